Context: an optimization exercise on an open-source flow, tuned for small area, a short achievable clock period and few clock cycles. The choices shown serve that exercise and are no tape-out recipe.
At most, simulation tests tie the RTL to the original design; equivalence was not proved.
Runs are listed by start time; runs that overlapped did not see each other's results, and the first one shown may already differ from the original design.
Not every run is shown, and edits may drop behaviour that the tests do not exercise.
Only the layout flow was run in runs 4, 6, 7 and 10; the RTL was not checked for function there.

### flow/design.v
module DSPBlock_17x24_F400_uid9 (clk, X, Y, R);
   input clk;
   input [16:0] X;
   input [23:0] Y;
   output [40:0] R;
   assign R = X * Y;
endmodule
module DSPBlock_7x24_F400_uid11 (clk, X, Y, R);
   input clk;
   input [6:0] X;
   input [23:0] Y;
   output [30:0] R;
   assign R = X * Y;
endmodule
module IntAdder_32_F400_uid14 (clk, X, Y, Cin, R);
   input clk;
   input [31:0] X;
   input [31:0] Y;
   input Cin;
   output [31:0] R;
   assign R = X + Y + {31'd0, Cin};
endmodule
module IntMultiplier_F400_uid5 (clk, X, Y, R);
   input clk;
   input [23:0] X;
   input [23:0] Y;
   output [47:0] R;
   wire [40:0] tile_0_output;
   wire [30:0] tile_1_output;
   wire [31:0] bitheapFinalAdd_bh7_In0;
   wire [31:0] bitheapFinalAdd_bh7_In1;
   wire [31:0] bitheapFinalAdd_bh7_Out;
   DSPBlock_17x24_F400_uid9 tile_0_mult (
      .clk(clk), .X(X[16:0]), .Y(Y[23:0]), .R(tile_0_output));
   DSPBlock_7x24_F400_uid11 tile_1_mult (
      .clk(clk), .X(X[23:17]), .Y(Y[23:0]), .R(tile_1_output));
   assign bitheapFinalAdd_bh7_In0 = {1'b0, tile_1_output[30:24], tile_0_output[40:17]};
   assign bitheapFinalAdd_bh7_In1 = {8'd0, tile_1_output[23:0]};
   IntAdder_32_F400_uid14 bitheapFinalAdd_bh7 (
      .clk(clk), .Cin(1'b0), .X(bitheapFinalAdd_bh7_In0), .Y(bitheapFinalAdd_bh7_In1),
      .R(bitheapFinalAdd_bh7_Out));
   assign R = {bitheapFinalAdd_bh7_Out[30:0], tile_0_output[16:0]};
endmodule
module IntAdder_33_F400_uid17 (clk, X, Y, Cin, R);
   input clk;
   input [32:0] X;
   input [32:0] Y;
   input Cin;
   output [32:0] R;
   wire Cin_1;
   reg Cin_1_d1;
   wire [33:0] X_1;
   reg [33:0] X_1_d1;
   wire [33:0] S_1;
   always @(posedge clk) begin
      Cin_1_d1 <= Cin_1;
      X_1_d1 <= X_1;
   end
   assign Cin_1 = Cin;
   assign X_1 = {1'b0, X};
   assign S_1 = X_1_d1 + {1'b0, Y} + {33'd0, Cin_1_d1};
   assign R = S_1[32:0];
endmodule
module FPMult_8_23_8_23_8_23_uid2_F400_uid3 (clk, X, Y, R);
   input clk;
   input [33:0] X;
   input [33:0] Y;
   output [33:0] R;
   wire sign;
   reg sign_d1;
   wire [7:0] expX;
   wire [7:0] expY;
   wire [9:0] expSumPreSub;
   wire [9:0] bias;
   wire [9:0] expSum;
   wire [23:0] sigX;
   wire [23:0] sigY;
   wire [47:0] sigProd;
   wire [3:0] excSel;
   reg [1:0] exc;
   reg [1:0] exc_d1;
   wire norm;
   wire [9:0] expPostNorm;
   wire [47:0] sigProdExt;
   wire [32:0] expSig;
   wire sticky;
   wire guard;
   wire round;
   wire [32:0] expSigPostRound;
   reg [1:0] excPostNorm;
   reg [1:0] finalExc;
   always @(posedge clk) begin
      sign_d1 <= sign;
      exc_d1 <= exc;
   end
   assign sign = X[31] ^ Y[31];
   assign expX = X[30:23];
   assign expY = Y[30:23];
   assign expSumPreSub = {2'b00, expX} + {2'b00, expY};
   assign bias = 10'd127;
   assign expSum = expSumPreSub - bias;
   assign sigX = {1'b1, X[22:0]};
   assign sigY = {1'b1, Y[22:0]};
   IntMultiplier_F400_uid5 SignificandMultiplication (
      .clk(clk), .X(sigX), .Y(sigY), .R(sigProd));
   assign excSel = {X[33:32], Y[33:32]};
   always @(*) begin
      case (excSel)
         4'b0000, 4'b0001, 4'b0100: exc = 2'b00;
         4'b0101: exc = 2'b01;
         4'b0110, 4'b1001, 4'b1010: exc = 2'b10;
         default: exc = 2'b11;
      endcase
   end
   assign norm = sigProd[47];
   assign expPostNorm = expSum + {9'd0, norm};
   assign sigProdExt = (norm == 1'b1) ? {sigProd[46:0], 1'b0} : {sigProd[45:0], 2'b00};
   assign expSig = {expPostNorm, sigProdExt[47:25]};
   assign sticky = sigProdExt[24];
   assign guard = (sigProdExt[23:0] == 24'd0) ? 1'b0 : 1'b1;
   assign round = sticky & ((guard & ~sigProdExt[25]) | sigProdExt[25]);
   IntAdder_33_F400_uid17 RoundingAdder (
      .clk(clk), .Cin(round), .X(expSig), .Y(33'd0), .R(expSigPostRound));
   always @(*) begin
      case (expSigPostRound[32:31])
         2'b00: excPostNorm = 2'b01;
         2'b01: excPostNorm = 2'b10;
         2'b11, 2'b10: excPostNorm = 2'b00;
         default: excPostNorm = 2'b11;
      endcase
   end
   always @(*) begin
      case (exc_d1)
         2'b11, 2'b10, 2'b00: finalExc = exc_d1;
         default: finalExc = excPostNorm;
      endcase
   end
   assign R = {finalExc, sign_d1, expSigPostRound[30:0]};
endmodule
module RightShifterSticky24_by_max_26_F400_uid4 (clk, X, S, R, Sticky);
   input clk;
   input [23:0] X;
   input [4:0] S;
   output [25:0] R;
   output Sticky;
   wire [4:0] ps;
   reg [4:0] ps_d1, ps_d2;
   wire [25:0] Xpadded;
   wire [25:0] level5;
   reg [25:0] level5_d1;
   wire stk4;
   reg stk4_d1;
   wire [25:0] level4;
   reg [25:0] level4_d1;
   wire stk3;
   wire [25:0] level3;
   reg [25:0] level3_d1;
   wire stk2;
   reg stk2_d1;
   wire [25:0] level2;
   reg [25:0] level2_d1, level2_d2;
   wire stk1;
   wire [25:0] level1;
   reg [25:0] level1_d1, level1_d2;
   wire stk0;
   wire [25:0] level0;
   always @(posedge clk) begin
      ps_d1 <= ps;
      ps_d2 <= ps_d1;
      level5_d1 <= level5;
      stk4_d1 <= stk4;
      level4_d1 <= level4;
      level3_d1 <= level3;
      stk2_d1 <= stk2;
      level2_d1 <= level2;
      level2_d2 <= level2_d1;
      level1_d1 <= level1;
      level1_d2 <= level1_d1;
   end
   assign ps = S;
   assign Xpadded = {X, 2'b00};
   assign level5 = Xpadded;
   assign stk4 = ((level5_d1[15:0] != 16'd0) && ps[4]) ? 1'b1 : 1'b0;
   assign level4 = (ps[4] == 1'b0) ? level5_d1 : {16'd0, level5_d1[25:16]};
   assign stk3 = (((level4_d1[7:0] != 8'd0) && ps_d1[3]) || stk4_d1) ? 1'b1 : 1'b0;
   assign level3 = (ps[3] == 1'b0) ? level4 : {8'd0, level4[25:8]};
   assign stk2 = (((level3_d1[3:0] != 4'd0) && ps_d1[2]) || stk3) ? 1'b1 : 1'b0;
   assign level2 = (ps[2] == 1'b0) ? level3 : {4'd0, level3[25:4]};
   assign stk1 = (((level2_d2[1:0] != 2'd0) && ps_d2[1]) || stk2_d1) ? 1'b1 : 1'b0;
   assign level1 = (ps[1] == 1'b0) ? level2 : {2'd0, level2[25:2]};
   assign stk0 = (((level1_d2[0:0] != 1'b0) && ps_d2[0]) || stk1) ? 1'b1 : 1'b0;
   assign level0 = (ps[0] == 1'b0) ? level1 : {1'b0, level1[25:1]};
   assign R = level0;
   assign Sticky = stk0;
endmodule
module IntAdder_27_F400_uid6 (clk, X, Y, Cin, R);
   input clk;
   input [26:0] X;
   input [26:0] Y;
   input Cin;
   output [26:0] R;
   wire Cin_1;
   reg Cin_1_d1;
   wire [27:0] X_1;
   reg [27:0] X_1_d1, X_1_d2, X_1_d3, X_1_d4;
   wire [27:0] Y_1;
   reg [27:0] Y_1_d1, Y_1_d2, Y_1_d3;
   wire [27:0] S_1;
   always @(posedge clk) begin
      Cin_1_d1 <= Cin_1;
      X_1_d1 <= X_1;
      X_1_d2 <= X_1_d1;
      X_1_d3 <= X_1_d2;
      X_1_d4 <= X_1_d3;
      Y_1_d1 <= Y_1;
      Y_1_d2 <= Y_1_d1;
      Y_1_d3 <= Y_1_d2;
   end
   assign Cin_1 = Cin;
   assign X_1 = {1'b0, X};
   assign Y_1 = {1'b0, Y};
   assign S_1 = X_1_d4 + Y_1_d3 + {27'd0, Cin_1_d1};
   assign R = S_1[26:0];
endmodule
module Normalizer_Z_28_28_28_F400_uid8 (clk, X, Count, R);
   input clk;
   input [27:0] X;
   output [4:0] Count;
   output [27:0] R;
   wire [27:0] level5;
   wire count4;
   reg count4_d1, count4_d2;
   wire [27:0] level4;
   reg [27:0] level4_d1;
   wire count3;
   reg count3_d1;
   wire [27:0] level3;
   wire count2;
   reg count2_d1;
   wire [27:0] level2;
   reg [27:0] level2_d1;
   wire count1;
   wire [27:0] level1;
   wire count0;
   wire [27:0] level0;
   always @(posedge clk) begin
      count4_d1 <= count4;
      count4_d2 <= count4_d1;
      level4_d1 <= level4;
      count3_d1 <= count3;
      count2_d1 <= count2;
      level2_d1 <= level2;
   end
   assign level5 = X;
   assign count4 = (level5[27:12] == 16'd0) ? 1'b1 : 1'b0;
   assign level4 = (count4 == 1'b0) ? level5 : {level5[11:0], 16'd0};
   assign count3 = (level4_d1[27:20] == 8'd0) ? 1'b1 : 1'b0;
   assign level3 = (count3 == 1'b0) ? level4_d1 : {level4_d1[19:0], 8'd0};
   assign count2 = (level3[27:24] == 4'd0) ? 1'b1 : 1'b0;
   assign level2 = (count2 == 1'b0) ? level3 : {level3[23:0], 4'd0};
   assign count1 = (level2_d1[27:26] == 2'd0) ? 1'b1 : 1'b0;
   assign level1 = (count1 == 1'b0) ? level2_d1 : {level2_d1[25:0], 2'd0};
   assign count0 = (level1[27] == 1'b0) ? 1'b1 : 1'b0;
   assign level0 = (count0 == 1'b0) ? level1 : {level1[26:0], 1'b0};
   assign R = level0;
   assign Count = {count4_d2, count3_d1, count2_d1, count1, count0};
endmodule
module IntAdder_34_F400_uid11 (clk, X, Y, Cin, R);
   input clk;
   input [33:0] X;
   input [33:0] Y;
   input Cin;
   output [33:0] R;
   assign R = X + Y + {33'd0, Cin};
endmodule
module FPAdd_8_23_F400_uid2 (clk, X, Y, R);
   input clk;
   input [33:0] X;
   input [33:0] Y;
   output [33:0] R;
   wire [32:0] excExpFracX;
   wire [32:0] excExpFracY;
   wire swap;
   wire [7:0] eXmeY;
   wire [7:0] eYmeX;
   wire [7:0] expDiff;
   reg [7:0] expDiff_d1;
   wire [33:0] newX;
   wire [33:0] newY;
   wire [7:0] expX;
   reg [7:0] expX_d1;
   wire [1:0] excX;
   wire [1:0] excY;
   wire signX;
   wire signY;
   wire EffSub;
   reg EffSub_d1, EffSub_d2, EffSub_d3, EffSub_d4, EffSub_d5, EffSub_d6, EffSub_d7, EffSub_d8;
   wire [5:0] sXsYExnXY;
   reg [5:0] sXsYExnXY_d1;
   wire [3:0] sdExnXY;
   wire [23:0] fracY;
   reg [1:0] excRt;
   reg [1:0] excRt_d1, excRt_d2, excRt_d3, excRt_d4, excRt_d5, excRt_d6, excRt_d7;
   wire signR;
   reg signR_d1, signR_d2, signR_d3, signR_d4, signR_d5, signR_d6;
   wire shiftedOut;
   wire [4:0] shiftVal;
   wire [25:0] shiftedFracY;
   wire sticky;
   reg sticky_d1;
   wire [26:0] fracYpad;
   wire [26:0] EffSubVector;
   reg [26:0] EffSubVector_d1;
   wire [26:0] fracYpadXorOp;
   wire [26:0] fracXpad;
   wire cInSigAdd;
   wire [26:0] fracAddResult;
   wire [27:0] fracSticky;
   wire [4:0] nZerosNew;
   reg [4:0] nZerosNew_d1;
   wire [27:0] shiftedFrac;
   reg [27:0] shiftedFrac_d1;
   wire [8:0] extendedExpInc;
   reg [8:0] extendedExpInc_d1, extendedExpInc_d2, extendedExpInc_d3, extendedExpInc_d4, extendedExpInc_d5, extendedExpInc_d6;
   wire [9:0] updatedExp;
   wire eqdiffsign;
   reg eqdiffsign_d1, eqdiffsign_d2;
   wire [33:0] expFrac;
   wire stk;
   reg stk_d1;
   wire rnd;
   reg rnd_d1;
   wire lsb;
   reg lsb_d1;
   wire needToRound;
   wire [33:0] RoundedExpFrac;
   wire [1:0] upExc;
   wire [22:0] fracR;
   reg [22:0] fracR_d1;
   wire [7:0] expR;
   reg [7:0] expR_d1;
   wire [3:0] exExpExc;
   reg [3:0] exExpExc_d1;
   reg [1:0] excRt2;
   wire [1:0] excR;
   wire signR2;
   reg signR2_d1, signR2_d2;
   wire [33:0] computedR;
   always @(posedge clk) begin
      expDiff_d1 <= expDiff;
      expX_d1 <= expX;
      EffSub_d1 <= EffSub;
      EffSub_d2 <= EffSub_d1;
      EffSub_d3 <= EffSub_d2;
      EffSub_d4 <= EffSub_d3;
      EffSub_d5 <= EffSub_d4;
      EffSub_d6 <= EffSub_d5;
      EffSub_d7 <= EffSub_d6;
      EffSub_d8 <= EffSub_d7;
      sXsYExnXY_d1 <= sXsYExnXY;
      excRt_d1 <= excRt;
      excRt_d2 <= excRt_d1;
      excRt_d3 <= excRt_d2;
      excRt_d4 <= excRt_d3;
      excRt_d5 <= excRt_d4;
      excRt_d6 <= excRt_d5;
      excRt_d7 <= excRt_d6;
      signR_d1 <= signR;
      signR_d2 <= signR_d1;
      signR_d3 <= signR_d2;
      signR_d4 <= signR_d3;
      signR_d5 <= signR_d4;
      signR_d6 <= signR_d5;
      sticky_d1 <= sticky;
      EffSubVector_d1 <= EffSubVector;
      nZerosNew_d1 <= nZerosNew;
      shiftedFrac_d1 <= shiftedFrac;
      extendedExpInc_d1 <= extendedExpInc;
      extendedExpInc_d2 <= extendedExpInc_d1;
      extendedExpInc_d3 <= extendedExpInc_d2;
      extendedExpInc_d4 <= extendedExpInc_d3;
      extendedExpInc_d5 <= extendedExpInc_d4;
      extendedExpInc_d6 <= extendedExpInc_d5;
      eqdiffsign_d1 <= eqdiffsign;
      eqdiffsign_d2 <= eqdiffsign_d1;
      stk_d1 <= stk;
      rnd_d1 <= rnd;
      lsb_d1 <= lsb;
      fracR_d1 <= fracR;
      expR_d1 <= expR;
      exExpExc_d1 <= exExpExc;
      signR2_d1 <= signR2;
      signR2_d2 <= signR2_d1;
   end
   assign excExpFracX = {X[33:32], X[30:0]};
   assign excExpFracY = {Y[33:32], Y[30:0]};
   assign swap = (excExpFracX < excExpFracY) ? 1'b1 : 1'b0;
   assign eXmeY = X[30:23] - Y[30:23];
   assign eYmeX = Y[30:23] - X[30:23];
   assign expDiff = (swap == 1'b0) ? eXmeY : eYmeX;
   assign newX = (swap == 1'b0) ? X : Y;
   assign newY = (swap == 1'b0) ? Y : X;
   assign expX = newX[30:23];
   assign excX = newX[33:32];
   assign excY = newY[33:32];
   assign signX = newX[31];
   assign signY = newY[31];
   assign EffSub = signX ^ signY;
   assign sXsYExnXY = {signX, signY, excX, excY};
   assign sdExnXY = {excX, excY};
   assign fracY = (excY == 2'b00) ? 24'd0 : {1'b1, newY[22:0]};
   always @(*) begin
      case (sXsYExnXY_d1)
         6'b000000, 6'b010000, 6'b100000, 6'b110000:
            excRt = 2'b00;
         6'b000101, 6'b010101, 6'b100101, 6'b110101,
         6'b000100, 6'b010100, 6'b100100, 6'b110100,
         6'b000001, 6'b010001, 6'b100001, 6'b110001:
            excRt = 2'b01;
         6'b111010, 6'b001010, 6'b001000, 6'b011000, 6'b101000, 6'b111000,
         6'b000010, 6'b010010, 6'b100010, 6'b110010, 6'b001001, 6'b011001,
         6'b101001, 6'b111001, 6'b000110, 6'b010110, 6'b100110, 6'b110110:
            excRt = 2'b10;
         default:
            excRt = 2'b11;
      endcase
   end
   assign signR = ((sXsYExnXY == 6'b100000) || (sXsYExnXY == 6'b010000)) ? 1'b0 : signX;
   assign shiftedOut = (expDiff_d1 > 8'd25) ? 1'b1 : 1'b0;
   assign shiftVal = (shiftedOut == 1'b0) ? expDiff_d1[4:0] : 5'd26;
   RightShifterSticky24_by_max_26_F400_uid4 RightShifterComponent (
      .clk(clk), .S(shiftVal), .X(fracY), .R(shiftedFracY), .Sticky(sticky));
   assign fracYpad = {1'b0, shiftedFracY};
   assign EffSubVector = {27{EffSub}};
   assign fracYpadXorOp = fracYpad ^ EffSubVector_d1;
   assign fracXpad = {2'b01, newX[22:0], 2'b00};
   assign cInSigAdd = EffSub_d3 & ~sticky;
   IntAdder_27_F400_uid6 fracAdder (
      .clk(clk), .Cin(cInSigAdd), .X(fracXpad), .Y(fracYpadXorOp), .R(fracAddResult));
   assign fracSticky = {fracAddResult, sticky_d1};
   Normalizer_Z_28_28_28_F400_uid8 LZCAndShifter (
      .clk(clk), .X(fracSticky), .Count(nZerosNew), .R(shiftedFrac));
   assign extendedExpInc = {1'b0, expX_d1} + 9'd1;
   assign updatedExp = {1'b0, extendedExpInc_d6} - {5'b00000, nZerosNew_d1};
   assign eqdiffsign = (nZerosNew == 5'b11111) ? 1'b1 : 1'b0;
   assign expFrac = {updatedExp, shiftedFrac_d1[26:3]};
   assign stk = shiftedFrac[2] | shiftedFrac[1] | shiftedFrac[0];
   assign rnd = shiftedFrac[3];
   assign lsb = shiftedFrac[4];
   assign needToRound = ((rnd_d1 && stk_d1) || (rnd_d1 && !stk_d1 && lsb_d1)) ? 1'b1 : 1'b0;
   IntAdder_34_F400_uid11 roundingAdder (
      .clk(clk), .Cin(needToRound), .X(expFrac), .Y(34'd0), .R(RoundedExpFrac));
   assign upExc = RoundedExpFrac[33:32];
   assign fracR = RoundedExpFrac[23:1];
   assign expR = RoundedExpFrac[31:24];
   assign exExpExc = {upExc, excRt_d6};
   always @(*) begin
      case (exExpExc_d1)
         4'b0000, 4'b0100, 4'b1000, 4'b1100, 4'b1001, 4'b1101:
            excRt2 = 2'b00;
         4'b0001:
            excRt2 = 2'b01;
         4'b0010, 4'b0110, 4'b1010, 4'b1110, 4'b0101:
            excRt2 = 2'b10;
         default:
            excRt2 = 2'b11;
      endcase
   end
   assign excR = (eqdiffsign_d2 && EffSub_d8 && !(excRt_d7 == 2'b11)) ? 2'b00 : excRt2;
   assign signR2 = (eqdiffsign && EffSub_d6) ? 1'b0 : signR_d6;
   assign computedR = {excR, signR2_d2, expR_d1, fracR_d1};
   assign R = computedR;
endmodule
module IntComparator_31_111_F400_uid4 (clk, X, Y, XltY, XeqY, XgtY);
   input clk;
   input [30:0] X;
   input [30:0] Y;
   output XltY;
   output XeqY;
   output XgtY;
   wire XltYi, XeqYi, XgtYi;
   assign XltYi = (X < Y) ? 1'b1 : 1'b0;
   assign XeqYi = (X == Y) ? 1'b1 : 1'b0;
   assign XgtYi = ~(XeqYi | XltYi);
   assign XltY = XltYi;
   assign XeqY = XeqYi;
   assign XgtY = XgtYi;
endmodule
module FPComparator_8_23_F400_uid2 (clk, X, Y, unordered, XltY, XeqY, XgtY, XleY, XgeY);
   input clk;
   input [33:0] X;
   input [33:0] Y;
   output unordered;
   output XltY;
   output XeqY;
   output XgtY;
   output XleY;
   output XgeY;
   wire [1:0] excX, excY;
   wire signX, signY;
   wire [30:0] ExpFracX, ExpFracY;
   wire isZeroX, isZeroY, isNormalX, isNormalY, isInfX, isInfY, isNaNX, isNaNY;
   wire negativeX, positiveX, negativeY, positiveY;
   wire ExpFracXeqExpFracY, ExpFracXltExpFracY, ExpFracXgtExpFracY;
   wire sameSign, XeqYNum, XltYNum, XgtYNum, unorderedR;
   assign excX = X[33:32];
   assign excY = Y[33:32];
   assign signX = X[31];
   assign signY = Y[31];
   assign ExpFracX = X[30:0];
   assign ExpFracY = Y[30:0];
   assign isZeroX = (excX == 2'b00);
   assign isZeroY = (excY == 2'b00);
   assign isNormalX = (excX == 2'b01);
   assign isNormalY = (excY == 2'b01);
   assign isInfX = (excX == 2'b10);
   assign isInfY = (excY == 2'b10);
   assign isNaNX = (excX == 2'b11);
   assign isNaNY = (excY == 2'b11);
   assign negativeX = signX;
   assign positiveX = ~signX;
   assign negativeY = signY;
   assign positiveY = ~signY;
   IntComparator_31_111_F400_uid4 ExpFracCmp (
      .clk(clk), .X(ExpFracX), .Y(ExpFracY),
      .XeqY(ExpFracXeqExpFracY), .XgtY(ExpFracXgtExpFracY), .XltY(ExpFracXltExpFracY));
   assign sameSign = ~(signX ^ signY);
   assign XeqYNum = (isZeroX & isZeroY)
                  | (isInfX & isInfY & sameSign)
                  | (isNormalX & isNormalY & sameSign & ExpFracXeqExpFracY);
   assign XltYNum = ((~(isInfX & positiveX)) & (isInfY & positiveY))
                  | ((negativeX | isZeroX) & (isNormalY & positiveY))
                  | ((negativeX & ~isZeroX) & isZeroY)
                  | (isNormalX & isNormalY & positiveX & positiveY & ExpFracXltExpFracY)
                  | (isNormalX & isNormalY & negativeX & negativeY & ExpFracXgtExpFracY)
                  | ((isInfX & negativeX) & (~(isInfY & negativeY)));
   assign XgtYNum = ((~(isInfY & positiveY)) & (isInfX & positiveX))
                  | ((negativeY | isZeroY) & (isNormalX & positiveX))
                  | ((negativeY & ~isZeroY) & isZeroX)
                  | (isNormalX & isNormalY & positiveY & positiveX & ExpFracXgtExpFracY)
                  | (isNormalX & isNormalY & negativeY & negativeX & ExpFracXltExpFracY)
                  | ((isInfY & negativeY) & (~(isInfX & negativeX)));
   assign unorderedR = isNaNX | isNaNY;
   assign XltY = XltYNum & ~unorderedR;
   assign XeqY = XeqYNum & ~unorderedR;
   assign XgtY = XgtYNum & ~unorderedR;
   assign XleY = (XeqYNum | XltYNum) & ~unorderedR;
   assign XgeY = (XeqYNum | XgtYNum) & ~unorderedR;
   assign unordered = unorderedR;
endmodule
module conv_pool (clk, rst, in_valid, in_ready, in_w, in_x0, in_x1, in_x2, in_x3,
                  in_bias, in_last, out_valid, out_z);
   input clk;
   input rst;
   input in_valid;
   output in_ready;
   input [33:0] in_w;
   input [33:0] in_x0;
   input [33:0] in_x1;
   input [33:0] in_x2;
   input [33:0] in_x3;
   input [33:0] in_bias;
   input in_last;
   output reg out_valid;
   output [33:0] out_z;
   reg [33:0] W, X0, X1, X2, X3, BIAS;
   reg last;
   reg busy;
   reg bias_slot;
   reg [3:0] count_temp;
   wire [33:0] R0, R1, R2, R3;
   reg [33:0] R1_0, R1_1, R1_2, R1_3;
   reg [33:0] Acc0, Acc1, Acc2, Acc3;
   wire [33:0] TempOut0, TempOut1, TempOut2, TempOut3;
   reg pool_start, pool_p1, pool_p2;
   assign in_ready = ~busy;
   FPMult_8_23_8_23_8_23_uid2_F400_uid3 Mult0 (clk, W, X0, R0);
   FPMult_8_23_8_23_8_23_uid2_F400_uid3 Mult1 (clk, W, X1, R1);
   FPMult_8_23_8_23_8_23_uid2_F400_uid3 Mult2 (clk, W, X2, R2);
   FPMult_8_23_8_23_8_23_uid2_F400_uid3 Mult3 (clk, W, X3, R3);
   FPAdd_8_23_F400_uid2 Adder0 (clk, R1_0, Acc0, TempOut0);
   FPAdd_8_23_F400_uid2 Adder1 (clk, R1_1, Acc1, TempOut1);
   FPAdd_8_23_F400_uid2 Adder2 (clk, R1_2, Acc2, TempOut2);
   FPAdd_8_23_F400_uid2 Adder3 (clk, R1_3, Acc3, TempOut3);
   always @(posedge clk) begin
      R1_0 <= bias_slot ? BIAS : R0;
      R1_1 <= bias_slot ? BIAS : R1;
      R1_2 <= bias_slot ? BIAS : R2;
      R1_3 <= bias_slot ? BIAS : R3;
      if (in_valid && !busy) begin
         W <= in_w;
         X0 <= in_x0;
         X1 <= in_x1;
         X2 <= in_x2;
         X3 <= in_x3;
         BIAS <= in_bias;
         last <= in_last;
      end
   end
   wire capture = busy && (count_temp == 4'd12);
   always @(posedge clk) begin
      if (rst) begin
         busy <= 1'b0;
         bias_slot <= 1'b0;
         count_temp <= 4'd0;
         Acc0 <= 34'd0;
         Acc1 <= 34'd0;
         Acc2 <= 34'd0;
         Acc3 <= 34'd0;
         pool_start <= 1'b0;
      end else begin
         pool_start <= 1'b0;
         if (!busy) begin
            if (in_valid) begin
               busy <= 1'b1;
               count_temp <= 4'd1;
            end
         end else if (capture) begin
            if (bias_slot) begin
               busy <= 1'b0;
               bias_slot <= 1'b0;
               count_temp <= 4'd0;
               pool_start <= 1'b1;
               Acc0 <= 34'd0;
               Acc1 <= 34'd0;
               Acc2 <= 34'd0;
               Acc3 <= 34'd0;
            end else begin
               Acc0 <= TempOut0;
               Acc1 <= TempOut1;
               Acc2 <= TempOut2;
               Acc3 <= TempOut3;
               if (last) begin
                  bias_slot <= 1'b1;
                  count_temp <= 4'd1;
               end else begin
                  busy <= 1'b0;
                  count_temp <= 4'd0;
               end
            end
         end else begin
            count_temp <= count_temp + 4'd1;
         end
      end
   end
   reg [33:0] Relu0, Relu1, Relu2, Relu3;
   always @(posedge clk) begin
      if (capture && bias_slot) begin
         Relu0 <= TempOut0[31] ? 34'd0 : TempOut0;
         Relu1 <= TempOut1[31] ? 34'd0 : TempOut1;
         Relu2 <= TempOut2[31] ? 34'd0 : TempOut2;
         Relu3 <= TempOut3[31] ? 34'd0 : TempOut3;
      end
   end
   reg [33:0] AB, CD, Data;
   wire unorderedAB, AltB, AeqB, AgtB, AleB, AgeB;
   wire unorderedCD, CltD, CeqD, CgtD, CleD, CgeD;
   wire unorderedABCD, ABltCD, ABeqCD, ABgtCD, ABleCD, ABgeCD;
   FPComparator_8_23_F400_uid2 CompInstanceAB (clk, Relu0, Relu1, unorderedAB, AltB, AeqB, AgtB, AleB, AgeB);
   FPComparator_8_23_F400_uid2 CompInstanceCD (clk, Relu2, Relu3, unorderedCD, CltD, CeqD, CgtD, CleD, CgeD);
   FPComparator_8_23_F400_uid2 CompInstanceABCD (clk, AB, CD, unorderedABCD, ABltCD, ABeqCD, ABgtCD, ABleCD, ABgeCD);
   always @(posedge clk) begin
      if (pool_start) begin
         if (AltB && CltD) begin AB <= Relu1; CD <= Relu3; end
         else if (AgeB && CltD) begin AB <= Relu0; CD <= Relu3; end
         else if (AltB && CgeD) begin AB <= Relu1; CD <= Relu2; end
         else if (AgeB && CgeD) begin AB <= Relu0; CD <= Relu2; end
      end
      if (pool_p1) begin
         if (ABgeCD) Data <= AB;
         else if (ABltCD) Data <= CD;
         else Data <= 34'd0;
      end
   end
   always @(posedge clk) begin
      if (rst) begin
         pool_p1 <= 1'b0;
         out_valid <= 1'b0;
      end else begin
         pool_p1 <= pool_start;
         out_valid <= pool_p1;
      end
   end
   assign out_z = Data;
endmodule
### flow/run.sh
#!/bin/bash
# synth_recipe.tcl (not shown) runs the flow's synth.tcl, then flattens the netlist and writes it again
# the make line also repeats each setting of config.mk as NAME=value (left out here)
make -C /OpenROAD-flow-scripts/flow DESIGN_CONFIG=/design/flow/config.mk WORK_HOME=/design/flow/orfs CLKGATE_MAP_FILE= SYNTH_SCRIPT=/design/flow/synth_recipe.tcl finish
### flow/config.mk
export PLATFORM = sky130hd
export DESIGN_NAME = conv_pool
export DESIGN_NICKNAME = conv_pool
export VERILOG_FILES = /design/flow/design.v
export SDC_FILE = /design/flow/constraint.sdc
export NUM_CORES = 4
export LEC_CHECK = 0
export CAP_MARGIN = 20
export CORE_MARGIN = 2
export CORE_UTILIZATION = 40
export SLEW_MARGIN = 20
### flow/constraint.sdc
create_clock -name core_clock -period 11.0 [get_ports {clk}]
set_input_delay 2.2000 -clock core_clock [delete_from_list [all_inputs] [get_ports {clk}]]
set_output_delay 2.2000 -clock core_clock [all_outputs]
set_load 0.01 [all_outputs]
==> results of run 1 <==
==> cell usage in the layout (no fill, tap or decap), drive strengths merged, types with 71 or more instances in the layout <==
cell type,instances
inv,2689
dfxtp,2241
nand2,2223
fa,1772
ha,1179
and2,953
a21oi,869
nor2,818
o21ai,620
xnor2,539
edfxtp,436
mux2i,425
clkbuf,395
xor2,347
buf,319
a21o,294
nand3,272
nor2b,254
clkdlybuf4s50,241
nor3b,156
mux2,143
nor3,136
nand2b,127
and3,116
o21a,108
nand4,107
a31oi,106
o21bai,100
clkinv,74
nor4,71
==> cells by family (layout without fill, tap and decap cells) <==
group | after synthesis | after routing | synth area share
AOI/OAI and AO/OA | 2591 | 2591 | 0.09058
xor gates and xnor gates | 885 | 886 | 0.04409
adders and majority gates | 2951 | 2951 | 0.2838
buffers and inverters | 3426 | 3753 | 0.07286
DFF | 2677 | 2677 | 0.3274
muxes | 576 | 576 | 0.03415
other | 1 | 14 | 0.00002119
and+or+nand+nor | 5388 | 5388 | 0.1471
==> worst register-to-register path, delay by kind of cell, from the launching register on <==
family	cells	cell delay [ns]
compound gates	13	2.52
xor+xnor	3	0.53
fa+ha+maj	10	4.06
buf+inv	9	1.00
flops	1	0.55
simple gates	7	1.56
==> through the flow <==
stage               cells  setup TNS (ns)    util  cell area (um2)
floorplan           18500               0       -           177000
finish              24740               0  0.4461           196800
detailed placement  24180         -0.7237  0.4231           186700
global placement    24180         -0.1729  0.4231           186700
global route        24730      -0.0006430  0.4461           196800
CTS                 24710               0  0.4451           196400
==> final cells by class <==
class | count | share of cell area
multi-input cells | 12390 | 0.5412
flip-flops and latches | 2677 | 0.2945
inverters | 2666 | 0.05087
clock buffers | 392 | 0.04140
well taps | 5904 | 0.03753
repair buffers | 563 | 0.02654
clock inverters | 132 | 0.007813
diodes | 13 | 0.0001653
==> repair_timing <==
action / CTS / global route
buffers inserted: 2 / 14
setup endpoints to repair: 6 / 26
endpoints found under the hold margin: 0 / 0
resized for setup: 2 / 42
cloned: 0 / 3
pin swaps: 0 / 1
==> how the worst max path moves through the flow <==
stage / startpoint / to / slack (ns) / cells after the start
floorplan: W[10] / Mult2.RoundingAdder.X_1_d1[31] / 0.91 / 46
global placement: W[8] / Mult3.RoundingAdder.X_1_d1[31] / -0.15 / 41
detailed placement: X3[12] / Mult3.RoundingAdder.X_1_d1[31] / -0.31 / 38
CTS: W[7] / Mult3.RoundingAdder.X_1_d1[31] / 0.08 / 42
global route: W[6] / Mult3.RoundingAdder.X_1_d1[31] / -0.0006 / 42
finish: W[6] / Mult3.RoundingAdder.X_1_d1[31] / 0.58 / 42
==> routing by layer <==
layer	wire (um)	GRT usage	up-vias
li1	-	-	59680
met1	220500	0.2918	60830
met2	224700	0.3552	3006
met3	23760	0.02452	664
met4	17970	0.07138	4
met5	27	0	-
==> summary.txt, run 1 <==
Global routing
  • First-pass GRT wire length: 745.7 mm
  • Largest net degree at the start of global routing: 160
  • Vias in the first global route: 125,800
  • Initial antenna violation count: 23
  • Aggregate global routing overflow: 0
  • GRT Util Overall: 0.2145

Final layout
  • Multi-input gate area: 106,500 um2
  • Fin nets: around 22,000
  • Fillers: 42,200
  • Register area: 57,960 um2
  • Ratio of cells with drive above 1 in the final layout: 0.05844
  • P&R area growth vs syn: 11.20%

Clock network
  • Post-CTS Hold Buffers: 0
  • CTS buffer count: 289
  • H-tree levels: 5
  • CTS tree: done
  • Root Buffer: clkbuf_16
  • Clock latency (worst-skew pair): roughly 0.96 ns
  • Clock transition at path regs: 0.06 ns
  • CTS Sinks: 2,677
  • CTS max path bufs: 4

Timing
  • Min cycle time layout: ~10 ns
  • # setup viols final: 0
  • Highest clock rate: approximately 96 MHz
  • Normalized max-slew margin: 0.1609
  • Final Cycle Share: 0.9477
  • Worst-Margin Slew: ~1.2 ns
  • Hold WS: 0.2838 ns
  • Slew Viols, Final: 0
  • Fin. Hold Viols: 0
  • Final setup margin: 0.5758 ns
  • Worst Skew: 0.09633 ns

Routing
  • Drt wl/cell: 19.68 um
  • Vias: 124,200
  • Initial DRC count: 8,343
  • Vias per cell: 5.019
  • Antenna Nets Post-Route: 0
  • Number of remaining DRC errors: 0
  • Router iterations before antenna repair: 6
  • Final WL: 486.9 mm

Synth
  • Post-synth top flop: dfxtp_1
  • Most used standard cell by instance count after synthesis: inv_1
  • Top cell type's share of synthesized area: 0.2535
  • Mean Syn Cell Area: 9.570 um2
  • Ys Warns: 7
  • Post-synth EDFFs: 436
  • Post-synth ARST share: 0
  • Synth area leader: dfxtp_1
  • Synth Instances: 18,500
  • #FFs+latches synth: 2,677
  • Post-synth top cells: inv_1, dfxtp_1, nand2_1, fa_1, ha_1
  • Cell Area, Synth: 177,000 um2
  • Post-synthesis sequential area ratio: 0.3274
  • Area contributors post-synth: dfxtp_1, fa_1, ha_1
  • Netlist cell types: around 110

Critical path
  • CP bufs+invs: 9
  • Critical Path AT: ~11 ns
  • Startpoint Class: flip-flop
  • CP max stage cell: edfxtp_1
  • Critical path's top delay family: adder cells
  • Max stage delay on crit path: 0.55 ns
  • Maximum fanout along the worst path: 11
  • FF-to-FF setup slack: 0.58 ns
  • Cell mode on critical path: fa_1
  • Critical R2R Launch: W[6]
  • Critical path class: flip-flop to flip-flop
  • Reg2Reg Depth: 42
  • Req. time, crit path: 11.76 ns
  • Reg2reg end: Mult3.RoundingAdder.X_1_d1[31]
  • CP endpoint kind: flip-flop

Place
  • I/O Buffers: 242
  • HPWL after DPL: roughly 380 mm
  • Place WS: -0.3076 ns
  • Final Wtd Congestion: between 0.8 and 0.9

Hold path
  • Hold EP: Adder3.fracAdder.Y_1_d2[20]
  • Hold Path Cell Cnt: 0
  • Hold WC Path Type: flip-flop to flip-flop
  • Hold Crit Start: Adder3.fracAdder.Y_1_d1[20]

Die
  • Die width: 669.2 um
  • Row Count: roughly 240
  • Chip Height: 669.2 um
  • Starting density of the core: 0.4012
  • Core Footprint: 441,100 um2
  • Full die area: 447,800 um2
  • I/O Pins: 244

Outcome
  • Status: finished clean

Job
  • Max Cap Viol: 0
Testbench counts, summed over its fixed seeds: cycles 57,467.
Power of run 1 is not shown: default switching activity piles up to over one toggle a cycle in this logic, so the estimate is an artifact.
==> inputs of run 2 (changes only) <==
==> flow/design.v (replaced) <==
module booth_enc (b, neg, one, two);
   input [23:0] b;
   output [11:0] neg;
   output [11:0] one;
   output [11:0] two;
   wire [24:0] bx = {b, 1'b0};
   genvar i;
   generate for (i = 0; i < 12; i = i + 1) begin : g
      wire lo = bx[2*i];
      wire m = bx[2*i+1];
      wire z = bx[2*i+2];
      assign neg[i] = z & ~(m & lo);
      assign one[i] = m ^ lo;
      assign two[i] = (z & ~m & ~lo) | (~z & m & lo);
   end endgenerate
endmodule
module mul24_csa (a, neg, one, two, s, c);
   input [23:0] a;
   input [11:0] neg;
   input [11:0] one;
   input [11:0] two;
   output [47:0] s;
   output [47:0] c;
   wire s1;
   wire c2;
   wire s3;
   wire c4;
   wire s5;
   wire c6;
   wire s7;
   wire c8;
   wire s9;
   wire c10;
   wire s11;
   wire c12;
   wire s13;
   wire c14;
   wire s15;
   wire c16;
   wire s17;
   wire c18;
   wire s19;
   wire c20;
   wire s21;
   wire c22;
   wire s23;
   wire c24;
   wire s25;
   wire c26;
   wire s27;
   wire c28;
   wire s29;
   wire c30;
   wire s31;
   wire c32;
   wire s33;
   wire c34;
   wire s35;
   wire c36;
   wire s37;
   wire c38;
   wire s39;
   wire c40;
   wire s41;
   wire c42;
   wire s43;
   wire c44;
   wire s45;
   wire c46;
   wire s47;
   wire c48;
   wire s49;
   wire c50;
   wire s51;
   wire c52;
   wire s53;
   wire c54;
   wire s55;
   wire c56;
   wire s57;
   wire c58;
   wire s59;
   wire c60;
   wire s61;
   wire c62;
   wire s63;
   wire c64;
   wire s65;
   wire c66;
   wire s67;
   wire c68;
   wire s69;
   wire c70;
   wire s71;
   wire c72;
   wire s73;
   wire c74;
   wire s75;
   wire c76;
   wire s77;
   wire c78;
   wire s79;
   wire c80;
   wire s81;
   wire c82;
   wire s83;
   wire c84;
   wire s85;
   wire c86;
   wire s87;
   wire c88;
   wire s89;
   wire c90;
   wire s91;
   wire c92;
   wire s93;
   wire c94;
   wire s95;
   wire c96;
   wire s97;
   wire c98;
   wire s99;
   wire c100;
   wire s101;
   wire c102;
   wire s103;
   wire c104;
   wire s105;
   wire c106;
   wire s107;
   wire c108;
   wire s109;
   wire c110;
   wire s111;
   wire c112;
   wire s113;
   wire c114;
   wire s115;
   wire c116;
   wire s117;
   wire c118;
   wire s119;
   wire c120;
   wire s121;
   wire c122;
   wire s123;
   wire c124;
   wire s125;
   wire c126;
   wire s127;
   wire c128;
   wire s129;
   wire c130;
   wire s131;
   wire c132;
   wire s133;
   wire c134;
   wire s135;
   wire c136;
   wire s137;
   wire c138;
   wire s139;
   wire c140;
   wire s141;
   wire c142;
   wire s143;
   wire c144;
   wire s145;
   wire c146;
   wire s147;
   wire c148;
   wire s149;
   wire c150;
   wire s151;
   wire c152;
   wire s153;
   wire c154;
   wire s155;
   wire c156;
   wire s157;
   wire c158;
   wire s159;
   wire c160;
   wire s161;
   wire c162;
   wire s163;
   wire c164;
   wire s165;
   wire c166;
   wire s167;
   wire c168;
   wire s169;
   wire c170;
   wire s171;
   wire c172;
   wire s173;
   wire c174;
   wire s175;
   wire c176;
   wire s177;
   wire c178;
   wire s179;
   wire c180;
   wire s181;
   wire c182;
   wire s183;
   wire c184;
   wire s185;
   wire c186;
   wire s187;
   wire c188;
   wire s189;
   wire c190;
   wire s191;
   wire c192;
   wire s193;
   wire c194;
   wire s195;
   wire c196;
   wire s197;
   wire c198;
   wire s199;
   wire c200;
   wire s201;
   wire c202;
   wire s203;
   wire c204;
   wire s205;
   wire c206;
   wire s207;
   wire c208;
   wire s209;
   wire c210;
   wire s211;
   wire c212;
   wire s213;
   wire c214;
   wire s215;
   wire c216;
   wire s217;
   wire c218;
   wire s219;
   wire c220;
   wire s221;
   wire c222;
   wire s223;
   wire c224;
   wire s225;
   wire c226;
   wire s227;
   wire c228;
   wire s229;
   wire c230;
   wire s231;
   wire c232;
   wire s233;
   wire c234;
   wire s235;
   wire c236;
   wire s237;
   wire c238;
   wire s239;
   wire c240;
   wire s241;
   wire c242;
   wire s243;
   wire c244;
   wire s245;
   wire c246;
   wire s247;
   wire c248;
   wire s249;
   wire c250;
   wire s251;
   wire c252;
   wire s253;
   wire c254;
   wire s255;
   wire c256;
   wire s257;
   wire c258;
   wire s259;
   wire c260;
   wire s261;
   wire c262;
   wire s263;
   wire c264;
   wire s265;
   wire c266;
   wire s267;
   wire c268;
   wire s269;
   wire c270;
   wire s271;
   wire c272;
   wire s273;
   wire c274;
   wire s275;
   wire c276;
   wire s277;
   wire c278;
   wire s279;
   wire c280;
   wire s281;
   wire c282;
   wire s283;
   wire c284;
   wire s285;
   wire c286;
   wire s287;
   wire c288;
   wire s289;
   wire c290;
   wire s291;
   wire c292;
   wire s293;
   wire c294;
   wire s295;
   wire c296;
   wire s297;
   wire c298;
   wire s299;
   wire c300;
   wire s301;
   wire c302;
   wire s303;
   wire c304;
   wire s305;
   wire c306;
   wire s307;
   wire c308;
   wire s309;
   wire c310;
   wire s311;
   wire c312;
   wire s313;
   wire c314;
   wire s315;
   wire c316;
   wire s317;
   wire c318;
   wire s319;
   wire c320;
   wire s321;
   wire c322;
   wire s323;
   wire c324;
   wire s325;
   wire c326;
   wire s327;
   wire c328;
   wire s329;
   wire c330;
   wire s331;
   wire c332;
   wire s333;
   wire c334;
   wire s335;
   wire c336;
   wire s337;
   wire c338;
   wire s339;
   wire c340;
   wire s341;
   wire c342;
   wire s343;
   wire c344;
   wire s345;
   wire c346;
   wire s347;
   wire c348;
   wire s349;
   wire c350;
   wire s351;
   wire c352;
   wire s353;
   wire c354;
   wire s355;
   wire c356;
   wire s357;
   wire c358;
   wire s359;
   wire c360;
   wire s361;
   wire c362;
   wire s363;
   wire c364;
   wire s365;
   wire c366;
   wire s367;
   wire c368;
   wire s369;
   wire c370;
   wire s371;
   wire c372;
   wire s373;
   wire c374;
   wire s375;
   wire c376;
   wire s377;
   wire c378;
   wire s379;
   wire c380;
   wire s381;
   wire c382;
   wire s383;
   wire c384;
   wire s385;
   wire c386;
   wire s387;
   wire c388;
   wire s389;
   wire c390;
   wire s391;
   wire c392;
   wire s393;
   wire c394;
   wire s395;
   wire c396;
   wire s397;
   wire c398;
   wire s399;
   wire c400;
   wire s401;
   wire c402;
   wire s403;
   wire c404;
   wire s405;
   wire c406;
   wire s407;
   wire c408;
   wire s409;
   wire c410;
   wire s411;
   wire c412;
   wire s413;
   wire c414;
   wire s415;
   wire c416;
   wire s417;
   wire c418;
   wire s419;
   wire c420;
   wire s421;
   wire c422;
   wire s423;
   wire c424;
   wire s425;
   wire c426;
   wire s427;
   wire c428;
   wire s429;
   wire c430;
   wire s431;
   wire c432;
   wire s433;
   wire c434;
   wire s435;
   wire c436;
   wire s437;
   wire c438;
   wire s439;
   wire c440;
   wire s441;
   wire c442;
   wire s443;
   wire c444;
   wire s445;
   wire c446;
   wire s447;
   wire c448;
   wire s449;
   wire c450;
   wire s451;
   wire c452;
   wire s453;
   wire c454;
   wire s455;
   wire c456;
   wire s457;
   wire c458;
   wire s459;
   wire c460;
   wire s461;
   wire c462;
   wire s463;
   wire c464;
   wire s465;
   wire c466;
   wire s467;
   wire c468;
   wire s469;
   wire c470;
   wire s471;
   wire c472;
   wire s473;
   wire c474;
   wire s475;
   wire c476;
   wire s477;
   wire c478;
   wire s479;
   wire c480;
   wire s481;
   wire c482;
   wire s483;
   wire c484;
   wire s485;
   wire c486;
   wire s487;
   wire c488;
   wire s489;
   wire c490;
   wire s491;
   wire c492;
   wire s493;
   wire c494;
   wire s495;
   wire c496;
   wire s497;
   wire c498;
   wire s499;
   wire c500;
   wire s501;
   wire c502;
   wire s503;
   wire c504;
   wire s505;
   wire c506;
   wire s507;
   wire c508;
   wire s509;
   wire c510;
   wire s511;
   wire c512;
   wire s513;
   wire c514;
   wire s515;
   wire c516;
   wire s517;
   wire c518;
   wire s519;
   wire c520;
   wire s521;
   wire c522;
   wire s523;
   wire c524;
   wire s525;
   wire c526;
   wire s527;
   wire c528;
   wire s529;
   wire c530;
   wire s531;
   wire c532;
   wire s533;
   wire c534;
   wire s535;
   wire c536;
   wire s537;
   wire c538;
   wire s539;
   wire c540;
   wire s541;
   wire c542;
   wire s543;
   wire c544;
   wire s545;
   wire c546;
   wire s547;
   wire c548;
   wire s549;
   wire c550;
   wire s551;
   wire c552;
   wire s553;
   wire c554;
   wire s555;
   wire c556;
   wire s557;
   wire c558;
   wire s559;
   wire c560;
   wire s561;
   wire c562;
   wire s563;
   wire c564;
   wire s565;
   wire c566;
   wire s567;
   wire c568;
   wire s569;
   wire c570;
   wire s571;
   wire c572;
   wire s573;
   wire c574;
   wire s575;
   wire c576;
   wire s577;
   wire c578;
   wire s579;
   wire c580;
   wire s581;
   wire c582;
   wire s583;
   wire c584;
   wire s585;
   wire c586;
   wire s587;
   wire c588;
   wire s589;
   wire c590;
   wire s591;
   wire c592;
   wire s593;
   wire c594;
   wire s595;
   wire c596;
   wire bneg0 = neg[0];
   wire bone0 = one[0];
   wire btwo0 = two[0];
   wire [24:0] pp0;
   assign pp0[0] = ((bone0 & a[0]) | (btwo0 & 1'b0)) ^ bneg0;
   assign pp0[1] = ((bone0 & a[1]) | (btwo0 & a[0])) ^ bneg0;
   assign pp0[2] = ((bone0 & a[2]) | (btwo0 & a[1])) ^ bneg0;
   assign pp0[3] = ((bone0 & a[3]) | (btwo0 & a[2])) ^ bneg0;
   assign pp0[4] = ((bone0 & a[4]) | (btwo0 & a[3])) ^ bneg0;
   assign pp0[5] = ((bone0 & a[5]) | (btwo0 & a[4])) ^ bneg0;
   assign pp0[6] = ((bone0 & a[6]) | (btwo0 & a[5])) ^ bneg0;
   assign pp0[7] = ((bone0 & a[7]) | (btwo0 & a[6])) ^ bneg0;
   assign pp0[8] = ((bone0 & a[8]) | (btwo0 & a[7])) ^ bneg0;
   assign pp0[9] = ((bone0 & a[9]) | (btwo0 & a[8])) ^ bneg0;
   assign pp0[10] = ((bone0 & a[10]) | (btwo0 & a[9])) ^ bneg0;
   assign pp0[11] = ((bone0 & a[11]) | (btwo0 & a[10])) ^ bneg0;
   assign pp0[12] = ((bone0 & a[12]) | (btwo0 & a[11])) ^ bneg0;
   assign pp0[13] = ((bone0 & a[13]) | (btwo0 & a[12])) ^ bneg0;
   assign pp0[14] = ((bone0 & a[14]) | (btwo0 & a[13])) ^ bneg0;
   assign pp0[15] = ((bone0 & a[15]) | (btwo0 & a[14])) ^ bneg0;
   assign pp0[16] = ((bone0 & a[16]) | (btwo0 & a[15])) ^ bneg0;
   assign pp0[17] = ((bone0 & a[17]) | (btwo0 & a[16])) ^ bneg0;
   assign pp0[18] = ((bone0 & a[18]) | (btwo0 & a[17])) ^ bneg0;
   assign pp0[19] = ((bone0 & a[19]) | (btwo0 & a[18])) ^ bneg0;
   assign pp0[20] = ((bone0 & a[20]) | (btwo0 & a[19])) ^ bneg0;
   assign pp0[21] = ((bone0 & a[21]) | (btwo0 & a[20])) ^ bneg0;
   assign pp0[22] = ((bone0 & a[22]) | (btwo0 & a[21])) ^ bneg0;
   assign pp0[23] = ((bone0 & a[23]) | (btwo0 & a[22])) ^ bneg0;
   assign pp0[24] = ((bone0 & 1'b0) | (btwo0 & a[23])) ^ bneg0;
   wire bneg1 = neg[1];
   wire bone1 = one[1];
   wire btwo1 = two[1];
   wire [24:0] pp1;
   assign pp1[0] = ((bone1 & a[0]) | (btwo1 & 1'b0)) ^ bneg1;
   assign pp1[1] = ((bone1 & a[1]) | (btwo1 & a[0])) ^ bneg1;
   assign pp1[2] = ((bone1 & a[2]) | (btwo1 & a[1])) ^ bneg1;
   assign pp1[3] = ((bone1 & a[3]) | (btwo1 & a[2])) ^ bneg1;
   assign pp1[4] = ((bone1 & a[4]) | (btwo1 & a[3])) ^ bneg1;
   assign pp1[5] = ((bone1 & a[5]) | (btwo1 & a[4])) ^ bneg1;
   assign pp1[6] = ((bone1 & a[6]) | (btwo1 & a[5])) ^ bneg1;
   assign pp1[7] = ((bone1 & a[7]) | (btwo1 & a[6])) ^ bneg1;
   assign pp1[8] = ((bone1 & a[8]) | (btwo1 & a[7])) ^ bneg1;
   assign pp1[9] = ((bone1 & a[9]) | (btwo1 & a[8])) ^ bneg1;
   assign pp1[10] = ((bone1 & a[10]) | (btwo1 & a[9])) ^ bneg1;
   assign pp1[11] = ((bone1 & a[11]) | (btwo1 & a[10])) ^ bneg1;
   assign pp1[12] = ((bone1 & a[12]) | (btwo1 & a[11])) ^ bneg1;
   assign pp1[13] = ((bone1 & a[13]) | (btwo1 & a[12])) ^ bneg1;
   assign pp1[14] = ((bone1 & a[14]) | (btwo1 & a[13])) ^ bneg1;
   assign pp1[15] = ((bone1 & a[15]) | (btwo1 & a[14])) ^ bneg1;
   assign pp1[16] = ((bone1 & a[16]) | (btwo1 & a[15])) ^ bneg1;
   assign pp1[17] = ((bone1 & a[17]) | (btwo1 & a[16])) ^ bneg1;
   assign pp1[18] = ((bone1 & a[18]) | (btwo1 & a[17])) ^ bneg1;
   assign pp1[19] = ((bone1 & a[19]) | (btwo1 & a[18])) ^ bneg1;
   assign pp1[20] = ((bone1 & a[20]) | (btwo1 & a[19])) ^ bneg1;
   assign pp1[21] = ((bone1 & a[21]) | (btwo1 & a[20])) ^ bneg1;
   assign pp1[22] = ((bone1 & a[22]) | (btwo1 & a[21])) ^ bneg1;
   assign pp1[23] = ((bone1 & a[23]) | (btwo1 & a[22])) ^ bneg1;
   assign pp1[24] = ((bone1 & 1'b0) | (btwo1 & a[23])) ^ bneg1;
   wire bneg2 = neg[2];
   wire bone2 = one[2];
   wire btwo2 = two[2];
   wire [24:0] pp2;
   assign pp2[0] = ((bone2 & a[0]) | (btwo2 & 1'b0)) ^ bneg2;
   assign pp2[1] = ((bone2 & a[1]) | (btwo2 & a[0])) ^ bneg2;
   assign pp2[2] = ((bone2 & a[2]) | (btwo2 & a[1])) ^ bneg2;
   assign pp2[3] = ((bone2 & a[3]) | (btwo2 & a[2])) ^ bneg2;
   assign pp2[4] = ((bone2 & a[4]) | (btwo2 & a[3])) ^ bneg2;
   assign pp2[5] = ((bone2 & a[5]) | (btwo2 & a[4])) ^ bneg2;
   assign pp2[6] = ((bone2 & a[6]) | (btwo2 & a[5])) ^ bneg2;
   assign pp2[7] = ((bone2 & a[7]) | (btwo2 & a[6])) ^ bneg2;
   assign pp2[8] = ((bone2 & a[8]) | (btwo2 & a[7])) ^ bneg2;
   assign pp2[9] = ((bone2 & a[9]) | (btwo2 & a[8])) ^ bneg2;
   assign pp2[10] = ((bone2 & a[10]) | (btwo2 & a[9])) ^ bneg2;
   assign pp2[11] = ((bone2 & a[11]) | (btwo2 & a[10])) ^ bneg2;
   assign pp2[12] = ((bone2 & a[12]) | (btwo2 & a[11])) ^ bneg2;
   assign pp2[13] = ((bone2 & a[13]) | (btwo2 & a[12])) ^ bneg2;
   assign pp2[14] = ((bone2 & a[14]) | (btwo2 & a[13])) ^ bneg2;
   assign pp2[15] = ((bone2 & a[15]) | (btwo2 & a[14])) ^ bneg2;
   assign pp2[16] = ((bone2 & a[16]) | (btwo2 & a[15])) ^ bneg2;
   assign pp2[17] = ((bone2 & a[17]) | (btwo2 & a[16])) ^ bneg2;
   assign pp2[18] = ((bone2 & a[18]) | (btwo2 & a[17])) ^ bneg2;
   assign pp2[19] = ((bone2 & a[19]) | (btwo2 & a[18])) ^ bneg2;
   assign pp2[20] = ((bone2 & a[20]) | (btwo2 & a[19])) ^ bneg2;
   assign pp2[21] = ((bone2 & a[21]) | (btwo2 & a[20])) ^ bneg2;
   assign pp2[22] = ((bone2 & a[22]) | (btwo2 & a[21])) ^ bneg2;
   assign pp2[23] = ((bone2 & a[23]) | (btwo2 & a[22])) ^ bneg2;
   assign pp2[24] = ((bone2 & 1'b0) | (btwo2 & a[23])) ^ bneg2;
   wire bneg3 = neg[3];
   wire bone3 = one[3];
   wire btwo3 = two[3];
   wire [24:0] pp3;
   assign pp3[0] = ((bone3 & a[0]) | (btwo3 & 1'b0)) ^ bneg3;
   assign pp3[1] = ((bone3 & a[1]) | (btwo3 & a[0])) ^ bneg3;
   assign pp3[2] = ((bone3 & a[2]) | (btwo3 & a[1])) ^ bneg3;
   assign pp3[3] = ((bone3 & a[3]) | (btwo3 & a[2])) ^ bneg3;
   assign pp3[4] = ((bone3 & a[4]) | (btwo3 & a[3])) ^ bneg3;
   assign pp3[5] = ((bone3 & a[5]) | (btwo3 & a[4])) ^ bneg3;
   assign pp3[6] = ((bone3 & a[6]) | (btwo3 & a[5])) ^ bneg3;
   assign pp3[7] = ((bone3 & a[7]) | (btwo3 & a[6])) ^ bneg3;
   assign pp3[8] = ((bone3 & a[8]) | (btwo3 & a[7])) ^ bneg3;
   assign pp3[9] = ((bone3 & a[9]) | (btwo3 & a[8])) ^ bneg3;
   assign pp3[10] = ((bone3 & a[10]) | (btwo3 & a[9])) ^ bneg3;
   assign pp3[11] = ((bone3 & a[11]) | (btwo3 & a[10])) ^ bneg3;
   assign pp3[12] = ((bone3 & a[12]) | (btwo3 & a[11])) ^ bneg3;
   assign pp3[13] = ((bone3 & a[13]) | (btwo3 & a[12])) ^ bneg3;
   assign pp3[14] = ((bone3 & a[14]) | (btwo3 & a[13])) ^ bneg3;
   assign pp3[15] = ((bone3 & a[15]) | (btwo3 & a[14])) ^ bneg3;
   assign pp3[16] = ((bone3 & a[16]) | (btwo3 & a[15])) ^ bneg3;
   assign pp3[17] = ((bone3 & a[17]) | (btwo3 & a[16])) ^ bneg3;
   assign pp3[18] = ((bone3 & a[18]) | (btwo3 & a[17])) ^ bneg3;
   assign pp3[19] = ((bone3 & a[19]) | (btwo3 & a[18])) ^ bneg3;
   assign pp3[20] = ((bone3 & a[20]) | (btwo3 & a[19])) ^ bneg3;
   assign pp3[21] = ((bone3 & a[21]) | (btwo3 & a[20])) ^ bneg3;
   assign pp3[22] = ((bone3 & a[22]) | (btwo3 & a[21])) ^ bneg3;
   assign pp3[23] = ((bone3 & a[23]) | (btwo3 & a[22])) ^ bneg3;
   assign pp3[24] = ((bone3 & 1'b0) | (btwo3 & a[23])) ^ bneg3;
   wire bneg4 = neg[4];
   wire bone4 = one[4];
   wire btwo4 = two[4];
   wire [24:0] pp4;
   assign pp4[0] = ((bone4 & a[0]) | (btwo4 & 1'b0)) ^ bneg4;
   assign pp4[1] = ((bone4 & a[1]) | (btwo4 & a[0])) ^ bneg4;
   assign pp4[2] = ((bone4 & a[2]) | (btwo4 & a[1])) ^ bneg4;
   assign pp4[3] = ((bone4 & a[3]) | (btwo4 & a[2])) ^ bneg4;
   assign pp4[4] = ((bone4 & a[4]) | (btwo4 & a[3])) ^ bneg4;
   assign pp4[5] = ((bone4 & a[5]) | (btwo4 & a[4])) ^ bneg4;
   assign pp4[6] = ((bone4 & a[6]) | (btwo4 & a[5])) ^ bneg4;
   assign pp4[7] = ((bone4 & a[7]) | (btwo4 & a[6])) ^ bneg4;
   assign pp4[8] = ((bone4 & a[8]) | (btwo4 & a[7])) ^ bneg4;
   assign pp4[9] = ((bone4 & a[9]) | (btwo4 & a[8])) ^ bneg4;
   assign pp4[10] = ((bone4 & a[10]) | (btwo4 & a[9])) ^ bneg4;
   assign pp4[11] = ((bone4 & a[11]) | (btwo4 & a[10])) ^ bneg4;
   assign pp4[12] = ((bone4 & a[12]) | (btwo4 & a[11])) ^ bneg4;
   assign pp4[13] = ((bone4 & a[13]) | (btwo4 & a[12])) ^ bneg4;
   assign pp4[14] = ((bone4 & a[14]) | (btwo4 & a[13])) ^ bneg4;
   assign pp4[15] = ((bone4 & a[15]) | (btwo4 & a[14])) ^ bneg4;
   assign pp4[16] = ((bone4 & a[16]) | (btwo4 & a[15])) ^ bneg4;
   assign pp4[17] = ((bone4 & a[17]) | (btwo4 & a[16])) ^ bneg4;
   assign pp4[18] = ((bone4 & a[18]) | (btwo4 & a[17])) ^ bneg4;
   assign pp4[19] = ((bone4 & a[19]) | (btwo4 & a[18])) ^ bneg4;
   assign pp4[20] = ((bone4 & a[20]) | (btwo4 & a[19])) ^ bneg4;
   assign pp4[21] = ((bone4 & a[21]) | (btwo4 & a[20])) ^ bneg4;
   assign pp4[22] = ((bone4 & a[22]) | (btwo4 & a[21])) ^ bneg4;
   assign pp4[23] = ((bone4 & a[23]) | (btwo4 & a[22])) ^ bneg4;
   assign pp4[24] = ((bone4 & 1'b0) | (btwo4 & a[23])) ^ bneg4;
   wire bneg5 = neg[5];
   wire bone5 = one[5];
   wire btwo5 = two[5];
   wire [24:0] pp5;
   assign pp5[0] = ((bone5 & a[0]) | (btwo5 & 1'b0)) ^ bneg5;
   assign pp5[1] = ((bone5 & a[1]) | (btwo5 & a[0])) ^ bneg5;
   assign pp5[2] = ((bone5 & a[2]) | (btwo5 & a[1])) ^ bneg5;
   assign pp5[3] = ((bone5 & a[3]) | (btwo5 & a[2])) ^ bneg5;
   assign pp5[4] = ((bone5 & a[4]) | (btwo5 & a[3])) ^ bneg5;
   assign pp5[5] = ((bone5 & a[5]) | (btwo5 & a[4])) ^ bneg5;
   assign pp5[6] = ((bone5 & a[6]) | (btwo5 & a[5])) ^ bneg5;
   assign pp5[7] = ((bone5 & a[7]) | (btwo5 & a[6])) ^ bneg5;
   assign pp5[8] = ((bone5 & a[8]) | (btwo5 & a[7])) ^ bneg5;
   assign pp5[9] = ((bone5 & a[9]) | (btwo5 & a[8])) ^ bneg5;
   assign pp5[10] = ((bone5 & a[10]) | (btwo5 & a[9])) ^ bneg5;
   assign pp5[11] = ((bone5 & a[11]) | (btwo5 & a[10])) ^ bneg5;
   assign pp5[12] = ((bone5 & a[12]) | (btwo5 & a[11])) ^ bneg5;
   assign pp5[13] = ((bone5 & a[13]) | (btwo5 & a[12])) ^ bneg5;
   assign pp5[14] = ((bone5 & a[14]) | (btwo5 & a[13])) ^ bneg5;
   assign pp5[15] = ((bone5 & a[15]) | (btwo5 & a[14])) ^ bneg5;
   assign pp5[16] = ((bone5 & a[16]) | (btwo5 & a[15])) ^ bneg5;
   assign pp5[17] = ((bone5 & a[17]) | (btwo5 & a[16])) ^ bneg5;
   assign pp5[18] = ((bone5 & a[18]) | (btwo5 & a[17])) ^ bneg5;
   assign pp5[19] = ((bone5 & a[19]) | (btwo5 & a[18])) ^ bneg5;
   assign pp5[20] = ((bone5 & a[20]) | (btwo5 & a[19])) ^ bneg5;
   assign pp5[21] = ((bone5 & a[21]) | (btwo5 & a[20])) ^ bneg5;
   assign pp5[22] = ((bone5 & a[22]) | (btwo5 & a[21])) ^ bneg5;
   assign pp5[23] = ((bone5 & a[23]) | (btwo5 & a[22])) ^ bneg5;
   assign pp5[24] = ((bone5 & 1'b0) | (btwo5 & a[23])) ^ bneg5;
   wire bneg6 = neg[6];
   wire bone6 = one[6];
   wire btwo6 = two[6];
   wire [24:0] pp6;
   assign pp6[0] = ((bone6 & a[0]) | (btwo6 & 1'b0)) ^ bneg6;
   assign pp6[1] = ((bone6 & a[1]) | (btwo6 & a[0])) ^ bneg6;
   assign pp6[2] = ((bone6 & a[2]) | (btwo6 & a[1])) ^ bneg6;
   assign pp6[3] = ((bone6 & a[3]) | (btwo6 & a[2])) ^ bneg6;
   assign pp6[4] = ((bone6 & a[4]) | (btwo6 & a[3])) ^ bneg6;
   assign pp6[5] = ((bone6 & a[5]) | (btwo6 & a[4])) ^ bneg6;
   assign pp6[6] = ((bone6 & a[6]) | (btwo6 & a[5])) ^ bneg6;
   assign pp6[7] = ((bone6 & a[7]) | (btwo6 & a[6])) ^ bneg6;
   assign pp6[8] = ((bone6 & a[8]) | (btwo6 & a[7])) ^ bneg6;
   assign pp6[9] = ((bone6 & a[9]) | (btwo6 & a[8])) ^ bneg6;
   assign pp6[10] = ((bone6 & a[10]) | (btwo6 & a[9])) ^ bneg6;
   assign pp6[11] = ((bone6 & a[11]) | (btwo6 & a[10])) ^ bneg6;
   assign pp6[12] = ((bone6 & a[12]) | (btwo6 & a[11])) ^ bneg6;
   assign pp6[13] = ((bone6 & a[13]) | (btwo6 & a[12])) ^ bneg6;
   assign pp6[14] = ((bone6 & a[14]) | (btwo6 & a[13])) ^ bneg6;
   assign pp6[15] = ((bone6 & a[15]) | (btwo6 & a[14])) ^ bneg6;
   assign pp6[16] = ((bone6 & a[16]) | (btwo6 & a[15])) ^ bneg6;
   assign pp6[17] = ((bone6 & a[17]) | (btwo6 & a[16])) ^ bneg6;
   assign pp6[18] = ((bone6 & a[18]) | (btwo6 & a[17])) ^ bneg6;
   assign pp6[19] = ((bone6 & a[19]) | (btwo6 & a[18])) ^ bneg6;
   assign pp6[20] = ((bone6 & a[20]) | (btwo6 & a[19])) ^ bneg6;
   assign pp6[21] = ((bone6 & a[21]) | (btwo6 & a[20])) ^ bneg6;
   assign pp6[22] = ((bone6 & a[22]) | (btwo6 & a[21])) ^ bneg6;
   assign pp6[23] = ((bone6 & a[23]) | (btwo6 & a[22])) ^ bneg6;
   assign pp6[24] = ((bone6 & 1'b0) | (btwo6 & a[23])) ^ bneg6;
   wire bneg7 = neg[7];
   wire bone7 = one[7];
   wire btwo7 = two[7];
   wire [24:0] pp7;
   assign pp7[0] = ((bone7 & a[0]) | (btwo7 & 1'b0)) ^ bneg7;
   assign pp7[1] = ((bone7 & a[1]) | (btwo7 & a[0])) ^ bneg7;
   assign pp7[2] = ((bone7 & a[2]) | (btwo7 & a[1])) ^ bneg7;
   assign pp7[3] = ((bone7 & a[3]) | (btwo7 & a[2])) ^ bneg7;
   assign pp7[4] = ((bone7 & a[4]) | (btwo7 & a[3])) ^ bneg7;
   assign pp7[5] = ((bone7 & a[5]) | (btwo7 & a[4])) ^ bneg7;
   assign pp7[6] = ((bone7 & a[6]) | (btwo7 & a[5])) ^ bneg7;
   assign pp7[7] = ((bone7 & a[7]) | (btwo7 & a[6])) ^ bneg7;
   assign pp7[8] = ((bone7 & a[8]) | (btwo7 & a[7])) ^ bneg7;
   assign pp7[9] = ((bone7 & a[9]) | (btwo7 & a[8])) ^ bneg7;
   assign pp7[10] = ((bone7 & a[10]) | (btwo7 & a[9])) ^ bneg7;
   assign pp7[11] = ((bone7 & a[11]) | (btwo7 & a[10])) ^ bneg7;
   assign pp7[12] = ((bone7 & a[12]) | (btwo7 & a[11])) ^ bneg7;
   assign pp7[13] = ((bone7 & a[13]) | (btwo7 & a[12])) ^ bneg7;
   assign pp7[14] = ((bone7 & a[14]) | (btwo7 & a[13])) ^ bneg7;
   assign pp7[15] = ((bone7 & a[15]) | (btwo7 & a[14])) ^ bneg7;
   assign pp7[16] = ((bone7 & a[16]) | (btwo7 & a[15])) ^ bneg7;
   assign pp7[17] = ((bone7 & a[17]) | (btwo7 & a[16])) ^ bneg7;
   assign pp7[18] = ((bone7 & a[18]) | (btwo7 & a[17])) ^ bneg7;
   assign pp7[19] = ((bone7 & a[19]) | (btwo7 & a[18])) ^ bneg7;
   assign pp7[20] = ((bone7 & a[20]) | (btwo7 & a[19])) ^ bneg7;
   assign pp7[21] = ((bone7 & a[21]) | (btwo7 & a[20])) ^ bneg7;
   assign pp7[22] = ((bone7 & a[22]) | (btwo7 & a[21])) ^ bneg7;
   assign pp7[23] = ((bone7 & a[23]) | (btwo7 & a[22])) ^ bneg7;
   assign pp7[24] = ((bone7 & 1'b0) | (btwo7 & a[23])) ^ bneg7;
   wire bneg8 = neg[8];
   wire bone8 = one[8];
   wire btwo8 = two[8];
   wire [24:0] pp8;
   assign pp8[0] = ((bone8 & a[0]) | (btwo8 & 1'b0)) ^ bneg8;
   assign pp8[1] = ((bone8 & a[1]) | (btwo8 & a[0])) ^ bneg8;
   assign pp8[2] = ((bone8 & a[2]) | (btwo8 & a[1])) ^ bneg8;
   assign pp8[3] = ((bone8 & a[3]) | (btwo8 & a[2])) ^ bneg8;
   assign pp8[4] = ((bone8 & a[4]) | (btwo8 & a[3])) ^ bneg8;
   assign pp8[5] = ((bone8 & a[5]) | (btwo8 & a[4])) ^ bneg8;
   assign pp8[6] = ((bone8 & a[6]) | (btwo8 & a[5])) ^ bneg8;
   assign pp8[7] = ((bone8 & a[7]) | (btwo8 & a[6])) ^ bneg8;
   assign pp8[8] = ((bone8 & a[8]) | (btwo8 & a[7])) ^ bneg8;
   assign pp8[9] = ((bone8 & a[9]) | (btwo8 & a[8])) ^ bneg8;
   assign pp8[10] = ((bone8 & a[10]) | (btwo8 & a[9])) ^ bneg8;
   assign pp8[11] = ((bone8 & a[11]) | (btwo8 & a[10])) ^ bneg8;
   assign pp8[12] = ((bone8 & a[12]) | (btwo8 & a[11])) ^ bneg8;
   assign pp8[13] = ((bone8 & a[13]) | (btwo8 & a[12])) ^ bneg8;
   assign pp8[14] = ((bone8 & a[14]) | (btwo8 & a[13])) ^ bneg8;
   assign pp8[15] = ((bone8 & a[15]) | (btwo8 & a[14])) ^ bneg8;
   assign pp8[16] = ((bone8 & a[16]) | (btwo8 & a[15])) ^ bneg8;
   assign pp8[17] = ((bone8 & a[17]) | (btwo8 & a[16])) ^ bneg8;
   assign pp8[18] = ((bone8 & a[18]) | (btwo8 & a[17])) ^ bneg8;
   assign pp8[19] = ((bone8 & a[19]) | (btwo8 & a[18])) ^ bneg8;
   assign pp8[20] = ((bone8 & a[20]) | (btwo8 & a[19])) ^ bneg8;
   assign pp8[21] = ((bone8 & a[21]) | (btwo8 & a[20])) ^ bneg8;
   assign pp8[22] = ((bone8 & a[22]) | (btwo8 & a[21])) ^ bneg8;
   assign pp8[23] = ((bone8 & a[23]) | (btwo8 & a[22])) ^ bneg8;
   assign pp8[24] = ((bone8 & 1'b0) | (btwo8 & a[23])) ^ bneg8;
   wire bneg9 = neg[9];
   wire bone9 = one[9];
   wire btwo9 = two[9];
   wire [24:0] pp9;
   assign pp9[0] = ((bone9 & a[0]) | (btwo9 & 1'b0)) ^ bneg9;
   assign pp9[1] = ((bone9 & a[1]) | (btwo9 & a[0])) ^ bneg9;
   assign pp9[2] = ((bone9 & a[2]) | (btwo9 & a[1])) ^ bneg9;
   assign pp9[3] = ((bone9 & a[3]) | (btwo9 & a[2])) ^ bneg9;
   assign pp9[4] = ((bone9 & a[4]) | (btwo9 & a[3])) ^ bneg9;
   assign pp9[5] = ((bone9 & a[5]) | (btwo9 & a[4])) ^ bneg9;
   assign pp9[6] = ((bone9 & a[6]) | (btwo9 & a[5])) ^ bneg9;
   assign pp9[7] = ((bone9 & a[7]) | (btwo9 & a[6])) ^ bneg9;
   assign pp9[8] = ((bone9 & a[8]) | (btwo9 & a[7])) ^ bneg9;
   assign pp9[9] = ((bone9 & a[9]) | (btwo9 & a[8])) ^ bneg9;
   assign pp9[10] = ((bone9 & a[10]) | (btwo9 & a[9])) ^ bneg9;
   assign pp9[11] = ((bone9 & a[11]) | (btwo9 & a[10])) ^ bneg9;
   assign pp9[12] = ((bone9 & a[12]) | (btwo9 & a[11])) ^ bneg9;
   assign pp9[13] = ((bone9 & a[13]) | (btwo9 & a[12])) ^ bneg9;
   assign pp9[14] = ((bone9 & a[14]) | (btwo9 & a[13])) ^ bneg9;
   assign pp9[15] = ((bone9 & a[15]) | (btwo9 & a[14])) ^ bneg9;
   assign pp9[16] = ((bone9 & a[16]) | (btwo9 & a[15])) ^ bneg9;
   assign pp9[17] = ((bone9 & a[17]) | (btwo9 & a[16])) ^ bneg9;
   assign pp9[18] = ((bone9 & a[18]) | (btwo9 & a[17])) ^ bneg9;
   assign pp9[19] = ((bone9 & a[19]) | (btwo9 & a[18])) ^ bneg9;
   assign pp9[20] = ((bone9 & a[20]) | (btwo9 & a[19])) ^ bneg9;
   assign pp9[21] = ((bone9 & a[21]) | (btwo9 & a[20])) ^ bneg9;
   assign pp9[22] = ((bone9 & a[22]) | (btwo9 & a[21])) ^ bneg9;
   assign pp9[23] = ((bone9 & a[23]) | (btwo9 & a[22])) ^ bneg9;
   assign pp9[24] = ((bone9 & 1'b0) | (btwo9 & a[23])) ^ bneg9;
   wire bneg10 = neg[10];
   wire bone10 = one[10];
   wire btwo10 = two[10];
   wire [24:0] pp10;
   assign pp10[0] = ((bone10 & a[0]) | (btwo10 & 1'b0)) ^ bneg10;
   assign pp10[1] = ((bone10 & a[1]) | (btwo10 & a[0])) ^ bneg10;
   assign pp10[2] = ((bone10 & a[2]) | (btwo10 & a[1])) ^ bneg10;
   assign pp10[3] = ((bone10 & a[3]) | (btwo10 & a[2])) ^ bneg10;
   assign pp10[4] = ((bone10 & a[4]) | (btwo10 & a[3])) ^ bneg10;
   assign pp10[5] = ((bone10 & a[5]) | (btwo10 & a[4])) ^ bneg10;
   assign pp10[6] = ((bone10 & a[6]) | (btwo10 & a[5])) ^ bneg10;
   assign pp10[7] = ((bone10 & a[7]) | (btwo10 & a[6])) ^ bneg10;
   assign pp10[8] = ((bone10 & a[8]) | (btwo10 & a[7])) ^ bneg10;
   assign pp10[9] = ((bone10 & a[9]) | (btwo10 & a[8])) ^ bneg10;
   assign pp10[10] = ((bone10 & a[10]) | (btwo10 & a[9])) ^ bneg10;
   assign pp10[11] = ((bone10 & a[11]) | (btwo10 & a[10])) ^ bneg10;
   assign pp10[12] = ((bone10 & a[12]) | (btwo10 & a[11])) ^ bneg10;
   assign pp10[13] = ((bone10 & a[13]) | (btwo10 & a[12])) ^ bneg10;
   assign pp10[14] = ((bone10 & a[14]) | (btwo10 & a[13])) ^ bneg10;
   assign pp10[15] = ((bone10 & a[15]) | (btwo10 & a[14])) ^ bneg10;
   assign pp10[16] = ((bone10 & a[16]) | (btwo10 & a[15])) ^ bneg10;
   assign pp10[17] = ((bone10 & a[17]) | (btwo10 & a[16])) ^ bneg10;
   assign pp10[18] = ((bone10 & a[18]) | (btwo10 & a[17])) ^ bneg10;
   assign pp10[19] = ((bone10 & a[19]) | (btwo10 & a[18])) ^ bneg10;
   assign pp10[20] = ((bone10 & a[20]) | (btwo10 & a[19])) ^ bneg10;
   assign pp10[21] = ((bone10 & a[21]) | (btwo10 & a[20])) ^ bneg10;
   assign pp10[22] = ((bone10 & a[22]) | (btwo10 & a[21])) ^ bneg10;
   assign pp10[23] = ((bone10 & a[23]) | (btwo10 & a[22])) ^ bneg10;
   assign pp10[24] = ((bone10 & 1'b0) | (btwo10 & a[23])) ^ bneg10;
   wire bneg11 = neg[11];
   wire bone11 = one[11];
   wire btwo11 = two[11];
   wire [24:0] pp11;
   assign pp11[0] = ((bone11 & a[0]) | (btwo11 & 1'b0)) ^ bneg11;
   assign pp11[1] = ((bone11 & a[1]) | (btwo11 & a[0])) ^ bneg11;
   assign pp11[2] = ((bone11 & a[2]) | (btwo11 & a[1])) ^ bneg11;
   assign pp11[3] = ((bone11 & a[3]) | (btwo11 & a[2])) ^ bneg11;
   assign pp11[4] = ((bone11 & a[4]) | (btwo11 & a[3])) ^ bneg11;
   assign pp11[5] = ((bone11 & a[5]) | (btwo11 & a[4])) ^ bneg11;
   assign pp11[6] = ((bone11 & a[6]) | (btwo11 & a[5])) ^ bneg11;
   assign pp11[7] = ((bone11 & a[7]) | (btwo11 & a[6])) ^ bneg11;
   assign pp11[8] = ((bone11 & a[8]) | (btwo11 & a[7])) ^ bneg11;
   assign pp11[9] = ((bone11 & a[9]) | (btwo11 & a[8])) ^ bneg11;
   assign pp11[10] = ((bone11 & a[10]) | (btwo11 & a[9])) ^ bneg11;
   assign pp11[11] = ((bone11 & a[11]) | (btwo11 & a[10])) ^ bneg11;
   assign pp11[12] = ((bone11 & a[12]) | (btwo11 & a[11])) ^ bneg11;
   assign pp11[13] = ((bone11 & a[13]) | (btwo11 & a[12])) ^ bneg11;
   assign pp11[14] = ((bone11 & a[14]) | (btwo11 & a[13])) ^ bneg11;
   assign pp11[15] = ((bone11 & a[15]) | (btwo11 & a[14])) ^ bneg11;
   assign pp11[16] = ((bone11 & a[16]) | (btwo11 & a[15])) ^ bneg11;
   assign pp11[17] = ((bone11 & a[17]) | (btwo11 & a[16])) ^ bneg11;
   assign pp11[18] = ((bone11 & a[18]) | (btwo11 & a[17])) ^ bneg11;
   assign pp11[19] = ((bone11 & a[19]) | (btwo11 & a[18])) ^ bneg11;
   assign pp11[20] = ((bone11 & a[20]) | (btwo11 & a[19])) ^ bneg11;
   assign pp11[21] = ((bone11 & a[21]) | (btwo11 & a[20])) ^ bneg11;
   assign pp11[22] = ((bone11 & a[22]) | (btwo11 & a[21])) ^ bneg11;
   assign pp11[23] = ((bone11 & a[23]) | (btwo11 & a[22])) ^ bneg11;
   assign pp11[24] = ((bone11 & 1'b0) | (btwo11 & a[23])) ^ bneg11;
   assign s1 = ~bneg0 ^ pp1[23];
   assign c2 = ~bneg0 & pp1[23];
   assign s3 = pp1[24] ^ pp2[22];
   assign c4 = pp1[24] & pp2[22];
   assign s5 = pp0[16] ^ pp1[14];
   assign c6 = pp0[16] & pp1[14];
   assign s7 = pp0[17] ^ pp1[15];
   assign c8 = pp0[17] & pp1[15];
   assign s9 = pp0[18] ^ pp1[16] ^ pp2[14];
   assign c10 = (pp0[18] & pp1[16]) | (pp0[18] & pp2[14]) | (pp1[16] & pp2[14]);
   assign s11 = pp3[12] ^ pp4[10];
   assign c12 = pp3[12] & pp4[10];
   assign s13 = pp0[19] ^ pp1[17] ^ pp2[15];
   assign c14 = (pp0[19] & pp1[17]) | (pp0[19] & pp2[15]) | (pp1[17] & pp2[15]);
   assign s15 = pp3[13] ^ pp4[11];
   assign c16 = pp3[13] & pp4[11];
   assign s17 = pp0[20] ^ pp1[18] ^ pp2[16];
   assign c18 = (pp0[20] & pp1[18]) | (pp0[20] & pp2[16]) | (pp1[18] & pp2[16]);
   assign s19 = pp3[14] ^ pp4[12] ^ pp5[10];
   assign c20 = (pp3[14] & pp4[12]) | (pp3[14] & pp5[10]) | (pp4[12] & pp5[10]);
   assign s21 = pp6[8] ^ pp7[6];
   assign c22 = pp6[8] & pp7[6];
   assign s23 = pp0[21] ^ pp1[19] ^ pp2[17];
   assign c24 = (pp0[21] & pp1[19]) | (pp0[21] & pp2[17]) | (pp1[19] & pp2[17]);
   assign s25 = pp3[15] ^ pp4[13] ^ pp5[11];
   assign c26 = (pp3[15] & pp4[13]) | (pp3[15] & pp5[11]) | (pp4[13] & pp5[11]);
   assign s27 = pp6[9] ^ pp7[7];
   assign c28 = pp6[9] & pp7[7];
   assign s29 = pp0[22] ^ pp1[20] ^ pp2[18];
   assign c30 = (pp0[22] & pp1[20]) | (pp0[22] & pp2[18]) | (pp1[20] & pp2[18]);
   assign s31 = pp3[16] ^ pp4[14] ^ pp5[12];
   assign c32 = (pp3[16] & pp4[14]) | (pp3[16] & pp5[12]) | (pp4[14] & pp5[12]);
   assign s33 = pp6[10] ^ pp7[8] ^ pp8[6];
   assign c34 = (pp6[10] & pp7[8]) | (pp6[10] & pp8[6]) | (pp7[8] & pp8[6]);
   assign s35 = pp9[4] ^ pp10[2];
   assign c36 = pp9[4] & pp10[2];
   assign s37 = pp0[23] ^ pp1[21] ^ pp2[19];
   assign c38 = (pp0[23] & pp1[21]) | (pp0[23] & pp2[19]) | (pp1[21] & pp2[19]);
   assign s39 = pp3[17] ^ pp4[15] ^ pp5[13];
   assign c40 = (pp3[17] & pp4[15]) | (pp3[17] & pp5[13]) | (pp4[15] & pp5[13]);
   assign s41 = pp6[11] ^ pp7[9] ^ pp8[7];
   assign c42 = (pp6[11] & pp7[9]) | (pp6[11] & pp8[7]) | (pp7[9] & pp8[7]);
   assign s43 = pp9[5] ^ pp10[3];
   assign c44 = pp9[5] & pp10[3];
   assign s45 = pp0[24] ^ pp1[22] ^ pp2[20];
   assign c46 = (pp0[24] & pp1[22]) | (pp0[24] & pp2[20]) | (pp1[22] & pp2[20]);
   assign s47 = pp3[18] ^ pp4[16] ^ pp5[14];
   assign c48 = (pp3[18] & pp4[16]) | (pp3[18] & pp5[14]) | (pp4[16] & pp5[14]);
   assign s49 = pp6[12] ^ pp7[10] ^ pp8[8];
   assign c50 = (pp6[12] & pp7[10]) | (pp6[12] & pp8[8]) | (pp7[10] & pp8[8]);
   assign s51 = pp9[6] ^ pp10[4] ^ pp11[2];
   assign c52 = (pp9[6] & pp10[4]) | (pp9[6] & pp11[2]) | (pp10[4] & pp11[2]);
   assign s53 = pp2[21] ^ pp3[19] ^ pp4[17];
   assign c54 = (pp2[21] & pp3[19]) | (pp2[21] & pp4[17]) | (pp3[19] & pp4[17]);
   assign s55 = pp5[15] ^ pp6[13] ^ pp7[11];
   assign c56 = (pp5[15] & pp6[13]) | (pp5[15] & pp7[11]) | (pp6[13] & pp7[11]);
   assign s57 = pp8[9] ^ pp9[7] ^ pp10[5];
   assign c58 = (pp8[9] & pp9[7]) | (pp8[9] & pp10[5]) | (pp9[7] & pp10[5]);
   assign s59 = pp11[3] ^ a[1] ^ 1'b1;
   assign c60 = (pp11[3] & a[1]) | (pp11[3] & 1'b1) | (a[1] & 1'b1);
   assign s61 = pp3[20] ^ pp4[18] ^ pp5[16];
   assign c62 = (pp3[20] & pp4[18]) | (pp3[20] & pp5[16]) | (pp4[18] & pp5[16]);
   assign s63 = pp6[14] ^ pp7[12] ^ pp8[10];
   assign c64 = (pp6[14] & pp7[12]) | (pp6[14] & pp8[10]) | (pp7[12] & pp8[10]);
   assign s65 = pp9[8] ^ pp10[6] ^ pp11[4];
   assign c66 = (pp9[8] & pp10[6]) | (pp9[8] & pp11[4]) | (pp10[6] & pp11[4]);
   assign s67 = a[2] ^ 1'b1 ^ s3;
   assign c68 = (a[2] & 1'b1) | (a[2] & s3) | (1'b1 & s3);
   assign s69 = ~bneg1 ^ pp2[23] ^ pp3[21];
   assign c70 = (~bneg1 & pp2[23]) | (~bneg1 & pp3[21]) | (pp2[23] & pp3[21]);
   assign s71 = pp4[19] ^ pp5[17] ^ pp6[15];
   assign c72 = (pp4[19] & pp5[17]) | (pp4[19] & pp6[15]) | (pp5[17] & pp6[15]);
   assign s73 = pp7[13] ^ pp8[11] ^ pp9[9];
   assign c74 = (pp7[13] & pp8[11]) | (pp7[13] & pp9[9]) | (pp8[11] & pp9[9]);
   assign s75 = pp10[7] ^ pp11[5] ^ a[3];
   assign c76 = (pp10[7] & pp11[5]) | (pp10[7] & a[3]) | (pp11[5] & a[3]);
   assign s77 = pp2[24] ^ pp3[22] ^ pp4[20];
   assign c78 = (pp2[24] & pp3[22]) | (pp2[24] & pp4[20]) | (pp3[22] & pp4[20]);
   assign s79 = pp5[18] ^ pp6[16] ^ pp7[14];
   assign c80 = (pp5[18] & pp6[16]) | (pp5[18] & pp7[14]) | (pp6[16] & pp7[14]);
   assign s81 = pp8[12] ^ pp9[10] ^ pp10[8];
   assign c82 = (pp8[12] & pp9[10]) | (pp8[12] & pp10[8]) | (pp9[10] & pp10[8]);
   assign s83 = pp11[6] ^ a[4];
   assign c84 = pp11[6] & a[4];
   assign s85 = ~bneg2 ^ pp3[23] ^ pp4[21];
   assign c86 = (~bneg2 & pp3[23]) | (~bneg2 & pp4[21]) | (pp3[23] & pp4[21]);
   assign s87 = pp5[19] ^ pp6[17] ^ pp7[15];
   assign c88 = (pp5[19] & pp6[17]) | (pp5[19] & pp7[15]) | (pp6[17] & pp7[15]);
   assign s89 = pp8[13] ^ pp9[11] ^ pp10[9];
   assign c90 = (pp8[13] & pp9[11]) | (pp8[13] & pp10[9]) | (pp9[11] & pp10[9]);
   assign s91 = pp3[24] ^ pp4[22] ^ pp5[20];
   assign c92 = (pp3[24] & pp4[22]) | (pp3[24] & pp5[20]) | (pp4[22] & pp5[20]);
   assign s93 = pp6[18] ^ pp7[16] ^ pp8[14];
   assign c94 = (pp6[18] & pp7[16]) | (pp6[18] & pp8[14]) | (pp7[16] & pp8[14]);
   assign s95 = pp9[12] ^ pp10[10];
   assign c96 = pp9[12] & pp10[10];
   assign s97 = ~bneg3 ^ pp4[23] ^ pp5[21];
   assign c98 = (~bneg3 & pp4[23]) | (~bneg3 & pp5[21]) | (pp4[23] & pp5[21]);
   assign s99 = pp6[19] ^ pp7[17] ^ pp8[15];
   assign c100 = (pp6[19] & pp7[17]) | (pp6[19] & pp8[15]) | (pp7[17] & pp8[15]);
   assign s101 = pp4[24] ^ pp5[22] ^ pp6[20];
   assign c102 = (pp4[24] & pp5[22]) | (pp4[24] & pp6[20]) | (pp5[22] & pp6[20]);
   assign s103 = pp7[18] ^ pp8[16];
   assign c104 = pp7[18] & pp8[16];
   assign s105 = ~bneg4 ^ pp5[23] ^ pp6[21];
   assign c106 = (~bneg4 & pp5[23]) | (~bneg4 & pp6[21]) | (pp5[23] & pp6[21]);
   assign s107 = pp5[24] ^ pp6[22];
   assign c108 = pp5[24] & pp6[22];
   assign s109 = pp0[10] ^ pp1[8];
   assign c110 = pp0[10] & pp1[8];
   assign s111 = pp0[11] ^ pp1[9];
   assign c112 = pp0[11] & pp1[9];
   assign s113 = pp0[12] ^ pp1[10] ^ pp2[8];
   assign c114 = (pp0[12] & pp1[10]) | (pp0[12] & pp2[8]) | (pp1[10] & pp2[8]);
   assign s115 = pp3[6] ^ pp4[4];
   assign c116 = pp3[6] & pp4[4];
   assign s117 = pp0[13] ^ pp1[11] ^ pp2[9];
   assign c118 = (pp0[13] & pp1[11]) | (pp0[13] & pp2[9]) | (pp1[11] & pp2[9]);
   assign s119 = pp3[7] ^ pp4[5];
   assign c120 = pp3[7] & pp4[5];
   assign s121 = pp0[14] ^ pp1[12] ^ pp2[10];
   assign c122 = (pp0[14] & pp1[12]) | (pp0[14] & pp2[10]) | (pp1[12] & pp2[10]);
   assign s123 = pp3[8] ^ pp4[6] ^ pp5[4];
   assign c124 = (pp3[8] & pp4[6]) | (pp3[8] & pp5[4]) | (pp4[6] & pp5[4]);
   assign s125 = pp6[2] ^ pp7[0];
   assign c126 = pp6[2] & pp7[0];
   assign s127 = pp0[15] ^ pp1[13] ^ pp2[11];
   assign c128 = (pp0[15] & pp1[13]) | (pp0[15] & pp2[11]) | (pp1[13] & pp2[11]);
   assign s129 = pp3[9] ^ pp4[7] ^ pp5[5];
   assign c130 = (pp3[9] & pp4[7]) | (pp3[9] & pp5[5]) | (pp4[7] & pp5[5]);
   assign s131 = pp6[3] ^ pp7[1];
   assign c132 = pp6[3] & pp7[1];
   assign s133 = pp2[12] ^ pp3[10] ^ pp4[8];
   assign c134 = (pp2[12] & pp3[10]) | (pp2[12] & pp4[8]) | (pp3[10] & pp4[8]);
   assign s135 = pp5[6] ^ pp6[4] ^ pp7[2];
   assign c136 = (pp5[6] & pp6[4]) | (pp5[6] & pp7[2]) | (pp6[4] & pp7[2]);
   assign s137 = pp8[0] ^ bneg8 ^ s5;
   assign c138 = (pp8[0] & bneg8) | (pp8[0] & s5) | (bneg8 & s5);
   assign s139 = pp2[13] ^ pp3[11] ^ pp4[9];
   assign c140 = (pp2[13] & pp3[11]) | (pp2[13] & pp4[9]) | (pp3[11] & pp4[9]);
   assign s141 = pp5[7] ^ pp6[5] ^ pp7[3];
   assign c142 = (pp5[7] & pp6[5]) | (pp5[7] & pp7[3]) | (pp6[5] & pp7[3]);
   assign s143 = pp8[1] ^ s7 ^ c6;
   assign c144 = (pp8[1] & s7) | (pp8[1] & c6) | (s7 & c6);
   assign s145 = pp5[8] ^ pp6[6] ^ pp7[4];
   assign c146 = (pp5[8] & pp6[6]) | (pp5[8] & pp7[4]) | (pp6[6] & pp7[4]);
   assign s147 = pp8[2] ^ pp9[0] ^ bneg9;
   assign c148 = (pp8[2] & pp9[0]) | (pp8[2] & bneg9) | (pp9[0] & bneg9);
   assign s149 = s9 ^ s11 ^ c8;
   assign c150 = (s9 & s11) | (s9 & c8) | (s11 & c8);
   assign s151 = pp5[9] ^ pp6[7] ^ pp7[5];
   assign c152 = (pp5[9] & pp6[7]) | (pp5[9] & pp7[5]) | (pp6[7] & pp7[5]);
   assign s153 = pp8[3] ^ pp9[1] ^ s13;
   assign c154 = (pp8[3] & pp9[1]) | (pp8[3] & s13) | (pp9[1] & s13);
   assign s155 = s15 ^ c10 ^ c12;
   assign c156 = (s15 & c10) | (s15 & c12) | (c10 & c12);
   assign s157 = pp8[4] ^ pp9[2] ^ pp10[0];
   assign c158 = (pp8[4] & pp9[2]) | (pp8[4] & pp10[0]) | (pp9[2] & pp10[0]);
   assign s159 = bneg10 ^ s17 ^ s19;
   assign c160 = (bneg10 & s17) | (bneg10 & s19) | (s17 & s19);
   assign s161 = s21 ^ c14 ^ c16;
   assign c162 = (s21 & c14) | (s21 & c16) | (c14 & c16);
   assign s163 = pp8[5] ^ pp9[3] ^ pp10[1];
   assign c164 = (pp8[5] & pp9[3]) | (pp8[5] & pp10[1]) | (pp9[3] & pp10[1]);
   assign s165 = s23 ^ s25 ^ s27;
   assign c166 = (s23 & s25) | (s23 & s27) | (s25 & s27);
   assign s167 = c18 ^ c20 ^ c22;
   assign c168 = (c18 & c20) | (c18 & c22) | (c20 & c22);
   assign s169 = pp11[0] ^ bneg11 ^ s29;
   assign c170 = (pp11[0] & bneg11) | (pp11[0] & s29) | (bneg11 & s29);
   assign s171 = s31 ^ s33 ^ s35;
   assign c172 = (s31 & s33) | (s31 & s35) | (s33 & s35);
   assign s173 = c24 ^ c26 ^ c28;
   assign c174 = (c24 & c26) | (c24 & c28) | (c26 & c28);
   assign s175 = pp11[1] ^ s37 ^ s39;
   assign c176 = (pp11[1] & s37) | (pp11[1] & s39) | (s37 & s39);
   assign s177 = s41 ^ s43 ^ c30;
   assign c178 = (s41 & s43) | (s41 & c30) | (s43 & c30);
   assign s179 = c32 ^ c34 ^ c36;
   assign c180 = (c32 & c34) | (c32 & c36) | (c34 & c36);
   assign s181 = a[0] ^ s45 ^ s47;
   assign c182 = (a[0] & s45) | (a[0] & s47) | (s45 & s47);
   assign s183 = s49 ^ s51 ^ c38;
   assign c184 = (s49 & s51) | (s49 & c38) | (s51 & c38);
   assign s185 = c40 ^ c42 ^ c44;
   assign c186 = (c40 & c42) | (c40 & c44) | (c42 & c44);
   assign s187 = s1 ^ s53 ^ s55;
   assign c188 = (s1 & s53) | (s1 & s55) | (s53 & s55);
   assign s189 = s57 ^ s59 ^ c46;
   assign c190 = (s57 & s59) | (s57 & c46) | (s59 & c46);
   assign s191 = c48 ^ c50 ^ c52;
   assign c192 = (c48 & c50) | (c48 & c52) | (c50 & c52);
   assign s193 = c2 ^ s61 ^ s63;
   assign c194 = (c2 & s61) | (c2 & s63) | (s61 & s63);
   assign s195 = s65 ^ s67 ^ c54;
   assign c196 = (s65 & s67) | (s65 & c54) | (s67 & c54);
   assign s197 = c56 ^ c58 ^ c60;
   assign c198 = (c56 & c58) | (c56 & c60) | (c58 & c60);
   assign s199 = c4 ^ s69 ^ s71;
   assign c200 = (c4 & s69) | (c4 & s71) | (s69 & s71);
   assign s201 = s73 ^ s75 ^ c62;
   assign c202 = (s73 & s75) | (s73 & c62) | (s75 & c62);
   assign s203 = c64 ^ c66 ^ c68;
   assign c204 = (c64 & c66) | (c64 & c68) | (c66 & c68);
   assign s205 = 1'b1 ^ s77 ^ s79;
   assign c206 = (1'b1 & s77) | (1'b1 & s79) | (s77 & s79);
   assign s207 = s81 ^ s83 ^ c70;
   assign c208 = (s81 & s83) | (s81 & c70) | (s83 & c70);
   assign s209 = c72 ^ c74 ^ c76;
   assign c210 = (c72 & c74) | (c72 & c76) | (c74 & c76);
   assign s211 = pp11[7] ^ a[5] ^ s85;
   assign c212 = (pp11[7] & a[5]) | (pp11[7] & s85) | (a[5] & s85);
   assign s213 = s87 ^ s89 ^ c78;
   assign c214 = (s87 & s89) | (s87 & c78) | (s89 & c78);
   assign s215 = c80 ^ c82 ^ c84;
   assign c216 = (c80 & c82) | (c80 & c84) | (c82 & c84);
   assign s217 = pp11[8] ^ a[6] ^ 1'b1;
   assign c218 = (pp11[8] & a[6]) | (pp11[8] & 1'b1) | (a[6] & 1'b1);
   assign s219 = s91 ^ s93 ^ s95;
   assign c220 = (s91 & s93) | (s91 & s95) | (s93 & s95);
   assign s221 = c86 ^ c88 ^ c90;
   assign c222 = (c86 & c88) | (c86 & c90) | (c88 & c90);
   assign s223 = pp9[13] ^ pp10[11] ^ pp11[9];
   assign c224 = (pp9[13] & pp10[11]) | (pp9[13] & pp11[9]) | (pp10[11] & pp11[9]);
   assign s225 = a[7] ^ s97 ^ s99;
   assign c226 = (a[7] & s97) | (a[7] & s99) | (s97 & s99);
   assign s227 = c92 ^ c94 ^ c96;
   assign c228 = (c92 & c94) | (c92 & c96) | (c94 & c96);
   assign s229 = pp9[14] ^ pp10[12] ^ pp11[10];
   assign c230 = (pp9[14] & pp10[12]) | (pp9[14] & pp11[10]) | (pp10[12] & pp11[10]);
   assign s231 = a[8] ^ 1'b1 ^ s101;
   assign c232 = (a[8] & 1'b1) | (a[8] & s101) | (1'b1 & s101);
   assign s233 = s103 ^ c98 ^ c100;
   assign c234 = (s103 & c98) | (s103 & c100) | (c98 & c100);
   assign s235 = pp7[19] ^ pp8[17] ^ pp9[15];
   assign c236 = (pp7[19] & pp8[17]) | (pp7[19] & pp9[15]) | (pp8[17] & pp9[15]);
   assign s237 = pp10[13] ^ pp11[11] ^ a[9];
   assign c238 = (pp10[13] & pp11[11]) | (pp10[13] & a[9]) | (pp11[11] & a[9]);
   assign s239 = s105 ^ c102 ^ c104;
   assign c240 = (s105 & c102) | (s105 & c104) | (c102 & c104);
   assign s241 = pp7[20] ^ pp8[18] ^ pp9[16];
   assign c242 = (pp7[20] & pp8[18]) | (pp7[20] & pp9[16]) | (pp8[18] & pp9[16]);
   assign s243 = pp10[14] ^ pp11[12] ^ a[10];
   assign c244 = (pp10[14] & pp11[12]) | (pp10[14] & a[10]) | (pp11[12] & a[10]);
   assign s245 = 1'b1 ^ s107 ^ c106;
   assign c246 = (1'b1 & s107) | (1'b1 & c106) | (s107 & c106);
   assign s247 = ~bneg5 ^ pp6[23] ^ pp7[21];
   assign c248 = (~bneg5 & pp6[23]) | (~bneg5 & pp7[21]) | (pp6[23] & pp7[21]);
   assign s249 = pp8[19] ^ pp9[17] ^ pp10[15];
   assign c250 = (pp8[19] & pp9[17]) | (pp8[19] & pp10[15]) | (pp9[17] & pp10[15]);
   assign s251 = pp11[13] ^ a[11] ^ c108;
   assign c252 = (pp11[13] & a[11]) | (pp11[13] & c108) | (a[11] & c108);
   assign s253 = pp6[24] ^ pp7[22] ^ pp8[20];
   assign c254 = (pp6[24] & pp7[22]) | (pp6[24] & pp8[20]) | (pp7[22] & pp8[20]);
   assign s255 = pp9[18] ^ pp10[16] ^ pp11[14];
   assign c256 = (pp9[18] & pp10[16]) | (pp9[18] & pp11[14]) | (pp10[16] & pp11[14]);
   assign s257 = a[12] ^ 1'b1;
   assign c258 = a[12] & 1'b1;
   assign s259 = ~bneg6 ^ pp7[23] ^ pp8[21];
   assign c260 = (~bneg6 & pp7[23]) | (~bneg6 & pp8[21]) | (pp7[23] & pp8[21]);
   assign s261 = pp9[19] ^ pp10[17] ^ pp11[15];
   assign c262 = (pp9[19] & pp10[17]) | (pp9[19] & pp11[15]) | (pp10[17] & pp11[15]);
   assign s263 = pp7[24] ^ pp8[22] ^ pp9[20];
   assign c264 = (pp7[24] & pp8[22]) | (pp7[24] & pp9[20]) | (pp8[22] & pp9[20]);
   assign s265 = pp10[18] ^ pp11[16];
   assign c266 = pp10[18] & pp11[16];
   assign s267 = ~bneg7 ^ pp8[23] ^ pp9[21];
   assign c268 = (~bneg7 & pp8[23]) | (~bneg7 & pp9[21]) | (pp8[23] & pp9[21]);
   assign s269 = pp8[24] ^ pp9[22];
   assign c270 = pp8[24] & pp9[22];
   assign s271 = pp0[6] ^ pp1[4];
   assign c272 = pp0[6] & pp1[4];
   assign s273 = pp0[7] ^ pp1[5];
   assign c274 = pp0[7] & pp1[5];
   assign s275 = pp0[8] ^ pp1[6] ^ pp2[4];
   assign c276 = (pp0[8] & pp1[6]) | (pp0[8] & pp2[4]) | (pp1[6] & pp2[4]);
   assign s277 = pp3[2] ^ pp4[0];
   assign c278 = pp3[2] & pp4[0];
   assign s279 = pp0[9] ^ pp1[7] ^ pp2[5];
   assign c280 = (pp0[9] & pp1[7]) | (pp0[9] & pp2[5]) | (pp1[7] & pp2[5]);
   assign s281 = pp3[3] ^ pp4[1];
   assign c282 = pp3[3] & pp4[1];
   assign s283 = pp2[6] ^ pp3[4] ^ pp4[2];
   assign c284 = (pp2[6] & pp3[4]) | (pp2[6] & pp4[2]) | (pp3[4] & pp4[2]);
   assign s285 = pp5[0] ^ bneg5 ^ s109;
   assign c286 = (pp5[0] & bneg5) | (pp5[0] & s109) | (bneg5 & s109);
   assign s287 = pp2[7] ^ pp3[5] ^ pp4[3];
   assign c288 = (pp2[7] & pp3[5]) | (pp2[7] & pp4[3]) | (pp3[5] & pp4[3]);
   assign s289 = pp5[1] ^ s111 ^ c110;
   assign c290 = (pp5[1] & s111) | (pp5[1] & c110) | (s111 & c110);
   assign s291 = pp5[2] ^ pp6[0] ^ bneg6;
   assign c292 = (pp5[2] & pp6[0]) | (pp5[2] & bneg6) | (pp6[0] & bneg6);
   assign s293 = s113 ^ s115 ^ c112;
   assign c294 = (s113 & s115) | (s113 & c112) | (s115 & c112);
   assign s295 = pp5[3] ^ pp6[1] ^ s117;
   assign c296 = (pp5[3] & pp6[1]) | (pp5[3] & s117) | (pp6[1] & s117);
   assign s297 = s119 ^ c114 ^ c116;
   assign c298 = (s119 & c114) | (s119 & c116) | (c114 & c116);
   assign s299 = bneg7 ^ s121 ^ s123;
   assign c300 = (bneg7 & s121) | (bneg7 & s123) | (s121 & s123);
   assign s301 = s125 ^ c118 ^ c120;
   assign c302 = (s125 & c118) | (s125 & c120) | (c118 & c120);
   assign s303 = s127 ^ s129 ^ s131;
   assign c304 = (s127 & s129) | (s127 & s131) | (s129 & s131);
   assign s305 = c122 ^ c124 ^ c126;
   assign c306 = (c122 & c124) | (c122 & c126) | (c124 & c126);
   assign s307 = s133 ^ s135 ^ s137;
   assign c308 = (s133 & s135) | (s133 & s137) | (s135 & s137);
   assign s309 = c128 ^ c130 ^ c132;
   assign c310 = (c128 & c130) | (c128 & c132) | (c130 & c132);
   assign s311 = s139 ^ s141 ^ s143;
   assign c312 = (s139 & s141) | (s139 & s143) | (s141 & s143);
   assign s313 = c134 ^ c136 ^ c138;
   assign c314 = (c134 & c136) | (c134 & c138) | (c136 & c138);
   assign s315 = s145 ^ s147 ^ s149;
   assign c316 = (s145 & s147) | (s145 & s149) | (s147 & s149);
   assign s317 = c140 ^ c142 ^ c144;
   assign c318 = (c140 & c142) | (c140 & c144) | (c142 & c144);
   assign s319 = s151 ^ s153 ^ s155;
   assign c320 = (s151 & s153) | (s151 & s155) | (s153 & s155);
   assign s321 = c146 ^ c148 ^ c150;
   assign c322 = (c146 & c148) | (c146 & c150) | (c148 & c150);
   assign s323 = s157 ^ s159 ^ s161;
   assign c324 = (s157 & s159) | (s157 & s161) | (s159 & s161);
   assign s325 = c152 ^ c154 ^ c156;
   assign c326 = (c152 & c154) | (c152 & c156) | (c154 & c156);
   assign s327 = s163 ^ s165 ^ s167;
   assign c328 = (s163 & s165) | (s163 & s167) | (s165 & s167);
   assign s329 = c158 ^ c160 ^ c162;
   assign c330 = (c158 & c160) | (c158 & c162) | (c160 & c162);
   assign s331 = s169 ^ s171 ^ s173;
   assign c332 = (s169 & s171) | (s169 & s173) | (s171 & s173);
   assign s333 = c164 ^ c166 ^ c168;
   assign c334 = (c164 & c166) | (c164 & c168) | (c166 & c168);
   assign s335 = s175 ^ s177 ^ s179;
   assign c336 = (s175 & s177) | (s175 & s179) | (s177 & s179);
   assign s337 = c170 ^ c172 ^ c174;
   assign c338 = (c170 & c172) | (c170 & c174) | (c172 & c174);
   assign s339 = s181 ^ s183 ^ s185;
   assign c340 = (s181 & s183) | (s181 & s185) | (s183 & s185);
   assign s341 = c176 ^ c178 ^ c180;
   assign c342 = (c176 & c178) | (c176 & c180) | (c178 & c180);
   assign s343 = s187 ^ s189 ^ s191;
   assign c344 = (s187 & s189) | (s187 & s191) | (s189 & s191);
   assign s345 = c182 ^ c184 ^ c186;
   assign c346 = (c182 & c184) | (c182 & c186) | (c184 & c186);
   assign s347 = s193 ^ s195 ^ s197;
   assign c348 = (s193 & s195) | (s193 & s197) | (s195 & s197);
   assign s349 = c188 ^ c190 ^ c192;
   assign c350 = (c188 & c190) | (c188 & c192) | (c190 & c192);
   assign s351 = s199 ^ s201 ^ s203;
   assign c352 = (s199 & s201) | (s199 & s203) | (s201 & s203);
   assign s353 = c194 ^ c196 ^ c198;
   assign c354 = (c194 & c196) | (c194 & c198) | (c196 & c198);
   assign s355 = s205 ^ s207 ^ s209;
   assign c356 = (s205 & s207) | (s205 & s209) | (s207 & s209);
   assign s357 = c200 ^ c202 ^ c204;
   assign c358 = (c200 & c202) | (c200 & c204) | (c202 & c204);
   assign s359 = s211 ^ s213 ^ s215;
   assign c360 = (s211 & s213) | (s211 & s215) | (s213 & s215);
   assign s361 = c206 ^ c208 ^ c210;
   assign c362 = (c206 & c208) | (c206 & c210) | (c208 & c210);
   assign s363 = s217 ^ s219 ^ s221;
   assign c364 = (s217 & s219) | (s217 & s221) | (s219 & s221);
   assign s365 = c212 ^ c214 ^ c216;
   assign c366 = (c212 & c214) | (c212 & c216) | (c214 & c216);
   assign s367 = s223 ^ s225 ^ s227;
   assign c368 = (s223 & s225) | (s223 & s227) | (s225 & s227);
   assign s369 = c218 ^ c220 ^ c222;
   assign c370 = (c218 & c220) | (c218 & c222) | (c220 & c222);
   assign s371 = s229 ^ s231 ^ s233;
   assign c372 = (s229 & s231) | (s229 & s233) | (s231 & s233);
   assign s373 = c224 ^ c226 ^ c228;
   assign c374 = (c224 & c226) | (c224 & c228) | (c226 & c228);
   assign s375 = s235 ^ s237 ^ s239;
   assign c376 = (s235 & s237) | (s235 & s239) | (s237 & s239);
   assign s377 = c230 ^ c232 ^ c234;
   assign c378 = (c230 & c232) | (c230 & c234) | (c232 & c234);
   assign s379 = s241 ^ s243 ^ s245;
   assign c380 = (s241 & s243) | (s241 & s245) | (s243 & s245);
   assign s381 = c236 ^ c238 ^ c240;
   assign c382 = (c236 & c238) | (c236 & c240) | (c238 & c240);
   assign s383 = s247 ^ s249 ^ s251;
   assign c384 = (s247 & s249) | (s247 & s251) | (s249 & s251);
   assign s385 = c242 ^ c244 ^ c246;
   assign c386 = (c242 & c244) | (c242 & c246) | (c244 & c246);
   assign s387 = s253 ^ s255 ^ s257;
   assign c388 = (s253 & s255) | (s253 & s257) | (s255 & s257);
   assign s389 = c248 ^ c250 ^ c252;
   assign c390 = (c248 & c250) | (c248 & c252) | (c250 & c252);
   assign s391 = a[13] ^ s259 ^ s261;
   assign c392 = (a[13] & s259) | (a[13] & s261) | (s259 & s261);
   assign s393 = c254 ^ c256 ^ c258;
   assign c394 = (c254 & c256) | (c254 & c258) | (c256 & c258);
   assign s395 = a[14] ^ 1'b1 ^ s263;
   assign c396 = (a[14] & 1'b1) | (a[14] & s263) | (1'b1 & s263);
   assign s397 = s265 ^ c260 ^ c262;
   assign c398 = (s265 & c260) | (s265 & c262) | (c260 & c262);
   assign s399 = pp10[19] ^ pp11[17] ^ a[15];
   assign c400 = (pp10[19] & pp11[17]) | (pp10[19] & a[15]) | (pp11[17] & a[15]);
   assign s401 = s267 ^ c264 ^ c266;
   assign c402 = (s267 & c264) | (s267 & c266) | (c264 & c266);
   assign s403 = pp10[20] ^ pp11[18] ^ a[16];
   assign c404 = (pp10[20] & pp11[18]) | (pp10[20] & a[16]) | (pp11[18] & a[16]);
   assign s405 = 1'b1 ^ s269 ^ c268;
   assign c406 = (1'b1 & s269) | (1'b1 & c268) | (s269 & c268);
   assign s407 = ~bneg8 ^ pp9[23] ^ pp10[21];
   assign c408 = (~bneg8 & pp9[23]) | (~bneg8 & pp10[21]) | (pp9[23] & pp10[21]);
   assign s409 = pp11[19] ^ a[17] ^ c270;
   assign c410 = (pp11[19] & a[17]) | (pp11[19] & c270) | (a[17] & c270);
   assign s411 = pp9[24] ^ pp10[22] ^ pp11[20];
   assign c412 = (pp9[24] & pp10[22]) | (pp9[24] & pp11[20]) | (pp10[22] & pp11[20]);
   assign s413 = a[18] ^ 1'b1;
   assign c414 = a[18] & 1'b1;
   assign s415 = ~bneg9 ^ pp10[23] ^ pp11[21];
   assign c416 = (~bneg9 & pp10[23]) | (~bneg9 & pp11[21]) | (pp10[23] & pp11[21]);
   assign s417 = pp10[24] ^ pp11[22];
   assign c418 = pp10[24] & pp11[22];
   assign s419 = pp0[4] ^ pp1[2];
   assign c420 = pp0[4] & pp1[2];
   assign s421 = pp0[5] ^ pp1[3];
   assign c422 = pp0[5] & pp1[3];
   assign s423 = pp2[2] ^ pp3[0] ^ bneg3;
   assign c424 = (pp2[2] & pp3[0]) | (pp2[2] & bneg3) | (pp3[0] & bneg3);
   assign s425 = pp2[3] ^ pp3[1] ^ s273;
   assign c426 = (pp2[3] & pp3[1]) | (pp2[3] & s273) | (pp3[1] & s273);
   assign s427 = bneg4 ^ s275 ^ s277;
   assign c428 = (bneg4 & s275) | (bneg4 & s277) | (s275 & s277);
   assign s429 = s279 ^ s281 ^ c276;
   assign c430 = (s279 & s281) | (s279 & c276) | (s281 & c276);
   assign s431 = s283 ^ s285 ^ c280;
   assign c432 = (s283 & s285) | (s283 & c280) | (s285 & c280);
   assign s433 = s287 ^ s289 ^ c284;
   assign c434 = (s287 & s289) | (s287 & c284) | (s289 & c284);
   assign s435 = s291 ^ s293 ^ c288;
   assign c436 = (s291 & s293) | (s291 & c288) | (s293 & c288);
   assign s437 = s295 ^ s297 ^ c292;
   assign c438 = (s295 & s297) | (s295 & c292) | (s297 & c292);
   assign s439 = s299 ^ s301 ^ c296;
   assign c440 = (s299 & s301) | (s299 & c296) | (s301 & c296);
   assign s441 = s303 ^ s305 ^ c300;
   assign c442 = (s303 & s305) | (s303 & c300) | (s305 & c300);
   assign s443 = s307 ^ s309 ^ c304;
   assign c444 = (s307 & s309) | (s307 & c304) | (s309 & c304);
   assign s445 = s311 ^ s313 ^ c308;
   assign c446 = (s311 & s313) | (s311 & c308) | (s313 & c308);
   assign s447 = s315 ^ s317 ^ c312;
   assign c448 = (s315 & s317) | (s315 & c312) | (s317 & c312);
   assign s449 = s319 ^ s321 ^ c316;
   assign c450 = (s319 & s321) | (s319 & c316) | (s321 & c316);
   assign s451 = s323 ^ s325 ^ c320;
   assign c452 = (s323 & s325) | (s323 & c320) | (s325 & c320);
   assign s453 = s327 ^ s329 ^ c324;
   assign c454 = (s327 & s329) | (s327 & c324) | (s329 & c324);
   assign s455 = s331 ^ s333 ^ c328;
   assign c456 = (s331 & s333) | (s331 & c328) | (s333 & c328);
   assign s457 = s335 ^ s337 ^ c332;
   assign c458 = (s335 & s337) | (s335 & c332) | (s337 & c332);
   assign s459 = s339 ^ s341 ^ c336;
   assign c460 = (s339 & s341) | (s339 & c336) | (s341 & c336);
   assign s461 = s343 ^ s345 ^ c340;
   assign c462 = (s343 & s345) | (s343 & c340) | (s345 & c340);
   assign s463 = s347 ^ s349 ^ c344;
   assign c464 = (s347 & s349) | (s347 & c344) | (s349 & c344);
   assign s465 = s351 ^ s353 ^ c348;
   assign c466 = (s351 & s353) | (s351 & c348) | (s353 & c348);
   assign s467 = s355 ^ s357 ^ c352;
   assign c468 = (s355 & s357) | (s355 & c352) | (s357 & c352);
   assign s469 = s359 ^ s361 ^ c356;
   assign c470 = (s359 & s361) | (s359 & c356) | (s361 & c356);
   assign s471 = s363 ^ s365 ^ c360;
   assign c472 = (s363 & s365) | (s363 & c360) | (s365 & c360);
   assign s473 = s367 ^ s369 ^ c364;
   assign c474 = (s367 & s369) | (s367 & c364) | (s369 & c364);
   assign s475 = s371 ^ s373 ^ c368;
   assign c476 = (s371 & s373) | (s371 & c368) | (s373 & c368);
   assign s477 = s375 ^ s377 ^ c372;
   assign c478 = (s375 & s377) | (s375 & c372) | (s377 & c372);
   assign s479 = s379 ^ s381 ^ c376;
   assign c480 = (s379 & s381) | (s379 & c376) | (s381 & c376);
   assign s481 = s383 ^ s385 ^ c380;
   assign c482 = (s383 & s385) | (s383 & c380) | (s385 & c380);
   assign s483 = s387 ^ s389 ^ c384;
   assign c484 = (s387 & s389) | (s387 & c384) | (s389 & c384);
   assign s485 = s391 ^ s393 ^ c388;
   assign c486 = (s391 & s393) | (s391 & c388) | (s393 & c388);
   assign s487 = s395 ^ s397 ^ c392;
   assign c488 = (s395 & s397) | (s395 & c392) | (s397 & c392);
   assign s489 = s399 ^ s401 ^ c396;
   assign c490 = (s399 & s401) | (s399 & c396) | (s401 & c396);
   assign s491 = s403 ^ s405 ^ c400;
   assign c492 = (s403 & s405) | (s403 & c400) | (s405 & c400);
   assign s493 = s407 ^ s409 ^ c404;
   assign c494 = (s407 & s409) | (s407 & c404) | (s409 & c404);
   assign s495 = s411 ^ s413 ^ c408;
   assign c496 = (s411 & s413) | (s411 & c408) | (s413 & c408);
   assign s497 = a[19] ^ s415 ^ c412;
   assign c498 = (a[19] & s415) | (a[19] & c412) | (s415 & c412);
   assign s499 = a[20] ^ 1'b1 ^ s417;
   assign c500 = (a[20] & 1'b1) | (a[20] & s417) | (1'b1 & s417);
   assign s501 = ~bneg10 ^ pp11[23] ^ a[21];
   assign c502 = (~bneg10 & pp11[23]) | (~bneg10 & a[21]) | (pp11[23] & a[21]);
   assign s503 = pp11[24] ^ a[22];
   assign c504 = pp11[24] & a[22];
   assign s505 = pp0[2] ^ pp1[0];
   assign c506 = pp0[2] & pp1[0];
   assign s507 = pp0[3] ^ pp1[1];
   assign c508 = pp0[3] & pp1[1];
   assign s509 = pp2[0] ^ bneg2 ^ s419;
   assign c510 = (pp2[0] & bneg2) | (pp2[0] & s419) | (bneg2 & s419);
   assign s511 = pp2[1] ^ s421 ^ c420;
   assign c512 = (pp2[1] & s421) | (pp2[1] & c420) | (s421 & c420);
   assign s513 = s271 ^ s423 ^ c422;
   assign c514 = (s271 & s423) | (s271 & c422) | (s423 & c422);
   assign s515 = c272 ^ s425 ^ c424;
   assign c516 = (c272 & s425) | (c272 & c424) | (s425 & c424);
   assign s517 = c274 ^ s427 ^ c426;
   assign c518 = (c274 & s427) | (c274 & c426) | (s427 & c426);
   assign s519 = c278 ^ s429 ^ c428;
   assign c520 = (c278 & s429) | (c278 & c428) | (s429 & c428);
   assign s521 = c282 ^ s431 ^ c430;
   assign c522 = (c282 & s431) | (c282 & c430) | (s431 & c430);
   assign s523 = c286 ^ s433 ^ c432;
   assign c524 = (c286 & s433) | (c286 & c432) | (s433 & c432);
   assign s525 = c290 ^ s435 ^ c434;
   assign c526 = (c290 & s435) | (c290 & c434) | (s435 & c434);
   assign s527 = c294 ^ s437 ^ c436;
   assign c528 = (c294 & s437) | (c294 & c436) | (s437 & c436);
   assign s529 = c298 ^ s439 ^ c438;
   assign c530 = (c298 & s439) | (c298 & c438) | (s439 & c438);
   assign s531 = c302 ^ s441 ^ c440;
   assign c532 = (c302 & s441) | (c302 & c440) | (s441 & c440);
   assign s533 = c306 ^ s443 ^ c442;
   assign c534 = (c306 & s443) | (c306 & c442) | (s443 & c442);
   assign s535 = c310 ^ s445 ^ c444;
   assign c536 = (c310 & s445) | (c310 & c444) | (s445 & c444);
   assign s537 = c314 ^ s447 ^ c446;
   assign c538 = (c314 & s447) | (c314 & c446) | (s447 & c446);
   assign s539 = c318 ^ s449 ^ c448;
   assign c540 = (c318 & s449) | (c318 & c448) | (s449 & c448);
   assign s541 = c322 ^ s451 ^ c450;
   assign c542 = (c322 & s451) | (c322 & c450) | (s451 & c450);
   assign s543 = c326 ^ s453 ^ c452;
   assign c544 = (c326 & s453) | (c326 & c452) | (s453 & c452);
   assign s545 = c330 ^ s455 ^ c454;
   assign c546 = (c330 & s455) | (c330 & c454) | (s455 & c454);
   assign s547 = c334 ^ s457 ^ c456;
   assign c548 = (c334 & s457) | (c334 & c456) | (s457 & c456);
   assign s549 = c338 ^ s459 ^ c458;
   assign c550 = (c338 & s459) | (c338 & c458) | (s459 & c458);
   assign s551 = c342 ^ s461 ^ c460;
   assign c552 = (c342 & s461) | (c342 & c460) | (s461 & c460);
   assign s553 = c346 ^ s463 ^ c462;
   assign c554 = (c346 & s463) | (c346 & c462) | (s463 & c462);
   assign s555 = c350 ^ s465 ^ c464;
   assign c556 = (c350 & s465) | (c350 & c464) | (s465 & c464);
   assign s557 = c354 ^ s467 ^ c466;
   assign c558 = (c354 & s467) | (c354 & c466) | (s467 & c466);
   assign s559 = c358 ^ s469 ^ c468;
   assign c560 = (c358 & s469) | (c358 & c468) | (s469 & c468);
   assign s561 = c362 ^ s471 ^ c470;
   assign c562 = (c362 & s471) | (c362 & c470) | (s471 & c470);
   assign s563 = c366 ^ s473 ^ c472;
   assign c564 = (c366 & s473) | (c366 & c472) | (s473 & c472);
   assign s565 = c370 ^ s475 ^ c474;
   assign c566 = (c370 & s475) | (c370 & c474) | (s475 & c474);
   assign s567 = c374 ^ s477 ^ c476;
   assign c568 = (c374 & s477) | (c374 & c476) | (s477 & c476);
   assign s569 = c378 ^ s479 ^ c478;
   assign c570 = (c378 & s479) | (c378 & c478) | (s479 & c478);
   assign s571 = c382 ^ s481 ^ c480;
   assign c572 = (c382 & s481) | (c382 & c480) | (s481 & c480);
   assign s573 = c386 ^ s483 ^ c482;
   assign c574 = (c386 & s483) | (c386 & c482) | (s483 & c482);
   assign s575 = c390 ^ s485 ^ c484;
   assign c576 = (c390 & s485) | (c390 & c484) | (s485 & c484);
   assign s577 = c394 ^ s487 ^ c486;
   assign c578 = (c394 & s487) | (c394 & c486) | (s487 & c486);
   assign s579 = c398 ^ s489 ^ c488;
   assign c580 = (c398 & s489) | (c398 & c488) | (s489 & c488);
   assign s581 = c402 ^ s491 ^ c490;
   assign c582 = (c402 & s491) | (c402 & c490) | (s491 & c490);
   assign s583 = c406 ^ s493 ^ c492;
   assign c584 = (c406 & s493) | (c406 & c492) | (s493 & c492);
   assign s585 = c410 ^ s495 ^ c494;
   assign c586 = (c410 & s495) | (c410 & c494) | (s495 & c494);
   assign s587 = c414 ^ s497 ^ c496;
   assign c588 = (c414 & s497) | (c414 & c496) | (s497 & c496);
   assign s589 = c416 ^ s499 ^ c498;
   assign c590 = (c416 & s499) | (c416 & c498) | (s499 & c498);
   assign s591 = c418 ^ s501 ^ c500;
   assign c592 = (c418 & s501) | (c418 & c500) | (s501 & c500);
   assign s593 = 1'b1 ^ s503 ^ c502;
   assign c594 = (1'b1 & s503) | (1'b1 & c502) | (s503 & c502);
   assign s595 = ~bneg11 ^ a[23] ^ c504;
   assign c596 = (~bneg11 & a[23]) | (~bneg11 & c504) | (a[23] & c504);
   assign s[0] = pp0[0];
   assign c[0] = bneg0;
   assign s[1] = pp0[1];
   assign c[1] = 1'b0;
   assign s[2] = bneg1;
   assign c[2] = s505;
   assign s[3] = s507;
   assign c[3] = c506;
   assign s[4] = s509;
   assign c[4] = c508;
   assign s[5] = s511;
   assign c[5] = c510;
   assign s[6] = s513;
   assign c[6] = c512;
   assign s[7] = s515;
   assign c[7] = c514;
   assign s[8] = s517;
   assign c[8] = c516;
   assign s[9] = s519;
   assign c[9] = c518;
   assign s[10] = s521;
   assign c[10] = c520;
   assign s[11] = s523;
   assign c[11] = c522;
   assign s[12] = s525;
   assign c[12] = c524;
   assign s[13] = s527;
   assign c[13] = c526;
   assign s[14] = s529;
   assign c[14] = c528;
   assign s[15] = s531;
   assign c[15] = c530;
   assign s[16] = s533;
   assign c[16] = c532;
   assign s[17] = s535;
   assign c[17] = c534;
   assign s[18] = s537;
   assign c[18] = c536;
   assign s[19] = s539;
   assign c[19] = c538;
   assign s[20] = s541;
   assign c[20] = c540;
   assign s[21] = s543;
   assign c[21] = c542;
   assign s[22] = s545;
   assign c[22] = c544;
   assign s[23] = s547;
   assign c[23] = c546;
   assign s[24] = s549;
   assign c[24] = c548;
   assign s[25] = s551;
   assign c[25] = c550;
   assign s[26] = s553;
   assign c[26] = c552;
   assign s[27] = s555;
   assign c[27] = c554;
   assign s[28] = s557;
   assign c[28] = c556;
   assign s[29] = s559;
   assign c[29] = c558;
   assign s[30] = s561;
   assign c[30] = c560;
   assign s[31] = s563;
   assign c[31] = c562;
   assign s[32] = s565;
   assign c[32] = c564;
   assign s[33] = s567;
   assign c[33] = c566;
   assign s[34] = s569;
   assign c[34] = c568;
   assign s[35] = s571;
   assign c[35] = c570;
   assign s[36] = s573;
   assign c[36] = c572;
   assign s[37] = s575;
   assign c[37] = c574;
   assign s[38] = s577;
   assign c[38] = c576;
   assign s[39] = s579;
   assign c[39] = c578;
   assign s[40] = s581;
   assign c[40] = c580;
   assign s[41] = s583;
   assign c[41] = c582;
   assign s[42] = s585;
   assign c[42] = c584;
   assign s[43] = s587;
   assign c[43] = c586;
   assign s[44] = s589;
   assign c[44] = c588;
   assign s[45] = s591;
   assign c[45] = c590;
   assign s[46] = s593;
   assign c[46] = c592;
   assign s[47] = s595;
   assign c[47] = c594;
endmodule
module fpadd_step1 (X, Y, fracX, expX, fracY, shiftVal, effSub, excRt, signR);
   input [33:0] X;
   input [33:0] Y;
   output [22:0] fracX;
   output [7:0] expX;
   output [23:0] fracY;
   output [4:0] shiftVal;
   output effSub;
   output reg [1:0] excRt;
   output signR;
   wire swap = {X[33:32], X[30:0]} < {Y[33:32], Y[30:0]};
   wire [7:0] eXmeY = X[30:23] - Y[30:23];
   wire [7:0] eYmeX = Y[30:23] - X[30:23];
   wire [4:0] svXY = (eXmeY > 8'd25) ? 5'd26 : eXmeY[4:0];
   wire [4:0] svYX = (eYmeX > 8'd25) ? 5'd26 : eYmeX[4:0];
   wire [33:0] newX = swap ? Y : X;
   wire [33:0] newY = swap ? X : Y;
   wire [1:0] excX = newX[33:32];
   wire [1:0] excY = newY[33:32];
   wire signX = newX[31];
   wire signY = newY[31];
   wire [5:0] sXsYExnXY = {signX, signY, excX, excY};
   assign shiftVal = swap ? svYX : svXY;
   assign fracX = newX[22:0];
   assign expX = newX[30:23];
   assign fracY = (excY == 2'b00) ? 24'd0 : {1'b1, newY[22:0]};
   assign effSub = signX ^ signY;
   assign signR = ((sXsYExnXY == 6'b100000) || (sXsYExnXY == 6'b010000)) ? 1'b0 : signX;
   always @(*) begin
      case (sXsYExnXY)
         6'b000000, 6'b010000, 6'b100000, 6'b110000:
            excRt = 2'b00;
         6'b000101, 6'b010101, 6'b100101, 6'b110101,
         6'b000100, 6'b010100, 6'b100100, 6'b110100,
         6'b000001, 6'b010001, 6'b100001, 6'b110001:
            excRt = 2'b01;
         6'b111010, 6'b001010, 6'b001000, 6'b011000, 6'b101000, 6'b111000,
         6'b000010, 6'b010010, 6'b100010, 6'b110010, 6'b001001, 6'b011001,
         6'b101001, 6'b111001, 6'b000110, 6'b010110, 6'b100110, 6'b110110:
            excRt = 2'b10;
         default:
            excRt = 2'b11;
      endcase
   end
endmodule
module fpadd_step2 (fracX, fracY, shiftVal, effSub, sum, sticky);
   input [22:0] fracX;
   input [23:0] fracY;
   input [4:0] shiftVal;
   input effSub;
   output [26:0] sum;
   output sticky;
   wire [25:0] padded = {fracY, 2'b00};
   wire [25:0] shifted = padded >> shiftVal;
   wire [25:0] lost = padded & ~({26{1'b1}} << shiftVal);
   assign sticky = |lost;
   wire [26:0] yOp = {1'b0, shifted} ^ {27{effSub}};
   wire [26:0] xOp = {2'b01, fracX, 2'b00};
   assign sum = xOp + yOp + {26'd0, effSub & ~sticky};
endmodule
module fpadd_step3 (sum, sticky, expX, updatedExp, frac, needToRound, eqdiffsign);
   input [26:0] sum;
   input sticky;
   input [7:0] expX;
   output [9:0] updatedExp;
   output [22:0] frac;
   output needToRound;
   output eqdiffsign;
   wire [27:0] level5 = {sum, sticky};
   wire count4 = (level5[27:12] == 16'd0);
   wire [27:0] level4 = count4 ? {level5[11:0], 16'd0} : level5;
   wire count3 = (level4[27:20] == 8'd0);
   wire [27:0] level3 = count3 ? {level4[19:0], 8'd0} : level4;
   wire count2 = (level3[27:24] == 4'd0);
   wire [27:0] level2 = count2 ? {level3[23:0], 4'd0} : level3;
   wire count1 = (level2[27:26] == 2'd0);
   wire [27:0] level1 = count1 ? {level2[25:0], 2'd0} : level2;
   wire count0 = ~level1[27];
   wire [27:0] level0 = count0 ? {level1[26:0], 1'b0} : level1;
   wire [4:0] count = {count4, count3, count2, count1, count0};
   assign eqdiffsign = (count == 5'b11111);
   assign updatedExp = {2'b00, expX} + 10'd1 - {5'd0, count};
   assign frac = level0[26:4];
   wire stk = |level0[2:0];
   wire rnd = level0[3];
   wire lsb = level0[4];
   assign needToRound = rnd & (stk | lsb);
endmodule
module fpadd_step4 (updatedExp, frac, needToRound, eqdiffsign, effSub, excRt, signR, R);
   input [9:0] updatedExp;
   input [22:0] frac;
   input needToRound;
   input eqdiffsign;
   input effSub;
   input [1:0] excRt;
   input signR;
   output [33:0] R;
   wire [32:0] rounded = {updatedExp, frac} + {32'd0, needToRound};
   wire [3:0] exExpExc = {rounded[32:31], excRt};
   reg [1:0] excRt2;
   always @(*) begin
      case (exExpExc)
         4'b0000, 4'b0100, 4'b1000, 4'b1100, 4'b1001, 4'b1101:
            excRt2 = 2'b00;
         4'b0001:
            excRt2 = 2'b01;
         4'b0010, 4'b0110, 4'b1010, 4'b1110, 4'b0101:
            excRt2 = 2'b10;
         default:
            excRt2 = 2'b11;
      endcase
   end
   wire [1:0] excR = (eqdiffsign && effSub && !(excRt == 2'b11)) ? 2'b00 : excRt2;
   wire signR2 = (eqdiffsign && effSub) ? 1'b0 : signR;
   assign R = {excR, signR2, rounded[30:0]};
endmodule
module relu_key (X, K);
   input [33:0] X;
   output [31:0] K;
   wire pos = (X[33:32] == 2'b01) & ~X[31];
   assign K = pos ? {1'b1, X[30:0]} : 32'd0;
endmodule
module conv_pool (clk, rst, in_valid, in_ready, in_w, in_x0, in_x1, in_x2, in_x3,
                  in_bias, in_last, out_valid, out_z);
   input clk;
   input rst;
   input in_valid;
   output in_ready;
   input [33:0] in_w;
   input [33:0] in_x0;
   input [33:0] in_x1;
   input [33:0] in_x2;
   input [33:0] in_x3;
   input [33:0] in_bias;
   input in_last;
   output reg out_valid;
   output [33:0] out_z;
   reg [1:0] slot;      
   reg [1:0] step;      
   reg bph;             
   reg lastr;           
   reg newvec;          
   wire adv = in_valid && (step == slot);
   assign in_ready = (slot == 2'd3) && (step == 2'd3) && (bph || !lastr);
   always @(posedge clk) begin
      if (rst) begin
         slot <= 2'd0;
         step <= 2'd0;
         bph <= 1'b0;
         newvec <= 1'b1;
      end else begin
         slot <= slot + 2'd1;
         if (adv) begin
            step <= step + 2'd1;
            if (step == 2'd3) begin
               if (!bph && lastr) begin
                  bph <= 1'b1;
               end else begin
                  bph <= 1'b0;
                  newvec <= bph;
               end
            end
         end
      end
   end
   always @(posedge clk) begin
      if (adv && step == 2'd0 && !bph)
         lastr <= in_last;
   end
   reg [33:0] xsel;
   always @(*) begin
      case (slot)
         2'd0: xsel = in_x0;
         2'd1: xsel = in_x1;
         2'd2: xsel = in_x2;
         default: xsel = in_x3;
      endcase
   end
   wire [33:0] xin = bph ? in_bias : xsel;
   wire [11:0] bneg, bone, btwo;
   booth_enc benc (.b({1'b1, in_w[22:0]}), .neg(bneg), .one(bone), .two(btwo));
   reg [33:0] aX;
   reg [1:0] aWexc;
   reg aWsign;
   reg [7:0] aWexp;
   reg [11:0] aNeg, aOne, aTwo;
   reg aFirst, aBias;
   always @(posedge clk) begin
      aX[31:0] <= xin[31:0];
      aX[33:32] <= adv ? xin[33:32] : 2'b00;
      aWexc <= (bph || !adv) ? 2'b01 : in_w[33:32];
      aWsign <= bph ? 1'b0 : in_w[31];
      aWexp <= bph ? 8'd127 : in_w[30:23];
      aNeg <= bph ? 12'h800 : bneg;
      aOne <= bph ? 12'd0 : bone;
      aTwo <= bph ? 12'h800 : btwo;
      aFirst <= adv && newvec && !bph;
   end
   always @(posedge clk) begin
      if (rst) aBias <= 1'b0;
      else aBias <= adv && bph;
   end
   wire [47:0] ps, pc;
   mul24_csa mul (.a({1'b1, aX[22:0]}), .neg(aNeg), .one(aOne), .two(aTwo), .s(ps), .c(pc));
   reg [3:0] excSel;
   reg [1:0] mExc;
   always @(*) begin
      case ({aX[33:32], aWexc})
         4'b0000, 4'b0001, 4'b0100: mExc = 2'b00;
         4'b0101: mExc = 2'b01;
         4'b0110, 4'b1001, 4'b1010: mExc = 2'b10;
         default: mExc = 2'b11;
      endcase
   end
   reg [47:0] m1S, m1C;
   reg [9:0] m1Exp;
   reg m1Sign;
   reg [1:0] m1Exc;
   reg m1First, m1Bias;
   always @(posedge clk) begin
      m1S <= ps;
      m1C <= pc;
      m1Exp <= {2'b00, aX[30:23]} + {2'b00, aWexp} - 10'd127;
      m1Sign <= aX[31] ^ aWsign;
      m1Exc <= mExc;
      m1First <= aFirst;
   end
   always @(posedge clk) begin
      if (rst) m1Bias <= 1'b0;
      else m1Bias <= aBias;
   end
   wire [47:0] prod = m1S + m1C;
   reg [25:0] m2P;
   reg m2St;
   reg [9:0] m2Exp;
   reg m2Sign;
   reg [1:0] m2Exc;
   reg m2First, m2Bias;
   always @(posedge clk) begin
      m2P <= prod[47:22];
      m2St <= |prod[21:0];
      m2Exp <= m1Exp;
      m2Sign <= m1Sign;
      m2Exc <= m1Exc;
      m2First <= m1First;
   end
   always @(posedge clk) begin
      if (rst) m2Bias <= 1'b0;
      else m2Bias <= m1Bias;
   end
   wire norm = m2P[25];
   wire [22:0] mFrac = norm ? m2P[24:2] : m2P[23:1];
   wire mRb = norm ? m2P[1] : m2P[0];
   wire mSt = norm ? (m2P[0] | m2St) : m2St;
   wire mRound = mRb & (mSt | mFrac[0]);
   wire [32:0] mRounded = {m2Exp + {9'd0, norm}, mFrac} + {32'd0, mRound};
   reg [1:0] excPostNorm;
   always @(*) begin
      case (mRounded[32:31])
         2'b00: excPostNorm = 2'b01;
         2'b01: excPostNorm = 2'b10;
         default: excPostNorm = 2'b00;
      endcase
   end
   wire [1:0] finalExc = (m2Exc == 2'b01) ? excPostNorm : m2Exc;
   reg [33:0] P;
   reg pFirst, pBias;
   always @(posedge clk) begin
      P <= {finalExc, m2Sign, mRounded[30:0]};
      pFirst <= m2First;
   end
   always @(posedge clk) begin
      if (rst) pBias <= 1'b0;
      else pBias <= m2Bias;
   end
   reg [33:0] R;
   wire [33:0] accX = {pFirst ? 2'b00 : R[33:32], R[31] & ~pFirst, R[30:0]};
   wire [22:0] a1FracX;
   wire [7:0] a1ExpX;
   wire [23:0] a1FracY;
   wire [4:0] a1Shift;
   wire a1EffSub, a1SignR;
   wire [1:0] a1ExcRt;
   fpadd_step1 add1 (.X(accX), .Y(P), .fracX(a1FracX), .expX(a1ExpX), .fracY(a1FracY),
                     .shiftVal(a1Shift), .effSub(a1EffSub), .excRt(a1ExcRt), .signR(a1SignR));
   reg [22:0] s1FracX;
   reg [7:0] s1ExpX;
   reg [23:0] s1FracY;
   reg [4:0] s1Shift;
   reg s1EffSub, s1SignR, s1Bias;
   reg [1:0] s1ExcRt;
   always @(posedge clk) begin
      s1FracX <= a1FracX;
      s1ExpX <= a1ExpX;
      s1FracY <= a1FracY;
      s1Shift <= a1Shift;
      s1EffSub <= a1EffSub;
      s1SignR <= a1SignR;
      s1ExcRt <= a1ExcRt;
   end
   wire [26:0] a2Sum;
   wire a2Sticky;
   fpadd_step2 add2 (.fracX(s1FracX), .fracY(s1FracY), .shiftVal(s1Shift), .effSub(s1EffSub),
                     .sum(a2Sum), .sticky(a2Sticky));
   reg [26:0] s2Sum;
   reg s2Sticky, s2EffSub, s2SignR, s2Bias;
   reg [7:0] s2ExpX;
   reg [1:0] s2ExcRt;
   always @(posedge clk) begin
      s2Sum <= a2Sum;
      s2Sticky <= a2Sticky;
      s2ExpX <= s1ExpX;
      s2EffSub <= s1EffSub;
      s2SignR <= s1SignR;
      s2ExcRt <= s1ExcRt;
   end
   wire [9:0] a3Exp;
   wire [22:0] a3Frac;
   wire a3Round, a3Eq;
   fpadd_step3 add3 (.sum(s2Sum), .sticky(s2Sticky), .expX(s2ExpX), .updatedExp(a3Exp),
                     .frac(a3Frac), .needToRound(a3Round), .eqdiffsign(a3Eq));
   reg [9:0] s3Exp;
   reg [22:0] s3Frac;
   reg s3Round, s3Eq, s3EffSub, s3SignR, s3Bias;
   reg [1:0] s3ExcRt;
   always @(posedge clk) begin
      s3Exp <= a3Exp;
      s3Frac <= a3Frac;
      s3Round <= a3Round;
      s3Eq <= a3Eq;
      s3EffSub <= s2EffSub;
      s3SignR <= s2SignR;
      s3ExcRt <= s2ExcRt;
   end
   wire [33:0] a4R;
   fpadd_step4 add4 (.updatedExp(s3Exp), .frac(s3Frac), .needToRound(s3Round), .eqdiffsign(s3Eq),
                     .effSub(s3EffSub), .excRt(s3ExcRt), .signR(s3SignR), .R(a4R));
   reg rBias;
   always @(posedge clk) begin
      R <= a4R;
   end
   always @(posedge clk) begin
      if (rst) begin
         s1Bias <= 1'b0;
         s2Bias <= 1'b0;
         s3Bias <= 1'b0;
         rBias <= 1'b0;
      end else begin
         s1Bias <= pBias;
         s2Bias <= s1Bias;
         s3Bias <= s2Bias;
         rBias <= s3Bias;
      end
   end
   wire [31:0] key;
   relu_key rk (.X(R), .K(key));
   reg [31:0] mx;
   always @(posedge clk) begin
      if (rBias && (slot == 2'd0 || key > mx))
         mx <= key;
   end
   always @(posedge clk) begin
      if (rst) out_valid <= 1'b0;
      else out_valid <= rBias && (slot == 2'd3);
   end
   assign out_z = {1'b0, mx[31], 1'b0, mx[30:0]};
endmodule
==> summary.txt, run 2 <==
Critical path
  • Max stage delay on crit path: 0.72 ns (+0.17 ns)
  • CP endpoint kind: flip-flop
  • Critical Path AT: 6.29 ns (-4.89 ns)
  • Req. time, crit path: 11.53 ns (-0.23 ns)
  • Critical R2R Launch: s2Sum[16]
  • Maximum fanout along the worst path: 45 (+34)
  • Critical path's top delay family: simple AND/OR/NAND/NOR gates
  • Worst-path cell chain: nor4_1, and4_1, inv_1, o21ai_0, a221oi_4, buf_4, a21oi_1, inv_1, o21ai_1, buf_4, clkinv_1, ha_1, fa_1, nor2b_1, o21ai_0, nand2b_1, a211o_1, nand2b_1, o2111ai_1, o41ai_1
  • FF-to-FF setup slack: 5.25 ns (+4.67 ns)
  • CP bufs+invs: 5 (-4)
  • CP max stage cell: and4_1
  • Critical path class: flip-flop to flip-flop
  • Reg2Reg Depth: 20 (-52%)
  • Reg2reg end: s3Exp[8]
  • Startpoint Class: flip-flop

Timing
  • Unrepaired setup endpoints after global routing: no
  • Final setup margin: 5.248 ns (+4.672 ns)
  • Normalized max-slew margin: 0.2390 (+0.07813)
  • TNS Setup: 0 ns (unchanged)
  • # setup viols final: 0 (unchanged)
  • Min cycle time layout: 5.752 ns (-4.672 ns)
  • Fin. Hold Viols: 0 (unchanged)
  • Slew Viols, Final: 0 (unchanged)
  • Worst-Margin Slew: 1.140 ns (-0.1056 ns)
  • Highest clock rate: 173.8 MHz (+81%)
  • Final Cycle Share: 0.5230 (-0.4247)
  • Worst Skew: 0.03966 ns (-0.05667 ns)

Synth
  • Cell Area, Synth: 36,760 um2 (-79%)
  • Most used standard cell by instance count after synthesis: dfxtp_1
  • Synth Instances: 3,959 (-79%)
  • Post-synth EDFFs: 33 (-92%)
  • Netlist cell types: 82 (-23%)
  • Post-synth top cells: dfxtp_1, inv_1, xnor2_1, a22oi_1, fa_1
  • Post-synth ARST share: 0 (unchanged)
  • Post-synth top flop: dfxtp_1
  • Post-synthesis sequential area ratio: 0.2769 (-0.05055)
  • Top cell type's share of synthesized area: 0.2499 (-0.003527)
  • Synth area leader: dfxtp_1
  • Ys Warns: 3 (-4)
  • #FFs+latches synth: 492 (-82%)
  • Area contributors post-synth: dfxtp_1, fa_1, ha_1
  • Mean Syn Cell Area: 9.286 um2 (-3.0%)

Hold path
  • Hold Crit Start: s1ExpX[0]
  • Hold EP: s2ExpX[0]
  • Hold Path Cell Cnt: 0 (unchanged)
  • Hold WC Path Type: flip-flop to flip-flop

Global routing
  • GRT Util Overall: 0.2214 (+0.006861)
  • Initial antenna violation count: 1 (-96%)
  • First-pass GRT wire length: 166.2 mm (-78%)
  • Largest net degree at the start of global routing: 84 (-48%)
  • Aggregate global routing overflow: 0 (unchanged)
  • Vias in the first global route: 29,920 (-76%)

Final layout
  • Largest register FFs: 48
  • Largest Register: m1S
  • Commonest cells after routing, fill and taps aside: dfxtp_1, inv_1, xnor2_1
  • P&R area growth vs syn: 15.16%
  • Ratio of cells with drive above 1 in the final layout: 0.06806 (+0.009616)
  • Most common cell after layout, fill and taps aside: dfxtp_1
  • Filler-free cell count of the finished design: 5,316 (-79%)
  • Fin nets: 4,771 (-78%)
  • Top Registers: m1S x48, m1C x47

Outcome
  • Status: finished clean

Clock network
  • CTS buffer count: 56 (-81%)
  • CTS Sinks: 492 (-82%)
  • Setup Buffers After CTS: 0 (-2)
  • Post-CTS Hold Buffers: 0 (unchanged)
  • Root Buffer: clkbuf_16
  • CTS max path bufs: 3 (-1)
  • Clock latency (worst-skew pair): 0.66 ns (-0.30 ns)
  • CTS tree: done
  • Clock transition at path regs: 0.07 ns (about the same)
  • H-tree levels: 2 (-3)
  • Post-CTS sizing: 0 (-2)

Die
  • I/O Pins: 244 (unchanged)
  • Chip Height: 307.2 um (-54%)
  • Starting density of the core: 0.4023 (+0.001078)
  • Row Count: 111 (-55%)
  • Die width: 307.2 um (-54%)
  • Core Footprint: 91,390 um2 (-79%)
  • Full die area: 94,350 um2 (-79%)

Routing
  • Number of remaining DRC errors: 0 (unchanged)
  • Vias: 29,340 (-76%)
  • Antenna Nets Post-Route: 0 (unchanged)
  • Initial DRC count: 2,054 (-75%)
  • Vias per cell: 5.519 (+10%)
  • Router iterations before antenna repair: 8 (+2)
  • Drt wl/cell: 19.84 um (+0.81%)
  • Final WL: 105.5 mm (-78%)

Place
  • I/O Buffers: 241 (-0.41%)
  • Final Wtd Congestion: 0.8825 (-1.5%)
  • DP Cell Count: 5,209 (-78%)
  • HPWL after DPL: 75.68 mm (-80%)
  • Place WS: 5.285 ns (+5.592 ns)

Job
  • Max Cap Viol: 0 (unchanged)
==> run 2: cell count changes in the layout (fill, tap and decap cells not counted), moves of 235 or more <==
cell       previous run  this run
nand2_1            2223       180
a21oi_1             858       182
and2_1              951        46
inv_1              2648       385
nor2_1              792       188
ha_1               1179       231
a22oi_1              33       268
mux2i_1             425        59
clkbuf_16           298        57
o21ai_0             595       126
fa_1               1772       250
dfxtp_1            2238       457
edfxtp_1            436        33
==> run 2: routing by layer <==
layer / share of wire / vias up / global-route usage
met5: 0 / - / 0
met2: 0.47 / 1106 / 0.3724
met4: 0.042 / 0 / 0.09314
met3: 0.066 / 279 / 0.03494
met1: 0.42 / 13990 / 0.2819
li1: - / 13970 / -
==> run 2: worst max path at each step <==
stage,start,end,slack (ns),depth (start not counted)
6_report,s2Sum[16],s3Exp[8],5.25,20
3_5_place_dp,s2Sum[16],s3Exp[8],5.28,20
3_3_place_gp,s2Sum[16],s3Exp[8],5.22,20
5_1_grt,s2Sum[16],s3Exp[8],4.78,20
2_1_floorplan,s1Shift[0],s2Sum[25],6.18,19
4_1_cts,s2Sum[16],s3Exp[8],5.28,20
==> run 2: cell families (layout without fill, tap and decap cells) <==
group | count (synthesis) | in the layout | synth area share
xor gates and xnor gates | 477 | 477 | 0.1136
other | 1 | 3 | 0.0001020
DFF | 492 | 492 | 0.2769
adders and majority gates | 483 | 483 | 0.2154
AOI/OAI and AO/OA | 969 | 969 | 0.1840
and+or+nand+nor | 767 | 767 | 0.1044
buffers and inverters | 653 | 822 | 0.06718
muxes | 117 | 117 | 0.03842
==> run 2: layout make-up <==
type / instances / area [um2]
antenna: 1 / 2.502
clock buffer: 72 / 1553
clock inverter: 34 / 447.9
fill: 8749 / 49050
inverter: 392 / 1471
multi-input combinational: 2815 / 24160
sequential: 492 / 10180
tap: 1186 / 1484
timing repair buffer: 324 / 3035
==> run 2: stage by stage <==
step                      utilization  cell area [um2]  hold WS (ns)
after floorplan                     -            36770        0.3096
after global placement         0.4413            40330        0.3109
after detailed placement       0.4413            40330        0.3121
after CTS                      0.4632            42330        0.3202
after global routing           0.4632            42330        0.3301
final                          0.4633            42340        0.3186
Testbench counts for the RTL of run 2, summed over its fixed seeds: cycles 17,796.
Power of run 2 is not shown: the default activity estimate is doubtful for this run.
==> inputs of run 3 (changes only) <==
--- a/flow/config.mk
+++ b/flow/config.mk
@@ -5,7 +5,10 @@
 export SDC_FILE = /design/flow/constraint.sdc
 export NUM_CORES = 4
 export LEC_CHECK = 0
+export ABC_CLOCK_PERIOD_IN_PS = 3000
 export CAP_MARGIN = 20
 export CORE_MARGIN = 2
 export CORE_UTILIZATION = 40
+export GPL_TIMING_DRIVEN = 0
+export SETUP_SLACK_MARGIN = 5
 export SLEW_MARGIN = 20
==> summary.txt, run 3 <==
Clock network
  • CTS Sinks: 492 (unchanged)
  • CTS max path bufs: 3 (unchanged)
  • H-tree levels: 2 (unchanged)
  • Setup Buffers After CTS: 0 (unchanged)
  • Clock latency (worst-skew pair): 0.65 ns (about the same)
  • Post-CTS Hold Buffers: 0 (unchanged)
  • CTS buffer count: 54 (-3.6%)
  • Post-CTS sizing: 0 (unchanged)
  • CTS tree: done
  • Clock transition at path regs: 0.06 ns (about the same)
  • Root Buffer: clkbuf_16

Final layout
  • Commonest cells after routing, fill and taps aside: dfxtp_1, inv_1, xnor2_1
  • Post-Route Utilization: 0.4659 (+0.002683)
  • Register area: 10,180 um2 (about the same)
  • Fillers: 8,907 (+1.8%)
  • Diode count: 0 (-1)
  • Top Registers: m1S x48, m1C x47
  • Largest register FFs: 48 (unchanged)
  • Fin nets: 4,947 (+3.7%)
  • P&R area growth vs syn: 15.83%
  • Ratio of cells with drive above 1 in the final layout: 0.04534 (-0.02272)
  • Largest Register: m1S
  • Multi-input gate area: 24,130 um2 (-0.14%)
  • Most common cell after layout, fill and taps aside: dfxtp_1

Die
  • Full die area: 94,350 um2 (unchanged)
  • Starting density of the core: 0.4023 (unchanged)
  • Die width: 307.2 um (unchanged)
  • Chip Height: 307.2 um (unchanged)
  • Row Count: 111 (unchanged)
  • I/O Pins: 244 (unchanged)
  • Core Footprint: 91,390 um2 (unchanged)

Routing
  • Vias per cell: 5.573 (+0.98%)
  • Initial DRC count: 2,729 (+33%)
  • WL met2: 56.53 mm (+14%)
  • Antenna Nets Post-Route: 0 (unchanged)
  • Router iterations before antenna repair: 9 (+1)
  • WL met3: 8.499 mm (+22%)
  • Drt wl/cell: 21.95 um (+11%)
  • Highest Signal Layer: met5
  • Vias: 30,580 (+4.2%)
  • Final WL: 120.5 mm (+14%)
  • Number of remaining DRC errors: 0 (unchanged)
  • Met1 Wirelength: 48.81 mm (+9.2%)

Place
  • HPWL after DPL: 95.81 mm (+27%)
  • Final Wtd Congestion: 1.081 (+22%)
  • I/O Buffers: 241 (unchanged)

Synth
  • Area contributors post-synth: dfxtp_1, fa_1, ha_1
  • Top cell type's share of synthesized area: 0.2499 (unchanged)
  • Post-synth EDFFs: 33 (unchanged)
  • Synth area leader: dfxtp_1
  • Most used standard cell by instance count after synthesis: dfxtp_1
  • Netlist cell types: 82 (unchanged)
  • #FFs+latches synth: 492 (unchanged)
  • Ys Warns: 3 (unchanged)
  • Cell Area, Synth: 36,760 um2 (unchanged)
  • Post-synth top flop: dfxtp_1
  • Post-synth top cells: dfxtp_1, inv_1, xnor2_1, a22oi_1, fa_1
  • Post-synth ARST share: 0 (unchanged)
  • Post-synthesis sequential area ratio: 0.2769 (unchanged)
  • Mean Syn Cell Area: 9.286 um2 (unchanged)
  • Synth Instances: 3,959 (unchanged)

Timing
  • Normalized max-slew margin: 0.2396 (+0.0006040)
  • Worst Skew: 0.03184 ns (-0.007813 ns)
  • Unrepaired setup endpoints after global routing: no
  • TNS Setup: 0 ns (unchanged)
  • Worst-Margin Slew: 1.141 ns (+0.0006526 ns)
  • Final Cycle Share: 0.5040 (-0.01900)
  • Slew Viols, Final: 0 (unchanged)
  • Highest clock rate: 180.4 MHz (+3.8%)
  • # setup viols final: 0 (unchanged)
  • Fin. Hold Viols: 0 (unchanged)
  • Min cycle time layout: 5.543 ns (-0.2090 ns)

Critical path
  • Startpoint Class: flip-flop
  • CP startpoint: s1Shift[1]
  • Critical Path AT: 6.10 ns (-0.19 ns)
  • Critical path class: flip-flop to flip-flop
  • Maximum fanout along the worst path: 10 (-78%)
  • Critical R2R Launch: s1Shift[1]
  • Req. time, crit path: 11.56 ns (+0.03 ns)
  • CP endpoint kind: flip-flop

Global routing
  • Initial antenna violation count: 2 (+1)
  • Aggregate global routing overflow: 0 (unchanged)
  • First-pass GRT wire length: 182.2 mm (+9.6%)
  • Largest net degree at the start of global routing: 33 (-61%)
  • GRT Util Overall: 0.2504 (+0.02901)
  • Vias in the first global route: 30,740 (+2.8%)

Job
  • Max Cap Viol: 0 (unchanged)

Outcome
  • Status: finished clean

Hold path
  • Hold WC Path Type: flip-flop to flip-flop
  • Hold Crit Start: s1ExpX[1]
-- run 3: routing by layer --
layer	vias to the layer above	track usage
met1	14600	0.3059
met3	362	0.04218
met4	2	0.1235
met2	1306	0.4264
li1	14310	-
met5	-	0
-- run 3: layout make-up --
| class | count | area share |
|---|---|---|
| buffer | 261 | 0.02351 |
| inverter | 392 | 0.03456 |
| sequential | 492 | 0.2391 |
| clock inverter | 27 | 0.008286 |
| multi-input combinational | 2815 | 0.5666 |
| tap | 1186 | 0.03485 |
| clock buffer | 73 | 0.03650 |
| timing repair buffer | 241 | 0.05665 |
-- run 3: cells by family (layout without fill, tap and decap cells) --
family	Yosys count	in the layout	share of synthesized area
buffers and inverters	653	994	0.06718
multiplexers	117	117	0.03842
flip-flops	492	492	0.2769
AND/OR/NAND/NOR	767	767	0.1044
AO/OA/AOI/OAI	969	969	0.1840
other	1	2	0.0001020
adder cells (fa/ha/maj)	483	483	0.2154
XOR/XNOR	477	477	0.1136
-- run 3: stage by stage --
stage | area, um2 | setup slack, ns | instances | hold WS [ns]
2_1_floorplan | 36770 | 6.175 | 3960 | 0.3096
3_3_place_gp | 40660 | 5.231 | 5387 | 0.3102
3_5_place_dp | 40670 | 5.280 | 5387 | 0.3121
4_1_cts | 42580 | 5.260 | 5487 | 0.3255
5_1_grt | 42580 | 5.100 | 5487 | 0.3340
6_report | 42580 | 5.457 | 5487 | 0.3228
-- run 3: path summary, 6_finish.rpt --
kind                                   to  slack, ns  cells past startpoint
worst min-delay path            s2ExpX[1]       0.32                      0
worst max-delay path            s2Sum[26]       5.46                     19
worst min register to register  s2ExpX[1]       0.32                      0
worst max register to register  s2Sum[26]       5.46                     19
-- run 3: critical path: stages (launching register included) --
cell	delay (ns)
dfxtp_1	0.37
clkbuf_1	0.34
buf_1	0.47
clkbuf_1	0.50
mux4_2	0.40
mux2_2	0.29
o21ai_0	0.16
o22ai_1	0.17
xnor2_1	0.18
ha_1	0.39
a21o_1	0.13
a21oi_1	0.10
o211ai_1	0.29
a41o_1	0.29
a41o_1	0.26
nand3_1	0.13
nand3_1	0.13
nand2_1	0.09
or4b_2	0.63
o211ai_1	0.11
Power of run 3 is not shown: the default activity estimate is doubtful for this run.
--- run 4: outline of the changes from run 3 ---
flow/design.v: 2027 -> 2059 lines; modules unchanged: 2
  mul24_csa: edited, 1644 -> 1636 lines, shown in part
  tz_pad: new, 10 lines
  fpadd_step1: edited, 45 -> 52 lines
  fpadd_step2: edited, 15 -> 14 lines
  fpadd_step3: edited, 28 -> 43 lines
  fpadd_step4: edited, 28 -> 34 lines
  conv_pool: edited, 245 -> 248 lines
==> module mul24_csa as of run 4, first 131 of 1636 lines <==
module mul24_csa (a, neg, one, two, s, c);
   input [23:0] a;
   input [11:0] neg;
   input [11:0] one;
   input [11:0] two;
   output [47:0] s;
   output [47:0] c;
   wire s1;
   wire c2;
   wire s3;
   wire c4;
   wire s5;
   wire c6;
   wire s7;
   wire c8;
   wire s9;
   wire c10;
   wire s11;
   wire c12;
   wire s13;
   wire c14;
   wire s15;
   wire c16;
   wire s17;
   wire c18;
   wire s19;
   wire c20;
   wire s21;
   wire c22;
   wire s23;
   wire c24;
   wire s25;
   wire c26;
   wire s27;
   wire c28;
   wire s29;
   wire c30;
   wire s31;
   wire c32;
   wire s33;
   wire c34;
   wire s35;
   wire c36;
   wire s37;
   wire c38;
   wire s39;
   wire c40;
   wire s41;
   wire c42;
   wire s43;
   wire c44;
   wire s45;
   wire c46;
   wire s47;
   wire c48;
   wire s49;
   wire c50;
   wire s51;
   wire c52;
   wire s53;
   wire c54;
   wire s55;
   wire c56;
   wire s57;
   wire c58;
   wire s59;
   wire c60;
   wire s61;
   wire c62;
   wire s63;
   wire c64;
   wire s65;
   wire c66;
   wire s67;
   wire c68;
   wire s69;
   wire c70;
   wire s71;
   wire c72;
   wire s73;
   wire c74;
   wire s75;
   wire c76;
   wire s77;
   wire c78;
   wire s79;
   wire c80;
   wire s81;
   wire c82;
   wire s83;
   wire c84;
   wire s85;
   wire c86;
   wire s87;
   wire c88;
   wire s89;
   wire c90;
   wire s91;
   wire c92;
   wire s93;
   wire c94;
   wire s95;
   wire c96;
   wire s97;
   wire c98;
   wire s99;
   wire c100;
   wire s101;
   wire c102;
   wire s103;
   wire c104;
   wire s105;
   wire c106;
   wire s107;
   wire c108;
   wire s109;
   wire c110;
   wire s111;
   wire c112;
   wire s113;
   wire c114;
   wire s115;
   wire c116;
   wire s117;
   wire c118;
   wire s119;
   wire c120;
   wire s121;
   wire c122;
   wire s123;
   wire c124;
==> module tz_pad as of run 4 <==
module tz_pad (f, tz);
   input [22:0] f;
   output reg [4:0] tz;
   integer i;
   always @(*) begin
      tz = 5'd25;
      for (i = 22; i >= 0; i = i - 1)
         if (f[i]) tz = i[4:0] + 5'd2;
   end
endmodule
==> module fpadd_step1, changes in run 4 <==
@@ -1,13 +1,14 @@
-module fpadd_step1 (X, Y, fracX, expX, fracY, shiftVal, effSub, excRt, signR);
+module fpadd_step1 (X, Y, fracX, expX, fracYc, shiftLo, effSub, excRt, signR, sticky);
    input [33:0] X;
    input [33:0] Y;
    output [22:0] fracX;
    output [7:0] expX;
-   output [23:0] fracY;
-   output [4:0] shiftVal;
+   output [25:0] fracYc;      
+   output [2:0] shiftLo;      
    output effSub;
    output reg [1:0] excRt;
    output signR;
+   output sticky;      
    wire swap = {X[33:32], X[30:0]} < {Y[33:32], Y[30:0]};
    wire [7:0] eXmeY = X[30:23] - Y[30:23];
    wire [7:0] eYmeX = Y[30:23] - X[30:23];
@@ -20,7 +21,13 @@
    wire signX = newX[31];
    wire signY = newY[31];
    wire [5:0] sXsYExnXY = {signX, signY, excX, excY};
-   assign shiftVal = swap ? svYX : svXY;
+   wire [4:0] shiftVal = swap ? svYX : svXY;
+   wire [23:0] fracY;
+   wire [25:0] padded = {fracY, 2'b00};
+   assign fracYc = padded >> {shiftVal[4:3], 3'b000};
+   assign shiftLo = shiftVal[2:0];
+   wire [25:0] lostMask = ~({26{1'b1}} << {shiftVal[4:3], 3'b000});
+   assign sticky = |(padded & lostMask);
    assign fracX = newX[22:0];
    assign expX = newX[30:23];
    assign fracY = (excY == 2'b00) ? 24'd0 : {1'b1, newY[22:0]};
==> module fpadd_step2 as of run 4 <==
module fpadd_step2 (fracX, fracYc, shiftLo, effSub, sticky, sum, allSticky);
   input [22:0] fracX;
   input [25:0] fracYc;
   input [2:0] shiftLo;
   input effSub;
   input sticky;       
   output [26:0] sum;
   output allSticky;
   wire [25:0] shifted = fracYc >> shiftLo;
   assign allSticky = sticky | |(fracYc[6:0] & ~({7{1'b1}} << shiftLo));
   wire [26:0] yOp = {1'b0, shifted} ^ {27{effSub}};
   wire [26:0] xOp = {2'b01, fracX, 2'b00};
   assign sum = xOp + yOp + {26'd0, effSub & ~allSticky};
endmodule
==> module fpadd_step3 as of run 4 <==
module fpadd_step3 (sum, sticky, expX, updatedExp, vc, countLo, eqdiffsign);
   input [26:0] sum;
   input sticky;
   input [7:0] expX;
   output [9:0] updatedExp;
   output [27:0] vc;           
   output [1:0] countLo;       
   output eqdiffsign;
   wire [27:0] v = {sum, sticky};
   wire [31:0] x = {v, 4'b1111};
   wire [15:0] nz1;           
   wire [15:0] c1;            
   wire [7:0] nz2;
   wire [15:0] c2;
   wire [3:0] nz3;
   wire [11:0] c3;
   wire [1:0] nz4;
   wire [7:0] c4;
   genvar i;
   generate
      for (i = 0; i < 16; i = i + 1) begin : l1
         assign nz1[i] = x[2*i+1] | x[2*i];
         assign c1[i] = ~x[2*i+1];
      end
      for (i = 0; i < 8; i = i + 1) begin : l2
         assign nz2[i] = nz1[2*i+1] | nz1[2*i];
         assign c2[2*i+1:2*i] = nz1[2*i+1] ? {1'b0, c1[2*i+1]} : {1'b1, c1[2*i]};
      end
      for (i = 0; i < 4; i = i + 1) begin : l3
         assign nz3[i] = nz2[2*i+1] | nz2[2*i];
         assign c3[3*i+2:3*i] = nz2[2*i+1] ? {1'b0, c2[4*i+3:4*i+2]} : {1'b1, c2[4*i+1:4*i]};
      end
      for (i = 0; i < 2; i = i + 1) begin : l4
         assign nz4[i] = nz3[2*i+1] | nz3[2*i];
         assign c4[4*i+3:4*i] = nz3[2*i+1] ? {1'b0, c3[6*i+5:6*i+3]} : {1'b1, c3[6*i+2:6*i]};
      end
   endgenerate
   wire [4:0] count = nz4[1] ? {1'b0, c4[7:4]} : {1'b1, c4[3:0]};
   assign vc = v << {count[4:2], 2'b00};
   assign countLo = count[1:0];
   assign eqdiffsign = (v == 28'd0);
   assign updatedExp = {2'b00, expX} + 10'd1 - {5'd0, count};
endmodule
==> module fpadd_step4, changes in run 4 <==
@@ -1,12 +1,18 @@
-module fpadd_step4 (updatedExp, frac, needToRound, eqdiffsign, effSub, excRt, signR, R);
+module fpadd_step4 (updatedExp, vc, countLo, eqdiffsign, effSub, excRt, signR, R);
    input [9:0] updatedExp;
-   input [22:0] frac;
-   input needToRound;
+   input [27:0] vc;
+   input [1:0] countLo;
    input eqdiffsign;
    input effSub;
    input [1:0] excRt;
    input signR;
    output [33:0] R;
+   wire [27:0] level0 = vc << countLo;
+   wire [22:0] frac = level0[26:4];
+   wire stk = |level0[2:0];
+   wire rnd = level0[3];
+   wire lsb = level0[4];
+   wire needToRound = rnd & (stk | lsb);
    wire [32:0] rounded = {updatedExp, frac} + {32'd0, needToRound};
    wire [3:0] exExpExc = {rounded[32:31], excRt};
    reg [1:0] excRt2;
==> module conv_pool, changes in run 4 <==
@@ -19,31 +19,30 @@
    reg lastr;           
    reg newvec;          
    wire adv = in_valid && (step == slot);
-   assign in_ready = (slot == 2'd3) && (step == 2'd3) && (bph || !lastr);
-   always @(posedge clk) begin
+   reg rdy;
+   assign in_ready = rdy;
+   wire [1:0] slotN = slot + 2'd1;
+   wire [1:0] stepN = adv ? step + 2'd1 : step;
+   wire toBias = adv && (step == 2'd3) && !bph && lastr;
+   wire accept = adv && (step == 2'd3) && (bph || !lastr);
+   wire bphN = toBias ? 1'b1 : (accept ? 1'b0 : bph);
+   wire lastrN = (adv && step == 2'd0 && !bph) ? in_last : lastr;
+   always @(posedge clk) begin
+      lastr <= lastrN;
       if (rst) begin
          slot <= 2'd0;
          step <= 2'd0;
          bph <= 1'b0;
          newvec <= 1'b1;
+         rdy <= 1'b0;
       end else begin
-         slot <= slot + 2'd1;
-         if (adv) begin
-            step <= step + 2'd1;
-            if (step == 2'd3) begin
-               if (!bph && lastr) begin
-                  bph <= 1'b1;
-               end else begin
-                  bph <= 1'b0;
-                  newvec <= bph;
-               end
-            end
-         end
+         slot <= slotN;
+         step <= stepN;
+         bph <= bphN;
+         if (accept)
+            newvec <= bph;
+         rdy <= (slotN == 2'd3) && (stepN == 2'd3) && (bphN || !lastrN);
       end
-   end
-   always @(posedge clk) begin
-      if (adv && step == 2'd0 && !bph)
-         lastr <= in_last;
    end
    reg [33:0] xsel;
    always @(*) begin
@@ -155,17 +154,18 @@
    wire [33:0] accX = {pFirst ? 2'b00 : R[33:32], R[31] & ~pFirst, R[30:0]};
    wire [22:0] a1FracX;
    wire [7:0] a1ExpX;
-   wire [23:0] a1FracY;
-   wire [4:0] a1Shift;
-   wire a1EffSub, a1SignR;
+   wire [25:0] a1FracY;
+   wire [2:0] a1Shift;
+   wire a1EffSub, a1SignR, a1Sticky;
    wire [1:0] a1ExcRt;
-   fpadd_step1 add1 (.X(accX), .Y(P), .fracX(a1FracX), .expX(a1ExpX), .fracY(a1FracY),
-                     .shiftVal(a1Shift), .effSub(a1EffSub), .excRt(a1ExcRt), .signR(a1SignR));
+   fpadd_step1 add1 (.X(accX), .Y(P), .fracX(a1FracX), .expX(a1ExpX), .fracYc(a1FracY),
+                     .shiftLo(a1Shift), .effSub(a1EffSub), .excRt(a1ExcRt), .signR(a1SignR),
+                     .sticky(a1Sticky));
    reg [22:0] s1FracX;
    reg [7:0] s1ExpX;
-   reg [23:0] s1FracY;
-   reg [4:0] s1Shift;
-   reg s1EffSub, s1SignR, s1Bias;
+   reg [25:0] s1FracY;
+   reg [2:0] s1Shift;
+   reg s1EffSub, s1SignR, s1Sticky, s1Bias;
    reg [1:0] s1ExcRt;
    always @(posedge clk) begin
       s1FracX <= a1FracX;
@@ -173,13 +173,14 @@
       s1FracY <= a1FracY;
       s1Shift <= a1Shift;
       s1EffSub <= a1EffSub;
+      s1Sticky <= a1Sticky;
       s1SignR <= a1SignR;
       s1ExcRt <= a1ExcRt;
    end
    wire [26:0] a2Sum;
    wire a2Sticky;
-   fpadd_step2 add2 (.fracX(s1FracX), .fracY(s1FracY), .shiftVal(s1Shift), .effSub(s1EffSub),
-                     .sum(a2Sum), .sticky(a2Sticky));
+   fpadd_step2 add2 (.fracX(s1FracX), .fracYc(s1FracY), .shiftLo(s1Shift), .effSub(s1EffSub),
+                     .sticky(s1Sticky), .sum(a2Sum), .allSticky(a2Sticky));
    reg [26:0] s2Sum;
    reg s2Sticky, s2EffSub, s2SignR, s2Bias;
    reg [7:0] s2ExpX;
@@ -193,13 +194,15 @@
       s2ExcRt <= s1ExcRt;
    end
    wire [9:0] a3Exp;
-   wire [22:0] a3Frac;
-   wire a3Round, a3Eq;
+   wire [27:0] a3Frac;
+   wire [1:0] a3Round;
+   wire a3Eq;
    fpadd_step3 add3 (.sum(s2Sum), .sticky(s2Sticky), .expX(s2ExpX), .updatedExp(a3Exp),
-                     .frac(a3Frac), .needToRound(a3Round), .eqdiffsign(a3Eq));
+                     .vc(a3Frac), .countLo(a3Round), .eqdiffsign(a3Eq));
    reg [9:0] s3Exp;
-   reg [22:0] s3Frac;
-   reg s3Round, s3Eq, s3EffSub, s3SignR, s3Bias;
+   reg [27:0] s3Frac;
+   reg [1:0] s3Round;
+   reg s3Eq, s3EffSub, s3SignR, s3Bias;
    reg [1:0] s3ExcRt;
    always @(posedge clk) begin
       s3Exp <= a3Exp;
@@ -211,7 +214,7 @@
       s3ExcRt <= s2ExcRt;
    end
    wire [33:0] a4R;
-   fpadd_step4 add4 (.updatedExp(s3Exp), .frac(s3Frac), .needToRound(s3Round), .eqdiffsign(s3Eq),
+   fpadd_step4 add4 (.updatedExp(s3Exp), .vc(s3Frac), .countLo(s3Round), .eqdiffsign(s3Eq),
                      .effSub(s3EffSub), .excRt(s3ExcRt), .signR(s3SignR), .R(a4R));
    reg rBias;
    always @(posedge clk) begin
==> flow/config.mk (replaced) <==
export PLATFORM = sky130hd
export DESIGN_NAME = conv_pool
export DESIGN_NICKNAME = conv_pool
export VERILOG_FILES = /design/flow/design.v
export SDC_FILE = /design/flow/constraint.sdc
export NUM_CORES = 4
export LEC_CHECK = 0
export CAP_MARGIN = 70
export CORE_MARGIN = 2
export CORE_UTILIZATION = 40
export SLEW_MARGIN = 70
==> summary.txt, run 4 <==
Outcome
  • Status: finished clean

Global routing
  • Largest net degree at the start of global routing: 65 (+97%)
  • Aggregate global routing overflow: 0 (unchanged)
  • First-pass GRT wire length: 166.4 mm (-8.7%)
  • Vias in the first global route: 29,570 (-3.8%)
  • Initial antenna violation count: 3 (+1)
  • GRT Util Overall: 0.2226 (-0.02785)

Clock network
  • H-tree levels: 2 (unchanged)
  • Post-CTS sizing: 0 (unchanged)
  • Clock transition at path regs: 0.06 ns (about the same)
  • CTS Sinks: 499 (+1.4%)
  • Root Buffer: clkbuf_16
  • CTS max path bufs: 3 (unchanged)
  • Setup Buffers After CTS: 0 (unchanged)
  • Post-CTS Hold Buffers: 0 (unchanged)
  • Clock latency (worst-skew pair): 0.64 ns (about the same)
  • CTS buffer count: 55 (+1.9%)
  • CTS tree: done

Die
  • Die width: 307.5 um (+0.12%)
  • Full die area: 94,570 um2 (+0.23%)
  • Row Count: 111 (unchanged)
  • Starting density of the core: 0.4026 (about the same)
  • Chip Height: 307.5 um (+0.12%)
  • Core Footprint: 91,520 um2 (+0.15%)
  • I/O Pins: 244 (unchanged)

Final layout
  • Commonest cells after routing, fill and taps aside: dfxtp_1, inv_1, xnor2_1
  • Largest Register: m1S
  • Most common cell after layout, fill and taps aside: dfxtp_1
  • Post-Layout Inst Area: 42,860 um2 (+0.66%)
  • Largest register FFs: 48 (unchanged)
  • Fin nets: 4,776 (-3.5%)
  • Diode count: 0 (unchanged)
  • Ratio of cells with drive above 1 in the final layout: 0.08079 (+0.03546)
  • Top Registers: m1S x48, m1C x47
  • P&R area growth vs syn: 16.31%

Routing
  • Vias: 29,210 (-4.5%)
  • Number of remaining DRC errors: 0 (unchanged)
  • Initial DRC count: 2,288 (-16%)
  • Vias per cell: 5.491 (-1.5%)
  • Drt wl/cell: 19.90 um (-9.4%)
  • Final WL: 105.9 mm (-12%)
  • Antenna Nets Post-Route: 0 (unchanged)
  • Router iterations before antenna repair: 7 (-2)

Critical path
  • Reg2reg end: s2Sum[26]
  • Critical Path AT: 5.12 ns (-0.98 ns)
  • Startpoint Class: flip-flop
  • FF-to-FF setup slack: 6.40 ns (+0.94 ns)
  • Maximum fanout along the worst path: 23 (+13)
  • Reg2Reg Depth: 15 (-4)
  • Critical R2R Launch: s1Shift[2]
  • CP endpoint kind: flip-flop
  • Critical path class: flip-flop to flip-flop
  • Req. time, crit path: 11.52 ns (-0.04 ns)

Hold path
  • Hold Path Cell Cnt: 0 (unchanged)
  • Hold EP: s3SignR
  • Hold Crit Start: s2SignR
  • Hold WC Path Type: flip-flop to flip-flop

Synth
  • Area contributors post-synth: dfxtp_1, fa_1, xnor2_1
  • Mean Syn Cell Area: 9.334 um2 (+0.51%)
  • Most used standard cell by instance count after synthesis: dfxtp_1
  • Cell Area, Synth: 36,850 um2 (+0.23%)
  • Post-synth top cells: dfxtp_1, inv_1, xnor2_1, a22oi_1, fa_1
  • Post-synth ARST share: 0 (unchanged)
  • Post-synthesis sequential area ratio: 0.2798 (+0.002883)
  • Synth Instances: 3,948 (-0.28%)
  • Ys Warns: 3 (unchanged)
  • #FFs+latches synth: 499 (+1.4%)
  • Top cell type's share of synthesized area: 0.2537 (+0.003761)
  • Netlist cell types: 83 (+1.2%)
  • Post-synth top flop: dfxtp_1
  • Synth area leader: dfxtp_1
  • Post-synth EDFFs: 32 (-3.0%)

Timing
  • Highest clock rate: 217.4 MHz (+21%)
  • Min cycle time layout: 4.599 ns (-0.9443 ns)
  • # setup viols final: 0 (unchanged)
  • Worst Skew: 0.01811 ns (-0.01374 ns)
  • Fin. Hold Viols: 0 (unchanged)
  • Final Cycle Share: 0.4181 (-0.08584)
  • Unrepaired setup endpoints after global routing: no
  • Slew Viols, Final: 0 (unchanged)
  • TNS Setup: 0 ns (unchanged)

Place
  • I/O Buffers: 241 (unchanged)
  • DP Area: 40,770 um2 (+0.24%)
  • HPWL after DPL: 76.92 mm (-20%)
  • Final Wtd Congestion: 0.8850 (-18%)

Job
  • Max Cap Viol: 0 (unchanged)
run 4: area by class of cell:
class | instances | area, um2
fill | 8671 | 48660
clock buffer | 69 | 1541
timing repair buffer | 319 | 3161
multi-input combinational | 2807 | 24330
clock inverter | 34 | 442.9
sequential | 499 | 10370
inverter | 406 | 1534
tap | 1186 | 1484
run 4: worst max path at each step:
stage | from | slack, ns | end
after floorplan | s1Shift[1] | 6.32 | s2Sum[26]
after global placement | s1Shift[0] | 6.33 | s2Sum[26]
after detailed placement | s1Shift[0] | 6.41 | s2Sum[26]
after CTS | s1Shift[0] | 6.38 | s2Sum[26]
after global routing | s1Shift[2] | 6.11 | s2Sum[26]
final | s1Shift[2] | 6.40 | s2Sum[26]
run 4: kinds of logic (layout without fill, tap and decap cells):
| group | Yosys count | after routing | share of synthesized area |
|---|---|---|---|
| AO/OA/AOI/OAI | 918 | 918 | 0.1725 |
| AND/OR/NAND/NOR | 800 | 800 | 0.1060 |
| buffers and inverters | 643 | 828 | 0.06686 |
| flip-flops | 499 | 499 | 0.2798 |
| adder cells (fa/ha/maj) | 480 | 480 | 0.2143 |
| XOR/XNOR | 471 | 471 | 0.1119 |
| multiplexers | 136 | 136 | 0.04852 |
| other | 1 | 2 | 0.0001018 |
run 4: stage by stage:
step                hold slack (ns)  utilization  std cells  setup slack (ns)
finish                       0.3223       0.4683       5320             6.401
global route                 0.3307       0.4683       5320             6.105
CTS                          0.3263       0.4671       5318             6.382
detailed placement           0.3121       0.4454       5215             6.414
global placement             0.3097       0.4407       5204             6.326
floorplan                    0.3096            -       3949             6.317
run 4: critical path: stages, from the launching register on:
cell and delay (ns):
dfxtp_1 0.31, buf_4 0.29, clkinv_1 0.42, mux4_2 0.41
xnor2_1 0.15, ha_1 0.35, a21o_1 0.19, a21oi_1 0.26
o21a_1 0.17, o211ai_1 0.09, a31oi_1 0.34, a31oi_1 0.21
a221o_1 0.37, o41ai_2 0.40, o21ba_2 0.19, mux2_1 0.32
run 4: metal layers:
layer,vias up,track usage,routed length (um)
li1,13890,-,-
met1,14040,0.2863,45490
met2,1051,0.3742,49760
met3,228,0.03771,6796
met4,2,0.08247,3817
met5,-,0,13
Power of run 4 is not shown: the default activity estimate is doubtful for this run.
## Run 5: large edit since run 4, in outline
flow/design.v: 2059 -> 2061 lines; modules unchanged: 3
  mul24_csa: edited, 1636 -> 1644 lines, shown in part
  fpadd_step1: edited, 52 -> 52 lines
  fpadd_step2: edited, 14 -> 13 lines
  fpadd_step3: edited, 43 -> 47 lines
  fpadd_step4: edited, 34 -> 28 lines
  conv_pool: edited, 248 -> 245 lines
==> module mul24_csa, changes in run 5, first 42 of 1389 lines <==
@@ -597,6 +597,10 @@
    wire c590;
    wire s591;
    wire c592;
+   wire s593;
+   wire c594;
+   wire s595;
+   wire c596;
    wire bneg0 = neg[0];
    wire bone0 = one[0];
    wire btwo0 = two[0];
@@ -945,692 +949,696 @@
    assign pp11[22] = ((bone11 & a[22]) | (btwo11 & a[21])) ^ bneg11;
    assign pp11[23] = ((bone11 & a[23]) | (btwo11 & a[22])) ^ bneg11;
    assign pp11[24] = ((bone11 & 1'b0) | (btwo11 & a[23])) ^ bneg11;
-   assign s1 = pp0[16] ^ pp1[14];
-   assign c2 = pp0[16] & pp1[14];
-   assign s3 = pp0[17] ^ pp1[15];
-   assign c4 = pp0[17] & pp1[15];
-   assign s5 = pp0[18] ^ pp1[16] ^ pp2[14];
-   assign c6 = (pp0[18] & pp1[16]) | (pp0[18] & pp2[14]) | (pp1[16] & pp2[14]);
-   assign s7 = pp3[12] ^ pp4[10];
-   assign c8 = pp3[12] & pp4[10];
-   assign s9 = pp0[19] ^ pp1[17] ^ pp2[15];
-   assign c10 = (pp0[19] & pp1[17]) | (pp0[19] & pp2[15]) | (pp1[17] & pp2[15]);
-   assign s11 = pp3[13] ^ pp4[11];
-   assign c12 = pp3[13] & pp4[11];
-   assign s13 = pp0[20] ^ pp1[18] ^ pp2[16];
-   assign c14 = (pp0[20] & pp1[18]) | (pp0[20] & pp2[16]) | (pp1[18] & pp2[16]);
-   assign s15 = pp3[14] ^ pp4[12] ^ pp5[10];
-   assign c16 = (pp3[14] & pp4[12]) | (pp3[14] & pp5[10]) | (pp4[12] & pp5[10]);
-   assign s17 = pp6[8] ^ pp7[6];
-   assign c18 = pp6[8] & pp7[6];
-   assign s19 = pp0[21] ^ pp1[19] ^ pp2[17];
-   assign c20 = (pp0[21] & pp1[19]) | (pp0[21] & pp2[17]) | (pp1[19] & pp2[17]);
-   assign s21 = pp3[15] ^ pp4[13] ^ pp5[11];
-   assign c22 = (pp3[15] & pp4[13]) | (pp3[15] & pp5[11]) | (pp4[13] & pp5[11]);
-   assign s23 = pp6[9] ^ pp7[7];
-   assign c24 = pp6[9] & pp7[7];
-   assign s25 = pp0[22] ^ pp1[20] ^ pp2[18];
-   assign c26 = (pp0[22] & pp1[20]) | (pp0[22] & pp2[18]) | (pp1[20] & pp2[18]);
-   assign s27 = pp3[16] ^ pp4[14] ^ pp5[12];
==> module fpadd_step1, changes in run 5 <==
@@ -1,10 +1,10 @@
-module fpadd_step1 (X, Y, fracX, expX, fracYc, shiftLo, effSub, excRt, signR, sticky);
+module fpadd_step1 (X, Y, fracX, expX, fracY, shiftVal, effSub, excRt, signR, sticky);
    input [33:0] X;
    input [33:0] Y;
    output [22:0] fracX;
    output [7:0] expX;
-   output [25:0] fracYc;      
-   output [2:0] shiftLo;      
+   output [23:0] fracY;
+   output [4:0] shiftVal;
    output effSub;
    output reg [1:0] excRt;
    output signR;
@@ -21,13 +21,13 @@
    wire signX = newX[31];
    wire signY = newY[31];
    wire [5:0] sXsYExnXY = {signX, signY, excX, excY};
-   wire [4:0] shiftVal = swap ? svYX : svXY;
-   wire [23:0] fracY;
-   wire [25:0] padded = {fracY, 2'b00};
-   assign fracYc = padded >> {shiftVal[4:3], 3'b000};
-   assign shiftLo = shiftVal[2:0];
-   wire [25:0] lostMask = ~({26{1'b1}} << {shiftVal[4:3], 3'b000});
-   assign sticky = |(padded & lostMask);
+   assign shiftVal = swap ? svYX : svXY;
+   wire [4:0] tzX, tzY;
+   tz_pad tzx (.f(X[22:0]), .tz(tzX));
+   tz_pad tzy (.f(Y[22:0]), .tz(tzY));
+   wire stXY = (Y[33:32] != 2'b00) && ({1'b0, tzY} < {1'b0, svXY});
+   wire stYX = (X[33:32] != 2'b00) && ({1'b0, tzX} < {1'b0, svYX});
+   assign sticky = swap ? stYX : stXY;
    assign fracX = newX[22:0];
    assign expX = newX[30:23];
    assign fracY = (excY == 2'b00) ? 24'd0 : {1'b1, newY[22:0]};
==> module fpadd_step2 as of run 5 <==
module fpadd_step2 (fracX, fracY, shiftVal, effSub, sticky, sum);
   input [22:0] fracX;
   input [23:0] fracY;
   input [4:0] shiftVal;
   input effSub;
   input sticky;
   output [26:0] sum;
   wire [25:0] padded = {fracY, 2'b00};
   wire [25:0] shifted = padded >> shiftVal;
   wire [26:0] yOp = {1'b0, shifted} ^ {27{effSub}};
   wire [26:0] xOp = {2'b01, fracX, 2'b00};
   assign sum = xOp + yOp + {26'd0, effSub & ~sticky};
endmodule
==> module fpadd_step3, changes in run 5 <==
@@ -1,10 +1,10 @@
-module fpadd_step3 (sum, sticky, expX, updatedExp, vc, countLo, eqdiffsign);
+module fpadd_step3 (sum, sticky, expX, updatedExp, frac, needToRound, eqdiffsign);
    input [26:0] sum;
    input sticky;
    input [7:0] expX;
    output [9:0] updatedExp;
-   output [27:0] vc;           
-   output [1:0] countLo;       
+   output [22:0] frac;
+   output needToRound;
    output eqdiffsign;
    wire [27:0] v = {sum, sticky};
    wire [31:0] x = {v, 4'b1111};
@@ -36,8 +36,12 @@
       end
    endgenerate
    wire [4:0] count = nz4[1] ? {1'b0, c4[7:4]} : {1'b1, c4[3:0]};
-   assign vc = v << {count[4:2], 2'b00};
-   assign countLo = count[1:0];
+   wire [27:0] level0 = v << count;
    assign eqdiffsign = (v == 28'd0);
    assign updatedExp = {2'b00, expX} + 10'd1 - {5'd0, count};
+   assign frac = level0[26:4];
+   wire stk = |level0[2:0];
+   wire rnd = level0[3];
+   wire lsb = level0[4];
+   assign needToRound = rnd & (stk | lsb);
 endmodule
==> module fpadd_step4 as of run 5 <==
module fpadd_step4 (updatedExp, frac, needToRound, eqdiffsign, effSub, excRt, signR, R);
   input [9:0] updatedExp;
   input [22:0] frac;
   input needToRound;
   input eqdiffsign;
   input effSub;
   input [1:0] excRt;
   input signR;
   output [33:0] R;
   wire [32:0] rounded = {updatedExp, frac} + {32'd0, needToRound};
   wire [3:0] exExpExc = {rounded[32:31], excRt};
   reg [1:0] excRt2;
   always @(*) begin
      case (exExpExc)
         4'b0000, 4'b0100, 4'b1000, 4'b1100, 4'b1001, 4'b1101:
            excRt2 = 2'b00;
         4'b0001:
            excRt2 = 2'b01;
         4'b0010, 4'b0110, 4'b1010, 4'b1110, 4'b0101:
            excRt2 = 2'b10;
         default:
            excRt2 = 2'b11;
      endcase
   end
   wire [1:0] excR = (eqdiffsign && effSub && !(excRt == 2'b11)) ? 2'b00 : excRt2;
   wire signR2 = (eqdiffsign && effSub) ? 1'b0 : signR;
   assign R = {excR, signR2, rounded[30:0]};
endmodule
==> module conv_pool, changes in run 5 <==
@@ -154,17 +154,17 @@
    wire [33:0] accX = {pFirst ? 2'b00 : R[33:32], R[31] & ~pFirst, R[30:0]};
    wire [22:0] a1FracX;
    wire [7:0] a1ExpX;
-   wire [25:0] a1FracY;
-   wire [2:0] a1Shift;
+   wire [23:0] a1FracY;
+   wire [4:0] a1Shift;
    wire a1EffSub, a1SignR, a1Sticky;
    wire [1:0] a1ExcRt;
-   fpadd_step1 add1 (.X(accX), .Y(P), .fracX(a1FracX), .expX(a1ExpX), .fracYc(a1FracY),
-                     .shiftLo(a1Shift), .effSub(a1EffSub), .excRt(a1ExcRt), .signR(a1SignR),
+   fpadd_step1 add1 (.X(accX), .Y(P), .fracX(a1FracX), .expX(a1ExpX), .fracY(a1FracY),
+                     .shiftVal(a1Shift), .effSub(a1EffSub), .excRt(a1ExcRt), .signR(a1SignR),
                      .sticky(a1Sticky));
    reg [22:0] s1FracX;
    reg [7:0] s1ExpX;
-   reg [25:0] s1FracY;
-   reg [2:0] s1Shift;
+   reg [23:0] s1FracY;
+   reg [4:0] s1Shift;
    reg s1EffSub, s1SignR, s1Sticky, s1Bias;
    reg [1:0] s1ExcRt;
    always @(posedge clk) begin
@@ -178,31 +178,28 @@
       s1ExcRt <= a1ExcRt;
    end
    wire [26:0] a2Sum;
-   wire a2Sticky;
-   fpadd_step2 add2 (.fracX(s1FracX), .fracYc(s1FracY), .shiftLo(s1Shift), .effSub(s1EffSub),
-                     .sticky(s1Sticky), .sum(a2Sum), .allSticky(a2Sticky));
+   fpadd_step2 add2 (.fracX(s1FracX), .fracY(s1FracY), .shiftVal(s1Shift), .effSub(s1EffSub),
+                     .sticky(s1Sticky), .sum(a2Sum));
    reg [26:0] s2Sum;
    reg s2Sticky, s2EffSub, s2SignR, s2Bias;
    reg [7:0] s2ExpX;
    reg [1:0] s2ExcRt;
    always @(posedge clk) begin
       s2Sum <= a2Sum;
-      s2Sticky <= a2Sticky;
+      s2Sticky <= s1Sticky;
       s2ExpX <= s1ExpX;
       s2EffSub <= s1EffSub;
       s2SignR <= s1SignR;
       s2ExcRt <= s1ExcRt;
    end
    wire [9:0] a3Exp;
-   wire [27:0] a3Frac;
-   wire [1:0] a3Round;
-   wire a3Eq;
+   wire [22:0] a3Frac;
+   wire a3Round, a3Eq;
    fpadd_step3 add3 (.sum(s2Sum), .sticky(s2Sticky), .expX(s2ExpX), .updatedExp(a3Exp),
-                     .vc(a3Frac), .countLo(a3Round), .eqdiffsign(a3Eq));
+                     .frac(a3Frac), .needToRound(a3Round), .eqdiffsign(a3Eq));
    reg [9:0] s3Exp;
-   reg [27:0] s3Frac;
-   reg [1:0] s3Round;
-   reg s3Eq, s3EffSub, s3SignR, s3Bias;
+   reg [22:0] s3Frac;
+   reg s3Round, s3Eq, s3EffSub, s3SignR, s3Bias;
    reg [1:0] s3ExcRt;
    always @(posedge clk) begin
       s3Exp <= a3Exp;
@@ -214,7 +211,7 @@
       s3ExcRt <= s2ExcRt;
    end
    wire [33:0] a4R;
-   fpadd_step4 add4 (.updatedExp(s3Exp), .vc(s3Frac), .countLo(s3Round), .eqdiffsign(s3Eq),
+   fpadd_step4 add4 (.updatedExp(s3Exp), .frac(s3Frac), .needToRound(s3Round), .eqdiffsign(s3Eq),
                      .effSub(s3EffSub), .excRt(s3ExcRt), .signR(s3SignR), .R(a4R));
    reg rBias;
    always @(posedge clk) begin
==> summary.txt, run 5 <==
Final layout
  • Most common cell after layout, fill and taps aside: dfxtp_1
  • Largest register FFs: 48 (unchanged)
  • P&R area growth vs syn: 15.37%
  • Top Registers: m1S x48, m1C x47
  • Largest Register: m1S
  • Fillers: 9,051 (+4.4%)
  • Fin nets: 4,977 (+4.2%)
  • Commonest cells after routing, fill and taps aside: dfxtp_1, inv_1, xnor2_1
  • Filler-free cell count of the finished design: 5,577 (+4.8%)
  • Ratio of cells with drive above 1 in the final layout: 0.07265 (-0.008142)

Die
  • I/O Pins: 244 (unchanged)
  • Starting density of the core: 0.4034 (+0.0008315)
  • Full die area: 96,600 um2 (+2.2%)
  • Chip Height: 310.8 um (+1.1%)
  • Die width: 310.8 um (+1.1%)
  • Row Count: 112 (+0.90%)
  • Core Footprint: 93,330 um2 (+2.0%)

Routing
  • Vias per cell: 5.556 (+1.2%)
  • Drt wl/cell: 20.24 um (+1.7%)
  • Router iterations before antenna repair: 8 (+1)
  • Vias: 30,990 (+6.1%)
  • Number of remaining DRC errors: 0 (unchanged)
  • Final WL: 112.9 mm (+6.6%)
  • Antenna Nets Post-Route: 0 (unchanged)
  • Initial DRC count: 2,857 (+25%)

Clock network
  • Post-CTS Hold Buffers: 0 (unchanged)
  • Setup Buffers After CTS: 0 (unchanged)
  • CTS buffer count: 53 (-3.6%)
  • Clock transition at path regs: 0.06 ns (about the same)
  • CTS tree: done
  • CTS max path bufs: 3 (unchanged)
  • Clock latency (worst-skew pair): 0.65 ns (about the same)
  • Root Buffer: clkbuf_16
  • H-tree levels: 2 (unchanged)
  • CTS Sinks: 494 (-1.0%)
  • Post-CTS sizing: 0 (unchanged)

Synth
  • Netlist cell types: 102 (+23%)
  • Mean Syn Cell Area: 9.054 um2 (-3.0%)
  • Post-synth top cells: dfxtp_1, inv_1, xnor2_1, a22oi_1, fa_1
  • Post-synth top flop: dfxtp_1
  • Ys Warns: 4 (+1)
  • Synth area leader: dfxtp_1
  • Post-synth ARST share: 0 (unchanged)
  • Post-synthesis sequential area ratio: 0.2712 (-0.008636)
  • Synth Instances: 4,159 (+5.3%)
  • Cell Area, Synth: 37,650 um2 (+2.2%)
  • Post-synth EDFFs: 32 (unchanged)
  • Top cell type's share of synthesized area: 0.2456 (-0.008079)
  • Area contributors post-synth: dfxtp_1, fa_1, ha_1
  • Most used standard cell by instance count after synthesis: dfxtp_1
  • #FFs+latches synth: 494 (-1.0%)

Timing
  • Slew Viols, Final: 0 (unchanged)
  • Min cycle time layout: 4.598 ns (-0.001630 ns)
  • Highest clock rate: 217.5 MHz (about the same)
  • Worst Skew: 0.02721 ns (+0.009099 ns)
  • Final setup margin: 6.402 ns (+0.001630 ns)
  • Final Cycle Share: 0.4180 (about the same)
  • Unrepaired setup endpoints after global routing: no
  • # setup viols final: 0 (unchanged)
  • Fin. Hold Viols: 0 (unchanged)
  • TNS Setup: 0 ns (unchanged)

Hold path
  • Hold Path Cell Cnt: 0 (unchanged)
  • Hold WC Path Type: flip-flop to flip-flop

Critical path
  • Req. time, crit path: 11.56 ns (+0.04 ns)
  • Reg2Reg Depth: 20 (+5)
  • CP endpoint kind: flip-flop
  • Startpoint Class: flip-flop
  • Critical path class: flip-flop to flip-flop
  • Maximum fanout along the worst path: 23 (unchanged)
  • Critical Path AT: 5.16 ns (+0.04 ns)

Outcome
  • Status: finished clean

Global routing
  • Aggregate global routing overflow: 0 (unchanged)
  • Largest net degree at the start of global routing: 77 (+18%)
  • GRT Util Overall: 0.2279 (+0.005327)
  • Vias in the first global route: 31,090 (+5.1%)
  • Initial antenna violation count: 1 (-2)
  • First-pass GRT wire length: 176.2 mm (+5.9%)

Place
  • DP Cell Count: 5,474 (+5.0%)
  • HPWL after DPL: 81.75 mm (+6.3%)
  • Place WS: 6.299 ns (-0.1152 ns)
  • Final Wtd Congestion: 0.9022 (+1.9%)
  • I/O Buffers: 241 (unchanged)

Job
  • Max Cap Viol: 0 (unchanged)
[run 5: worst paths after layout]
path	from	to	slack (ns)
setup / recovery	s1Shift[0]	s2Sum[26]	6.40
hold / removal	m1Exp[7]	m2Exp[7]	0.33
setup reg to reg	s1Shift[0]	s2Sum[26]	6.40
hold reg to reg	m1Exp[7]	m2Exp[7]	0.33
[run 5: stage by stage]
step           utilization  hold WS (ns)  cell area [um2]
2_1_floorplan            -        0.3096            37660
3_3_place_gp        0.4407        0.3099            41130
3_5_place_dp        0.4448        0.3121            41510
4_1_cts             0.4638        0.3254            43290
5_1_grt             0.4654        0.3313            43440
6_report            0.4654        0.3254            43440
[run 5: area by class of cell]
cell class	instances	area [um2]	area share
clock buffers	71	1464	0.03370
diodes	1	2.502	0.00005761
inverters	418	1597	0.03675
clock inverters	27	311.5	0.007172
flip-flops and latches	494	10250	0.2359
multi-input cells	2984	25040	0.5765
repair buffers	328	3204	0.07377
well taps	1254	1569	0.03612
[run 5: cells by family after synthesis]
logic type / share of synthesized area
DFF: 0.2712
and+or+nand+nor: 0.1151
muxes: 0.02359
AOI/OAI and AO/OA: 0.1991
other: 0.00009959
buffers and inverters: 0.07051
adders and majority gates: 0.2127
xor gates and xnor gates: 0.1077
[run 5: routing by layer]
metal	share of wire	GRT usage	wire [um]
met1	0.41	0.2911	46710
met2	0.48	0.3877	53890
met3	0.073	0.03566	8247
met4	0.035	0.08454	3998
met5	0.00012	0	13
[run 5: critical path, stage by stage, from the launching register on]
cell and delay [ns]:
dfxtp_1 0.30, buf_4 0.19, buf_16 0.19, mux4_1 0.61, and2_1 0.20, a211oi_1 0.21, a21oi_1 0.08, nand2_1 0.08
o21ai_0 0.09, xor2_1 0.16, ha_1 0.24, ha_1 0.21, a21o_1 0.14, a211o_1 0.12, a21oi_1 0.09, o21a_1 0.21
o31ai_2 0.38, a41oi_2 0.23, o31a_1 0.35, a21oi_1 0.16, mux2i_1 0.23
Testbench counts for the RTL of run 5, summed over its fixed seeds: cycles 17,796.
Power of run 5 is not shown: the default activity estimate is doubtful for this run.
## Run 6: large edit since run 5, in outline
flow/design.v: 2061 -> 2090 lines; modules unchanged: 3
  mul24_csa: edited, 1644 -> 1636 lines, shown in part
  fpadd_step1: edited, 52 -> 53 lines
  fpadd_step2: edited, 13 -> 14 lines
  fpadd_step3: edited, 47 -> 43 lines
  fpadd_step4: edited, 28 -> 34 lines
  lt_tree: new, 22 lines
  conv_pool: edited, 245 -> 256 lines
==> module mul24_csa as of run 6, first 131 of 1636 lines <==
module mul24_csa (a, neg, one, two, s, c);
   input [23:0] a;
   input [11:0] neg;
   input [11:0] one;
   input [11:0] two;
   output [47:0] s;
   output [47:0] c;
   wire s1;
   wire c2;
   wire s3;
   wire c4;
   wire s5;
   wire c6;
   wire s7;
   wire c8;
   wire s9;
   wire c10;
   wire s11;
   wire c12;
   wire s13;
   wire c14;
   wire s15;
   wire c16;
   wire s17;
   wire c18;
   wire s19;
   wire c20;
   wire s21;
   wire c22;
   wire s23;
   wire c24;
   wire s25;
   wire c26;
   wire s27;
   wire c28;
   wire s29;
   wire c30;
   wire s31;
   wire c32;
   wire s33;
   wire c34;
   wire s35;
   wire c36;
   wire s37;
   wire c38;
   wire s39;
   wire c40;
   wire s41;
   wire c42;
   wire s43;
   wire c44;
   wire s45;
   wire c46;
   wire s47;
   wire c48;
   wire s49;
   wire c50;
   wire s51;
   wire c52;
   wire s53;
   wire c54;
   wire s55;
   wire c56;
   wire s57;
   wire c58;
   wire s59;
   wire c60;
   wire s61;
   wire c62;
   wire s63;
   wire c64;
   wire s65;
   wire c66;
   wire s67;
   wire c68;
   wire s69;
   wire c70;
   wire s71;
   wire c72;
   wire s73;
   wire c74;
   wire s75;
   wire c76;
   wire s77;
   wire c78;
   wire s79;
   wire c80;
   wire s81;
   wire c82;
   wire s83;
   wire c84;
   wire s85;
   wire c86;
   wire s87;
   wire c88;
   wire s89;
   wire c90;
   wire s91;
   wire c92;
   wire s93;
   wire c94;
   wire s95;
   wire c96;
   wire s97;
   wire c98;
   wire s99;
   wire c100;
   wire s101;
   wire c102;
   wire s103;
   wire c104;
   wire s105;
   wire c106;
   wire s107;
   wire c108;
   wire s109;
   wire c110;
   wire s111;
   wire c112;
   wire s113;
   wire c114;
   wire s115;
   wire c116;
   wire s117;
   wire c118;
   wire s119;
   wire c120;
   wire s121;
   wire c122;
   wire s123;
   wire c124;
==> module fpadd_step1 as of run 6 <==
module fpadd_step1 (X, Y, fracX, expX, fracYc, shiftLo, effSub, excRt, signR, sticky);
   input [33:0] X;
   input [33:0] Y;
   output [22:0] fracX;
   output [7:0] expX;
   output [25:0] fracYc;      
   output [2:0] shiftLo;      
   output effSub;
   output reg [1:0] excRt;
   output signR;
   output sticky;      
   wire swap;
   lt_tree #(.W(33)) cmp (.A({X[33:32], X[30:0]}), .B({Y[33:32], Y[30:0]}), .LT(swap));
   wire [7:0] eXmeY = X[30:23] - Y[30:23];
   wire [7:0] eYmeX = Y[30:23] - X[30:23];
   wire [4:0] svXY = (eXmeY > 8'd25) ? 5'd26 : eXmeY[4:0];
   wire [4:0] svYX = (eYmeX > 8'd25) ? 5'd26 : eYmeX[4:0];
   wire [33:0] newX = swap ? Y : X;
   wire [33:0] newY = swap ? X : Y;
   wire [1:0] excX = newX[33:32];
   wire [1:0] excY = newY[33:32];
   wire signX = newX[31];
   wire signY = newY[31];
   wire [5:0] sXsYExnXY = {signX, signY, excX, excY};
   wire [4:0] shiftVal = swap ? svYX : svXY;
   wire [23:0] fracY;
   wire [25:0] padded = {fracY, 2'b00};
   assign fracYc = padded >> {shiftVal[4:3], 3'b000};
   assign shiftLo = shiftVal[2:0];
   wire [25:0] lostMask = ~({26{1'b1}} << {shiftVal[4:3], 3'b000});
   assign sticky = |(padded & lostMask);
   assign fracX = newX[22:0];
   assign expX = newX[30:23];
   assign fracY = (excY == 2'b00) ? 24'd0 : {1'b1, newY[22:0]};
   assign effSub = signX ^ signY;
   assign signR = ((sXsYExnXY == 6'b100000) || (sXsYExnXY == 6'b010000)) ? 1'b0 : signX;
   always @(*) begin
      case (sXsYExnXY)
         6'b000000, 6'b010000, 6'b100000, 6'b110000:
            excRt = 2'b00;
         6'b000101, 6'b010101, 6'b100101, 6'b110101,
         6'b000100, 6'b010100, 6'b100100, 6'b110100,
         6'b000001, 6'b010001, 6'b100001, 6'b110001:
            excRt = 2'b01;
         6'b111010, 6'b001010, 6'b001000, 6'b011000, 6'b101000, 6'b111000,
         6'b000010, 6'b010010, 6'b100010, 6'b110010, 6'b001001, 6'b011001,
         6'b101001, 6'b111001, 6'b000110, 6'b010110, 6'b100110, 6'b110110:
            excRt = 2'b10;
         default:
            excRt = 2'b11;
      endcase
   end
endmodule
==> module fpadd_step2 as of run 6 <==
module fpadd_step2 (fracX, fracYc, shiftLo, effSub, sticky, sum, allSticky);
   input [22:0] fracX;
   input [25:0] fracYc;
   input [2:0] shiftLo;
   input effSub;
   input sticky;       
   output [26:0] sum;
   output allSticky;
   wire [25:0] shifted = fracYc >> shiftLo;
   assign allSticky = sticky | |(fracYc[6:0] & ~({7{1'b1}} << shiftLo));
   wire [26:0] yOp = {1'b0, shifted} ^ {27{effSub}};
   wire [26:0] xOp = {2'b01, fracX, 2'b00};
   assign sum = xOp + yOp + {26'd0, effSub & ~allSticky};
endmodule
==> module fpadd_step3, changes in run 6 <==
@@ -1,10 +1,10 @@
-module fpadd_step3 (sum, sticky, expX, updatedExp, frac, needToRound, eqdiffsign);
+module fpadd_step3 (sum, sticky, expX, updatedExp, vc, countLo, eqdiffsign);
    input [26:0] sum;
    input sticky;
    input [7:0] expX;
    output [9:0] updatedExp;
-   output [22:0] frac;
-   output needToRound;
+   output [27:0] vc;           
+   output [2:0] countLo;       
    output eqdiffsign;
    wire [27:0] v = {sum, sticky};
    wire [31:0] x = {v, 4'b1111};
@@ -36,12 +36,8 @@
       end
    endgenerate
    wire [4:0] count = nz4[1] ? {1'b0, c4[7:4]} : {1'b1, c4[3:0]};
-   wire [27:0] level0 = v << count;
+   assign vc = v << {count[4:3], 3'b000};
+   assign countLo = count[2:0];
    assign eqdiffsign = (v == 28'd0);
    assign updatedExp = {2'b00, expX} + 10'd1 - {5'd0, count};
-   assign frac = level0[26:4];
-   wire stk = |level0[2:0];
-   wire rnd = level0[3];
-   wire lsb = level0[4];
-   assign needToRound = rnd & (stk | lsb);
 endmodule
==> module fpadd_step4, changes in run 6 <==
@@ -1,12 +1,18 @@
-module fpadd_step4 (updatedExp, frac, needToRound, eqdiffsign, effSub, excRt, signR, R);
+module fpadd_step4 (updatedExp, vc, countLo, eqdiffsign, effSub, excRt, signR, R);
    input [9:0] updatedExp;
-   input [22:0] frac;
-   input needToRound;
+   input [27:0] vc;
+   input [2:0] countLo;
    input eqdiffsign;
    input effSub;
    input [1:0] excRt;
    input signR;
    output [33:0] R;
+   wire [27:0] level0 = vc << countLo;
+   wire [22:0] frac = level0[26:4];
+   wire stk = |level0[2:0];
+   wire rnd = level0[3];
+   wire lsb = level0[4];
+   wire needToRound = rnd & (stk | lsb);
    wire [32:0] rounded = {updatedExp, frac} + {32'd0, needToRound};
    wire [3:0] exExpExc = {rounded[32:31], excRt};
    reg [1:0] excRt2;
==> module lt_tree as of run 6 <==
module lt_tree (A, B, LT);
   parameter W = 33;
   input [W-1:0] A;
   input [W-1:0] B;
   output LT;
   reg [63:0] g, e;
   integer i, l;
   always @(*) begin
      g = 64'd0;
      e = {64{1'b1}};
      for (i = 0; i < W; i = i + 1) begin
         g[i] = ~A[i] & B[i];
         e[i] = ~(A[i] ^ B[i]);
      end
      for (l = 0; l < 6; l = l + 1)
         for (i = 0; i < (32 >> l); i = i + 1) begin
            g[i] = g[2*i+1] | (e[2*i+1] & g[2*i]);
            e[i] = e[2*i+1] & e[2*i];
         end
   end
   assign LT = g[0];
endmodule
==> module conv_pool, changes in run 6 <==
@@ -130,7 +130,13 @@
    wire mRb = norm ? m2P[1] : m2P[0];
    wire mSt = norm ? (m2P[0] | m2St) : m2St;
    wire mRound = mRb & (mSt | mFrac[0]);
-   wire [32:0] mRounded = {m2Exp + {9'd0, norm}, mFrac} + {32'd0, mRound};
+   wire [22:0] fracUp = mFrac + 23'd1;
+   wire [22:0] mFracR = mRound ? fracUp : mFrac;
+   wire carry = mRound & (&mFrac);
+   wire [9:0] exp1 = m2Exp + 10'd1;
+   wire [9:0] exp2 = m2Exp + 10'd2;
+   wire [9:0] mExpR = (norm & carry) ? exp2 : ((norm | carry) ? exp1 : m2Exp);
+   wire [32:0] mRounded = {mExpR, mFracR};
    reg [1:0] excPostNorm;
    always @(*) begin
       case (mRounded[32:31])
@@ -154,17 +160,17 @@
    wire [33:0] accX = {pFirst ? 2'b00 : R[33:32], R[31] & ~pFirst, R[30:0]};
    wire [22:0] a1FracX;
    wire [7:0] a1ExpX;
-   wire [23:0] a1FracY;
-   wire [4:0] a1Shift;
+   wire [25:0] a1FracY;
+   wire [2:0] a1Shift;
    wire a1EffSub, a1SignR, a1Sticky;
    wire [1:0] a1ExcRt;
-   fpadd_step1 add1 (.X(accX), .Y(P), .fracX(a1FracX), .expX(a1ExpX), .fracY(a1FracY),
-                     .shiftVal(a1Shift), .effSub(a1EffSub), .excRt(a1ExcRt), .signR(a1SignR),
+   fpadd_step1 add1 (.X(accX), .Y(P), .fracX(a1FracX), .expX(a1ExpX), .fracYc(a1FracY),
+                     .shiftLo(a1Shift), .effSub(a1EffSub), .excRt(a1ExcRt), .signR(a1SignR),
                      .sticky(a1Sticky));
    reg [22:0] s1FracX;
    reg [7:0] s1ExpX;
-   reg [23:0] s1FracY;
-   reg [4:0] s1Shift;
+   reg [25:0] s1FracY;
+   reg [2:0] s1Shift;
    reg s1EffSub, s1SignR, s1Sticky, s1Bias;
    reg [1:0] s1ExcRt;
    always @(posedge clk) begin
@@ -178,28 +184,31 @@
       s1ExcRt <= a1ExcRt;
    end
    wire [26:0] a2Sum;
-   fpadd_step2 add2 (.fracX(s1FracX), .fracY(s1FracY), .shiftVal(s1Shift), .effSub(s1EffSub),
-                     .sticky(s1Sticky), .sum(a2Sum));
+   wire a2Sticky;
+   fpadd_step2 add2 (.fracX(s1FracX), .fracYc(s1FracY), .shiftLo(s1Shift), .effSub(s1EffSub),
+                     .sticky(s1Sticky), .sum(a2Sum), .allSticky(a2Sticky));
    reg [26:0] s2Sum;
    reg s2Sticky, s2EffSub, s2SignR, s2Bias;
    reg [7:0] s2ExpX;
    reg [1:0] s2ExcRt;
    always @(posedge clk) begin
       s2Sum <= a2Sum;
-      s2Sticky <= s1Sticky;
+      s2Sticky <= a2Sticky;
       s2ExpX <= s1ExpX;
       s2EffSub <= s1EffSub;
       s2SignR <= s1SignR;
       s2ExcRt <= s1ExcRt;
    end
    wire [9:0] a3Exp;
-   wire [22:0] a3Frac;
-   wire a3Round, a3Eq;
+   wire [27:0] a3Frac;
+   wire [2:0] a3Round;
+   wire a3Eq;
    fpadd_step3 add3 (.sum(s2Sum), .sticky(s2Sticky), .expX(s2ExpX), .updatedExp(a3Exp),
-                     .frac(a3Frac), .needToRound(a3Round), .eqdiffsign(a3Eq));
+                     .vc(a3Frac), .countLo(a3Round), .eqdiffsign(a3Eq));
    reg [9:0] s3Exp;
-   reg [22:0] s3Frac;
-   reg s3Round, s3Eq, s3EffSub, s3SignR, s3Bias;
+   reg [27:0] s3Frac;
+   reg [2:0] s3Round;
+   reg s3Eq, s3EffSub, s3SignR, s3Bias;
    reg [1:0] s3ExcRt;
    always @(posedge clk) begin
       s3Exp <= a3Exp;
@@ -211,7 +220,7 @@
       s3ExcRt <= s2ExcRt;
    end
    wire [33:0] a4R;
-   fpadd_step4 add4 (.updatedExp(s3Exp), .frac(s3Frac), .needToRound(s3Round), .eqdiffsign(s3Eq),
+   fpadd_step4 add4 (.updatedExp(s3Exp), .vc(s3Frac), .countLo(s3Round), .eqdiffsign(s3Eq),
                      .effSub(s3EffSub), .excRt(s3ExcRt), .signR(s3SignR), .R(a4R));
    reg rBias;
    always @(posedge clk) begin
@@ -233,8 +242,10 @@
    wire [31:0] key;
    relu_key rk (.X(R), .K(key));
    reg [31:0] mx;
-   always @(posedge clk) begin
-      if (rBias && (slot == 2'd0 || key > mx))
+   wire mxLess;
+   lt_tree #(.W(32)) mxcmp (.A(mx), .B(key), .LT(mxLess));
+   always @(posedge clk) begin
+      if (rBias && (slot == 2'd0 || mxLess))
          mx <= key;
    end
    always @(posedge clk) begin
--- a/flow/config.mk
+++ b/flow/config.mk
@@ -8,4 +8,5 @@
 export CAP_MARGIN = 70
 export CORE_MARGIN = 2
 export CORE_UTILIZATION = 40
+export PLACE_DENSITY = 0.75
 export SLEW_MARGIN = 70
==> summary.txt, run 6 <==
Outcome
  • Status: finished clean

Synth
  • Mean Syn Cell Area: 9.430 um2 (+4.2%)
  • Post-synthesis sequential area ratio: 0.2752 (+0.004095)
  • Netlist cell types: 123 (+21%)
  • Synth Instances: 3,980 (-4.3%)
  • Synth area leader: dfxtp_1
  • Area contributors post-synth: dfxtp_1, fa_1, ha_1
  • #FFs+latches synth: 500 (+1.2%)
  • Cell Area, Synth: 37,530 um2 (-0.33%)
  • Top cell type's share of synthesized area: 0.2496 (+0.004011)
  • Most used standard cell by instance count after synthesis: dfxtp_1
  • Post-synth top flop: dfxtp_1
  • Post-synth EDFFs: 32 (unchanged)
  • Post-synth top cells: dfxtp_1, inv_1, xnor2_1, a22oi_1, fa_1
  • Ys Warns: 5 (+1)
  • Post-synth ARST share: 0 (unchanged)

Routing
  • Vias per cell: 5.572 (+0.28%)
  • Initial DRC count: 2,945 (+3.1%)
  • Number of remaining DRC errors: 0 (unchanged)
  • Drt wl/cell: 19.37 um (-4.3%)
  • Router iterations before antenna repair: 7 (-1)
  • Vias: 30,080 (-2.9%)
  • Final WL: 104.6 mm (-7.3%)
  • Antenna Nets Post-Route: 0 (unchanged)

Final layout
  • P&R area growth vs syn: 15.27% (about the same)
  • Largest Register: m1S
  • Ratio of cells with drive above 1 in the final layout: 0.08086 (+0.008208)
  • Top Registers: m1S x48, m1C x47
  • Largest register FFs: 48 (unchanged)
  • Most common cell after layout, fill and taps aside: dfxtp_1
  • Commonest cells after routing, fill and taps aside: dfxtp_1, inv_1, xnor2_1
  • Fin nets: 4,787 (-3.8%)

Clock network
  • Root Buffer: clkbuf_16
  • CTS max path bufs: 3 (unchanged)
  • Clock latency (worst-skew pair): 0.62 ns (-0.03 ns)
  • Post-CTS Hold Buffers: 0 (unchanged)
  • Clock transition at path regs: 0.07 ns (about the same)
  • H-tree levels: 2 (unchanged)
  • CTS Sinks: 500 (+1.2%)
  • Post-CTS sizing: 0 (unchanged)
  • CTS tree: done
  • Setup Buffers After CTS: 0 (unchanged)
  • CTS buffer count: 53 (unchanged)

Critical path
  • Critical path class: flip-flop to flip-flop
  • Startpoint Class: flip-flop
  • Critical path's top delay family: compound AO/OA/AOI/OAI gates
  • Cell mode on critical path: ha_1
  • CP bufs+invs: 1 (-1)
  • Max stage delay on crit path: 0.56 ns (-0.05 ns)
  • Req. time, crit path: 11.51 ns (-0.05 ns)
  • CP max stage cell: mux4_2
  • Maximum fanout along the worst path: 20 (-13%)
  • CP endpoint kind: flip-flop
  • Critical Path AT: 5.07 ns (-0.09 ns)
  • Worst-path cell chain: clkinv_2, mux4_2, xnor2_1, ha_1, ha_1, a21o_1, a21oi_2, o21bai_1, a221oi_4, nand4_2, a221o_2, a311oi_2, o41ai_1, and2_0, o32ai_1

Die
  • Row Count: 112 (unchanged)
  • Core Footprint: 93,190 um2 (-0.15%)
  • Die width: 310.3 um (-0.16%)
  • Starting density of the core: 0.4027 (-0.0007225)
  • Chip Height: 310.3 um (-0.16%)
  • Full die area: 96,290 um2 (-0.32%)
  • I/O Pins: 244 (unchanged)

Hold path
  • Hold WC Path Type: flip-flop to flip-flop

Timing
  • # setup viols final: 0 (unchanged)
  • Highest clock rate: 219.4 MHz (+0.85%)
  • Slew Viols, Final: 0 (unchanged)
  • Worst-Margin Slew: 0.4867 ns
  • Final Cycle Share: 0.4144 (-0.003529)
  • Normalized max-slew margin: 0.6726
  • TNS Setup: 0 ns (unchanged)
  • Unrepaired setup endpoints after global routing: no
  • Fin. Hold Viols: 0 (unchanged)
  • Min cycle time layout: 4.559 ns (-0.03882 ns)
  • Worst Skew: 0.01473 ns (-0.01247 ns)

Global routing
  • Vias in the first global route: 30,670 (-1.4%)
  • Initial antenna violation count: 2 (+1)
  • First-pass GRT wire length: 165.6 mm (-6.0%)
  • Largest net degree at the start of global routing: 65 (-16%)
  • Aggregate global routing overflow: 0 (unchanged)
  • GRT Util Overall: 0.2156 (-0.01231)

Job
  • Max Cap Viol: 0 (unchanged)

Place
  • Final Wtd Congestion: 0.9064 (+0.47%)
  • HPWL after DPL: 76.49 mm (-6.4%)
  • I/O Buffers: 241 (unchanged)
[run 6: path summary, 6_finish.rpt]
path	startpoint	end	slack [ns]	cells after the start
min reg2reg	s1ExcRt[0]	s2ExcRt[0]	0.32	0
max	s1Shift[1]	s2Sum[26]	6.44	15
max reg2reg	s1Shift[1]	s2Sum[26]	6.44	15
min	s1ExcRt[0]	s2ExcRt[0]	0.32	0
[run 6: kinds of logic (layout without fill, tap and decap cells)]
logic type | count (synthesis) | in the layout | share of synthesized area
other | 1 | 4 | 0.00009992
adder cells (fa/ha/maj) | 481 | 481 | 0.2108
buffers and inverters | 645 | 807 | 0.06871
XOR/XNOR | 470 | 470 | 0.1097
AND/OR/NAND/NOR | 799 | 799 | 0.1071
flip-flops | 500 | 500 | 0.2752
AO/OA/AOI/OAI | 935 | 935 | 0.1788
multiplexers | 149 | 149 | 0.04967
[run 6: per-stage QoR]
step	util	instances	hold slack [ns]	instance area, um2	setup slack, ns
3_3_place_gp	0.4389	5288	0.3103	40900	6.142
4_1_cts	0.4631	5396	0.3260	43160	6.443
5_1_grt	0.4642	5397	0.3283	43250	6.156
2_1_floorplan	-	3981	0.3096	37530	6.295
6_report	0.4642	5399	0.3241	43260	6.441
3_5_place_dp	0.4431	5296	0.3121	41290	6.471
[run 6: layout make-up]
cell class / instances / area, um2
well taps: 1254 / 1569
diodes: 2 / 5.005
inverters: 396 / 1498
repair buffers: 311 / 3009
clock inverters: 35 / 390.4
clock buffers: 65 / 1476
flip-flops and latches: 500 / 10390
fillers: 8614 / 49930
multi-input cells: 2836 / 24920
[run 6: layer usage]
layer	vias up	part of all wire	track usage
met3	324	0.082	0.04318
met4	2	0.042	0.08943
met2	1454	0.48	0.3682
met5	-	0.00012	0
li1	14020	-	-
met1	14290	0.40	0.2647
Power of run 6 is not shown: the default activity estimate is doubtful for this run.
==> inputs of run 7 (changes only) <==
--- a/flow/design.v
+++ b/flow/design.v
@@ -14,13 +14,14 @@
       assign two[i] = (z & ~m & ~lo) | (~z & m & lo);
    end endgenerate
 endmodule
-module mul24_csa (a, neg, one, two, s, c);
+module mul24_csa (a, neg, one, two, s, c, t);
    input [23:0] a;
    input [11:0] neg;
    input [11:0] one;
    input [11:0] two;
    output [47:0] s;
    output [47:0] c;
+   output [47:0] t;
    wire s1;
    wire c2;
    wire s3;
@@ -521,98 +522,6 @@
    wire c498;
    wire s499;
    wire c500;
-   wire s501;
-   wire c502;
-   wire s503;
-   wire c504;
-   wire s505;
-   wire c506;
-   wire s507;
-   wire c508;
-   wire s509;
-   wire c510;
-   wire s511;
-   wire c512;
-   wire s513;
-   wire c514;
-   wire s515;
-   wire c516;
-   wire s517;
-   wire c518;
-   wire s519;
-   wire c520;
-   wire s521;
-   wire c522;
-   wire s523;
-   wire c524;
-   wire s525;
-   wire c526;
-   wire s527;
-   wire c528;
-   wire s529;
-   wire c530;
-   wire s531;
-   wire c532;
-   wire s533;
-   wire c534;
-   wire s535;
-   wire c536;
-   wire s537;
-   wire c538;
-   wire s539;
-   wire c540;
-   wire s541;
-   wire c542;
-   wire s543;
-   wire c544;
-   wire s545;
-   wire c546;
-   wire s547;
-   wire c548;
-   wire s549;
-   wire c550;
-   wire s551;
-   wire c552;
-   wire s553;
-   wire c554;
-   wire s555;
-   wire c556;
-   wire s557;
-   wire c558;
-   wire s559;
-   wire c560;
-   wire s561;
-   wire c562;
-   wire s563;
-   wire c564;
-   wire s565;
-   wire c566;
-   wire s567;
-   wire c568;
-   wire s569;
-   wire c570;
-   wire s571;
-   wire c572;
-   wire s573;
-   wire c574;
-   wire s575;
-   wire c576;
-   wire s577;
-   wire c578;
-   wire s579;
-   wire c580;
-   wire s581;
-   wire c582;
-   wire s583;
-   wire c584;
-   wire s585;
-   wire c586;
-   wire s587;
-   wire c588;
-   wire s589;
-   wire c590;
-   wire s591;
-   wire c592;
    wire bneg0 = neg[0];
    wire bone0 = one[0];
    wire btwo0 = two[0];
@@ -1461,194 +1370,150 @@
    assign c498 = (~bneg10 & pp11[23]) | (~bneg10 & a[21]) | (pp11[23] & a[21]);
    assign s499 = pp11[24] ^ a[22];
    assign c500 = pp11[24] & a[22];
-   assign s501 = pp0[2] ^ pp1[0];
-   assign c502 = pp0[2] & pp1[0];
-   assign s503 = pp0[3] ^ pp1[1];
-   assign c504 = pp0[3] & pp1[1];
-   assign s505 = pp2[0] ^ bneg2 ^ s415;
-   assign c506 = (pp2[0] & bneg2) | (pp2[0] & s415) | (bneg2 & s415);
-   assign s507 = pp2[1] ^ s417 ^ c416;
-   assign c508 = (pp2[1] & s417) | (pp2[1] & c416) | (s417 & c416);
-   assign s509 = s267 ^ s419 ^ c418;
-   assign c510 = (s267 & s419) | (s267 & c418) | (s419 & c418);
-   assign s511 = c268 ^ s421 ^ c420;
-   assign c512 = (c268 & s421) | (c268 & c420) | (s421 & c420);
-   assign s513 = c270 ^ s423 ^ c422;
-   assign c514 = (c270 & s423) | (c270 & c422) | (s423 & c422);
-   assign s515 = c274 ^ s425 ^ c424;
-   assign c516 = (c274 & s425) | (c274 & c424) | (s425 & c424);
-   assign s517 = c278 ^ s427 ^ c426;
-   assign c518 = (c278 & s427) | (c278 & c426) | (s427 & c426);
-   assign s519 = c282 ^ s429 ^ c428;
-   assign c520 = (c282 & s429) | (c282 & c428) | (s429 & c428);
-   assign s521 = c286 ^ s431 ^ c430;
-   assign c522 = (c286 & s431) | (c286 & c430) | (s431 & c430);
-   assign s523 = c290 ^ s433 ^ c432;
-   assign c524 = (c290 & s433) | (c290 & c432) | (s433 & c432);
-   assign s525 = c294 ^ s435 ^ c434;
-   assign c526 = (c294 & s435) | (c294 & c434) | (s435 & c434);
-   assign s527 = c298 ^ s437 ^ c436;
-   assign c528 = (c298 & s437) | (c298 & c436) | (s437 & c436);
-   assign s529 = c302 ^ s439 ^ c438;
-   assign c530 = (c302 & s439) | (c302 & c438) | (s439 & c438);
-   assign s531 = c306 ^ s441 ^ c440;
-   assign c532 = (c306 & s441) | (c306 & c440) | (s441 & c440);
-   assign s533 = c310 ^ s443 ^ c442;
-   assign c534 = (c310 & s443) | (c310 & c442) | (s443 & c442);
-   assign s535 = c314 ^ s445 ^ c444;
-   assign c536 = (c314 & s445) | (c314 & c444) | (s445 & c444);
-   assign s537 = c318 ^ s447 ^ c446;
-   assign c538 = (c318 & s447) | (c318 & c446) | (s447 & c446);
-   assign s539 = c322 ^ s449 ^ c448;
-   assign c540 = (c322 & s449) | (c322 & c448) | (s449 & c448);
-   assign s541 = c326 ^ s451 ^ c450;
-   assign c542 = (c326 & s451) | (c326 & c450) | (s451 & c450);
-   assign s543 = c330 ^ s453 ^ c452;
-   assign c544 = (c330 & s453) | (c330 & c452) | (s453 & c452);
-   assign s545 = c334 ^ s455 ^ c454;
-   assign c546 = (c334 & s455) | (c334 & c454) | (s455 & c454);
-   assign s547 = c338 ^ s457 ^ c456;
-   assign c548 = (c338 & s457) | (c338 & c456) | (s457 & c456);
-   assign s549 = c342 ^ s459 ^ c458;
-   assign c550 = (c342 & s459) | (c342 & c458) | (s459 & c458);
-   assign s551 = c346 ^ s461 ^ c460;
-   assign c552 = (c346 & s461) | (c346 & c460) | (s461 & c460);
-   assign s553 = c350 ^ s463 ^ c462;
-   assign c554 = (c350 & s463) | (c350 & c462) | (s463 & c462);
-   assign s555 = c354 ^ s465 ^ c464;
-   assign c556 = (c354 & s465) | (c354 & c464) | (s465 & c464);
-   assign s557 = c358 ^ s467 ^ c466;
-   assign c558 = (c358 & s467) | (c358 & c466) | (s467 & c466);
-   assign s559 = c362 ^ s469 ^ c468;
-   assign c560 = (c362 & s469) | (c362 & c468) | (s469 & c468);
-   assign s561 = c366 ^ s471 ^ c470;
-   assign c562 = (c366 & s471) | (c366 & c470) | (s471 & c470);
-   assign s563 = c370 ^ s473 ^ c472;
-   assign c564 = (c370 & s473) | (c370 & c472) | (s473 & c472);
-   assign s565 = c374 ^ s475 ^ c474;
-   assign c566 = (c374 & s475) | (c374 & c474) | (s475 & c474);
-   assign s567 = c378 ^ s477 ^ c476;
-   assign c568 = (c378 & s477) | (c378 & c476) | (s477 & c476);
-   assign s569 = c382 ^ s479 ^ c478;
-   assign c570 = (c382 & s479) | (c382 & c478) | (s479 & c478);
-   assign s571 = c386 ^ s481 ^ c480;
-   assign c572 = (c386 & s481) | (c386 & c480) | (s481 & c480);
-   assign s573 = c390 ^ s483 ^ c482;
-   assign c574 = (c390 & s483) | (c390 & c482) | (s483 & c482);
-   assign s575 = c394 ^ s485 ^ c484;
-   assign c576 = (c394 & s485) | (c394 & c484) | (s485 & c484);
-   assign s577 = c398 ^ s487 ^ c486;
-   assign c578 = (c398 & s487) | (c398 & c486) | (s487 & c486);
-   assign s579 = c402 ^ s489 ^ c488;
-   assign c580 = (c402 & s489) | (c402 & c488) | (s489 & c488);
-   assign s581 = c406 ^ s491 ^ c490;
-   assign c582 = (c406 & s491) | (c406 & c490) | (s491 & c490);
-   assign s583 = c410 ^ s493 ^ c492;
-   assign c584 = (c410 & s493) | (c410 & c492) | (s493 & c492);
-   assign s585 = c412 ^ s495 ^ c494;
-   assign c586 = (c412 & s495) | (c412 & c494) | (s495 & c494);
-   assign s587 = c414 ^ s497 ^ c496;
-   assign c588 = (c414 & s497) | (c414 & c496) | (s497 & c496);
-   assign s589 = 1'b1 ^ s499 ^ c498;
-   assign c590 = (1'b1 & s499) | (1'b1 & c498) | (s499 & c498);
-   assign s591 = ~bneg11 ^ a[23] ^ c500;
-   assign c592 = (~bneg11 & a[23]) | (~bneg11 & c500) | (a[23] & c500);
    assign s[0] = pp0[0];
    assign c[0] = bneg0;
+   assign t[0] = 1'b0;
    assign s[1] = pp0[1];
    assign c[1] = 1'b0;
-   assign s[2] = bneg1;
-   assign c[2] = s501;
-   assign s[3] = s503;
-   assign c[3] = c502;
-   assign s[4] = s505;
-   assign c[4] = c504;
-   assign s[5] = s507;
-   assign c[5] = c506;
-   assign s[6] = s509;
-   assign c[6] = c508;
-   assign s[7] = s511;
-   assign c[7] = c510;
-   assign s[8] = s513;
-   assign c[8] = c512;
-   assign s[9] = s515;
-   assign c[9] = c514;
-   assign s[10] = s517;
-   assign c[10] = c516;
-   assign s[11] = s519;
-   assign c[11] = c518;
-   assign s[12] = s521;
-   assign c[12] = c520;
-   assign s[13] = s523;
-   assign c[13] = c522;
-   assign s[14] = s525;
-   assign c[14] = c524;
-   assign s[15] = s527;
-   assign c[15] = c526;
-   assign s[16] = s529;
-   assign c[16] = c528;
-   assign s[17] = s531;
-   assign c[17] = c530;
-   assign s[18] = s533;
-   assign c[18] = c532;
-   assign s[19] = s535;
-   assign c[19] = c534;
-   assign s[20] = s537;
-   assign c[20] = c536;
-   assign s[21] = s539;
-   assign c[21] = c538;
-   assign s[22] = s541;
-   assign c[22] = c540;
-   assign s[23] = s543;
-   assign c[23] = c542;
-   assign s[24] = s545;
-   assign c[24] = c544;
-   assign s[25] = s547;
-   assign c[25] = c546;
-   assign s[26] = s549;
-   assign c[26] = c548;
-   assign s[27] = s551;
-   assign c[27] = c550;
-   assign s[28] = s553;
-   assign c[28] = c552;
-   assign s[29] = s555;
-   assign c[29] = c554;
-   assign s[30] = s557;
-   assign c[30] = c556;
-   assign s[31] = s559;
-   assign c[31] = c558;
-   assign s[32] = s561;
-   assign c[32] = c560;
-   assign s[33] = s563;
-   assign c[33] = c562;
-   assign s[34] = s565;
-   assign c[34] = c564;
-   assign s[35] = s567;
-   assign c[35] = c566;
-   assign s[36] = s569;
-   assign c[36] = c568;
-   assign s[37] = s571;
-   assign c[37] = c570;
-   assign s[38] = s573;
-   assign c[38] = c572;
-   assign s[39] = s575;
-   assign c[39] = c574;
-   assign s[40] = s577;
-   assign c[40] = c576;
-   assign s[41] = s579;
-   assign c[41] = c578;
-   assign s[42] = s581;
-   assign c[42] = c580;
-   assign s[43] = s583;
-   assign c[43] = c582;
-   assign s[44] = s585;
-   assign c[44] = c584;
-   assign s[45] = s587;
-   assign c[45] = c586;
-   assign s[46] = s589;
-   assign c[46] = c588;
-   assign s[47] = s591;
-   assign c[47] = c590;
+   assign t[1] = 1'b0;
+   assign s[2] = pp0[2];
+   assign c[2] = pp1[0];
+   assign t[2] = bneg1;
+   assign s[3] = pp0[3];
+   assign c[3] = pp1[1];
+   assign t[3] = 1'b0;
+   assign s[4] = pp2[0];
+   assign c[4] = bneg2;
+   assign t[4] = s415;
+   assign s[5] = pp2[1];
+   assign c[5] = s417;
+   assign t[5] = c416;
+   assign s[6] = s267;
+   assign c[6] = s419;
+   assign t[6] = c418;
+   assign s[7] = c268;
+   assign c[7] = s421;
+   assign t[7] = c420;
+   assign s[8] = c270;
+   assign c[8] = s423;
+   assign t[8] = c422;
+   assign s[9] = c274;
+   assign c[9] = s425;
+   assign t[9] = c424;
+   assign s[10] = c278;
+   assign c[10] = s427;
+   assign t[10] = c426;
+   assign s[11] = c282;
+   assign c[11] = s429;
+   assign t[11] = c428;
+   assign s[12] = c286;
+   assign c[12] = s431;
+   assign t[12] = c430;
+   assign s[13] = c290;
+   assign c[13] = s433;
+   assign t[13] = c432;
+   assign s[14] = c294;
+   assign c[14] = s435;
+   assign t[14] = c434;
+   assign s[15] = c298;
+   assign c[15] = s437;
+   assign t[15] = c436;
+   assign s[16] = c302;
+   assign c[16] = s439;
+   assign t[16] = c438;
+   assign s[17] = c306;
+   assign c[17] = s441;
+   assign t[17] = c440;
+   assign s[18] = c310;
+   assign c[18] = s443;
+   assign t[18] = c442;
+   assign s[19] = c314;
+   assign c[19] = s445;
+   assign t[19] = c444;
+   assign s[20] = c318;
+   assign c[20] = s447;
+   assign t[20] = c446;
+   assign s[21] = c322;
+   assign c[21] = s449;
+   assign t[21] = c448;
+   assign s[22] = c326;
+   assign c[22] = s451;
+   assign t[22] = c450;
+   assign s[23] = c330;
+   assign c[23] = s453;
+   assign t[23] = c452;
+   assign s[24] = c334;
+   assign c[24] = s455;
+   assign t[24] = c454;
+   assign s[25] = c338;
+   assign c[25] = s457;
+   assign t[25] = c456;
+   assign s[26] = c342;
+   assign c[26] = s459;
+   assign t[26] = c458;
+   assign s[27] = c346;
+   assign c[27] = s461;
+   assign t[27] = c460;
+   assign s[28] = c350;
+   assign c[28] = s463;
+   assign t[28] = c462;
+   assign s[29] = c354;
+   assign c[29] = s465;
+   assign t[29] = c464;
+   assign s[30] = c358;
+   assign c[30] = s467;
+   assign t[30] = c466;
+   assign s[31] = c362;
+   assign c[31] = s469;
+   assign t[31] = c468;
+   assign s[32] = c366;
+   assign c[32] = s471;
+   assign t[32] = c470;
+   assign s[33] = c370;
+   assign c[33] = s473;
+   assign t[33] = c472;
+   assign s[34] = c374;
+   assign c[34] = s475;
+   assign t[34] = c474;
+   assign s[35] = c378;
+   assign c[35] = s477;
+   assign t[35] = c476;
+   assign s[36] = c382;
+   assign c[36] = s479;
+   assign t[36] = c478;
+   assign s[37] = c386;
+   assign c[37] = s481;
+   assign t[37] = c480;
+   assign s[38] = c390;
+   assign c[38] = s483;
+   assign t[38] = c482;
+   assign s[39] = c394;
+   assign c[39] = s485;
+   assign t[39] = c484;
+   assign s[40] = c398;
+   assign c[40] = s487;
+   assign t[40] = c486;
+   assign s[41] = c402;
+   assign c[41] = s489;
+   assign t[41] = c488;
+   assign s[42] = c406;
+   assign c[42] = s491;
+   assign t[42] = c490;
+   assign s[43] = c410;
+   assign c[43] = s493;
+   assign t[43] = c492;
+   assign s[44] = c412;
+   assign c[44] = s495;
+   assign t[44] = c494;
+   assign s[45] = c414;
+   assign c[45] = s497;
+   assign t[45] = c496;
+   assign s[46] = 1'b1;
+   assign c[46] = s499;
+   assign t[46] = c498;
+   assign s[47] = ~bneg11;
+   assign c[47] = a[23];
+   assign t[47] = c500;
 endmodule
 module tz_pad (f, tz);
    input [22:0] f;
@@ -1660,7 +1525,7 @@
          if (f[i]) tz = i[4:0] + 5'd2;
    end
 endmodule
-module fpadd_step1 (X, Y, fracX, expX, fracYc, shiftLo, effSub, excRt, signR, sticky);
+module fpadd_step1 (X, Y, fracX, expX, fracYc, shiftLo, effSub, rev, excRt, signR, sticky);
    input [33:0] X;
    input [33:0] Y;
    output [22:0] fracX;
@@ -1668,15 +1533,29 @@
    output [25:0] fracYc;      
    output [2:0] shiftLo;      
    output effSub;
+   output rev;                
    output reg [1:0] excRt;
    output signR;
    output sticky;      
    wire swap;
    lt_tree #(.W(33)) cmp (.A({X[33:32], X[30:0]}), .B({Y[33:32], Y[30:0]}), .LT(swap));
-   wire [7:0] eXmeY = X[30:23] - Y[30:23];
-   wire [7:0] eYmeX = Y[30:23] - X[30:23];
-   wire [4:0] svXY = (eXmeY > 8'd25) ? 5'd26 : eXmeY[4:0];
-   wire [4:0] svYX = (eYmeX > 8'd25) ? 5'd26 : eYmeX[4:0];
+   wire zX = (X[33:32] == 2'b00);
+   wire zY = (Y[33:32] == 2'b00);
+   wire [8:0] dXY = {1'b0, X[30:23]} - {1'b0, Y[30:23]};
+   wire [7:0] dYX = Y[30:23] - X[30:23];
+   wire xBig = zY | (~zX & ~dXY[8]);
+   wire [7:0] d = xBig ? dXY[7:0] : dYX;
+   wire [4:0] shiftVal = (|d[7:5]) ? 5'd31 : d[4:0];
+   wire [22:0] bigF = xBig ? X[22:0] : Y[22:0];
+   wire [23:0] fracY = xBig ? (zY ? 24'd0 : {1'b1, Y[22:0]}) : (zX ? 24'd0 : {1'b1, X[22:0]});
+   wire [25:0] padded = {fracY, 2'b00};
+   assign fracYc = padded >> {shiftVal[4:3], 3'b000};
+   assign shiftLo = shiftVal[2:0];
+   wire [25:0] lostMask = ~({26{1'b1}} << {shiftVal[4:3], 3'b000});
+   assign sticky = |(padded & lostMask);
+   assign fracX = bigF;
+   assign expX = xBig ? X[30:23] : Y[30:23];
+   assign rev = ~(swap ^ xBig);
    wire [33:0] newX = swap ? Y : X;
    wire [33:0] newY = swap ? X : Y;
    wire [1:0] excX = newX[33:32];
@@ -1684,16 +1563,6 @@
    wire signX = newX[31];
    wire signY = newY[31];
    wire [5:0] sXsYExnXY = {signX, signY, excX, excY};
-   wire [4:0] shiftVal = swap ? svYX : svXY;
-   wire [23:0] fracY;
-   wire [25:0] padded = {fracY, 2'b00};
-   assign fracYc = padded >> {shiftVal[4:3], 3'b000};
-   assign shiftLo = shiftVal[2:0];
-   wire [25:0] lostMask = ~({26{1'b1}} << {shiftVal[4:3], 3'b000});
-   assign sticky = |(padded & lostMask);
-   assign fracX = newX[22:0];
-   assign expX = newX[30:23];
-   assign fracY = (excY == 2'b00) ? 24'd0 : {1'b1, newY[22:0]};
    assign effSub = signX ^ signY;
    assign signR = ((sXsYExnXY == 6'b100000) || (sXsYExnXY == 6'b010000)) ? 1'b0 : signX;
    always @(*) begin
@@ -1713,28 +1582,38 @@
       endcase
    end
 endmodule
-module fpadd_step2 (fracX, fracYc, shiftLo, effSub, sticky, sum, allSticky);
+module fpadd_step2 (fracX, fracYc, shiftLo, effSub, rev, sticky, sumLo, carryLo, sumHi0, sumHi1, allSticky);
    input [22:0] fracX;
    input [25:0] fracYc;
    input [2:0] shiftLo;
    input effSub;
+   input rev;
    input sticky;       
-   output [26:0] sum;
+   output [12:0] sumLo;       
+   output carryLo;
+   output [13:0] sumHi0;
+   output [13:0] sumHi1;
    output allSticky;
    wire [25:0] shifted = fracYc >> shiftLo;
    assign allSticky = sticky | |(fracYc[6:0] & ~({7{1'b1}} << shiftLo));
-   wire [26:0] yOp = {1'b0, shifted} ^ {27{effSub}};
-   wire [26:0] xOp = {2'b01, fracX, 2'b00};
-   assign sum = xOp + yOp + {26'd0, effSub & ~allSticky};
+   wire [26:0] yOp = {1'b0, shifted} ^ {27{effSub & ~rev}};
+   wire [26:0] xOp = {2'b01, fracX, 2'b00} ^ {27{effSub & rev}};
+   assign {carryLo, sumLo} = {1'b0, xOp[12:0]} + {1'b0, yOp[12:0]} + {13'd0, effSub & ~allSticky};
+   assign sumHi0 = xOp[26:13] + yOp[26:13];
+   assign sumHi1 = xOp[26:13] + yOp[26:13] + 14'd1;
 endmodule
-module fpadd_step3 (sum, sticky, expX, updatedExp, vc, countLo, eqdiffsign);
-   input [26:0] sum;
+module fpadd_step3 (sumLo, carryLo, sumHi0, sumHi1, sticky, expX, updatedExp, vc, countLo, eqdiffsign);
+   input [12:0] sumLo;
+   input carryLo;
+   input [13:0] sumHi0;
+   input [13:0] sumHi1;
    input sticky;
    input [7:0] expX;
    output [9:0] updatedExp;
    output [27:0] vc;           
-   output [2:0] countLo;       
+   output [3:0] countLo;       
    output eqdiffsign;
+   wire [26:0] sum = {carryLo ? sumHi1 : sumHi0, sumLo};
    wire [27:0] v = {sum, sticky};
    wire [31:0] x = {v, 4'b1111};
    wire [15:0] nz1;           
@@ -1765,15 +1644,15 @@
       end
    endgenerate
    wire [4:0] count = nz4[1] ? {1'b0, c4[7:4]} : {1'b1, c4[3:0]};
-   assign vc = v << {count[4:3], 3'b000};
-   assign countLo = count[2:0];
+   assign vc = v << {count[4], 4'b0000};
+   assign countLo = count[3:0];
    assign eqdiffsign = (v == 28'd0);
    assign updatedExp = {2'b00, expX} + 10'd1 - {5'd0, count};
 endmodule
 module fpadd_step4 (updatedExp, vc, countLo, eqdiffsign, effSub, excRt, signR, R);
    input [9:0] updatedExp;
    input [27:0] vc;
-   input [2:0] countLo;
+   input [3:0] countLo;
    input eqdiffsign;
    input effSub;
    input [1:0] excRt;
@@ -1911,8 +1790,8 @@
       if (rst) aBias <= 1'b0;
       else aBias <= adv && bph;
    end
-   wire [47:0] ps, pc;
-   mul24_csa mul (.a({1'b1, aX[22:0]}), .neg(aNeg), .one(aOne), .two(aTwo), .s(ps), .c(pc));
+   wire [47:0] ps, pc, pt;
+   mul24_csa mul (.a({1'b1, aX[22:0]}), .neg(aNeg), .one(aOne), .two(aTwo), .s(ps), .c(pc), .t(pt));
    reg [3:0] excSel;
    reg [1:0] mExc;
    always @(*) begin
@@ -1923,7 +1802,7 @@
          default: mExc = 2'b11;
       endcase
    end
-   reg [47:0] m1S, m1C;
+   reg [47:0] m1S, m1C, m1T;
    reg [9:0] m1Exp;
    reg m1Sign;
    reg [1:0] m1Exc;
@@ -1931,6 +1810,7 @@
    always @(posedge clk) begin
       m1S <= ps;
       m1C <= pc;
+      m1T <= pt;
       m1Exp <= {2'b00, aX[30:23]} + {2'b00, aWexp} - 10'd127;
       m1Sign <= aX[31] ^ aWsign;
       m1Exc <= mExc;
@@ -1940,7 +1820,7 @@
       if (rst) m1Bias <= 1'b0;
       else m1Bias <= aBias;
    end
-   wire [47:0] prod = m1S + m1C;
+   wire [47:0] prod = m1S + m1C + m1T;
    reg [25:0] m2P;
    reg m2St;
    reg [9:0] m2Exp;
@@ -1996,16 +1876,16 @@
    wire [7:0] a1ExpX;
    wire [25:0] a1FracY;
    wire [2:0] a1Shift;
-   wire a1EffSub, a1SignR, a1Sticky;
+   wire a1EffSub, a1SignR, a1Sticky, a1Rev;
    wire [1:0] a1ExcRt;
    fpadd_step1 add1 (.X(accX), .Y(P), .fracX(a1FracX), .expX(a1ExpX), .fracYc(a1FracY),
-                     .shiftLo(a1Shift), .effSub(a1EffSub), .excRt(a1ExcRt), .signR(a1SignR),
+                     .shiftLo(a1Shift), .effSub(a1EffSub), .rev(a1Rev), .excRt(a1ExcRt), .signR(a1SignR),
                      .sticky(a1Sticky));
    reg [22:0] s1FracX;
    reg [7:0] s1ExpX;
    reg [25:0] s1FracY;
    reg [2:0] s1Shift;
-   reg s1EffSub, s1SignR, s1Sticky, s1Bias;
+   reg s1EffSub, s1SignR, s1Sticky, s1Rev, s1Bias;
    reg [1:0] s1ExcRt;
    always @(posedge clk) begin
       s1FracX <= a1FracX;
@@ -2014,19 +1894,28 @@
       s1Shift <= a1Shift;
       s1EffSub <= a1EffSub;
       s1Sticky <= a1Sticky;
+      s1Rev <= a1Rev;
       s1SignR <= a1SignR;
       s1ExcRt <= a1ExcRt;
    end
-   wire [26:0] a2Sum;
+   wire [12:0] a2SumLo;
+   wire [13:0] a2SumHi0, a2SumHi1;
+   wire a2CarryLo;
    wire a2Sticky;
-   fpadd_step2 add2 (.fracX(s1FracX), .fracYc(s1FracY), .shiftLo(s1Shift), .effSub(s1EffSub),
-                     .sticky(s1Sticky), .sum(a2Sum), .allSticky(a2Sticky));
-   reg [26:0] s2Sum;
+   fpadd_step2 add2 (.fracX(s1FracX), .fracYc(s1FracY), .shiftLo(s1Shift), .effSub(s1EffSub), .rev(s1Rev),
+                     .sticky(s1Sticky), .sumLo(a2SumLo), .carryLo(a2CarryLo),
+                     .sumHi0(a2SumHi0), .sumHi1(a2SumHi1), .allSticky(a2Sticky));
+   reg [12:0] s2SumLo;
+   reg [13:0] s2SumHi0, s2SumHi1;
+   reg s2CarryLo;
    reg s2Sticky, s2EffSub, s2SignR, s2Bias;
    reg [7:0] s2ExpX;
    reg [1:0] s2ExcRt;
    always @(posedge clk) begin
-      s2Sum <= a2Sum;
+      s2SumLo <= a2SumLo;
+      s2CarryLo <= a2CarryLo;
+      s2SumHi0 <= a2SumHi0;
+      s2SumHi1 <= a2SumHi1;
       s2Sticky <= a2Sticky;
       s2ExpX <= s1ExpX;
       s2EffSub <= s1EffSub;
@@ -2035,13 +1924,13 @@
    end
    wire [9:0] a3Exp;
    wire [27:0] a3Frac;
-   wire [2:0] a3Round;
+   wire [3:0] a3Round;
    wire a3Eq;
-   fpadd_step3 add3 (.sum(s2Sum), .sticky(s2Sticky), .expX(s2ExpX), .updatedExp(a3Exp),
+   fpadd_step3 add3 (.sumLo(s2SumLo), .carryLo(s2CarryLo), .sumHi0(s2SumHi0), .sumHi1(s2SumHi1), .sticky(s2Sticky), .expX(s2ExpX), .updatedExp(a3Exp),
                      .vc(a3Frac), .countLo(a3Round), .eqdiffsign(a3Eq));
    reg [9:0] s3Exp;
    reg [27:0] s3Frac;
-   reg [2:0] s3Round;
+   reg [3:0] s3Round;
    reg s3Eq, s3EffSub, s3SignR, s3Bias;
    reg [1:0] s3ExcRt;
    always @(posedge clk) begin
@@ -2076,10 +1965,8 @@
    wire [31:0] key;
    relu_key rk (.X(R), .K(key));
    reg [31:0] mx;
-   wire mxLess;
-   lt_tree #(.W(32)) mxcmp (.A(mx), .B(key), .LT(mxLess));
    always @(posedge clk) begin
-      if (rBias && (slot == 2'd0 || mxLess))
+      if (rBias && (slot == 2'd0 || key > mx))
          mx <= key;
    end
    always @(posedge clk) begin
==> summary.txt, run 7 <==
Synth
  • Mean Syn Cell Area: 9.531 um2 (+1.1%)
  • Post-synth EDFFs: 32 (unchanged)
  • Synth Instances: 4,088 (+2.7%)
  • Post-synth ARST share: 0 (unchanged)
  • Area contributors post-synth: dfxtp_1, fa_1, xnor2_1
  • Ys Warns: 4 (-1)
  • Synth area leader: dfxtp_1
  • Post-synthesis sequential area ratio: 0.2960 (+0.02072)
  • Post-synth top flop: dfxtp_1
  • Top cell type's share of synthesized area: 0.2713 (+0.02166)
  • Most used standard cell by instance count after synthesis: dfxtp_1
  • Post-synth top cells: dfxtp_1, xnor2_1, inv_1, a22oi_1, fa_1
  • Netlist cell types: 93 (-24%)
  • Cell Area, Synth: 38,960 um2 (+3.8%)
  • #FFs+latches synth: 560 (+12%)

Routing
  • Drt wl/cell: 19.17 um (-1.0%)
  • Vias: 30,610 (+1.7%)
  • Antenna Nets Post-Route: 0 (unchanged)
  • Final WL: 105.9 mm (+1.2%)
  • Vias per cell: 5.544 (-0.50%)
  • Number of remaining DRC errors: 0 (unchanged)
  • Initial DRC count: 3,204 (+8.8%)
  • Router iterations before antenna repair: 9 (+2)

Die
  • Core Footprint: 96,570 um2 (+3.6%)
  • I/O Pins: 244 (unchanged)
  • Chip Height: 316.1 um (+1.9%)
  • Full die area: 99,920 um2 (+3.8%)
  • Starting density of the core: 0.4035 (+0.0007443)
  • Row Count: 114 (+1.8%)
  • Die width: 316.1 um (+1.9%)

Critical path
  • Startpoint Class: flip-flop
  • Critical path class: flip-flop to flip-flop
  • FF-to-FF setup slack: 6.79 ns (+0.35 ns)
  • Reg2Reg Depth: 15 (unchanged)
  • Req. time, crit path: 11.57 ns (+0.06 ns)
  • Reg2reg end: s2SumHi1[13]
  • Critical Path AT: 4.77 ns (-0.30 ns)
  • Critical R2R Launch: s1Shift[1]
  • Maximum fanout along the worst path: 25 (+25%)
  • CP endpoint kind: flip-flop

Global routing
  • Vias in the first global route: 30,750 (+0.26%)
  • Aggregate global routing overflow: 0 (unchanged)
  • First-pass GRT wire length: 166.6 mm (+0.60%)
  • GRT Util Overall: 0.2091 (-0.006434)
  • Initial antenna violation count: 2 (unchanged)
  • Largest net degree at the start of global routing: 65 (unchanged)

Final layout
  • Fin nets: 4,894 (+2.2%)
  • Most common cell after layout, fill and taps aside: dfxtp_1
  • Largest Register: m1S
  • Fillers: 8,842 (+2.6%)
  • Top Registers: m1S x47, m1C x46, m1T x45
  • Post-Route Utilization: 0.4664 (+0.002158)
  • P&R area growth vs syn: 15.59%
  • Ratio of cells with drive above 1 in the final layout: 0.08598 (+0.005124)
  • Largest register FFs: 47 (-2.1%)
  • Commonest cells after routing, fill and taps aside: dfxtp_1, xnor2_1, inv_1
  • Diode count: 0 (-2)

Clock network
  • CTS buffer count: 57 (+7.5%)
  • CTS tree: done
  • Clock latency (worst-skew pair): 0.64 ns (+0.02 ns)
  • CTS Sinks: 560 (+12%)
  • H-tree levels: 2 (unchanged)
  • CTS max path bufs: 3 (unchanged)
  • Post-CTS Hold Buffers: 0 (unchanged)
  • Clock transition at path regs: 0.06 ns (about the same)
  • Setup Buffers After CTS: 0 (unchanged)
  • Root Buffer: clkbuf_16
  • Post-CTS sizing: 0 (unchanged)

Place
  • I/O Buffers: 241 (unchanged)
  • Final Wtd Congestion: 0.9641 (+6.4%)
  • Place WS: 6.726 ns (+0.2551 ns)
  • HPWL after DPL: 76.77 mm (+0.36%)

Timing
  • Final Cycle Share: 0.3826 (-0.03187)
  • Min cycle time layout: 4.208 ns (-0.3506 ns)
  • Unrepaired setup endpoints after global routing: no
  • # setup viols final: 0 (unchanged)
  • Highest clock rate: 237.6 MHz (+8.3%)
  • Worst Skew: 0.02068 ns (+0.005945 ns)
  • Slew Viols, Final: 0 (unchanged)
  • Hold WS: 0.3258 ns (+0.001643 ns)
  • Final setup margin: 6.792 ns (+0.3506 ns)
  • TNS Setup: 0 ns (unchanged)
  • Fin. Hold Viols: 0 (unchanged)

Hold path
  • Hold Path Cell Cnt: 0 (unchanged)
  • Hold WC Path Type: flip-flop to flip-flop
  • Hold EP: m2Exp[8]
  • Hold Crit Start: m1Exp[8]

Job
  • Max Cap Viol: 0 (unchanged)

Outcome
  • Status: finished clean
==> run 7: changes by cell type after synthesis, sizes merged, moves of 26 or more <==
cell / change
dfxtp: +60
xnor2: +79
clkbuf: +29
nor2b: +27
mux2i: -49
inv: -26
xor2: -45
o21ai: -27
mux2: +38
==> run 7: logic make-up after synthesis <==
group,Yosys count,synth area share
XOR/XNOR,504,0.1133
other,1,0.00009625
multiplexers,150,0.05273
adder cells (fa/ha/maj),491,0.2071
AO/OA/AOI/OAI,916,0.1622
buffers and inverters,635,0.06371
flip-flops,560,0.2960
AND/OR/NAND/NOR,831,0.1049
==> run 7: worst max-delay path by stage <==
stage / depth (start not counted) / from / slack (ns) / to
global placement: 15 / s1Shift[1] / 6.11 / s2SumHi1[13]
CTS: 18 / s1Shift[0] / 6.70 / s2SumHi1[13]
global route: 15 / s1Shift[1] / 6.41 / s2SumHi1[13]
floorplan: 19 / s1Shift[0] / 6.82 / s2SumHi1[13]
detailed placement: 18 / s1Shift[0] / 6.73 / s2SumHi1[13]
finish: 15 / s1Shift[1] / 6.79 / s2SumHi1[13]
==> run 7: critical path, cell delays in order, from the launching register on <==
cell and delay (ns):
dfxtp_4 0.53, mux4_2 0.57, mux2i_1 0.18, xnor2_1 0.14, ha_1 0.21, inv_1 0.07
fa_1 0.40, nor2b_1 0.16, o31a_1 0.17, o21ai_0 0.11, a21oi_1 0.26, xor2_1 0.33
nand4_1 0.19, or3_1 0.41, nor3_1 0.23, xor2_1 0.16
==> run 7: routing by layer <==
metal | up-vias | global-route usage | share of wire
li1 | 14300 | - | -
met1 | 14510 | 0.2668 | 0.41
met2 | 1480 | 0.3486 | 0.46
met3 | 314 | 0.04173 | 0.089
met4 | 4 | 0.08025 | 0.038
met5 | - | 0.004735 | 0.00077
==> run 7: layout make-up <==
cell class	instances	area, um2	share of cell area
inverters	372	1416	0.03145
repair buffers	312	3039	0.06749
well taps	1276	1597	0.03545
clock buffers	78	1712	0.03801
multi-input cells	2894	25270	0.5612
clock inverters	29	402.9	0.008946
flip-flops and latches	560	11590	0.2575
==> run 7: per-stage QoR <==
stage,area [um2],std cells
6_report,45030,5521
3_5_place_dp,42790,5413
2_1_floorplan,38960,4089
5_1_grt,45030,5521
3_3_place_gp,42410,5407
4_1_cts,44900,5520
Power of run 7 is not shown: the default activity estimate is doubtful for this run.
==> inputs of run 8 (changes only) <==
--- a/flow/design.v
+++ b/flow/design.v
@@ -1598,20 +1598,21 @@
    assign allSticky = sticky | |(fracYc[6:0] & ~({7{1'b1}} << shiftLo));
    wire [26:0] yOp = {1'b0, shifted} ^ {27{effSub & ~rev}};
    wire [26:0] xOp = {2'b01, fracX, 2'b00} ^ {27{effSub & rev}};
-   assign {carryLo, sumLo} = {1'b0, xOp[12:0]} + {1'b0, yOp[12:0]} + {13'd0, effSub & ~allSticky};
+   wire cin = effSub & ~allSticky;
+   wire [14:0] lo2 = {1'b0, xOp[12:0], cin} + {1'b0, yOp[12:0], cin};
+   assign {carryLo, sumLo} = lo2[14:1];
    assign sumHi0 = xOp[26:13] + yOp[26:13];
-   assign sumHi1 = xOp[26:13] + yOp[26:13] + 14'd1;
+   wire [14:0] hi2 = {xOp[26:13], 1'b1} + {yOp[26:13], 1'b1};
+   assign sumHi1 = hi2[14:1];
 endmodule
-module fpadd_step3 (sumLo, carryLo, sumHi0, sumHi1, sticky, expX, updatedExp, vc, countLo, eqdiffsign);
+module fpadd_step3 (sumLo, carryLo, sumHi0, sumHi1, sticky, vc, count, eqdiffsign);
    input [12:0] sumLo;
    input carryLo;
    input [13:0] sumHi0;
    input [13:0] sumHi1;
    input sticky;
-   input [7:0] expX;
-   output [9:0] updatedExp;
    output [27:0] vc;           
-   output [3:0] countLo;       
+   output [4:0] count;         
    output eqdiffsign;
    wire [26:0] sum = {carryLo ? sumHi1 : sumHi0, sumLo};
    wire [27:0] v = {sum, sticky};
@@ -1643,22 +1644,21 @@
          assign c4[4*i+3:4*i] = nz3[2*i+1] ? {1'b0, c3[6*i+5:6*i+3]} : {1'b1, c3[6*i+2:6*i]};
       end
    endgenerate
-   wire [4:0] count = nz4[1] ? {1'b0, c4[7:4]} : {1'b1, c4[3:0]};
+   assign count = nz4[1] ? {1'b0, c4[7:4]} : {1'b1, c4[3:0]};
    assign vc = v << {count[4], 4'b0000};
-   assign countLo = count[3:0];
    assign eqdiffsign = (v == 28'd0);
-   assign updatedExp = {2'b00, expX} + 10'd1 - {5'd0, count};
 endmodule
-module fpadd_step4 (updatedExp, vc, countLo, eqdiffsign, effSub, excRt, signR, R);
-   input [9:0] updatedExp;
+module fpadd_step4 (expX, vc, count, eqdiffsign, effSub, excRt, signR, R);
+   input [7:0] expX;
    input [27:0] vc;
-   input [3:0] countLo;
+   input [4:0] count;
    input eqdiffsign;
    input effSub;
    input [1:0] excRt;
    input signR;
    output [33:0] R;
-   wire [27:0] level0 = vc << countLo;
+   wire [9:0] updatedExp = {2'b00, expX} + 10'd1 - {5'd0, count};
+   wire [27:0] level0 = vc << count[3:0];
    wire [22:0] frac = level0[26:4];
    wire stk = |level0[2:0];
    wire rnd = level0[3];
@@ -1820,7 +1820,9 @@
       if (rst) m1Bias <= 1'b0;
       else m1Bias <= aBias;
    end
-   wire [47:0] prod = m1S + m1C + m1T;
+   wire [47:0] rowS = m1S ^ m1C ^ m1T;
+   wire [47:0] rowC = (m1S & m1C) | (m1S & m1T) | (m1C & m1T);
+   wire [47:0] prod = rowS + {rowC[46:0], 1'b0};
    reg [25:0] m2P;
    reg m2St;
    reg [9:0] m2Exp;
@@ -1922,28 +1924,27 @@
       s2SignR <= s1SignR;
       s2ExcRt <= s1ExcRt;
    end
-   wire [9:0] a3Exp;
    wire [27:0] a3Frac;
-   wire [3:0] a3Round;
+   wire [4:0] a3Count;
    wire a3Eq;
-   fpadd_step3 add3 (.sumLo(s2SumLo), .carryLo(s2CarryLo), .sumHi0(s2SumHi0), .sumHi1(s2SumHi1), .sticky(s2Sticky), .expX(s2ExpX), .updatedExp(a3Exp),
-                     .vc(a3Frac), .countLo(a3Round), .eqdiffsign(a3Eq));
-   reg [9:0] s3Exp;
+   fpadd_step3 add3 (.sumLo(s2SumLo), .carryLo(s2CarryLo), .sumHi0(s2SumHi0), .sumHi1(s2SumHi1),
+                     .sticky(s2Sticky), .vc(a3Frac), .count(a3Count), .eqdiffsign(a3Eq));
+   reg [7:0] s3ExpX;
    reg [27:0] s3Frac;
-   reg [3:0] s3Round;
+   reg [4:0] s3Count;
    reg s3Eq, s3EffSub, s3SignR, s3Bias;
    reg [1:0] s3ExcRt;
    always @(posedge clk) begin
-      s3Exp <= a3Exp;
+      s3ExpX <= s2ExpX;
       s3Frac <= a3Frac;
-      s3Round <= a3Round;
+      s3Count <= a3Count;
       s3Eq <= a3Eq;
       s3EffSub <= s2EffSub;
       s3SignR <= s2SignR;
       s3ExcRt <= s2ExcRt;
    end
    wire [33:0] a4R;
-   fpadd_step4 add4 (.updatedExp(s3Exp), .vc(s3Frac), .countLo(s3Round), .eqdiffsign(s3Eq),
+   fpadd_step4 add4 (.expX(s3ExpX), .vc(s3Frac), .count(s3Count), .eqdiffsign(s3Eq),
                      .effSub(s3EffSub), .excRt(s3ExcRt), .signR(s3SignR), .R(a4R));
    reg rBias;
    always @(posedge clk) begin
==> summary.txt, run 8 <==
Clock network
  • Root Buffer: clkbuf_16
  • Post-CTS Hold Buffers: 0 (unchanged)
  • Post-CTS sizing: 0 (unchanged)
  • Clock transition at path regs: 0.06 ns (about the same)
  • H-tree levels: 2 (unchanged)
  • CTS Sinks: 559 (-0.18%)
  • Clock latency (worst-skew pair): 0.66 ns (+0.02 ns)
  • Setup Buffers After CTS: 0 (unchanged)
  • CTS tree: done
  • CTS max path bufs: 3 (unchanged)
  • CTS buffer count: 59 (+3.5%)

Synth
  • Synth Instances: 4,171 (+2.0%)
  • Synth area leader: dfxtp_1
  • Post-synth ARST share: 0 (unchanged)
  • Ys Warns: 4 (unchanged)
  • #FFs+latches synth: 559 (-0.18%)
  • Most used standard cell by instance count after synthesis: dfxtp_1
  • Post-synth EDFFs: 32 (unchanged)
  • Post-synth top flop: dfxtp_1
  • Post-synth top cells: dfxtp_1, xnor2_1, inv_1, a22oi_1, fa_1
  • Top cell type's share of synthesized area: 0.2663 (-0.004978)
  • Netlist cell types: 95 (+2.2%)
  • Area contributors post-synth: dfxtp_1, fa_1, xnor2_1
  • Cell Area, Synth: 39,610 um2 (+1.7%)
  • Post-synthesis sequential area ratio: 0.2906 (-0.005385)
  • Mean Syn Cell Area: 9.498 um2 (-0.35%)

Final layout
  • Ratio of cells with drive above 1 in the final layout: 0.08314 (-0.002842)
  • Post-Route Utilization: 0.4655 (-0.0008720)
  • Commonest cells after routing, fill and taps aside: dfxtp_1, xnor2_1, inv_1
  • Register area: 11,560 um2 (-0.32%)
  • Largest Register: m1S
  • Most common cell after layout, fill and taps aside: dfxtp_1
  • Largest register FFs: 47 (unchanged)
  • Fillers: 9,036 (+2.2%)
  • Top Registers: m1S x47, m1C x46, m1T x45
  • P&R area growth vs syn: 15.48% (about the same)
  • Fin nets: 4,990 (+2.0%)
  • Multi-input gate area: 25,970 um2 (+2.7%)

Critical path
  • Setup crit end: m2P[24]
  • Maximum fanout along the worst path: 7 (-72%)
  • Max stage delay on crit path: 0.44 ns (-0.13 ns)
  • FF-to-FF setup slack: 6.96 ns (+0.17 ns)
  • CP endpoint kind: flip-flop
  • Critical Path AT: 4.56 ns (-0.21 ns)
  • CP max stage cell: fa_1
  • Req. time, crit path: 11.52 ns (-0.05 ns)
  • Critical path class: flip-flop to flip-flop
  • Reg2reg end: m2P[24]
  • CP startpoint: m1S[2]
  • Critical R2R Launch: m1S[2]
  • Startpoint Class: flip-flop
  • Worst-path cell chain: fa_1, ha_1, a31oi_1, o21ai_0, a221o_1, a21o_1, o41ai_1, buf_4, o21a_1, o211ai_1, a2111oi_0, nor3b_1
  • Reg2Reg Depth: 12 (-3)

Die
  • Starting density of the core: 0.4031 (about the same)
  • Row Count: 115 (+0.88%)
  • I/O Pins: 244 (unchanged)
  • Full die area: 101,600 um2 (+1.7%)
  • Die width: 318.7 um (+0.82%)
  • Chip Height: 318.7 um (+0.82%)
  • Core Footprint: 98,280 um2 (+1.8%)

Outcome
  • Status: finished clean

Routing
  • Final WL: 110.5 mm (+4.4%)
  • Router iterations before antenna repair: 6 (-3)
  • Vias: 31,620 (+3.3%)
  • Initial DRC count: 3,128 (-2.4%)
  • Number of remaining DRC errors: 0 (unchanged)
  • Drt wl/cell: 19.62 um (+2.3%)
  • Antenna Nets Post-Route: 0 (unchanged)
  • Vias per cell: 5.617 (+1.3%)

Timing
  • Unrepaired setup endpoints after global routing: no
  • Highest clock rate: 247.6 MHz (+4.2%)
  • # setup viols final: 0 (unchanged)
  • TNS Setup: 0 ns (unchanged)
  • Slew Viols, Final: 0 (unchanged)
  • Worst Skew: 0.03137 ns (+0.01069 ns)
  • Fin. Hold Viols: 0 (unchanged)
  • Min cycle time layout: 4.039 ns (-0.1690 ns)
  • Final Cycle Share: 0.3672 (-0.01536)

Job
  • Max Cap Viol: 0 (unchanged)

Global routing
  • Aggregate global routing overflow: 0 (unchanged)
  • GRT Util Overall: 0.2122 (+0.003104)
  • Vias in the first global route: 31,950 (+3.9%)
  • Largest net degree at the start of global routing: 65 (unchanged)
  • First-pass GRT wire length: 173.8 mm (+4.4%)
  • Initial antenna violation count: 0 (-2)

Hold path
  • Hold Crit Start: s2ExpX[2]
  • Hold WC Path Type: flip-flop to flip-flop

Place
  • Final Wtd Congestion: 0.9538 (-1.1%)
  • HPWL after DPL: 80.14 mm (+4.4%)
  • I/O Buffers: 241 (unchanged)
==> run 8: stage by stage <==
stage | cell area [um2] | hold WS (ns) | setup WS (ns) | cells
floorplan | 39620 | 0.3096 | 6.843 | 4172
global placement | 43120 | 0.3097 | 6.924 | 5501
detailed placement | 43480 | 0.3121 | 7.086 | 5514
CTS | 45570 | 0.3203 | 7.021 | 5625
global route | 45740 | 0.3235 | 6.736 | 5629
finish | 45750 | 0.3186 | 6.961 | 5630
==> run 8: worst min-delay path by stage <==
stage	slack, ns	endpoint	cells after the start
2_1_floorplan	0.31	P[31]	0
3_3_place_gp	0.31	s2ExcRt[0]	0
3_5_place_dp	0.31	s3ExpX[2]	0
4_1_cts	0.32	s3ExpX[2]	0
5_1_grt	0.32	s3ExpX[2]	0
6_report	0.32	s3ExpX[2]	0
==> run 8: layer usage <==
layer | vias to the layer above | routed length [um] | track usage
met5 | - | 0 | 0
met4 | 0 | 4635 | 0.08878
met3 | 344 | 9215 | 0.03867
met2 | 1492 | 52060 | 0.3572
met1 | 15130 | 44550 | 0.2670
li1 | 14660 | - | -
==> run 8: area by class of cell <==
type,count,area share
multi-input cells,2980,0.5676
flip-flops and latches,559,0.2526
repair buffers,326,0.06827
clock buffers,78,0.03813
well taps,1287,0.03520
inverters,366,0.03052
clock inverters,33,0.007576
diodes,1,0.00005470
==> run 8: logic make-up after synthesis <==
family,count (synthesis),share of synthesized area
AOI/OAI and AO/OA,942,0.1638
muxes,200,0.06431
DFF,559,0.2906
other,1,0.00009466
and+or+nand+nor,842,0.1045
buffers and inverters,633,0.06181
adders and majority gates,492,0.2040
xor gates and xnor gates,502,0.1110
==> run 8: worst max-delay path: cells and delay by family, from the launching register on <==
kind | cells | cell delay [ns]
fa+ha+maj | 2 | 0.82
compound gates | 8 | 2.43
simple gates | 1 | 0.12
buf+inv | 1 | 0.21
flops | 1 | 0.32
Testbench counts for the RTL of run 8, summed over its fixed seeds: cycles 17,796.
Power of run 8 is not shown: the default activity estimate is doubtful for this run.
==> inputs of run 9 (changes only) <==
--- a/flow/config.mk
+++ b/flow/config.mk
@@ -8,5 +8,7 @@
 export CAP_MARGIN = 70
 export CORE_MARGIN = 2
 export CORE_UTILIZATION = 40
+export CTS_BUF_LIST = sky130_fd_sc_hd__clkbuf_4 sky130_fd_sc_hd__clkbuf_8
+export CTS_CLUSTER_SIZE = 40
 export PLACE_DENSITY = 0.75
 export SLEW_MARGIN = 70
==> summary.txt, run 9 <==
Clock network
  • H-tree levels: 3 (+1)
  • Setup Buffers After CTS: 0 (unchanged)
  • Post-CTS sizing: 0 (unchanged)
  • CTS buffer count: 91 (+54%)
  • CTS Sinks: 559 (unchanged)
  • CTS max path bufs: 3 (unchanged)
  • Root Buffer: clkbuf_8
  • CTS tree: done
  • Clock latency (worst-skew pair): 0.76 ns (+0.10 ns)
  • Post-CTS Hold Buffers: 0 (unchanged)
  • Clock transition at path regs: 0.07 ns (about the same)

Timing
  • Unrepaired setup endpoints after global routing: no
  • Min cycle time layout: 4.062 ns (+0.02285 ns)
  • Slew Viols, Final: 0 (unchanged)
  • # setup viols final: 0 (unchanged)
  • Hold WS: 0.3186 ns (+0.00005000 ns)
  • Highest clock rate: 246.2 MHz (-0.56%)
  • Fin. Hold Viols: 0 (unchanged)
  • Worst Skew: 0.06110 ns (+0.02973 ns)
  • Final Cycle Share: 0.3693 (+0.002077)
  • TNS Setup: 0 ns (unchanged)

Critical path
  • Maximum fanout along the worst path: 7 (unchanged)
  • CP bufs+invs: 1 (unchanged)
  • Critical path class: flip-flop to flip-flop
  • CP endpoint kind: flip-flop
  • CP Depth: 12 (unchanged)
  • Max stage delay on crit path: 0.44 ns (about the same)
  • Critical Path AT: 4.63 ns (+0.07 ns)
  • Startpoint Class: flip-flop
  • Critical path's top delay family: compound AO/OA/AOI/OAI gates
  • Req. time, crit path: 11.57 ns (+0.05 ns)
  • Reg2Reg Depth: 12 (unchanged)
  • CP max stage cell: fa_1
  • Critical R2R Launch: m1S[2]
  • Worst-path cell chain: fa_1, ha_1, a31oi_1, o21ai_0, a221o_1, a21o_1, o41ai_1, buf_4, o21a_1, o211ai_1, a2111oi_0, nor3b_1
  • CP startpoint: m1S[2]

Routing
  • Vias: 31,760 (+0.44%)
  • Initial DRC count: 3,074 (-1.7%)
  • Router iterations before antenna repair: 10 (+4)
  • Final WL: 110.4 mm (about the same)
  • Vias per cell: 5.587 (-0.54%)
  • Drt wl/cell: 19.41 um (-1.1%)
  • Number of remaining DRC errors: 0 (unchanged)
  • Antenna Nets Post-Route: 0 (unchanged)

Global routing
  • Aggregate global routing overflow: 0 (unchanged)
  • Largest net degree at the start of global routing: 65 (unchanged)
  • GRT Util Overall: 0.2124 (about the same)
  • Initial antenna violation count: 1 (+1)
  • First-pass GRT wire length: 173.4 mm (-0.24%)
  • Vias in the first global route: 32,090 (+0.43%)

Synth
  • Post-synth EDFFs: 32 (unchanged)
  • #FFs+latches synth: 559 (unchanged)
  • Top cell type's share of synthesized area: 0.2663 (unchanged)
  • Post-synth top cells: dfxtp_1, xnor2_1, inv_1, a22oi_1, fa_1
  • Ys Warns: 4 (unchanged)
  • Area contributors post-synth: dfxtp_1, fa_1, xnor2_1
  • Most used standard cell by instance count after synthesis: dfxtp_1
  • Synth area leader: dfxtp_1
  • Mean Syn Cell Area: 9.498 um2 (unchanged)
  • Post-synth top flop: dfxtp_1
  • Synth Instances: 4,171 (unchanged)
  • Netlist cell types: 95 (unchanged)
  • Post-synthesis sequential area ratio: 0.2906 (unchanged)
  • Post-synth ARST share: 0 (unchanged)
  • Cell Area, Synth: 39,610 um2 (unchanged)

Place
  • HPWL after DPL: 80.14 mm (unchanged)
  • I/O Buffers: 241 (unchanged)
  • Final Wtd Congestion: 0.9538 (unchanged)

Final layout
  • Commonest cells after routing, fill and taps aside: dfxtp_1, xnor2_1, inv_1
  • Fin nets: 5,022 (+0.64%)
  • Largest Register: m1S
  • Largest register FFs: 47 (unchanged)
  • P&R area growth vs syn: 15.27%
  • Top Registers: m1S x47, m1C x46, m1T x45
  • Ratio of cells with drive above 1 in the final layout: 0.09506 (+0.01192)
  • Most common cell after layout, fill and taps aside: dfxtp_1

Job
  • Max Cap Viol: 0 (unchanged)

Die
  • Row Count: 115 (unchanged)
  • Chip Height: 318.7 um (unchanged)
  • I/O Pins: 244 (unchanged)
  • Full die area: 101,600 um2 (unchanged)
  • Die width: 318.7 um (unchanged)
  • Starting density of the core: 0.4031 (unchanged)
  • Core Footprint: 98,280 um2 (unchanged)

Hold path
  • Hold WC Path Type: flip-flop to flip-flop
  • Hold Path Cell Cnt: 0 (unchanged)
  • Hold Crit Start: s2EffSub

Outcome
  • Status: finished clean
==> run 9: cell count changes in the layout (fill, tap and decap cells not counted), moves of 5 or more <==
cell	change
clkinv_2	+8
clkbuf_8	+99
clkbuf_4	+22
clkbuf_16	-64
clkinvlp_4	-5
clkbuf_1	-5
==> run 9: layout make-up <==
type / count / area (um2)
Tap cell: 1287 / 1610
Sequential cell: 559 / 11560
Clock inverter: 36 / 370.4
Fill cell: 9066 / 52610
Antenna cell: 1 / 2.502
Multi-Input combinational cell: 2980 / 25950
Clock buffer: 130 / 1652
Inverter: 366 / 1396
Timing Repair Buffer: 326 / 3123
==> run 9: logic make-up after synthesis <==
logic type	after synthesis	share of synthesized area
AND/OR/NAND/NOR	842	0.1045
adder cells (fa/ha/maj)	492	0.2040
other	1	0.00009466
XOR/XNOR	502	0.1110
buffers and inverters	633	0.06181
AO/OA/AOI/OAI	942	0.1638
multiplexers	200	0.06431
flip-flops	559	0.2906
==> run 9: per-stage QoR <==
step | area, um2 | std cells | worst slack, ns | utilization
2_1_floorplan | 39620 | 4172 | 6.843 | -
3_3_place_gp | 43120 | 5501 | 6.924 | 0.4388
3_5_place_dp | 43480 | 5514 | 7.086 | 0.4424
4_1_cts | 45500 | 5680 | 6.950 | 0.4630
5_1_grt | 45670 | 5685 | 6.725 | 0.4647
6_report | 45670 | 5685 | 6.938 | 0.4647
==> run 9: per-layer routing <==
| metal | vias up | track usage | wire length [um] |
|---|---|---|---|
| li1 | 14740 | - | - |
| met2 | 1448 | 0.3560 | 51880 |
| met3 | 337 | 0.04134 | 8547 |
| met5 | - | 0 | 0 |
| met1 | 15230 | 0.2644 | 45300 |
| met4 | 0 | 0.09489 | 4627 |
==> run 9: worst paths after layout <==
check                  end  slack, ns
setup reg to reg   m2P[24]       6.94
hold / removal    s3EffSub       0.32
setup / recovery   m2P[24]       6.94
hold reg to reg   s3EffSub       0.32
==> run 9: worst register-to-register path, cell delays in order, from the launching register on <==
cell and delay (ns):
dfxtp_1 0.32, fa_1 0.44, ha_1 0.38, a31oi_1 0.32, o21ai_0 0.15, a221o_1 0.44
a21o_1 0.27, o41ai_1 0.35, buf_4 0.21, o21a_1 0.23, o211ai_1 0.21, a2111oi_0 0.44
nor3b_1 0.12
Power of run 9 is not shown: the default activity estimate is doubtful for this run.
==> inputs of run 10 (changes only) <==
--- a/flow/design.v
+++ b/flow/design.v
@@ -14,14 +14,13 @@
       assign two[i] = (z & ~m & ~lo) | (~z & m & lo);
    end endgenerate
 endmodule
-module mul24_csa (a, neg, one, two, s, c, t);
+module mul24_csa (a, neg, one, two, s, c);
    input [23:0] a;
    input [11:0] neg;
    input [11:0] one;
    input [11:0] two;
    output [47:0] s;
    output [47:0] c;
-   output [47:0] t;
    wire s1;
    wire c2;
    wire s3;
@@ -522,6 +521,98 @@
    wire c498;
    wire s499;
    wire c500;
+   wire s501;
+   wire c502;
+   wire s503;
+   wire c504;
+   wire s505;
+   wire c506;
+   wire s507;
+   wire c508;
+   wire s509;
+   wire c510;
+   wire s511;
+   wire c512;
+   wire s513;
+   wire c514;
+   wire s515;
+   wire c516;
+   wire s517;
+   wire c518;
+   wire s519;
+   wire c520;
+   wire s521;
+   wire c522;
+   wire s523;
+   wire c524;
+   wire s525;
+   wire c526;
+   wire s527;
+   wire c528;
+   wire s529;
+   wire c530;
+   wire s531;
+   wire c532;
+   wire s533;
+   wire c534;
+   wire s535;
+   wire c536;
+   wire s537;
+   wire c538;
+   wire s539;
+   wire c540;
+   wire s541;
+   wire c542;
+   wire s543;
+   wire c544;
+   wire s545;
+   wire c546;
+   wire s547;
+   wire c548;
+   wire s549;
+   wire c550;
+   wire s551;
+   wire c552;
+   wire s553;
+   wire c554;
+   wire s555;
+   wire c556;
+   wire s557;
+   wire c558;
+   wire s559;
+   wire c560;
+   wire s561;
+   wire c562;
+   wire s563;
+   wire c564;
+   wire s565;
+   wire c566;
+   wire s567;
+   wire c568;
+   wire s569;
+   wire c570;
+   wire s571;
+   wire c572;
+   wire s573;
+   wire c574;
+   wire s575;
+   wire c576;
+   wire s577;
+   wire c578;
+   wire s579;
+   wire c580;
+   wire s581;
+   wire c582;
+   wire s583;
+   wire c584;
+   wire s585;
+   wire c586;
+   wire s587;
+   wire c588;
+   wire s589;
+   wire c590;
+   wire s591;
+   wire c592;
    wire bneg0 = neg[0];
    wire bone0 = one[0];
    wire btwo0 = two[0];
@@ -1370,150 +1461,194 @@
    assign c498 = (~bneg10 & pp11[23]) | (~bneg10 & a[21]) | (pp11[23] & a[21]);
    assign s499 = pp11[24] ^ a[22];
    assign c500 = pp11[24] & a[22];
+   assign s501 = pp0[2] ^ pp1[0];
+   assign c502 = pp0[2] & pp1[0];
+   assign s503 = pp0[3] ^ pp1[1];
+   assign c504 = pp0[3] & pp1[1];
+   assign s505 = pp2[0] ^ bneg2 ^ s415;
+   assign c506 = (pp2[0] & bneg2) | (pp2[0] & s415) | (bneg2 & s415);
+   assign s507 = pp2[1] ^ s417 ^ c416;
+   assign c508 = (pp2[1] & s417) | (pp2[1] & c416) | (s417 & c416);
+   assign s509 = s267 ^ s419 ^ c418;
+   assign c510 = (s267 & s419) | (s267 & c418) | (s419 & c418);
+   assign s511 = c268 ^ s421 ^ c420;
+   assign c512 = (c268 & s421) | (c268 & c420) | (s421 & c420);
+   assign s513 = c270 ^ s423 ^ c422;
+   assign c514 = (c270 & s423) | (c270 & c422) | (s423 & c422);
+   assign s515 = c274 ^ s425 ^ c424;
+   assign c516 = (c274 & s425) | (c274 & c424) | (s425 & c424);
+   assign s517 = c278 ^ s427 ^ c426;
+   assign c518 = (c278 & s427) | (c278 & c426) | (s427 & c426);
+   assign s519 = c282 ^ s429 ^ c428;
+   assign c520 = (c282 & s429) | (c282 & c428) | (s429 & c428);
+   assign s521 = c286 ^ s431 ^ c430;
+   assign c522 = (c286 & s431) | (c286 & c430) | (s431 & c430);
+   assign s523 = c290 ^ s433 ^ c432;
+   assign c524 = (c290 & s433) | (c290 & c432) | (s433 & c432);
+   assign s525 = c294 ^ s435 ^ c434;
+   assign c526 = (c294 & s435) | (c294 & c434) | (s435 & c434);
+   assign s527 = c298 ^ s437 ^ c436;
+   assign c528 = (c298 & s437) | (c298 & c436) | (s437 & c436);
+   assign s529 = c302 ^ s439 ^ c438;
+   assign c530 = (c302 & s439) | (c302 & c438) | (s439 & c438);
+   assign s531 = c306 ^ s441 ^ c440;
+   assign c532 = (c306 & s441) | (c306 & c440) | (s441 & c440);
+   assign s533 = c310 ^ s443 ^ c442;
+   assign c534 = (c310 & s443) | (c310 & c442) | (s443 & c442);
+   assign s535 = c314 ^ s445 ^ c444;
+   assign c536 = (c314 & s445) | (c314 & c444) | (s445 & c444);
+   assign s537 = c318 ^ s447 ^ c446;
+   assign c538 = (c318 & s447) | (c318 & c446) | (s447 & c446);
+   assign s539 = c322 ^ s449 ^ c448;
+   assign c540 = (c322 & s449) | (c322 & c448) | (s449 & c448);
+   assign s541 = c326 ^ s451 ^ c450;
+   assign c542 = (c326 & s451) | (c326 & c450) | (s451 & c450);
+   assign s543 = c330 ^ s453 ^ c452;
+   assign c544 = (c330 & s453) | (c330 & c452) | (s453 & c452);
+   assign s545 = c334 ^ s455 ^ c454;
+   assign c546 = (c334 & s455) | (c334 & c454) | (s455 & c454);
+   assign s547 = c338 ^ s457 ^ c456;
+   assign c548 = (c338 & s457) | (c338 & c456) | (s457 & c456);
+   assign s549 = c342 ^ s459 ^ c458;
+   assign c550 = (c342 & s459) | (c342 & c458) | (s459 & c458);
+   assign s551 = c346 ^ s461 ^ c460;
+   assign c552 = (c346 & s461) | (c346 & c460) | (s461 & c460);
+   assign s553 = c350 ^ s463 ^ c462;
+   assign c554 = (c350 & s463) | (c350 & c462) | (s463 & c462);
+   assign s555 = c354 ^ s465 ^ c464;
+   assign c556 = (c354 & s465) | (c354 & c464) | (s465 & c464);
+   assign s557 = c358 ^ s467 ^ c466;
+   assign c558 = (c358 & s467) | (c358 & c466) | (s467 & c466);
+   assign s559 = c362 ^ s469 ^ c468;
+   assign c560 = (c362 & s469) | (c362 & c468) | (s469 & c468);
+   assign s561 = c366 ^ s471 ^ c470;
+   assign c562 = (c366 & s471) | (c366 & c470) | (s471 & c470);
+   assign s563 = c370 ^ s473 ^ c472;
+   assign c564 = (c370 & s473) | (c370 & c472) | (s473 & c472);
+   assign s565 = c374 ^ s475 ^ c474;
+   assign c566 = (c374 & s475) | (c374 & c474) | (s475 & c474);
+   assign s567 = c378 ^ s477 ^ c476;
+   assign c568 = (c378 & s477) | (c378 & c476) | (s477 & c476);
+   assign s569 = c382 ^ s479 ^ c478;
+   assign c570 = (c382 & s479) | (c382 & c478) | (s479 & c478);
+   assign s571 = c386 ^ s481 ^ c480;
+   assign c572 = (c386 & s481) | (c386 & c480) | (s481 & c480);
+   assign s573 = c390 ^ s483 ^ c482;
+   assign c574 = (c390 & s483) | (c390 & c482) | (s483 & c482);
+   assign s575 = c394 ^ s485 ^ c484;
+   assign c576 = (c394 & s485) | (c394 & c484) | (s485 & c484);
+   assign s577 = c398 ^ s487 ^ c486;
+   assign c578 = (c398 & s487) | (c398 & c486) | (s487 & c486);
+   assign s579 = c402 ^ s489 ^ c488;
+   assign c580 = (c402 & s489) | (c402 & c488) | (s489 & c488);
+   assign s581 = c406 ^ s491 ^ c490;
+   assign c582 = (c406 & s491) | (c406 & c490) | (s491 & c490);
+   assign s583 = c410 ^ s493 ^ c492;
+   assign c584 = (c410 & s493) | (c410 & c492) | (s493 & c492);
+   assign s585 = c412 ^ s495 ^ c494;
+   assign c586 = (c412 & s495) | (c412 & c494) | (s495 & c494);
+   assign s587 = c414 ^ s497 ^ c496;
+   assign c588 = (c414 & s497) | (c414 & c496) | (s497 & c496);
+   assign s589 = 1'b1 ^ s499 ^ c498;
+   assign c590 = (1'b1 & s499) | (1'b1 & c498) | (s499 & c498);
+   assign s591 = ~bneg11 ^ a[23] ^ c500;
+   assign c592 = (~bneg11 & a[23]) | (~bneg11 & c500) | (a[23] & c500);
    assign s[0] = pp0[0];
    assign c[0] = bneg0;
-   assign t[0] = 1'b0;
    assign s[1] = pp0[1];
    assign c[1] = 1'b0;
-   assign t[1] = 1'b0;
-   assign s[2] = pp0[2];
-   assign c[2] = pp1[0];
-   assign t[2] = bneg1;
-   assign s[3] = pp0[3];
-   assign c[3] = pp1[1];
-   assign t[3] = 1'b0;
-   assign s[4] = pp2[0];
-   assign c[4] = bneg2;
-   assign t[4] = s415;
-   assign s[5] = pp2[1];
-   assign c[5] = s417;
-   assign t[5] = c416;
-   assign s[6] = s267;
-   assign c[6] = s419;
-   assign t[6] = c418;
-   assign s[7] = c268;
-   assign c[7] = s421;
-   assign t[7] = c420;
-   assign s[8] = c270;
-   assign c[8] = s423;
-   assign t[8] = c422;
-   assign s[9] = c274;
-   assign c[9] = s425;
-   assign t[9] = c424;
-   assign s[10] = c278;
-   assign c[10] = s427;
-   assign t[10] = c426;
-   assign s[11] = c282;
-   assign c[11] = s429;
-   assign t[11] = c428;
-   assign s[12] = c286;
-   assign c[12] = s431;
-   assign t[12] = c430;
-   assign s[13] = c290;
-   assign c[13] = s433;
-   assign t[13] = c432;
-   assign s[14] = c294;
-   assign c[14] = s435;
-   assign t[14] = c434;
-   assign s[15] = c298;
-   assign c[15] = s437;
-   assign t[15] = c436;
-   assign s[16] = c302;
-   assign c[16] = s439;
-   assign t[16] = c438;
-   assign s[17] = c306;
-   assign c[17] = s441;
-   assign t[17] = c440;
-   assign s[18] = c310;
-   assign c[18] = s443;
-   assign t[18] = c442;
-   assign s[19] = c314;
-   assign c[19] = s445;
-   assign t[19] = c444;
-   assign s[20] = c318;
-   assign c[20] = s447;
-   assign t[20] = c446;
-   assign s[21] = c322;
-   assign c[21] = s449;
-   assign t[21] = c448;
-   assign s[22] = c326;
-   assign c[22] = s451;
-   assign t[22] = c450;
-   assign s[23] = c330;
-   assign c[23] = s453;
-   assign t[23] = c452;
-   assign s[24] = c334;
-   assign c[24] = s455;
-   assign t[24] = c454;
-   assign s[25] = c338;
-   assign c[25] = s457;
-   assign t[25] = c456;
-   assign s[26] = c342;
-   assign c[26] = s459;
-   assign t[26] = c458;
-   assign s[27] = c346;
-   assign c[27] = s461;
-   assign t[27] = c460;
-   assign s[28] = c350;
-   assign c[28] = s463;
-   assign t[28] = c462;
-   assign s[29] = c354;
-   assign c[29] = s465;
-   assign t[29] = c464;
-   assign s[30] = c358;
-   assign c[30] = s467;
-   assign t[30] = c466;
-   assign s[31] = c362;
-   assign c[31] = s469;
-   assign t[31] = c468;
-   assign s[32] = c366;
-   assign c[32] = s471;
-   assign t[32] = c470;
-   assign s[33] = c370;
-   assign c[33] = s473;
-   assign t[33] = c472;
-   assign s[34] = c374;
-   assign c[34] = s475;
-   assign t[34] = c474;
-   assign s[35] = c378;
-   assign c[35] = s477;
-   assign t[35] = c476;
-   assign s[36] = c382;
-   assign c[36] = s479;
-   assign t[36] = c478;
-   assign s[37] = c386;
-   assign c[37] = s481;
-   assign t[37] = c480;
-   assign s[38] = c390;
-   assign c[38] = s483;
-   assign t[38] = c482;
-   assign s[39] = c394;
-   assign c[39] = s485;
-   assign t[39] = c484;
-   assign s[40] = c398;
-   assign c[40] = s487;
-   assign t[40] = c486;
-   assign s[41] = c402;
-   assign c[41] = s489;
-   assign t[41] = c488;
-   assign s[42] = c406;
-   assign c[42] = s491;
-   assign t[42] = c490;
-   assign s[43] = c410;
-   assign c[43] = s493;
-   assign t[43] = c492;
-   assign s[44] = c412;
-   assign c[44] = s495;
-   assign t[44] = c494;
-   assign s[45] = c414;
-   assign c[45] = s497;
-   assign t[45] = c496;
-   assign s[46] = 1'b1;
-   assign c[46] = s499;
-   assign t[46] = c498;
-   assign s[47] = ~bneg11;
-   assign c[47] = a[23];
-   assign t[47] = c500;
+   assign s[2] = bneg1;
+   assign c[2] = s501;
+   assign s[3] = s503;
+   assign c[3] = c502;
+   assign s[4] = s505;
+   assign c[4] = c504;
+   assign s[5] = s507;
+   assign c[5] = c506;
+   assign s[6] = s509;
+   assign c[6] = c508;
+   assign s[7] = s511;
+   assign c[7] = c510;
+   assign s[8] = s513;
+   assign c[8] = c512;
+   assign s[9] = s515;
+   assign c[9] = c514;
+   assign s[10] = s517;
+   assign c[10] = c516;
+   assign s[11] = s519;
+   assign c[11] = c518;
+   assign s[12] = s521;
+   assign c[12] = c520;
+   assign s[13] = s523;
+   assign c[13] = c522;
+   assign s[14] = s525;
+   assign c[14] = c524;
+   assign s[15] = s527;
+   assign c[15] = c526;
+   assign s[16] = s529;
+   assign c[16] = c528;
+   assign s[17] = s531;
+   assign c[17] = c530;
+   assign s[18] = s533;
+   assign c[18] = c532;
+   assign s[19] = s535;
+   assign c[19] = c534;
+   assign s[20] = s537;
+   assign c[20] = c536;
+   assign s[21] = s539;
+   assign c[21] = c538;
+   assign s[22] = s541;
+   assign c[22] = c540;
+   assign s[23] = s543;
+   assign c[23] = c542;
+   assign s[24] = s545;
+   assign c[24] = c544;
+   assign s[25] = s547;
+   assign c[25] = c546;
+   assign s[26] = s549;
+   assign c[26] = c548;
+   assign s[27] = s551;
+   assign c[27] = c550;
+   assign s[28] = s553;
+   assign c[28] = c552;
+   assign s[29] = s555;
+   assign c[29] = c554;
+   assign s[30] = s557;
+   assign c[30] = c556;
+   assign s[31] = s559;
+   assign c[31] = c558;
+   assign s[32] = s561;
+   assign c[32] = c560;
+   assign s[33] = s563;
+   assign c[33] = c562;
+   assign s[34] = s565;
+   assign c[34] = c564;
+   assign s[35] = s567;
+   assign c[35] = c566;
+   assign s[36] = s569;
+   assign c[36] = c568;
+   assign s[37] = s571;
+   assign c[37] = c570;
+   assign s[38] = s573;
+   assign c[38] = c572;
+   assign s[39] = s575;
+   assign c[39] = c574;
+   assign s[40] = s577;
+   assign c[40] = c576;
+   assign s[41] = s579;
+   assign c[41] = c578;
+   assign s[42] = s581;
+   assign c[42] = c580;
+   assign s[43] = s583;
+   assign c[43] = c582;
+   assign s[44] = s585;
+   assign c[44] = c584;
+   assign s[45] = s587;
+   assign c[45] = c586;
+   assign s[46] = s589;
+   assign c[46] = c588;
+   assign s[47] = s591;
+   assign c[47] = c590;
 endmodule
 module tz_pad (f, tz);
    input [22:0] f;
@@ -1525,7 +1660,7 @@
          if (f[i]) tz = i[4:0] + 5'd2;
    end
 endmodule
-module fpadd_step1 (X, Y, fracX, expX, fracYc, shiftLo, effSub, rev, excRt, signR, sticky);
+module fpadd_step1 (X, Y, fracX, expX, fracYc, shiftLo, effSub, rev, sticky, excIn);
    input [33:0] X;
    input [33:0] Y;
    output [22:0] fracX;
@@ -1534,9 +1669,8 @@
    output [2:0] shiftLo;      
    output effSub;
    output rev;                
-   output reg [1:0] excRt;
-   output signR;
-   output sticky;      
+   output sticky;             
+   output [6:0] excIn;        
    wire swap;
    lt_tree #(.W(33)) cmp (.A({X[33:32], X[30:0]}), .B({Y[33:32], Y[30:0]}), .LT(swap));
    wire zX = (X[33:32] == 2'b00);
@@ -1544,26 +1678,33 @@
    wire [8:0] dXY = {1'b0, X[30:23]} - {1'b0, Y[30:23]};
    wire [7:0] dYX = Y[30:23] - X[30:23];
    wire xBig = zY | (~zX & ~dXY[8]);
-   wire [7:0] d = xBig ? dXY[7:0] : dYX;
-   wire [4:0] shiftVal = (|d[7:5]) ? 5'd31 : d[4:0];
-   wire [22:0] bigF = xBig ? X[22:0] : Y[22:0];
-   wire [23:0] fracY = xBig ? (zY ? 24'd0 : {1'b1, Y[22:0]}) : (zX ? 24'd0 : {1'b1, X[22:0]});
-   wire [25:0] padded = {fracY, 2'b00};
-   assign fracYc = padded >> {shiftVal[4:3], 3'b000};
-   assign shiftLo = shiftVal[2:0];
-   wire [25:0] lostMask = ~({26{1'b1}} << {shiftVal[4:3], 3'b000});
-   assign sticky = |(padded & lostMask);
-   assign fracX = bigF;
+   wire [4:0] shY = (|dXY[7:5]) ? 5'd31 : dXY[4:0];
+   wire [4:0] shX = (|dYX[7:5]) ? 5'd31 : dYX[4:0];
+   wire [25:0] padY = zY ? 26'd0 : {1'b1, Y[22:0], 2'b00};
+   wire [25:0] padX = zX ? 26'd0 : {1'b1, X[22:0], 2'b00};
+   wire [25:0] cY = padY >> {shY[4:3], 3'b000};
+   wire [25:0] cX = padX >> {shX[4:3], 3'b000};
+   wire stY = |(padY & ~({26{1'b1}} << {shY[4:3], 3'b000}));
+   wire stX = |(padX & ~({26{1'b1}} << {shX[4:3], 3'b000}));
+   assign fracYc = xBig ? cY : cX;
+   assign sticky = xBig ? stY : stX;
+   assign shiftLo = xBig ? shY[2:0] : shX[2:0];
+   assign fracX = xBig ? X[22:0] : Y[22:0];
    assign expX = xBig ? X[30:23] : Y[30:23];
    assign rev = ~(swap ^ xBig);
-   wire [33:0] newX = swap ? Y : X;
-   wire [33:0] newY = swap ? X : Y;
-   wire [1:0] excX = newX[33:32];
-   wire [1:0] excY = newY[33:32];
-   wire signX = newX[31];
-   wire signY = newY[31];
+   assign effSub = X[31] ^ Y[31];
+   assign excIn = {swap, X[31], Y[31], X[33:32], Y[33:32]};
+endmodule
+module fpadd_exc (excIn, excRt, signR);
+   input [6:0] excIn;
+   output reg [1:0] excRt;
+   output signR;
+   wire swap = excIn[6];
+   wire signX = swap ? excIn[4] : excIn[5];
+   wire signY = swap ? excIn[5] : excIn[4];
+   wire [1:0] excX = swap ? excIn[1:0] : excIn[3:2];
+   wire [1:0] excY = swap ? excIn[3:2] : excIn[1:0];
    wire [5:0] sXsYExnXY = {signX, signY, excX, excY};
-   assign effSub = signX ^ signY;
    assign signR = ((sXsYExnXY == 6'b100000) || (sXsYExnXY == 6'b010000)) ? 1'b0 : signX;
    always @(*) begin
       case (sXsYExnXY)
@@ -1582,10 +1723,11 @@
       endcase
    end
 endmodule
-module fpadd_step2 (fracX, fracYc, shiftLo, effSub, rev, sticky, sumLo, carryLo, sumHi0, sumHi1, allSticky);
+module fpadd_step2 (fracX, fracYc, shiftLo, shiftLoN, effSub, rev, sticky, sumLo, carryLo, sumHi0, sumHi1, allSticky);
    input [22:0] fracX;
    input [25:0] fracYc;
    input [2:0] shiftLo;
+   input [2:0] shiftLoN;      
    input effSub;
    input rev;
    input sticky;       
@@ -1594,8 +1736,10 @@
    output [13:0] sumHi0;
    output [13:0] sumHi1;
    output allSticky;
-   wire [25:0] shifted = fracYc >> shiftLo;
-   assign allSticky = sticky | |(fracYc[6:0] & ~({7{1'b1}} << shiftLo));
+   wire [25:0] shA = fracYc >> shiftLo;
+   wire [25:0] shB = fracYc >> ~shiftLoN;
+   wire [25:0] shifted = {shA[25:13], shB[12:0]};
+   assign allSticky = sticky | |(fracYc[6:0] & ~({7{1'b1}} << ~shiftLoN));
    wire [26:0] yOp = {1'b0, shifted} ^ {27{effSub & ~rev}};
    wire [26:0] xOp = {2'b01, fracX, 2'b00} ^ {27{effSub & rev}};
    wire cin = effSub & ~allSticky;
@@ -1648,17 +1792,20 @@
    assign vc = v << {count[4], 4'b0000};
    assign eqdiffsign = (v == 28'd0);
 endmodule
-module fpadd_step4 (expX, vc, count, eqdiffsign, effSub, excRt, signR, R);
+module fpadd_step4 (expX, vc, count, countN, eqdiffsign, effSub, excRt, signR, R);
    input [7:0] expX;
    input [27:0] vc;
    input [4:0] count;
+   input [3:0] countN;        
    input eqdiffsign;
    input effSub;
    input [1:0] excRt;
    input signR;
    output [33:0] R;
    wire [9:0] updatedExp = {2'b00, expX} + 10'd1 - {5'd0, count};
-   wire [27:0] level0 = vc << count[3:0];
+   wire [27:0] lvA = vc << count[3:0];
+   wire [27:0] lvB = vc << ~countN;
+   wire [27:0] level0 = {lvA[27:14], lvB[13:0]};
    wire [22:0] frac = level0[26:4];
    wire stk = |level0[2:0];
    wire rnd = level0[3];
@@ -1790,8 +1937,8 @@
       if (rst) aBias <= 1'b0;
       else aBias <= adv && bph;
    end
-   wire [47:0] ps, pc, pt;
-   mul24_csa mul (.a({1'b1, aX[22:0]}), .neg(aNeg), .one(aOne), .two(aTwo), .s(ps), .c(pc), .t(pt));
+   wire [47:0] ps, pc;
+   mul24_csa mul (.a({1'b1, aX[22:0]}), .neg(aNeg), .one(aOne), .two(aTwo), .s(ps), .c(pc));
    reg [3:0] excSel;
    reg [1:0] mExc;
    always @(*) begin
@@ -1802,7 +1949,7 @@
          default: mExc = 2'b11;
       endcase
    end
-   reg [47:0] m1S, m1C, m1T;
+   reg [47:0] m1S, m1C;
    reg [9:0] m1Exp;
    reg m1Sign;
    reg [1:0] m1Exc;
@@ -1810,7 +1957,6 @@
    always @(posedge clk) begin
       m1S <= ps;
       m1C <= pc;
-      m1T <= pt;
       m1Exp <= {2'b00, aX[30:23]} + {2'b00, aWexp} - 10'd127;
       m1Sign <= aX[31] ^ aWsign;
       m1Exc <= mExc;
@@ -1820,9 +1966,7 @@
       if (rst) m1Bias <= 1'b0;
       else m1Bias <= aBias;
    end
-   wire [47:0] rowS = m1S ^ m1C ^ m1T;
-   wire [47:0] rowC = (m1S & m1C) | (m1S & m1T) | (m1C & m1T);
-   wire [47:0] prod = rowS + {rowC[46:0], 1'b0};
+   wire [47:0] prod = m1S + m1C;
    reg [25:0] m2P;
    reg m2St;
    reg [9:0] m2Exp;
@@ -1878,38 +2022,41 @@
    wire [7:0] a1ExpX;
    wire [25:0] a1FracY;
    wire [2:0] a1Shift;
-   wire a1EffSub, a1SignR, a1Sticky, a1Rev;
-   wire [1:0] a1ExcRt;
+   wire a1EffSub, a1Sticky, a1Rev;
+   wire [6:0] a1ExcIn;
    fpadd_step1 add1 (.X(accX), .Y(P), .fracX(a1FracX), .expX(a1ExpX), .fracYc(a1FracY),
-                     .shiftLo(a1Shift), .effSub(a1EffSub), .rev(a1Rev), .excRt(a1ExcRt), .signR(a1SignR),
-                     .sticky(a1Sticky));
+                     .shiftLo(a1Shift), .effSub(a1EffSub), .rev(a1Rev), .sticky(a1Sticky),
+                     .excIn(a1ExcIn));
    reg [22:0] s1FracX;
    reg [7:0] s1ExpX;
    reg [25:0] s1FracY;
-   reg [2:0] s1Shift;
-   reg s1EffSub, s1SignR, s1Sticky, s1Rev, s1Bias;
-   reg [1:0] s1ExcRt;
+   reg [2:0] s1Shift, s1ShiftN;
+   reg s1EffSub, s1Sticky, s1Rev, s1Bias;
+   reg [6:0] s1ExcIn;
    always @(posedge clk) begin
       s1FracX <= a1FracX;
       s1ExpX <= a1ExpX;
       s1FracY <= a1FracY;
       s1Shift <= a1Shift;
+      s1ShiftN <= ~a1Shift;
       s1EffSub <= a1EffSub;
       s1Sticky <= a1Sticky;
       s1Rev <= a1Rev;
-      s1SignR <= a1SignR;
-      s1ExcRt <= a1ExcRt;
+      s1ExcIn <= a1ExcIn;
    end
    wire [12:0] a2SumLo;
    wire [13:0] a2SumHi0, a2SumHi1;
    wire a2CarryLo;
    wire a2Sticky;
-   fpadd_step2 add2 (.fracX(s1FracX), .fracYc(s1FracY), .shiftLo(s1Shift), .effSub(s1EffSub), .rev(s1Rev),
+   fpadd_step2 add2 (.fracX(s1FracX), .fracYc(s1FracY), .shiftLo(s1Shift), .shiftLoN(s1ShiftN), .effSub(s1EffSub), .rev(s1Rev),
                      .sticky(s1Sticky), .sumLo(a2SumLo), .carryLo(a2CarryLo),
                      .sumHi0(a2SumHi0), .sumHi1(a2SumHi1), .allSticky(a2Sticky));
    reg [12:0] s2SumLo;
    reg [13:0] s2SumHi0, s2SumHi1;
    reg s2CarryLo;
+   wire a2SignR;
+   wire [1:0] a2ExcRt;
+   fpadd_exc addx (.excIn(s1ExcIn), .excRt(a2ExcRt), .signR(a2SignR));
    reg s2Sticky, s2EffSub, s2SignR, s2Bias;
    reg [7:0] s2ExpX;
    reg [1:0] s2ExcRt;
@@ -1921,8 +2068,8 @@
       s2Sticky <= a2Sticky;
       s2ExpX <= s1ExpX;
       s2EffSub <= s1EffSub;
-      s2SignR <= s1SignR;
-      s2ExcRt <= s1ExcRt;
+      s2SignR <= a2SignR;
+      s2ExcRt <= a2ExcRt;
    end
    wire [27:0] a3Frac;
    wire [4:0] a3Count;
@@ -1932,19 +2079,21 @@
    reg [7:0] s3ExpX;
    reg [27:0] s3Frac;
    reg [4:0] s3Count;
+   reg [3:0] s3CountN;
    reg s3Eq, s3EffSub, s3SignR, s3Bias;
    reg [1:0] s3ExcRt;
    always @(posedge clk) begin
       s3ExpX <= s2ExpX;
       s3Frac <= a3Frac;
       s3Count <= a3Count;
+      s3CountN <= ~a3Count[3:0];
       s3Eq <= a3Eq;
       s3EffSub <= s2EffSub;
       s3SignR <= s2SignR;
       s3ExcRt <= s2ExcRt;
    end
    wire [33:0] a4R;
-   fpadd_step4 add4 (.expX(s3ExpX), .vc(s3Frac), .count(s3Count), .eqdiffsign(s3Eq),
+   fpadd_step4 add4 (.expX(s3ExpX), .vc(s3Frac), .count(s3Count), .countN(s3CountN), .eqdiffsign(s3Eq),
                      .effSub(s3EffSub), .excRt(s3ExcRt), .signR(s3SignR), .R(a4R));
    reg rBias;
    always @(posedge clk) begin
--- a/flow/config.mk
+++ b/flow/config.mk
@@ -8,7 +8,5 @@
 export CAP_MARGIN = 70
 export CORE_MARGIN = 2
 export CORE_UTILIZATION = 40
-export CTS_BUF_LIST = sky130_fd_sc_hd__clkbuf_4 sky130_fd_sc_hd__clkbuf_8
-export CTS_CLUSTER_SIZE = 40
 export PLACE_DENSITY = 0.75
 export SLEW_MARGIN = 70
==> summary.txt, run 10 <==
Synth
  • Synth area leader: dfxtp_1
  • Synth Area in Compound Gates: 0.1661 (+0.002295)
  • Netlist cell types: 95 (unchanged)
  • Post-synth top flop: dfxtp_1
  • Area contributors post-synth: dfxtp_1, fa_1, xnor2_1
  • Adder-cell share of the synthesized area: 0.2050 (+0.001048)
  • Post-synthesis sequential area ratio: 0.2793 (-0.01130)
  • Post-synth EDFFs: 32 (unchanged)
  • Synth Instances: 4,131 (-0.96%)
  • Post-synthesis mux area share: 0.05825 (-0.006059)
  • Ys Warns: 4 (unchanged)
  • Mean Syn Cell Area: 9.422 um2 (-0.79%)
  • Post-Synth XOR/XNOR Area: 0.1156 (+0.004637)
  • #FFs+latches synth: 527 (-5.7%)
  • Most used standard cell by instance count after synthesis: dfxtp_1
  • Cell Area, Synth: 38,920 um2 (-1.7%)
  • Largest family of logic cells by synthesized area: adder cells
  • Post-synth ARST share: 0 (unchanged)
  • Post-synth top cells: dfxtp_1, inv_1, xnor2_1, a22oi_1, fa_1
  • Synth Area in Simple Gates: 0.1097 (+0.005229)
  • Top cell type's share of synthesized area: 0.2546 (-0.01173)

Critical path
  • Worst-path cell chain: buf_4, clkinv_2, xnor2_1, fa_1, inv_1, fa_1, inv_1, fa_1, fa_1, inv_1, fa_1
  • CP endpoint kind: flip-flop
  • Startpoint Class: flip-flop
  • Maximum fanout along the worst path: 19 (+12)
  • CP max stage cell: fa_1
  • Critical path class: flip-flop to flip-flop
  • Req. time, crit path: 11.51 ns (-0.06 ns)
  • Critical Path AT: 4.71 ns (+0.08 ns)
  • Cell mode on critical path: fa_1
  • Max stage delay on crit path: 0.55 ns (+0.11 ns)

Routing
  • Initial DRC count: 3,020 (-1.8%)
  • Vias: 31,240 (-1.6%)
  • Number of remaining DRC errors: 0 (unchanged)
  • Vias per cell: 5.611 (+0.44%)
  • Antenna Nets Post-Route: 0 (unchanged)
  • Router iterations before antenna repair: 8 (-2)
  • Final WL: 108.0 mm (-2.2%)
  • Drt wl/cell: 19.40 um (about the same)

Clock network
  • CTS max path bufs: 3 (unchanged)
  • Clock transition at path regs: 0.06 ns (about the same)
  • Post-CTS sizing: 0 (unchanged)
  • CTS Sinks: 527 (-5.7%)
  • Root Buffer: clkbuf_16
  • H-tree levels: 2 (-1)
  • CTS buffer count: 55 (-40%)
  • Setup Buffers After CTS: 0 (unchanged)
  • CTS tree: done
  • Post-CTS Hold Buffers: 0 (unchanged)
  • Clock latency (worst-skew pair): 0.65 ns (-0.11 ns)

Final layout
  • Fillers: 8,885 (-2.0%)
  • P&R area growth vs syn: 15.28% (about the same)
  • Commonest cells after routing, fill and taps aside: dfxtp_1, inv_1, xnor2_1
  • Largest Register: m1S
  • Ratio of cells with drive above 1 in the final layout: 0.08320 (-0.01187)
  • Multi-input gate area: 25,830 um2 (-0.47%)
  • Top Registers: m1S x48, m1C x47
  • Largest register FFs: 48 (+2.1%)
  • Register area: 10,960 um2 (-5.1%)
  • Fin nets: 4,938 (-1.7%)
  • Most common cell after layout, fill and taps aside: dfxtp_1
  • Diode count: 0 (-1)

Global routing
  • Largest net degree at the start of global routing: 65 (unchanged)
  • Initial antenna violation count: 3 (+2)
  • Vias in the first global route: 31,640 (-1.4%)
  • First-pass GRT wire length: 170.4 mm (-1.7%)
  • GRT Util Overall: 0.2134 (+0.001038)
  • Aggregate global routing overflow: 0 (unchanged)

Timing
  • TNS Setup: 0 ns (unchanged)
  • Slew Viols, Final: 0 (unchanged)
  • Final Cycle Share: 0.3818 (+0.01257)
  • Worst Skew: 0.02586 ns (-0.03524 ns)
  • Min cycle time layout: 4.200 ns (+0.1383 ns)
  • Unrepaired setup endpoints after global routing: no
  • # setup viols final: 0 (unchanged)
  • Fin. Hold Viols: 0 (unchanged)
  • Highest clock rate: 238.1 MHz (-3.3%)

Die
  • Die width: 315.9 um (-0.86%)
  • I/O Pins: 244 (unchanged)
  • Starting density of the core: 0.4031 (about the same)
  • Chip Height: 315.9 um (-0.86%)
  • Row Count: 114 (-0.87%)
  • Core Footprint: 96,570 um2 (-1.7%)
  • Full die area: 99,820 um2 (-1.7%)

Outcome
  • Status: finished clean

Place
  • HPWL after DPL: 78.45 mm (-2.1%)
  • Final Wtd Congestion: 0.9365 (-1.8%)
  • I/O Buffers: 241 (unchanged)

Job
  • Max Cap Viol: 0 (unchanged)

Hold path
  • Hold WC Path Type: flip-flop to flip-flop
==> run 10: cell types whose count changed after synthesis, moves of 19 or more <==
cell / change
dfxtp_1: -32
inv_1: +36
mux2i_1: -43
nor2_1: -30
nor2b_1: +19
xnor2_1: -59
xor2_1: +69
==> run 10: worst paths after layout <==
check             slack (ns)     start        to  depth (start not counted)
setup / recovery        6.80   aNeg[0]   m1S[20]                         11
hold / removal          0.32  m1Exp[9]  m2Exp[9]                          0
setup reg to reg        6.80   aNeg[0]   m1S[20]                         11
hold reg to reg         0.32  m1Exp[9]  m2Exp[9]                          0
==> run 10: worst max-delay path: cells and delay by family (launching register included) <==
kind / cells / cell delay, ns
xor+xnor: 1 / 0.28
fa+ha+maj: 5 / 2.52
buf+inv: 5 / 0.93
flops: 1 / 0.30
==> run 10: per-stage QoR <==
stage / hold slack [ns] / std cells / setup slack [ns] / cell area, um2 / util
after global placement: 0.3099 / 5447 / 6.656 / 42340 / 0.4385
after floorplan: 0.3096 / 4132 / 6.758 / 38930 / -
after detailed placement: 0.3121 / 5463 / 6.982 / 42820 / 0.4435
after CTS: 0.3212 / 5565 / 6.978 / 44730 / 0.4632
after global routing: 0.3302 / 5567 / 6.701 / 44870 / 0.4647
final: 0.3203 / 5567 / 6.800 / 44870 / 0.4647
==> run 10: final cells by class <==
class,instances,share of cell area
clock buffers,74,0.03594
repair buffers,316,0.06801
well taps,1276,0.03558
flip-flops and latches,527,0.2443
clock inverters,28,0.006580
inverters,400,0.03388
multi-input cells,2946,0.5757
==> run 10: cells by family after synthesis <==
| kind of cell | Yosys count |
|---|---|
| adders and majority gates | 485 |
| buffers and inverters | 659 |
| DFF | 527 |
| muxes | 156 |
| and+or+nand+nor | 847 |
| xor gates and xnor gates | 513 |
| AOI/OAI and AO/OA | 943 |
| other | 1 |
==> run 10: layer usage <==
metal	share of wire	track usage	vias to the layer above
met1	0.39	0.2579	14800
met4	0.046	0.09963	2
li1	-	-	14490
met3	0.088	0.04545	385
met5	0.00012	0	-
met2	0.47	0.3625	1561
Power of run 10 is not shown: the default activity estimate is doubtful for this run.
==> inputs of run 11 (changes only) <==
--- a/flow/design.v
+++ b/flow/design.v
@@ -14,11 +14,14 @@
       assign two[i] = (z & ~m & ~lo) | (~z & m & lo);
    end endgenerate
 endmodule
-module mul24_csa (a, neg, one, two, s, c);
+module mul24_csa (a, neg, one, two, negN, oneN, twoN, s, c);
    input [23:0] a;
    input [11:0] neg;
    input [11:0] one;
    input [11:0] two;
+   input [11:0] negN;    
+   input [11:0] oneN;    
+   input [11:0] twoN;
    output [47:0] s;
    output [47:0] c;
    wire s1;
@@ -630,18 +633,18 @@
    assign pp0[10] = ((bone0 & a[10]) | (btwo0 & a[9])) ^ bneg0;
    assign pp0[11] = ((bone0 & a[11]) | (btwo0 & a[10])) ^ bneg0;
    assign pp0[12] = ((bone0 & a[12]) | (btwo0 & a[11])) ^ bneg0;
-   assign pp0[13] = ((bone0 & a[13]) | (btwo0 & a[12])) ^ bneg0;
-   assign pp0[14] = ((bone0 & a[14]) | (btwo0 & a[13])) ^ bneg0;
-   assign pp0[15] = ((bone0 & a[15]) | (btwo0 & a[14])) ^ bneg0;
-   assign pp0[16] = ((bone0 & a[16]) | (btwo0 & a[15])) ^ bneg0;
-   assign pp0[17] = ((bone0 & a[17]) | (btwo0 & a[16])) ^ bneg0;
-   assign pp0[18] = ((bone0 & a[18]) | (btwo0 & a[17])) ^ bneg0;
-   assign pp0[19] = ((bone0 & a[19]) | (btwo0 & a[18])) ^ bneg0;
-   assign pp0[20] = ((bone0 & a[20]) | (btwo0 & a[19])) ^ bneg0;
-   assign pp0[21] = ((bone0 & a[21]) | (btwo0 & a[20])) ^ bneg0;
-   assign pp0[22] = ((bone0 & a[22]) | (btwo0 & a[21])) ^ bneg0;
-   assign pp0[23] = ((bone0 & a[23]) | (btwo0 & a[22])) ^ bneg0;
-   assign pp0[24] = ((bone0 & 1'b0) | (btwo0 & a[23])) ^ bneg0;
+   assign pp0[13] = ((~oneN[0] & a[13]) | (~twoN[0] & a[12])) ^ ~negN[0];
+   assign pp0[14] = ((~oneN[0] & a[14]) | (~twoN[0] & a[13])) ^ ~negN[0];
+   assign pp0[15] = ((~oneN[0] & a[15]) | (~twoN[0] & a[14])) ^ ~negN[0];
+   assign pp0[16] = ((~oneN[0] & a[16]) | (~twoN[0] & a[15])) ^ ~negN[0];
+   assign pp0[17] = ((~oneN[0] & a[17]) | (~twoN[0] & a[16])) ^ ~negN[0];
+   assign pp0[18] = ((~oneN[0] & a[18]) | (~twoN[0] & a[17])) ^ ~negN[0];
+   assign pp0[19] = ((~oneN[0] & a[19]) | (~twoN[0] & a[18])) ^ ~negN[0];
+   assign pp0[20] = ((~oneN[0] & a[20]) | (~twoN[0] & a[19])) ^ ~negN[0];
+   assign pp0[21] = ((~oneN[0] & a[21]) | (~twoN[0] & a[20])) ^ ~negN[0];
+   assign pp0[22] = ((~oneN[0] & a[22]) | (~twoN[0] & a[21])) ^ ~negN[0];
+   assign pp0[23] = ((~oneN[0] & a[23]) | (~twoN[0] & a[22])) ^ ~negN[0];
+   assign pp0[24] = ((~oneN[0] & 1'b0) | (~twoN[0] & a[23])) ^ ~negN[0];
    wire bneg1 = neg[1];
    wire bone1 = one[1];
    wire btwo1 = two[1];
@@ -659,18 +662,18 @@
    assign pp1[10] = ((bone1 & a[10]) | (btwo1 & a[9])) ^ bneg1;
    assign pp1[11] = ((bone1 & a[11]) | (btwo1 & a[10])) ^ bneg1;
    assign pp1[12] = ((bone1 & a[12]) | (btwo1 & a[11])) ^ bneg1;
-   assign pp1[13] = ((bone1 & a[13]) | (btwo1 & a[12])) ^ bneg1;
-   assign pp1[14] = ((bone1 & a[14]) | (btwo1 & a[13])) ^ bneg1;
-   assign pp1[15] = ((bone1 & a[15]) | (btwo1 & a[14])) ^ bneg1;
-   assign pp1[16] = ((bone1 & a[16]) | (btwo1 & a[15])) ^ bneg1;
-   assign pp1[17] = ((bone1 & a[17]) | (btwo1 & a[16])) ^ bneg1;
-   assign pp1[18] = ((bone1 & a[18]) | (btwo1 & a[17])) ^ bneg1;
-   assign pp1[19] = ((bone1 & a[19]) | (btwo1 & a[18])) ^ bneg1;
-   assign pp1[20] = ((bone1 & a[20]) | (btwo1 & a[19])) ^ bneg1;
-   assign pp1[21] = ((bone1 & a[21]) | (btwo1 & a[20])) ^ bneg1;
-   assign pp1[22] = ((bone1 & a[22]) | (btwo1 & a[21])) ^ bneg1;
-   assign pp1[23] = ((bone1 & a[23]) | (btwo1 & a[22])) ^ bneg1;
-   assign pp1[24] = ((bone1 & 1'b0) | (btwo1 & a[23])) ^ bneg1;
+   assign pp1[13] = ((~oneN[1] & a[13]) | (~twoN[1] & a[12])) ^ ~negN[1];
+   assign pp1[14] = ((~oneN[1] & a[14]) | (~twoN[1] & a[13])) ^ ~negN[1];
+   assign pp1[15] = ((~oneN[1] & a[15]) | (~twoN[1] & a[14])) ^ ~negN[1];
+   assign pp1[16] = ((~oneN[1] & a[16]) | (~twoN[1] & a[15])) ^ ~negN[1];
+   assign pp1[17] = ((~oneN[1] & a[17]) | (~twoN[1] & a[16])) ^ ~negN[1];
+   assign pp1[18] = ((~oneN[1] & a[18]) | (~twoN[1] & a[17])) ^ ~negN[1];
+   assign pp1[19] = ((~oneN[1] & a[19]) | (~twoN[1] & a[18])) ^ ~negN[1];
+   assign pp1[20] = ((~oneN[1] & a[20]) | (~twoN[1] & a[19])) ^ ~negN[1];
+   assign pp1[21] = ((~oneN[1] & a[21]) | (~twoN[1] & a[20])) ^ ~negN[1];
+   assign pp1[22] = ((~oneN[1] & a[22]) | (~twoN[1] & a[21])) ^ ~negN[1];
+   assign pp1[23] = ((~oneN[1] & a[23]) | (~twoN[1] & a[22])) ^ ~negN[1];
+   assign pp1[24] = ((~oneN[1] & 1'b0) | (~twoN[1] & a[23])) ^ ~negN[1];
    wire bneg2 = neg[2];
    wire bone2 = one[2];
    wire btwo2 = two[2];
@@ -688,18 +691,18 @@
    assign pp2[10] = ((bone2 & a[10]) | (btwo2 & a[9])) ^ bneg2;
    assign pp2[11] = ((bone2 & a[11]) | (btwo2 & a[10])) ^ bneg2;
    assign pp2[12] = ((bone2 & a[12]) | (btwo2 & a[11])) ^ bneg2;
-   assign pp2[13] = ((bone2 & a[13]) | (btwo2 & a[12])) ^ bneg2;
-   assign pp2[14] = ((bone2 & a[14]) | (btwo2 & a[13])) ^ bneg2;
-   assign pp2[15] = ((bone2 & a[15]) | (btwo2 & a[14])) ^ bneg2;
-   assign pp2[16] = ((bone2 & a[16]) | (btwo2 & a[15])) ^ bneg2;
-   assign pp2[17] = ((bone2 & a[17]) | (btwo2 & a[16])) ^ bneg2;
-   assign pp2[18] = ((bone2 & a[18]) | (btwo2 & a[17])) ^ bneg2;
-   assign pp2[19] = ((bone2 & a[19]) | (btwo2 & a[18])) ^ bneg2;
-   assign pp2[20] = ((bone2 & a[20]) | (btwo2 & a[19])) ^ bneg2;
-   assign pp2[21] = ((bone2 & a[21]) | (btwo2 & a[20])) ^ bneg2;
-   assign pp2[22] = ((bone2 & a[22]) | (btwo2 & a[21])) ^ bneg2;
-   assign pp2[23] = ((bone2 & a[23]) | (btwo2 & a[22])) ^ bneg2;
-   assign pp2[24] = ((bone2 & 1'b0) | (btwo2 & a[23])) ^ bneg2;
+   assign pp2[13] = ((~oneN[2] & a[13]) | (~twoN[2] & a[12])) ^ ~negN[2];
+   assign pp2[14] = ((~oneN[2] & a[14]) | (~twoN[2] & a[13])) ^ ~negN[2];
+   assign pp2[15] = ((~oneN[2] & a[15]) | (~twoN[2] & a[14])) ^ ~negN[2];
+   assign pp2[16] = ((~oneN[2] & a[16]) | (~twoN[2] & a[15])) ^ ~negN[2];
+   assign pp2[17] = ((~oneN[2] & a[17]) | (~twoN[2] & a[16])) ^ ~negN[2];
+   assign pp2[18] = ((~oneN[2] & a[18]) | (~twoN[2] & a[17])) ^ ~negN[2];
+   assign pp2[19] = ((~oneN[2] & a[19]) | (~twoN[2] & a[18])) ^ ~negN[2];
+   assign pp2[20] = ((~oneN[2] & a[20]) | (~twoN[2] & a[19])) ^ ~negN[2];
+   assign pp2[21] = ((~oneN[2] & a[21]) | (~twoN[2] & a[20])) ^ ~negN[2];
+   assign pp2[22] = ((~oneN[2] & a[22]) | (~twoN[2] & a[21])) ^ ~negN[2];
+   assign pp2[23] = ((~oneN[2] & a[23]) | (~twoN[2] & a[22])) ^ ~negN[2];
+   assign pp2[24] = ((~oneN[2] & 1'b0) | (~twoN[2] & a[23])) ^ ~negN[2];
    wire bneg3 = neg[3];
    wire bone3 = one[3];
    wire btwo3 = two[3];
@@ -717,18 +720,18 @@
    assign pp3[10] = ((bone3 & a[10]) | (btwo3 & a[9])) ^ bneg3;
    assign pp3[11] = ((bone3 & a[11]) | (btwo3 & a[10])) ^ bneg3;
    assign pp3[12] = ((bone3 & a[12]) | (btwo3 & a[11])) ^ bneg3;
-   assign pp3[13] = ((bone3 & a[13]) | (btwo3 & a[12])) ^ bneg3;
-   assign pp3[14] = ((bone3 & a[14]) | (btwo3 & a[13])) ^ bneg3;
-   assign pp3[15] = ((bone3 & a[15]) | (btwo3 & a[14])) ^ bneg3;
-   assign pp3[16] = ((bone3 & a[16]) | (btwo3 & a[15])) ^ bneg3;
-   assign pp3[17] = ((bone3 & a[17]) | (btwo3 & a[16])) ^ bneg3;
-   assign pp3[18] = ((bone3 & a[18]) | (btwo3 & a[17])) ^ bneg3;
-   assign pp3[19] = ((bone3 & a[19]) | (btwo3 & a[18])) ^ bneg3;
-   assign pp3[20] = ((bone3 & a[20]) | (btwo3 & a[19])) ^ bneg3;
-   assign pp3[21] = ((bone3 & a[21]) | (btwo3 & a[20])) ^ bneg3;
-   assign pp3[22] = ((bone3 & a[22]) | (btwo3 & a[21])) ^ bneg3;
-   assign pp3[23] = ((bone3 & a[23]) | (btwo3 & a[22])) ^ bneg3;
-   assign pp3[24] = ((bone3 & 1'b0) | (btwo3 & a[23])) ^ bneg3;
+   assign pp3[13] = ((~oneN[3] & a[13]) | (~twoN[3] & a[12])) ^ ~negN[3];
+   assign pp3[14] = ((~oneN[3] & a[14]) | (~twoN[3] & a[13])) ^ ~negN[3];
+   assign pp3[15] = ((~oneN[3] & a[15]) | (~twoN[3] & a[14])) ^ ~negN[3];
+   assign pp3[16] = ((~oneN[3] & a[16]) | (~twoN[3] & a[15])) ^ ~negN[3];
+   assign pp3[17] = ((~oneN[3] & a[17]) | (~twoN[3] & a[16])) ^ ~negN[3];
+   assign pp3[18] = ((~oneN[3] & a[18]) | (~twoN[3] & a[17])) ^ ~negN[3];
+   assign pp3[19] = ((~oneN[3] & a[19]) | (~twoN[3] & a[18])) ^ ~negN[3];
+   assign pp3[20] = ((~oneN[3] & a[20]) | (~twoN[3] & a[19])) ^ ~negN[3];
+   assign pp3[21] = ((~oneN[3] & a[21]) | (~twoN[3] & a[20])) ^ ~negN[3];
+   assign pp3[22] = ((~oneN[3] & a[22]) | (~twoN[3] & a[21])) ^ ~negN[3];
+   assign pp3[23] = ((~oneN[3] & a[23]) | (~twoN[3] & a[22])) ^ ~negN[3];
+   assign pp3[24] = ((~oneN[3] & 1'b0) | (~twoN[3] & a[23])) ^ ~negN[3];
    wire bneg4 = neg[4];
    wire bone4 = one[4];
    wire btwo4 = two[4];
@@ -746,18 +749,18 @@
    assign pp4[10] = ((bone4 & a[10]) | (btwo4 & a[9])) ^ bneg4;
    assign pp4[11] = ((bone4 & a[11]) | (btwo4 & a[10])) ^ bneg4;
    assign pp4[12] = ((bone4 & a[12]) | (btwo4 & a[11])) ^ bneg4;
-   assign pp4[13] = ((bone4 & a[13]) | (btwo4 & a[12])) ^ bneg4;
-   assign pp4[14] = ((bone4 & a[14]) | (btwo4 & a[13])) ^ bneg4;
-   assign pp4[15] = ((bone4 & a[15]) | (btwo4 & a[14])) ^ bneg4;
-   assign pp4[16] = ((bone4 & a[16]) | (btwo4 & a[15])) ^ bneg4;
-   assign pp4[17] = ((bone4 & a[17]) | (btwo4 & a[16])) ^ bneg4;
-   assign pp4[18] = ((bone4 & a[18]) | (btwo4 & a[17])) ^ bneg4;
-   assign pp4[19] = ((bone4 & a[19]) | (btwo4 & a[18])) ^ bneg4;
-   assign pp4[20] = ((bone4 & a[20]) | (btwo4 & a[19])) ^ bneg4;
-   assign pp4[21] = ((bone4 & a[21]) | (btwo4 & a[20])) ^ bneg4;
-   assign pp4[22] = ((bone4 & a[22]) | (btwo4 & a[21])) ^ bneg4;
-   assign pp4[23] = ((bone4 & a[23]) | (btwo4 & a[22])) ^ bneg4;
-   assign pp4[24] = ((bone4 & 1'b0) | (btwo4 & a[23])) ^ bneg4;
+   assign pp4[13] = ((~oneN[4] & a[13]) | (~twoN[4] & a[12])) ^ ~negN[4];
+   assign pp4[14] = ((~oneN[4] & a[14]) | (~twoN[4] & a[13])) ^ ~negN[4];
+   assign pp4[15] = ((~oneN[4] & a[15]) | (~twoN[4] & a[14])) ^ ~negN[4];
+   assign pp4[16] = ((~oneN[4] & a[16]) | (~twoN[4] & a[15])) ^ ~negN[4];
+   assign pp4[17] = ((~oneN[4] & a[17]) | (~twoN[4] & a[16])) ^ ~negN[4];
+   assign pp4[18] = ((~oneN[4] & a[18]) | (~twoN[4] & a[17])) ^ ~negN[4];
+   assign pp4[19] = ((~oneN[4] & a[19]) | (~twoN[4] & a[18])) ^ ~negN[4];
+   assign pp4[20] = ((~oneN[4] & a[20]) | (~twoN[4] & a[19])) ^ ~negN[4];
+   assign pp4[21] = ((~oneN[4] & a[21]) | (~twoN[4] & a[20])) ^ ~negN[4];
+   assign pp4[22] = ((~oneN[4] & a[22]) | (~twoN[4] & a[21])) ^ ~negN[4];
+   assign pp4[23] = ((~oneN[4] & a[23]) | (~twoN[4] & a[22])) ^ ~negN[4];
+   assign pp4[24] = ((~oneN[4] & 1'b0) | (~twoN[4] & a[23])) ^ ~negN[4];
    wire bneg5 = neg[5];
    wire bone5 = one[5];
    wire btwo5 = two[5];
@@ -775,18 +778,18 @@
    assign pp5[10] = ((bone5 & a[10]) | (btwo5 & a[9])) ^ bneg5;
    assign pp5[11] = ((bone5 & a[11]) | (btwo5 & a[10])) ^ bneg5;
    assign pp5[12] = ((bone5 & a[12]) | (btwo5 & a[11])) ^ bneg5;
-   assign pp5[13] = ((bone5 & a[13]) | (btwo5 & a[12])) ^ bneg5;
-   assign pp5[14] = ((bone5 & a[14]) | (btwo5 & a[13])) ^ bneg5;
-   assign pp5[15] = ((bone5 & a[15]) | (btwo5 & a[14])) ^ bneg5;
-   assign pp5[16] = ((bone5 & a[16]) | (btwo5 & a[15])) ^ bneg5;
-   assign pp5[17] = ((bone5 & a[17]) | (btwo5 & a[16])) ^ bneg5;
-   assign pp5[18] = ((bone5 & a[18]) | (btwo5 & a[17])) ^ bneg5;
-   assign pp5[19] = ((bone5 & a[19]) | (btwo5 & a[18])) ^ bneg5;
-   assign pp5[20] = ((bone5 & a[20]) | (btwo5 & a[19])) ^ bneg5;
-   assign pp5[21] = ((bone5 & a[21]) | (btwo5 & a[20])) ^ bneg5;
-   assign pp5[22] = ((bone5 & a[22]) | (btwo5 & a[21])) ^ bneg5;
-   assign pp5[23] = ((bone5 & a[23]) | (btwo5 & a[22])) ^ bneg5;
-   assign pp5[24] = ((bone5 & 1'b0) | (btwo5 & a[23])) ^ bneg5;
+   assign pp5[13] = ((~oneN[5] & a[13]) | (~twoN[5] & a[12])) ^ ~negN[5];
+   assign pp5[14] = ((~oneN[5] & a[14]) | (~twoN[5] & a[13])) ^ ~negN[5];
+   assign pp5[15] = ((~oneN[5] & a[15]) | (~twoN[5] & a[14])) ^ ~negN[5];
+   assign pp5[16] = ((~oneN[5] & a[16]) | (~twoN[5] & a[15])) ^ ~negN[5];
+   assign pp5[17] = ((~oneN[5] & a[17]) | (~twoN[5] & a[16])) ^ ~negN[5];
+   assign pp5[18] = ((~oneN[5] & a[18]) | (~twoN[5] & a[17])) ^ ~negN[5];
+   assign pp5[19] = ((~oneN[5] & a[19]) | (~twoN[5] & a[18])) ^ ~negN[5];
+   assign pp5[20] = ((~oneN[5] & a[20]) | (~twoN[5] & a[19])) ^ ~negN[5];
+   assign pp5[21] = ((~oneN[5] & a[21]) | (~twoN[5] & a[20])) ^ ~negN[5];
+   assign pp5[22] = ((~oneN[5] & a[22]) | (~twoN[5] & a[21])) ^ ~negN[5];
+   assign pp5[23] = ((~oneN[5] & a[23]) | (~twoN[5] & a[22])) ^ ~negN[5];
+   assign pp5[24] = ((~oneN[5] & 1'b0) | (~twoN[5] & a[23])) ^ ~negN[5];
    wire bneg6 = neg[6];
    wire bone6 = one[6];
    wire btwo6 = two[6];
@@ -804,18 +807,18 @@
    assign pp6[10] = ((bone6 & a[10]) | (btwo6 & a[9])) ^ bneg6;
    assign pp6[11] = ((bone6 & a[11]) | (btwo6 & a[10])) ^ bneg6;
    assign pp6[12] = ((bone6 & a[12]) | (btwo6 & a[11])) ^ bneg6;
-   assign pp6[13] = ((bone6 & a[13]) | (btwo6 & a[12])) ^ bneg6;
-   assign pp6[14] = ((bone6 & a[14]) | (btwo6 & a[13])) ^ bneg6;
-   assign pp6[15] = ((bone6 & a[15]) | (btwo6 & a[14])) ^ bneg6;
-   assign pp6[16] = ((bone6 & a[16]) | (btwo6 & a[15])) ^ bneg6;
-   assign pp6[17] = ((bone6 & a[17]) | (btwo6 & a[16])) ^ bneg6;
-   assign pp6[18] = ((bone6 & a[18]) | (btwo6 & a[17])) ^ bneg6;
-   assign pp6[19] = ((bone6 & a[19]) | (btwo6 & a[18])) ^ bneg6;
-   assign pp6[20] = ((bone6 & a[20]) | (btwo6 & a[19])) ^ bneg6;
-   assign pp6[21] = ((bone6 & a[21]) | (btwo6 & a[20])) ^ bneg6;
-   assign pp6[22] = ((bone6 & a[22]) | (btwo6 & a[21])) ^ bneg6;
-   assign pp6[23] = ((bone6 & a[23]) | (btwo6 & a[22])) ^ bneg6;
-   assign pp6[24] = ((bone6 & 1'b0) | (btwo6 & a[23])) ^ bneg6;
+   assign pp6[13] = ((~oneN[6] & a[13]) | (~twoN[6] & a[12])) ^ ~negN[6];
+   assign pp6[14] = ((~oneN[6] & a[14]) | (~twoN[6] & a[13])) ^ ~negN[6];
+   assign pp6[15] = ((~oneN[6] & a[15]) | (~twoN[6] & a[14])) ^ ~negN[6];
+   assign pp6[16] = ((~oneN[6] & a[16]) | (~twoN[6] & a[15])) ^ ~negN[6];
+   assign pp6[17] = ((~oneN[6] & a[17]) | (~twoN[6] & a[16])) ^ ~negN[6];
+   assign pp6[18] = ((~oneN[6] & a[18]) | (~twoN[6] & a[17])) ^ ~negN[6];
+   assign pp6[19] = ((~oneN[6] & a[19]) | (~twoN[6] & a[18])) ^ ~negN[6];
+   assign pp6[20] = ((~oneN[6] & a[20]) | (~twoN[6] & a[19])) ^ ~negN[6];
+   assign pp6[21] = ((~oneN[6] & a[21]) | (~twoN[6] & a[20])) ^ ~negN[6];
+   assign pp6[22] = ((~oneN[6] & a[22]) | (~twoN[6] & a[21])) ^ ~negN[6];
+   assign pp6[23] = ((~oneN[6] & a[23]) | (~twoN[6] & a[22])) ^ ~negN[6];
+   assign pp6[24] = ((~oneN[6] & 1'b0) | (~twoN[6] & a[23])) ^ ~negN[6];
    wire bneg7 = neg[7];
    wire bone7 = one[7];
    wire btwo7 = two[7];
@@ -833,18 +836,18 @@
    assign pp7[10] = ((bone7 & a[10]) | (btwo7 & a[9])) ^ bneg7;
    assign pp7[11] = ((bone7 & a[11]) | (btwo7 & a[10])) ^ bneg7;
    assign pp7[12] = ((bone7 & a[12]) | (btwo7 & a[11])) ^ bneg7;
-   assign pp7[13] = ((bone7 & a[13]) | (btwo7 & a[12])) ^ bneg7;
-   assign pp7[14] = ((bone7 & a[14]) | (btwo7 & a[13])) ^ bneg7;
-   assign pp7[15] = ((bone7 & a[15]) | (btwo7 & a[14])) ^ bneg7;
-   assign pp7[16] = ((bone7 & a[16]) | (btwo7 & a[15])) ^ bneg7;
-   assign pp7[17] = ((bone7 & a[17]) | (btwo7 & a[16])) ^ bneg7;
-   assign pp7[18] = ((bone7 & a[18]) | (btwo7 & a[17])) ^ bneg7;
-   assign pp7[19] = ((bone7 & a[19]) | (btwo7 & a[18])) ^ bneg7;
-   assign pp7[20] = ((bone7 & a[20]) | (btwo7 & a[19])) ^ bneg7;
-   assign pp7[21] = ((bone7 & a[21]) | (btwo7 & a[20])) ^ bneg7;
-   assign pp7[22] = ((bone7 & a[22]) | (btwo7 & a[21])) ^ bneg7;
-   assign pp7[23] = ((bone7 & a[23]) | (btwo7 & a[22])) ^ bneg7;
-   assign pp7[24] = ((bone7 & 1'b0) | (btwo7 & a[23])) ^ bneg7;
+   assign pp7[13] = ((~oneN[7] & a[13]) | (~twoN[7] & a[12])) ^ ~negN[7];
+   assign pp7[14] = ((~oneN[7] & a[14]) | (~twoN[7] & a[13])) ^ ~negN[7];
+   assign pp7[15] = ((~oneN[7] & a[15]) | (~twoN[7] & a[14])) ^ ~negN[7];
+   assign pp7[16] = ((~oneN[7] & a[16]) | (~twoN[7] & a[15])) ^ ~negN[7];
+   assign pp7[17] = ((~oneN[7] & a[17]) | (~twoN[7] & a[16])) ^ ~negN[7];
+   assign pp7[18] = ((~oneN[7] & a[18]) | (~twoN[7] & a[17])) ^ ~negN[7];
+   assign pp7[19] = ((~oneN[7] & a[19]) | (~twoN[7] & a[18])) ^ ~negN[7];
+   assign pp7[20] = ((~oneN[7] & a[20]) | (~twoN[7] & a[19])) ^ ~negN[7];
+   assign pp7[21] = ((~oneN[7] & a[21]) | (~twoN[7] & a[20])) ^ ~negN[7];
+   assign pp7[22] = ((~oneN[7] & a[22]) | (~twoN[7] & a[21])) ^ ~negN[7];
+   assign pp7[23] = ((~oneN[7] & a[23]) | (~twoN[7] & a[22])) ^ ~negN[7];
+   assign pp7[24] = ((~oneN[7] & 1'b0) | (~twoN[7] & a[23])) ^ ~negN[7];
    wire bneg8 = neg[8];
    wire bone8 = one[8];
    wire btwo8 = two[8];
@@ -862,18 +865,18 @@
    assign pp8[10] = ((bone8 & a[10]) | (btwo8 & a[9])) ^ bneg8;
    assign pp8[11] = ((bone8 & a[11]) | (btwo8 & a[10])) ^ bneg8;
    assign pp8[12] = ((bone8 & a[12]) | (btwo8 & a[11])) ^ bneg8;
-   assign pp8[13] = ((bone8 & a[13]) | (btwo8 & a[12])) ^ bneg8;
-   assign pp8[14] = ((bone8 & a[14]) | (btwo8 & a[13])) ^ bneg8;
-   assign pp8[15] = ((bone8 & a[15]) | (btwo8 & a[14])) ^ bneg8;
-   assign pp8[16] = ((bone8 & a[16]) | (btwo8 & a[15])) ^ bneg8;
-   assign pp8[17] = ((bone8 & a[17]) | (btwo8 & a[16])) ^ bneg8;
-   assign pp8[18] = ((bone8 & a[18]) | (btwo8 & a[17])) ^ bneg8;
-   assign pp8[19] = ((bone8 & a[19]) | (btwo8 & a[18])) ^ bneg8;
-   assign pp8[20] = ((bone8 & a[20]) | (btwo8 & a[19])) ^ bneg8;
-   assign pp8[21] = ((bone8 & a[21]) | (btwo8 & a[20])) ^ bneg8;
-   assign pp8[22] = ((bone8 & a[22]) | (btwo8 & a[21])) ^ bneg8;
-   assign pp8[23] = ((bone8 & a[23]) | (btwo8 & a[22])) ^ bneg8;
-   assign pp8[24] = ((bone8 & 1'b0) | (btwo8 & a[23])) ^ bneg8;
+   assign pp8[13] = ((~oneN[8] & a[13]) | (~twoN[8] & a[12])) ^ ~negN[8];
+   assign pp8[14] = ((~oneN[8] & a[14]) | (~twoN[8] & a[13])) ^ ~negN[8];
+   assign pp8[15] = ((~oneN[8] & a[15]) | (~twoN[8] & a[14])) ^ ~negN[8];
+   assign pp8[16] = ((~oneN[8] & a[16]) | (~twoN[8] & a[15])) ^ ~negN[8];
+   assign pp8[17] = ((~oneN[8] & a[17]) | (~twoN[8] & a[16])) ^ ~negN[8];
+   assign pp8[18] = ((~oneN[8] & a[18]) | (~twoN[8] & a[17])) ^ ~negN[8];
+   assign pp8[19] = ((~oneN[8] & a[19]) | (~twoN[8] & a[18])) ^ ~negN[8];
+   assign pp8[20] = ((~oneN[8] & a[20]) | (~twoN[8] & a[19])) ^ ~negN[8];
+   assign pp8[21] = ((~oneN[8] & a[21]) | (~twoN[8] & a[20])) ^ ~negN[8];
+   assign pp8[22] = ((~oneN[8] & a[22]) | (~twoN[8] & a[21])) ^ ~negN[8];
+   assign pp8[23] = ((~oneN[8] & a[23]) | (~twoN[8] & a[22])) ^ ~negN[8];
+   assign pp8[24] = ((~oneN[8] & 1'b0) | (~twoN[8] & a[23])) ^ ~negN[8];
    wire bneg9 = neg[9];
    wire bone9 = one[9];
    wire btwo9 = two[9];
@@ -891,18 +894,18 @@
    assign pp9[10] = ((bone9 & a[10]) | (btwo9 & a[9])) ^ bneg9;
    assign pp9[11] = ((bone9 & a[11]) | (btwo9 & a[10])) ^ bneg9;
    assign pp9[12] = ((bone9 & a[12]) | (btwo9 & a[11])) ^ bneg9;
-   assign pp9[13] = ((bone9 & a[13]) | (btwo9 & a[12])) ^ bneg9;
-   assign pp9[14] = ((bone9 & a[14]) | (btwo9 & a[13])) ^ bneg9;
-   assign pp9[15] = ((bone9 & a[15]) | (btwo9 & a[14])) ^ bneg9;
-   assign pp9[16] = ((bone9 & a[16]) | (btwo9 & a[15])) ^ bneg9;
-   assign pp9[17] = ((bone9 & a[17]) | (btwo9 & a[16])) ^ bneg9;
-   assign pp9[18] = ((bone9 & a[18]) | (btwo9 & a[17])) ^ bneg9;
-   assign pp9[19] = ((bone9 & a[19]) | (btwo9 & a[18])) ^ bneg9;
-   assign pp9[20] = ((bone9 & a[20]) | (btwo9 & a[19])) ^ bneg9;
-   assign pp9[21] = ((bone9 & a[21]) | (btwo9 & a[20])) ^ bneg9;
-   assign pp9[22] = ((bone9 & a[22]) | (btwo9 & a[21])) ^ bneg9;
-   assign pp9[23] = ((bone9 & a[23]) | (btwo9 & a[22])) ^ bneg9;
-   assign pp9[24] = ((bone9 & 1'b0) | (btwo9 & a[23])) ^ bneg9;
+   assign pp9[13] = ((~oneN[9] & a[13]) | (~twoN[9] & a[12])) ^ ~negN[9];
+   assign pp9[14] = ((~oneN[9] & a[14]) | (~twoN[9] & a[13])) ^ ~negN[9];
+   assign pp9[15] = ((~oneN[9] & a[15]) | (~twoN[9] & a[14])) ^ ~negN[9];
+   assign pp9[16] = ((~oneN[9] & a[16]) | (~twoN[9] & a[15])) ^ ~negN[9];
+   assign pp9[17] = ((~oneN[9] & a[17]) | (~twoN[9] & a[16])) ^ ~negN[9];
+   assign pp9[18] = ((~oneN[9] & a[18]) | (~twoN[9] & a[17])) ^ ~negN[9];
+   assign pp9[19] = ((~oneN[9] & a[19]) | (~twoN[9] & a[18])) ^ ~negN[9];
+   assign pp9[20] = ((~oneN[9] & a[20]) | (~twoN[9] & a[19])) ^ ~negN[9];
+   assign pp9[21] = ((~oneN[9] & a[21]) | (~twoN[9] & a[20])) ^ ~negN[9];
+   assign pp9[22] = ((~oneN[9] & a[22]) | (~twoN[9] & a[21])) ^ ~negN[9];
+   assign pp9[23] = ((~oneN[9] & a[23]) | (~twoN[9] & a[22])) ^ ~negN[9];
+   assign pp9[24] = ((~oneN[9] & 1'b0) | (~twoN[9] & a[23])) ^ ~negN[9];
    wire bneg10 = neg[10];
    wire bone10 = one[10];
    wire btwo10 = two[10];
@@ -920,18 +923,18 @@
    assign pp10[10] = ((bone10 & a[10]) | (btwo10 & a[9])) ^ bneg10;
    assign pp10[11] = ((bone10 & a[11]) | (btwo10 & a[10])) ^ bneg10;
    assign pp10[12] = ((bone10 & a[12]) | (btwo10 & a[11])) ^ bneg10;
-   assign pp10[13] = ((bone10 & a[13]) | (btwo10 & a[12])) ^ bneg10;
-   assign pp10[14] = ((bone10 & a[14]) | (btwo10 & a[13])) ^ bneg10;
-   assign pp10[15] = ((bone10 & a[15]) | (btwo10 & a[14])) ^ bneg10;
-   assign pp10[16] = ((bone10 & a[16]) | (btwo10 & a[15])) ^ bneg10;
-   assign pp10[17] = ((bone10 & a[17]) | (btwo10 & a[16])) ^ bneg10;
-   assign pp10[18] = ((bone10 & a[18]) | (btwo10 & a[17])) ^ bneg10;
-   assign pp10[19] = ((bone10 & a[19]) | (btwo10 & a[18])) ^ bneg10;
-   assign pp10[20] = ((bone10 & a[20]) | (btwo10 & a[19])) ^ bneg10;
-   assign pp10[21] = ((bone10 & a[21]) | (btwo10 & a[20])) ^ bneg10;
-   assign pp10[22] = ((bone10 & a[22]) | (btwo10 & a[21])) ^ bneg10;
-   assign pp10[23] = ((bone10 & a[23]) | (btwo10 & a[22])) ^ bneg10;
-   assign pp10[24] = ((bone10 & 1'b0) | (btwo10 & a[23])) ^ bneg10;
+   assign pp10[13] = ((~oneN[10] & a[13]) | (~twoN[10] & a[12])) ^ ~negN[10];
+   assign pp10[14] = ((~oneN[10] & a[14]) | (~twoN[10] & a[13])) ^ ~negN[10];
+   assign pp10[15] = ((~oneN[10] & a[15]) | (~twoN[10] & a[14])) ^ ~negN[10];
+   assign pp10[16] = ((~oneN[10] & a[16]) | (~twoN[10] & a[15])) ^ ~negN[10];
+   assign pp10[17] = ((~oneN[10] & a[17]) | (~twoN[10] & a[16])) ^ ~negN[10];
+   assign pp10[18] = ((~oneN[10] & a[18]) | (~twoN[10] & a[17])) ^ ~negN[10];
+   assign pp10[19] = ((~oneN[10] & a[19]) | (~twoN[10] & a[18])) ^ ~negN[10];
+   assign pp10[20] = ((~oneN[10] & a[20]) | (~twoN[10] & a[19])) ^ ~negN[10];
+   assign pp10[21] = ((~oneN[10] & a[21]) | (~twoN[10] & a[20])) ^ ~negN[10];
+   assign pp10[22] = ((~oneN[10] & a[22]) | (~twoN[10] & a[21])) ^ ~negN[10];
+   assign pp10[23] = ((~oneN[10] & a[23]) | (~twoN[10] & a[22])) ^ ~negN[10];
+   assign pp10[24] = ((~oneN[10] & 1'b0) | (~twoN[10] & a[23])) ^ ~negN[10];
    wire bneg11 = neg[11];
    wire bone11 = one[11];
    wire btwo11 = two[11];
@@ -949,18 +952,18 @@
    assign pp11[10] = ((bone11 & a[10]) | (btwo11 & a[9])) ^ bneg11;
    assign pp11[11] = ((bone11 & a[11]) | (btwo11 & a[10])) ^ bneg11;
    assign pp11[12] = ((bone11 & a[12]) | (btwo11 & a[11])) ^ bneg11;
-   assign pp11[13] = ((bone11 & a[13]) | (btwo11 & a[12])) ^ bneg11;
-   assign pp11[14] = ((bone11 & a[14]) | (btwo11 & a[13])) ^ bneg11;
-   assign pp11[15] = ((bone11 & a[15]) | (btwo11 & a[14])) ^ bneg11;
-   assign pp11[16] = ((bone11 & a[16]) | (btwo11 & a[15])) ^ bneg11;
-   assign pp11[17] = ((bone11 & a[17]) | (btwo11 & a[16])) ^ bneg11;
-   assign pp11[18] = ((bone11 & a[18]) | (btwo11 & a[17])) ^ bneg11;
-   assign pp11[19] = ((bone11 & a[19]) | (btwo11 & a[18])) ^ bneg11;
-   assign pp11[20] = ((bone11 & a[20]) | (btwo11 & a[19])) ^ bneg11;
-   assign pp11[21] = ((bone11 & a[21]) | (btwo11 & a[20])) ^ bneg11;
-   assign pp11[22] = ((bone11 & a[22]) | (btwo11 & a[21])) ^ bneg11;
-   assign pp11[23] = ((bone11 & a[23]) | (btwo11 & a[22])) ^ bneg11;
-   assign pp11[24] = ((bone11 & 1'b0) | (btwo11 & a[23])) ^ bneg11;
+   assign pp11[13] = ((~oneN[11] & a[13]) | (~twoN[11] & a[12])) ^ ~negN[11];
+   assign pp11[14] = ((~oneN[11] & a[14]) | (~twoN[11] & a[13])) ^ ~negN[11];
+   assign pp11[15] = ((~oneN[11] & a[15]) | (~twoN[11] & a[14])) ^ ~negN[11];
+   assign pp11[16] = ((~oneN[11] & a[16]) | (~twoN[11] & a[15])) ^ ~negN[11];
+   assign pp11[17] = ((~oneN[11] & a[17]) | (~twoN[11] & a[16])) ^ ~negN[11];
+   assign pp11[18] = ((~oneN[11] & a[18]) | (~twoN[11] & a[17])) ^ ~negN[11];
+   assign pp11[19] = ((~oneN[11] & a[19]) | (~twoN[11] & a[18])) ^ ~negN[11];
+   assign pp11[20] = ((~oneN[11] & a[20]) | (~twoN[11] & a[19])) ^ ~negN[11];
+   assign pp11[21] = ((~oneN[11] & a[21]) | (~twoN[11] & a[20])) ^ ~negN[11];
+   assign pp11[22] = ((~oneN[11] & a[22]) | (~twoN[11] & a[21])) ^ ~negN[11];
+   assign pp11[23] = ((~oneN[11] & a[23]) | (~twoN[11] & a[22])) ^ ~negN[11];
+   assign pp11[24] = ((~oneN[11] & 1'b0) | (~twoN[11] & a[23])) ^ ~negN[11];
    assign s1 = pp0[16] ^ pp1[14];
    assign c2 = pp0[16] & pp1[14];
    assign s3 = pp0[17] ^ pp1[15];
@@ -1921,6 +1924,7 @@
    reg aWsign;
    reg [7:0] aWexp;
    reg [11:0] aNeg, aOne, aTwo;
+   reg [11:0] aNegN, aOneN, aTwoN;    
    reg aFirst, aBias;
    always @(posedge clk) begin
       aX[31:0] <= xin[31:0];
@@ -1929,6 +1933,9 @@
       aWsign <= bph ? 1'b0 : in_w[31];
       aWexp <= bph ? 8'd127 : in_w[30:23];
       aNeg <= bph ? 12'h800 : bneg;
+      aNegN <= bph ? ~12'h800 : ~bneg;
+      aOneN <= bph ? ~12'd0 : ~bone;
+      aTwoN <= bph ? ~12'h800 : ~btwo;
       aOne <= bph ? 12'd0 : bone;
       aTwo <= bph ? 12'h800 : btwo;
       aFirst <= adv && newvec && !bph;
@@ -1938,7 +1945,8 @@
       else aBias <= adv && bph;
    end
    wire [47:0] ps, pc;
-   mul24_csa mul (.a({1'b1, aX[22:0]}), .neg(aNeg), .one(aOne), .two(aTwo), .s(ps), .c(pc));
+   mul24_csa mul (.a({1'b1, aX[22:0]}), .neg(aNeg), .one(aOne), .two(aTwo),
+                 .negN(aNegN), .oneN(aOneN), .twoN(aTwoN), .s(ps), .c(pc));
    reg [3:0] excSel;
    reg [1:0] mExc;
    always @(*) begin
==> summary.txt, run 11 <==
Timing
  • # setup viols final: 0 (unchanged)
  • Min cycle time layout: 3.983 ns (-0.2173 ns)
  • Unrepaired setup endpoints after global routing: no
  • Final Cycle Share: 0.3621 (-0.01975)
  • Worst Skew: 0.02509 ns (-0.0007634 ns)
  • Fin. Hold Viols: 0 (unchanged)
  • Highest clock rate: 251.1 MHz (+5.5%)
  • Slew Viols, Final: 0 (unchanged)
  • TNS Setup: 0 ns (unchanged)

Final layout
  • Most common cell after layout, fill and taps aside: inv_1
  • Largest register FFs: 48 (unchanged)
  • Fillers: 9,054 (+1.9%)
  • Ratio of cells with drive above 1 in the final layout: 0.1020 (+0.01878)
  • Top Registers: m1S x48, m1C x47
  • Commonest cells after routing, fill and taps aside: inv_1, dfxtp_1, xnor2_1
  • Fin nets: 4,988 (+1.0%)
  • Largest Register: m1S
  • Multi-input gate area: 25,790 um2 (-0.16%)
  • P&R area growth vs syn: 15.13%
  • Register area: 11,770 um2 (+7.4%)

Critical path
  • Critical Path AT: 4.50 ns (-0.21 ns)
  • Reg2reg end: m1S[27]
  • Max stage delay on crit path: 0.58 ns (+0.03 ns)
  • FF-to-FF setup slack: 7.02 ns (+0.22 ns)
  • Critical path class: flip-flop to flip-flop
  • Maximum fanout along the worst path: 14 (-5)
  • Startpoint Class: flip-flop
  • CP max stage cell: dfxtp_2
  • CP endpoint kind: flip-flop
  • Req. time, crit path: 11.52 ns (about the same)
  • Reg2Reg Depth: 9 (-2)
  • Critical R2R Launch: aX[12]
  • Worst-path cell chain: inv_2, o22ai_1, xor2_1, fa_1, fa_1, fa_1, fa_1, inv_1, fa_1
  • Cell mode on critical path: fa_1

Synth
  • Post-synth top flop: dfxtp_1
  • Ys Warns: 4 (unchanged)
  • Post-synth ARST share: 0 (unchanged)
  • Post-synthesis sequential area ratio: 0.2909 (+0.01163)
  • Cell Area, Synth: 39,840 um2 (+2.4%)
  • Synth Instances: 4,206 (+1.8%)
  • Synth area leader: dfxtp_1
  • Post-synth EDFFs: 32 (unchanged)
  • #FFs+latches synth: 563 (+6.8%)
  • Post-synth top cells: dfxtp_1, inv_1, xnor2_1, fa_1, nand2_1
  • Top cell type's share of synthesized area: 0.2668 (+0.01220)
  • Area contributors post-synth: dfxtp_1, fa_1, ha_1
  • Mean Syn Cell Area: 9.473 um2 (+0.54%)
  • Most used standard cell by instance count after synthesis: dfxtp_1
  • Netlist cell types: 103 (+8.4%)

Routing
  • Met1 Wirelength: 45.35 mm (+7.0%)
  • Highest Signal Layer: met4
  • Drt wl/cell: 19.37 um (-0.12%)
  • Final WL: 109.1 mm (+1.1%)
  • Vias per cell: 5.596 (-0.27%)
  • WL met2: 50.60 mm (-1.0%)
  • Antenna Nets Post-Route: 0 (unchanged)
  • Number of remaining DRC errors: 0 (unchanged)
  • WL met3: 9.211 mm (-3.0%)
  • Router iterations before antenna repair: 7 (-1)
  • Vias: 31,520 (+0.92%)
  • Initial DRC count: 3,190 (+5.6%)

Global routing
  • Largest net degree at the start of global routing: 65 (unchanged)
  • Aggregate global routing overflow: 0 (unchanged)
  • First-pass GRT wire length: 170.5 mm (about the same)
  • Initial antenna violation count: 1 (-2)
  • Vias in the first global route: 31,200 (-1.4%)
  • GRT Util Overall: 0.2072 (-0.006219)

Job
  • Max Cap Viol: 0 (unchanged)

Hold path
  • Hold EP: s3ExpX[1]
  • Hold Crit Start: s2ExpX[1]
  • Hold Path Cell Cnt: 0 (unchanged)
  • Hold WC Path Type: flip-flop to flip-flop

Place
  • HPWL after DPL: 82.33 mm (+5.0%)
  • Final Wtd Congestion: 0.9437 (+0.77%)
  • I/O Buffers: 241 (unchanged)

Clock network
  • Post-CTS Hold Buffers: 0 (unchanged)
  • H-tree levels: 2 (unchanged)
  • Setup Buffers After CTS: 0 (unchanged)
  • CTS buffer count: 59 (+7.3%)
  • CTS max path bufs: 3 (unchanged)
  • CTS Sinks: 563 (+6.8%)
  • Clock latency (worst-skew pair): 0.64 ns (about the same)
  • CTS tree: done
  • Clock transition at path regs: 0.07 ns (about the same)
  • Root Buffer: clkbuf_16
  • Post-CTS sizing: 0 (unchanged)

Die
  • Full die area: 102,200 um2 (+2.3%)
  • Chip Height: 319.6 um (+1.2%)
  • Core Footprint: 98,560 um2 (+2.1%)
  • Starting density of the core: 0.4043 (+0.001171)
  • Row Count: 115 (+0.88%)
  • I/O Pins: 244 (unchanged)
  • Die width: 319.6 um (+1.2%)

Outcome
  • Status: finished clean
==> run 11: changes by cell type in the layout (fill, tap and decap cells not counted), sizes merged, moves of 12 or more <==
cell / before / now
nor2: 205 / 151
o21ai: 128 / 147
a22oi: 269 / 147
xnor2: 341 / 304
dfxtp: 495 / 531
inv: 399 / 470
xor2: 172 / 205
nand3: 44 / 56
a21oi: 191 / 156
or3b: 2 / 19
buf: 72 / 41
o22ai: 24 / 139
nor2b: 83 / 64
==> run 11: worst max-delay path, delay by kind of cell (launching register included) <==
kind / cells / cell delay, ns
fa+ha+maj: 5 / 2.49
compound gates: 1 / 0.20
xor+xnor: 1 / 0.30
buf+inv: 2 / 0.29
flops: 1 / 0.58
==> run 11: logic make-up (layout without fill, tap and decap cells) <==
| kind of cell | Yosys count | after routing | share of synthesized area |
|---|---|---|---|
| adders and majority gates | 487 | 487 | 0.2008 |
| buffers and inverters | 724 | 861 | 0.07157 |
| DFF | 563 | 563 | 0.2909 |
| AOI/OAI and AO/OA | 946 | 946 | 0.1603 |
| other | 1 | 4 | 0.00009412 |
| muxes | 159 | 159 | 0.05835 |
| and+or+nand+nor | 817 | 817 | 0.1060 |
| xor gates and xnor gates | 509 | 509 | 0.1119 |
==> run 11: layout make-up <==
type	instances	area share
Sequential cell	563	0.2567
Clock buffer	79	0.03854
Antenna cell	2	0.0001091
Clock inverter	31	0.007010
Timing Repair Buffer	287	0.06167
Tap cell	1287	0.03510
Multi-Input combinational cell	2920	0.5622
Inverter	464	0.03865
==> run 11: how the worst max path moves through the flow <==
stage / slack (ns) / from / cells after the start / to
floorplan: 6.35 / R[32] / 11 / mx[0]
global placement: 6.68 / aX[12] / 9 / m1S[27]
detailed placement: 7.03 / aX[21] / 12 / m1S[30]
CTS: 6.99 / R[32] / 14 / mx[6]
global route: 6.82 / R[32] / 14 / mx[6]
finish: 7.02 / aX[12] / 9 / m1S[27]
==> run 11: routing by layer <==
metal	track usage	vias up
li1	-	14680
met1	0.2652	15130
met2	0.3414	1441
met3	0.04331	274
met4	0.08176	0
met5	0	-
==> run 11: through the flow <==
step                      setup slack [ns]  hold slack (ns)  utilization  cell area (um2)  cells
after floorplan                      6.347           0.3096            -            39850   4207
after global placement               6.681           0.3103       0.4360            42980   5497
after detailed placement             7.027           0.3121       0.4425            43620   5517
after CTS                            6.993           0.3256       0.4637            45710   5627
after global routing                 6.822           0.3321       0.4654            45870   5631
final                                7.017           0.3235       0.4654            45870   5633
Testbench counts for the RTL of run 11, summed over its fixed seeds: cycles 17,796.
Power of run 11 is not shown: the default activity estimate is doubtful for this run.
==> inputs of run 12 (changes only) <==
==> flow/flow/run.sh (new file) <==
#!/bin/bash
# Layout flow: the standard flow (standard.sh), with one change: the
# buffers that buffer_ports puts on every input and output port are buf_2
# cells instead of ORFS's default pick, the delay buffer clkdlybuf4s50_1.
set -euo pipefail
echo 'export BUFFER_PORTS_ARGS = -buffer_cell sky130_fd_sc_hd__buf_2' >> config.mk
bash standard.sh > standard.log 2>&1
==> flow/standard.sh (new file) <==
#!/bin/bash
# synth_recipe.tcl (not shown) runs the flow's synth.tcl, then flattens the netlist and writes it again
# the make line also repeats each setting of config.mk as NAME=value (left out here)
make -C /OpenROAD-flow-scripts/flow DESIGN_CONFIG=/design/flow/config.mk WORK_HOME=/design/flow/orfs CLKGATE_MAP_FILE= SYNTH_SCRIPT=/design/flow/synth_recipe.tcl "${@:-finish}"
--- a/flow/config.mk
+++ b/flow/config.mk
@@ -10,3 +10,4 @@
 export CORE_UTILIZATION = 40
 export PLACE_DENSITY = 0.75
 export SLEW_MARGIN = 70
+export BUFFER_PORTS_ARGS = -buffer_cell sky130_fd_sc_hd__buf_2
removed: flow/run.sh
==> summary.txt, run 12 <==
Outcome
  • Status: finished clean

Final layout
  • P&R area growth vs syn: 11.64%
  • Largest Register: m1S
  • Largest register FFs: 48 (unchanged)
  • Ratio of cells with drive above 1 in the final layout: 0.1571 (+0.05509)
  • Post-Layout Inst Area: 44,480 um2 (-3.0%)
  • Fin nets: 4,986 (-0.040%)
  • Most common cell after layout, fill and taps aside: inv_1
  • Commonest cells after routing, fill and taps aside: inv_1, dfxtp_1, xnor2_1
  • Top Registers: m1S x48, m1C x47

Hold path
  • Hold WC Path Type: flip-flop to flip-flop
  • Hold Path Cell Cnt: 0 (unchanged)

Synth
  • Post-synth ARST share: 0 (unchanged)
  • Area contributors post-synth: dfxtp_1, fa_1, ha_1
  • Most used standard cell by instance count after synthesis: dfxtp_1
  • Post-synthesis sequential area ratio: 0.2909 (unchanged)
  • Cell Area, Synth: 39,840 um2 (unchanged)
  • Synth area leader: dfxtp_1
  • Synth Instances: 4,206 (unchanged)
  • Post-synth EDFFs: 32 (unchanged)
  • Post-synth top flop: dfxtp_1
  • Top cell type's share of synthesized area: 0.2668 (unchanged)
  • Ys Warns: 4 (unchanged)
  • Post-synth top cells: dfxtp_1, inv_1, xnor2_1, fa_1, nand2_1
  • Mean Syn Cell Area: 9.473 um2 (unchanged)
  • #FFs+latches synth: 563 (unchanged)
  • Netlist cell types: 103 (unchanged)

Clock network
  • H-tree levels: 2 (unchanged)
  • CTS Sinks: 563 (unchanged)
  • CTS max path bufs: 3 (unchanged)
  • Post-CTS sizing: 0 (unchanged)
  • Post-CTS Hold Buffers: 0 (unchanged)
  • CTS buffer count: 58 (-1.7%)
  • Clock latency (worst-skew pair): 0.64 ns (about the same)
  • CTS tree: done
  • Clock transition at path regs: 0.07 ns (about the same)
  • Root Buffer: clkbuf_16
  • Setup Buffers After CTS: 0 (unchanged)

Die
  • I/O Pins: 244 (unchanged)
  • Core Footprint: 98,560 um2 (unchanged)
  • Row Count: 115 (unchanged)
  • Die width: 319.6 um (unchanged)
  • Starting density of the core: 0.4043 (unchanged)
  • Full die area: 102,200 um2 (unchanged)
  • Chip Height: 319.6 um (unchanged)

Place
  • I/O Buffers: 241 (unchanged)
  • Final Wtd Congestion: 0.9388 (-0.52%)
  • HPWL after DPL: 80.94 mm (-1.7%)
  • DP Area: 42,330 um2 (-3.0%)

Critical path
  • Req. time, crit path: 11.52 ns (about the same)
  • Critical Path AT: 4.48 ns (-0.02 ns)
  • Startpoint Class: flip-flop
  • CP Depth: 9 (unchanged)
  • CP bufs+invs: 2 (unchanged)
  • Worst-path cell chain: inv_2, o22ai_1, xor2_1, fa_1, fa_1, fa_1, fa_1, inv_1, fa_1
  • Max stage delay on crit path: 0.59 ns (about the same)
  • CP max stage cell: dfxtp_2
  • Cell mode on critical path: fa_1
  • Reg2Reg Depth: 9 (unchanged)
  • Maximum fanout along the worst path: 14 (unchanged)
  • Critical path's top delay family: adder cells
  • FF-to-FF setup slack: 7.03 ns (+0.02 ns)
  • CP endpoint kind: flip-flop
  • Critical path class: flip-flop to flip-flop

Timing
  • Worst Skew: 0.02590 ns (+0.0008108 ns)
  • # setup viols final: 0 (unchanged)
  • TNS Setup: 0 ns (unchanged)
  • Fin. Hold Viols: 0 (unchanged)
  • Final Cycle Share: 0.3605 (-0.001610)
  • Highest clock rate: 252.2 MHz (+0.45%)
  • Min cycle time layout: 3.965 ns (-0.01771 ns)
  • Unrepaired setup endpoints after global routing: no
  • Slew Viols, Final: 0 (unchanged)

Global routing
  • Largest net degree at the start of global routing: 79 (+22%)
  • First-pass GRT wire length: 168.0 mm (-1.5%)
  • Aggregate global routing overflow: 0 (unchanged)
  • Initial antenna violation count: 2 (+1)
  • Vias in the first global route: 30,910 (-0.91%)
  • GRT Util Overall: 0.2030 (-0.004186)

Routing
  • Vias: 31,330 (-0.62%)
  • Router iterations before antenna repair: 12 (+5)
  • Antenna Nets Post-Route: 0 (unchanged)
  • Vias per cell: 5.565 (-0.57%)
  • Drt wl/cell: 18.95 um (-2.2%)
  • Number of remaining DRC errors: 0 (unchanged)
  • Initial DRC count: 3,504 (+9.8%)
  • Final WL: 106.7 mm (-2.3%)

Job
  • Max Cap Viol: 0 (unchanged)
-- run 12: cell counts after synthesis --
Identical to the previous run, type by type.
-- run 12: logic make-up (layout without fill, tap and decap cells) --
kind of cell    after synthesis  in the layout  share of synthesized area
xor+xnor                    509            509                     0.1119
compound gates              946            946                     0.1603
other cells                   1              3                 0.00009412
simple gates                817            817                     0.1060
flops                       563            563                     0.2909
buf+inv                     724            859                    0.07157
fa+ha+maj                   487            487                     0.2008
mux                         159            159                    0.05835
-- run 12: stage by stage --
step	utilization	instances	hold slack [ns]	setup slack, ns
finish	0.4513	5630	0.3242	7.035
global placement	0.4238	5497	0.3107	6.635
CTS	0.4495	5623	0.3256	7.076
detailed placement	0.4295	5514	0.3121	7.076
global route	0.4513	5629	0.3273	6.923
floorplan	-	4207	0.3096	6.347
-- run 12: area by class of cell --
class | instances | area (um2)
clock inverter | 37 | 325.3
fill | 9087 | 54080
timing repair buffer | 286 | 1573
sequential | 563 | 11770
tap | 1287 | 1610
inverter | 464 | 1775
antenna | 1 | 2.502
clock buffer | 72 | 1648
multi-input combinational | 2920 | 25780
-- run 12: routing by layer --
layer | share of wire | vias to the layer above | global-route usage
met5 | 0.00012 | - | 0
met4 | 0.038 | 2 | 0.07966
met3 | 0.090 | 275 | 0.04673
met2 | 0.46 | 1453 | 0.3325
met1 | 0.42 | 14910 | 0.2590
li1 | - | 14690 | -
-- run 12: worst register-to-register path: cells and delay by family (launching register included) --
kind,cells,cell delay (ns)
buffers and inverters,2,0.30
XOR/XNOR,1,0.28
flip-flops,1,0.59
adder cells (fa/ha/maj),5,2.50
AO/OA/AOI/OAI,1,0.20
-- run 12: worst paths after layout --
| kind | startpoint | to |
|---|---|---|
| worst max-delay path | aX[12] | m1S[27] |
| worst min-delay path | s2ExpX[2] | s3ExpX[2] |
| worst max register to register | aX[12] | m1S[27] |
| worst min register to register | s2ExpX[2] | s3ExpX[2] |
Power of run 12 is not shown: the default activity estimate is doubtful for this run.
==> inputs of run 13 (changes only) <==
--- a/flow/config.mk
+++ b/flow/config.mk
@@ -5,9 +5,9 @@
 export SDC_FILE = /design/flow/constraint.sdc
 export NUM_CORES = 4
 export LEC_CHECK = 0
-export CAP_MARGIN = 70
+export CAP_MARGIN = 50
 export CORE_MARGIN = 2
 export CORE_UTILIZATION = 40
 export PLACE_DENSITY = 0.75
-export SLEW_MARGIN = 70
+export SLEW_MARGIN = 50
 export BUFFER_PORTS_ARGS = -buffer_cell sky130_fd_sc_hd__buf_2
==> summary.txt, run 13 <==
Outcome
  • Status: finished clean

Global routing
  • Vias in the first global route: 30,590 (-1.1%)
  • Aggregate global routing overflow: 0 (unchanged)
  • GRT Util Overall: 0.2029 (about the same)
  • Initial antenna violation count: 1 (-1)
  • Largest net degree at the start of global routing: 79 (unchanged)
  • First-pass GRT wire length: 167.3 mm (-0.39%)

Critical path
  • Maximum fanout along the worst path: 14 (unchanged)
  • Req. time, crit path: 11.51 ns (about the same)
  • FF-to-FF setup slack: 6.52 ns (-0.52 ns)
  • Critical Path AT: 5.00 ns (+0.52 ns)
  • Reg2Reg Depth: 9 (unchanged)
  • Reg2reg end: m1S[27]
  • CP endpoint kind: flip-flop
  • Critical R2R Launch: aX[12]
  • Startpoint Class: flip-flop
  • Critical path class: flip-flop to flip-flop

Clock network
  • CTS buffer count: 57 (-1.7%)
  • Root Buffer: clkbuf_16
  • H-tree levels: 2 (unchanged)
  • Clock latency (worst-skew pair): 0.64 ns (about the same)
  • CTS max path bufs: 3 (unchanged)
  • Clock transition at path regs: 0.07 ns (about the same)
  • CTS tree: done
  • Post-CTS Hold Buffers: 0 (unchanged)
  • Post-CTS sizing: 0 (unchanged)
  • CTS Sinks: 563 (unchanged)
  • Setup Buffers After CTS: 0 (unchanged)

Place
  • HPWL after DPL: 80.42 mm (-0.65%)
  • I/O Buffers: 241 (unchanged)
  • Final Wtd Congestion: 0.9388 (unchanged)

Die
  • Core Footprint: 98,560 um2 (unchanged)
  • Row Count: 115 (unchanged)
  • Full die area: 102,200 um2 (unchanged)
  • Chip Height: 319.6 um (unchanged)
  • Die width: 319.6 um (unchanged)
  • I/O Pins: 244 (unchanged)
  • Starting density of the core: 0.4043 (unchanged)

Synth
  • Post-synth ARST share: 0 (unchanged)
  • #FFs+latches synth: 563 (unchanged)
  • Synth area leader: dfxtp_1
  • Post-synth top flop: dfxtp_1
  • Cell Area, Synth: 39,840 um2 (unchanged)
  • Post-synth top cells: dfxtp_1, inv_1, xnor2_1, fa_1, nand2_1
  • Area contributors post-synth: dfxtp_1, fa_1, ha_1
  • Post-synthesis sequential area ratio: 0.2909 (unchanged)
  • Most used standard cell by instance count after synthesis: dfxtp_1
  • Post-synth EDFFs: 32 (unchanged)
  • Netlist cell types: 103 (unchanged)
  • Mean Syn Cell Area: 9.473 um2 (unchanged)
  • Synth Instances: 4,206 (unchanged)
  • Top cell type's share of synthesized area: 0.2668 (unchanged)
  • Ys Warns: 4 (unchanged)

Timing
  • Unrepaired setup endpoints after global routing: no
  • TNS Setup: 0 ns (unchanged)
  • Fin. Hold Viols: 0 (unchanged)
  • Worst Skew: 0.03082 ns (+0.004922 ns)
  • Normalized max-slew margin: 0.4940
  • Worst-Margin Slew: around 0.76 ns
  • Final Cycle Share: 0.4077 (+0.04724)
  • Highest clock rate: 223.0 MHz (-12%)
  • Slew Viols, Final: 0 (unchanged)
  • Min cycle time layout: 4.485 ns (+0.5196 ns)
  • # setup viols final: 0 (unchanged)

Routing
  • Final WL: 106.3 mm (-0.37%)
  • Initial DRC count: 3,840 (+9.6%)
  • Router iterations before antenna repair: 8 (-4)
  • Drt wl/cell: 18.94 um (about the same)
  • Antenna Nets Post-Route: 0 (unchanged)
  • Vias: 31,340 (+0.048%)
  • Vias per cell: 5.586 (+0.39%)
  • Number of remaining DRC errors: 0 (unchanged)

Hold path
  • Hold WC Path Type: flip-flop to flip-flop
  • Hold Crit Start: m2First
  • Hold EP: pFirst
  • Hold Path Cell Cnt: 0 (unchanged)

Final layout
  • Largest register FFs: 48 (unchanged)
  • Commonest cells after routing, fill and taps aside: dfxtp_1, inv_1, xnor2_1
  • Largest Register: m1S
  • Top Registers: m1S x48, m1C x47
  • Fin nets: 4,968 (-0.36%)
  • Fillers: 9,204 (+1.3%)
  • Ratio of cells with drive above 1 in the final layout: 0.1277 (-0.02941)
  • P&R area growth vs syn: 10.09%
  • Most common cell after layout, fill and taps aside: dfxtp_1
  • Diode count: 0 (-1)

Job
  • Max Cap Viol: 0 (unchanged)
## run 13: cell counts after synthesis
No cell type changed its count.
## run 13: critical path: stages (launching register included)
cell     delay [ns]
dfxtp_1        0.80
inv_1          0.48
o22ai_1        0.27
xor2_1         0.27
fa_1           0.47
fa_1           0.58
fa_1           0.45
fa_1           0.56
inv_1          0.05
fa_1           0.44
## run 13: cells by family after synthesis
family | after synthesis | share of synthesized area
AOI/OAI and AO/OA | 946 | 0.1603
and+or+nand+nor | 817 | 0.1060
buffers and inverters | 724 | 0.07157
DFF | 563 | 0.2909
xor gates and xnor gates | 509 | 0.1119
adders and majority gates | 487 | 0.2008
muxes | 159 | 0.05835
other | 1 | 0.00009412
## run 13: how the worst max path moves through the flow
| stage | startpoint | endpoint | slack [ns] | cells after the start |
|---|---|---|---|---|
| 2_1_floorplan | R[32] | mx[0] | 6.35 | 11 |
| 3_3_place_gp | aX[12] | m1S[27] | 6.64 | 9 |
| 3_5_place_dp | aX[12] | m1S[27] | 6.58 | 9 |
| 4_1_cts | aX[12] | m1S[27] | 6.56 | 9 |
| 5_1_grt | aX[12] | m1S[27] | 6.37 | 9 |
| 6_report | aX[12] | m1S[27] | 6.52 | 9 |
## run 13: metal layers
layer	GRT usage	wire length, um
met4	0.08585	4389
met1	0.2654	44760
met2	0.3275	48080
met5	0	0
met3	0.03882	9043
## run 13: area by class of cell
type	instances	area, um2	share of cell area
clock buffer	79	1654	0.03771
clock inverter	29	281.5	0.006418
inverter	464	1744	0.03976
multi-input combinational	2920	25490	0.5811
sequential	563	11630	0.2652
tap	1287	1610	0.03671
timing repair buffer	269	1450	0.03306
## run 13: metrics by stage
stage | hold WS, ns | util | area, um2 | instances | setup WS (ns)
6_report | 0.3253 | 0.4450 | 43860 | 5611 | 6.515
5_1_grt | 0.3282 | 0.4450 | 43860 | 5611 | 6.370
4_1_cts | 0.3253 | 0.4448 | 43840 | 5610 | 6.563
3_5_place_dp | 0.3121 | 0.4252 | 41910 | 5502 | 6.575
3_3_place_gp | 0.3107 | 0.4238 | 41770 | 5497 | 6.635
2_1_floorplan | 0.3096 | - | 39850 | 4207 | 6.347
Power of run 13 is not shown: the default activity estimate is doubtful for this run.
==> inputs of run 14 (changes only) <==
--- a/flow/config.mk
+++ b/flow/config.mk
@@ -5,9 +5,9 @@
 export SDC_FILE = /design/flow/constraint.sdc
 export NUM_CORES = 4
 export LEC_CHECK = 0
-export CAP_MARGIN = 50
+export CAP_MARGIN = 85
 export CORE_MARGIN = 2
 export CORE_UTILIZATION = 40
 export PLACE_DENSITY = 0.75
-export SLEW_MARGIN = 50
+export SLEW_MARGIN = 85
 export BUFFER_PORTS_ARGS = -buffer_cell sky130_fd_sc_hd__buf_2
==> summary.txt, run 14 <==
Outcome
  • Status: finished clean

Routing
  • Final WL: 123.5 mm (+16%)
  • Vias per cell: 5.755 (+3.0%)
  • Initial DRC count: 3,957 (+3.0%)
  • Router iterations before antenna repair: 9 (+1)
  • Vias: 34,490 (+10%)
  • Drt wl/cell: 20.61 um (+8.8%)
  • Antenna Nets Post-Route: 0 (unchanged)
  • Number of remaining DRC errors: 0 (unchanged)

Clock network
  • Post-CTS sizing: 0 (unchanged)
  • CTS Sinks: 563 (unchanged)
  • H-tree levels: 2 (unchanged)
  • CTS max path bufs: 3 (unchanged)
  • CTS buffer count: 59 (+3.5%)
  • Clock transition at path regs: 0.07 ns (about the same)
  • Root Buffer: clkbuf_16
  • CTS tree: done
  • Post-CTS Hold Buffers: 0 (unchanged)
  • Clock latency (worst-skew pair): 0.65 ns (about the same)
  • Setup Buffers After CTS: 0 (unchanged)

Final layout
  • Largest register FFs: 48 (unchanged)
  • Ratio of cells with drive above 1 in the final layout: 0.3394 (+0.2118)
  • Most common cell after layout, fill and taps aside: inv_1
  • Fillers: 7,686 (-16%)
  • Commonest cells after routing, fill and taps aside: inv_1, dfxtp_1, buf_2
  • P&R area growth vs syn: 33.23%
  • Fin nets: 5,348 (+7.6%)
  • Post-Layout Inst Area: 53,080 um2 (+21%)
  • Top Registers: m1S x48, m1C x47
  • Largest Register: m1S
  • Post-Route Utilization: 0.5386 (+0.09354)

Timing
  • TNS Setup: 0 ns (unchanged)
  • Unrepaired setup endpoints after global routing: no
  • # setup viols final: 0 (unchanged)
  • Final Cycle Share: 0.9234 (+0.5157)
  • Worst Skew: 0.02844 ns (-0.002386 ns)
  • Highest clock rate: 98.45 MHz (-56%)
  • Min cycle time layout: 10.16 ns (+5.672 ns)
  • Fin. Hold Viols: 0 (unchanged)
  • Slew Viols, Final: 0 (unchanged)

Synth
  • Netlist cell types: 103 (unchanged)
  • #FFs+latches synth: 563 (unchanged)
  • Most used standard cell by instance count after synthesis: dfxtp_1
  • Area contributors post-synth: dfxtp_1, fa_1, ha_1
  • Cell Area, Synth: 39,840 um2 (unchanged)
  • Synth Instances: 4,206 (unchanged)
  • Post-synth ARST share: 0 (unchanged)
  • Top cell type's share of synthesized area: 0.2668 (unchanged)
  • Ys Warns: 4 (unchanged)
  • Post-synthesis sequential area ratio: 0.2909 (unchanged)
  • Post-synth top flop: dfxtp_1
  • Synth area leader: dfxtp_1
  • Mean Syn Cell Area: 9.473 um2 (unchanged)
  • Post-synth top cells: dfxtp_1, inv_1, xnor2_1, fa_1, nand2_1
  • Post-synth EDFFs: 32 (unchanged)

Critical path
  • FF-to-FF setup slack: 0.84 ns (-5.67 ns)
  • CP max stage cell: clkdlybuf4s50_1
  • Reg2Reg Depth: 27 (+18)
  • CP endpoint kind: flip-flop
  • Max stage delay on crit path: 0.54 ns (-0.26 ns)
  • Cell mode on critical path: clkdlybuf4s50_1
  • Critical path class: flip-flop to flip-flop
  • Req. time, crit path: 11.54 ns (+0.03 ns)
  • CP Depth: 27 (+18)
  • Setup crit end: m2St
  • CP startpoint: m1S[4]
  • CP bufs+invs: 18 (+16)
  • Reg2reg end: m2St
  • Critical path's top delay family: buffers and inverters
  • Critical Path AT: 10.69 ns (+5.69 ns)
  • Maximum fanout along the worst path: 4 (-10)
  • Critical R2R Launch: m1S[4]
  • Startpoint Class: flip-flop

Die
  • I/O Pins: 244 (unchanged)
  • Chip Height: 319.6 um (unchanged)
  • Row Count: 115 (unchanged)
  • Starting density of the core: 0.4043 (unchanged)
  • Full die area: 102,200 um2 (unchanged)
  • Core Footprint: 98,560 um2 (unchanged)
  • Die width: 319.6 um (unchanged)

Global routing
  • First-pass GRT wire length: 179.5 mm (+7.3%)
  • Initial antenna violation count: 2 (+1)
  • Aggregate global routing overflow: 0 (unchanged)
  • Vias in the first global route: 33,550 (+9.7%)
  • Largest net degree at the start of global routing: 37 (-53%)
  • GRT Util Overall: 0.2170 (+0.01411)

Hold path
  • Hold WC Path Type: flip-flop to flip-flop
  • Hold Path Cell Cnt: 0 (unchanged)

Job
  • Max Cap Viol: 0 (unchanged)

Place
  • HPWL after DPL: 87.83 mm (+9.2%)
  • I/O Buffers: 241 (unchanged)
  • Final Wtd Congestion: 0.9388 (unchanged)
  • DP Area: 47,630 um2 (+14%)
-- run 14: changes by cell type in the layout (fill, tap and decap cells not counted), sizes merged --
| cell | previous run | this run |
|---|---|---|
| clkdlybuf4s25 | 0 | 12 |
| clkdlybuf4s18 | 0 | 3 |
| clkbuf | 79 | 97 |
| clkinvlp | 6 | 4 |
| inv | 472 | 468 |
| diode | 0 | 1 |
| bufinv | 2 | 4 |
| clkdlybuf4s15 | 0 | 7 |
| dlymetal6s2s | 0 | 3 |
| clkdlybuf4s50 | 0 | 140 |
| buf | 269 | 456 |
| clkinv | 13 | 28 |
-- run 14: final cells by class --
class / count / area, um2 / share of cell area
antenna: 1 / 2.502 / 0.00004714
clock buffer: 71 / 1629 / 0.03069
clock inverter: 40 / 396.6 / 0.007472
inverter: 464 / 1884 / 0.03550
multi-input combinational: 2920 / 30530 / 0.5752
sequential: 563 / 12100 / 0.2279
tap: 1287 / 1610 / 0.03033
timing repair buffer: 647 / 4933 / 0.09294
-- run 14: kinds of logic (layout without fill, tap and decap cells) --
| family | Yosys count | after routing | synth area share |
|---|---|---|---|
| AO/OA/AOI/OAI | 946 | 946 | 0.1603 |
| AND/OR/NAND/NOR | 817 | 817 | 0.1060 |
| buffers and inverters | 724 | 1222 | 0.07157 |
| flip-flops | 563 | 563 | 0.2909 |
| XOR/XNOR | 509 | 509 | 0.1119 |
| adder cells (fa/ha/maj) | 487 | 487 | 0.2008 |
| multiplexers | 159 | 159 | 0.05835 |
| other | 1 | 3 | 0.00009412 |
-- run 14: through the flow --
stage          hold WS, ns  instances  worst slack (ns)
2_1_floorplan       0.3096       4207             6.347
3_3_place_gp        0.3107       5497             6.635
3_5_place_dp        0.3121       5771             4.261
4_1_cts             0.3218       5882             4.214
5_1_grt             0.3250       5992            0.5006
6_report            0.3216       5993            0.8429
-- run 14: how the worst min path moves through the flow --
stage | start | endpoint | slack [ns]
3_5_place_dp | aFirst | m1First | 0.31
3_3_place_gp | s2EffSub | s3EffSub | 0.31
2_1_floorplan | m2Sign | P[31] | 0.31
4_1_cts | aFirst | m1First | 0.32
5_1_grt | s2ExpX[6] | s3ExpX[6] | 0.33
6_report | aFirst | m1First | 0.32
-- run 14: worst reg2reg max path: stages, from the launching register on --
cell,delay [ns]
dfxtp_1,0.33
ha_1,0.26
nor3_2,0.22
a22oi_2,0.09
dlymetal6s2s_1,0.18
buf_1,0.13
clkbuf_1,0.14
a2111oi_4,0.36
clkdlybuf4s50_1,0.53
clkdlybuf4s50_1,0.49
clkdlybuf4s50_1,0.48
clkdlybuf4s50_1,0.49
clkdlybuf4s50_1,0.48
clkdlybuf4s50_1,0.47
clkdlybuf4s50_1,0.48
clkdlybuf4s50_1,0.50
o2111ai_2,0.13
a2111oi_4,0.30
clkdlybuf4s50_1,0.53
clkdlybuf4s50_1,0.47
clkdlybuf4s50_1,0.48
clkdlybuf4s50_1,0.47
clkdlybuf4s50_1,0.47
nand4_1,0.16
nor4b_4,0.32
clkdlybuf4s50_1,0.54
clkdlybuf4s50_1,0.49
nand3_1,0.06
-- run 14: routing by layer --
metal / up-vias / global-route usage / share of wire
met5: - / 0 / 0
met4: 0 / 0.09298 / 0.050
met3: 474 / 0.04471 / 0.089
met1: 16690 / 0.2737 / 0.38
li1: 15350 / - / -
met2: 1975 / 0.3598 / 0.48
Power of run 14 is not shown: the default activity estimate is doubtful for this run.
==> inputs of run 15 (changes only) <==
==> flow/config.mk (replaced) <==
export PLATFORM = sky130hd
export DESIGN_NAME = conv_pool
export DESIGN_NICKNAME = conv_pool
export VERILOG_FILES = /design/flow/design.v
export SDC_FILE = /design/flow/constraint.sdc
export NUM_CORES = 4
export LEC_CHECK = 0
export CAP_MARGIN = 70
export CORE_MARGIN = 2
export CORE_UTILIZATION = 55
export PLACE_DENSITY = 0.85
export SLEW_MARGIN = 70
export BUFFER_PORTS_ARGS = -buffer_cell sky130_fd_sc_hd__buf_2
==> summary.txt, run 15 <==
Global routing
  • Largest net degree at the start of global routing: 73 (+97%)
  • Vias in the first global route: 32,530 (-3.0%)
  • Met1 Track Usage GR: 0.3528 (+0.07915)
  • Aggregate global routing overflow: 0 (unchanged)
  • GRT Max-Usage Layer: met2
  • GR Util met2: 0.4810 (+0.1212)
  • Initial antenna violation count: 1 (-1)
  • Met3 Track Usage GR: 0.05984 (+0.01513)
  • First-pass GRT wire length: 172.6 mm (-3.8%)
  • GRT Util Overall: 0.2866 (+0.06965)

Synth
  • Top cell type's share of synthesized area: 0.2668 (unchanged)
  • Post-synth ARST share: 0 (unchanged)
  • Ys Warns: 4 (unchanged)
  • Synth area leader: dfxtp_1
  • Most used standard cell by instance count after synthesis: dfxtp_1
  • Post-synth EDFFs: 32 (unchanged)
  • Post-synth top flop: dfxtp_1
  • Mean Syn Cell Area: 9.473 um2 (unchanged)
  • Post-synthesis sequential area ratio: 0.2909 (unchanged)
  • Synth Instances: 4,206 (unchanged)
  • Post-synth top cells: dfxtp_1, inv_1, xnor2_1, fa_1, nand2_1
  • Area contributors post-synth: dfxtp_1, fa_1, ha_1
  • #FFs+latches synth: 563 (unchanged)
  • Cell Area, Synth: 39,840 um2 (unchanged)
  • Netlist cell types: 103 (unchanged)

Clock network
  • Clock transition at path regs: 0.06 ns (about the same)
  • H-tree levels: 2 (unchanged)
  • Setup Buffers After CTS: 0 (unchanged)
  • Clock latency (worst-skew pair): 0.65 ns (about the same)
  • CTS tree: done
  • CTS max path bufs: 3 (unchanged)
  • CTS Sinks: 563 (unchanged)
  • CTS buffer count: 60 (+1.7%)
  • Root Buffer: clkbuf_16
  • Post-CTS Hold Buffers: 0 (unchanged)
  • Post-CTS sizing: 0 (unchanged)

Final layout
  • Largest register FFs: 48 (unchanged)
  • Largest Register: m1S
  • Fillers: 5,627 (-27%)
  • Ratio of cells with drive above 1 in the final layout: 0.1544 (-0.1850)
  • Top Registers: m1S x48, m1C x47
  • P&R area growth vs syn: 10.97%
  • Commonest cells after routing, fill and taps aside: inv_1, dfxtp_1, xnor2_1
  • Most common cell after layout, fill and taps aside: inv_1
  • Fin nets: 4,983 (-6.8%)

Critical path
  • Critical path class: flip-flop to flip-flop
  • Startpoint Class: flip-flop
  • Maximum fanout along the worst path: 14 (+10)
  • Critical Path AT: 4.60 ns (-6.09 ns)
  • CP endpoint kind: flip-flop
  • FF-to-FF setup slack: 6.91 ns (+6.06 ns)
  • Req. time, crit path: 11.50 ns (-0.04 ns)
  • Reg2Reg Depth: 9 (-67%)
  • Critical R2R Launch: aX[12]
  • Reg2reg end: m1S[27]

Hold path
  • Hold Path Cell Cnt: 0 (unchanged)
  • Hold EP: m2Exp[4]
  • Hold Crit Start: m1Exp[4]
  • Hold WC Path Type: flip-flop to flip-flop

Routing
  • Router iterations before antenna repair: 9 (unchanged)
  • Initial DRC count: 4,138 (+4.6%)
  • Number of remaining DRC errors: 0 (unchanged)
  • Antenna Nets Post-Route: 0 (unchanged)
  • Vias: 32,190 (-6.7%)
  • Vias per cell: 6.084 (+5.7%)
  • Drt wl/cell: 20.47 um (-0.69%)
  • Final WL: 108.3 mm (-12%)

Timing
  • Highest clock rate: 244.2 MHz (+150%)
  • Min cycle time layout: 4.094 ns (-6.063 ns)
  • Fin. Hold Viols: 0 (unchanged)
  • Worst Skew: 0.05493 ns (+0.02649 ns)
  • TNS Setup: 0 ns (unchanged)
  • Final Cycle Share: 0.3722 (-0.5512)
  • Unrepaired setup endpoints after global routing: no
  • Slew Viols, Final: 0 (unchanged)
  • # setup viols final: 0 (unchanged)

Die
  • Die width: 273.2 um (-15%)
  • Chip Height: 273.2 um (-15%)
  • I/O Pins: 244 (unchanged)
  • Full die area: 74,610 um2 (-27%)
  • Row Count: 98 (-15%)
  • Starting density of the core: 0.5564 (+0.1522)
  • Core Footprint: 71,610 um2 (-27%)

Place
  • Final Wtd Congestion: 0.9664 (+2.9%)
  • I/O Buffers: 241 (unchanged)
  • HPWL after DPL: 79.03 mm (-10%)

Outcome
  • Status: finished clean

Job
  • Max Cap Viol: 0 (unchanged)
[run 15: cell counts after synthesis]
No cell type changed its count.
[run 15: final cells by class]
class                           instances  area [um2]  share of cell area
Antenna cell                            1       2.502          0.00005660
Clock buffer                           77        1627             0.03679
Clock inverter                         35       466.7             0.01056
Inverter                              464        1774             0.04013
Multi-Input combinational cell       2920       25840              0.5845
Sequential cell                       563       11760              0.2660
Tap cell                              950        1189             0.02688
Timing Repair Buffer                  281        1554             0.03515
[run 15: layer usage]
metal  share of wire  wire (um)
met5               0          0
met4           0.050       5424
met3           0.094      10160
met2            0.47      51190
met1            0.38      41550
[run 15: worst max-delay path by stage]
stage | start | to | slack, ns | cells past startpoint
2_1_floorplan | R[32] | mx[0] | 6.35 | 11
3_3_place_gp | aX[12] | m1S[27] | 6.63 | 9
4_1_cts | aX[12] | m1S[27] | 6.96 | 9
3_5_place_dp | aX[12] | m1S[27] | 7.08 | 9
6_report | aX[12] | m1S[27] | 6.91 | 9
5_1_grt | aX[22] | m1S[27] | 6.82 | 11
[run 15: logic make-up after synthesis]
kind of cell             Yosys count  synth area share
buffers and inverters            724           0.07157
multiplexers                     159           0.05835
flip-flops                       563            0.2909
AND/OR/NAND/NOR                  817            0.1060
XOR/XNOR                         509            0.1119
adder cells (fa/ha/maj)          487            0.2008
AO/OA/AOI/OAI                    946            0.1603
other                              1        0.00009412
[run 15: worst max-delay path, stage by stage (launching register included)]
cell     delay, ns
dfxtp_2       0.60
inv_2         0.25
o22ai_1       0.19
xor2_1        0.34
fa_1          0.50
fa_1          0.59
fa_1          0.45
fa_1          0.54
inv_1         0.05
fa_1          0.44
[run 15: stage by stage]
| stage | worst slack, ns | cells | util | instance area (um2) | hold slack [ns] |
|---|---|---|---|---|---|
| 3_5_place_dp | 7.082 | 5173 | 0.5852 | 41910 | 0.3121 |
| 2_1_floorplan | 6.347 | 4207 | - | 39850 | 0.3096 |
| 3_3_place_gp | 6.627 | 5156 | 0.5770 | 41320 | 0.3104 |
| 4_1_cts | 6.963 | 5285 | 0.6144 | 44000 | 0.3189 |
| 6_report | 6.906 | 5291 | 0.6174 | 44210 | 0.3200 |
| 5_1_grt | 6.817 | 5290 | 0.6174 | 44210 | 0.3234 |
Power of run 15 is not shown: the default activity estimate is doubtful for this run.
==> inputs of run 16 (changes only) <==
--- a/flow/design.v
+++ b/flow/design.v
@@ -14,8 +14,9 @@
       assign two[i] = (z & ~m & ~lo) | (~z & m & lo);
    end endgenerate
 endmodule
-module mul24_csa (a, neg, one, two, negN, oneN, twoN, s, c);
+module mul24_csa (a, aN, neg, one, two, negN, oneN, twoN, s, c);
    input [23:0] a;
+   input [23:0] aN;      
    input [11:0] neg;
    input [11:0] one;
    input [11:0] two;
@@ -794,176 +795,176 @@
    wire bone6 = one[6];
    wire btwo6 = two[6];
    wire [24:0] pp6;
-   assign pp6[0] = ((bone6 & a[0]) | (btwo6 & 1'b0)) ^ bneg6;
-   assign pp6[1] = ((bone6 & a[1]) | (btwo6 & a[0])) ^ bneg6;
-   assign pp6[2] = ((bone6 & a[2]) | (btwo6 & a[1])) ^ bneg6;
-   assign pp6[3] = ((bone6 & a[3]) | (btwo6 & a[2])) ^ bneg6;
-   assign pp6[4] = ((bone6 & a[4]) | (btwo6 & a[3])) ^ bneg6;
-   assign pp6[5] = ((bone6 & a[5]) | (btwo6 & a[4])) ^ bneg6;
-   assign pp6[6] = ((bone6 & a[6]) | (btwo6 & a[5])) ^ bneg6;
-   assign pp6[7] = ((bone6 & a[7]) | (btwo6 & a[6])) ^ bneg6;
-   assign pp6[8] = ((bone6 & a[8]) | (btwo6 & a[7])) ^ bneg6;
-   assign pp6[9] = ((bone6 & a[9]) | (btwo6 & a[8])) ^ bneg6;
-   assign pp6[10] = ((bone6 & a[10]) | (btwo6 & a[9])) ^ bneg6;
-   assign pp6[11] = ((bone6 & a[11]) | (btwo6 & a[10])) ^ bneg6;
-   assign pp6[12] = ((bone6 & a[12]) | (btwo6 & a[11])) ^ bneg6;
-   assign pp6[13] = ((~oneN[6] & a[13]) | (~twoN[6] & a[12])) ^ ~negN[6];
-   assign pp6[14] = ((~oneN[6] & a[14]) | (~twoN[6] & a[13])) ^ ~negN[6];
-   assign pp6[15] = ((~oneN[6] & a[15]) | (~twoN[6] & a[14])) ^ ~negN[6];
-   assign pp6[16] = ((~oneN[6] & a[16]) | (~twoN[6] & a[15])) ^ ~negN[6];
-   assign pp6[17] = ((~oneN[6] & a[17]) | (~twoN[6] & a[16])) ^ ~negN[6];
-   assign pp6[18] = ((~oneN[6] & a[18]) | (~twoN[6] & a[17])) ^ ~negN[6];
-   assign pp6[19] = ((~oneN[6] & a[19]) | (~twoN[6] & a[18])) ^ ~negN[6];
-   assign pp6[20] = ((~oneN[6] & a[20]) | (~twoN[6] & a[19])) ^ ~negN[6];
-   assign pp6[21] = ((~oneN[6] & a[21]) | (~twoN[6] & a[20])) ^ ~negN[6];
-   assign pp6[22] = ((~oneN[6] & a[22]) | (~twoN[6] & a[21])) ^ ~negN[6];
-   assign pp6[23] = ((~oneN[6] & a[23]) | (~twoN[6] & a[22])) ^ ~negN[6];
-   assign pp6[24] = ((~oneN[6] & 1'b0) | (~twoN[6] & a[23])) ^ ~negN[6];
+   assign pp6[0] = ((bone6 & ~aN[0]) | (btwo6 & 1'b0)) ^ bneg6;
+   assign pp6[1] = ((bone6 & ~aN[1]) | (btwo6 & ~aN[0])) ^ bneg6;
+   assign pp6[2] = ((bone6 & ~aN[2]) | (btwo6 & ~aN[1])) ^ bneg6;
+   assign pp6[3] = ((bone6 & ~aN[3]) | (btwo6 & ~aN[2])) ^ bneg6;
+   assign pp6[4] = ((bone6 & ~aN[4]) | (btwo6 & ~aN[3])) ^ bneg6;
+   assign pp6[5] = ((bone6 & ~aN[5]) | (btwo6 & ~aN[4])) ^ bneg6;
+   assign pp6[6] = ((bone6 & ~aN[6]) | (btwo6 & ~aN[5])) ^ bneg6;
+   assign pp6[7] = ((bone6 & ~aN[7]) | (btwo6 & ~aN[6])) ^ bneg6;
+   assign pp6[8] = ((bone6 & ~aN[8]) | (btwo6 & ~aN[7])) ^ bneg6;
+   assign pp6[9] = ((bone6 & ~aN[9]) | (btwo6 & ~aN[8])) ^ bneg6;
+   assign pp6[10] = ((bone6 & ~aN[10]) | (btwo6 & ~aN[9])) ^ bneg6;
+   assign pp6[11] = ((bone6 & ~aN[11]) | (btwo6 & ~aN[10])) ^ bneg6;
+   assign pp6[12] = ((bone6 & ~aN[12]) | (btwo6 & ~aN[11])) ^ bneg6;
+   assign pp6[13] = ((~oneN[6] & ~aN[13]) | (~twoN[6] & ~aN[12])) ^ ~negN[6];
+   assign pp6[14] = ((~oneN[6] & ~aN[14]) | (~twoN[6] & ~aN[13])) ^ ~negN[6];
+   assign pp6[15] = ((~oneN[6] & ~aN[15]) | (~twoN[6] & ~aN[14])) ^ ~negN[6];
+   assign pp6[16] = ((~oneN[6] & ~aN[16]) | (~twoN[6] & ~aN[15])) ^ ~negN[6];
+   assign pp6[17] = ((~oneN[6] & ~aN[17]) | (~twoN[6] & ~aN[16])) ^ ~negN[6];
+   assign pp6[18] = ((~oneN[6] & ~aN[18]) | (~twoN[6] & ~aN[17])) ^ ~negN[6];
+   assign pp6[19] = ((~oneN[6] & ~aN[19]) | (~twoN[6] & ~aN[18])) ^ ~negN[6];
+   assign pp6[20] = ((~oneN[6] & ~aN[20]) | (~twoN[6] & ~aN[19])) ^ ~negN[6];
+   assign pp6[21] = ((~oneN[6] & ~aN[21]) | (~twoN[6] & ~aN[20])) ^ ~negN[6];
+   assign pp6[22] = ((~oneN[6] & ~aN[22]) | (~twoN[6] & ~aN[21])) ^ ~negN[6];
+   assign pp6[23] = ((~oneN[6] & ~aN[23]) | (~twoN[6] & ~aN[22])) ^ ~negN[6];
+   assign pp6[24] = ((~oneN[6] & 1'b0) | (~twoN[6] & ~aN[23])) ^ ~negN[6];
    wire bneg7 = neg[7];
    wire bone7 = one[7];
    wire btwo7 = two[7];
    wire [24:0] pp7;
-   assign pp7[0] = ((bone7 & a[0]) | (btwo7 & 1'b0)) ^ bneg7;
-   assign pp7[1] = ((bone7 & a[1]) | (btwo7 & a[0])) ^ bneg7;
-   assign pp7[2] = ((bone7 & a[2]) | (btwo7 & a[1])) ^ bneg7;
-   assign pp7[3] = ((bone7 & a[3]) | (btwo7 & a[2])) ^ bneg7;
-   assign pp7[4] = ((bone7 & a[4]) | (btwo7 & a[3])) ^ bneg7;
-   assign pp7[5] = ((bone7 & a[5]) | (btwo7 & a[4])) ^ bneg7;
-   assign pp7[6] = ((bone7 & a[6]) | (btwo7 & a[5])) ^ bneg7;
-   assign pp7[7] = ((bone7 & a[7]) | (btwo7 & a[6])) ^ bneg7;
-   assign pp7[8] = ((bone7 & a[8]) | (btwo7 & a[7])) ^ bneg7;
-   assign pp7[9] = ((bone7 & a[9]) | (btwo7 & a[8])) ^ bneg7;
-   assign pp7[10] = ((bone7 & a[10]) | (btwo7 & a[9])) ^ bneg7;
-   assign pp7[11] = ((bone7 & a[11]) | (btwo7 & a[10])) ^ bneg7;
-   assign pp7[12] = ((bone7 & a[12]) | (btwo7 & a[11])) ^ bneg7;
-   assign pp7[13] = ((~oneN[7] & a[13]) | (~twoN[7] & a[12])) ^ ~negN[7];
-   assign pp7[14] = ((~oneN[7] & a[14]) | (~twoN[7] & a[13])) ^ ~negN[7];
-   assign pp7[15] = ((~oneN[7] & a[15]) | (~twoN[7] & a[14])) ^ ~negN[7];
-   assign pp7[16] = ((~oneN[7] & a[16]) | (~twoN[7] & a[15])) ^ ~negN[7];
-   assign pp7[17] = ((~oneN[7] & a[17]) | (~twoN[7] & a[16])) ^ ~negN[7];
-   assign pp7[18] = ((~oneN[7] & a[18]) | (~twoN[7] & a[17])) ^ ~negN[7];
-   assign pp7[19] = ((~oneN[7] & a[19]) | (~twoN[7] & a[18])) ^ ~negN[7];
-   assign pp7[20] = ((~oneN[7] & a[20]) | (~twoN[7] & a[19])) ^ ~negN[7];
-   assign pp7[21] = ((~oneN[7] & a[21]) | (~twoN[7] & a[20])) ^ ~negN[7];
-   assign pp7[22] = ((~oneN[7] & a[22]) | (~twoN[7] & a[21])) ^ ~negN[7];
-   assign pp7[23] = ((~oneN[7] & a[23]) | (~twoN[7] & a[22])) ^ ~negN[7];
-   assign pp7[24] = ((~oneN[7] & 1'b0) | (~twoN[7] & a[23])) ^ ~negN[7];
+   assign pp7[0] = ((bone7 & ~aN[0]) | (btwo7 & 1'b0)) ^ bneg7;
+   assign pp7[1] = ((bone7 & ~aN[1]) | (btwo7 & ~aN[0])) ^ bneg7;
+   assign pp7[2] = ((bone7 & ~aN[2]) | (btwo7 & ~aN[1])) ^ bneg7;
+   assign pp7[3] = ((bone7 & ~aN[3]) | (btwo7 & ~aN[2])) ^ bneg7;
+   assign pp7[4] = ((bone7 & ~aN[4]) | (btwo7 & ~aN[3])) ^ bneg7;
+   assign pp7[5] = ((bone7 & ~aN[5]) | (btwo7 & ~aN[4])) ^ bneg7;
+   assign pp7[6] = ((bone7 & ~aN[6]) | (btwo7 & ~aN[5])) ^ bneg7;
+   assign pp7[7] = ((bone7 & ~aN[7]) | (btwo7 & ~aN[6])) ^ bneg7;
+   assign pp7[8] = ((bone7 & ~aN[8]) | (btwo7 & ~aN[7])) ^ bneg7;
+   assign pp7[9] = ((bone7 & ~aN[9]) | (btwo7 & ~aN[8])) ^ bneg7;
+   assign pp7[10] = ((bone7 & ~aN[10]) | (btwo7 & ~aN[9])) ^ bneg7;
+   assign pp7[11] = ((bone7 & ~aN[11]) | (btwo7 & ~aN[10])) ^ bneg7;
+   assign pp7[12] = ((bone7 & ~aN[12]) | (btwo7 & ~aN[11])) ^ bneg7;
+   assign pp7[13] = ((~oneN[7] & ~aN[13]) | (~twoN[7] & ~aN[12])) ^ ~negN[7];
+   assign pp7[14] = ((~oneN[7] & ~aN[14]) | (~twoN[7] & ~aN[13])) ^ ~negN[7];
+   assign pp7[15] = ((~oneN[7] & ~aN[15]) | (~twoN[7] & ~aN[14])) ^ ~negN[7];
+   assign pp7[16] = ((~oneN[7] & ~aN[16]) | (~twoN[7] & ~aN[15])) ^ ~negN[7];
+   assign pp7[17] = ((~oneN[7] & ~aN[17]) | (~twoN[7] & ~aN[16])) ^ ~negN[7];
+   assign pp7[18] = ((~oneN[7] & ~aN[18]) | (~twoN[7] & ~aN[17])) ^ ~negN[7];
+   assign pp7[19] = ((~oneN[7] & ~aN[19]) | (~twoN[7] & ~aN[18])) ^ ~negN[7];
+   assign pp7[20] = ((~oneN[7] & ~aN[20]) | (~twoN[7] & ~aN[19])) ^ ~negN[7];
+   assign pp7[21] = ((~oneN[7] & ~aN[21]) | (~twoN[7] & ~aN[20])) ^ ~negN[7];
+   assign pp7[22] = ((~oneN[7] & ~aN[22]) | (~twoN[7] & ~aN[21])) ^ ~negN[7];
+   assign pp7[23] = ((~oneN[7] & ~aN[23]) | (~twoN[7] & ~aN[22])) ^ ~negN[7];
+   assign pp7[24] = ((~oneN[7] & 1'b0) | (~twoN[7] & ~aN[23])) ^ ~negN[7];
    wire bneg8 = neg[8];
    wire bone8 = one[8];
    wire btwo8 = two[8];
    wire [24:0] pp8;
-   assign pp8[0] = ((bone8 & a[0]) | (btwo8 & 1'b0)) ^ bneg8;
-   assign pp8[1] = ((bone8 & a[1]) | (btwo8 & a[0])) ^ bneg8;
-   assign pp8[2] = ((bone8 & a[2]) | (btwo8 & a[1])) ^ bneg8;
-   assign pp8[3] = ((bone8 & a[3]) | (btwo8 & a[2])) ^ bneg8;
-   assign pp8[4] = ((bone8 & a[4]) | (btwo8 & a[3])) ^ bneg8;
-   assign pp8[5] = ((bone8 & a[5]) | (btwo8 & a[4])) ^ bneg8;
-   assign pp8[6] = ((bone8 & a[6]) | (btwo8 & a[5])) ^ bneg8;
-   assign pp8[7] = ((bone8 & a[7]) | (btwo8 & a[6])) ^ bneg8;
-   assign pp8[8] = ((bone8 & a[8]) | (btwo8 & a[7])) ^ bneg8;
-   assign pp8[9] = ((bone8 & a[9]) | (btwo8 & a[8])) ^ bneg8;
-   assign pp8[10] = ((bone8 & a[10]) | (btwo8 & a[9])) ^ bneg8;
-   assign pp8[11] = ((bone8 & a[11]) | (btwo8 & a[10])) ^ bneg8;
-   assign pp8[12] = ((bone8 & a[12]) | (btwo8 & a[11])) ^ bneg8;
-   assign pp8[13] = ((~oneN[8] & a[13]) | (~twoN[8] & a[12])) ^ ~negN[8];
-   assign pp8[14] = ((~oneN[8] & a[14]) | (~twoN[8] & a[13])) ^ ~negN[8];
-   assign pp8[15] = ((~oneN[8] & a[15]) | (~twoN[8] & a[14])) ^ ~negN[8];
-   assign pp8[16] = ((~oneN[8] & a[16]) | (~twoN[8] & a[15])) ^ ~negN[8];
-   assign pp8[17] = ((~oneN[8] & a[17]) | (~twoN[8] & a[16])) ^ ~negN[8];
-   assign pp8[18] = ((~oneN[8] & a[18]) | (~twoN[8] & a[17])) ^ ~negN[8];
-   assign pp8[19] = ((~oneN[8] & a[19]) | (~twoN[8] & a[18])) ^ ~negN[8];
-   assign pp8[20] = ((~oneN[8] & a[20]) | (~twoN[8] & a[19])) ^ ~negN[8];
-   assign pp8[21] = ((~oneN[8] & a[21]) | (~twoN[8] & a[20])) ^ ~negN[8];
-   assign pp8[22] = ((~oneN[8] & a[22]) | (~twoN[8] & a[21])) ^ ~negN[8];
-   assign pp8[23] = ((~oneN[8] & a[23]) | (~twoN[8] & a[22])) ^ ~negN[8];
-   assign pp8[24] = ((~oneN[8] & 1'b0) | (~twoN[8] & a[23])) ^ ~negN[8];
+   assign pp8[0] = ((bone8 & ~aN[0]) | (btwo8 & 1'b0)) ^ bneg8;
+   assign pp8[1] = ((bone8 & ~aN[1]) | (btwo8 & ~aN[0])) ^ bneg8;
+   assign pp8[2] = ((bone8 & ~aN[2]) | (btwo8 & ~aN[1])) ^ bneg8;
+   assign pp8[3] = ((bone8 & ~aN[3]) | (btwo8 & ~aN[2])) ^ bneg8;
+   assign pp8[4] = ((bone8 & ~aN[4]) | (btwo8 & ~aN[3])) ^ bneg8;
+   assign pp8[5] = ((bone8 & ~aN[5]) | (btwo8 & ~aN[4])) ^ bneg8;
+   assign pp8[6] = ((bone8 & ~aN[6]) | (btwo8 & ~aN[5])) ^ bneg8;
+   assign pp8[7] = ((bone8 & ~aN[7]) | (btwo8 & ~aN[6])) ^ bneg8;
+   assign pp8[8] = ((bone8 & ~aN[8]) | (btwo8 & ~aN[7])) ^ bneg8;
+   assign pp8[9] = ((bone8 & ~aN[9]) | (btwo8 & ~aN[8])) ^ bneg8;
+   assign pp8[10] = ((bone8 & ~aN[10]) | (btwo8 & ~aN[9])) ^ bneg8;
+   assign pp8[11] = ((bone8 & ~aN[11]) | (btwo8 & ~aN[10])) ^ bneg8;
+   assign pp8[12] = ((bone8 & ~aN[12]) | (btwo8 & ~aN[11])) ^ bneg8;
+   assign pp8[13] = ((~oneN[8] & ~aN[13]) | (~twoN[8] & ~aN[12])) ^ ~negN[8];
+   assign pp8[14] = ((~oneN[8] & ~aN[14]) | (~twoN[8] & ~aN[13])) ^ ~negN[8];
+   assign pp8[15] = ((~oneN[8] & ~aN[15]) | (~twoN[8] & ~aN[14])) ^ ~negN[8];
+   assign pp8[16] = ((~oneN[8] & ~aN[16]) | (~twoN[8] & ~aN[15])) ^ ~negN[8];
+   assign pp8[17] = ((~oneN[8] & ~aN[17]) | (~twoN[8] & ~aN[16])) ^ ~negN[8];
+   assign pp8[18] = ((~oneN[8] & ~aN[18]) | (~twoN[8] & ~aN[17])) ^ ~negN[8];
+   assign pp8[19] = ((~oneN[8] & ~aN[19]) | (~twoN[8] & ~aN[18])) ^ ~negN[8];
+   assign pp8[20] = ((~oneN[8] & ~aN[20]) | (~twoN[8] & ~aN[19])) ^ ~negN[8];
+   assign pp8[21] = ((~oneN[8] & ~aN[21]) | (~twoN[8] & ~aN[20])) ^ ~negN[8];
+   assign pp8[22] = ((~oneN[8] & ~aN[22]) | (~twoN[8] & ~aN[21])) ^ ~negN[8];
+   assign pp8[23] = ((~oneN[8] & ~aN[23]) | (~twoN[8] & ~aN[22])) ^ ~negN[8];
+   assign pp8[24] = ((~oneN[8] & 1'b0) | (~twoN[8] & ~aN[23])) ^ ~negN[8];
    wire bneg9 = neg[9];
    wire bone9 = one[9];
    wire btwo9 = two[9];
    wire [24:0] pp9;
-   assign pp9[0] = ((bone9 & a[0]) | (btwo9 & 1'b0)) ^ bneg9;
-   assign pp9[1] = ((bone9 & a[1]) | (btwo9 & a[0])) ^ bneg9;
-   assign pp9[2] = ((bone9 & a[2]) | (btwo9 & a[1])) ^ bneg9;
-   assign pp9[3] = ((bone9 & a[3]) | (btwo9 & a[2])) ^ bneg9;
-   assign pp9[4] = ((bone9 & a[4]) | (btwo9 & a[3])) ^ bneg9;
-   assign pp9[5] = ((bone9 & a[5]) | (btwo9 & a[4])) ^ bneg9;
-   assign pp9[6] = ((bone9 & a[6]) | (btwo9 & a[5])) ^ bneg9;
-   assign pp9[7] = ((bone9 & a[7]) | (btwo9 & a[6])) ^ bneg9;
-   assign pp9[8] = ((bone9 & a[8]) | (btwo9 & a[7])) ^ bneg9;
-   assign pp9[9] = ((bone9 & a[9]) | (btwo9 & a[8])) ^ bneg9;
-   assign pp9[10] = ((bone9 & a[10]) | (btwo9 & a[9])) ^ bneg9;
-   assign pp9[11] = ((bone9 & a[11]) | (btwo9 & a[10])) ^ bneg9;
-   assign pp9[12] = ((bone9 & a[12]) | (btwo9 & a[11])) ^ bneg9;
-   assign pp9[13] = ((~oneN[9] & a[13]) | (~twoN[9] & a[12])) ^ ~negN[9];
-   assign pp9[14] = ((~oneN[9] & a[14]) | (~twoN[9] & a[13])) ^ ~negN[9];
-   assign pp9[15] = ((~oneN[9] & a[15]) | (~twoN[9] & a[14])) ^ ~negN[9];
-   assign pp9[16] = ((~oneN[9] & a[16]) | (~twoN[9] & a[15])) ^ ~negN[9];
-   assign pp9[17] = ((~oneN[9] & a[17]) | (~twoN[9] & a[16])) ^ ~negN[9];
-   assign pp9[18] = ((~oneN[9] & a[18]) | (~twoN[9] & a[17])) ^ ~negN[9];
-   assign pp9[19] = ((~oneN[9] & a[19]) | (~twoN[9] & a[18])) ^ ~negN[9];
-   assign pp9[20] = ((~oneN[9] & a[20]) | (~twoN[9] & a[19])) ^ ~negN[9];
-   assign pp9[21] = ((~oneN[9] & a[21]) | (~twoN[9] & a[20])) ^ ~negN[9];
-   assign pp9[22] = ((~oneN[9] & a[22]) | (~twoN[9] & a[21])) ^ ~negN[9];
-   assign pp9[23] = ((~oneN[9] & a[23]) | (~twoN[9] & a[22])) ^ ~negN[9];
-   assign pp9[24] = ((~oneN[9] & 1'b0) | (~twoN[9] & a[23])) ^ ~negN[9];
+   assign pp9[0] = ((bone9 & ~aN[0]) | (btwo9 & 1'b0)) ^ bneg9;
+   assign pp9[1] = ((bone9 & ~aN[1]) | (btwo9 & ~aN[0])) ^ bneg9;
+   assign pp9[2] = ((bone9 & ~aN[2]) | (btwo9 & ~aN[1])) ^ bneg9;
+   assign pp9[3] = ((bone9 & ~aN[3]) | (btwo9 & ~aN[2])) ^ bneg9;
+   assign pp9[4] = ((bone9 & ~aN[4]) | (btwo9 & ~aN[3])) ^ bneg9;
+   assign pp9[5] = ((bone9 & ~aN[5]) | (btwo9 & ~aN[4])) ^ bneg9;
+   assign pp9[6] = ((bone9 & ~aN[6]) | (btwo9 & ~aN[5])) ^ bneg9;
+   assign pp9[7] = ((bone9 & ~aN[7]) | (btwo9 & ~aN[6])) ^ bneg9;
+   assign pp9[8] = ((bone9 & ~aN[8]) | (btwo9 & ~aN[7])) ^ bneg9;
+   assign pp9[9] = ((bone9 & ~aN[9]) | (btwo9 & ~aN[8])) ^ bneg9;
+   assign pp9[10] = ((bone9 & ~aN[10]) | (btwo9 & ~aN[9])) ^ bneg9;
+   assign pp9[11] = ((bone9 & ~aN[11]) | (btwo9 & ~aN[10])) ^ bneg9;
+   assign pp9[12] = ((bone9 & ~aN[12]) | (btwo9 & ~aN[11])) ^ bneg9;
+   assign pp9[13] = ((~oneN[9] & ~aN[13]) | (~twoN[9] & ~aN[12])) ^ ~negN[9];
+   assign pp9[14] = ((~oneN[9] & ~aN[14]) | (~twoN[9] & ~aN[13])) ^ ~negN[9];
+   assign pp9[15] = ((~oneN[9] & ~aN[15]) | (~twoN[9] & ~aN[14])) ^ ~negN[9];
+   assign pp9[16] = ((~oneN[9] & ~aN[16]) | (~twoN[9] & ~aN[15])) ^ ~negN[9];
+   assign pp9[17] = ((~oneN[9] & ~aN[17]) | (~twoN[9] & ~aN[16])) ^ ~negN[9];
+   assign pp9[18] = ((~oneN[9] & ~aN[18]) | (~twoN[9] & ~aN[17])) ^ ~negN[9];
+   assign pp9[19] = ((~oneN[9] & ~aN[19]) | (~twoN[9] & ~aN[18])) ^ ~negN[9];
+   assign pp9[20] = ((~oneN[9] & ~aN[20]) | (~twoN[9] & ~aN[19])) ^ ~negN[9];
+   assign pp9[21] = ((~oneN[9] & ~aN[21]) | (~twoN[9] & ~aN[20])) ^ ~negN[9];
+   assign pp9[22] = ((~oneN[9] & ~aN[22]) | (~twoN[9] & ~aN[21])) ^ ~negN[9];
+   assign pp9[23] = ((~oneN[9] & ~aN[23]) | (~twoN[9] & ~aN[22])) ^ ~negN[9];
+   assign pp9[24] = ((~oneN[9] & 1'b0) | (~twoN[9] & ~aN[23])) ^ ~negN[9];
    wire bneg10 = neg[10];
    wire bone10 = one[10];
    wire btwo10 = two[10];
    wire [24:0] pp10;
-   assign pp10[0] = ((bone10 & a[0]) | (btwo10 & 1'b0)) ^ bneg10;
-   assign pp10[1] = ((bone10 & a[1]) | (btwo10 & a[0])) ^ bneg10;
-   assign pp10[2] = ((bone10 & a[2]) | (btwo10 & a[1])) ^ bneg10;
-   assign pp10[3] = ((bone10 & a[3]) | (btwo10 & a[2])) ^ bneg10;
-   assign pp10[4] = ((bone10 & a[4]) | (btwo10 & a[3])) ^ bneg10;
-   assign pp10[5] = ((bone10 & a[5]) | (btwo10 & a[4])) ^ bneg10;
-   assign pp10[6] = ((bone10 & a[6]) | (btwo10 & a[5])) ^ bneg10;
-   assign pp10[7] = ((bone10 & a[7]) | (btwo10 & a[6])) ^ bneg10;
-   assign pp10[8] = ((bone10 & a[8]) | (btwo10 & a[7])) ^ bneg10;
-   assign pp10[9] = ((bone10 & a[9]) | (btwo10 & a[8])) ^ bneg10;
-   assign pp10[10] = ((bone10 & a[10]) | (btwo10 & a[9])) ^ bneg10;
-   assign pp10[11] = ((bone10 & a[11]) | (btwo10 & a[10])) ^ bneg10;
-   assign pp10[12] = ((bone10 & a[12]) | (btwo10 & a[11])) ^ bneg10;
-   assign pp10[13] = ((~oneN[10] & a[13]) | (~twoN[10] & a[12])) ^ ~negN[10];
-   assign pp10[14] = ((~oneN[10] & a[14]) | (~twoN[10] & a[13])) ^ ~negN[10];
-   assign pp10[15] = ((~oneN[10] & a[15]) | (~twoN[10] & a[14])) ^ ~negN[10];
-   assign pp10[16] = ((~oneN[10] & a[16]) | (~twoN[10] & a[15])) ^ ~negN[10];
-   assign pp10[17] = ((~oneN[10] & a[17]) | (~twoN[10] & a[16])) ^ ~negN[10];
-   assign pp10[18] = ((~oneN[10] & a[18]) | (~twoN[10] & a[17])) ^ ~negN[10];
-   assign pp10[19] = ((~oneN[10] & a[19]) | (~twoN[10] & a[18])) ^ ~negN[10];
-   assign pp10[20] = ((~oneN[10] & a[20]) | (~twoN[10] & a[19])) ^ ~negN[10];
-   assign pp10[21] = ((~oneN[10] & a[21]) | (~twoN[10] & a[20])) ^ ~negN[10];
-   assign pp10[22] = ((~oneN[10] & a[22]) | (~twoN[10] & a[21])) ^ ~negN[10];
-   assign pp10[23] = ((~oneN[10] & a[23]) | (~twoN[10] & a[22])) ^ ~negN[10];
-   assign pp10[24] = ((~oneN[10] & 1'b0) | (~twoN[10] & a[23])) ^ ~negN[10];
+   assign pp10[0] = ((bone10 & ~aN[0]) | (btwo10 & 1'b0)) ^ bneg10;
+   assign pp10[1] = ((bone10 & ~aN[1]) | (btwo10 & ~aN[0])) ^ bneg10;
+   assign pp10[2] = ((bone10 & ~aN[2]) | (btwo10 & ~aN[1])) ^ bneg10;
+   assign pp10[3] = ((bone10 & ~aN[3]) | (btwo10 & ~aN[2])) ^ bneg10;
+   assign pp10[4] = ((bone10 & ~aN[4]) | (btwo10 & ~aN[3])) ^ bneg10;
+   assign pp10[5] = ((bone10 & ~aN[5]) | (btwo10 & ~aN[4])) ^ bneg10;
+   assign pp10[6] = ((bone10 & ~aN[6]) | (btwo10 & ~aN[5])) ^ bneg10;
+   assign pp10[7] = ((bone10 & ~aN[7]) | (btwo10 & ~aN[6])) ^ bneg10;
+   assign pp10[8] = ((bone10 & ~aN[8]) | (btwo10 & ~aN[7])) ^ bneg10;
+   assign pp10[9] = ((bone10 & ~aN[9]) | (btwo10 & ~aN[8])) ^ bneg10;
+   assign pp10[10] = ((bone10 & ~aN[10]) | (btwo10 & ~aN[9])) ^ bneg10;
+   assign pp10[11] = ((bone10 & ~aN[11]) | (btwo10 & ~aN[10])) ^ bneg10;
+   assign pp10[12] = ((bone10 & ~aN[12]) | (btwo10 & ~aN[11])) ^ bneg10;
+   assign pp10[13] = ((~oneN[10] & ~aN[13]) | (~twoN[10] & ~aN[12])) ^ ~negN[10];
+   assign pp10[14] = ((~oneN[10] & ~aN[14]) | (~twoN[10] & ~aN[13])) ^ ~negN[10];
+   assign pp10[15] = ((~oneN[10] & ~aN[15]) | (~twoN[10] & ~aN[14])) ^ ~negN[10];
+   assign pp10[16] = ((~oneN[10] & ~aN[16]) | (~twoN[10] & ~aN[15])) ^ ~negN[10];
+   assign pp10[17] = ((~oneN[10] & ~aN[17]) | (~twoN[10] & ~aN[16])) ^ ~negN[10];
+   assign pp10[18] = ((~oneN[10] & ~aN[18]) | (~twoN[10] & ~aN[17])) ^ ~negN[10];
+   assign pp10[19] = ((~oneN[10] & ~aN[19]) | (~twoN[10] & ~aN[18])) ^ ~negN[10];
+   assign pp10[20] = ((~oneN[10] & ~aN[20]) | (~twoN[10] & ~aN[19])) ^ ~negN[10];
+   assign pp10[21] = ((~oneN[10] & ~aN[21]) | (~twoN[10] & ~aN[20])) ^ ~negN[10];
+   assign pp10[22] = ((~oneN[10] & ~aN[22]) | (~twoN[10] & ~aN[21])) ^ ~negN[10];
+   assign pp10[23] = ((~oneN[10] & ~aN[23]) | (~twoN[10] & ~aN[22])) ^ ~negN[10];
+   assign pp10[24] = ((~oneN[10] & 1'b0) | (~twoN[10] & ~aN[23])) ^ ~negN[10];
    wire bneg11 = neg[11];
    wire bone11 = one[11];
    wire btwo11 = two[11];
    wire [24:0] pp11;
-   assign pp11[0] = ((bone11 & a[0]) | (btwo11 & 1'b0)) ^ bneg11;
-   assign pp11[1] = ((bone11 & a[1]) | (btwo11 & a[0])) ^ bneg11;
-   assign pp11[2] = ((bone11 & a[2]) | (btwo11 & a[1])) ^ bneg11;
-   assign pp11[3] = ((bone11 & a[3]) | (btwo11 & a[2])) ^ bneg11;
-   assign pp11[4] = ((bone11 & a[4]) | (btwo11 & a[3])) ^ bneg11;
-   assign pp11[5] = ((bone11 & a[5]) | (btwo11 & a[4])) ^ bneg11;
-   assign pp11[6] = ((bone11 & a[6]) | (btwo11 & a[5])) ^ bneg11;
-   assign pp11[7] = ((bone11 & a[7]) | (btwo11 & a[6])) ^ bneg11;
-   assign pp11[8] = ((bone11 & a[8]) | (btwo11 & a[7])) ^ bneg11;
-   assign pp11[9] = ((bone11 & a[9]) | (btwo11 & a[8])) ^ bneg11;
-   assign pp11[10] = ((bone11 & a[10]) | (btwo11 & a[9])) ^ bneg11;
-   assign pp11[11] = ((bone11 & a[11]) | (btwo11 & a[10])) ^ bneg11;
-   assign pp11[12] = ((bone11 & a[12]) | (btwo11 & a[11])) ^ bneg11;
-   assign pp11[13] = ((~oneN[11] & a[13]) | (~twoN[11] & a[12])) ^ ~negN[11];
-   assign pp11[14] = ((~oneN[11] & a[14]) | (~twoN[11] & a[13])) ^ ~negN[11];
-   assign pp11[15] = ((~oneN[11] & a[15]) | (~twoN[11] & a[14])) ^ ~negN[11];
-   assign pp11[16] = ((~oneN[11] & a[16]) | (~twoN[11] & a[15])) ^ ~negN[11];
-   assign pp11[17] = ((~oneN[11] & a[17]) | (~twoN[11] & a[16])) ^ ~negN[11];
-   assign pp11[18] = ((~oneN[11] & a[18]) | (~twoN[11] & a[17])) ^ ~negN[11];
-   assign pp11[19] = ((~oneN[11] & a[19]) | (~twoN[11] & a[18])) ^ ~negN[11];
-   assign pp11[20] = ((~oneN[11] & a[20]) | (~twoN[11] & a[19])) ^ ~negN[11];
-   assign pp11[21] = ((~oneN[11] & a[21]) | (~twoN[11] & a[20])) ^ ~negN[11];
-   assign pp11[22] = ((~oneN[11] & a[22]) | (~twoN[11] & a[21])) ^ ~negN[11];
-   assign pp11[23] = ((~oneN[11] & a[23]) | (~twoN[11] & a[22])) ^ ~negN[11];
-   assign pp11[24] = ((~oneN[11] & 1'b0) | (~twoN[11] & a[23])) ^ ~negN[11];
+   assign pp11[0] = ((bone11 & ~aN[0]) | (btwo11 & 1'b0)) ^ bneg11;
+   assign pp11[1] = ((bone11 & ~aN[1]) | (btwo11 & ~aN[0])) ^ bneg11;
+   assign pp11[2] = ((bone11 & ~aN[2]) | (btwo11 & ~aN[1])) ^ bneg11;
+   assign pp11[3] = ((bone11 & ~aN[3]) | (btwo11 & ~aN[2])) ^ bneg11;
+   assign pp11[4] = ((bone11 & ~aN[4]) | (btwo11 & ~aN[3])) ^ bneg11;
+   assign pp11[5] = ((bone11 & ~aN[5]) | (btwo11 & ~aN[4])) ^ bneg11;
+   assign pp11[6] = ((bone11 & ~aN[6]) | (btwo11 & ~aN[5])) ^ bneg11;
+   assign pp11[7] = ((bone11 & ~aN[7]) | (btwo11 & ~aN[6])) ^ bneg11;
+   assign pp11[8] = ((bone11 & ~aN[8]) | (btwo11 & ~aN[7])) ^ bneg11;
+   assign pp11[9] = ((bone11 & ~aN[9]) | (btwo11 & ~aN[8])) ^ bneg11;
+   assign pp11[10] = ((bone11 & ~aN[10]) | (btwo11 & ~aN[9])) ^ bneg11;
+   assign pp11[11] = ((bone11 & ~aN[11]) | (btwo11 & ~aN[10])) ^ bneg11;
+   assign pp11[12] = ((bone11 & ~aN[12]) | (btwo11 & ~aN[11])) ^ bneg11;
+   assign pp11[13] = ((~oneN[11] & ~aN[13]) | (~twoN[11] & ~aN[12])) ^ ~negN[11];
+   assign pp11[14] = ((~oneN[11] & ~aN[14]) | (~twoN[11] & ~aN[13])) ^ ~negN[11];
+   assign pp11[15] = ((~oneN[11] & ~aN[15]) | (~twoN[11] & ~aN[14])) ^ ~negN[11];
+   assign pp11[16] = ((~oneN[11] & ~aN[16]) | (~twoN[11] & ~aN[15])) ^ ~negN[11];
+   assign pp11[17] = ((~oneN[11] & ~aN[17]) | (~twoN[11] & ~aN[16])) ^ ~negN[11];
+   assign pp11[18] = ((~oneN[11] & ~aN[18]) | (~twoN[11] & ~aN[17])) ^ ~negN[11];
+   assign pp11[19] = ((~oneN[11] & ~aN[19]) | (~twoN[11] & ~aN[18])) ^ ~negN[11];
+   assign pp11[20] = ((~oneN[11] & ~aN[20]) | (~twoN[11] & ~aN[19])) ^ ~negN[11];
+   assign pp11[21] = ((~oneN[11] & ~aN[21]) | (~twoN[11] & ~aN[20])) ^ ~negN[11];
+   assign pp11[22] = ((~oneN[11] & ~aN[22]) | (~twoN[11] & ~aN[21])) ^ ~negN[11];
+   assign pp11[23] = ((~oneN[11] & ~aN[23]) | (~twoN[11] & ~aN[22])) ^ ~negN[11];
+   assign pp11[24] = ((~oneN[11] & 1'b0) | (~twoN[11] & ~aN[23])) ^ ~negN[11];
    assign s1 = pp0[16] ^ pp1[14];
    assign c2 = pp0[16] & pp1[14];
    assign s3 = pp0[17] ^ pp1[15];
@@ -1920,6 +1921,7 @@
    wire [11:0] bneg, bone, btwo;
    booth_enc benc (.b({1'b1, in_w[22:0]}), .neg(bneg), .one(bone), .two(btwo));
    reg [33:0] aX;
+   reg [22:0] aXfN;     
    reg [1:0] aWexc;
    reg aWsign;
    reg [7:0] aWexp;
@@ -1928,6 +1930,7 @@
    reg aFirst, aBias;
    always @(posedge clk) begin
       aX[31:0] <= xin[31:0];
+      aXfN <= ~xin[22:0];
       aX[33:32] <= adv ? xin[33:32] : 2'b00;
       aWexc <= (bph || !adv) ? 2'b01 : in_w[33:32];
       aWsign <= bph ? 1'b0 : in_w[31];
@@ -1945,7 +1948,7 @@
       else aBias <= adv && bph;
    end
    wire [47:0] ps, pc;
-   mul24_csa mul (.a({1'b1, aX[22:0]}), .neg(aNeg), .one(aOne), .two(aTwo),
+   mul24_csa mul (.a({1'b1, aX[22:0]}), .aN({1'b0, aXfN}), .neg(aNeg), .one(aOne), .two(aTwo),
                  .negN(aNegN), .oneN(aOneN), .twoN(aTwoN), .s(ps), .c(pc));
    reg [3:0] excSel;
    reg [1:0] mExc;
--- a/flow/config.mk
+++ b/flow/config.mk
@@ -7,7 +7,7 @@
 export LEC_CHECK = 0
 export CAP_MARGIN = 70
 export CORE_MARGIN = 2
-export CORE_UTILIZATION = 55
-export PLACE_DENSITY = 0.85
+export CORE_UTILIZATION = 40
+export PLACE_DENSITY = 0.75
 export SLEW_MARGIN = 70
 export BUFFER_PORTS_ARGS = -buffer_cell sky130_fd_sc_hd__buf_2
==> summary.txt, run 16 <==
Timing
  • Final Cycle Share: 0.3634 (-0.008801)
  • Unrepaired setup endpoints after global routing: no
  • Hold WS: 0.3233 ns (+0.003309 ns)
  • # setup viols final: 0 (unchanged)
  • Highest clock rate: 250.2 MHz (+2.4%)
  • Min cycle time layout: 3.997 ns (-0.09681 ns)
  • Fin. Hold Viols: 0 (unchanged)
  • TNS Setup: 0 ns (unchanged)
  • Slew Viols, Final: 0 (unchanged)
  • Worst Skew: 0.04215 ns (-0.01278 ns)

Clock network
  • Root Buffer: clkbuf_16
  • H-tree levels: 2 (unchanged)
  • CTS Sinks: 586 (+4.1%)
  • Post-CTS Hold Buffers: 0 (unchanged)
  • Clock latency (worst-skew pair): 0.67 ns (+0.02 ns)
  • Post-CTS sizing: 0 (unchanged)
  • CTS max path bufs: 3 (unchanged)
  • CTS buffer count: 60 (unchanged)
  • Setup Buffers After CTS: 0 (unchanged)
  • Clock transition at path regs: 0.07 ns (about the same)
  • CTS tree: done

Die
  • Starting density of the core: 0.4042 (-0.1522)
  • Row Count: 116 (+18%)
  • I/O Pins: 244 (unchanged)
  • Chip Height: 322.4 um (+18%)
  • Full die area: 103,900 um2 (+39%)
  • Core Footprint: 100,300 um2 (+40%)
  • Die width: 322.4 um (+18%)

Place
  • Final Wtd Congestion: 0.9559 (-1.1%)
  • I/O Buffers: 241 (unchanged)
  • DP Area: 43,120 um2 (+2.9%)
  • HPWL after DPL: 87.11 mm (+10%)

Final layout
  • Largest register FFs: 48 (unchanged)
  • Post-Route Utilization: 0.4531 (-0.1644)
  • Multi-input gate area: 25,980 um2 (+0.54%)
  • P&R area growth vs syn: 12.08%
  • Register area: 12,230 um2 (+4.0%)
  • Most common cell after layout, fill and taps aside: inv_1
  • Post-Layout Inst Area: 45,440 um2 (+2.8%)
  • Commonest cells after routing, fill and taps aside: inv_1, dfxtp_1, xnor2_1
  • Ratio of cells with drive above 1 in the final layout: 0.1596 (+0.005250)
  • Top Registers: m1S x48, m1C x47
  • Fin nets: 5,048 (+1.3%)
  • Largest Register: m1S
  • Fillers: 9,399 (+67%)

Job
  • Max Cap Viol: 0 (unchanged)

Global routing
  • First-pass GRT wire length: 174.1 mm (+0.86%)
  • GRT Util Overall: 0.2110 (-0.07566)
  • Vias in the first global route: 31,270 (-3.9%)
  • Largest net degree at the start of global routing: 65 (-11%)
  • Initial antenna violation count: 1 (unchanged)
  • Aggregate global routing overflow: 0 (unchanged)

Critical path
  • CP endpoint kind: flip-flop
  • Req. time, crit path: 11.52 ns (+0.02 ns)
  • FF-to-FF setup slack: 7.00 ns (+0.10 ns)
  • Maximum fanout along the worst path: 8 (-6)
  • Critical Path AT: 4.52 ns (-0.08 ns)
  • Critical path class: flip-flop to flip-flop
  • Startpoint Class: flip-flop

Synth
  • Post-synthesis sequential area ratio: 0.2973 (+0.006357)
  • Area contributors post-synth: dfxtp_1, fa_1, ha_1
  • Netlist cell types: 98 (-4.9%)
  • Post-synth ARST share: 0 (unchanged)
  • #FFs+latches synth: 586 (+4.1%)
  • Most used standard cell by instance count after synthesis: dfxtp_1
  • Synth area leader: dfxtp_1
  • Cell Area, Synth: 40,540 um2 (+1.7%)
  • Post-synth EDFFs: 32 (unchanged)
  • Post-synth top flop: dfxtp_1
  • Top cell type's share of synthesized area: 0.2736 (+0.006771)
  • Synth Instances: 4,274 (+1.6%)
  • Mean Syn Cell Area: 9.486 um2 (+0.13%)
  • Ys Warns: 4 (unchanged)
  • Post-synth top cells: dfxtp_1, inv_1, xnor2_1, fa_1, ha_1

Routing
  • Vias per cell: 5.480 (-9.9%)
  • Initial DRC count: 3,069 (-26%)
  • Router iterations before antenna repair: 9 (unchanged)
  • Vias: 31,580 (-1.9%)
  • Number of remaining DRC errors: 0 (unchanged)
  • Final WL: 111.6 mm (+3.1%)
  • Drt wl/cell: 19.38 um (-5.3%)
  • Antenna Nets Post-Route: 0 (unchanged)

Hold path
  • Hold WC Path Type: flip-flop to flip-flop

Outcome
  • Status: finished clean
## run 16: worst max-delay path, stage by stage, from the launching register on
cell and delay, ns:
dfxtp_1 0.58, inv_1 0.27, o22ai_1 0.20, xor2_1 0.11, fa_1 0.52, inv_1 0.06
fa_1 0.51, inv_1 0.08, fa_1 0.50, fa_1 0.55, inv_1 0.05, fa_1 0.43
## run 16: stage by stage
stage	std cells	setup slack, ns
floorplan	4275	6.846
global placement	5629	6.976
detailed placement	5647	7.039
CTS	5758	7.020
global route	5761	6.839
finish	5762	7.003
## run 16: area by class of cell
type,count,share of cell area
repair buffers,276,0.03445
multi-input cells,2951,0.5718
flip-flops and latches,586,0.2692
inverters,480,0.03965
well taps,1357,0.03737
clock inverters,24,0.007655
diodes,1,0.00005507
clock buffers,87,0.03982
## run 16: worst paths after layout
check	start	endpoint	depth (start not counted)
max	aX[12]	m1S[23]	11
min	m1Exp[4]	m2Exp[4]	0
max reg2reg	aX[12]	m1S[23]	11
min reg2reg	m1Exp[4]	m2Exp[4]	0
## run 16: cell families (layout without fill, tap and decap cells)
family | Yosys count | in the layout | share of synthesized area
AO/OA/AOI/OAI | 954 | 954 | 0.1572
AND/OR/NAND/NOR | 834 | 834 | 0.1061
buffers and inverters | 738 | 867 | 0.07092
flip-flops | 586 | 586 | 0.2973
XOR/XNOR | 503 | 503 | 0.1087
adder cells (fa/ha/maj) | 486 | 486 | 0.1971
multiplexers | 172 | 172 | 0.06262
other | 1 | 3 | 0.00009250
## run 16: routing by layer
metal,wire length [um],vias up,GRT usage
met2,51140,1339,0.3449
li1,-,14860,-
met4,3880,0,0.07477
met1,47880,15140,0.2795
met5,0,-,0
met3,8748,236,0.03792
Testbench counts for the RTL of run 16, summed over its fixed seeds: cycles 17,796.
Power of run 16 is not shown: the default activity estimate is doubtful for this run.
==> inputs of run 17 (changes only) <==
--- a/flow/design.v
+++ b/flow/design.v
@@ -14,7 +14,7 @@
       assign two[i] = (z & ~m & ~lo) | (~z & m & lo);
    end endgenerate
 endmodule
-module mul24_csa (a, aN, neg, one, two, negN, oneN, twoN, s, c);
+module mul24_csa (a, aN, neg, one, two, negN, oneN, twoN, s, c, t);
    input [23:0] a;
    input [23:0] aN;      
    input [11:0] neg;
@@ -25,6 +25,7 @@
    input [11:0] twoN;
    output [47:0] s;
    output [47:0] c;
+   output [47:0] t;
    wire s1;
    wire c2;
    wire s3;
@@ -525,98 +526,6 @@
    wire c498;
    wire s499;
    wire c500;
-   wire s501;
-   wire c502;
-   wire s503;
-   wire c504;
-   wire s505;
-   wire c506;
-   wire s507;
-   wire c508;
-   wire s509;
-   wire c510;
-   wire s511;
-   wire c512;
-   wire s513;
-   wire c514;
-   wire s515;
-   wire c516;
-   wire s517;
-   wire c518;
-   wire s519;
-   wire c520;
-   wire s521;
-   wire c522;
-   wire s523;
-   wire c524;
-   wire s525;
-   wire c526;
-   wire s527;
-   wire c528;
-   wire s529;
-   wire c530;
-   wire s531;
-   wire c532;
-   wire s533;
-   wire c534;
-   wire s535;
-   wire c536;
-   wire s537;
-   wire c538;
-   wire s539;
-   wire c540;
-   wire s541;
-   wire c542;
-   wire s543;
-   wire c544;
-   wire s545;
-   wire c546;
-   wire s547;
-   wire c548;
-   wire s549;
-   wire c550;
-   wire s551;
-   wire c552;
-   wire s553;
-   wire c554;
-   wire s555;
-   wire c556;
-   wire s557;
-   wire c558;
-   wire s559;
-   wire c560;
-   wire s561;
-   wire c562;
-   wire s563;
-   wire c564;
-   wire s565;
-   wire c566;
-   wire s567;
-   wire c568;
-   wire s569;
-   wire c570;
-   wire s571;
-   wire c572;
-   wire s573;
-   wire c574;
-   wire s575;
-   wire c576;
-   wire s577;
-   wire c578;
-   wire s579;
-   wire c580;
-   wire s581;
-   wire c582;
-   wire s583;
-   wire c584;
-   wire s585;
-   wire c586;
-   wire s587;
-   wire c588;
-   wire s589;
-   wire c590;
-   wire s591;
-   wire c592;
    wire bneg0 = neg[0];
    wire bone0 = one[0];
    wire btwo0 = two[0];
@@ -1465,194 +1374,150 @@
    assign c498 = (~bneg10 & pp11[23]) | (~bneg10 & a[21]) | (pp11[23] & a[21]);
    assign s499 = pp11[24] ^ a[22];
    assign c500 = pp11[24] & a[22];
-   assign s501 = pp0[2] ^ pp1[0];
-   assign c502 = pp0[2] & pp1[0];
-   assign s503 = pp0[3] ^ pp1[1];
-   assign c504 = pp0[3] & pp1[1];
-   assign s505 = pp2[0] ^ bneg2 ^ s415;
-   assign c506 = (pp2[0] & bneg2) | (pp2[0] & s415) | (bneg2 & s415);
-   assign s507 = pp2[1] ^ s417 ^ c416;
-   assign c508 = (pp2[1] & s417) | (pp2[1] & c416) | (s417 & c416);
-   assign s509 = s267 ^ s419 ^ c418;
-   assign c510 = (s267 & s419) | (s267 & c418) | (s419 & c418);
-   assign s511 = c268 ^ s421 ^ c420;
-   assign c512 = (c268 & s421) | (c268 & c420) | (s421 & c420);
-   assign s513 = c270 ^ s423 ^ c422;
-   assign c514 = (c270 & s423) | (c270 & c422) | (s423 & c422);
-   assign s515 = c274 ^ s425 ^ c424;
-   assign c516 = (c274 & s425) | (c274 & c424) | (s425 & c424);
-   assign s517 = c278 ^ s427 ^ c426;
-   assign c518 = (c278 & s427) | (c278 & c426) | (s427 & c426);
-   assign s519 = c282 ^ s429 ^ c428;
-   assign c520 = (c282 & s429) | (c282 & c428) | (s429 & c428);
-   assign s521 = c286 ^ s431 ^ c430;
-   assign c522 = (c286 & s431) | (c286 & c430) | (s431 & c430);
-   assign s523 = c290 ^ s433 ^ c432;
-   assign c524 = (c290 & s433) | (c290 & c432) | (s433 & c432);
-   assign s525 = c294 ^ s435 ^ c434;
-   assign c526 = (c294 & s435) | (c294 & c434) | (s435 & c434);
-   assign s527 = c298 ^ s437 ^ c436;
-   assign c528 = (c298 & s437) | (c298 & c436) | (s437 & c436);
-   assign s529 = c302 ^ s439 ^ c438;
-   assign c530 = (c302 & s439) | (c302 & c438) | (s439 & c438);
-   assign s531 = c306 ^ s441 ^ c440;
-   assign c532 = (c306 & s441) | (c306 & c440) | (s441 & c440);
-   assign s533 = c310 ^ s443 ^ c442;
-   assign c534 = (c310 & s443) | (c310 & c442) | (s443 & c442);
-   assign s535 = c314 ^ s445 ^ c444;
-   assign c536 = (c314 & s445) | (c314 & c444) | (s445 & c444);
-   assign s537 = c318 ^ s447 ^ c446;
-   assign c538 = (c318 & s447) | (c318 & c446) | (s447 & c446);
-   assign s539 = c322 ^ s449 ^ c448;
-   assign c540 = (c322 & s449) | (c322 & c448) | (s449 & c448);
-   assign s541 = c326 ^ s451 ^ c450;
-   assign c542 = (c326 & s451) | (c326 & c450) | (s451 & c450);
-   assign s543 = c330 ^ s453 ^ c452;
-   assign c544 = (c330 & s453) | (c330 & c452) | (s453 & c452);
-   assign s545 = c334 ^ s455 ^ c454;
-   assign c546 = (c334 & s455) | (c334 & c454) | (s455 & c454);
-   assign s547 = c338 ^ s457 ^ c456;
-   assign c548 = (c338 & s457) | (c338 & c456) | (s457 & c456);
-   assign s549 = c342 ^ s459 ^ c458;
-   assign c550 = (c342 & s459) | (c342 & c458) | (s459 & c458);
-   assign s551 = c346 ^ s461 ^ c460;
-   assign c552 = (c346 & s461) | (c346 & c460) | (s461 & c460);
-   assign s553 = c350 ^ s463 ^ c462;
-   assign c554 = (c350 & s463) | (c350 & c462) | (s463 & c462);
-   assign s555 = c354 ^ s465 ^ c464;
-   assign c556 = (c354 & s465) | (c354 & c464) | (s465 & c464);
-   assign s557 = c358 ^ s467 ^ c466;
-   assign c558 = (c358 & s467) | (c358 & c466) | (s467 & c466);
-   assign s559 = c362 ^ s469 ^ c468;
-   assign c560 = (c362 & s469) | (c362 & c468) | (s469 & c468);
-   assign s561 = c366 ^ s471 ^ c470;
-   assign c562 = (c366 & s471) | (c366 & c470) | (s471 & c470);
-   assign s563 = c370 ^ s473 ^ c472;
-   assign c564 = (c370 & s473) | (c370 & c472) | (s473 & c472);
-   assign s565 = c374 ^ s475 ^ c474;
-   assign c566 = (c374 & s475) | (c374 & c474) | (s475 & c474);
-   assign s567 = c378 ^ s477 ^ c476;
-   assign c568 = (c378 & s477) | (c378 & c476) | (s477 & c476);
-   assign s569 = c382 ^ s479 ^ c478;
-   assign c570 = (c382 & s479) | (c382 & c478) | (s479 & c478);
-   assign s571 = c386 ^ s481 ^ c480;
-   assign c572 = (c386 & s481) | (c386 & c480) | (s481 & c480);
-   assign s573 = c390 ^ s483 ^ c482;
-   assign c574 = (c390 & s483) | (c390 & c482) | (s483 & c482);
-   assign s575 = c394 ^ s485 ^ c484;
-   assign c576 = (c394 & s485) | (c394 & c484) | (s485 & c484);
-   assign s577 = c398 ^ s487 ^ c486;
-   assign c578 = (c398 & s487) | (c398 & c486) | (s487 & c486);
-   assign s579 = c402 ^ s489 ^ c488;
-   assign c580 = (c402 & s489) | (c402 & c488) | (s489 & c488);
-   assign s581 = c406 ^ s491 ^ c490;
-   assign c582 = (c406 & s491) | (c406 & c490) | (s491 & c490);
-   assign s583 = c410 ^ s493 ^ c492;
-   assign c584 = (c410 & s493) | (c410 & c492) | (s493 & c492);
-   assign s585 = c412 ^ s495 ^ c494;
-   assign c586 = (c412 & s495) | (c412 & c494) | (s495 & c494);
-   assign s587 = c414 ^ s497 ^ c496;
-   assign c588 = (c414 & s497) | (c414 & c496) | (s497 & c496);
-   assign s589 = 1'b1 ^ s499 ^ c498;
-   assign c590 = (1'b1 & s499) | (1'b1 & c498) | (s499 & c498);
-   assign s591 = ~bneg11 ^ a[23] ^ c500;
-   assign c592 = (~bneg11 & a[23]) | (~bneg11 & c500) | (a[23] & c500);
    assign s[0] = pp0[0];
    assign c[0] = bneg0;
+   assign t[0] = 1'b0;
    assign s[1] = pp0[1];
    assign c[1] = 1'b0;
-   assign s[2] = bneg1;
-   assign c[2] = s501;
-   assign s[3] = s503;
-   assign c[3] = c502;
-   assign s[4] = s505;
-   assign c[4] = c504;
-   assign s[5] = s507;
-   assign c[5] = c506;
-   assign s[6] = s509;
-   assign c[6] = c508;
-   assign s[7] = s511;
-   assign c[7] = c510;
-   assign s[8] = s513;
-   assign c[8] = c512;
-   assign s[9] = s515;
-   assign c[9] = c514;
-   assign s[10] = s517;
-   assign c[10] = c516;
-   assign s[11] = s519;
-   assign c[11] = c518;
-   assign s[12] = s521;
-   assign c[12] = c520;
-   assign s[13] = s523;
-   assign c[13] = c522;
-   assign s[14] = s525;
-   assign c[14] = c524;
-   assign s[15] = s527;
-   assign c[15] = c526;
-   assign s[16] = s529;
-   assign c[16] = c528;
-   assign s[17] = s531;
-   assign c[17] = c530;
-   assign s[18] = s533;
-   assign c[18] = c532;
-   assign s[19] = s535;
-   assign c[19] = c534;
-   assign s[20] = s537;
-   assign c[20] = c536;
-   assign s[21] = s539;
-   assign c[21] = c538;
-   assign s[22] = s541;
-   assign c[22] = c540;
-   assign s[23] = s543;
-   assign c[23] = c542;
-   assign s[24] = s545;
-   assign c[24] = c544;
-   assign s[25] = s547;
-   assign c[25] = c546;
-   assign s[26] = s549;
-   assign c[26] = c548;
-   assign s[27] = s551;
-   assign c[27] = c550;
-   assign s[28] = s553;
-   assign c[28] = c552;
-   assign s[29] = s555;
-   assign c[29] = c554;
-   assign s[30] = s557;
-   assign c[30] = c556;
-   assign s[31] = s559;
-   assign c[31] = c558;
-   assign s[32] = s561;
-   assign c[32] = c560;
-   assign s[33] = s563;
-   assign c[33] = c562;
-   assign s[34] = s565;
-   assign c[34] = c564;
-   assign s[35] = s567;
-   assign c[35] = c566;
-   assign s[36] = s569;
-   assign c[36] = c568;
-   assign s[37] = s571;
-   assign c[37] = c570;
-   assign s[38] = s573;
-   assign c[38] = c572;
-   assign s[39] = s575;
-   assign c[39] = c574;
-   assign s[40] = s577;
-   assign c[40] = c576;
-   assign s[41] = s579;
-   assign c[41] = c578;
-   assign s[42] = s581;
-   assign c[42] = c580;
-   assign s[43] = s583;
-   assign c[43] = c582;
-   assign s[44] = s585;
-   assign c[44] = c584;
-   assign s[45] = s587;
-   assign c[45] = c586;
-   assign s[46] = s589;
-   assign c[46] = c588;
-   assign s[47] = s591;
-   assign c[47] = c590;
+   assign t[1] = 1'b0;
+   assign s[2] = pp0[2];
+   assign c[2] = pp1[0];
+   assign t[2] = bneg1;
+   assign s[3] = pp0[3];
+   assign c[3] = pp1[1];
+   assign t[3] = 1'b0;
+   assign s[4] = pp2[0];
+   assign c[4] = bneg2;
+   assign t[4] = s415;
+   assign s[5] = pp2[1];
+   assign c[5] = s417;
+   assign t[5] = c416;
+   assign s[6] = s267;
+   assign c[6] = s419;
+   assign t[6] = c418;
+   assign s[7] = c268;
+   assign c[7] = s421;
+   assign t[7] = c420;
+   assign s[8] = c270;
+   assign c[8] = s423;
+   assign t[8] = c422;
+   assign s[9] = c274;
+   assign c[9] = s425;
+   assign t[9] = c424;
+   assign s[10] = c278;
+   assign c[10] = s427;
+   assign t[10] = c426;
+   assign s[11] = c282;
+   assign c[11] = s429;
+   assign t[11] = c428;
+   assign s[12] = c286;
+   assign c[12] = s431;
+   assign t[12] = c430;
+   assign s[13] = c290;
+   assign c[13] = s433;
+   assign t[13] = c432;
+   assign s[14] = c294;
+   assign c[14] = s435;
+   assign t[14] = c434;
+   assign s[15] = c298;
+   assign c[15] = s437;
+   assign t[15] = c436;
+   assign s[16] = c302;
+   assign c[16] = s439;
+   assign t[16] = c438;
+   assign s[17] = c306;
+   assign c[17] = s441;
+   assign t[17] = c440;
+   assign s[18] = c310;
+   assign c[18] = s443;
+   assign t[18] = c442;
+   assign s[19] = c314;
+   assign c[19] = s445;
+   assign t[19] = c444;
+   assign s[20] = c318;
+   assign c[20] = s447;
+   assign t[20] = c446;
+   assign s[21] = c322;
+   assign c[21] = s449;
+   assign t[21] = c448;
+   assign s[22] = c326;
+   assign c[22] = s451;
+   assign t[22] = c450;
+   assign s[23] = c330;
+   assign c[23] = s453;
+   assign t[23] = c452;
+   assign s[24] = c334;
+   assign c[24] = s455;
+   assign t[24] = c454;
+   assign s[25] = c338;
+   assign c[25] = s457;
+   assign t[25] = c456;
+   assign s[26] = c342;
+   assign c[26] = s459;
+   assign t[26] = c458;
+   assign s[27] = c346;
+   assign c[27] = s461;
+   assign t[27] = c460;
+   assign s[28] = c350;
+   assign c[28] = s463;
+   assign t[28] = c462;
+   assign s[29] = c354;
+   assign c[29] = s465;
+   assign t[29] = c464;
+   assign s[30] = c358;
+   assign c[30] = s467;
+   assign t[30] = c466;
+   assign s[31] = c362;
+   assign c[31] = s469;
+   assign t[31] = c468;
+   assign s[32] = c366;
+   assign c[32] = s471;
+   assign t[32] = c470;
+   assign s[33] = c370;
+   assign c[33] = s473;
+   assign t[33] = c472;
+   assign s[34] = c374;
+   assign c[34] = s475;
+   assign t[34] = c474;
+   assign s[35] = c378;
+   assign c[35] = s477;
+   assign t[35] = c476;
+   assign s[36] = c382;
+   assign c[36] = s479;
+   assign t[36] = c478;
+   assign s[37] = c386;
+   assign c[37] = s481;
+   assign t[37] = c480;
+   assign s[38] = c390;
+   assign c[38] = s483;
+   assign t[38] = c482;
+   assign s[39] = c394;
+   assign c[39] = s485;
+   assign t[39] = c484;
+   assign s[40] = c398;
+   assign c[40] = s487;
+   assign t[40] = c486;
+   assign s[41] = c402;
+   assign c[41] = s489;
+   assign t[41] = c488;
+   assign s[42] = c406;
+   assign c[42] = s491;
+   assign t[42] = c490;
+   assign s[43] = c410;
+   assign c[43] = s493;
+   assign t[43] = c492;
+   assign s[44] = c412;
+   assign c[44] = s495;
+   assign t[44] = c494;
+   assign s[45] = c414;
+   assign c[45] = s497;
+   assign t[45] = c496;
+   assign s[46] = 1'b1;
+   assign c[46] = s499;
+   assign t[46] = c498;
+   assign s[47] = ~bneg11;
+   assign c[47] = a[23];
+   assign t[47] = c500;
 endmodule
 module tz_pad (f, tz);
    input [22:0] f;
@@ -1947,9 +1812,9 @@
       if (rst) aBias <= 1'b0;
       else aBias <= adv && bph;
    end
-   wire [47:0] ps, pc;
+   wire [47:0] ps, pc, pt;
    mul24_csa mul (.a({1'b1, aX[22:0]}), .aN({1'b0, aXfN}), .neg(aNeg), .one(aOne), .two(aTwo),
-                 .negN(aNegN), .oneN(aOneN), .twoN(aTwoN), .s(ps), .c(pc));
+                 .negN(aNegN), .oneN(aOneN), .twoN(aTwoN), .s(ps), .c(pc), .t(pt));
    reg [3:0] excSel;
    reg [1:0] mExc;
    always @(*) begin
@@ -1960,7 +1825,7 @@
          default: mExc = 2'b11;
       endcase
    end
-   reg [47:0] m1S, m1C;
+   reg [47:0] m1S, m1C, m1T;
    reg [9:0] m1Exp;
    reg m1Sign;
    reg [1:0] m1Exc;
@@ -1968,6 +1833,7 @@
    always @(posedge clk) begin
       m1S <= ps;
       m1C <= pc;
+      m1T <= pt;
       m1Exp <= {2'b00, aX[30:23]} + {2'b00, aWexp} - 10'd127;
       m1Sign <= aX[31] ^ aWsign;
       m1Exc <= mExc;
@@ -1977,7 +1843,9 @@
       if (rst) m1Bias <= 1'b0;
       else m1Bias <= aBias;
    end
-   wire [47:0] prod = m1S + m1C;
+   wire [47:0] rowS = m1S ^ m1C ^ m1T;
+   wire [47:0] rowC = (m1S & m1C) | (m1S & m1T) | (m1C & m1T);
+   wire [47:0] prod = rowS + {rowC[46:0], 1'b0};
    reg [25:0] m2P;
    reg m2St;
    reg [9:0] m2Exp;
==> summary.txt, run 17 <==
Routing
  • Drt wl/cell: 19.73 um (+1.8%)
  • Vias: 31,940 (+1.1%)
  • Final WL: 114.6 mm (+2.6%)
  • Vias per cell: 5.498 (+0.33%)
  • Router iterations before antenna repair: 10 (+1)
  • Initial DRC count: 2,931 (-4.5%)
  • Number of remaining DRC errors: 0 (unchanged)
  • Antenna Nets Post-Route: 0 (unchanged)

Die
  • Full die area: 104,500 um2 (+0.53%)
  • Chip Height: 323.2 um (+0.26%)
  • Starting density of the core: 0.4018 (-0.002478)
  • Core Footprint: 101,400 um2 (+1.2%)
  • I/O Pins: 244 (unchanged)
  • Row Count: 117 (+0.86%)
  • Die width: 323.2 um (+0.26%)

Final layout
  • Ratio of cells with drive above 1 in the final layout: 0.1499 (-0.009718)
  • Largest Register: m1S
  • P&R area growth vs syn: 12.32%
  • Top Registers: m1S x47, m1C x46, m1T x45
  • Commonest cells after routing, fill and taps aside: dfxtp_1, inv_1, xnor2_1
  • Most common cell after layout, fill and taps aside: dfxtp_1
  • Largest register FFs: 47 (-2.1%)
  • Fin nets: 5,082 (+0.67%)

Synth
  • Post-synthesis sequential area ratio: 0.3168 (+0.01954)
  • Mean Syn Cell Area: 9.510 um2 (+0.25%)
  • Most used standard cell by instance count after synthesis: dfxtp_1
  • Synth area leader: dfxtp_1
  • #FFs+latches synth: 629 (+7.3%)
  • Synth Instances: 4,286 (+0.28%)
  • Ys Warns: 4 (unchanged)
  • Area contributors post-synth: dfxtp_1, fa_1, xnor2_1
  • Cell Area, Synth: 40,760 um2 (+0.53%)
  • Netlist cell types: 87 (-11%)
  • Post-synth top cells: dfxtp_1, inv_1, xnor2_1, fa_1, ha_1
  • Post-synth ARST share: 0 (unchanged)
  • Post-synth EDFFs: 32 (unchanged)
  • Post-synth top flop: dfxtp_1
  • Top cell type's share of synthesized area: 0.2932 (+0.01967)

Place
  • Final Wtd Congestion: 0.9557 (about the same)
  • I/O Buffers: 241 (unchanged)
  • HPWL after DPL: 90.03 mm (+3.4%)

Clock network
  • CTS max path bufs: 3 (unchanged)
  • Root Buffer: clkbuf_16
  • CTS Sinks: 629 (+7.3%)
  • Clock transition at path regs: 0.07 ns (about the same)
  • Clock latency (worst-skew pair): 0.65 ns (-0.02 ns)
  • CTS buffer count: 61 (+1.7%)
  • Setup Buffers After CTS: 0 (unchanged)
  • Post-CTS sizing: 0 (unchanged)
  • CTS tree: done
  • H-tree levels: 2 (unchanged)
  • Post-CTS Hold Buffers: 0 (unchanged)

Global routing
  • First-pass GRT wire length: 178.3 mm (+2.4%)
  • Largest net degree at the start of global routing: 77 (+18%)
  • GRT Util Overall: 0.2169 (+0.005911)
  • Initial antenna violation count: 8 (+7)
  • Aggregate global routing overflow: 0 (unchanged)
  • Vias in the first global route: 31,740 (+1.5%)

Critical path
  • Req. time, crit path: 11.59 ns (+0.07 ns)
  • Critical path class: flip-flop to flip-flop
  • Startpoint Class: flip-flop
  • Critical Path AT: 4.44 ns (-0.08 ns)
  • CP endpoint kind: flip-flop
  • Maximum fanout along the worst path: 10 (+2)
  • FF-to-FF setup slack: 7.14 ns (+0.14 ns)

Timing
  • Unrepaired setup endpoints after global routing: no
  • Slew Viols, Final: 0 (unchanged)
  • Min cycle time layout: 3.856 ns (-0.1420 ns)
  • TNS Setup: 0 ns (unchanged)
  • Highest clock rate: 259.4 MHz (+3.7%)
  • Final Cycle Share: 0.3505 (-0.01291)
  • # setup viols final: 0 (unchanged)
  • Fin. Hold Viols: 0 (unchanged)
  • Worst Skew: 0.02465 ns (-0.01750 ns)

Job
  • Max Cap Viol: 0 (unchanged)

Hold path
  • Hold WC Path Type: flip-flop to flip-flop

Outcome
  • Status: finished clean
## run 17: cell count changes after synthesis, moves of 10 or more
cell      change
o21ai_1      -27
a21oi_1      +20
nand2b_1     -22
nor2_1       +16
a221oi_1     +10
o21ai_0      +25
mux2i_1      +26
dfxtp_1      +43
xnor2_1      +32
a21o_1       -19
mux4_2       -33
xor2_1       -21
## run 17: final cells by class
cell class | count | area (um2)
Multi-Input combinational cell | 2939 | 25390
Tap cell | 1368 | 1712
Timing Repair Buffer | 284 | 1607
Fill cell | 9479 | 55670
Clock buffer | 72 | 1704
Inverter | 473 | 1775
Clock inverter | 39 | 500.5
Sequential cell | 629 | 13080
Antenna cell | 4 | 10.01
## run 17: critical path, stage by stage, from the launching register on
cell	delay, ns
dfxtp_1	0.44
inv_1	0.11
ha_1	0.22
fa_1	0.42
nor2b_1	0.12
o21ai_0	0.11
a21oi_1	0.35
o21a_1	0.20
mux2i_1	0.08
o2bb2ai_1	0.26
nand2_1	0.22
or4_1	0.75
nor2_2	0.32
a22o_1	0.21
## run 17: routing by layer
| metal | GRT usage | vias to the layer above | routed length [um] |
|---|---|---|---|
| met3 | 0.04245 | 286 | 9434 |
| met2 | 0.3558 | 1414 | 52770 |
| li1 | - | 14900 | - |
| met4 | 0.09364 | 2 | 4902 |
| met5 | 0 | - | 12 |
| met1 | 0.2777 | 15330 | 47480 |
## run 17: through the flow
stage | util | setup WS, ns | cells | hold WS [ns] | cell area (um2)
finish | 0.4513 | 7.144 | 5808 | 0.3259 | 45780
detailed placement | 0.4272 | 7.136 | 5688 | 0.3121 | 43340
global route | 0.4512 | 6.836 | 5807 | 0.3294 | 45780
CTS | 0.4489 | 7.125 | 5799 | 0.3264 | 45540
floorplan | - | 7.225 | 4287 | 0.3096 | 40760
global placement | 0.4220 | 6.713 | 5664 | 0.3102 | 42820
## run 17: kinds of logic (layout without fill, tap and decap cells)
family | count (synthesis) | in the layout | synth area share
flip-flops | 629 | 629 | 0.3168
multiplexers | 173 | 173 | 0.05412
AND/OR/NAND/NOR | 821 | 821 | 0.1021
AO/OA/AOI/OAI | 942 | 942 | 0.1517
adder cells (fa/ha/maj) | 487 | 487 | 0.1968
XOR/XNOR | 514 | 514 | 0.1105
buffers and inverters | 719 | 868 | 0.06790
other | 1 | 6 | 0.00009201
## run 17: worst paths after layout
check / cells past startpoint / to / start
setup / recovery: 13 / s1FracY[24] / R[23]
hold / removal: 0 / s3EffSub / s2EffSub
setup reg to reg: 13 / s1FracY[24] / R[23]
hold reg to reg: 0 / s3EffSub / s2EffSub
Testbench counts for the RTL of run 17, summed over its fixed seeds: cycles 17,796.
Power of run 17 is not shown: the default activity estimate is doubtful for this run.
==> inputs of run 18 (changes only) <==
==> flow/design.v: back to that of run 11 <==
--- a/flow/config.mk
+++ b/flow/config.mk
@@ -5,9 +5,9 @@
 export SDC_FILE = /design/flow/constraint.sdc
 export NUM_CORES = 4
 export LEC_CHECK = 0
-export CAP_MARGIN = 70
+export CAP_MARGIN = 75
 export CORE_MARGIN = 2
 export CORE_UTILIZATION = 40
 export PLACE_DENSITY = 0.75
-export SLEW_MARGIN = 70
+export SLEW_MARGIN = 75
 export BUFFER_PORTS_ARGS = -buffer_cell sky130_fd_sc_hd__buf_2
==> summary.txt, run 18 <==
Synth
  • Post-synthesis sequential area ratio: 0.2909 (-0.02590)
  • Post-synth EDFFs: 32 (unchanged)
  • Synth Instances: 4,206 (-1.9%)
  • #FFs+latches synth: 563 (-10%)
  • Most used standard cell by instance count after synthesis: dfxtp_1
  • Synth area leader: dfxtp_1
  • Netlist cell types: 103 (+18%)
  • Post-synth ARST share: 0 (unchanged)
  • Cell Area, Synth: 39,840 um2 (-2.2%)
  • Post-synth top cells: dfxtp_1, inv_1, xnor2_1, fa_1, nand2_1
  • Post-synth top flop: dfxtp_1
  • Mean Syn Cell Area: 9.473 um2 (-0.38%)
  • Area contributors post-synth: dfxtp_1, fa_1, ha_1
  • Ys Warns: 4 (unchanged)
  • Top cell type's share of synthesized area: 0.2668 (-0.02644)

Clock network
  • CTS max path bufs: 3 (unchanged)
  • CTS tree: done
  • Root Buffer: clkbuf_16
  • Post-CTS Hold Buffers: 0 (unchanged)
  • CTS Sinks: 563 (-10%)
  • H-tree levels: 2 (unchanged)
  • CTS buffer count: 59 (-3.3%)
  • Post-CTS sizing: 0 (unchanged)
  • Clock latency (worst-skew pair): 0.65 ns (about the same)
  • Clock transition at path regs: 0.07 ns (about the same)
  • Setup Buffers After CTS: 0 (unchanged)

Global routing
  • Largest net degree at the start of global routing: 65 (-16%)
  • First-pass GRT wire length: 168.4 mm (-5.6%)
  • GRT Util Overall: 0.2041 (-0.01282)
  • Vias in the first global route: 30,870 (-2.7%)
  • Initial antenna violation count: 1 (-7)
  • Aggregate global routing overflow: 0 (unchanged)

Timing
  • Worst Skew: 0.01990 ns (-0.004753 ns)
  • Min cycle time layout: 3.885 ns (+0.02947 ns)
  • TNS Setup: 0 ns (unchanged)
  • Fin. Hold Viols: 0 (unchanged)
  • Slew Viols, Final: 0 (unchanged)
  • # setup viols final: 0 (unchanged)
  • Highest clock rate: 257.4 MHz (-0.76%)
  • Unrepaired setup endpoints after global routing: no
  • Final Cycle Share: 0.3532 (+0.002679)

Die
  • Core Footprint: 98,560 um2 (-2.8%)
  • Starting density of the core: 0.4043 (+0.002494)
  • Row Count: 115 (-1.7%)
  • Full die area: 102,200 um2 (-2.2%)
  • I/O Pins: 244 (unchanged)
  • Chip Height: 319.6 um (-1.1%)
  • Die width: 319.6 um (-1.1%)

Place
  • HPWL after DPL: 81.42 mm (-9.6%)
  • Final Wtd Congestion: 0.9388 (-1.8%)
  • DP Area: 42,710 um2 (-1.4%)
  • I/O Buffers: 241 (unchanged)

Routing
  • Vias per cell: 5.587 (+1.6%)
  • Number of remaining DRC errors: 0 (unchanged)
  • Drt wl/cell: 19.04 um (-3.5%)
  • Vias: 31,540 (-1.2%)
  • Initial DRC count: 3,427 (+17%)
  • Antenna Nets Post-Route: 0 (unchanged)
  • Router iterations before antenna repair: 10 (unchanged)
  • Final WL: 107.5 mm (-6.2%)

Critical path
  • Startpoint Class: flip-flop
  • Critical path class: flip-flop to flip-flop
  • CP startpoint: aX[21]
  • Critical R2R Launch: aX[21]
  • FF-to-FF setup slack: 7.12 ns (-0.03 ns)
  • Critical Path AT: 4.41 ns (-0.03 ns)
  • Reg2reg end: m1S[30]
  • Req. time, crit path: 11.52 ns (-0.07 ns)
  • Maximum fanout along the worst path: 24 (+14)
  • Reg2Reg Depth: 11 (-2)
  • Setup crit end: m1S[30]
  • CP endpoint kind: flip-flop

Final layout
  • Fin nets: 5,001 (-1.6%)
  • Commonest cells after routing, fill and taps aside: inv_1, dfxtp_1, xnor2_1
  • Largest register FFs: 48 (+2.1%)
  • Ratio of cells with drive above 1 in the final layout: 0.1668 (+0.01691)
  • Most common cell after layout, fill and taps aside: inv_1
  • Top Registers: m1S x48, m1C x47
  • P&R area growth vs syn: 13.14%
  • Largest Register: m1S
  • Post-Route Utilization: 0.4574 (+0.006101)
  • Post-Layout Inst Area: 45,080 um2 (-1.5%)

Outcome
  • Status: finished clean

Hold path
  • Hold WC Path Type: flip-flop to flip-flop

Job
  • Max Cap Viol: 0 (unchanged)
run 18: cell count changes after synthesis, moves of 17 or more:
cell	delta
a21o_1	+17
a21oi_1	-17
a22oi_1	+71
dfxtp_1	-66
mux2i_1	-30
nand2_1	+23
nor2_1	-42
nor2b_1	-18
o22ai_1	-79
xnor2_1	-34
xor2_1	+29
run 18: final cells by class:
class / count / area [um2]
Antenna cell: 1 / 2.502
Clock buffer: 74 / 1645
Clock inverter: 37 / 435.4
Fill cell: 9091 / 53480
Inverter: 464 / 1778
Multi-Input combinational cell: 2920 / 26050
Sequential cell: 563 / 11820
Tap cell: 1287 / 1610
Timing Repair Buffer: 300 / 1745
run 18: worst max-delay path, cell delays in order (launching register included):
cell and delay, ns:
dfxtp_1 0.42, inv_4 0.16, o22ai_1 0.23, xor2_1 0.21, fa_1 0.48, fa_1 0.55
inv_1 0.07, fa_1 0.50, inv_1 0.06, fa_1 0.55, inv_1 0.06, fa_1 0.45
run 18: per-stage QoR:
step	hold slack, ns	worst slack [ns]	instances
floorplan	0.3096	6.347	4207
global placement	0.3107	6.635	5497
detailed placement	0.3121	7.055	5532
CTS	0.3245	7.029	5643
global route	0.3252	6.855	5645
finish	0.3244	7.115	5646
run 18: how the worst min path moves through the flow:
stage               startpoint         to  slack (ns)  cells past startpoint
finish               s2ExpX[6]  s3ExpX[6]        0.32                      0
global route         s2ExpX[6]  s3ExpX[6]        0.33                      0
CTS                  s1ExpX[7]  s2ExpX[7]        0.32                      0
detailed placement    s2EffSub   s3EffSub        0.31                      0
global placement      s2EffSub   s3EffSub        0.31                      0
floorplan               m2Sign      P[31]        0.31                      0
run 18: metal layers:
layer  share of wire  track usage
met4           0.038      0.07945
met2            0.46       0.3329
met5               0            0
met3           0.085      0.03749
met1            0.42       0.2677
run 18: cells by family (layout without fill, tap and decap cells):
group           after synthesis  in the layout  share of synthesized area
mux                         159            159                    0.05835
simple gates                817            817                     0.1060
compound gates              946            946                     0.1603
fa+ha+maj                   487            487                     0.2008
xor+xnor                    509            509                     0.1119
other cells                   1              3                 0.00009412
buf+inv                     724            875                    0.07157
flops                       563            563                     0.2909
Testbench counts for the RTL of run 18, summed over its fixed seeds: cycles 17,796.
Power of run 18 is not shown: the default activity estimate is doubtful for this run.
==> inputs of run 19 (changes only) <==
==> flow/config.mk (replaced) <==
export PLATFORM = sky130hd
export DESIGN_NAME = conv_pool
export DESIGN_NICKNAME = conv_pool
export VERILOG_FILES = /design/flow/design.v
export SDC_FILE = /design/flow/constraint.sdc
export NUM_CORES = 4
export LEC_CHECK = 0
export CAP_MARGIN = 70
export CORE_MARGIN = 2
export CORE_UTILIZATION = 40
export PLACE_DENSITY = 0.65
export SLEW_MARGIN = 70
export BUFFER_PORTS_ARGS = -buffer_cell sky130_fd_sc_hd__buf_2
==> summary.txt, run 19 <==
Outcome
  • Status: finished clean

Global routing
  • First-pass GRT wire length: 171.1 mm (+1.6%)
  • Initial antenna violation count: 1 (unchanged)
  • Aggregate global routing overflow: 0 (unchanged)
  • Largest net degree at the start of global routing: 65 (unchanged)
  • Vias in the first global route: 30,860 (-0.026%)
  • GRT Util Overall: 0.2084 (+0.004364)

Critical path
  • Req. time, crit path: 11.53 ns (about the same)
  • Maximum fanout along the worst path: 14 (-42%)
  • Startpoint Class: flip-flop
  • CP endpoint kind: flip-flop
  • Critical path class: flip-flop to flip-flop
  • Critical Path AT: 4.50 ns (+0.09 ns)

Final layout
  • Fin nets: 4,992 (-0.18%)
  • Largest register FFs: 48 (unchanged)
  • Ratio of cells with drive above 1 in the final layout: 0.1547 (-0.01207)
  • Most common cell after layout, fill and taps aside: inv_1
  • Post-Layout Inst Area: 44,670 um2 (-0.92%)
  • P&R area growth vs syn: 12.10%
  • Top Registers: m1S x48, m1C x47
  • Largest Register: m1S
  • Filler-free cell count of the finished design: 5,638 (-0.14%)
  • Commonest cells after routing, fill and taps aside: inv_1, dfxtp_1, xnor2_1

Hold path
  • Hold WC Path Type: flip-flop to flip-flop

Synth
  • Cell Area, Synth: 39,840 um2 (unchanged)
  • Mean Syn Cell Area: 9.473 um2 (unchanged)
  • Post-Synth XOR/XNOR Area: 0.1119 (unchanged)
  • Synth area leader: dfxtp_1
  • Synth Area in Compound Gates: 0.1603 (unchanged)
  • Post-synth EDFFs: 32 (unchanged)
  • Largest family of logic cells by synthesized area: adder cells
  • Synth Area in Simple Gates: 0.1060 (unchanged)
  • Adder-cell share of the synthesized area: 0.2008 (unchanged)
  • #FFs+latches synth: 563 (unchanged)
  • Netlist cell types: 103 (unchanged)
  • Top cell type's share of synthesized area: 0.2668 (unchanged)
  • Post-synth top flop: dfxtp_1
  • Post-synthesis sequential area ratio: 0.2909 (unchanged)
  • Most used standard cell by instance count after synthesis: dfxtp_1
  • Post-synth ARST share: 0 (unchanged)
  • Post-synth top cells: dfxtp_1, inv_1, xnor2_1, fa_1, nand2_1
  • Post-synthesis mux area share: 0.05835 (unchanged)
  • Area contributors post-synth: dfxtp_1, fa_1, ha_1
  • Synth Instances: 4,206 (unchanged)
  • Ys Warns: 4 (unchanged)

Clock network
  • Clock latency (worst-skew pair): 0.65 ns (about the same)
  • CTS max path bufs: 3 (unchanged)
  • Setup Buffers After CTS: 0 (unchanged)
  • Root Buffer: clkbuf_16
  • CTS buffer count: 60 (+1.7%)
  • Post-CTS Hold Buffers: 0 (unchanged)
  • CTS Sinks: 563 (unchanged)
  • Clock transition at path regs: 0.07 ns (about the same)
  • CTS tree: done
  • H-tree levels: 2 (unchanged)
  • Post-CTS sizing: 0 (unchanged)

Timing
  • Final setup margin: 7.028 ns (-0.08655 ns)
  • Slew Viols, Final: 0 (unchanged)
  • Fin. Hold Viols: 0 (unchanged)
  • # setup viols final: 0 (unchanged)
  • Highest clock rate: 251.8 MHz (-2.2%)
  • Final Cycle Share: 0.3610 (+0.007868)
  • Worst Skew: 0.02502 ns (+0.005128 ns)
  • Unrepaired setup endpoints after global routing: no
  • Min cycle time layout: 3.972 ns (+0.08655 ns)
  • TNS Setup: 0 ns (unchanged)

Place
  • I/O Buffers: 241 (unchanged)
  • Place WS: 7.057 ns (+0.001450 ns)
  • Final Wtd Congestion: 0.9031 (-3.8%)
  • DP Area: 42,430 um2 (-0.67%)
  • DP Cell Count: 5,522 (-0.18%)
  • HPWL after DPL: 82.10 mm (+0.83%)

Die
  • Row Count: 115 (unchanged)
  • I/O Pins: 244 (unchanged)
  • Full die area: 102,200 um2 (unchanged)
  • Core Footprint: 98,560 um2 (unchanged)
  • Chip Height: 319.6 um (unchanged)
  • Die width: 319.6 um (unchanged)
  • Starting density of the core: 0.4043 (unchanged)

Routing
  • Drt wl/cell: 19.31 um (+1.4%)
  • Vias per cell: 5.497 (-1.6%)
  • Final WL: 108.9 mm (+1.3%)
  • Vias: 30,990 (-1.7%)
  • Router iterations before antenna repair: 9 (-1)
  • Antenna Nets Post-Route: 0 (unchanged)
  • Number of remaining DRC errors: 0 (unchanged)
  • Initial DRC count: 2,859 (-17%)

Job
  • Max Cap Viol: 0 (unchanged)
-- run 19: critical path, cell delays in order, from the launching register on --
cell and delay, ns:
dfxtp_2 0.59, inv_2 0.25, o22ai_1 0.20, xor2_1 0.29, fa_1 0.47, fa_1 0.57
fa_1 0.45, fa_1 0.54, inv_1 0.05, fa_1 0.43
-- run 19: metrics by stage --
| stage | utilization | hold slack, ns |
|---|---|---|
| after global routing | 0.4531 | 0.3259 |
| after detailed placement | 0.4305 | 0.3121 |
| final | 0.4532 | 0.3200 |
| after floorplan | - | 0.3096 |
| after CTS | 0.4519 | 0.3216 |
| after global placement | 0.4241 | 0.3099 |
-- run 19: kinds of logic after synthesis --
logic type | count (synthesis)
adders and majority gates | 487
AOI/OAI and AO/OA | 946
buffers and inverters | 724
other | 1
xor gates and xnor gates | 509
and+or+nand+nor | 817
muxes | 159
DFF | 563
-- run 19: final timing paths --
path	cells after the start	slack, ns	endpoint	from
max reg2reg	9	7.03	m1S[27]	aX[12]
max	9	7.03	m1S[27]	aX[12]
min	0	0.32	s3ExpX[1]	s2ExpX[1]
min reg2reg	0	0.32	s3ExpX[1]	s2ExpX[1]
-- run 19: layout make-up --
| cell class | instances | area, um2 |
|---|---|---|
| antenna | 2 | 5.005 |
| clock buffer | 80 | 1708 |
| clock inverter | 32 | 402.9 |
| fill | 9332 | 53900 |
| inverter | 464 | 1775 |
| multi-input combinational | 2920 | 25780 |
| sequential | 563 | 11740 |
| tap | 1287 | 1610 |
| timing repair buffer | 290 | 1650 |
-- run 19: metal layers --
metal | vias up | routed length [um] | share of wire | GRT usage
met5 | - | 0 | 0 | 0
met4 | 0 | 4078 | 0.037 | 0.07998
met3 | 241 | 8070 | 0.074 | 0.03704
met2 | 1199 | 49490 | 0.45 | 0.3381
met1 | 14840 | 47220 | 0.43 | 0.2763
li1 | 14710 | - | - | -
Power of run 19 is not shown: the default activity estimate is doubtful for this run.

-- what the ideal ports hide --
The results above use ideal ports. As a check the final layouts listed here were re-extracted and re-timed, cells and wires unchanged. Step 1: set_driving_cell puts a clkbuf_16 on clk and a buf_2 on each other input, an assumption about the parent block. Step 2, shift: input delay + t, output delay - t, t = (earliest + latest rising clock arrival at the registers) / 2. This alone moves slack from input paths to output paths. Slacks: no drivers / after step 1 / after step 2; pairs: no drivers / after step 1.
run | shift t [ns] | setup WS [ns] | worst setup path after step 2
run 1 | 1.026 | 0.576 / 0.576 / 0.576 | register to register
run 2 | 0.705 | 5.248 / 5.248 / 5.248 | register to register
run 3 | 0.705 | 5.457 / 5.457 / 5.457 | register to register
run 4 | 0.696 | 6.401 / 6.401 / 6.401 | register to register
run 5 | 0.698 | 6.402 / 6.402 / 6.402 | register to register
run 6 | 0.675 | 6.441 / 6.441 / 6.441 | register to register
run 7 | 0.698 | 6.792 / 6.792 / 6.792 | register to register
run 8 | 0.710 | 6.961 / 6.961 / 6.961 | register to register
run 9 | 0.784 | 6.938 / 6.938 / 6.938 | register to register
run 10 | 0.698 | 6.800 / 6.800 / 6.800 | register to register
run 11 | 0.687 | 7.017 / 7.017 / 7.017 | register to register
run 12 | 0.694 | 7.035 / 7.035 / 7.035 | register to register
run 13 | 0.690 | 6.515 / 6.515 / 6.515 | register to register
run 14 | 0.702 | 0.843 / 0.843 / 0.843 | register to register
run 15 | 0.691 | 6.906 / 6.906 / 6.906 | register to register
run 16 | 0.710 | 7.003 / 7.003 / 7.003 | register to register
run 17 | 0.700 | 7.144 / 7.144 / 7.128 | input to register
run 18 | 0.704 | 7.115 / 7.115 / 7.115 | register to register
run 19 | 0.699 | 7.028 / 7.028 / 7.028 | register to register
After both steps every run listed still meets setup and hold. For run 17, which loses most, drivers alone change the setup slack by 0.000 ns; drivers and shift together by -0.016 ns.
